This is an optimization exercise on Yosys and OpenROAD, whose aim is small area and a short achievable clock period, not a production implementation. Only simulation tests tie the RTL to the original design; equivalence was not proved. Runs are listed by start time; runs that overlapped did not see each other's results, and the first one shown may already differ from the original design. The series may have gaps, and a smaller design here may also do less where the tests do not look.

### run.sh
#!/bin/bash
# synth_recipe.tcl (not shown) runs the flow's synth.tcl, then flattens the netlist and writes it again
# the make line also repeats each setting of config.mk as NAME=value (left out here)
make -C /OpenROAD-flow-scripts/flow DESIGN_CONFIG=/design/flow/config.mk WORK_HOME=/design/flow/orfs CLKGATE_MAP_FILE= SYNTH_SCRIPT=/design/flow/synth_recipe.tcl finish
### config.mk
export PLATFORM = sky130hd
export DESIGN_NAME = FPU_Main
export DESIGN_NICKNAME = FPU_Main
export VERILOG_FILES = /design/flow/design.v
export SDC_FILE = /design/flow/constraint.sdc
export NUM_CORES = 8
export LEC_CHECK = 0
export CAP_MARGIN = 20
export CORE_MARGIN = 2
export CORE_UTILIZATION = 40
export SLEW_MARGIN = 20
### constraint.sdc
create_clock -name core_clock -period 25.0 [get_ports {clk}]
set_input_delay 5.0000 -clock core_clock [delete_from_list [all_inputs] [get_ports {clk}]]
set_output_delay 5.0000 -clock core_clock [all_outputs]
set_load 0.01 [all_outputs]
### design.v
module FPU_Main (
    input clk,
    input [31:0] A,
    input [31:0] B,
    input [1:0] S,
    output [31:0] O
);
    localparam [1:0] OP_ADD = 2'd0, OP_SQRT = 2'd1, OP_MUL = 2'd2, OP_DIV = 2'd3;
    localparam [31:0] C_GUESS_M = 32'h3ff0f0f1;   
    localparam [31:0] C_GUESS_A = 32'h4034b4b5;   
    localparam [31:0] C_TWO     = 32'h40000000;
    localparam [31:0] C_X0      = 32'h3f5a827a;   
    localparam [31:0] C_R0      = 32'h3f95f61a;   
    localparam [31:0] C_SQ2     = 32'h3fb504f3;
    localparam [31:0] C_ONE     = 32'h3f800000;
    reg [31:0] A_r, B_r, t, y;      
    reg [1:0]  S_r;
    reg [4:0]  step;
    reg [8:0]  chg;                 
    assign O = t;
    wire sq = (S_r == OP_SQRT);
    wire restart = |chg;
    wire [7:0] Exponent = A_r[30:23];
    wire pos = (Exponent >= 8'd127) ? 1'b1 : 1'b0;
    wire [7:0] Exp_2 = pos ? (Exponent - 8'd127) / 2 : (Exponent - 8'd127 - 1) / 2;
    wire sq_rem = (Exponent - 8'd127) % 2;
    localparam [2:0] MX_DP = 3'd0, MX_T = 3'd1, MX_RC = 3'd2, MX_R0 = 3'd3, MX_ONE = 3'd4, MX_B = 3'd5;
    localparam [2:0] MY_C1 = 3'd0, MY_Y = 3'd1, MY_A = 3'd2, MY_AP = 3'd3, MY_C3E = 3'd4, MY_C3 = 3'd5;
    localparam [1:0] AX_NEGF = 2'd0, AX_NEG = 2'd1, AX_T = 2'd2;
    localparam [1:0] AY_C2 = 2'd0, AY_TWO = 2'd1, AY_X0 = 2'd2, AY_B = 2'd3;
    localparam [2:0] W_NONE = 3'd0, W_TM = 3'd1, W_TA = 3'd2, W_YM = 3'd3, W_YA = 3'd4, W_XA = 3'd5;
    reg [2:0] mxs, mys, wd;
    reg [1:0] axs, ays;
    reg       pfx;                  
    reg [3:0] j;                    
    reg       inner;
    always @* begin
        inner = 1'b0; j = 4'd0;
        if (S_r == OP_DIV) begin
            inner = (step < 5'd12); j = step[3:0];
        end else if (step >= 5'd2 && step < 5'd14) begin
            inner = 1'b1; j = step[3:0] - 4'd2;
        end else if (step >= 5'd15 && step < 5'd27) begin
            inner = 1'b1; j = step[3:0] - 4'd15;
        end
    end
    always @* begin
        mxs = MX_DP; mys = MY_C1; axs = AX_T; ays = AY_B; pfx = 1'b1; wd = W_NONE;
        if ((S_r == OP_DIV || S_r == OP_SQRT) && inner) begin
            case (j)
                4'd0: begin mxs = MX_DP; mys = MY_C1; wd = W_TM; end
                4'd1: begin axs = AX_NEGF; ays = AY_C2; pfx = 1'b0; wd = W_YA; end
                4'd2, 4'd5, 4'd8: begin mxs = MX_DP; mys = MY_Y; wd = W_TM; end
                4'd3, 4'd6, 4'd9: begin axs = AX_NEG; ays = AY_TWO; pfx = 1'b0; wd = W_TA; end
                4'd4, 4'd7: begin mxs = MX_T; mys = MY_Y; wd = W_YM; end
                4'd10: begin mxs = MX_T; mys = MY_Y; wd = W_TM; end
                4'd11: begin mxs = MX_RC; mys = sq ? MY_AP : MY_A; wd = W_TM; end
                default: ;
            endcase
        end else if (S_r == OP_SQRT) begin
            case (step)
                5'd0: begin mxs = MX_R0; mys = MY_AP; wd = W_TM; end
                5'd1: begin axs = AX_T; ays = AY_X0; pfx = 1'b1; wd = W_XA; end
                5'd14, 5'd27: begin axs = AX_T; ays = AY_B; pfx = 1'b1; wd = W_XA; end
                5'd28: begin mxs = MX_B; mys = MY_C3E; wd = W_TM; end
                5'd29: begin mxs = MX_T; mys = MY_C3; wd = sq_rem ? W_TM : W_NONE; end
                default: ;
            endcase
        end else if (S_r == OP_ADD) begin
            case (step)
                5'd0: begin mxs = MX_ONE; mys = MY_A; wd = W_TM; end
                5'd1: begin axs = AX_T; ays = AY_B; pfx = 1'b1; wd = W_TA; end
                default: ;
            endcase
        end else if (S_r == OP_MUL) begin
            if (step == 5'd0) begin mxs = MX_B; mys = MY_A; wd = W_TM; end
        end
    end
    reg [31:0] mx, my;
    always @* begin
        case (mxs)
            MX_DP:  mx = {1'b0, 8'd126, B_r[22:0]};
            MX_T:   mx = t;
            MX_RC:  mx = {B_r[31], t[30:23] + 8'd126 - B_r[30:23], t[22:0]};
            MX_R0:  mx = C_R0;
            MX_ONE: mx = C_ONE;
            default: mx = B_r;
        endcase
        case (mys)
            MY_C1:  my = C_GUESS_M;
            MY_Y:   my = y;
            MY_A:   my = A_r;
            MY_AP:  my = {1'b0, 8'd126, A_r[22:0]};
            MY_C3E: my = {1'b0, 8'd127 + Exp_2, C_SQ2[22:0]};
            default: my = C_SQ2;
        endcase
    end
    wire [47:0] prod = {1'b1, mx[22:0]} * {1'b1, my[22:0]};
    wire [7:0]  pexp = mx[30:23] + my[30:23] - 8'd127;
    wire [31:0] mres = {mx[31] ^ my[31],
                        prod[47] ? pexp + 8'd1 : pexp,
                        prod[47] ? prod[46:24] : prod[45:23]};
    reg [31:0] ax, ay;
    always @* begin
        case (axs)
            AX_NEGF: ax = {1'b1, t[30:0]};
            AX_NEG:  ax = {~t[31], t[30:0]};
            default: ax = t;
        endcase
        case (ays)
            AY_C2:  ay = C_GUESS_A;
            AY_TWO: ay = C_TWO;
            AY_X0:  ay = C_X0;
            default: ay = B_r;
        endcase
    end
    wire        half = (wd == W_XA);
    wire [7:0]  xe = ax[30:23], ye = ay[30:23];
    wire        xbig = (xe > ye) || ((xe == ye) && pfx);
    wire [23:0] bm = xbig ? {1'b1, ax[22:0]} : {1'b1, ay[22:0]};
    wire [7:0]  be = xbig ? xe : ye;
    wire        bs = xbig ? ax[31] : ay[31];
    wire [23:0] sm = xbig ? {1'b1, ay[22:0]} : {1'b1, ax[22:0]};
    wire        ss = xbig ? ay[31] : ax[31];
    wire [7:0]  de = xbig ? xe - ye : ye - xe;
    wire [23:0] sh = (de >= 8'd24) ? 24'd0 : (sm >> de[4:0]);
    wire [24:0] sum = (bs == ss) ? {1'b0, bm} + {1'b0, sh} : {1'b0, bm} - {1'b0, sh};
    reg  [4:0]  lz;
    integer k;
    always @* begin
        lz = 5'd24;
        for (k = 0; k < 24; k = k + 1)
            if (sum[k]) lz = 5'd23 - k[4:0];
    end
    wire [23:0] nrm = sum[23:0] << lz;
    wire [7:0]  be_h = be - {7'd0, half};
    wire [7:0]  aexp = sum[24] ? be_h + 8'd1 : be_h - {3'd0, lz};
    wire [22:0] aman = sum[24] ? sum[23:1] : nrm[22:0];
    wire [31:0] ares = {bs, aexp, aman};
    always @(posedge clk) begin
        A_r <= A;
        S_r <= S;
        chg <= {S != S_r,
                (A[7:0] != A_r[7:0]), (A[15:8] != A_r[15:8]), (A[23:16] != A_r[23:16]), (A[31:24] != A_r[31:24]),
                (B[7:0] != B_r[7:0]) && !sq, (B[15:8] != B_r[15:8]) && !sq,
                (B[23:16] != B_r[23:16]) && !sq, (B[31:24] != B_r[31:24]) && !sq};
        if (restart)
            step <= 5'd0;
        else if (step != 5'd31)
            step <= step + 5'd1;
        if (!sq || restart)
            B_r <= B;
        else if (wd == W_XA)
            B_r <= ares;
        if (!restart) begin
            if (wd == W_TM) t <= mres;
            if (wd == W_TA) t <= ares;
            if (wd == W_YM) y <= mres;
            if (wd == W_YA) y <= ares;
        end
    end
endmodule
==> results.txt, run 1 <==
status finished clean; Core Rows approximately 110; area delta synth->final 8.626%; Slew @ Worst Pin 1116 ps; clock tree sinks around 140; crit-path max FO 35; die area between 80000 and 90000 um2; Reg-to-Reg Start step[0]; CP Data Arrival Time around 17000 ps; critical path startpoint step[0]; WL final 126900 um; top cells by area, synth fa_1 (29%), ha_1 (9.5%), edfxtp_1 (8.6%); IO Count 99; Worst-path clk slew approximately 70 ps; first-pass GRT wire length 191600 um; CTS buffer count 17; CP required ~25000 ps; WHS about 600 ps; via count between 30000 and 40000; kind of critical path reg2reg; Yosys top cell by area fa_1; port bufs between 90 and 100; Die Y a little under 300 um; EDFF count, synth 96; delay-heaviest family, CP compound AO/OA/AOI/OAI gates; clk_skew 13.61 ps; final setup vio count 0; crit path time final around 17000 ps; Mapped Area between 30000 and 40000 um2; reg2reg setup slack approximately 8000 ps; max-slew violation count 0; CP max-delay cell nor4_1; DRC 0; Vias/cell around 5.9; period utilisation layout 68.86%; Final Hold Vio Count 0; number of diodes 0; final RePlAce weighted congestion 0.9759; CP Depth 55; GR Overflow Total 0; CP Launch Type flip-flop; CTS resizes 0; initial DRC count about 2900; Max transition margin around a quarter; Yosys top cell area share between 20% and 30%; CTS H-tree lvls 4; share of cells above drive strength 1 ~5.7%; Worst Setup EP y[30]; buffer and inverter count on the worst path 2; Final nets around 5000; final setup TNS 0 ps; postcts setup bufs 0; root buffer cell clkbuf_16; Post-DRT Antenna Nets 0; clk buf depth 2; final worst setup slack ~7800 ps; first-pass detailed-route iteration total 6; Max Cap Viol 0; Post-CTS Hold Fix Bufs 0; Total Routing Usage GR about 29%; hpwl dp about 99000 um; number of global-route vias before repair ~30000; Critical Path End Type flip-flop; Top FF cell, synth edfxtp_1; Synth Instances 4089; Avg Cell Area, Syn approximately 8.2 um2; Seq/Total Area, Yosys 11.41%; largest net degree at the start of global routing between 50 and 60; initial antenna violation count 1; initial core utilization approximately two fifths; Clock Latency Late Sink ~440 ps; Die Width 294.2 um; Ys Warns 1; Worst Hold Depth 3; Most common cell on crit path a21oi_1; hold crit path type reg2reg; synth unique cells around 110; pre-CTS setup slack 8210 ps; unrepaired setup endpoints after global routing no; core area around 84000 um2; CTS tree yes; slowest cell delay on critical path a little under 700 ps; Synth Register Bits ~140; worst r2r dst y[30]; R2R cell count between 50 and 60; async set-reset flop share out of synthesis 0%; max frequency roughly 0.058 GHz; WL per Instance between 20 and 25 um
worst register-to-register path: cells and delay by family, from the launching register on:
family                     cells  cell delay [ps]
xor gates and xnor gates       4              970
buffers and inverters          2              460
adders and majority gates      7             2360
and+or+nand+nor               12             4470
AOI/OAI and AO/OA             28             7570
DFF                            1              580
muxes                          2              510
metal layers:
layer | share of wire [%] | vias up | routed length [um] | GRT usage, %
li1 | - | 13590 | - | -
met1 | 42 | 15370 | 53000 | 39.41
met2 | 46 | 1410 | 58340 | 47.79
met3 | 8.4 | 283 | 10600 | 4.872
met4 | 3.9 | 2 | 4909 | 10.30
met5 | 0.010 | - | 13 | 0
cell families (layout without fill, tap and decap cells):
logic type                 count (synthesis)  count (layout)  synth area share (%)
and+or+nand+nor                         1293            1293                 16.64
AOI/OAI and AO/OA                        825             825                 16.71
buffers and inverters                    821             829                 9.391
adders and majority gates                742             742                 38.40
xor gates and xnor gates                 182             182                 4.731
DFF                                      144             144                 11.41
muxes                                     82              82                 2.729
worst min path at each step:
stage	startpoint	to	slack (ps)
final	A_r[4]	chg[7]	600
after global routing	A_r[4]	chg[7]	630
after CTS	A_r[4]	chg[7]	610
after detailed placement	A_r[1]	chg[7]	590
after global placement	A_r[4]	chg[7]	580
after floorplan	A_r[31]	chg[4]	540
flip-flops by register name (all words and copies together) (netlist names):
register,flops
A_r,32
B_r,32
t,32
y,32
chg,9
step,5
S_r,2
Yosys cell counts (48+ instances only):
library cell / n
ha_1: 255
edfxtp_1: 96
nor3_1: 81
inv_1: 607
a21oi_1: 202
o21ai_0: 163
nor2_1: 308
mux2i_1: 48
clkbuf_1: 166
xor2_1: 104
xnor2_1: 78
fa_1: 487
a21o_1: 50
dfxtp_1: 48
nand2_1: 657
placed cells by master, fill, tap and decap left out, drive strengths merged, types with 21 or more instances in the layout:
cell	instances
a211oi	38
nand3	42
xnor2	78
nor3	83
buf	88
o21ai	187
and2	39
nor2	310
a21o	50
o22ai	25
edfxtp	96
a31oi	21
o211ai	32
ha	255
xor2	104
mux2	29
o31ai	26
clkdlybuf4s50	98
mux2i	48
nand4	25
inv	614
a21oi	204
nor4	32
nand2	658
dfxtp	48
fa	487
final cells by class:
class	instances	area [um2]
multi-input combinational	3124	26890
timing repair buffer	186	1642
inverter	611	2296
clock inverter	14	155.1
fill	8392	46950
sequential	144	3844
clock buffer	18	429.2
tap	1080	1351
through the flow:
| step | std cells | cell area, um2 | util [%] |
|---|---|---|---|
| after detailed placement | 5145 | 36020 | 43.11 |
| final | 5177 | 36600 | 43.81 |
| after floorplan | 4089 | 33700 | - |
| after global routing | 5177 | 36600 | 43.81 |
| after CTS | 5177 | 36600 | 43.81 |
| after global placement | 5145 | 36020 | 43.11 |
Power of run 1 is not shown: default switching activity piles up to over one toggle a cycle in this logic, so the estimate is an artifact.
==> run 2: too many edits to list; what changed since run 1 <==
design.v: 162 -> 3030 lines; modules unchanged: 0
  fpu_tree: new, 2802 lines, shown in part
  fpu_fa: new, 4 lines
  fpu_hai: new, 4 lines
  FPU_Main: edited, 162 -> 220 lines
==> module fpu_tree as of run 2, first 114 of 2802 lines <==
module fpu_tree (input [23:0] xv, input [23:0] yv, input [25:0] ad, input cin, output [48:0] p);
    wire pp1;
    wire pp2;
    wire pp3;
    wire pp4;
    wire pp5;
    wire pp6;
    wire pp7;
    wire pp8;
    wire pp9;
    wire pp10;
    wire pp11;
    wire pp12;
    wire pp13;
    wire pp14;
    wire pp15;
    wire pp16;
    wire pp17;
    wire pp18;
    wire pp19;
    wire pp20;
    wire pp21;
    wire pp22;
    wire pp23;
    wire pp24;
    wire pp25;
    wire pp26;
    wire pp27;
    wire pp28;
    wire pp29;
    wire pp30;
    wire pp31;
    wire pp32;
    wire pp33;
    wire pp34;
    wire pp35;
    wire pp36;
    wire pp37;
    wire pp38;
    wire pp39;
    wire pp40;
    wire pp41;
    wire pp42;
    wire pp43;
    wire pp44;
    wire pp45;
    wire pp46;
    wire pp47;
    wire pp48;
    wire pp49;
    wire pp50;
    wire pp51;
    wire pp52;
    wire pp53;
    wire pp54;
    wire pp55;
    wire pp56;
    wire pp57;
    wire pp58;
    wire pp59;
    wire pp60;
    wire pp61;
    wire pp62;
    wire pp63;
    wire pp64;
    wire pp65;
    wire pp66;
    wire pp67;
    wire pp68;
    wire pp69;
    wire pp70;
    wire pp71;
    wire pp72;
    wire pp73;
    wire pp74;
    wire pp75;
    wire pp76;
    wire pp77;
    wire pp78;
    wire pp79;
    wire pp80;
    wire pp81;
    wire pp82;
    wire pp83;
    wire pp84;
    wire pp85;
    wire pp86;
    wire pp87;
    wire pp88;
    wire pp89;
    wire pp90;
    wire pp91;
    wire pp92;
    wire pp93;
    wire pp94;
    wire pp95;
    wire pp96;
    wire pp97;
    wire pp98;
    wire pp99;
    wire pp100;
    wire pp101;
    wire pp102;
    wire pp103;
    wire pp104;
    wire pp105;
    wire pp106;
    wire pp107;
    wire pp108;
    wire pp109;
    wire pp110;
    wire pp111;
    wire pp112;
    wire pp113;
==> module fpu_fa as of run 2 <==
module fpu_fa (input a, input b, input ci, output s, output co);
    assign s = a ^ b ^ ci;
    assign co = (a & b) | (a & ci) | (b & ci);
endmodule
==> module fpu_hai as of run 2 <==
module fpu_hai (input a, input b, output s, output co);
    assign s = ~(a ^ b);
    assign co = a | b;
endmodule
==> module FPU_Main as of run 2 <==
module FPU_Main (
    input clk,
    input [31:0] A,
    input [31:0] B,
    input [1:0] S,
    output [31:0] O
);
    localparam [1:0] OP_ADD = 2'd0, OP_SQRT = 2'd1, OP_MUL = 2'd2, OP_DIV = 2'd3;
    localparam [31:0] C_GUESS_M = 32'h3ff0f0f1;   
    localparam [31:0] C_GUESS_A = 32'h4034b4b5;   
    localparam [31:0] C_TWO     = 32'h40000000;
    localparam [31:0] C_X0      = 32'h3f5a827a;   
    localparam [31:0] C_R0      = 32'h3f95f61a;   
    localparam [31:0] C_SQ2     = 32'h3fb504f3;
    reg [31:0] A_r, B_r, t, y;      
    reg [1:0]  S_r;
    reg [4:0]  step;
    reg [8:0]  chg;                 
    reg        nn;                  
    assign O = t;
    wire sq = (S_r == OP_SQRT);
    wire restart = |chg;
    wire [7:0] Exponent = A_r[30:23];
    wire pos = (Exponent >= 8'd127) ? 1'b1 : 1'b0;
    wire [7:0] Exp_2 = pos ? (Exponent - 8'd127) / 2 : (Exponent - 8'd127 - 1) / 2;
    wire sq_rem = (Exponent - 8'd127) % 2;
    wire [8:0] dab = {1'b0, A_r[30:23]} - {1'b0, B_r[30:23]};
    wire [8:0] dba = {1'b0, B_r[30:23]} - {1'b0, A_r[30:23]};
    wire       abig = ~dab[8];                       
    wire [7:0] de = abig ? dab[7:0] : dba[7:0];
    wire       de0 = (de == 8'd0);
    wire       sub0 = A_r[31] ^ B_r[31];
    wire [4:0] nstep = restart ? 5'd0 : (step == 5'd31) ? 5'd31 : step + 5'd1;
    localparam [4:0] O_NONE = 5'd0,
        O_DP_C1 = 5'd1,    
        O_C2_T  = 5'd2,    
        O_DP_Y  = 5'd3,    
        O_TWO_T = 5'd4,    
        O_T_Y_Y = 5'd5,    
        O_T_Y_T = 5'd6,    
        O_RC_N  = 5'd7,    
        O_R0_AP = 5'd8,    
        O_X0_T  = 5'd9,    
        O_X_T   = 5'd10,   
        O_X_C3E = 5'd11,   
        O_T_C3  = 5'd12,   
        O_B_A   = 5'd13,   
        O_SHA   = 5'd14,   
        O_ALN   = 5'd15,   
        O_ADD   = 5'd16,   
        O_SHN   = 5'd17,   
        O_NRM   = 5'd18;   
    reg [3:0] j;
    reg       inner;
    reg [4:0] op;
    always @* begin
        inner = 1'b0; j = 4'd0;
        if (S_r == OP_DIV) begin
            inner = (nstep < 5'd12); j = nstep[3:0];
        end else if (nstep >= 5'd2 && nstep < 5'd14) begin
            inner = 1'b1; j = nstep[3:0] - 4'd2;
        end else if (nstep >= 5'd15 && nstep < 5'd27) begin
            inner = 1'b1; j = nstep[3:0] - 4'd15;
        end
        op = O_NONE;
        if ((S_r == OP_DIV || S_r == OP_SQRT) && inner) begin
            case (j)
                4'd0: op = O_DP_C1;
                4'd1: op = O_C2_T;
                4'd2, 4'd5, 4'd8: op = O_DP_Y;
                4'd3, 4'd6, 4'd9: op = O_TWO_T;
                4'd4, 4'd7: op = O_T_Y_Y;
                4'd10: op = O_T_Y_T;
                4'd11: op = O_RC_N;
                default: ;
            endcase
        end else if (S_r == OP_SQRT) begin
            case (nstep)
                5'd0: op = O_R0_AP;
                5'd1: op = O_X0_T;
                5'd14, 5'd27: op = O_X_T;
                5'd28: op = O_X_C3E;
                5'd29: op = sq_rem ? O_T_C3 : O_NONE;
                default: ;
            endcase
        end else if (S_r == OP_ADD) begin
            case (nstep)
                5'd0: op = O_SHA;
                5'd1: op = O_ALN;
                5'd2: op = O_ADD;
                5'd3: op = O_SHN;
                5'd4: op = O_NRM;
                default: ;
            endcase
        end else begin
            if (nstep == 5'd0) op = O_B_A;
        end
    end
    reg x_br, x_dp, x_t, x_rc, x_ar, x_tr, x_r0, x_c2, x_two, x_x0;
    reg y_c1, y_y, y_a, y_ap, y_c3e, y_c3, y_one, y_half, y_sh;
    reg a_dv, a_sq, a_s0, a_ref_x;
    reg w_mul, w_sqa, w_dva, w_s0a, w_raw, w_nrm;
    reg we_t, we_y, we_x, we_yd, c_nn, c_aln;
    always @(posedge clk) begin
        step <= nstep;
        x_br  <= (op == O_X_T) || (op == O_X_C3E) || (op == O_B_A) ||
                 (((op == O_ALN) && abig) || ((op == O_ADD) && !abig));
        x_ar  <= ((op == O_ALN) && !abig) || ((op == O_ADD) && abig);
        x_dp  <= (op == O_DP_C1) || (op == O_DP_Y);
        x_t   <= (op == O_T_Y_Y) || (op == O_T_Y_T) || (op == O_T_C3);
        x_rc  <= (op == O_RC_N);
        x_tr  <= (op == O_NRM);
        x_r0  <= (op == O_R0_AP);
        x_c2  <= (op == O_C2_T);
        x_two <= (op == O_TWO_T);
        x_x0  <= (op == O_X0_T);
        y_c1  <= (op == O_DP_C1);
        y_y   <= (op == O_DP_Y) || (op == O_T_Y_Y) || (op == O_T_Y_T);
        y_a   <= ((op == O_RC_N) && !sq) || (op == O_B_A);
        y_ap  <= ((op == O_RC_N) && sq) || (op == O_R0_AP);
        y_c3e <= (op == O_X_C3E);
        y_c3  <= (op == O_T_C3);
        y_one <= (op == O_C2_T) || (op == O_TWO_T) || (op == O_ADD);
        y_half <= (op == O_X0_T) || (op == O_X_T);
        y_sh  <= (op == O_ALN) || (op == O_NRM);
        a_dv  <= (op == O_C2_T) || (op == O_TWO_T);
        a_sq  <= (op == O_X0_T) || (op == O_X_T);
        a_ref_x <= (op == O_X_T);
        a_s0  <= (op == O_ADD);
        w_sqa <= (op == O_X0_T) || (op == O_X_T);
        w_dva <= (op == O_C2_T) || (op == O_TWO_T);
        w_s0a <= (op == O_ADD);
        w_raw <= (op == O_ALN);
        w_nrm <= (op == O_NRM);
        w_mul <= !((op == O_X0_T) || (op == O_X_T) || (op == O_C2_T) || (op == O_TWO_T) ||
                   (op == O_ADD) || (op == O_ALN) || (op == O_NRM));
        we_t  <= (op == O_DP_C1) || (op == O_DP_Y) || (op == O_TWO_T) || (op == O_T_Y_T) ||
                 (op == O_RC_N) || (op == O_R0_AP) || (op == O_X_C3E) || (op == O_T_C3) ||
                 (op == O_B_A) || (op == O_ALN) || (op == O_ADD) || (op == O_NRM);
        we_y  <= (op == O_C2_T) || (op == O_T_Y_Y);
        we_x  <= (op == O_X0_T) || (op == O_X_T);
        we_yd <= (op == O_SHA) || (op == O_SHN);
        c_nn  <= (op == O_SHN) || (op == O_NRM);
        c_aln <= (op == O_SHA);
    end
    wire [22:0] xm = ({23{x_br | x_dp}} & B_r[22:0]) | ({23{x_t | x_rc | x_tr}} & t[22:0])
                   | ({23{x_ar}} & A_r[22:0])
                   | ({23{x_r0}} & C_R0[22:0]) | ({23{x_c2}} & C_GUESS_A[22:0])
                   | ({23{x_two}} & C_TWO[22:0]) | ({23{x_x0}} & C_X0[22:0]);
    wire        hx = ~x_tr;
    wire [7:0]  xe = ({8{x_br}} & B_r[30:23]) | ({8{x_dp}} & 8'd126) | ({8{x_t | x_tr}} & t[30:23])
                   | ({8{x_rc}} & (t[30:23] + 8'd126 - B_r[30:23])) | ({8{x_ar}} & A_r[30:23])
                   | ({8{x_r0}} & C_R0[30:23]) | ({8{x_c2}} & C_GUESS_A[30:23])
                   | ({8{x_two}} & C_TWO[30:23]) | ({8{x_x0}} & C_X0[30:23]);
    wire        xs = ((x_br | x_rc) & B_r[31]) | ((x_t | x_tr) & t[31]) | (x_ar & A_r[31]);
    wire [22:0] ym = ({23{y_y | y_sh}} & y[22:0]) | ({23{y_a | y_ap}} & A_r[22:0])
                   | ({23{y_c1}} & C_GUESS_M[22:0]) | ({23{y_c3e | y_c3}} & C_SQ2[22:0]);
    wire        hy = ~y_sh | y[31];
    wire [7:0]  ye = ({8{y_y | y_sh}} & y[30:23]) | ({8{y_a}} & A_r[30:23]) | ({8{y_ap | y_half}} & 8'd126)
                   | ({8{y_c1 | y_c3 | y_one}} & 8'd127) | ({8{y_c3e}} & (8'd127 + Exp_2));
    wire        ys = (y_y & y[31]) | (y_a & A_r[31]);
    wire [1:0]  ref2 = a_ref_x ? B_r[24:23] : C_X0[24:23];
    wire [1:0]  dq = t[24:23] - ref2;                
    wire        sh_p1 = a_sq & (dq == 2'd1);
    wire        sh_m1 = (a_sq & (dq == 2'd3)) | (a_dv & t[23]);
    wire        sh_m2 = a_dv & ~t[23];
    wire        sh_0  = (a_sq & (dq == 2'd0)) | a_s0;
    wire [23:0] av = {a_s0 ? de0 : 1'b1, t[22:0]};
    wire [25:0] aal = ({26{sh_p1}} & {1'b0, av, 1'b0}) | ({26{sh_0}} & {2'b00, av})
                    | ({26{sh_m1}} & {3'b000, av[23:1]}) | ({26{sh_m2}} & {4'b0000, av[23:2]});
    wire        asub = a_dv | (a_s0 & sub0);
    wire [25:0] ad = aal ^ {26{asub}};
    wire [48:0] p;
    fpu_tree u_tree (.xv({hx, xm}), .yv({hy, ym}), .ad(ad), .cin(asub), .p(p));
    wire [7:0]  e0 = xe + ye - 8'd127;
    wire        lo = ~(p[47] | p[46] | p[45] | p[44]);
    wire s48 = w_sqa & p[48];
    wire s47 = p[47] & ((w_sqa & ~p[48]) | w_mul | w_s0a);
    wire s46 = (~p[47] & ((w_sqa & ~p[48]) | w_mul | (w_s0a & (p[46] | lo)))) | w_raw;
    wire s45 = p[45] & (w_dva | (w_s0a & ~p[47] & ~p[46]));
    wire s44 = ~p[45] & (w_dva | (w_s0a & ~p[47] & ~p[46] & p[44]));
    wire s23 = w_nrm;
    wire [22:0] rm = ({23{s48}} & p[47:25]) | ({23{s47}} & p[46:24]) | ({23{s46}} & p[45:23])
                   | ({23{s45}} & p[44:22]) | ({23{s44}} & p[43:21]) | ({23{s23}} & p[22:0]);
    wire [7:0]  re = ({8{s48}} & (e0 + 8'd2)) | ({8{s47}} & (e0 + 8'd1)) | ({8{s46 | s23}} & e0)
                   | ({8{s45}} & (e0 - 8'd1)) | ({8{s44}} & (e0 - 8'd2));
    wire [31:0] res = {xs ^ ys, re, rm};
    reg  [4:0]  lz;
    integer k;
    always @* begin
        lz = 5'd24;
        for (k = 0; k < 23; k = k + 1)
            if (t[k]) lz = 5'd23 - k[4:0];
    end
    wire [4:0]  sa = c_aln ? 5'd23 - de[4:0] : lz;
    wire        sv = c_aln ? (de < 8'd24) : 1'b1;
    reg  [22:0] oh;
    always @* begin
        for (k = 0; k < 23; k = k + 1)
            oh[k] = sv & (sa == k[4:0]);
    end
    wire [31:0] ydec = {sv & (sa == 5'd23), 8'd127 - {3'd0, lz}, oh};
    wire go = ~c_nn | nn;
    always @(posedge clk) begin
        A_r <= A;
        S_r <= S;
        chg <= {S != S_r,
                (A[7:0] != A_r[7:0]), (A[15:8] != A_r[15:8]), (A[23:16] != A_r[23:16]), (A[31:24] != A_r[31:24]),
                (B[7:0] != B_r[7:0]) && !sq, (B[15:8] != B_r[15:8]) && !sq,
                (B[23:16] != B_r[23:16]) && !sq, (B[31:24] != B_r[31:24]) && !sq};
        if (!sq)
            B_r <= B;
        else if (we_x)
            B_r <= res;
        if (we_t && go) t <= res;
        if (we_y) y <= res;
        else if (we_yd && go) y <= ydec;
        if (w_s0a) nn <= lo;
    end
endmodule
removed: run.sh
==> flow/run.sh (new file) <==
#!/bin/bash
set -euo pipefail
bash standard.sh synth > synth.log 2>&1
bash standard.sh SETUP_SLACK_MARGIN=18 finish > layout.log 2>&1
==> standard.sh (new file) <==
#!/bin/bash
# synth_recipe.tcl (not shown) runs the flow's synth.tcl, then flattens the netlist and writes it again
# the make line also repeats each setting of config.mk as NAME=value (left out here)
make -C /OpenROAD-flow-scripts/flow DESIGN_CONFIG=/design/flow/config.mk WORK_HOME=/design/flow/orfs CLKGATE_MAP_FILE= SYNTH_SCRIPT=/design/flow/synth_recipe.tcl "${@:-finish}"
--- a/config.mk
+++ b/config.mk
@@ -9,3 +9,5 @@
 export CORE_MARGIN = 2
 export CORE_UTILIZATION = 40
 export SLEW_MARGIN = 20
+export SYNTH_HIERARCHICAL = 1
+export SYNTH_MINIMUM_KEEP_SIZE = 0
==> run 2 against run 1 <==
  * Area after synthesis shrank 13%
  * Wire length shrank 11%
  * First-iteration DRC count grew 20%
  * Worst hold slack gained 69 ps
  * Clock skew grew 1.5 ps
  * Final cell count shrank 17%
  * Worst setup slack gained 8200 ps
  * Still clean
  * Sequential cell count grew 30
  * Die area shrank 13%
==> results.txt, run 2 <==
status finished clean; most frequent cells in the layout nand2_1 (867), fa_1 (488), inv_1 (216); Critical Path End Type flip-flop; DRC 0; met3 Track Usage GR 8.740%; Yosys top cell area share 35.06%; clk buf depth 2; EDFF count, synth 97; initial DRC count roughly 3400; met1 Usage GRT between 30% and 40%; kind of critical path reg2reg; Worst Setup EP y[17]; clk_skew 15.15 ps; WL final around 110000 um; list of most frequent post-synthesis cells nand2_1 (900), fa_1 (512), inv_1 (225); Most common cell on crit path fa_1; Top FF cell, synth edfxtp_1; R2R cell count 31; Max transition margin a little over a quarter; first-pass GRT wire length between 150000 and 200000 um; Die Width 274.3 um; top cells by area, synth fa_1 (35%), nand2_1 (12%), edfxtp_1 (10%); clock tree sinks 174; grt met2 use between 40% and 50%; Die Y roughly 270 um; largest net degree at the start of global routing 41; Synth Instances about 3200; Vias/cell 6.164; Yosys top cell by area fa_1; final setup vio count 0; CTS H-tree lvls 4; Post-DRT Antenna Nets 0; unrepaired setup endpoints after global routing yes; max-slew violation count 0; IO Count 99; Seq/Total Area, Yosys between 10% and 20%; number of global-route vias before repair 26720; crit-path max FO 10; CTS tree yes; first-pass detailed-route iteration total 14; most numerous cell in the Yosys netlist nand2_1; synth unique cells between 100 and 150; CP Launch Type flip-flop; Max Cap Viol 0; critical path startpoint x_r0; via count roughly 26000; CTS buffer count 17; core area ~73000 um2; Clock Latency Late Sink 450 ps; area delta synth->final 15.53%; most common cell after layout, fill and taps aside nand2_1; Worst-path clk slew ~80 ps; WHS roughly 670 ps; final setup TNS 0 ps; Final Hold Vio Count 0; final RePlAce weighted congestion between 0.9 and 1; async set-reset flop share out of synthesis 0%; Post-Layout Inst Area approximately 34000 um2; GR Overflow Total 0; Reg-to-Reg Start x_r0; grt peak-use layer met2; Avg Cell Area, Syn approximately 9 um2; reg2reg setup slack 16000 ps; CP Data Arrival Time approximately 9200 ps; CP required roughly 25000 ps; max frequency 0.1111 GHz; Post-DP Area 31270 um2; slowest cell delay on critical path 580 ps; Ys Warns 7; Core Rows just under 100; CP max-delay cell fa_1; Synth Register Bits ~170; share of cells above drive strength 1 12.97%; initial core utilization 40.21%; port bufs 98; Slew @ Worst Pin about 1100 ps; Post-CTS Hold Fix Bufs 0; die area 75270 um2; worst hold start A_r[20]; WL per Instance roughly 26 um; Total Routing Usage GR a little under 30%; worst r2r dst y[17]; initial antenna violation count 2; Final nets slightly above 4000; crit path time final around 9000 ps; period utilisation layout between 30% and 40%; hpwl dp approximately 77000 um; Mapped Area just under 30000 um2; root buffer cell clkbuf_16; hold crit path type reg2reg; Final Core Density 46.45%
## run 2: changes by cell type in the layout (fill, tap and decap cells not counted), sizes merged, moves of 51 or more
cell | previous run | this run
o21ai | 187 | 95
a222oi | 0 | 51
nor2 | 310 | 90
nor3 | 83 | 28
nand2 | 658 | 902
a21oi | 204 | 114
ha | 255 | 132
buf | 88 | 161
inv | 614 | 233
## run 2: repair_timing
item	4_1_cts	5_1_grt
endpoints found under the setup margin	94	94
resized for setup	108	117
setup buffers	63	36
gates cloned	9	6
pin swaps	73	78
## run 2: logic make-up after synthesis
family / share of synthesized area [%]
AOI/OAI and AO/OA: 14.47
xor gates and xnor gates: 4.999
adders and majority gates: 40.71
buffers and inverters: 5.791
DFF: 15.24
muxes: 0.5050
and+or+nand+nor: 18.28
## run 2: Yosys stat by module (local to each module, per instance)
module    cell area (um2)  cells  times used  flops+latches
fpu_tree             5239   1065           1              0
fpu_hai             27.53      5          23              0
fpu_fa              20.02      1         507              0
FPU_Main            13210   1552           1            174
## run 2: critical path: cells and delay by family, from the launching register on
| family | cells | cell delay, ps |
|---|---|---|
| AOI/OAI and AO/OA | 9 | 1860 |
| adders and majority gates | 8 | 3550 |
| buffers and inverters | 6 | 670 |
| DFF | 1 | 440 |
| and+or+nand+nor | 8 | 2200 |
## run 2: how the worst min path moves through the flow
stage                         to  slack (ps)  cells past startpoint
after global placement    chg[5]         660                      3
after CTS                 chg[5]         680                      3
after floorplan               nn         470                      0
after global routing      chg[5]         720                      3
final                     chg[5]         670                      3
after detailed placement  chg[5]         660                      3
## run 2: per-stage QoR
| stage | setup WS (ps) | std cells |
|---|---|---|
| after floorplan | 16370 | 3239 |
| after global placement | 14560 | 4143 |
| after detailed placement | 14450 | 4144 |
| after CTS | 16080 | 4248 |
| after global routing | 15850 | 4290 |
| final | 16000 | 4291 |
## run 2: area by class of cell
type	instances	area, um2
Clock buffer	21	470.5
Clock inverter	11	141.4
Multi-Input combinational cell	2635	24110
Sequential cell	174	4464
Tap cell	959	1200
Timing Repair Buffer	264	2539
Fill cell	6939	38940
Antenna cell	1	2.502
Inverter	226	850.8
## run 2: per-layer routing
| layer | wire, um | share of wire, % |
|---|---|---|
| met3 | 14250 | 13 |
| met4 | 5426 | 4.8 |
| met2 | 50390 | 45 |
| met1 | 42480 | 38 |
| met5 | 40 | 0.036 |
Power of run 2 is left out for the same reason.
==> inputs of run 3 (changes only) <==
--- a/design.v
+++ b/design.v
@@ -1662,6 +1662,316 @@
     wire c1661;
     wire s1662;
     wire c1663;
+    wire g1664;
+    wire p1665;
+    wire g1666;
+    wire p1667;
+    wire g1668;
+    wire p1669;
+    wire g1670;
+    wire p1671;
+    wire g1672;
+    wire p1673;
+    wire g1674;
+    wire p1675;
+    wire g1676;
+    wire p1677;
+    wire g1678;
+    wire p1679;
+    wire g1680;
+    wire p1681;
+    wire g1682;
+    wire p1683;
+    wire g1684;
+    wire p1685;
+    wire g1686;
+    wire p1687;
+    wire g1688;
+    wire p1689;
+    wire g1690;
+    wire p1691;
+    wire g1692;
+    wire p1693;
+    wire g1694;
+    wire p1695;
+    wire g1696;
+    wire p1697;
+    wire g1698;
+    wire p1699;
+    wire g1700;
+    wire p1701;
+    wire g1702;
+    wire p1703;
+    wire g1704;
+    wire p1705;
+    wire g1706;
+    wire p1707;
+    wire g1708;
+    wire p1709;
+    wire g1710;
+    wire p1711;
+    wire g1712;
+    wire p1713;
+    wire g1714;
+    wire p1715;
+    wire g1716;
+    wire p1717;
+    wire g1718;
+    wire p1719;
+    wire g1720;
+    wire p1721;
+    wire g1722;
+    wire p1723;
+    wire g1724;
+    wire p1725;
+    wire g1726;
+    wire p1727;
+    wire g1728;
+    wire p1729;
+    wire g1730;
+    wire p1731;
+    wire g1732;
+    wire p1733;
+    wire g1734;
+    wire p1735;
+    wire g1736;
+    wire p1737;
+    wire g1738;
+    wire p1739;
+    wire g1740;
+    wire p1741;
+    wire g1742;
+    wire p1743;
+    wire g1744;
+    wire p1745;
+    wire g1746;
+    wire p1747;
+    wire g1748;
+    wire p1749;
+    wire g1750;
+    wire p1751;
+    wire g1752;
+    wire p1753;
+    wire g1754;
+    wire p1755;
+    wire g1756;
+    wire p1757;
+    wire g1758;
+    wire p1759;
+    wire g1760;
+    wire p1761;
+    wire G1762;
+    wire G1763;
+    wire P1764;
+    wire G1765;
+    wire P1766;
+    wire G1767;
+    wire P1768;
+    wire G1769;
+    wire P1770;
+    wire G1771;
+    wire P1772;
+    wire G1773;
+    wire P1774;
+    wire G1775;
+    wire P1776;
+    wire G1777;
+    wire P1778;
+    wire G1779;
+    wire P1780;
+    wire G1781;
+    wire P1782;
+    wire G1783;
+    wire P1784;
+    wire G1785;
+    wire P1786;
+    wire G1787;
+    wire P1788;
+    wire G1789;
+    wire P1790;
+    wire G1791;
+    wire P1792;
+    wire G1793;
+    wire P1794;
+    wire G1795;
+    wire P1796;
+    wire G1797;
+    wire P1798;
+    wire G1799;
+    wire P1800;
+    wire G1801;
+    wire P1802;
+    wire G1803;
+    wire P1804;
+    wire G1805;
+    wire P1806;
+    wire G1807;
+    wire P1808;
+    wire G1809;
+    wire G1810;
+    wire G1811;
+    wire P1812;
+    wire G1813;
+    wire P1814;
+    wire G1815;
+    wire P1816;
+    wire G1817;
+    wire P1818;
+    wire G1819;
+    wire P1820;
+    wire G1821;
+    wire P1822;
+    wire G1823;
+    wire P1824;
+    wire G1825;
+    wire P1826;
+    wire G1827;
+    wire P1828;
+    wire G1829;
+    wire P1830;
+    wire G1831;
+    wire P1832;
+    wire G1833;
+    wire P1834;
+    wire G1835;
+    wire P1836;
+    wire G1837;
+    wire P1838;
+    wire G1839;
+    wire P1840;
+    wire G1841;
+    wire P1842;
+    wire G1843;
+    wire P1844;
+    wire G1845;
+    wire P1846;
+    wire G1847;
+    wire P1848;
+    wire G1849;
+    wire P1850;
+    wire G1851;
+    wire P1852;
+    wire G1853;
+    wire P1854;
+    wire G1855;
+    wire G1856;
+    wire G1857;
+    wire G1858;
+    wire G1859;
+    wire P1860;
+    wire G1861;
+    wire P1862;
+    wire G1863;
+    wire P1864;
+    wire G1865;
+    wire P1866;
+    wire G1867;
+    wire P1868;
+    wire G1869;
+    wire P1870;
+    wire G1871;
+    wire P1872;
+    wire G1873;
+    wire P1874;
+    wire G1875;
+    wire P1876;
+    wire G1877;
+    wire P1878;
+    wire G1879;
+    wire P1880;
+    wire G1881;
+    wire P1882;
+    wire G1883;
+    wire P1884;
+    wire G1885;
+    wire P1886;
+    wire G1887;
+    wire P1888;
+    wire G1889;
+    wire P1890;
+    wire G1891;
+    wire P1892;
+    wire G1893;
+    wire P1894;
+    wire G1895;
+    wire P1896;
+    wire G1897;
+    wire P1898;
+    wire G1899;
+    wire G1900;
+    wire G1901;
+    wire G1902;
+    wire G1903;
+    wire G1904;
+    wire G1905;
+    wire G1906;
+    wire G1907;
+    wire P1908;
+    wire G1909;
+    wire P1910;
+    wire G1911;
+    wire P1912;
+    wire G1913;
+    wire P1914;
+    wire G1915;
+    wire P1916;
+    wire G1917;
+    wire P1918;
+    wire G1919;
+    wire P1920;
+    wire G1921;
+    wire P1922;
+    wire G1923;
+    wire P1924;
+    wire G1925;
+    wire P1926;
+    wire G1927;
+    wire P1928;
+    wire G1929;
+    wire P1930;
+    wire G1931;
+    wire P1932;
+    wire G1933;
+    wire P1934;
+    wire G1935;
+    wire P1936;
+    wire G1937;
+    wire P1938;
+    wire G1939;
+    wire G1940;
+    wire G1941;
+    wire G1942;
+    wire G1943;
+    wire G1944;
+    wire G1945;
+    wire G1946;
+    wire G1947;
+    wire G1948;
+    wire G1949;
+    wire G1950;
+    wire G1951;
+    wire G1952;
+    wire G1953;
+    wire G1954;
+    wire G1955;
+    wire P1956;
+    wire G1957;
+    wire G1958;
+    wire G1959;
+    wire G1960;
+    wire G1961;
+    wire G1962;
+    wire G1963;
+    wire G1964;
+    wire G1965;
+    wire G1966;
+    wire G1967;
+    wire G1968;
+    wire G1969;
+    wire G1970;
+    wire G1971;
+    wire G1972;
+    wire G1973;
     assign pp1 = ~(xv[0] & yv[0]);
     assign pp2 = ~(xv[1] & yv[0]);
     assign pp3 = ~(xv[2] & yv[0]);
@@ -2265,34 +2575,34 @@
     assign an601 = ~ad[24];
     assign an602 = ~ad[25];
     assign cn603 = ~cin;
-    fpu_hai h1 (.a(pp26), .b(pp3), .s(s604), .co(c605));
+    fpu_fa h1 (.a(pp26), .b(pp3), .ci(1'b1), .s(s604), .co(c605));
     fpu_fa f1 (.a(pp27), .b(pp4), .ci(pp50), .s(s606), .co(c607));
-    fpu_hai h2 (.a(pp73), .b(c605), .s(s608), .co(c609));
+    fpu_fa h2 (.a(pp73), .b(c605), .ci(1'b1), .s(s608), .co(c609));
     fpu_fa f2 (.a(pp28), .b(pp5), .ci(pp51), .s(s610), .co(c611));
-    fpu_fa f3 (.a(pp74), .b(pp97), .ci(c609), .s(s612), .co(c613));
-    fpu_hai h3 (.a(c607), .b(s610), .s(s614), .co(c615));
+    fpu_fa f3 (.a(pp74), .b(pp97), .ci(c607), .s(s612), .co(c613));
+    fpu_fa h3 (.a(s610), .b(c609), .ci(1'b1), .s(s614), .co(c615));
     fpu_fa f4 (.a(pp121), .b(pp29), .ci(pp52), .s(s616), .co(c617));
     fpu_fa f5 (.a(pp6), .b(pp75), .ci(pp98), .s(s618), .co(c619));
     fpu_fa f6 (.a(c611), .b(s616), .ci(s618), .s(s620), .co(c621));
-    fpu_hai h4 (.a(c615), .b(c613), .s(s622), .co(c623));
+    fpu_fa h4 (.a(c613), .b(s620), .ci(1'b1), .s(s622), .co(c623));
     fpu_fa f7 (.a(pp122), .b(pp145), .ci(pp30), .s(s624), .co(c625));
     fpu_fa f8 (.a(pp53), .b(pp7), .ci(pp76), .s(s626), .co(c627));
     fpu_fa f9 (.a(pp99), .b(c617), .ci(c619), .s(s628), .co(c629));
     fpu_fa f10 (.a(s624), .b(s626), .ci(c621), .s(s630), .co(c631));
-    fpu_hai h5 (.a(s628), .b(c623), .s(s632), .co(c633));
+    fpu_fa h5 (.a(s628), .b(s630), .ci(1'b1), .s(s632), .co(c633));
     fpu_fa f11 (.a(pp100), .b(pp123), .ci(pp146), .s(s634), .co(c635));
     fpu_fa f12 (.a(pp169), .b(pp31), .ci(pp54), .s(s636), .co(c637));
     fpu_fa f13 (.a(pp77), .b(pp8), .ci(c625), .s(s638), .co(c639));
     fpu_fa f14 (.a(c627), .b(s634), .ci(s636), .s(s640), .co(c641));
     fpu_fa f15 (.a(s638), .b(c629), .ci(s640), .s(s642), .co(c643));
-    fpu_hai h6 (.a(c633), .b(c631), .s(s644), .co(c645));
+    fpu_fa h6 (.a(c631), .b(s642), .ci(1'b1), .s(s644), .co(c645));
     fpu_fa f16 (.a(pp101), .b(pp124), .ci(pp147), .s(s646), .co(c647));
     fpu_fa f17 (.a(pp170), .b(pp193), .ci(pp32), .s(s648), .co(c649));
     fpu_fa f18 (.a(pp55), .b(pp78), .ci(pp9), .s(s650), .co(c651));
     fpu_fa f19 (.a(c635), .b(c637), .ci(s646), .s(s652), .co(c653));
     fpu_fa f20 (.a(s648), .b(s650), .ci(c639), .s(s654), .co(c655));
     fpu_fa f21 (.a(c641), .b(s652), .ci(s654), .s(s656), .co(c657));
-    fpu_hai h7 (.a(c643), .b(c645), .s(s658), .co(c659));
+    fpu_fa h7 (.a(c643), .b(s656), .ci(1'b1), .s(s658), .co(c659));
     fpu_fa f22 (.a(pp10), .b(pp102), .ci(pp125), .s(s660), .co(c661));
     fpu_fa f23 (.a(pp148), .b(pp171), .ci(pp194), .s(s662), .co(c663));
     fpu_fa f24 (.a(pp217), .b(pp33), .ci(pp56), .s(s664), .co(c665));
@@ -2300,7 +2610,7 @@
     fpu_fa f26 (.a(c651), .b(s660), .ci(s662), .s(s668), .co(c669));
     fpu_fa f27 (.a(s664), .b(c653), .ci(s666), .s(s670), .co(c671));
     fpu_fa f28 (.a(s668), .b(c655), .ci(s670), .s(s672), .co(c673));
-    fpu_hai h8 (.a(c657), .b(c659), .s(s674), .co(c675));
+    fpu_fa h8 (.a(c657), .b(s672), .ci(1'b1), .s(s674), .co(c675));
     fpu_fa f29 (.a(pp103), .b(pp11), .ci(pp126), .s(s676), .co(c677));
     fpu_fa f30 (.a(pp149), .b(pp172), .ci(pp195), .s(s678), .co(c679));
     fpu_fa f31 (.a(pp218), .b(pp241), .ci(pp34), .s(s680), .co(c681));
@@ -2309,7 +2619,7 @@
     fpu_fa f34 (.a(s678), .b(s680), .ci(s682), .s(s686), .co(c687));
     fpu_fa f35 (.a(c667), .b(c669), .ci(s684), .s(s688), .co(c689));
     fpu_fa f36 (.a(s686), .b(c671), .ci(s688), .s(s690), .co(c691));
-    fpu_hai h9 (.a(c673), .b(s690), .s(s692), .co(c693));
+    fpu_fa h9 (.a(c673), .b(s690), .ci(1'b1), .s(s692), .co(c693));
     fpu_fa f37 (.a(pp104), .b(pp12), .ci(pp127), .s(s694), .co(c695));
     fpu_fa f38 (.a(pp150), .b(pp173), .ci(pp196), .s(s696), .co(c697));
     fpu_fa f39 (.a(pp219), .b(pp242), .ci(pp265), .s(s698), .co(c699));
@@ -2319,7 +2629,7 @@
     fpu_fa f43 (.a(s700), .b(c683), .ci(c685), .s(s706), .co(c707));
     fpu_fa f44 (.a(s702), .b(s704), .ci(c687), .s(s708), .co(c709));
     fpu_fa f45 (.a(s706), .b(c689), .ci(s708), .s(s710), .co(c711));
-    fpu_hai h10 (.a(c691), .b(c693), .s(s712), .co(c713));
+    fpu_fa h10 (.a(c691), .b(s710), .ci(1'b1), .s(s712), .co(c713));
     fpu_fa f46 (.a(pp105), .b(pp128), .ci(pp13), .s(s714), .co(c715));
     fpu_fa f47 (.a(pp151), .b(pp174), .ci(pp197), .s(s716), .co(c717));
     fpu_fa f48 (.a(pp220), .b(pp243), .ci(pp266), .s(s718), .co(c719));
@@ -2330,7 +2640,7 @@
     fpu_fa f53 (.a(c703), .b(c705), .ci(s722), .s(s728), .co(c729));
     fpu_fa f54 (.a(s724), .b(s726), .ci(c707), .s(s730), .co(c731));
     fpu_fa f55 (.a(s728), .b(c709), .ci(s730), .s(s732), .co(c733));
-    fpu_hai h11 (.a(c711), .b(s732), .s(s734), .co(c735));
+    fpu_fa h11 (.a(c711), .b(s732), .ci(1'b1), .s(s734), .co(c735));
     fpu_fa f56 (.a(pp106), .b(pp129), .ci(pp14), .s(s736), .co(c737));
     fpu_fa f57 (.a(pp152), .b(pp175), .ci(pp198), .s(s738), .co(c739));
     fpu_fa f58 (.a(pp221), .b(pp244), .ci(pp267), .s(s740), .co(c741));
@@ -2342,7 +2652,7 @@
     fpu_fa f64 (.a(c725), .b(c727), .ci(s746), .s(s752), .co(c753));
     fpu_fa f65 (.a(s748), .b(s750), .ci(c729), .s(s754), .co(c755));
     fpu_fa f66 (.a(s752), .b(c731), .ci(s754), .s(s756), .co(c757));
-    fpu_hai h12 (.a(c733), .b(s756), .s(s758), .co(c759));
+    fpu_fa h12 (.a(c733), .b(s756), .ci(1'b1), .s(s758), .co(c759));
     fpu_fa f67 (.a(pp107), .b(pp130), .ci(pp15), .s(s760), .co(c761));
     fpu_fa f68 (.a(pp153), .b(pp176), .ci(pp199), .s(s762), .co(c763));
     fpu_fa f69 (.a(pp222), .b(pp245), .ci(pp268), .s(s764), .co(c765));
@@ -2355,7 +2665,7 @@
     fpu_fa f76 (.a(s770), .b(s772), .ci(s774), .s(s778), .co(c779));
     fpu_fa f77 (.a(c751), .b(s776), .ci(c753), .s(s780), .co(c781));
     fpu_fa f78 (.a(s778), .b(c755), .ci(s780), .s(s782), .co(c783));
-    fpu_hai h13 (.a(c757), .b(s782), .s(s784), .co(c785));
+    fpu_fa h13 (.a(c757), .b(s782), .ci(1'b1), .s(s784), .co(c785));
     fpu_fa f79 (.a(pp108), .b(pp131), .ci(pp154), .s(s786), .co(c787));
     fpu_fa f80 (.a(pp16), .b(pp177), .ci(pp200), .s(s788), .co(c789));
     fpu_fa f81 (.a(pp223), .b(pp246), .ci(pp269), .s(s790), .co(c791));
@@ -2369,7 +2679,7 @@
     fpu_fa f89 (.a(s798), .b(s800), .ci(s802), .s(s806), .co(c807));
     fpu_fa f90 (.a(c777), .b(c779), .ci(s804), .s(s808), .co(c809));
     fpu_fa f91 (.a(s806), .b(c781), .ci(s808), .s(s810), .co(c811));
-    fpu_hai h14 (.a(c783), .b(s810), .s(s812), .co(c813));
+    fpu_fa h14 (.a(c783), .b(s810), .ci(1'b1), .s(s812), .co(c813));
     fpu_fa f92 (.a(pp109), .b(pp132), .ci(pp155), .s(s814), .co(c815));
     fpu_fa f93 (.a(pp17), .b(pp178), .ci(pp201), .s(s816), .co(c817));
     fpu_fa f94 (.a(pp224), .b(pp247), .ci(pp270), .s(s818), .co(c819));
@@ -2384,7 +2694,7 @@
     fpu_fa f103 (.a(s830), .b(c803), .ci(s832), .s(s836), .co(c837));
     fpu_fa f104 (.a(c805), .b(s834), .ci(c807), .s(s838), .co(c839));
     fpu_fa f105 (.a(s836), .b(c809), .ci(s838), .s(s840), .co(c841));
-    fpu_hai h15 (.a(c811), .b(s840), .s(s842), .co(c843));
+    fpu_fa h15 (.a(c811), .b(s840), .ci(1'b1), .s(s842), .co(c843));
     fpu_fa f106 (.a(pp110), .b(pp133), .ci(pp156), .s(s844), .co(c845));
     fpu_fa f107 (.a(pp179), .b(pp18), .ci(pp202), .s(s846), .co(c847));
     fpu_fa f108 (.a(pp225), .b(pp248), .ci(pp271), .s(s848), .co(c849));
@@ -2400,7 +2710,7 @@
     fpu_fa f118 (.a(s862), .b(c833), .ci(c835), .s(s868), .co(c869));
     fpu_fa f119 (.a(s864), .b(s866), .ci(c837), .s(s870), .co(c871));
     fpu_fa f120 (.a(s868), .b(c839), .ci(s870), .s(s872), .co(c873));
-    fpu_hai h16 (.a(c841), .b(s872), .s(s874), .co(c875));
+    fpu_fa h16 (.a(c841), .b(s872), .ci(1'b1), .s(s874), .co(c875));
     fpu_fa f121 (.a(pp111), .b(pp134), .ci(pp157), .s(s876), .co(c877));
     fpu_fa f122 (.a(pp180), .b(pp19), .ci(pp203), .s(s878), .co(c879));
     fpu_fa f123 (.a(pp226), .b(pp249), .ci(pp272), .s(s880), .co(c881));
@@ -2417,7 +2727,7 @@
     fpu_fa f134 (.a(s896), .b(c865), .ci(c867), .s(s902), .co(c903));
     fpu_fa f135 (.a(s898), .b(s900), .ci(c869), .s(s904), .co(c905));
     fpu_fa f136 (.a(s902), .b(c871), .ci(s904), .s(s906), .co(c907));
-    fpu_hai h17 (.a(c873), .b(s906), .s(s908), .co(c909));
+    fpu_fa h17 (.a(c873), .b(s906), .ci(1'b1), .s(s908), .co(c909));
     fpu_fa f137 (.a(pp112), .b(pp135), .ci(pp158), .s(s910), .co(c911));
     fpu_fa f138 (.a(pp181), .b(pp20), .ci(pp204), .s(s912), .co(c913));
     fpu_fa f139 (.a(pp227), .b(pp250), .ci(pp273), .s(s914), .co(c915));
@@ -2435,7 +2745,7 @@
     fpu_fa f151 (.a(s932), .b(c899), .ci(s934), .s(s938), .co(c939));
     fpu_fa f152 (.a(c901), .b(s936), .ci(c903), .s(s940), .co(c941));
     fpu_fa f153 (.a(s938), .b(c905), .ci(s940), .s(s942), .co(c943));
-    fpu_hai h18 (.a(c907), .b(s942), .s(s944), .co(c945));
+    fpu_fa h18 (.a(c907), .b(s942), .ci(1'b1), .s(s944), .co(c945));
     fpu_fa f154 (.a(pp113), .b(pp136), .ci(pp159), .s(s946), .co(c947));
     fpu_fa f155 (.a(pp182), .b(pp205), .ci(pp21), .s(s948), .co(c949));
     fpu_fa f156 (.a(pp228), .b(pp251), .ci(pp274), .s(s950), .co(c951));
@@ -2454,7 +2764,7 @@
     fpu_fa f169 (.a(c935), .b(s970), .ci(s972), .s(s976), .co(c977));
     fpu_fa f170 (.a(c937), .b(s974), .ci(c939), .s(s978), .co(c979));
     fpu_fa f171 (.a(s976), .b(c941), .ci(s978), .s(s980), .co(c981));
-    fpu_hai h19 (.a(c943), .b(s980), .s(s982), .co(c983));
+    fpu_fa h19 (.a(c943), .b(s980), .ci(1'b1), .s(s982), .co(c983));
     fpu_fa f172 (.a(pp114), .b(pp137), .ci(pp160), .s(s984), .co(c985));
     fpu_fa f173 (.a(pp183), .b(pp206), .ci(pp22), .s(s986), .co(c987));
     fpu_fa f174 (.a(pp229), .b(pp252), .ci(pp275), .s(s988), .co(c989));
@@ -2474,7 +2784,7 @@
     fpu_fa f188 (.a(c973), .b(s1010), .ci(s1012), .s(s1016), .co(c1017));
     fpu_fa f189 (.a(c975), .b(s1014), .ci(c977), .s(s1018), .co(c1019));
     fpu_fa f190 (.a(s1016), .b(c979), .ci(s1018), .s(s1020), .co(c1021));
-    fpu_hai h20 (.a(c981), .b(s1020), .s(s1022), .co(c1023));
+    fpu_fa h20 (.a(c981), .b(s1020), .ci(1'b1), .s(s1022), .co(c1023));
     fpu_fa f191 (.a(pp115), .b(pp138), .ci(pp161), .s(s1024), .co(c1025));
     fpu_fa f192 (.a(pp184), .b(pp207), .ci(pp23), .s(s1026), .co(c1027));
     fpu_fa f193 (.a(pp230), .b(pp253), .ci(pp276), .s(s1028), .co(c1029));
@@ -2495,7 +2805,7 @@
     fpu_fa f208 (.a(c1013), .b(s1052), .ci(s1054), .s(s1058), .co(c1059));
     fpu_fa f209 (.a(c1015), .b(s1056), .ci(c1017), .s(s1060), .co(c1061));
     fpu_fa f210 (.a(s1058), .b(c1019), .ci(s1060), .s(s1062), .co(c1063));
-    fpu_hai h21 (.a(c1021), .b(s1062), .s(s1064), .co(c1065));
+    fpu_fa h21 (.a(c1021), .b(s1062), .ci(1'b1), .s(s1064), .co(c1065));
     fpu_fa f211 (.a(pp116), .b(pp139), .ci(pp162), .s(s1066), .co(c1067));
     fpu_fa f212 (.a(pp185), .b(pp208), .ci(pp231), .s(s1068), .co(c1069));
     fpu_fa f213 (.a(pp24), .b(pp254), .ci(pp277), .s(s1070), .co(c1071));
@@ -2518,7 +2828,7 @@
     fpu_fa f230 (.a(s1098), .b(c1055), .ci(c1057), .s(s1104), .co(c1105));
     fpu_fa f231 (.a(s1100), .b(s1102), .ci(c1059), .s(s1106), .co(c1107));
     fpu_fa f232 (.a(s1104), .b(c1061), .ci(s1106), .s(s1108), .co(c1109));
-    fpu_hai h22 (.a(c1063), .b(s1108), .s(s1110), .co(c1111));
+    fpu_fa h22 (.a(c1063), .b(s1108), .ci(1'b1), .s(s1110), .co(c1111));
     fpu_fa f233 (.a(pp117), .b(pp140), .ci(pp163), .s(s1112), .co(c1113));
     fpu_fa f234 (.a(pp186), .b(pp209), .ci(pp232), .s(s1114), .co(c1115));
     fpu_fa f235 (.a(pp255), .b(pp278), .ci(pp301), .s(s1116), .co(c1117));
@@ -2541,7 +2851,7 @@
     fpu_fa f252 (.a(c1101), .b(s1144), .ci(c1103), .s(s1150), .co(c1151));
     fpu_fa f253 (.a(s1146), .b(s1148), .ci(c1105), .s(s1152), .co(c1153));
     fpu_fa f254 (.a(s1150), .b(c1107), .ci(s1152), .s(s1154), .co(c1155));
-    fpu_hai h23 (.a(c1109), .b(s1154), .s(s1156), .co(c1157));
+    fpu_fa h23 (.a(c1109), .b(s1154), .ci(1'b1), .s(s1156), .co(c1157));
     fpu_fa f255 (.a(pp118), .b(pp141), .ci(pp164), .s(s1158), .co(c1159));
     fpu_fa f256 (.a(pp187), .b(pp210), .ci(pp233), .s(s1160), .co(c1161));
     fpu_fa f257 (.a(pp256), .b(pp279), .ci(pp302), .s(s1162), .co(c1163));
@@ -2795,18 +3105,300 @@
     fpu_fa f505 (.a(pp552), .b(pp575), .ci(c1653), .s(s1658), .co(c1659));
     fpu_fa f506 (.a(s1658), .b(an599), .ci(c1655), .s(s1660), .co(c1661));
     fpu_fa f507 (.a(pp576), .b(c1659), .ci(an600), .s(s1662), .co(c1663));
-    wire [48:0] r0 = {an602, an601, s1662, s1660, s1656, s1650, s1642, c1621, s1620, s1606, s1590, c1553, c1531, s1530, c1481, s1480, s1452, c1391, c1357, c1321, c1283, s1282, s1242, c1157, c1111, c1065, c1023, c983, c945, c909, c875, c843, c813, c785, c759, c735, c713, s710, c675, s672, s656, s642, s632, s620, s614, s608, pp49, pp2, pp1};
-    wire [48:0] r1 = {1'b1, c1663, c1661, c1657, c1651, c1643, c1633, s1632, c1607, c1591, c1573, s1572, s1552, c1507, s1506, c1453, c1423, s1422, s1390, s1356, s1320, c1243, c1201, s1200, s1156, s1110, s1064, s1022, s982, s944, s908, s874, s842, s812, s784, s758, s734, s712, s692, s674, s658, s644, s630, s622, s612, s606, s604, pp25, 1'b1};
-    wire [48:0] q = r0 + r1 + 49'd1;
-    assign p = ~q;
+    fpu_nor2 n0 (.a(pp1), .b(1'b1), .y(g1664));
+    fpu_xor2 x0 (.a(pp1), .b(1'b1), .y(p1665));
+    fpu_nor2 n1 (.a(pp2), .b(pp25), .y(g1666));
+    fpu_xor2 x1 (.a(pp2), .b(pp25), .y(p1667));
+    fpu_nor2 n2 (.a(pp49), .b(s604), .y(g1668));
+    fpu_xor2 x2 (.a(pp49), .b(s604), .y(p1669));
+    fpu_nor2 n3 (.a(s606), .b(s608), .y(g1670));
+    fpu_xor2 x3 (.a(s606), .b(s608), .y(p1671));
+    fpu_nor2 n4 (.a(s612), .b(s614), .y(g1672));
+    fpu_xor2 x4 (.a(s612), .b(s614), .y(p1673));
+    fpu_nor2 n5 (.a(c615), .b(s622), .y(g1674));
+    fpu_xor2 x5 (.a(c615), .b(s622), .y(p1675));
+    fpu_nor2 n6 (.a(c623), .b(s632), .y(g1676));
+    fpu_xor2 x6 (.a(c623), .b(s632), .y(p1677));
+    fpu_nor2 n7 (.a(c633), .b(s644), .y(g1678));
+    fpu_xor2 x7 (.a(c633), .b(s644), .y(p1679));
+    fpu_nor2 n8 (.a(c645), .b(s658), .y(g1680));
+    fpu_xor2 x8 (.a(c645), .b(s658), .y(p1681));
+    fpu_nor2 n9 (.a(c659), .b(s674), .y(g1682));
+    fpu_xor2 x9 (.a(c659), .b(s674), .y(p1683));
+    fpu_nor2 n10 (.a(c675), .b(s692), .y(g1684));
+    fpu_xor2 x10 (.a(c675), .b(s692), .y(p1685));
+    fpu_nor2 n11 (.a(c693), .b(s712), .y(g1686));
+    fpu_xor2 x11 (.a(c693), .b(s712), .y(p1687));
+    fpu_nor2 n12 (.a(c713), .b(s734), .y(g1688));
+    fpu_xor2 x12 (.a(c713), .b(s734), .y(p1689));
+    fpu_nor2 n13 (.a(c735), .b(s758), .y(g1690));
+    fpu_xor2 x13 (.a(c735), .b(s758), .y(p1691));
+    fpu_nor2 n14 (.a(c759), .b(s784), .y(g1692));
+    fpu_xor2 x14 (.a(c759), .b(s784), .y(p1693));
+    fpu_nor2 n15 (.a(c785), .b(s812), .y(g1694));
+    fpu_xor2 x15 (.a(c785), .b(s812), .y(p1695));
+    fpu_nor2 n16 (.a(c813), .b(s842), .y(g1696));
+    fpu_xor2 x16 (.a(c813), .b(s842), .y(p1697));
+    fpu_nor2 n17 (.a(c843), .b(s874), .y(g1698));
+    fpu_xor2 x17 (.a(c843), .b(s874), .y(p1699));
+    fpu_nor2 n18 (.a(c875), .b(s908), .y(g1700));
+    fpu_xor2 x18 (.a(c875), .b(s908), .y(p1701));
+    fpu_nor2 n19 (.a(c909), .b(s944), .y(g1702));
+    fpu_xor2 x19 (.a(c909), .b(s944), .y(p1703));
+    fpu_nor2 n20 (.a(c945), .b(s982), .y(g1704));
+    fpu_xor2 x20 (.a(c945), .b(s982), .y(p1705));
+    fpu_nor2 n21 (.a(c983), .b(s1022), .y(g1706));
+    fpu_xor2 x21 (.a(c983), .b(s1022), .y(p1707));
+    fpu_nor2 n22 (.a(c1023), .b(s1064), .y(g1708));
+    fpu_xor2 x22 (.a(c1023), .b(s1064), .y(p1709));
+    fpu_nor2 n23 (.a(c1065), .b(s1110), .y(g1710));
+    fpu_xor2 x23 (.a(c1065), .b(s1110), .y(p1711));
+    fpu_nor2 n24 (.a(c1111), .b(s1156), .y(g1712));
+    fpu_xor2 x24 (.a(c1111), .b(s1156), .y(p1713));
+    fpu_nor2 n25 (.a(s1200), .b(c1157), .y(g1714));
+    fpu_xor2 x25 (.a(s1200), .b(c1157), .y(p1715));
+    fpu_nor2 n26 (.a(s1242), .b(c1201), .y(g1716));
+    fpu_xor2 x26 (.a(s1242), .b(c1201), .y(p1717));
+    fpu_nor2 n27 (.a(s1282), .b(c1243), .y(g1718));
+    fpu_xor2 x27 (.a(s1282), .b(c1243), .y(p1719));
+    fpu_nor2 n28 (.a(c1283), .b(s1320), .y(g1720));
+    fpu_xor2 x28 (.a(c1283), .b(s1320), .y(p1721));
+    fpu_nor2 n29 (.a(c1321), .b(s1356), .y(g1722));
+    fpu_xor2 x29 (.a(c1321), .b(s1356), .y(p1723));
+    fpu_nor2 n30 (.a(c1357), .b(s1390), .y(g1724));
+    fpu_xor2 x30 (.a(c1357), .b(s1390), .y(p1725));
+    fpu_nor2 n31 (.a(c1391), .b(s1422), .y(g1726));
+    fpu_xor2 x31 (.a(c1391), .b(s1422), .y(p1727));
+    fpu_nor2 n32 (.a(s1452), .b(c1423), .y(g1728));
+    fpu_xor2 x32 (.a(s1452), .b(c1423), .y(p1729));
+    fpu_nor2 n33 (.a(s1480), .b(c1453), .y(g1730));
+    fpu_xor2 x33 (.a(s1480), .b(c1453), .y(p1731));
+    fpu_nor2 n34 (.a(c1481), .b(s1506), .y(g1732));
+    fpu_xor2 x34 (.a(c1481), .b(s1506), .y(p1733));
+    fpu_nor2 n35 (.a(s1530), .b(c1507), .y(g1734));
+    fpu_xor2 x35 (.a(s1530), .b(c1507), .y(p1735));
+    fpu_nor2 n36 (.a(c1531), .b(s1552), .y(g1736));
+    fpu_xor2 x36 (.a(c1531), .b(s1552), .y(p1737));
+    fpu_nor2 n37 (.a(c1553), .b(s1572), .y(g1738));
+    fpu_xor2 x37 (.a(c1553), .b(s1572), .y(p1739));
+    fpu_nor2 n38 (.a(s1590), .b(c1573), .y(g1740));
+    fpu_xor2 x38 (.a(s1590), .b(c1573), .y(p1741));
+    fpu_nor2 n39 (.a(s1606), .b(c1591), .y(g1742));
+    fpu_xor2 x39 (.a(s1606), .b(c1591), .y(p1743));
+    fpu_nor2 n40 (.a(s1620), .b(c1607), .y(g1744));
+    fpu_xor2 x40 (.a(s1620), .b(c1607), .y(p1745));
+    fpu_nor2 n41 (.a(c1621), .b(s1632), .y(g1746));
+    fpu_xor2 x41 (.a(c1621), .b(s1632), .y(p1747));
+    fpu_nor2 n42 (.a(s1642), .b(c1633), .y(g1748));
+    fpu_xor2 x42 (.a(s1642), .b(c1633), .y(p1749));
+    fpu_nor2 n43 (.a(s1650), .b(c1643), .y(g1750));
+    fpu_xor2 x43 (.a(s1650), .b(c1643), .y(p1751));
+    fpu_nor2 n44 (.a(s1656), .b(c1651), .y(g1752));
+    fpu_xor2 x44 (.a(s1656), .b(c1651), .y(p1753));
+    fpu_nor2 n45 (.a(s1660), .b(c1657), .y(g1754));
+    fpu_xor2 x45 (.a(s1660), .b(c1657), .y(p1755));
+    fpu_nor2 n46 (.a(s1662), .b(c1661), .y(g1756));
+    fpu_xor2 x46 (.a(s1662), .b(c1661), .y(p1757));
+    fpu_nor2 n47 (.a(an601), .b(c1663), .y(g1758));
+    fpu_xor2 x47 (.a(an601), .b(c1663), .y(p1759));
+    fpu_nor2 n48 (.a(an602), .b(1'b1), .y(g1760));
+    fpu_xor2 x48 (.a(an602), .b(1'b1), .y(p1761));
+    fpu_g k1 (.gh(g1666), .ph(p1667), .gl(g1664), .g(G1762));
+    fpu_gp k2 (.gh(g1670), .ph(p1671), .gl(g1668), .pl(p1669), .g(G1763), .p(P1764));
+    fpu_gp k3 (.gh(g1674), .ph(p1675), .gl(g1672), .pl(p1673), .g(G1765), .p(P1766));
+    fpu_gp k4 (.gh(g1678), .ph(p1679), .gl(g1676), .pl(p1677), .g(G1767), .p(P1768));
+    fpu_gp k5 (.gh(g1682), .ph(p1683), .gl(g1680), .pl(p1681), .g(G1769), .p(P1770));
+    fpu_gp k6 (.gh(g1686), .ph(p1687), .gl(g1684), .pl(p1685), .g(G1771), .p(P1772));
+    fpu_gp k7 (.gh(g1690), .ph(p1691), .gl(g1688), .pl(p1689), .g(G1773), .p(P1774));
+    fpu_gp k8 (.gh(g1694), .ph(p1695), .gl(g1692), .pl(p1693), .g(G1775), .p(P1776));
+    fpu_gp k9 (.gh(g1698), .ph(p1699), .gl(g1696), .pl(p1697), .g(G1777), .p(P1778));
+    fpu_gp k10 (.gh(g1702), .ph(p1703), .gl(g1700), .pl(p1701), .g(G1779), .p(P1780));
+    fpu_gp k11 (.gh(g1706), .ph(p1707), .gl(g1704), .pl(p1705), .g(G1781), .p(P1782));
+    fpu_gp k12 (.gh(g1710), .ph(p1711), .gl(g1708), .pl(p1709), .g(G1783), .p(P1784));
+    fpu_gp k13 (.gh(g1714), .ph(p1715), .gl(g1712), .pl(p1713), .g(G1785), .p(P1786));
+    fpu_gp k14 (.gh(g1718), .ph(p1719), .gl(g1716), .pl(p1717), .g(G1787), .p(P1788));
+    fpu_gp k15 (.gh(g1722), .ph(p1723), .gl(g1720), .pl(p1721), .g(G1789), .p(P1790));
+    fpu_gp k16 (.gh(g1726), .ph(p1727), .gl(g1724), .pl(p1725), .g(G1791), .p(P1792));
+    fpu_gp k17 (.gh(g1730), .ph(p1731), .gl(g1728), .pl(p1729), .g(G1793), .p(P1794));
+    fpu_gp k18 (.gh(g1734), .ph(p1735), .gl(g1732), .pl(p1733), .g(G1795), .p(P1796));
+    fpu_gp k19 (.gh(g1738), .ph(p1739), .gl(g1736), .pl(p1737), .g(G1797), .p(P1798));
+    fpu_gp k20 (.gh(g1742), .ph(p1743), .gl(g1740), .pl(p1741), .g(G1799), .p(P1800));
+    fpu_gp k21 (.gh(g1746), .ph(p1747), .gl(g1744), .pl(p1745), .g(G1801), .p(P1802));
+    fpu_gp k22 (.gh(g1750), .ph(p1751), .gl(g1748), .pl(p1749), .g(G1803), .p(P1804));
+    fpu_gp k23 (.gh(g1754), .ph(p1755), .gl(g1752), .pl(p1753), .g(G1805), .p(P1806));
+    fpu_gp k24 (.gh(g1758), .ph(p1759), .gl(g1756), .pl(p1757), .g(G1807), .p(P1808));
+    fpu_g k25 (.gh(g1668), .ph(p1669), .gl(G1762), .g(G1809));
+    fpu_g k26 (.gh(G1763), .ph(P1764), .gl(G1762), .g(G1810));
+    fpu_gp k27 (.gh(g1676), .ph(p1677), .gl(G1765), .pl(P1766), .g(G1811), .p(P1812));
+    fpu_gp k28 (.gh(G1767), .ph(P1768), .gl(G1765), .pl(P1766), .g(G1813), .p(P1814));
+    fpu_gp k29 (.gh(g1684), .ph(p1685), .gl(G1769), .pl(P1770), .g(G1815), .p(P1816));
+    fpu_gp k30 (.gh(G1771), .ph(P1772), .gl(G1769), .pl(P1770), .g(G1817), .p(P1818));
+    fpu_gp k31 (.gh(g1692), .ph(p1693), .gl(G1773), .pl(P1774), .g(G1819), .p(P1820));
+    fpu_gp k32 (.gh(G1775), .ph(P1776), .gl(G1773), .pl(P1774), .g(G1821), .p(P1822));
+    fpu_gp k33 (.gh(g1700), .ph(p1701), .gl(G1777), .pl(P1778), .g(G1823), .p(P1824));
+    fpu_gp k34 (.gh(G1779), .ph(P1780), .gl(G1777), .pl(P1778), .g(G1825), .p(P1826));
+    fpu_gp k35 (.gh(g1708), .ph(p1709), .gl(G1781), .pl(P1782), .g(G1827), .p(P1828));
+    fpu_gp k36 (.gh(G1783), .ph(P1784), .gl(G1781), .pl(P1782), .g(G1829), .p(P1830));
+    fpu_gp k37 (.gh(g1716), .ph(p1717), .gl(G1785), .pl(P1786), .g(G1831), .p(P1832));
+    fpu_gp k38 (.gh(G1787), .ph(P1788), .gl(G1785), .pl(P1786), .g(G1833), .p(P1834));
+    fpu_gp k39 (.gh(g1724), .ph(p1725), .gl(G1789), .pl(P1790), .g(G1835), .p(P1836));
+    fpu_gp k40 (.gh(G1791), .ph(P1792), .gl(G1789), .pl(P1790), .g(G1837), .p(P1838));
+    fpu_gp k41 (.gh(g1732), .ph(p1733), .gl(G1793), .pl(P1794), .g(G1839), .p(P1840));
+    fpu_gp k42 (.gh(G1795), .ph(P1796), .gl(G1793), .pl(P1794), .g(G1841), .p(P1842));
+    fpu_gp k43 (.gh(g1740), .ph(p1741), .gl(G1797), .pl(P1798), .g(G1843), .p(P1844));
+    fpu_gp k44 (.gh(G1799), .ph(P1800), .gl(G1797), .pl(P1798), .g(G1845), .p(P1846));
+    fpu_gp k45 (.gh(g1748), .ph(p1749), .gl(G1801), .pl(P1802), .g(G1847), .p(P1848));
+    fpu_gp k46 (.gh(G1803), .ph(P1804), .gl(G1801), .pl(P1802), .g(G1849), .p(P1850));
+    fpu_gp k47 (.gh(g1756), .ph(p1757), .gl(G1805), .pl(P1806), .g(G1851), .p(P1852));
+    fpu_gp k48 (.gh(G1807), .ph(P1808), .gl(G1805), .pl(P1806), .g(G1853), .p(P1854));
+    fpu_g k49 (.gh(g1672), .ph(p1673), .gl(G1810), .g(G1855));
+    fpu_g k50 (.gh(G1765), .ph(P1766), .gl(G1810), .g(G1856));
+    fpu_g k51 (.gh(G1811), .ph(P1812), .gl(G1810), .g(G1857));
+    fpu_g k52 (.gh(G1813), .ph(P1814), .gl(G1810), .g(G1858));
+    fpu_gp k53 (.gh(g1688), .ph(p1689), .gl(G1817), .pl(P1818), .g(G1859), .p(P1860));
+    fpu_gp k54 (.gh(G1773), .ph(P1774), .gl(G1817), .pl(P1818), .g(G1861), .p(P1862));
+    fpu_gp k55 (.gh(G1819), .ph(P1820), .gl(G1817), .pl(P1818), .g(G1863), .p(P1864));
+    fpu_gp k56 (.gh(G1821), .ph(P1822), .gl(G1817), .pl(P1818), .g(G1865), .p(P1866));
+    fpu_gp k57 (.gh(g1704), .ph(p1705), .gl(G1825), .pl(P1826), .g(G1867), .p(P1868));
+    fpu_gp k58 (.gh(G1781), .ph(P1782), .gl(G1825), .pl(P1826), .g(G1869), .p(P1870));
+    fpu_gp k59 (.gh(G1827), .ph(P1828), .gl(G1825), .pl(P1826), .g(G1871), .p(P1872));
+    fpu_gp k60 (.gh(G1829), .ph(P1830), .gl(G1825), .pl(P1826), .g(G1873), .p(P1874));
+    fpu_gp k61 (.gh(g1720), .ph(p1721), .gl(G1833), .pl(P1834), .g(G1875), .p(P1876));
+    fpu_gp k62 (.gh(G1789), .ph(P1790), .gl(G1833), .pl(P1834), .g(G1877), .p(P1878));
+    fpu_gp k63 (.gh(G1835), .ph(P1836), .gl(G1833), .pl(P1834), .g(G1879), .p(P1880));
+    fpu_gp k64 (.gh(G1837), .ph(P1838), .gl(G1833), .pl(P1834), .g(G1881), .p(P1882));
+    fpu_gp k65 (.gh(g1736), .ph(p1737), .gl(G1841), .pl(P1842), .g(G1883), .p(P1884));
+    fpu_gp k66 (.gh(G1797), .ph(P1798), .gl(G1841), .pl(P1842), .g(G1885), .p(P1886));
+    fpu_gp k67 (.gh(G1843), .ph(P1844), .gl(G1841), .pl(P1842), .g(G1887), .p(P1888));
+    fpu_gp k68 (.gh(G1845), .ph(P1846), .gl(G1841), .pl(P1842), .g(G1889), .p(P1890));
+    fpu_gp k69 (.gh(g1752), .ph(p1753), .gl(G1849), .pl(P1850), .g(G1891), .p(P1892));
+    fpu_gp k70 (.gh(G1805), .ph(P1806), .gl(G1849), .pl(P1850), .g(G1893), .p(P1894));
+    fpu_gp k71 (.gh(G1851), .ph(P1852), .gl(G1849), .pl(P1850), .g(G1895), .p(P1896));
+    fpu_gp k72 (.gh(G1853), .ph(P1854), .gl(G1849), .pl(P1850), .g(G1897), .p(P1898));
+    fpu_g k73 (.gh(g1680), .ph(p1681), .gl(G1858), .g(G1899));
+    fpu_g k74 (.gh(G1769), .ph(P1770), .gl(G1858), .g(G1900));
+    fpu_g k75 (.gh(G1815), .ph(P1816), .gl(G1858), .g(G1901));
+    fpu_g k76 (.gh(G1817), .ph(P1818), .gl(G1858), .g(G1902));
+    fpu_g k77 (.gh(G1859), .ph(P1860), .gl(G1858), .g(G1903));
+    fpu_g k78 (.gh(G1861), .ph(P1862), .gl(G1858), .g(G1904));
+    fpu_g k79 (.gh(G1863), .ph(P1864), .gl(G1858), .g(G1905));
+    fpu_g k80 (.gh(G1865), .ph(P1866), .gl(G1858), .g(G1906));
+    fpu_gp k81 (.gh(g1712), .ph(p1713), .gl(G1873), .pl(P1874), .g(G1907), .p(P1908));
+    fpu_gp k82 (.gh(G1785), .ph(P1786), .gl(G1873), .pl(P1874), .g(G1909), .p(P1910));
+    fpu_gp k83 (.gh(G1831), .ph(P1832), .gl(G1873), .pl(P1874), .g(G1911), .p(P1912));
+    fpu_gp k84 (.gh(G1833), .ph(P1834), .gl(G1873), .pl(P1874), .g(G1913), .p(P1914));
+    fpu_gp k85 (.gh(G1875), .ph(P1876), .gl(G1873), .pl(P1874), .g(G1915), .p(P1916));
+    fpu_gp k86 (.gh(G1877), .ph(P1878), .gl(G1873), .pl(P1874), .g(G1917), .p(P1918));
+    fpu_gp k87 (.gh(G1879), .ph(P1880), .gl(G1873), .pl(P1874), .g(G1919), .p(P1920));
+    fpu_gp k88 (.gh(G1881), .ph(P1882), .gl(G1873), .pl(P1874), .g(G1921), .p(P1922));
+    fpu_gp k89 (.gh(g1744), .ph(p1745), .gl(G1889), .pl(P1890), .g(G1923), .p(P1924));
+    fpu_gp k90 (.gh(G1801), .ph(P1802), .gl(G1889), .pl(P1890), .g(G1925), .p(P1926));
+    fpu_gp k91 (.gh(G1847), .ph(P1848), .gl(G1889), .pl(P1890), .g(G1927), .p(P1928));
+    fpu_gp k92 (.gh(G1849), .ph(P1850), .gl(G1889), .pl(P1890), .g(G1929), .p(P1930));
+    fpu_gp k93 (.gh(G1891), .ph(P1892), .gl(G1889), .pl(P1890), .g(G1931), .p(P1932));
+    fpu_gp k94 (.gh(G1893), .ph(P1894), .gl(G1889), .pl(P1890), .g(G1933), .p(P1934));
+    fpu_gp k95 (.gh(G1895), .ph(P1896), .gl(G1889), .pl(P1890), .g(G1935), .p(P1936));
+    fpu_gp k96 (.gh(G1897), .ph(P1898), .gl(G1889), .pl(P1890), .g(G1937), .p(P1938));
+    fpu_g k97 (.gh(g1696), .ph(p1697), .gl(G1906), .g(G1939));
+    fpu_g k98 (.gh(G1777), .ph(P1778), .gl(G1906), .g(G1940));
+    fpu_g k99 (.gh(G1823), .ph(P1824), .gl(G1906), .g(G1941));
+    fpu_g k100 (.gh(G1825), .ph(P1826), .gl(G1906), .g(G1942));
+    fpu_g k101 (.gh(G1867), .ph(P1868), .gl(G1906), .g(G1943));
+    fpu_g k102 (.gh(G1869), .ph(P1870), .gl(G1906), .g(G1944));
+    fpu_g k103 (.gh(G1871), .ph(P1872), .gl(G1906), .g(G1945));
+    fpu_g k104 (.gh(G1873), .ph(P1874), .gl(G1906), .g(G1946));
+    fpu_g k105 (.gh(G1907), .ph(P1908), .gl(G1906), .g(G1947));
+    fpu_g k106 (.gh(G1909), .ph(P1910), .gl(G1906), .g(G1948));
+    fpu_g k107 (.gh(G1911), .ph(P1912), .gl(G1906), .g(G1949));
+    fpu_g k108 (.gh(G1913), .ph(P1914), .gl(G1906), .g(G1950));
+    fpu_g k109 (.gh(G1915), .ph(P1916), .gl(G1906), .g(G1951));
+    fpu_g k110 (.gh(G1917), .ph(P1918), .gl(G1906), .g(G1952));
+    fpu_g k111 (.gh(G1919), .ph(P1920), .gl(G1906), .g(G1953));
+    fpu_g k112 (.gh(G1921), .ph(P1922), .gl(G1906), .g(G1954));
+    fpu_gp k113 (.gh(g1760), .ph(p1761), .gl(G1937), .pl(P1938), .g(G1955), .p(P1956));
+    fpu_g k114 (.gh(g1728), .ph(p1729), .gl(G1954), .g(G1957));
+    fpu_g k115 (.gh(G1793), .ph(P1794), .gl(G1954), .g(G1958));
+    fpu_g k116 (.gh(G1839), .ph(P1840), .gl(G1954), .g(G1959));
+    fpu_g k117 (.gh(G1841), .ph(P1842), .gl(G1954), .g(G1960));
+    fpu_g k118 (.gh(G1883), .ph(P1884), .gl(G1954), .g(G1961));
+    fpu_g k119 (.gh(G1885), .ph(P1886), .gl(G1954), .g(G1962));
+    fpu_g k120 (.gh(G1887), .ph(P1888), .gl(G1954), .g(G1963));
+    fpu_g k121 (.gh(G1889), .ph(P1890), .gl(G1954), .g(G1964));
+    fpu_g k122 (.gh(G1923), .ph(P1924), .gl(G1954), .g(G1965));
+    fpu_g k123 (.gh(G1925), .ph(P1926), .gl(G1954), .g(G1966));
+    fpu_g k124 (.gh(G1927), .ph(P1928), .gl(G1954), .g(G1967));
+    fpu_g k125 (.gh(G1929), .ph(P1930), .gl(G1954), .g(G1968));
+    fpu_g k126 (.gh(G1931), .ph(P1932), .gl(G1954), .g(G1969));
+    fpu_g k127 (.gh(G1933), .ph(P1934), .gl(G1954), .g(G1970));
+    fpu_g k128 (.gh(G1935), .ph(P1936), .gl(G1954), .g(G1971));
+    fpu_g k129 (.gh(G1937), .ph(P1938), .gl(G1954), .g(G1972));
+    fpu_g k130 (.gh(G1955), .ph(P1956), .gl(G1954), .g(G1973));
+    assign p[0] = p1665;
+    assign p[1] = p1667 ^ g1664;
+    assign p[2] = p1669 ^ G1762;
+    assign p[3] = p1671 ^ G1809;
+    assign p[4] = p1673 ^ G1810;
+    assign p[5] = p1675 ^ G1855;
+    assign p[6] = p1677 ^ G1856;
+    assign p[7] = p1679 ^ G1857;
+    assign p[8] = p1681 ^ G1858;
+    assign p[9] = p1683 ^ G1899;
+    assign p[10] = p1685 ^ G1900;
+    assign p[11] = p1687 ^ G1901;
+    assign p[12] = p1689 ^ G1902;
+    assign p[13] = p1691 ^ G1903;
+    assign p[14] = p1693 ^ G1904;
+    assign p[15] = p1695 ^ G1905;
+    assign p[16] = p1697 ^ G1906;
+    assign p[17] = p1699 ^ G1939;
+    assign p[18] = p1701 ^ G1940;
+    assign p[19] = p1703 ^ G1941;
+    assign p[20] = p1705 ^ G1942;
+    assign p[21] = p1707 ^ G1943;
+    assign p[22] = p1709 ^ G1944;
+    assign p[23] = p1711 ^ G1945;
+    assign p[24] = p1713 ^ G1946;
+    assign p[25] = p1715 ^ G1947;
+    assign p[26] = p1717 ^ G1948;
+    assign p[27] = p1719 ^ G1949;
+    assign p[28] = p1721 ^ G1950;
+    assign p[29] = p1723 ^ G1951;
+    assign p[30] = p1725 ^ G1952;
+    assign p[31] = p1727 ^ G1953;
+    assign p[32] = p1729 ^ G1954;
+    assign p[33] = p1731 ^ G1957;
+    assign p[34] = p1733 ^ G1958;
+    assign p[35] = p1735 ^ G1959;
+    assign p[36] = p1737 ^ G1960;
+    assign p[37] = p1739 ^ G1961;
+    assign p[38] = p1741 ^ G1962;
+    assign p[39] = p1743 ^ G1963;
+    assign p[40] = p1745 ^ G1964;
+    assign p[41] = p1747 ^ G1965;
+    assign p[42] = p1749 ^ G1966;
+    assign p[43] = p1751 ^ G1967;
+    assign p[44] = p1753 ^ G1968;
+    assign p[45] = p1755 ^ G1969;
+    assign p[46] = p1757 ^ G1970;
+    assign p[47] = p1759 ^ G1971;
+    assign p[48] = p1761 ^ G1972;
 endmodule
 module fpu_fa (input a, input b, input ci, output s, output co);
     assign s = a ^ b ^ ci;
     assign co = (a & b) | (a & ci) | (b & ci);
 endmodule
-module fpu_hai (input a, input b, output s, output co);
-    assign s = ~(a ^ b);
-    assign co = a | b;
+module fpu_nor2 (input a, input b, output y);
+    assign y = ~(a | b);
+endmodule
+module fpu_xor2 (input a, input b, output y);
+    assign y = a ^ b;
+endmodule
+module fpu_g (input gh, input ph, input gl, output g);
+    assign g = gh | (ph & gl);
+endmodule
+module fpu_gp (input gh, input ph, input gl, input pl, output g, output p);
+    assign g = gh | (ph & gl);
+    assign p = ph & pl;
 endmodule
 module FPU_Main (
     input clk,
@@ -2825,8 +3417,10 @@
     reg [31:0] A_r, B_r, t, y;      
     reg [1:0]  S_r;
     reg [4:0]  step;
-    reg [8:0]  chg;                 
+    reg [1:0]  chg;                 
     reg        nn;                  
+    reg [4:0]  sa;                  
+    reg        sv;                  
     assign O = t;
     wire sq = (S_r == OP_SQRT);
     wire restart = |chg;
@@ -2840,6 +3434,13 @@
     wire [7:0] de = abig ? dab[7:0] : dba[7:0];
     wire       de0 = (de == 8'd0);
     wire       sub0 = A_r[31] ^ B_r[31];
+    reg  [4:0] lz;                                   
+    integer k;
+    always @* begin
+        lz = 5'd24;
+        for (k = 0; k < 23; k = k + 1)
+            if (t[k]) lz = 5'd23 - k[4:0];
+    end
     wire [4:0] nstep = restart ? 5'd0 : (step == 5'd31) ? 5'd31 : step + 5'd1;
     localparam [4:0] O_NONE = 5'd0,
         O_DP_C1 = 5'd1,    
@@ -2855,7 +3456,6 @@
         O_X_C3E = 5'd11,   
         O_T_C3  = 5'd12,   
         O_B_A   = 5'd13,   
-        O_SHA   = 5'd14,   
         O_ALN   = 5'd15,   
         O_ADD   = 5'd16,   
         O_SHN   = 5'd17,   
@@ -2895,44 +3495,74 @@
             endcase
         end else if (S_r == OP_ADD) begin
             case (nstep)
-                5'd0: op = O_SHA;
-                5'd1: op = O_ALN;
-                5'd2: op = O_ADD;
-                5'd3: op = O_SHN;
-                5'd4: op = O_NRM;
+                5'd0: op = O_ALN;
+                5'd1: op = O_ADD;
+                5'd2: op = O_SHN;
+                5'd3: op = O_NRM;
                 default: ;
             endcase
         end else begin
             if (nstep == 5'd0) op = O_B_A;
         end
     end
+    wire n_x_br = (op == O_X_T) || (op == O_X_C3E) || (op == O_B_A) ||
+                  ((op == O_ALN) && abig) || ((op == O_ADD) && !abig);
+    wire n_x_ar = ((op == O_ALN) && !abig) || ((op == O_ADD) && abig);
+    wire n_x_dp = (op == O_DP_C1) || (op == O_DP_Y);
+    wire n_x_t  = (op == O_T_Y_Y) || (op == O_T_Y_T) || (op == O_T_C3);
+    wire n_x_rc = (op == O_RC_N);
+    wire n_x_tr = (op == O_NRM);
+    wire n_x_r0 = (op == O_R0_AP);
+    wire n_x_c2 = (op == O_C2_T);
+    wire n_x_two = (op == O_TWO_T);
+    wire n_x_x0 = (op == O_X0_T);
+    wire n_y_c1 = (op == O_DP_C1);
+    wire n_y_y  = (op == O_DP_Y) || (op == O_T_Y_Y) || (op == O_T_Y_T);
+    wire n_y_a  = ((op == O_RC_N) && !sq) || (op == O_B_A);
+    wire n_y_ap = ((op == O_RC_N) && sq) || (op == O_R0_AP);
+    wire n_y_c3e = (op == O_X_C3E);
+    wire n_y_c3 = (op == O_T_C3);
+    wire n_y_one = (op == O_C2_T) || (op == O_TWO_T) || (op == O_ADD);
+    wire n_y_half = (op == O_X0_T) || (op == O_X_T);
+    wire n_y_sh = (op == O_ALN) || (op == O_NRM);
     reg x_br, x_dp, x_t, x_rc, x_ar, x_tr, x_r0, x_c2, x_two, x_x0;
-    reg y_c1, y_y, y_a, y_ap, y_c3e, y_c3, y_one, y_half, y_sh;
+    reg y_c1, y_y, y_a, y_ap, y_c3e, y_c3, y_one, y_half;
+    reg sxb, sxt, sxa, syy, sya, shen, hy_r, hx_r;
+    reg kx_a, kx_b, kx_c, kx_d, kx_e, kx_f, kx_g;    
+    reg ky_p, ky_q, ky_r;                            
     reg a_dv, a_sq, a_s0, a_ref_x;
     reg w_mul, w_sqa, w_dva, w_s0a, w_raw, w_nrm;
-    reg we_t, we_y, we_x, we_yd, c_nn, c_aln;
+    reg we_t, we_y, we_x, c_nn;
+    reg        c_shn;                                 
+    wire [4:0] n_sa = (op == O_ALN) ? 5'd23 - de[4:0] : c_shn ? lz : sa;
+    wire       n_sv = (op == O_ALN) ? (de < 8'd24) : c_shn ? 1'b1 : sv;
     always @(posedge clk) begin
         step <= nstep;
-        x_br  <= (op == O_X_T) || (op == O_X_C3E) || (op == O_B_A) ||
-                 (((op == O_ALN) && abig) || ((op == O_ADD) && !abig));
-        x_ar  <= ((op == O_ALN) && !abig) || ((op == O_ADD) && abig);
-        x_dp  <= (op == O_DP_C1) || (op == O_DP_Y);
-        x_t   <= (op == O_T_Y_Y) || (op == O_T_Y_T) || (op == O_T_C3);
-        x_rc  <= (op == O_RC_N);
-        x_tr  <= (op == O_NRM);
-        x_r0  <= (op == O_R0_AP);
-        x_c2  <= (op == O_C2_T);
-        x_two <= (op == O_TWO_T);
-        x_x0  <= (op == O_X0_T);
-        y_c1  <= (op == O_DP_C1);
-        y_y   <= (op == O_DP_Y) || (op == O_T_Y_Y) || (op == O_T_Y_T);
-        y_a   <= ((op == O_RC_N) && !sq) || (op == O_B_A);
-        y_ap  <= ((op == O_RC_N) && sq) || (op == O_R0_AP);
-        y_c3e <= (op == O_X_C3E);
-        y_c3  <= (op == O_T_C3);
-        y_one <= (op == O_C2_T) || (op == O_TWO_T) || (op == O_ADD);
-        y_half <= (op == O_X0_T) || (op == O_X_T);
-        y_sh  <= (op == O_ALN) || (op == O_NRM);
+        x_br <= n_x_br; x_ar <= n_x_ar; x_dp <= n_x_dp; x_t <= n_x_t; x_rc <= n_x_rc; x_tr <= n_x_tr;
+        x_r0 <= n_x_r0; x_c2 <= n_x_c2; x_two <= n_x_two; x_x0 <= n_x_x0;
+        y_c1 <= n_y_c1; y_y <= n_y_y; y_a <= n_y_a; y_ap <= n_y_ap; y_c3e <= n_y_c3e; y_c3 <= n_y_c3;
+        y_one <= n_y_one; y_half <= n_y_half;
+        sxb <= n_x_br | n_x_dp;
+        sxt <= n_x_t | n_x_rc | n_x_tr;
+        sxa <= n_x_ar;
+        syy <= n_y_y;
+        sya <= n_y_a | n_y_ap;
+        hx_r <= ~n_x_tr;
+        sa <= n_sa;
+        sv <= n_sv;
+        c_shn <= (op == O_SHN);
+        shen <= n_y_sh & n_sv;
+        hy_r <= ~n_y_sh | ((n_sa == 5'd23) & n_sv);
+        kx_a <= n_x_c2;
+        kx_b <= n_x_r0 | n_x_x0;
+        kx_c <= n_x_r0 | n_x_c2 | n_x_x0;
+        kx_d <= n_x_c2 | n_x_x0;
+        kx_e <= n_x_x0;
+        kx_f <= n_x_r0 | n_x_c2;
+        kx_g <= n_x_r0;
+        ky_p <= n_y_c1 | n_y_c3e | n_y_c3;
+        ky_q <= n_y_c3e | n_y_c3;
+        ky_r <= n_y_c1;
         a_dv  <= (op == O_C2_T) || (op == O_TWO_T);
         a_sq  <= (op == O_X0_T) || (op == O_X_T);
         a_ref_x <= (op == O_X_T);
@@ -2942,32 +3572,37 @@
         w_s0a <= (op == O_ADD);
         w_raw <= (op == O_ALN);
         w_nrm <= (op == O_NRM);
-        w_mul <= !((op == O_X0_T) || (op == O_X_T) || (op == O_C2_T) || (op == O_TWO_T) ||
-                   (op == O_ADD) || (op == O_ALN) || (op == O_NRM));
+        w_mul <= (op == O_DP_C1) || (op == O_DP_Y) || (op == O_T_Y_Y) || (op == O_T_Y_T) ||
+                 (op == O_RC_N) || (op == O_R0_AP) || (op == O_X_C3E) || (op == O_T_C3) || (op == O_B_A);
         we_t  <= (op == O_DP_C1) || (op == O_DP_Y) || (op == O_TWO_T) || (op == O_T_Y_T) ||
                  (op == O_RC_N) || (op == O_R0_AP) || (op == O_X_C3E) || (op == O_T_C3) ||
                  (op == O_B_A) || (op == O_ALN) || (op == O_ADD) || (op == O_NRM);
         we_y  <= (op == O_C2_T) || (op == O_T_Y_Y);
         we_x  <= (op == O_X0_T) || (op == O_X_T);
-        we_yd <= (op == O_SHA) || (op == O_SHN);
-        c_nn  <= (op == O_SHN) || (op == O_NRM);
-        c_aln <= (op == O_SHA);
+        c_nn  <= (op == O_NRM);
+    end
+    wire kx0 = 1'b0;
+    wire [22:0] kxv = {kx_e, kx_a, kx_c, kx_e, kx_f, kx_e, kx_g, kx_c, kx_g, kx_f, kx_f, kx0,
+                       kx_f, kx_b, kx0, kx_a, kx_e, kx_d, kx_c, kx_b, kx_a, kx_b, kx_a};
+    wire [22:0] kyv = {ky_r, ky_p, ky_p, kx0, ky_q, kx0, ky_q, ky_r, ky_r, ky_r, ky_r, kx0,
+                       ky_q, kx0, kx0, ky_p, ky_p, ky_p, ky_p, kx0, kx0, ky_q, ky_p};
+    reg  [22:0] oh;                                   
+    always @* begin
+        for (k = 0; k < 23; k = k + 1)
+            oh[k] = shen & (sa == k[4:0]);
     end
-    wire [22:0] xm = ({23{x_br | x_dp}} & B_r[22:0]) | ({23{x_t | x_rc | x_tr}} & t[22:0])
-                   | ({23{x_ar}} & A_r[22:0])
-                   | ({23{x_r0}} & C_R0[22:0]) | ({23{x_c2}} & C_GUESS_A[22:0])
-                   | ({23{x_two}} & C_TWO[22:0]) | ({23{x_x0}} & C_X0[22:0]);
-    wire        hx = ~x_tr;
+    wire [22:0] xm = ({23{sxb}} & B_r[22:0]) | ({23{sxt}} & t[22:0]) | ({23{sxa}} & A_r[22:0]) | kxv;
+    wire        hx = hx_r;
     wire [7:0]  xe = ({8{x_br}} & B_r[30:23]) | ({8{x_dp}} & 8'd126) | ({8{x_t | x_tr}} & t[30:23])
                    | ({8{x_rc}} & (t[30:23] + 8'd126 - B_r[30:23])) | ({8{x_ar}} & A_r[30:23])
                    | ({8{x_r0}} & C_R0[30:23]) | ({8{x_c2}} & C_GUESS_A[30:23])
                    | ({8{x_two}} & C_TWO[30:23]) | ({8{x_x0}} & C_X0[30:23]);
     wire        xs = ((x_br | x_rc) & B_r[31]) | ((x_t | x_tr) & t[31]) | (x_ar & A_r[31]);
-    wire [22:0] ym = ({23{y_y | y_sh}} & y[22:0]) | ({23{y_a | y_ap}} & A_r[22:0])
-                   | ({23{y_c1}} & C_GUESS_M[22:0]) | ({23{y_c3e | y_c3}} & C_SQ2[22:0]);
-    wire        hy = ~y_sh | y[31];
-    wire [7:0]  ye = ({8{y_y | y_sh}} & y[30:23]) | ({8{y_a}} & A_r[30:23]) | ({8{y_ap | y_half}} & 8'd126)
-                   | ({8{y_c1 | y_c3 | y_one}} & 8'd127) | ({8{y_c3e}} & (8'd127 + Exp_2));
+    wire [22:0] ym = ({23{syy}} & y[22:0]) | ({23{sya}} & A_r[22:0]) | kyv | oh;
+    wire        hy = hy_r;
+    wire [7:0]  ye = ({8{y_y}} & y[30:23]) | ({8{y_a}} & A_r[30:23]) | ({8{y_ap | y_half}} & 8'd126)
+                   | ({8{y_c1 | y_c3 | y_one}} & 8'd127) | ({8{y_c3e}} & (8'd127 + Exp_2))
+                   | ({8{w_nrm}} & (8'd127 - {3'd0, sa}));
     wire        ys = (y_y & y[31]) | (y_a & A_r[31]);
     wire [1:0]  ref2 = a_ref_x ? B_r[24:23] : C_X0[24:23];
     wire [1:0]  dq = t[24:23] - ref2;                
@@ -2983,48 +3618,41 @@
     wire [48:0] p;
     fpu_tree u_tree (.xv({hx, xm}), .yv({hy, ym}), .ad(ad), .cin(asub), .p(p));
     wire [7:0]  e0 = xe + ye - 8'd127;
-    wire        lo = ~(p[47] | p[46] | p[45] | p[44]);
-    wire s48 = w_sqa & p[48];
-    wire s47 = p[47] & ((w_sqa & ~p[48]) | w_mul | w_s0a);
-    wire s46 = (~p[47] & ((w_sqa & ~p[48]) | w_mul | (w_s0a & (p[46] | lo)))) | w_raw;
-    wire s45 = p[45] & (w_dva | (w_s0a & ~p[47] & ~p[46]));
-    wire s44 = ~p[45] & (w_dva | (w_s0a & ~p[47] & ~p[46] & p[44]));
-    wire s23 = w_nrm;
-    wire [22:0] rm = ({23{s48}} & p[47:25]) | ({23{s47}} & p[46:24]) | ({23{s46}} & p[45:23])
-                   | ({23{s45}} & p[44:22]) | ({23{s44}} & p[43:21]) | ({23{s23}} & p[22:0]);
-    wire [7:0]  re = ({8{s48}} & (e0 + 8'd2)) | ({8{s47}} & (e0 + 8'd1)) | ({8{s46 | s23}} & e0)
-                   | ({8{s45}} & (e0 - 8'd1)) | ({8{s44}} & (e0 - 8'd2));
-    wire [31:0] res = {xs ^ ys, re, rm};
-    reg  [4:0]  lz;
-    integer k;
-    always @* begin
-        lz = 5'd24;
-        for (k = 0; k < 23; k = k + 1)
-            if (t[k]) lz = 5'd23 - k[4:0];
-    end
-    wire [4:0]  sa = c_aln ? 5'd23 - de[4:0] : lz;
-    wire        sv = c_aln ? (de < 8'd24) : 1'b1;
-    reg  [22:0] oh;
-    always @* begin
-        for (k = 0; k < 23; k = k + 1)
-            oh[k] = sv & (sa == k[4:0]);
-    end
-    wire [31:0] ydec = {sv & (sa == 5'd23), 8'd127 - {3'd0, lz}, oh};
+    wire        h = ((w_mul | w_s0a) & p[47]) | (w_sqa & (p[48] | p[47])) | (w_dva & p[45]);
+    wire        hs48 = w_sqa & p[48];
+    wire        hs47 = (w_mul | w_s0a) | (w_sqa & ~p[48]);
+    wire        ls46 = w_mul | w_sqa | w_raw | w_s0a;
+    wire [22:0] hi_m = ({23{hs48}} & p[47:25]) | ({23{hs47}} & p[46:24]) | ({23{w_dva}} & p[44:22]);
+    wire [22:0] lo_m = ({23{ls46}} & p[45:23]) | ({23{w_dva}} & p[43:21]) | ({23{w_nrm}} & p[22:0]);
+    wire [7:0]  hi_e = ({8{hs48}} & (e0 + 8'd2)) | ({8{hs47}} & (e0 + 8'd1)) | ({8{w_dva}} & (e0 - 8'd1));
+    wire [7:0]  lo_e = ({8{ls46 | w_nrm}} & e0) | ({8{w_dva}} & (e0 - 8'd2));
+    wire        rs = xs ^ ys;
+    wire [31:0] res, b_in;
+    wire [31:0] b_lo = sq ? {rs, lo_e, lo_m} : B;
+    wire        hb = h & sq;
+    wire [31:0] r_hi = {rs, hi_e, hi_m};
+    wire [31:0] r_lo = {rs, lo_e, lo_m};
+    assign res[31] = rs;
+    assign b_in[31] = b_lo[31];
+    genvar gi;
+    generate
+        for (gi = 0; gi < 31; gi = gi + 1) begin : g_res
+            fpu_mux2 u_r (.s(h), .a(r_hi[gi]), .b(r_lo[gi]), .y(res[gi]));
+            fpu_mux2 u_b (.s(hb), .a(r_hi[gi]), .b(b_lo[gi]), .y(b_in[gi]));
+        end
+    endgenerate
     wire go = ~c_nn | nn;
     always @(posedge clk) begin
         A_r <= A;
         S_r <= S;
-        chg <= {S != S_r,
-                (A[7:0] != A_r[7:0]), (A[15:8] != A_r[15:8]), (A[23:16] != A_r[23:16]), (A[31:24] != A_r[31:24]),
-                (B[7:0] != B_r[7:0]) && !sq, (B[15:8] != B_r[15:8]) && !sq,
-                (B[23:16] != B_r[23:16]) && !sq, (B[31:24] != B_r[31:24]) && !sq};
-        if (!sq)
-            B_r <= B;
-        else if (we_x)
-            B_r <= res;
+        chg <= {(S != S_r) || (A != A_r), (B != B_r) && !sq};
+        if (!sq || we_x)
+            B_r <= b_in;
         if (we_t && go) t <= res;
         if (we_y) y <= res;
-        else if (we_yd && go) y <= ydec;
-        if (w_s0a) nn <= lo;
+        if (w_s0a) nn <= ~(p[47] | p[46]);
     end
 endmodule
+module fpu_mux2 (input s, input a, input b, output y);
+    assign y = s ? a : b;
+endmodule
==> flow/run.sh (replaced) <==
#!/bin/bash
set -euo pipefail
bash standard.sh synth > synth.log 2>&1
bash standard.sh SETUP_SLACK_MARGIN=17 finish > layout.log 2>&1
--- a/config.mk
+++ b/config.mk
@@ -5,6 +5,7 @@
 export SDC_FILE = /design/flow/constraint.sdc
 export NUM_CORES = 8
 export LEC_CHECK = 0
+export ABC_AREA = 1
 export CAP_MARGIN = 20
 export CORE_MARGIN = 2
 export CORE_UTILIZATION = 40
==> run 3 against run 2 <==
  * Still clean on timing, DRC and antenna
  * Via count rose by 10%
  * Core utilization fell by 1.3 points
  * First-iteration DRC count fell by 16%
  * Worst setup slack improved by 1300 ps
  * Sequential cell count rose by 8
  * Final area rose by 5.4%
  * Final cell count rose by 28%
  * Non-clock buffer count did not move
  * Clock skew fell by 5.8 ps
  * Worst hold slack got worse by 160 ps
  * Register-to-register slack improved by 1300 ps
  * Synthesized cell count rose by 32%
==> results.txt, run 3 <==
status finished clean; Worst Setup EP B_r[1]; kind of critical path reg2reg; Mapped Area roughly 32000 um2; most numerous cell in the Yosys netlist nand2_1; Worst-path clk slew 80 ps; Vias/cell between 5 and 6; core area 78870 um2; period utilisation layout a little under a third; top cells by area, synth fa_1 (34%), nand2_1 (22%), edfxtp_1 (9.2%); number of diodes 0; most common cell after layout, fill and taps aside nand2_1; max-slew violation count 0; WL final 115300 um; Critical Path End Type flip-flop; pre-CTS setup slack about 15000 ps; area delta synth->final 11.98%; CTS tree yes; CTS buffer count 17; hold crit path type reg2reg; worst r2r dst B_r[1]; slowest cell delay on critical path about 560 ps; filler instances ~8000; final RePlAce weighted congestion ~0.97; Most common cell on crit path nand2_1; CP Data Arrival Time roughly 7900 ps; port bufs between 90 and 100; Final nets about 5100; Die Y roughly 290 um; Post-CTS Hold Fix Bufs 0; Clock Latency Late Sink 460 ps; final worst setup slack about 17000 ps; Max Cap Viol 0; number of global-route vias before repair around 28000; Seq/Total Area, Yosys about 15%; via count 29170; Post-DRT Antenna Nets 0; Synth Instances 4277; Yosys top cell by area fa_1; Yosys top cell area share between 30% and 40%; DRC 0; Total Routing Usage GR 27.79%; Ys Warns 7; Max transition margin around 30%; Synth Register Bits roughly 180; Slew @ Worst Pin a little over 1000 ps; initial DRC count 2851; final setup TNS 0 ps; final setup vio count 0; WHS approximately 510 ps; GR Overflow Total 0; Final Core Density between 40% and 50%; clk buf depth 2; Avg Cell Area, Syn 7.434 um2; Final Hold Vio Count 0; EDFF count, synth slightly below 100; die area about 82000 um2; WL per Instance between 20 and 25 um; CP max-delay cell fa_1; IO Count between 90 and 100; synth unique cells 67; CP required approximately 25000 ps; Die Width approximately 290 um; initial core utilization between 40 and 50%; reg2reg setup slack 17280 ps; async set-reset flop share out of synthesis 0%; max frequency between 0.1 and 0.15 GHz; Top FF cell, synth edfxtp_1; hpwl dp ~81000 um; CTS H-tree lvls 4; R2R cell count 40; CP Launch Type flip-flop; first-pass detailed-route iteration total 6; root buffer cell clkbuf_16; critical path startpoint sa[1]; Reg-to-Reg Start sa[1]; clock tree sinks ~180; crit path time final around 7700 ps; share of cells above drive strength 1 approximately 7.7%; Reg area 4638 um2; crit-path max FO 14; initial antenna violation count 3; most frequent cells in the layout nand2_1 (1847), inv_1 (683), fa_1 (522); largest net degree at the start of global routing slightly below 50; multi-input logic area roughly 24000 um2; list of most frequent post-synthesis cells nand2_1 (1863), inv_1 (694), fa_1 (534); clk_skew ~9.4 ps; Core Rows between 100 and 150; first-pass GRT wire length 171200 um; unrepaired setup endpoints after global routing no
[run 3: worst min-delay path by stage]
| stage | from | to | slack (ps) | cells after the start |
|---|---|---|---|---|
| after floorplan | sv | sv | 450 | 2 |
| after global placement | sv | sv | 480 | 2 |
| after detailed placement | sv | sv | 490 | 2 |
| after CTS | sv | sv | 510 | 2 |
| after global routing | sv | sv | 570 | 2 |
| final | sv | sv | 510 | 2 |
[run 3: kinds of logic after synthesis]
kind of cell / synth area share [%]
XOR/XNOR: 3.030
other: 0.01179
adder cells (fa/ha/maj): 35.98
multiplexers: 0.03148
buffers and inverters: 12.43
AO/OA/AOI/OAI: 5.757
AND/OR/NAND/NOR: 28.24
flip-flops: 14.51
[run 3: area by class of cell]
cell class	count	share of cell area (%)
timing repair inverter	1	0.02460
multi-input combinational	3264	66.50
sequential	182	13.03
tap	1050	3.690
inverter	710	7.541
timing repair buffer	264	7.686
clock buffer	18	1.205
clock inverter	14	0.3303
[run 3: layer usage]
layer	vias up	GRT usage [%]	wire [um]
li1	13180	-	-
met1	14150	36.77	45820
met2	1534	44.14	52300
met3	309	6.483	11980
met5	-	0	29
met4	4	10.92	5169
[run 3: Yosys stat by module (local to each module, per instance)]
module,times used,flops+latches,cell area [um2]
fpu_gp,81,0,18.77
fpu_tree,1,0,4257
fpu_fa,530,0,20.02
fpu_g,47,0,11.26
fpu_nor2,48,0,3.754
fpu_xor2,49,0,18.77
FPU_Main,1,182,12850
fpu_mux2,62,0,15.01
[run 3: worst max-delay path, delay by kind of cell, from the launching register on]
kind | cells | cell delay, ps
buf+inv | 11 | 1440
flops | 1 | 410
simple gates | 20 | 1740
fa+ha+maj | 7 | 3310
compound gates | 2 | 540
[run 3: stage by stage]
step | cells | cell area [um2]
floorplan | 4304 | 31930
global placement | 5370 | 33540
detailed placement | 5370 | 33540
CTS | 5453 | 34880
global route | 5503 | 35600
finish | 5503 | 35600
[run 3: what timing repair did]
item,in CTS,in global routing
resized for setup,68,94
pin swaps,15,33
buffers inserted,40,40
gates cloned,11,10
setup endpoints to repair,93,93
Power of run 3 is left out for the same reason.
## Run 4: large edit since run 3, in outline
design.v: 3658 -> 3685 lines; modules unchanged: 6
  fpu_tree: edited, 3385 -> 3408 lines, shown in part
  fpu_xnor2: new, 3 lines
  fpu_or2: new, 3 lines
  FPU_Main: edited, 253 -> 251 lines
==> module fpu_tree, changes in run 4, first 31 of 647 lines <==
@@ -2575,34 +2575,41 @@
     assign an601 = ~ad[24];
     assign an602 = ~ad[25];
     assign cn603 = ~cin;
-    fpu_fa h1 (.a(pp26), .b(pp3), .ci(1'b1), .s(s604), .co(c605));
+    fpu_xnor2 hs1 (.a(pp26), .b(pp3), .y(s604));
+    fpu_or2 hc1 (.a(pp26), .b(pp3), .y(c605));
     fpu_fa f1 (.a(pp27), .b(pp4), .ci(pp50), .s(s606), .co(c607));
-    fpu_fa h2 (.a(pp73), .b(c605), .ci(1'b1), .s(s608), .co(c609));
+    fpu_xnor2 hs2 (.a(pp73), .b(c605), .y(s608));
+    fpu_or2 hc2 (.a(pp73), .b(c605), .y(c609));
     fpu_fa f2 (.a(pp28), .b(pp5), .ci(pp51), .s(s610), .co(c611));
     fpu_fa f3 (.a(pp74), .b(pp97), .ci(c607), .s(s612), .co(c613));
-    fpu_fa h3 (.a(s610), .b(c609), .ci(1'b1), .s(s614), .co(c615));
+    fpu_xnor2 hs3 (.a(c609), .b(s610), .y(s614));
+    fpu_or2 hc3 (.a(c609), .b(s610), .y(c615));
     fpu_fa f4 (.a(pp121), .b(pp29), .ci(pp52), .s(s616), .co(c617));
     fpu_fa f5 (.a(pp6), .b(pp75), .ci(pp98), .s(s618), .co(c619));
     fpu_fa f6 (.a(c611), .b(s616), .ci(s618), .s(s620), .co(c621));
-    fpu_fa h4 (.a(c613), .b(s620), .ci(1'b1), .s(s622), .co(c623));
+    fpu_xnor2 hs4 (.a(c615), .b(c613), .y(s622));
+    fpu_or2 hc4 (.a(c615), .b(c613), .y(c623));
     fpu_fa f7 (.a(pp122), .b(pp145), .ci(pp30), .s(s624), .co(c625));
     fpu_fa f8 (.a(pp53), .b(pp7), .ci(pp76), .s(s626), .co(c627));
     fpu_fa f9 (.a(pp99), .b(c617), .ci(c619), .s(s628), .co(c629));
     fpu_fa f10 (.a(s624), .b(s626), .ci(c621), .s(s630), .co(c631));
-    fpu_fa h5 (.a(s628), .b(s630), .ci(1'b1), .s(s632), .co(c633));
+    fpu_xnor2 hs5 (.a(s628), .b(c623), .y(s632));
+    fpu_or2 hc5 (.a(s628), .b(c623), .y(c633));
     fpu_fa f11 (.a(pp100), .b(pp123), .ci(pp146), .s(s634), .co(c635));
     fpu_fa f12 (.a(pp169), .b(pp31), .ci(pp54), .s(s636), .co(c637));
==> module fpu_xnor2 as of run 4 <==
module fpu_xnor2 (input a, input b, output y);
    assign y = ~(a ^ b);
endmodule
==> module fpu_or2 as of run 4 <==
module fpu_or2 (input a, input b, output y);
    assign y = a | b;
endmodule
==> module FPU_Main, changes in run 4 <==
@@ -57,7 +57,8 @@
         O_ALN   = 5'd15,   
         O_ADD   = 5'd16,   
         O_SHN   = 5'd17,   
-        O_NRM   = 5'd18;   
+        O_NRM   = 5'd18,   
+        O_IDT   = 5'd19;   
     reg [3:0] j;
     reg       inner;
     reg [4:0] op;
@@ -70,7 +71,7 @@
         end else if (nstep >= 5'd15 && nstep < 5'd27) begin
             inner = 1'b1; j = nstep[3:0] - 4'd15;
         end
-        op = O_NONE;
+        op = O_IDT;
         if ((S_r == OP_DIV || S_r == OP_SQRT) && inner) begin
             case (j)
                 4'd0: op = O_DP_C1;
@@ -88,7 +89,7 @@
                 5'd1: op = O_X0_T;
                 5'd14, 5'd27: op = O_X_T;
                 5'd28: op = O_X_C3E;
-                5'd29: op = sq_rem ? O_T_C3 : O_NONE;
+                5'd29: op = sq_rem ? O_T_C3 : O_IDT;
                 default: ;
             endcase
         end else if (S_r == OP_ADD) begin
@@ -96,7 +97,7 @@
                 5'd0: op = O_ALN;
                 5'd1: op = O_ADD;
                 5'd2: op = O_SHN;
-                5'd3: op = O_NRM;
+                5'd3: op = nn ? O_NRM : O_IDT;
                 default: ;
             endcase
         end else begin
@@ -107,9 +108,9 @@
                   ((op == O_ALN) && abig) || ((op == O_ADD) && !abig);
     wire n_x_ar = ((op == O_ALN) && !abig) || ((op == O_ADD) && abig);
     wire n_x_dp = (op == O_DP_C1) || (op == O_DP_Y);
-    wire n_x_t  = (op == O_T_Y_Y) || (op == O_T_Y_T) || (op == O_T_C3);
+    wire n_x_t  = (op == O_T_Y_Y) || (op == O_T_Y_T) || (op == O_T_C3) || (op == O_IDT);
     wire n_x_rc = (op == O_RC_N);
-    wire n_x_tr = (op == O_NRM);
+    wire n_x_tr = (op == O_NRM) || (op == O_SHN);
     wire n_x_r0 = (op == O_R0_AP);
     wire n_x_c2 = (op == O_C2_T);
     wire n_x_two = (op == O_TWO_T);
@@ -120,17 +121,18 @@
     wire n_y_ap = ((op == O_RC_N) && sq) || (op == O_R0_AP);
     wire n_y_c3e = (op == O_X_C3E);
     wire n_y_c3 = (op == O_T_C3);
-    wire n_y_one = (op == O_C2_T) || (op == O_TWO_T) || (op == O_ADD);
+    wire n_y_one = (op == O_ADD) || (op == O_SHN) || (op == O_IDT);
+    wire n_y_qtr = (op == O_C2_T) || (op == O_TWO_T);
     wire n_y_half = (op == O_X0_T) || (op == O_X_T);
     wire n_y_sh = (op == O_ALN) || (op == O_NRM);
     reg x_br, x_dp, x_t, x_rc, x_ar, x_tr, x_r0, x_c2, x_two, x_x0;
-    reg y_c1, y_y, y_a, y_ap, y_c3e, y_c3, y_one, y_half;
+    reg y_c1, y_y, y_a, y_ap, y_c3e, y_c3, y_one, y_half, y_qtr;
     reg sxb, sxt, sxa, syy, sya, shen, hy_r, hx_r;
     reg kx_a, kx_b, kx_c, kx_d, kx_e, kx_f, kx_g;    
     reg ky_p, ky_q, ky_r;                            
     reg a_dv, a_sq, a_s0, a_ref_x;
     reg w_mul, w_sqa, w_dva, w_s0a, w_raw, w_nrm;
-    reg we_t, we_y, we_x, c_nn;
+    reg we_y, we_x;
     reg        c_shn;                                 
     wire [4:0] n_sa = (op == O_ALN) ? 5'd23 - de[4:0] : c_shn ? lz : sa;
     wire       n_sv = (op == O_ALN) ? (de < 8'd24) : c_shn ? 1'b1 : sv;
@@ -139,7 +141,7 @@
         x_br <= n_x_br; x_ar <= n_x_ar; x_dp <= n_x_dp; x_t <= n_x_t; x_rc <= n_x_rc; x_tr <= n_x_tr;
         x_r0 <= n_x_r0; x_c2 <= n_x_c2; x_two <= n_x_two; x_x0 <= n_x_x0;
         y_c1 <= n_y_c1; y_y <= n_y_y; y_a <= n_y_a; y_ap <= n_y_ap; y_c3e <= n_y_c3e; y_c3 <= n_y_c3;
-        y_one <= n_y_one; y_half <= n_y_half;
+        y_one <= n_y_one; y_half <= n_y_half; y_qtr <= n_y_qtr;
         sxb <= n_x_br | n_x_dp;
         sxt <= n_x_t | n_x_rc | n_x_tr;
         sxa <= n_x_ar;
@@ -168,16 +170,13 @@
         w_sqa <= (op == O_X0_T) || (op == O_X_T);
         w_dva <= (op == O_C2_T) || (op == O_TWO_T);
         w_s0a <= (op == O_ADD);
-        w_raw <= (op == O_ALN);
+        w_raw <= (op == O_ALN) || (op == O_SHN);
         w_nrm <= (op == O_NRM);
         w_mul <= (op == O_DP_C1) || (op == O_DP_Y) || (op == O_T_Y_Y) || (op == O_T_Y_T) ||
-                 (op == O_RC_N) || (op == O_R0_AP) || (op == O_X_C3E) || (op == O_T_C3) || (op == O_B_A);
-        we_t  <= (op == O_DP_C1) || (op == O_DP_Y) || (op == O_TWO_T) || (op == O_T_Y_T) ||
-                 (op == O_RC_N) || (op == O_R0_AP) || (op == O_X_C3E) || (op == O_T_C3) ||
-                 (op == O_B_A) || (op == O_ALN) || (op == O_ADD) || (op == O_NRM);
+                 (op == O_RC_N) || (op == O_R0_AP) || (op == O_X_C3E) || (op == O_T_C3) || (op == O_B_A) ||
+                 (op == O_IDT);
         we_y  <= (op == O_C2_T) || (op == O_T_Y_Y);
         we_x  <= (op == O_X0_T) || (op == O_X_T);
-        c_nn  <= (op == O_NRM);
     end
     wire kx0 = 1'b0;
     wire [22:0] kxv = {kx_e, kx_a, kx_c, kx_e, kx_f, kx_e, kx_g, kx_c, kx_g, kx_f, kx_f, kx0,
@@ -199,7 +198,7 @@
     wire [22:0] ym = ({23{syy}} & y[22:0]) | ({23{sya}} & A_r[22:0]) | kyv | oh;
     wire        hy = hy_r;
     wire [7:0]  ye = ({8{y_y}} & y[30:23]) | ({8{y_a}} & A_r[30:23]) | ({8{y_ap | y_half}} & 8'd126)
-                   | ({8{y_c1 | y_c3 | y_one}} & 8'd127) | ({8{y_c3e}} & (8'd127 + Exp_2))
+                   | ({8{y_c1 | y_c3 | y_one}} & 8'd127) | ({8{y_qtr}} & 8'd125) | ({8{y_c3e}} & (8'd127 + Exp_2))
                    | ({8{w_nrm}} & (8'd127 - {3'd0, sa}));
     wire        ys = (y_y & y[31]) | (y_a & A_r[31]);
     wire [1:0]  ref2 = a_ref_x ? B_r[24:23] : C_X0[24:23];
@@ -222,8 +221,8 @@
     wire        ls46 = w_mul | w_sqa | w_raw | w_s0a;
     wire [22:0] hi_m = ({23{hs48}} & p[47:25]) | ({23{hs47}} & p[46:24]) | ({23{w_dva}} & p[44:22]);
     wire [22:0] lo_m = ({23{ls46}} & p[45:23]) | ({23{w_dva}} & p[43:21]) | ({23{w_nrm}} & p[22:0]);
-    wire [7:0]  hi_e = ({8{hs48}} & (e0 + 8'd2)) | ({8{hs47}} & (e0 + 8'd1)) | ({8{w_dva}} & (e0 - 8'd1));
-    wire [7:0]  lo_e = ({8{ls46 | w_nrm}} & e0) | ({8{w_dva}} & (e0 - 8'd2));
+    wire [7:0]  hi_e = hs48 ? (e0 + 8'd2) : (e0 + 8'd1);
+    wire [7:0]  lo_e = e0;
     wire        rs = xs ^ ys;
     wire [31:0] res, b_in;
     wire [31:0] b_lo = sq ? {rs, lo_e, lo_m} : B;
@@ -239,14 +238,13 @@
             fpu_mux2 u_b (.s(hb), .a(r_hi[gi]), .b(b_lo[gi]), .y(b_in[gi]));
         end
     endgenerate
-    wire go = ~c_nn | nn;
     always @(posedge clk) begin
         A_r <= A;
         S_r <= S;
         chg <= {(S != S_r) || (A != A_r), (B != B_r) && !sq};
         if (!sq || we_x)
             B_r <= b_in;
-        if (we_t && go) t <= res;
+        t <= res;
         if (we_y) y <= res;
         if (w_s0a) nn <= ~(p[47] | p[46]);
     end
==> run 4 against run 3 <==
  * Sequential share of layout area is 0.52 points lower
  * Final cell count is 0.55% higher
  * Global-route usage is 0.95 points lower
  * Worst setup slack worse by 7.7 ps
  * Wire length is 3.4% lower
  * Register-to-register slack hardly changed
  * Final area is 3.0% lower
  * Core utilization is 0.56 points lower
  * Synthesized cell count is 2.6% higher
  * Area after synthesis is 1.5% lower
  * Non-clock buffer count is 55 lower
  * Count of clock-buffer cells in the layout is 1 higher
  * Largest cell class unchanged
==> results.txt, run 4 <==
clock tree sinks between 150 and 200; Slew @ Worst Pin just over 1000 ps; Vias/cell between 5 and 6; Critical Path End Type flip-flop; root buffer cell clkbuf_16; kind of critical path reg2reg; initial core utilization roughly two fifths; filler instances about 8000; final setup TNS 0 ps; initial DRC count about 2800; number of global-route vias before repair around 28000; most numerous cell in the Yosys netlist nand2_1; status finished clean; Synth Register Bits around 180; EDFF count, synth 65; crit-path max FO slightly above 60; Mapped Area between 30000 and 40000 um2; Final Hold Vio Count 0; clk buf depth 2; Die Width roughly 280 um; Avg Cell Area, Syn 7.139 um2; clk_skew 19.37 ps; WL per Instance 20.13 um; critical path startpoint sa[0]; max-slew violation count 0; final RePlAce weighted congestion roughly 0.95; most frequent cells in the layout nand2_1 (1945), inv_1 (774), fa_1 (486); Clock Latency Late Sink 460 ps; Synth Instances ~4400; Most common cell on crit path nand2_1; slowest cell delay on critical path 660 ps; largest net degree at the start of global routing 63; reg2reg setup slack ~17000 ps; Top FF cell, synth dfxtp_1; IO Count 99; hold crit path type reg2reg; first-pass GRT wire length ~160000 um; GR Overflow Total 0; async set-reset flop share out of synthesis 0%; Ys Warns 7; first-pass detailed-route iteration total 6; worst hold start sv; Reg-to-Reg Start sa[0]; Core Rows roughly 100; core area 77470 um2; CP Launch Type flip-flop; period utilisation layout 30.91%; CTS buffer count 17; Seq/Total Area, Yosys a little over an eighth; hpwl dp 81890 um; R2R cell count 38; synth unique cells between 60 and 70; top cells by area, synth fa_1 (33%), nand2_1 (23%), inv_1 (9.4%); Die Y roughly 280 um; share of cells above drive strength 1 about 6.6%; unrepaired setup endpoints after global routing yes; worst r2r dst y[8]; CP Data Arrival Time ~7900 ps; initial antenna violation count 3; list of most frequent post-synthesis cells nand2_1 (1960), inv_1 (781), fa_1 (511); Worst-path clk slew approximately 80 ps; crit path time final slightly below 8000 ps; Yosys top cell by area fa_1; die area 80590 um2; Total Routing Usage GR around 27%; CTS tree yes; port bufs 98; CTS H-tree lvls 4; Final nets 5112; Post-DRT Antenna Nets 0; DRC 0; Hold EP sv; Worst Hold Depth 2; Yosys top cell area share between 30 and 40%; WL final 111400 um; area delta synth->final 10.23%; CP required 25160 ps; final worst setup slack ~17000 ps; max frequency roughly 0.13 GHz; most common cell after layout, fill and taps aside nand2_1; pre-CTS setup slack between 15000 and 20000 ps; final setup vio count 0; via count 28780; CP max-delay cell fa_2; Max transition margin a little under a third; Max Cap Viol 0
==> run 4: changes by cell type after synthesis, moves of 12 or more <==
cell,delta
nand2_1,+97
edfxtp_1,-32
inv_1,+87
nand4_1,+12
dfxtp_1,+32
fa_1,-23
==> run 4: worst max-delay path, delay by kind of cell, from the launching register on <==
| family | cells | cell delay (ps) |
|---|---|---|
| compound gates | 1 | 320 |
| fa+ha+maj | 7 | 3450 |
| buf+inv | 11 | 1260 |
| simple gates | 19 | 1970 |
| flops | 1 | 380 |
==> run 4: Yosys stat by module, one instance, submodules excluded, excerpt <==
module,times used,flip-flops and latches
FPU_Main,1,182
fpu_xnor2,23,0
fpu_g,47,0
fpu_gp,81,0
fpu_xor2,49,0
fpu_mux2,62,0
fpu_tree,1,0
fpu_or2,23,0
fpu_fa,507,0
==> run 4: timing repair <==
action / CTS / global route
buffers inserted: 3 / 33
resized for setup: 31 / 142
hold buffers: 0 / 0
hold endpoints to repair: 0 / 0
endpoints found under the setup margin: 94 / 93
cloned: 2 / 15
pin swaps: 3 / 27
==> run 4: layout make-up <==
type,instances,area (um2),share of cell area (%)
flip-flops and latches,182,4320,12.51
inverters,805,3043,8.810
repair inverters,1,8.758,0.02536
clock inverters,13,133.9,0.3876
diodes,2,5.005,0.01449
well taps,1040,1301,3.768
multi-input cells,3262,23130,66.98
clock buffers,19,432.9,1.253
repair buffers,209,2158,6.249
==> run 4: metrics by stage <==
stage          cell area, um2  std cells  hold WS, ps  utilization, %
3_3_place_gp            32930       5446        477.4           42.50
4_1_cts                 33620       5483        492.2           43.40
6_report                34540       5533        501.4           44.58
2_1_floorplan           31370       4393        447.8               -
3_5_place_dp            32930       5446        471.9           42.50
5_1_grt                 34530       5531        525.4           44.58
==> run 4: how the worst max path moves through the flow <==
stage,to,depth (start not counted),slack (ps)
3_3_place_gp,y[29],39,15270
3_5_place_dp,y[29],38,15210
6_report,y[8],38,17270
4_1_cts,y[29],38,16960
5_1_grt,y[29],43,16920
2_1_floorplan,B_r[0],35,17160
==> run 4: cell families after synthesis <==
logic type / Yosys count / synth area share [%]
fa+ha+maj: 567 / 34.89
simple gates: 2336 / 29.57
compound gates: 242 / 5.004
xor+xnor: 110 / 3.075
flops: 182 / 13.70
buf+inv: 950 / 13.71
other cells: 1 / 0.01197
mux: 1 / 0.03195
==> run 4: per-layer routing <==
| metal | vias up | global-route usage (%) | share of wire [%] |
|---|---|---|---|
| met3 | 334 | 4.807 | 9.1 |
| met1 | 13810 | 33.91 | 39 |
| li1 | 13200 | - | - |
| met5 | - | 0 | 0.019 |
| met2 | 1434 | 44.34 | 46 |
| met4 | 4 | 13.10 | 5.9 |
Power of run 4 is not shown: the default activity estimate is doubtful for this run.
==> inputs of run 5 (changes only) <==
--- a/design.v
+++ b/design.v
@@ -3476,7 +3476,7 @@
         O_C2_T  = 5'd2,    
         O_DP_Y  = 5'd3,    
         O_TWO_T = 5'd4,    
-        O_T_Y_Y = 5'd5,    
+        O_DPT_C1 = 5'd5,   
         O_T_Y_T = 5'd6,    
         O_RC_N  = 5'd7,    
         O_R0_AP = 5'd8,    
@@ -3505,12 +3505,11 @@
         op = O_IDT;
         if ((S_r == OP_DIV || S_r == OP_SQRT) && inner) begin
             case (j)
-                4'd0: op = O_DP_C1;
+                4'd0: op = sq ? O_DPT_C1 : O_DP_C1;
                 4'd1: op = O_C2_T;
                 4'd2, 4'd5, 4'd8: op = O_DP_Y;
                 4'd3, 4'd6, 4'd9: op = O_TWO_T;
-                4'd4, 4'd7: op = O_T_Y_Y;
-                4'd10: op = O_T_Y_T;
+                4'd4, 4'd7, 4'd10: op = O_T_Y_T;
                 4'd11: op = O_RC_N;
                 default: ;
             endcase
@@ -3535,19 +3534,21 @@
             if (nstep == 5'd0) op = O_B_A;
         end
     end
-    wire n_x_br = (op == O_X_T) || (op == O_X_C3E) || (op == O_B_A) ||
+    wire n_x_br = (op == O_X_T) || (op == O_B_A) ||
                   ((op == O_ALN) && abig) || ((op == O_ADD) && !abig);
     wire n_x_ar = ((op == O_ALN) && !abig) || ((op == O_ADD) && abig);
     wire n_x_dp = (op == O_DP_C1) || (op == O_DP_Y);
-    wire n_x_t  = (op == O_T_Y_Y) || (op == O_T_Y_T) || (op == O_T_C3) || (op == O_IDT);
+    wire n_x_t  = (op == O_T_Y_T) || (op == O_T_C3) || (op == O_IDT) || (op == O_X_C3E);
+    wire n_x_dpt = (op == O_DPT_C1);
     wire n_x_rc = (op == O_RC_N);
     wire n_x_tr = (op == O_NRM) || (op == O_SHN);
     wire n_x_r0 = (op == O_R0_AP);
     wire n_x_c2 = (op == O_C2_T);
     wire n_x_two = (op == O_TWO_T);
     wire n_x_x0 = (op == O_X0_T);
-    wire n_y_c1 = (op == O_DP_C1);
-    wire n_y_y  = (op == O_DP_Y) || (op == O_T_Y_Y) || (op == O_T_Y_T);
+    wire n_y_c1 = (op == O_DP_C1) || (op == O_DPT_C1);
+    wire n_y_y  = (op == O_T_Y_T);
+    wire n_y_t  = (op == O_DP_Y);
     wire n_y_a  = ((op == O_RC_N) && !sq) || (op == O_B_A);
     wire n_y_ap = ((op == O_RC_N) && sq) || (op == O_R0_AP);
     wire n_y_c3e = (op == O_X_C3E);
@@ -3563,7 +3564,7 @@
     reg ky_p, ky_q, ky_r;                            
     reg a_dv, a_sq, a_s0, a_ref_x;
     reg w_mul, w_sqa, w_dva, w_s0a, w_raw, w_nrm;
-    reg we_y, we_x;
+    reg we_y, we_x, x_dpt, y_t, syt;
     reg        c_shn;                                 
     wire [4:0] n_sa = (op == O_ALN) ? 5'd23 - de[4:0] : c_shn ? lz : sa;
     wire       n_sv = (op == O_ALN) ? (de < 8'd24) : c_shn ? 1'b1 : sv;
@@ -3574,7 +3575,10 @@
         y_c1 <= n_y_c1; y_y <= n_y_y; y_a <= n_y_a; y_ap <= n_y_ap; y_c3e <= n_y_c3e; y_c3 <= n_y_c3;
         y_one <= n_y_one; y_half <= n_y_half; y_qtr <= n_y_qtr;
         sxb <= n_x_br | n_x_dp;
-        sxt <= n_x_t | n_x_rc | n_x_tr;
+        sxt <= n_x_t | n_x_rc | n_x_tr | n_x_dpt;
+        x_dpt <= n_x_dpt;
+        y_t <= n_y_t;
+        syt <= n_y_t;
         sxa <= n_x_ar;
         syy <= n_y_y;
         sya <= n_y_a | n_y_ap;
@@ -3603,11 +3607,11 @@
         w_s0a <= (op == O_ADD);
         w_raw <= (op == O_ALN) || (op == O_SHN);
         w_nrm <= (op == O_NRM);
-        w_mul <= (op == O_DP_C1) || (op == O_DP_Y) || (op == O_T_Y_Y) || (op == O_T_Y_T) ||
+        w_mul <= (op == O_DP_C1) || (op == O_DP_Y) || (op == O_DPT_C1) || (op == O_T_Y_T) ||
                  (op == O_RC_N) || (op == O_R0_AP) || (op == O_X_C3E) || (op == O_T_C3) || (op == O_B_A) ||
                  (op == O_IDT);
-        we_y  <= (op == O_C2_T) || (op == O_T_Y_Y);
-        we_x  <= (op == O_X0_T) || (op == O_X_T);
+        we_y  <= (op == O_DP_Y);
+        we_x  <= (op == O_DPT_C1);
     end
     wire kx0 = 1'b0;
     wire [22:0] kxv = {kx_e, kx_a, kx_c, kx_e, kx_f, kx_e, kx_g, kx_c, kx_g, kx_f, kx_f, kx0,
@@ -3621,17 +3625,17 @@
     end
     wire [22:0] xm = ({23{sxb}} & B_r[22:0]) | ({23{sxt}} & t[22:0]) | ({23{sxa}} & A_r[22:0]) | kxv;
     wire        hx = hx_r;
-    wire [7:0]  xe = ({8{x_br}} & B_r[30:23]) | ({8{x_dp}} & 8'd126) | ({8{x_t | x_tr}} & t[30:23])
+    wire [7:0]  xe = ({8{x_br}} & B_r[30:23]) | ({8{x_dp | x_dpt}} & 8'd126) | ({8{x_t | x_tr}} & t[30:23])
                    | ({8{x_rc}} & (t[30:23] + 8'd126 - B_r[30:23])) | ({8{x_ar}} & A_r[30:23])
                    | ({8{x_r0}} & C_R0[30:23]) | ({8{x_c2}} & C_GUESS_A[30:23])
                    | ({8{x_two}} & C_TWO[30:23]) | ({8{x_x0}} & C_X0[30:23]);
     wire        xs = ((x_br | x_rc) & B_r[31]) | ((x_t | x_tr) & t[31]) | (x_ar & A_r[31]);
-    wire [22:0] ym = ({23{syy}} & y[22:0]) | ({23{sya}} & A_r[22:0]) | kyv | oh;
+    wire [22:0] ym = ({23{syy}} & y[22:0]) | ({23{syt}} & t[22:0]) | ({23{sya}} & A_r[22:0]) | kyv | oh;
     wire        hy = hy_r;
-    wire [7:0]  ye = ({8{y_y}} & y[30:23]) | ({8{y_a}} & A_r[30:23]) | ({8{y_ap | y_half}} & 8'd126)
+    wire [7:0]  ye = ({8{y_y}} & y[30:23]) | ({8{y_t}} & t[30:23]) | ({8{y_a}} & A_r[30:23]) | ({8{y_ap | y_half}} & 8'd126)
                    | ({8{y_c1 | y_c3 | y_one}} & 8'd127) | ({8{y_qtr}} & 8'd125) | ({8{y_c3e}} & (8'd127 + Exp_2))
                    | ({8{w_nrm}} & (8'd127 - {3'd0, sa}));
-    wire        ys = (y_y & y[31]) | (y_a & A_r[31]);
+    wire        ys = (y_y & y[31]) | (y_t & t[31]) | (y_a & A_r[31]);
     wire [1:0]  ref2 = a_ref_x ? B_r[24:23] : C_X0[24:23];
     wire [1:0]  dq = t[24:23] - ref2;                
     wire        sh_p1 = a_sq & (dq == 2'd1);
@@ -3652,31 +3656,37 @@
     wire        ls46 = w_mul | w_sqa | w_raw | w_s0a;
     wire [22:0] hi_m = ({23{hs48}} & p[47:25]) | ({23{hs47}} & p[46:24]) | ({23{w_dva}} & p[44:22]);
     wire [22:0] lo_m = ({23{ls46}} & p[45:23]) | ({23{w_dva}} & p[43:21]) | ({23{w_nrm}} & p[22:0]);
-    wire [7:0]  hi_e = hs48 ? (e0 + 8'd2) : (e0 + 8'd1);
+    wire [7:0]  e1 = e0 + 8'd1;
+    wire [7:0]  e2 = e0 + 8'd2;
+    wire [7:0]  hi_e;
+    genvar ge;
+    generate
+        for (ge = 0; ge < 8; ge = ge + 1) begin : g_hie
+            fpu_mux2 u_e (.s(hs48), .a(e2[ge]), .b(e1[ge]), .y(hi_e[ge]));
+        end
+    endgenerate
     wire [7:0]  lo_e = e0;
     wire        rs = xs ^ ys;
-    wire [31:0] res, b_in;
-    wire [31:0] b_lo = sq ? {rs, lo_e, lo_m} : B;
-    wire        hb = h & sq;
+    wire [31:0] res;
     wire [31:0] r_hi = {rs, hi_e, hi_m};
     wire [31:0] r_lo = {rs, lo_e, lo_m};
     assign res[31] = rs;
-    assign b_in[31] = b_lo[31];
     genvar gi;
     generate
         for (gi = 0; gi < 31; gi = gi + 1) begin : g_res
             fpu_mux2 u_r (.s(h), .a(r_hi[gi]), .b(r_lo[gi]), .y(res[gi]));
-            fpu_mux2 u_b (.s(hb), .a(r_hi[gi]), .b(b_lo[gi]), .y(b_in[gi]));
         end
     endgenerate
     always @(posedge clk) begin
         A_r <= A;
         S_r <= S;
         chg <= {(S != S_r) || (A != A_r), (B != B_r) && !sq};
-        if (!sq || we_x)
-            B_r <= b_in;
+        if (!sq)
+            B_r <= B;
+        else if (we_x)
+            B_r <= t;
         t <= res;
-        if (we_y) y <= res;
+        if (we_y) y <= t;
         if (w_s0a) nn <= ~(p[47] | p[46]);
     end
 endmodule
==> run 5 against run 4 <==
  * Critical path type unchanged
  * Wire length hardly changed
  * Worst setup slack worse by 96 ps
  * Final cell count is 1.9% lower
  * Count of clock-buffer cells in the layout is 2 lower
  * Maximum frequency is 1.2% lower
  * Non-clock buffer count is 26 lower
  * Still clean on timing, DRC and antenna
  * Critical endpoint is now t[0]
  * Clock skew is 4.8 ps lower
==> results.txt, run 5 <==
unrepaired setup endpoints after global routing no; Total Routing Usage GR roughly 29%; Ys Warns 7; slowest cell delay on critical path 700 ps; CP Data Arrival Time 8220 ps; hpwl dp about 80000 um; kind of critical path reg2reg; via count around 28000; simple-gate share of the synthesized area 28.74%; largest family of logic cells by synthesized area adder cells; die area between 70000 and 80000 um2; multiplexer share of the synthesized area 0%; Core Rows just over 100; CTS tree yes; initial DRC count approximately 2600; CP max-delay cell dfxtp_1; number of global-route vias before repair roughly 29000; core area 77210 um2; initial antenna violation count 1; Worst-path clk slew 80 ps; final RePlAce weighted congestion 0.9478; list of most frequent post-synthesis cells nand2_1 (1876), inv_1 (751), fa_1 (511); Final nets around 5000; worst r2r dst t[0]; Top FF cell, synth dfxtp_1; Hold EP y[28]; Clock Latency Late Sink ~500 ps; Seq/Total Area, Yosys between 10 and 15%; first-pass GRT wire length between 150000 and 200000 um; Synth Area in Adders 35.04%; max-slew violation count 0; most common cell after layout, fill and taps aside nand2_1; EDFF count, synth 65; XOR/XNOR Fraction of Synth Area 3.380%; Die Width ~280 um; CTS buffer count 17; reg2reg setup slack ~17000 ps; Reg-to-Reg Start t[4]; Yosys top cell area share about 33%; Synth Register Bits 183; Post-DRT Antenna Nets 0; Yosys top cell by area fa_1; synth unique cells 57; root buffer cell clkbuf_16; CP required approximately 25000 ps; Most common cell on crit path nand2_1; port bufs 98; Max Cap Viol 0; WL per Instance between 20 and 25 um; R2R cell count 37; clk_skew ~15 ps; Mapped Area 31090 um2; hold crit path type reg2reg; crit path time final 7825 ps; first-pass detailed-route iteration total 6; clk buf depth 2; Critical Path End Type flip-flop; complex-gate fraction of the synthesized area ~5.5%; Synth Instances 4317; initial core utilization roughly two fifths; IO Count 99; area delta synth->final 9.252%; final setup TNS 0 ps; top cells by area, synth fa_1 (33%), nand2_1 (23%), inv_1 (9.1%); clock tree sinks about 180; largest net degree at the start of global routing 57; Worst Hold Depth 0; share of cells above drive strength 1 approximately 5.3%; CP Launch Type flip-flop; Max transition margin 35.43%; Avg Cell Area, Syn slightly above 7 um2; period utilisation layout a little under a third; WL final between 100000 and 150000 um; Final Hold Vio Count 0; Vias/cell 5.228; max frequency between 0.1 and 0.15 GHz; most frequent cells in the layout nand2_1 (1867), inv_1 (745), fa_1 (503); status finished clean; final setup vio count 0; DRC 0; crit-path max FO 46; CTS H-tree lvls 4; worst hold start t[28]; GR Overflow Total 0; async set-reset flop share out of synthesis 0%; most numerous cell in the Yosys netlist nand2_1; critical path startpoint t[4]; Slew @ Worst Pin around 970 ps; Die Y 282.8 um
-- run 5: cells by family after synthesis --
family | Yosys count
AOI/OAI and AO/OA | 262
DFF | 183
other | 1
buffers and inverters | 920
adders and majority gates | 564
xor gates and xnor gates | 120
and+or+nand+nor | 2267
-- run 5: how the worst max path moves through the flow --
stage / to / slack, ps / cells past startpoint
global route: t[4] / 16920 / 37
detailed placement: t[9] / 16550 / 36
finish: t[0] / 17180 / 37
CTS: t[10] / 17020 / 39
global placement: t[8] / 16680 / 36
floorplan: t[0] / 16580 / 34
-- run 5: final cells by class --
class | instances | area (um2)
fill | 7920 | 43240
multi-input combinational | 3223 | 23110
sequential | 183 | 4325
inverter | 767 | 2892
timing repair buffer | 183 | 1747
tap | 1040 | 1301
clock buffer | 17 | 425.4
clock inverter | 15 | 163.9
antenna | 2 | 5.005
-- run 5: metrics by stage --
step	utilization [%]	worst slack [ps]	hold WS, ps	cells	instance area, um2
3_5_place_dp	42.58	16550	514.2	5366	32880
2_1_floorplan	-	16580	499.4	4321	31470
3_3_place_gp	42.58	16680	516.2	5366	32880
5_1_grt	43.99	16920	534.7	5429	33970
6_report	43.99	17180	528.4	5430	33970
4_1_cts	43.57	17020	531.9	5408	33640
-- run 5: Yosys stat by module, one instance, submodules excluded --
module     cell area, um2  flops+latches  copies in the design  cells
FPU_Main            12260            183                     1   1690
fpu_fa              20.02              0                   507      1
fpu_g               11.26              0                    47      3
fpu_gp              18.77              0                    81      5
fpu_mux2            15.01              0                    39      4
fpu_nor2            3.754              0                    48      1
fpu_or2             11.26              0                    23      3
fpu_tree             4257              0                     1    941
fpu_xnor2           18.77              0                    23      5
fpu_xor2            18.77              0                    49      5
-- run 5: worst max-delay path: cells and delay by family (launching register included) --
kind            cells  cell delay [ps]
buf+inv             9             1340
compound gates      2              660
fa+ha+maj           8             3590
flops               1              700
simple gates       18             1390
-- run 5: what timing repair did --
action	4_1_cts	5_1_grt
buffers inserted	5	20
pin swaps	5	5
gates cloned	5	0
resized for setup	11	32
endpoints found under the setup margin	31	31
hold buffers	0	0
-- run 5: metal layers --
metal  share of wire [%]  wire (um)  up-vias  GRT usage, %
li1                    -          -    13020             -
met1                  39      43500    13690         35.35
met2                  46      51650     1347         46.69
met3                 9.2      10210      331         6.792
met4                 5.4       5991        0         14.84
met5                   0          0        -             0
Power of run 5 is left out: the tool's default activity adds up to more than one toggle a clock period on the data nets, which glitch-free logic cannot reach.
==> inputs of run 6 (changes only) <==
--- a/design.v
+++ b/design.v
@@ -3485,6 +3485,7 @@
         O_X_C3E = 5'd11,   
         O_T_C3  = 5'd12,   
         O_B_A   = 5'd13,   
+        O_FIX   = 5'd14,   
         O_ALN   = 5'd15,   
         O_ADD   = 5'd16,   
         O_SHN   = 5'd17,   
@@ -3522,6 +3523,8 @@
                 5'd29: op = sq_rem ? O_T_C3 : O_IDT;
                 default: ;
             endcase
+        end else if (S_r == OP_DIV) begin
+            if (nstep == 5'd12) op = O_FIX;
         end else if (S_r == OP_ADD) begin
             case (nstep)
                 5'd0: op = O_ALN;
@@ -3538,7 +3541,7 @@
                   ((op == O_ALN) && abig) || ((op == O_ADD) && !abig);
     wire n_x_ar = ((op == O_ALN) && !abig) || ((op == O_ADD) && abig);
     wire n_x_dp = (op == O_DP_C1) || (op == O_DP_Y);
-    wire n_x_t  = (op == O_T_Y_T) || (op == O_T_C3) || (op == O_IDT) || (op == O_X_C3E);
+    wire n_x_t  = (op == O_T_Y_T) || (op == O_T_C3) || (op == O_IDT) || (op == O_X_C3E) || (op == O_FIX);
     wire n_x_dpt = (op == O_DPT_C1);
     wire n_x_rc = (op == O_RC_N);
     wire n_x_tr = (op == O_NRM) || (op == O_SHN);
@@ -3549,35 +3552,54 @@
     wire n_y_c1 = (op == O_DP_C1) || (op == O_DPT_C1);
     wire n_y_y  = (op == O_T_Y_T);
     wire n_y_t  = (op == O_DP_Y);
-    wire n_y_a  = ((op == O_RC_N) && !sq) || (op == O_B_A);
-    wire n_y_ap = ((op == O_RC_N) && sq) || (op == O_R0_AP);
+    wire n_y_a  = (op == O_B_A);
+    wire n_y_ap = (op == O_RC_N) || (op == O_R0_AP);
     wire n_y_c3e = (op == O_X_C3E);
     wire n_y_c3 = (op == O_T_C3);
     wire n_y_one = (op == O_ADD) || (op == O_SHN) || (op == O_IDT);
     wire n_y_qtr = (op == O_C2_T) || (op == O_TWO_T);
     wire n_y_half = (op == O_X0_T) || (op == O_X_T);
     wire n_y_sh = (op == O_ALN) || (op == O_NRM);
-    reg x_br, x_dp, x_t, x_rc, x_ar, x_tr, x_r0, x_c2, x_two, x_x0;
-    reg y_c1, y_y, y_a, y_ap, y_c3e, y_c3, y_one, y_half, y_qtr;
+    reg e1t, e1b, e2y, e2nb, e2a, e2x, e2s;
+    reg [7:0] kr;
+    reg xst, xsb, xsa, yss, yst, ysa;
     reg sxb, sxt, sxa, syy, sya, shen, hy_r, hx_r;
     reg kx_a, kx_b, kx_c, kx_d, kx_e, kx_f, kx_g;    
     reg ky_p, ky_q, ky_r;                            
     reg a_dv, a_sq, a_s0, a_ref_x;
     reg w_mul, w_sqa, w_dva, w_s0a, w_raw, w_nrm;
-    reg we_y, we_x, x_dpt, y_t, syt;
+    reg we_y, we_x, syt;
     reg        c_shn;                                 
     wire [4:0] n_sa = (op == O_ALN) ? 5'd23 - de[4:0] : c_shn ? lz : sa;
     wire       n_sv = (op == O_ALN) ? (de < 8'd24) : c_shn ? 1'b1 : sv;
     always @(posedge clk) begin
         step <= nstep;
-        x_br <= n_x_br; x_ar <= n_x_ar; x_dp <= n_x_dp; x_t <= n_x_t; x_rc <= n_x_rc; x_tr <= n_x_tr;
-        x_r0 <= n_x_r0; x_c2 <= n_x_c2; x_two <= n_x_two; x_x0 <= n_x_x0;
-        y_c1 <= n_y_c1; y_y <= n_y_y; y_a <= n_y_a; y_ap <= n_y_ap; y_c3e <= n_y_c3e; y_c3 <= n_y_c3;
-        y_one <= n_y_one; y_half <= n_y_half; y_qtr <= n_y_qtr;
+        e1t <= (op == O_DP_Y) || (op == O_T_Y_T) || (op == O_RC_N) || (op == O_X_C3E) || (op == O_T_C3) ||
+               (op == O_SHN) || (op == O_NRM) || (op == O_IDT) || (op == O_FIX);
+        e1b <= (op == O_X_T) || (op == O_B_A) || ((op == O_ADD) && !abig);
+        e2y <= (op == O_T_Y_T);
+        e2nb <= (op == O_RC_N);
+        e2a <= (op == O_B_A) || (op == O_FIX) || ((op == O_ADD) && abig);
+        e2x <= (op == O_X_C3E);
+        e2s <= (op == O_NRM);
+        case (op)
+            O_DP_C1, O_DPT_C1, O_C2_T, O_TWO_T, O_R0_AP, O_RC_N: kr <= 8'd126;
+            O_DP_Y, O_X_T: kr <= 8'd255;
+            O_T_Y_T, O_B_A: kr <= 8'd129;
+            O_X0_T:         kr <= 8'd125;
+            O_FIX:          kr <= 8'd130;
+            O_NRM:          kr <= 8'd1;
+            default:        kr <= 8'd0;
+        endcase
+        xst <= (op == O_T_Y_T) || (op == O_X_C3E) || (op == O_T_C3) || (op == O_SHN) || (op == O_NRM) ||
+               (op == O_IDT) || (op == O_FIX);
+        xsb <= (op == O_RC_N) || (op == O_X_T) || (op == O_B_A) || ((op == O_ADD) && !abig);
+        xsa <= (op == O_ADD) && abig;
+        yss <= (op == O_T_Y_T);
+        yst <= (op == O_DP_Y);
+        ysa <= (op == O_B_A) || (op == O_FIX);
         sxb <= n_x_br | n_x_dp;
         sxt <= n_x_t | n_x_rc | n_x_tr | n_x_dpt;
-        x_dpt <= n_x_dpt;
-        y_t <= n_y_t;
         syt <= n_y_t;
         sxa <= n_x_ar;
         syy <= n_y_y;
@@ -3609,7 +3631,7 @@
         w_nrm <= (op == O_NRM);
         w_mul <= (op == O_DP_C1) || (op == O_DP_Y) || (op == O_DPT_C1) || (op == O_T_Y_T) ||
                  (op == O_RC_N) || (op == O_R0_AP) || (op == O_X_C3E) || (op == O_T_C3) || (op == O_B_A) ||
-                 (op == O_IDT);
+                 (op == O_IDT) || (op == O_FIX);
         we_y  <= (op == O_DP_Y);
         we_x  <= (op == O_DPT_C1);
     end
@@ -3625,17 +3647,8 @@
     end
     wire [22:0] xm = ({23{sxb}} & B_r[22:0]) | ({23{sxt}} & t[22:0]) | ({23{sxa}} & A_r[22:0]) | kxv;
     wire        hx = hx_r;
-    wire [7:0]  xe = ({8{x_br}} & B_r[30:23]) | ({8{x_dp | x_dpt}} & 8'd126) | ({8{x_t | x_tr}} & t[30:23])
-                   | ({8{x_rc}} & (t[30:23] + 8'd126 - B_r[30:23])) | ({8{x_ar}} & A_r[30:23])
-                   | ({8{x_r0}} & C_R0[30:23]) | ({8{x_c2}} & C_GUESS_A[30:23])
-                   | ({8{x_two}} & C_TWO[30:23]) | ({8{x_x0}} & C_X0[30:23]);
-    wire        xs = ((x_br | x_rc) & B_r[31]) | ((x_t | x_tr) & t[31]) | (x_ar & A_r[31]);
     wire [22:0] ym = ({23{syy}} & y[22:0]) | ({23{syt}} & t[22:0]) | ({23{sya}} & A_r[22:0]) | kyv | oh;
     wire        hy = hy_r;
-    wire [7:0]  ye = ({8{y_y}} & y[30:23]) | ({8{y_t}} & t[30:23]) | ({8{y_a}} & A_r[30:23]) | ({8{y_ap | y_half}} & 8'd126)
-                   | ({8{y_c1 | y_c3 | y_one}} & 8'd127) | ({8{y_qtr}} & 8'd125) | ({8{y_c3e}} & (8'd127 + Exp_2))
-                   | ({8{w_nrm}} & (8'd127 - {3'd0, sa}));
-    wire        ys = (y_y & y[31]) | (y_t & t[31]) | (y_a & A_r[31]);
     wire [1:0]  ref2 = a_ref_x ? B_r[24:23] : C_X0[24:23];
     wire [1:0]  dq = t[24:23] - ref2;                
     wire        sh_p1 = a_sq & (dq == 2'd1);
@@ -3649,7 +3662,12 @@
     wire [25:0] ad = aal ^ {26{asub}};
     wire [48:0] p;
     fpu_tree u_tree (.xv({hx, xm}), .yv({hy, ym}), .ad(ad), .cin(asub), .p(p));
-    wire [7:0]  e0 = xe + ye - 8'd127;
+    wire [7:0]  ex1 = ({8{e1t}} & t[30:23]) | ({8{e1b}} & B_r[30:23]);
+    wire [7:0]  ex2 = ({8{e2y}} & y[30:23]) | ({8{e2nb}} & ~B_r[30:23]) | ({8{e2a}} & A_r[30:23])
+                    | ({8{e2x}} & Exp_2) | ({8{e2s}} & {3'b111, ~sa});
+    wire [7:0]  e0 = ex1 + ex2 + kr;
+    wire        xs = (xst & t[31]) | (xsb & B_r[31]) | (xsa & A_r[31]);
+    wire        ys = (yss & y[31]) | (yst & t[31]) | (ysa & A_r[31]);
     wire        h = ((w_mul | w_s0a) & p[47]) | (w_sqa & (p[48] | p[47])) | (w_dva & p[45]);
     wire        hs48 = w_sqa & p[48];
     wire        hs47 = (w_mul | w_s0a) | (w_sqa & ~p[48]);
==> run 6 against run 5 <==
  * Core utilization up 0.54 points
  * Final cell count down 1.5%
  * Final area down 0.10%
  * Sequential cell count up 2
  * Largest cell class unchanged
==> results.txt, run 6 <==
worst hold start sv; largest net degree at the start of global routing between 40 and 50; Worst-path clk slew ~80 ps; Layout Cells excl Fill 5350; crit-path max FO 23; R2R cell count 36; port bufs between 90 and 100; final RePlAce weighted congestion 0.9245; kind of critical path reg2reg; core area roughly 76000 um2; Die Width 281.8 um; CP Data Arrival Time 8050 ps; Synth Register Bits between 150 and 200; Final nets 4928; Reg area 4370 um2; CTS buffer count 17; status finished clean; root buffer cell clkbuf_16; unrepaired setup endpoints after global routing no; Ys Warns 7; die area 79400 um2; hpwl dp ~77000 um; final setup TNS 0 ps; synth unique cells a little under 60; Final Hold Vio Count 0; most frequent cells in the layout nand2_1 (1856), inv_1 (754), fa_1 (505); share of cells above drive strength 1 under 10%; via count 27810; Total Routing Usage GR between 20% and 30%; Worst Hold Depth 2; Post-CTS Hold Fix Bufs 0; CTS H-tree lvls 4; first-pass GRT wire length between 150000 and 200000 um; hold crit path type reg2reg; filler instances between 7000 and 8000; Placed Cells incl. Taps ~5300; CP required ~25000 ps; most common cell after layout, fill and taps aside nand2_1; CTS tree yes; Yosys top cell by area fa_1; Seq/Total Area, Yosys approximately 14%; initial DRC count around 2900; Slew @ Worst Pin around 960 ps; clock tree sinks between 150 and 200; Mapped Area between 30000 and 40000 um2; area delta synth->final 9.944%; IO Count ~100; async set-reset flop share out of synthesis 0%; GR Overflow Total 0; multi-input logic area around 23000 um2; worst r2r dst t[20]; WL final around 110000 um; Core Rows roughly 100; clk buf depth 2; period utilisation layout roughly 31%; initial core utilization between 40% and 50%; max frequency approximately 0.13 GHz; WL per Instance slightly above 20 um; Yosys top cell area share about 34%; clk_skew 17.87 ps; initial antenna violation count 3; slowest cell delay on critical path approximately 740 ps; EDFF count, synth 65; final setup vio count 0; max-slew violation count 0; number of diodes 0; Critical Path End Type flip-flop; Top FF cell, synth dfxtp_1; reg2reg setup slack approximately 17000 ps; Hold EP sv; Avg Cell Area, Syn 7.257 um2; CP Launch Type flip-flop; DRC 0; Synth Instances roughly 4300; Vias/cell 5.199; most numerous cell in the Yosys netlist nand2_1; list of most frequent post-synthesis cells nand2_1 (1865), inv_1 (761), fa_1 (517); CP max-delay cell dfxtp_1; Reg-to-Reg Start t[1]; Post-DRT Antenna Nets 0; Die Y approximately 280 um; number of global-route vias before repair 27930; first-pass detailed-route iteration total 7; top cells by area, synth fa_1 (34%), nand2_1 (23%), inv_1 (9.3%); Clock Latency Late Sink around 480 ps; Most common cell on crit path nand2_1; crit path time final 7628 ps; Max Cap Viol 0; Max transition margin between 30% and 40%
run 6: changes by cell type after synthesis, sizes merged, moves of 8 or more:
| cell | before | now |
|---|---|---|
| nor2 | 178 | 144 |
| ha | 53 | 37 |
| nand4 | 36 | 28 |
| o22ai | 5 | 18 |
| a21oi | 78 | 67 |
| xor2 | 76 | 66 |
run 6: area by class of cell:
cell class              instances  share of cell area (%)
flip-flops and latches        185                   12.88
repair buffers                174                   5.210
multi-input cells            3157                   67.72
clock buffers                  17                   1.254
clock inverters                15                  0.5605
inverters                     772                   8.577
well taps                    1030                   3.798
run 6: worst max path at each step:
stage	cells after the start	startpoint	to	slack, ps
floorplan	34	yst	t[0]	16600
global placement	37	sxt	t[7]	16810
detailed placement	35	yst	t[0]	16720
CTS	36	sxb	t[0]	17000
global route	38	t[9]	t[22]	16970
finish	36	t[1]	t[20]	17370
run 6: through the flow:
stage / cell area, um2 / hold slack (ps) / setup WS [ps] / util, %
final: 33930 / 469.0 / 17370 / 44.53
after global routing: 33930 / 487.4 / 16970 / 44.53
after CTS: 33500 / 458.3 / 17000 / 43.97
after detailed placement: 32670 / 438.0 / 16720 / 42.88
after global placement: 32670 / 436.4 / 16810 / 42.88
after floorplan: 31270 / 421.9 / 16600 / -
run 6: per-module statistics from Yosys, one instance, submodules excluded:
| module | cells inside | flip-flops and latches |
|---|---|---|
| FPU_Main | 1626 | 185 |
| fpu_tree | 941 | 0 |
| fpu_fa | 1 | 0 |
| fpu_gp | 5 | 0 |
| fpu_xnor2 | 5 | 0 |
| fpu_xor2 | 5 | 0 |
| fpu_mux2 | 4 | 0 |
| fpu_g | 3 | 0 |
| fpu_or2 | 3 | 0 |
| fpu_nor2 | 1 | 0 |
run 6: per-layer routing:
metal | share of wire, % | vias up | routed length [um] | track usage [%]
li1 | - | 12770 | - | -
met2 | 46 | 1399 | 49950 | 45.71
met1 | 39 | 13280 | 41750 | 34.22
met3 | 9.0 | 362 | 9729 | 5.013
met4 | 6.4 | 0 | 6974 | 15.37
met5 | 0 | - | 0 | 0
run 6: logic make-up after synthesis:
family	count (synthesis)	synth area share (%)
buffers and inverters	920	13.59
AO/OA/AOI/OAI	262	5.530
AND/OR/NAND/NOR	2224	28.69
XOR/XNOR	107	3.036
adder cells (fa/ha/maj)	554	35.03
flip-flops	185	14.11
other	1	0.01215
run 6: what timing repair did:
item | 4_1_cts | 5_1_grt
endpoints found under the setup margin | 23 | 31
setup buffers | 4 | 16
pin swaps | 6 | 6
cloned | 5 | 2
gates resized for setup | 12 | 52
run 6: critical path, delay by kind of cell (launching register included):
| family | cells | cell delay [ps] |
|---|---|---|
| AOI/OAI and AO/OA | 2 | 660 |
| adders and majority gates | 7 | 3420 |
| buffers and inverters | 10 | 1430 |
| DFF | 1 | 740 |
| and+or+nand+nor | 17 | 1250 |
Power of run 6 is not shown: the default activity estimate is doubtful for this run.
==> inputs of run 7 (changes only) <==
--- a/design.v
+++ b/design.v
@@ -1662,316 +1662,6 @@
     wire c1661;
     wire s1662;
     wire c1663;
-    wire g1664;
-    wire p1665;
-    wire g1666;
-    wire p1667;
-    wire g1668;
-    wire p1669;
-    wire g1670;
-    wire p1671;
-    wire g1672;
-    wire p1673;
-    wire g1674;
-    wire p1675;
-    wire g1676;
-    wire p1677;
-    wire g1678;
-    wire p1679;
-    wire g1680;
-    wire p1681;
-    wire g1682;
-    wire p1683;
-    wire g1684;
-    wire p1685;
-    wire g1686;
-    wire p1687;
-    wire g1688;
-    wire p1689;
-    wire g1690;
-    wire p1691;
-    wire g1692;
-    wire p1693;
-    wire g1694;
-    wire p1695;
-    wire g1696;
-    wire p1697;
-    wire g1698;
-    wire p1699;
-    wire g1700;
-    wire p1701;
-    wire g1702;
-    wire p1703;
-    wire g1704;
-    wire p1705;
-    wire g1706;
-    wire p1707;
-    wire g1708;
-    wire p1709;
-    wire g1710;
-    wire p1711;
-    wire g1712;
-    wire p1713;
-    wire g1714;
-    wire p1715;
-    wire g1716;
-    wire p1717;
-    wire g1718;
-    wire p1719;
-    wire g1720;
-    wire p1721;
-    wire g1722;
-    wire p1723;
-    wire g1724;
-    wire p1725;
-    wire g1726;
-    wire p1727;
-    wire g1728;
-    wire p1729;
-    wire g1730;
-    wire p1731;
-    wire g1732;
-    wire p1733;
-    wire g1734;
-    wire p1735;
-    wire g1736;
-    wire p1737;
-    wire g1738;
-    wire p1739;
-    wire g1740;
-    wire p1741;
-    wire g1742;
-    wire p1743;
-    wire g1744;
-    wire p1745;
-    wire g1746;
-    wire p1747;
-    wire g1748;
-    wire p1749;
-    wire g1750;
-    wire p1751;
-    wire g1752;
-    wire p1753;
-    wire g1754;
-    wire p1755;
-    wire g1756;
-    wire p1757;
-    wire g1758;
-    wire p1759;
-    wire g1760;
-    wire p1761;
-    wire G1762;
-    wire G1763;
-    wire P1764;
-    wire G1765;
-    wire P1766;
-    wire G1767;
-    wire P1768;
-    wire G1769;
-    wire P1770;
-    wire G1771;
-    wire P1772;
-    wire G1773;
-    wire P1774;
-    wire G1775;
-    wire P1776;
-    wire G1777;
-    wire P1778;
-    wire G1779;
-    wire P1780;
-    wire G1781;
-    wire P1782;
-    wire G1783;
-    wire P1784;
-    wire G1785;
-    wire P1786;
-    wire G1787;
-    wire P1788;
-    wire G1789;
-    wire P1790;
-    wire G1791;
-    wire P1792;
-    wire G1793;
-    wire P1794;
-    wire G1795;
-    wire P1796;
-    wire G1797;
-    wire P1798;
-    wire G1799;
-    wire P1800;
-    wire G1801;
-    wire P1802;
-    wire G1803;
-    wire P1804;
-    wire G1805;
-    wire P1806;
-    wire G1807;
-    wire P1808;
-    wire G1809;
-    wire G1810;
-    wire G1811;
-    wire P1812;
-    wire G1813;
-    wire P1814;
-    wire G1815;
-    wire P1816;
-    wire G1817;
-    wire P1818;
-    wire G1819;
-    wire P1820;
-    wire G1821;
-    wire P1822;
-    wire G1823;
-    wire P1824;
-    wire G1825;
-    wire P1826;
-    wire G1827;
-    wire P1828;
-    wire G1829;
-    wire P1830;
-    wire G1831;
-    wire P1832;
-    wire G1833;
-    wire P1834;
-    wire G1835;
-    wire P1836;
-    wire G1837;
-    wire P1838;
-    wire G1839;
-    wire P1840;
-    wire G1841;
-    wire P1842;
-    wire G1843;
-    wire P1844;
-    wire G1845;
-    wire P1846;
-    wire G1847;
-    wire P1848;
-    wire G1849;
-    wire P1850;
-    wire G1851;
-    wire P1852;
-    wire G1853;
-    wire P1854;
-    wire G1855;
-    wire G1856;
-    wire G1857;
-    wire G1858;
-    wire G1859;
-    wire P1860;
-    wire G1861;
-    wire P1862;
-    wire G1863;
-    wire P1864;
-    wire G1865;
-    wire P1866;
-    wire G1867;
-    wire P1868;
-    wire G1869;
-    wire P1870;
-    wire G1871;
-    wire P1872;
-    wire G1873;
-    wire P1874;
-    wire G1875;
-    wire P1876;
-    wire G1877;
-    wire P1878;
-    wire G1879;
-    wire P1880;
-    wire G1881;
-    wire P1882;
-    wire G1883;
-    wire P1884;
-    wire G1885;
-    wire P1886;
-    wire G1887;
-    wire P1888;
-    wire G1889;
-    wire P1890;
-    wire G1891;
-    wire P1892;
-    wire G1893;
-    wire P1894;
-    wire G1895;
-    wire P1896;
-    wire G1897;
-    wire P1898;
-    wire G1899;
-    wire G1900;
-    wire G1901;
-    wire G1902;
-    wire G1903;
-    wire G1904;
-    wire G1905;
-    wire G1906;
-    wire G1907;
-    wire P1908;
-    wire G1909;
-    wire P1910;
-    wire G1911;
-    wire P1912;
-    wire G1913;
-    wire P1914;
-    wire G1915;
-    wire P1916;
-    wire G1917;
-    wire P1918;
-    wire G1919;
-    wire P1920;
-    wire G1921;
-    wire P1922;
-    wire G1923;
-    wire P1924;
-    wire G1925;
-    wire P1926;
-    wire G1927;
-    wire P1928;
-    wire G1929;
-    wire P1930;
-    wire G1931;
-    wire P1932;
-    wire G1933;
-    wire P1934;
-    wire G1935;
-    wire P1936;
-    wire G1937;
-    wire P1938;
-    wire G1939;
-    wire G1940;
-    wire G1941;
-    wire G1942;
-    wire G1943;
-    wire G1944;
-    wire G1945;
-    wire G1946;
-    wire G1947;
-    wire G1948;
-    wire G1949;
-    wire G1950;
-    wire G1951;
-    wire G1952;
-    wire G1953;
-    wire G1954;
-    wire G1955;
-    wire P1956;
-    wire G1957;
-    wire G1958;
-    wire G1959;
-    wire G1960;
-    wire G1961;
-    wire G1962;
-    wire G1963;
-    wire G1964;
-    wire G1965;
-    wire G1966;
-    wire G1967;
-    wire G1968;
-    wire G1969;
-    wire G1970;
-    wire G1971;
-    wire G1972;
-    wire G1973;
     assign pp1 = ~(xv[0] & yv[0]);
     assign pp2 = ~(xv[1] & yv[0]);
     assign pp3 = ~(xv[2] & yv[0]);
@@ -3128,234 +2818,631 @@
     fpu_fa f505 (.a(pp552), .b(pp575), .ci(c1653), .s(s1658), .co(c1659));
     fpu_fa f506 (.a(s1658), .b(an599), .ci(c1655), .s(s1660), .co(c1661));
     fpu_fa f507 (.a(pp576), .b(c1659), .ci(an600), .s(s1662), .co(c1663));
-    fpu_nor2 n0 (.a(pp1), .b(1'b1), .y(g1664));
-    fpu_xor2 x0 (.a(pp1), .b(1'b1), .y(p1665));
-    fpu_nor2 n1 (.a(pp2), .b(pp25), .y(g1666));
-    fpu_xor2 x1 (.a(pp2), .b(pp25), .y(p1667));
-    fpu_nor2 n2 (.a(pp49), .b(s604), .y(g1668));
-    fpu_xor2 x2 (.a(pp49), .b(s604), .y(p1669));
-    fpu_nor2 n3 (.a(s608), .b(s606), .y(g1670));
-    fpu_xor2 x3 (.a(s608), .b(s606), .y(p1671));
-    fpu_nor2 n4 (.a(s614), .b(s612), .y(g1672));
-    fpu_xor2 x4 (.a(s614), .b(s612), .y(p1673));
-    fpu_nor2 n5 (.a(s620), .b(s622), .y(g1674));
-    fpu_xor2 x5 (.a(s620), .b(s622), .y(p1675));
-    fpu_nor2 n6 (.a(s632), .b(s630), .y(g1676));
-    fpu_xor2 x6 (.a(s632), .b(s630), .y(p1677));
-    fpu_nor2 n7 (.a(s642), .b(s644), .y(g1678));
-    fpu_xor2 x7 (.a(s642), .b(s644), .y(p1679));
-    fpu_nor2 n8 (.a(s656), .b(s658), .y(g1680));
-    fpu_xor2 x8 (.a(s656), .b(s658), .y(p1681));
-    fpu_nor2 n9 (.a(s672), .b(s674), .y(g1682));
-    fpu_xor2 x9 (.a(s672), .b(s674), .y(p1683));
-    fpu_nor2 n10 (.a(c675), .b(s692), .y(g1684));
-    fpu_xor2 x10 (.a(c675), .b(s692), .y(p1685));
-    fpu_nor2 n11 (.a(c693), .b(s712), .y(g1686));
-    fpu_xor2 x11 (.a(c693), .b(s712), .y(p1687));
-    fpu_nor2 n12 (.a(c713), .b(s734), .y(g1688));
-    fpu_xor2 x12 (.a(c713), .b(s734), .y(p1689));
-    fpu_nor2 n13 (.a(c735), .b(s758), .y(g1690));
-    fpu_xor2 x13 (.a(c735), .b(s758), .y(p1691));
-    fpu_nor2 n14 (.a(c759), .b(s784), .y(g1692));
-    fpu_xor2 x14 (.a(c759), .b(s784), .y(p1693));
-    fpu_nor2 n15 (.a(c785), .b(s812), .y(g1694));
-    fpu_xor2 x15 (.a(c785), .b(s812), .y(p1695));
-    fpu_nor2 n16 (.a(c813), .b(s842), .y(g1696));
-    fpu_xor2 x16 (.a(c813), .b(s842), .y(p1697));
-    fpu_nor2 n17 (.a(c843), .b(s874), .y(g1698));
-    fpu_xor2 x17 (.a(c843), .b(s874), .y(p1699));
-    fpu_nor2 n18 (.a(c875), .b(s908), .y(g1700));
-    fpu_xor2 x18 (.a(c875), .b(s908), .y(p1701));
-    fpu_nor2 n19 (.a(c909), .b(s944), .y(g1702));
-    fpu_xor2 x19 (.a(c909), .b(s944), .y(p1703));
-    fpu_nor2 n20 (.a(c945), .b(s982), .y(g1704));
-    fpu_xor2 x20 (.a(c945), .b(s982), .y(p1705));
-    fpu_nor2 n21 (.a(c983), .b(s1022), .y(g1706));
-    fpu_xor2 x21 (.a(c983), .b(s1022), .y(p1707));
-    fpu_nor2 n22 (.a(c1023), .b(s1064), .y(g1708));
-    fpu_xor2 x22 (.a(c1023), .b(s1064), .y(p1709));
-    fpu_nor2 n23 (.a(c1065), .b(s1110), .y(g1710));
-    fpu_xor2 x23 (.a(c1065), .b(s1110), .y(p1711));
-    fpu_nor2 n24 (.a(c1111), .b(s1156), .y(g1712));
-    fpu_xor2 x24 (.a(c1111), .b(s1156), .y(p1713));
-    fpu_nor2 n25 (.a(c1157), .b(s1200), .y(g1714));
-    fpu_xor2 x25 (.a(c1157), .b(s1200), .y(p1715));
-    fpu_nor2 n26 (.a(s1242), .b(c1201), .y(g1716));
-    fpu_xor2 x26 (.a(s1242), .b(c1201), .y(p1717));
-    fpu_nor2 n27 (.a(c1243), .b(s1282), .y(g1718));
-    fpu_xor2 x27 (.a(c1243), .b(s1282), .y(p1719));
-    fpu_nor2 n28 (.a(c1283), .b(s1320), .y(g1720));
-    fpu_xor2 x28 (.a(c1283), .b(s1320), .y(p1721));
-    fpu_nor2 n29 (.a(c1321), .b(s1356), .y(g1722));
-    fpu_xor2 x29 (.a(c1321), .b(s1356), .y(p1723));
-    fpu_nor2 n30 (.a(c1357), .b(s1390), .y(g1724));
-    fpu_xor2 x30 (.a(c1357), .b(s1390), .y(p1725));
-    fpu_nor2 n31 (.a(c1391), .b(s1422), .y(g1726));
-    fpu_xor2 x31 (.a(c1391), .b(s1422), .y(p1727));
-    fpu_nor2 n32 (.a(c1423), .b(s1452), .y(g1728));
-    fpu_xor2 x32 (.a(c1423), .b(s1452), .y(p1729));
-    fpu_nor2 n33 (.a(c1453), .b(s1480), .y(g1730));
-    fpu_xor2 x33 (.a(c1453), .b(s1480), .y(p1731));
-    fpu_nor2 n34 (.a(c1481), .b(s1506), .y(g1732));
-    fpu_xor2 x34 (.a(c1481), .b(s1506), .y(p1733));
-    fpu_nor2 n35 (.a(c1507), .b(s1530), .y(g1734));
-    fpu_xor2 x35 (.a(c1507), .b(s1530), .y(p1735));
-    fpu_nor2 n36 (.a(c1531), .b(s1552), .y(g1736));
-    fpu_xor2 x36 (.a(c1531), .b(s1552), .y(p1737));
-    fpu_nor2 n37 (.a(c1553), .b(s1572), .y(g1738));
-    fpu_xor2 x37 (.a(c1553), .b(s1572), .y(p1739));
-    fpu_nor2 n38 (.a(c1573), .b(s1590), .y(g1740));
-    fpu_xor2 x38 (.a(c1573), .b(s1590), .y(p1741));
-    fpu_nor2 n39 (.a(s1606), .b(c1591), .y(g1742));
-    fpu_xor2 x39 (.a(s1606), .b(c1591), .y(p1743));
-    fpu_nor2 n40 (.a(s1620), .b(c1607), .y(g1744));
-    fpu_xor2 x40 (.a(s1620), .b(c1607), .y(p1745));
-    fpu_nor2 n41 (.a(c1621), .b(s1632), .y(g1746));
-    fpu_xor2 x41 (.a(c1621), .b(s1632), .y(p1747));
-    fpu_nor2 n42 (.a(c1633), .b(s1642), .y(g1748));
-    fpu_xor2 x42 (.a(c1633), .b(s1642), .y(p1749));
-    fpu_nor2 n43 (.a(c1643), .b(s1650), .y(g1750));
-    fpu_xor2 x43 (.a(c1643), .b(s1650), .y(p1751));
-    fpu_nor2 n44 (.a(s1656), .b(c1651), .y(g1752));
-    fpu_xor2 x44 (.a(s1656), .b(c1651), .y(p1753));
-    fpu_nor2 n45 (.a(s1660), .b(c1657), .y(g1754));
-    fpu_xor2 x45 (.a(s1660), .b(c1657), .y(p1755));
-    fpu_nor2 n46 (.a(s1662), .b(c1661), .y(g1756));
-    fpu_xor2 x46 (.a(s1662), .b(c1661), .y(p1757));
-    fpu_nor2 n47 (.a(an601), .b(c1663), .y(g1758));
-    fpu_xor2 x47 (.a(an601), .b(c1663), .y(p1759));
-    fpu_nor2 n48 (.a(an602), .b(1'b1), .y(g1760));
-    fpu_xor2 x48 (.a(an602), .b(1'b1), .y(p1761));
-    fpu_g k1 (.gh(g1666), .ph(p1667), .gl(g1664), .g(G1762));
-    fpu_gp k2 (.gh(g1670), .ph(p1671), .gl(g1668), .pl(p1669), .g(G1763), .p(P1764));
-    fpu_gp k3 (.gh(g1674), .ph(p1675), .gl(g1672), .pl(p1673), .g(G1765), .p(P1766));
-    fpu_gp k4 (.gh(g1678), .ph(p1679), .gl(g1676), .pl(p1677), .g(G1767), .p(P1768));
-    fpu_gp k5 (.gh(g1682), .ph(p1683), .gl(g1680), .pl(p1681), .g(G1769), .p(P1770));
-    fpu_gp k6 (.gh(g1686), .ph(p1687), .gl(g1684), .pl(p1685), .g(G1771), .p(P1772));
-    fpu_gp k7 (.gh(g1690), .ph(p1691), .gl(g1688), .pl(p1689), .g(G1773), .p(P1774));
-    fpu_gp k8 (.gh(g1694), .ph(p1695), .gl(g1692), .pl(p1693), .g(G1775), .p(P1776));
-    fpu_gp k9 (.gh(g1698), .ph(p1699), .gl(g1696), .pl(p1697), .g(G1777), .p(P1778));
-    fpu_gp k10 (.gh(g1702), .ph(p1703), .gl(g1700), .pl(p1701), .g(G1779), .p(P1780));
-    fpu_gp k11 (.gh(g1706), .ph(p1707), .gl(g1704), .pl(p1705), .g(G1781), .p(P1782));
-    fpu_gp k12 (.gh(g1710), .ph(p1711), .gl(g1708), .pl(p1709), .g(G1783), .p(P1784));
-    fpu_gp k13 (.gh(g1714), .ph(p1715), .gl(g1712), .pl(p1713), .g(G1785), .p(P1786));
-    fpu_gp k14 (.gh(g1718), .ph(p1719), .gl(g1716), .pl(p1717), .g(G1787), .p(P1788));
-    fpu_gp k15 (.gh(g1722), .ph(p1723), .gl(g1720), .pl(p1721), .g(G1789), .p(P1790));
-    fpu_gp k16 (.gh(g1726), .ph(p1727), .gl(g1724), .pl(p1725), .g(G1791), .p(P1792));
-    fpu_gp k17 (.gh(g1730), .ph(p1731), .gl(g1728), .pl(p1729), .g(G1793), .p(P1794));
-    fpu_gp k18 (.gh(g1734), .ph(p1735), .gl(g1732), .pl(p1733), .g(G1795), .p(P1796));
-    fpu_gp k19 (.gh(g1738), .ph(p1739), .gl(g1736), .pl(p1737), .g(G1797), .p(P1798));
-    fpu_gp k20 (.gh(g1742), .ph(p1743), .gl(g1740), .pl(p1741), .g(G1799), .p(P1800));
-    fpu_gp k21 (.gh(g1746), .ph(p1747), .gl(g1744), .pl(p1745), .g(G1801), .p(P1802));
-    fpu_gp k22 (.gh(g1750), .ph(p1751), .gl(g1748), .pl(p1749), .g(G1803), .p(P1804));
-    fpu_gp k23 (.gh(g1754), .ph(p1755), .gl(g1752), .pl(p1753), .g(G1805), .p(P1806));
-    fpu_gp k24 (.gh(g1758), .ph(p1759), .gl(g1756), .pl(p1757), .g(G1807), .p(P1808));
-    fpu_g k25 (.gh(g1668), .ph(p1669), .gl(G1762), .g(G1809));
-    fpu_g k26 (.gh(G1763), .ph(P1764), .gl(G1762), .g(G1810));
-    fpu_gp k27 (.gh(g1676), .ph(p1677), .gl(G1765), .pl(P1766), .g(G1811), .p(P1812));
-    fpu_gp k28 (.gh(G1767), .ph(P1768), .gl(G1765), .pl(P1766), .g(G1813), .p(P1814));
-    fpu_gp k29 (.gh(g1684), .ph(p1685), .gl(G1769), .pl(P1770), .g(G1815), .p(P1816));
-    fpu_gp k30 (.gh(G1771), .ph(P1772), .gl(G1769), .pl(P1770), .g(G1817), .p(P1818));
-    fpu_gp k31 (.gh(g1692), .ph(p1693), .gl(G1773), .pl(P1774), .g(G1819), .p(P1820));
-    fpu_gp k32 (.gh(G1775), .ph(P1776), .gl(G1773), .pl(P1774), .g(G1821), .p(P1822));
-    fpu_gp k33 (.gh(g1700), .ph(p1701), .gl(G1777), .pl(P1778), .g(G1823), .p(P1824));
-    fpu_gp k34 (.gh(G1779), .ph(P1780), .gl(G1777), .pl(P1778), .g(G1825), .p(P1826));
-    fpu_gp k35 (.gh(g1708), .ph(p1709), .gl(G1781), .pl(P1782), .g(G1827), .p(P1828));
-    fpu_gp k36 (.gh(G1783), .ph(P1784), .gl(G1781), .pl(P1782), .g(G1829), .p(P1830));
-    fpu_gp k37 (.gh(g1716), .ph(p1717), .gl(G1785), .pl(P1786), .g(G1831), .p(P1832));
-    fpu_gp k38 (.gh(G1787), .ph(P1788), .gl(G1785), .pl(P1786), .g(G1833), .p(P1834));
-    fpu_gp k39 (.gh(g1724), .ph(p1725), .gl(G1789), .pl(P1790), .g(G1835), .p(P1836));
-    fpu_gp k40 (.gh(G1791), .ph(P1792), .gl(G1789), .pl(P1790), .g(G1837), .p(P1838));
-    fpu_gp k41 (.gh(g1732), .ph(p1733), .gl(G1793), .pl(P1794), .g(G1839), .p(P1840));
-    fpu_gp k42 (.gh(G1795), .ph(P1796), .gl(G1793), .pl(P1794), .g(G1841), .p(P1842));
-    fpu_gp k43 (.gh(g1740), .ph(p1741), .gl(G1797), .pl(P1798), .g(G1843), .p(P1844));
-    fpu_gp k44 (.gh(G1799), .ph(P1800), .gl(G1797), .pl(P1798), .g(G1845), .p(P1846));
-    fpu_gp k45 (.gh(g1748), .ph(p1749), .gl(G1801), .pl(P1802), .g(G1847), .p(P1848));
-    fpu_gp k46 (.gh(G1803), .ph(P1804), .gl(G1801), .pl(P1802), .g(G1849), .p(P1850));
-    fpu_gp k47 (.gh(g1756), .ph(p1757), .gl(G1805), .pl(P1806), .g(G1851), .p(P1852));
-    fpu_gp k48 (.gh(G1807), .ph(P1808), .gl(G1805), .pl(P1806), .g(G1853), .p(P1854));
-    fpu_g k49 (.gh(g1672), .ph(p1673), .gl(G1810), .g(G1855));
-    fpu_g k50 (.gh(G1765), .ph(P1766), .gl(G1810), .g(G1856));
-    fpu_g k51 (.gh(G1811), .ph(P1812), .gl(G1810), .g(G1857));
-    fpu_g k52 (.gh(G1813), .ph(P1814), .gl(G1810), .g(G1858));
-    fpu_gp k53 (.gh(g1688), .ph(p1689), .gl(G1817), .pl(P1818), .g(G1859), .p(P1860));
-    fpu_gp k54 (.gh(G1773), .ph(P1774), .gl(G1817), .pl(P1818), .g(G1861), .p(P1862));
-    fpu_gp k55 (.gh(G1819), .ph(P1820), .gl(G1817), .pl(P1818), .g(G1863), .p(P1864));
-    fpu_gp k56 (.gh(G1821), .ph(P1822), .gl(G1817), .pl(P1818), .g(G1865), .p(P1866));
-    fpu_gp k57 (.gh(g1704), .ph(p1705), .gl(G1825), .pl(P1826), .g(G1867), .p(P1868));
-    fpu_gp k58 (.gh(G1781), .ph(P1782), .gl(G1825), .pl(P1826), .g(G1869), .p(P1870));
-    fpu_gp k59 (.gh(G1827), .ph(P1828), .gl(G1825), .pl(P1826), .g(G1871), .p(P1872));
-    fpu_gp k60 (.gh(G1829), .ph(P1830), .gl(G1825), .pl(P1826), .g(G1873), .p(P1874));
-    fpu_gp k61 (.gh(g1720), .ph(p1721), .gl(G1833), .pl(P1834), .g(G1875), .p(P1876));
-    fpu_gp k62 (.gh(G1789), .ph(P1790), .gl(G1833), .pl(P1834), .g(G1877), .p(P1878));
-    fpu_gp k63 (.gh(G1835), .ph(P1836), .gl(G1833), .pl(P1834), .g(G1879), .p(P1880));
-    fpu_gp k64 (.gh(G1837), .ph(P1838), .gl(G1833), .pl(P1834), .g(G1881), .p(P1882));
-    fpu_gp k65 (.gh(g1736), .ph(p1737), .gl(G1841), .pl(P1842), .g(G1883), .p(P1884));
-    fpu_gp k66 (.gh(G1797), .ph(P1798), .gl(G1841), .pl(P1842), .g(G1885), .p(P1886));
-    fpu_gp k67 (.gh(G1843), .ph(P1844), .gl(G1841), .pl(P1842), .g(G1887), .p(P1888));
-    fpu_gp k68 (.gh(G1845), .ph(P1846), .gl(G1841), .pl(P1842), .g(G1889), .p(P1890));
-    fpu_gp k69 (.gh(g1752), .ph(p1753), .gl(G1849), .pl(P1850), .g(G1891), .p(P1892));
-    fpu_gp k70 (.gh(G1805), .ph(P1806), .gl(G1849), .pl(P1850), .g(G1893), .p(P1894));
-    fpu_gp k71 (.gh(G1851), .ph(P1852), .gl(G1849), .pl(P1850), .g(G1895), .p(P1896));
-    fpu_gp k72 (.gh(G1853), .ph(P1854), .gl(G1849), .pl(P1850), .g(G1897), .p(P1898));
-    fpu_g k73 (.gh(g1680), .ph(p1681), .gl(G1858), .g(G1899));
-    fpu_g k74 (.gh(G1769), .ph(P1770), .gl(G1858), .g(G1900));
-    fpu_g k75 (.gh(G1815), .ph(P1816), .gl(G1858), .g(G1901));
-    fpu_g k76 (.gh(G1817), .ph(P1818), .gl(G1858), .g(G1902));
-    fpu_g k77 (.gh(G1859), .ph(P1860), .gl(G1858), .g(G1903));
-    fpu_g k78 (.gh(G1861), .ph(P1862), .gl(G1858), .g(G1904));
-    fpu_g k79 (.gh(G1863), .ph(P1864), .gl(G1858), .g(G1905));
-    fpu_g k80 (.gh(G1865), .ph(P1866), .gl(G1858), .g(G1906));
-    fpu_gp k81 (.gh(g1712), .ph(p1713), .gl(G1873), .pl(P1874), .g(G1907), .p(P1908));
-    fpu_gp k82 (.gh(G1785), .ph(P1786), .gl(G1873), .pl(P1874), .g(G1909), .p(P1910));
-    fpu_gp k83 (.gh(G1831), .ph(P1832), .gl(G1873), .pl(P1874), .g(G1911), .p(P1912));
-    fpu_gp k84 (.gh(G1833), .ph(P1834), .gl(G1873), .pl(P1874), .g(G1913), .p(P1914));
-    fpu_gp k85 (.gh(G1875), .ph(P1876), .gl(G1873), .pl(P1874), .g(G1915), .p(P1916));
-    fpu_gp k86 (.gh(G1877), .ph(P1878), .gl(G1873), .pl(P1874), .g(G1917), .p(P1918));
-    fpu_gp k87 (.gh(G1879), .ph(P1880), .gl(G1873), .pl(P1874), .g(G1919), .p(P1920));
-    fpu_gp k88 (.gh(G1881), .ph(P1882), .gl(G1873), .pl(P1874), .g(G1921), .p(P1922));
-    fpu_gp k89 (.gh(g1744), .ph(p1745), .gl(G1889), .pl(P1890), .g(G1923), .p(P1924));
-    fpu_gp k90 (.gh(G1801), .ph(P1802), .gl(G1889), .pl(P1890), .g(G1925), .p(P1926));
-    fpu_gp k91 (.gh(G1847), .ph(P1848), .gl(G1889), .pl(P1890), .g(G1927), .p(P1928));
-    fpu_gp k92 (.gh(G1849), .ph(P1850), .gl(G1889), .pl(P1890), .g(G1929), .p(P1930));
-    fpu_gp k93 (.gh(G1891), .ph(P1892), .gl(G1889), .pl(P1890), .g(G1931), .p(P1932));
-    fpu_gp k94 (.gh(G1893), .ph(P1894), .gl(G1889), .pl(P1890), .g(G1933), .p(P1934));
-    fpu_gp k95 (.gh(G1895), .ph(P1896), .gl(G1889), .pl(P1890), .g(G1935), .p(P1936));
-    fpu_gp k96 (.gh(G1897), .ph(P1898), .gl(G1889), .pl(P1890), .g(G1937), .p(P1938));
-    fpu_g k97 (.gh(g1696), .ph(p1697), .gl(G1906), .g(G1939));
-    fpu_g k98 (.gh(G1777), .ph(P1778), .gl(G1906), .g(G1940));
-    fpu_g k99 (.gh(G1823), .ph(P1824), .gl(G1906), .g(G1941));
-    fpu_g k100 (.gh(G1825), .ph(P1826), .gl(G1906), .g(G1942));
-    fpu_g k101 (.gh(G1867), .ph(P1868), .gl(G1906), .g(G1943));
-    fpu_g k102 (.gh(G1869), .ph(P1870), .gl(G1906), .g(G1944));
-    fpu_g k103 (.gh(G1871), .ph(P1872), .gl(G1906), .g(G1945));
-    fpu_g k104 (.gh(G1873), .ph(P1874), .gl(G1906), .g(G1946));
-    fpu_g k105 (.gh(G1907), .ph(P1908), .gl(G1906), .g(G1947));
-    fpu_g k106 (.gh(G1909), .ph(P1910), .gl(G1906), .g(G1948));
-    fpu_g k107 (.gh(G1911), .ph(P1912), .gl(G1906), .g(G1949));
-    fpu_g k108 (.gh(G1913), .ph(P1914), .gl(G1906), .g(G1950));
-    fpu_g k109 (.gh(G1915), .ph(P1916), .gl(G1906), .g(G1951));
-    fpu_g k110 (.gh(G1917), .ph(P1918), .gl(G1906), .g(G1952));
-    fpu_g k111 (.gh(G1919), .ph(P1920), .gl(G1906), .g(G1953));
-    fpu_g k112 (.gh(G1921), .ph(P1922), .gl(G1906), .g(G1954));
-    fpu_gp k113 (.gh(g1760), .ph(p1761), .gl(G1937), .pl(P1938), .g(G1955), .p(P1956));
-    fpu_g k114 (.gh(g1728), .ph(p1729), .gl(G1954), .g(G1957));
-    fpu_g k115 (.gh(G1793), .ph(P1794), .gl(G1954), .g(G1958));
-    fpu_g k116 (.gh(G1839), .ph(P1840), .gl(G1954), .g(G1959));
-    fpu_g k117 (.gh(G1841), .ph(P1842), .gl(G1954), .g(G1960));
-    fpu_g k118 (.gh(G1883), .ph(P1884), .gl(G1954), .g(G1961));
-    fpu_g k119 (.gh(G1885), .ph(P1886), .gl(G1954), .g(G1962));
-    fpu_g k120 (.gh(G1887), .ph(P1888), .gl(G1954), .g(G1963));
-    fpu_g k121 (.gh(G1889), .ph(P1890), .gl(G1954), .g(G1964));
-    fpu_g k122 (.gh(G1923), .ph(P1924), .gl(G1954), .g(G1965));
-    fpu_g k123 (.gh(G1925), .ph(P1926), .gl(G1954), .g(G1966));
-    fpu_g k124 (.gh(G1927), .ph(P1928), .gl(G1954), .g(G1967));
-    fpu_g k125 (.gh(G1929), .ph(P1930), .gl(G1954), .g(G1968));
-    fpu_g k126 (.gh(G1931), .ph(P1932), .gl(G1954), .g(G1969));
-    fpu_g k127 (.gh(G1933), .ph(P1934), .gl(G1954), .g(G1970));
-    fpu_g k128 (.gh(G1935), .ph(P1936), .gl(G1954), .g(G1971));
-    fpu_g k129 (.gh(G1937), .ph(P1938), .gl(G1954), .g(G1972));
-    fpu_g k130 (.gh(G1955), .ph(P1956), .gl(G1954), .g(G1973));
+    wire [48:0] r0 = {an602, an601, s1662, s1660, s1656, c1643, c1633, c1621, s1620, s1606, c1573, c1553, c1531, c1507, c1481, c1453, c1423, c1391, c1357, c1321, c1283, c1243, s1242, c1157, c1111, c1065, c1023, c983, c945, c909, c875, c843, c813, c785, c759, c735, c713, c693, c675, s672, s656, s642, s632, s620, s614, s608, pp49, pp2, pp1};
+    wire [48:0] r1 = {1'b1, c1663, c1661, c1657, c1651, s1650, s1642, s1632, c1607, c1591, s1590, s1572, s1552, s1530, s1506, s1480, s1452, s1422, s1390, s1356, s1320, s1282, c1201, s1200, s1156, s1110, s1064, s1022, s982, s944, s908, s874, s842, s812, s784, s758, s734, s712, s692, s674, s658, s644, s630, s622, s612, s606, s604, pp25, 1'b1};
+    fpu_cpa u_cpa (.a(r0), .b(r1), .p(p));
+endmodule
+module fpu_cpa (input [48:0] a, input [48:0] b, output [48:0] p);
+    wire g1664;
+    wire p1665;
+    wire g1666;
+    wire p1667;
+    wire g1668;
+    wire p1669;
+    wire g1670;
+    wire p1671;
+    wire g1672;
+    wire p1673;
+    wire g1674;
+    wire p1675;
+    wire g1676;
+    wire p1677;
+    wire g1678;
+    wire p1679;
+    wire g1680;
+    wire p1681;
+    wire g1682;
+    wire p1683;
+    wire g1684;
+    wire p1685;
+    wire g1686;
+    wire p1687;
+    wire g1688;
+    wire p1689;
+    wire g1690;
+    wire p1691;
+    wire g1692;
+    wire p1693;
+    wire g1694;
+    wire p1695;
+    wire g1696;
+    wire p1697;
+    wire g1698;
+    wire p1699;
+    wire g1700;
+    wire p1701;
+    wire g1702;
+    wire p1703;
+    wire g1704;
+    wire p1705;
+    wire g1706;
+    wire p1707;
+    wire g1708;
+    wire p1709;
+    wire g1710;
+    wire p1711;
+    wire g1712;
+    wire p1713;
+    wire g1714;
+    wire p1715;
+    wire g1716;
+    wire p1717;
+    wire g1718;
+    wire p1719;
+    wire g1720;
+    wire p1721;
+    wire g1722;
+    wire p1723;
+    wire g1724;
+    wire p1725;
+    wire g1726;
+    wire p1727;
+    wire g1728;
+    wire p1729;
+    wire g1730;
+    wire p1731;
+    wire g1732;
+    wire p1733;
+    wire g1734;
+    wire p1735;
+    wire g1736;
+    wire p1737;
+    wire g1738;
+    wire p1739;
+    wire g1740;
+    wire p1741;
+    wire g1742;
+    wire p1743;
+    wire g1744;
+    wire p1745;
+    wire g1746;
+    wire p1747;
+    wire g1748;
+    wire p1749;
+    wire g1750;
+    wire p1751;
+    wire g1752;
+    wire p1753;
+    wire g1754;
+    wire p1755;
+    wire g1756;
+    wire p1757;
+    wire g1758;
+    wire p1759;
+    wire g1760;
+    wire p1761;
+    wire G1762;
+    wire G1763;
+    wire P1764;
+    wire G1765;
+    wire P1766;
+    wire G1767;
+    wire P1768;
+    wire G1769;
+    wire P1770;
+    wire G1771;
+    wire P1772;
+    wire G1773;
+    wire P1774;
+    wire G1775;
+    wire P1776;
+    wire G1777;
+    wire P1778;
+    wire G1779;
+    wire P1780;
+    wire G1781;
+    wire P1782;
+    wire G1783;
+    wire P1784;
+    wire G1785;
+    wire P1786;
+    wire G1787;
+    wire P1788;
+    wire G1789;
+    wire P1790;
+    wire G1791;
+    wire P1792;
+    wire G1793;
+    wire P1794;
+    wire G1795;
+    wire P1796;
+    wire G1797;
+    wire P1798;
+    wire G1799;
+    wire P1800;
+    wire G1801;
+    wire P1802;
+    wire G1803;
+    wire P1804;
+    wire G1805;
+    wire P1806;
+    wire G1807;
+    wire P1808;
+    wire G1809;
+    wire G1810;
+    wire G1811;
+    wire P1812;
+    wire G1813;
+    wire P1814;
+    wire G1815;
+    wire P1816;
+    wire G1817;
+    wire P1818;
+    wire G1819;
+    wire P1820;
+    wire G1821;
+    wire P1822;
+    wire G1823;
+    wire P1824;
+    wire G1825;
+    wire P1826;
+    wire G1827;
+    wire P1828;
+    wire G1829;
+    wire P1830;
+    wire G1831;
+    wire P1832;
+    wire G1833;
+    wire P1834;
+    wire G1835;
+    wire P1836;
+    wire G1837;
+    wire P1838;
+    wire G1839;
+    wire P1840;
+    wire G1841;
+    wire P1842;
+    wire G1843;
+    wire P1844;
+    wire G1845;
+    wire P1846;
+    wire G1847;
+    wire P1848;
+    wire G1849;
+    wire P1850;
+    wire G1851;
+    wire P1852;
+    wire G1853;
+    wire P1854;
+    wire G1855;
+    wire G1856;
+    wire G1857;
+    wire G1858;
+    wire G1859;
+    wire P1860;
+    wire G1861;
+    wire P1862;
+    wire G1863;
+    wire P1864;
+    wire G1865;
+    wire P1866;
+    wire G1867;
+    wire P1868;
+    wire G1869;
+    wire P1870;
+    wire G1871;
+    wire P1872;
+    wire G1873;
+    wire P1874;
+    wire G1875;
+    wire P1876;
+    wire G1877;
+    wire P1878;
+    wire G1879;
+    wire P1880;
+    wire G1881;
+    wire P1882;
+    wire G1883;
+    wire P1884;
+    wire G1885;
+    wire P1886;
+    wire G1887;
+    wire P1888;
+    wire G1889;
+    wire P1890;
+    wire G1891;
+    wire P1892;
+    wire G1893;
+    wire P1894;
+    wire G1895;
+    wire P1896;
+    wire G1897;
+    wire P1898;
+    wire G1899;
+    wire G1900;
+    wire G1901;
+    wire G1902;
+    wire G1903;
+    wire G1904;
+    wire G1905;
+    wire G1906;
+    wire G1907;
+    wire P1908;
+    wire G1909;
+    wire P1910;
+    wire G1911;
+    wire P1912;
+    wire G1913;
+    wire P1914;
+    wire G1915;
+    wire P1916;
+    wire G1917;
+    wire P1918;
+    wire G1919;
+    wire P1920;
+    wire G1921;
+    wire P1922;
+    wire G1923;
+    wire P1924;
+    wire G1925;
+    wire P1926;
+    wire G1927;
+    wire P1928;
+    wire G1929;
+    wire P1930;
+    wire G1931;
+    wire P1932;
+    wire G1933;
+    wire P1934;
+    wire G1935;
+    wire P1936;
+    wire G1937;
+    wire P1938;
+    wire G1939;
+    wire G1940;
+    wire G1941;
+    wire G1942;
+    wire G1943;
+    wire G1944;
+    wire G1945;
+    wire G1946;
+    wire G1947;
+    wire G1948;
+    wire G1949;
+    wire G1950;
+    wire G1951;
+    wire G1952;
+    wire G1953;
+    wire G1954;
+    wire G1955;
+    wire P1956;
+    wire G1957;
+    wire G1958;
+    wire G1959;
+    wire G1960;
+    wire G1961;
+    wire G1962;
+    wire G1963;
+    wire G1964;
+    wire G1965;
+    wire G1966;
+    wire G1967;
+    wire G1968;
+    wire G1969;
+    wire G1970;
+    wire G1971;
+    wire G1972;
+    wire G1973;
+    assign g1664 = ~(a[0] | b[0]);
+    assign p1665 = a[0] ^ b[0];
+    assign g1666 = ~(a[1] | b[1]);
+    assign p1667 = a[1] ^ b[1];
+    assign g1668 = ~(a[2] | b[2]);
+    assign p1669 = a[2] ^ b[2];
+    assign g1670 = ~(a[3] | b[3]);
+    assign p1671 = a[3] ^ b[3];
+    assign g1672 = ~(a[4] | b[4]);
+    assign p1673 = a[4] ^ b[4];
+    assign g1674 = ~(a[5] | b[5]);
+    assign p1675 = a[5] ^ b[5];
+    assign g1676 = ~(a[6] | b[6]);
+    assign p1677 = a[6] ^ b[6];
+    assign g1678 = ~(a[7] | b[7]);
+    assign p1679 = a[7] ^ b[7];
+    assign g1680 = ~(a[8] | b[8]);
+    assign p1681 = a[8] ^ b[8];
+    assign g1682 = ~(a[9] | b[9]);
+    assign p1683 = a[9] ^ b[9];
+    assign g1684 = ~(a[10] | b[10]);
+    assign p1685 = a[10] ^ b[10];
+    assign g1686 = ~(a[11] | b[11]);
+    assign p1687 = a[11] ^ b[11];
+    assign g1688 = ~(a[12] | b[12]);
+    assign p1689 = a[12] ^ b[12];
+    assign g1690 = ~(a[13] | b[13]);
+    assign p1691 = a[13] ^ b[13];
+    assign g1692 = ~(a[14] | b[14]);
+    assign p1693 = a[14] ^ b[14];
+    assign g1694 = ~(a[15] | b[15]);
+    assign p1695 = a[15] ^ b[15];
+    assign g1696 = ~(a[16] | b[16]);
+    assign p1697 = a[16] ^ b[16];
+    assign g1698 = ~(a[17] | b[17]);
+    assign p1699 = a[17] ^ b[17];
+    assign g1700 = ~(a[18] | b[18]);
+    assign p1701 = a[18] ^ b[18];
+    assign g1702 = ~(a[19] | b[19]);
+    assign p1703 = a[19] ^ b[19];
+    assign g1704 = ~(a[20] | b[20]);
+    assign p1705 = a[20] ^ b[20];
+    assign g1706 = ~(a[21] | b[21]);
+    assign p1707 = a[21] ^ b[21];
+    assign g1708 = ~(a[22] | b[22]);
+    assign p1709 = a[22] ^ b[22];
+    assign g1710 = ~(a[23] | b[23]);
+    assign p1711 = a[23] ^ b[23];
+    assign g1712 = ~(a[24] | b[24]);
+    assign p1713 = a[24] ^ b[24];
+    assign g1714 = ~(a[25] | b[25]);
+    assign p1715 = a[25] ^ b[25];
+    assign g1716 = ~(a[26] | b[26]);
+    assign p1717 = a[26] ^ b[26];
+    assign g1718 = ~(a[27] | b[27]);
+    assign p1719 = a[27] ^ b[27];
+    assign g1720 = ~(a[28] | b[28]);
+    assign p1721 = a[28] ^ b[28];
+    assign g1722 = ~(a[29] | b[29]);
+    assign p1723 = a[29] ^ b[29];
+    assign g1724 = ~(a[30] | b[30]);
+    assign p1725 = a[30] ^ b[30];
+    assign g1726 = ~(a[31] | b[31]);
+    assign p1727 = a[31] ^ b[31];
+    assign g1728 = ~(a[32] | b[32]);
+    assign p1729 = a[32] ^ b[32];
+    assign g1730 = ~(a[33] | b[33]);
+    assign p1731 = a[33] ^ b[33];
+    assign g1732 = ~(a[34] | b[34]);
+    assign p1733 = a[34] ^ b[34];
+    assign g1734 = ~(a[35] | b[35]);
+    assign p1735 = a[35] ^ b[35];
+    assign g1736 = ~(a[36] | b[36]);
+    assign p1737 = a[36] ^ b[36];
+    assign g1738 = ~(a[37] | b[37]);
+    assign p1739 = a[37] ^ b[37];
+    assign g1740 = ~(a[38] | b[38]);
+    assign p1741 = a[38] ^ b[38];
+    assign g1742 = ~(a[39] | b[39]);
+    assign p1743 = a[39] ^ b[39];
+    assign g1744 = ~(a[40] | b[40]);
+    assign p1745 = a[40] ^ b[40];
+    assign g1746 = ~(a[41] | b[41]);
+    assign p1747 = a[41] ^ b[41];
+    assign g1748 = ~(a[42] | b[42]);
+    assign p1749 = a[42] ^ b[42];
+    assign g1750 = ~(a[43] | b[43]);
+    assign p1751 = a[43] ^ b[43];
+    assign g1752 = ~(a[44] | b[44]);
+    assign p1753 = a[44] ^ b[44];
+    assign g1754 = ~(a[45] | b[45]);
+    assign p1755 = a[45] ^ b[45];
+    assign g1756 = ~(a[46] | b[46]);
+    assign p1757 = a[46] ^ b[46];
+    assign g1758 = ~(a[47] | b[47]);
+    assign p1759 = a[47] ^ b[47];
+    assign g1760 = ~(a[48] | b[48]);
+    assign p1761 = a[48] ^ b[48];
+    assign G1762 = g1666 | (p1667 & g1664);
+    assign G1763 = g1670 | (p1671 & g1668);
+    assign P1764 = p1671 & p1669;
+    assign G1765 = g1674 | (p1675 & g1672);
+    assign P1766 = p1675 & p1673;
+    assign G1767 = g1678 | (p1679 & g1676);
+    assign P1768 = p1679 & p1677;
+    assign G1769 = g1682 | (p1683 & g1680);
+    assign P1770 = p1683 & p1681;
+    assign G1771 = g1686 | (p1687 & g1684);
+    assign P1772 = p1687 & p1685;
+    assign G1773 = g1690 | (p1691 & g1688);
+    assign P1774 = p1691 & p1689;
+    assign G1775 = g1694 | (p1695 & g1692);
+    assign P1776 = p1695 & p1693;
+    assign G1777 = g1698 | (p1699 & g1696);
+    assign P1778 = p1699 & p1697;
+    assign G1779 = g1702 | (p1703 & g1700);
+    assign P1780 = p1703 & p1701;
+    assign G1781 = g1706 | (p1707 & g1704);
+    assign P1782 = p1707 & p1705;
+    assign G1783 = g1710 | (p1711 & g1708);
+    assign P1784 = p1711 & p1709;
+    assign G1785 = g1714 | (p1715 & g1712);
+    assign P1786 = p1715 & p1713;
+    assign G1787 = g1718 | (p1719 & g1716);
+    assign P1788 = p1719 & p1717;
+    assign G1789 = g1722 | (p1723 & g1720);
+    assign P1790 = p1723 & p1721;
+    assign G1791 = g1726 | (p1727 & g1724);
+    assign P1792 = p1727 & p1725;
+    assign G1793 = g1730 | (p1731 & g1728);
+    assign P1794 = p1731 & p1729;
+    assign G1795 = g1734 | (p1735 & g1732);
+    assign P1796 = p1735 & p1733;
+    assign G1797 = g1738 | (p1739 & g1736);
+    assign P1798 = p1739 & p1737;
+    assign G1799 = g1742 | (p1743 & g1740);
+    assign P1800 = p1743 & p1741;
+    assign G1801 = g1746 | (p1747 & g1744);
+    assign P1802 = p1747 & p1745;
+    assign G1803 = g1750 | (p1751 & g1748);
+    assign P1804 = p1751 & p1749;
+    assign G1805 = g1754 | (p1755 & g1752);
+    assign P1806 = p1755 & p1753;
+    assign G1807 = g1758 | (p1759 & g1756);
+    assign P1808 = p1759 & p1757;
+    assign G1809 = g1668 | (p1669 & G1762);
+    assign G1810 = G1763 | (P1764 & G1762);
+    assign G1811 = g1676 | (p1677 & G1765);
+    assign P1812 = p1677 & P1766;
+    assign G1813 = G1767 | (P1768 & G1765);
+    assign P1814 = P1768 & P1766;
+    assign G1815 = g1684 | (p1685 & G1769);
+    assign P1816 = p1685 & P1770;
+    assign G1817 = G1771 | (P1772 & G1769);
+    assign P1818 = P1772 & P1770;
+    assign G1819 = g1692 | (p1693 & G1773);
+    assign P1820 = p1693 & P1774;
+    assign G1821 = G1775 | (P1776 & G1773);
+    assign P1822 = P1776 & P1774;
+    assign G1823 = g1700 | (p1701 & G1777);
+    assign P1824 = p1701 & P1778;
+    assign G1825 = G1779 | (P1780 & G1777);
+    assign P1826 = P1780 & P1778;
+    assign G1827 = g1708 | (p1709 & G1781);
+    assign P1828 = p1709 & P1782;
+    assign G1829 = G1783 | (P1784 & G1781);
+    assign P1830 = P1784 & P1782;
+    assign G1831 = g1716 | (p1717 & G1785);
+    assign P1832 = p1717 & P1786;
+    assign G1833 = G1787 | (P1788 & G1785);
+    assign P1834 = P1788 & P1786;
+    assign G1835 = g1724 | (p1725 & G1789);
+    assign P1836 = p1725 & P1790;
+    assign G1837 = G1791 | (P1792 & G1789);
+    assign P1838 = P1792 & P1790;
+    assign G1839 = g1732 | (p1733 & G1793);
+    assign P1840 = p1733 & P1794;
+    assign G1841 = G1795 | (P1796 & G1793);
+    assign P1842 = P1796 & P1794;
+    assign G1843 = g1740 | (p1741 & G1797);
+    assign P1844 = p1741 & P1798;
+    assign G1845 = G1799 | (P1800 & G1797);
+    assign P1846 = P1800 & P1798;
+    assign G1847 = g1748 | (p1749 & G1801);
+    assign P1848 = p1749 & P1802;
+    assign G1849 = G1803 | (P1804 & G1801);
+    assign P1850 = P1804 & P1802;
+    assign G1851 = g1756 | (p1757 & G1805);
+    assign P1852 = p1757 & P1806;
+    assign G1853 = G1807 | (P1808 & G1805);
+    assign P1854 = P1808 & P1806;
+    assign G1855 = g1672 | (p1673 & G1810);
+    assign G1856 = G1765 | (P1766 & G1810);
+    assign G1857 = G1811 | (P1812 & G1810);
+    assign G1858 = G1813 | (P1814 & G1810);
+    assign G1859 = g1688 | (p1689 & G1817);
+    assign P1860 = p1689 & P1818;
+    assign G1861 = G1773 | (P1774 & G1817);
+    assign P1862 = P1774 & P1818;
+    assign G1863 = G1819 | (P1820 & G1817);
+    assign P1864 = P1820 & P1818;
+    assign G1865 = G1821 | (P1822 & G1817);
+    assign P1866 = P1822 & P1818;
+    assign G1867 = g1704 | (p1705 & G1825);
+    assign P1868 = p1705 & P1826;
+    assign G1869 = G1781 | (P1782 & G1825);
+    assign P1870 = P1782 & P1826;
+    assign G1871 = G1827 | (P1828 & G1825);
+    assign P1872 = P1828 & P1826;
+    assign G1873 = G1829 | (P1830 & G1825);
+    assign P1874 = P1830 & P1826;
+    assign G1875 = g1720 | (p1721 & G1833);
+    assign P1876 = p1721 & P1834;
+    assign G1877 = G1789 | (P1790 & G1833);
+    assign P1878 = P1790 & P1834;
+    assign G1879 = G1835 | (P1836 & G1833);
+    assign P1880 = P1836 & P1834;
+    assign G1881 = G1837 | (P1838 & G1833);
+    assign P1882 = P1838 & P1834;
+    assign G1883 = g1736 | (p1737 & G1841);
+    assign P1884 = p1737 & P1842;
+    assign G1885 = G1797 | (P1798 & G1841);
+    assign P1886 = P1798 & P1842;
+    assign G1887 = G1843 | (P1844 & G1841);
+    assign P1888 = P1844 & P1842;
+    assign G1889 = G1845 | (P1846 & G1841);
+    assign P1890 = P1846 & P1842;
+    assign G1891 = g1752 | (p1753 & G1849);
+    assign P1892 = p1753 & P1850;
+    assign G1893 = G1805 | (P1806 & G1849);
+    assign P1894 = P1806 & P1850;
+    assign G1895 = G1851 | (P1852 & G1849);
+    assign P1896 = P1852 & P1850;
+    assign G1897 = G1853 | (P1854 & G1849);
+    assign P1898 = P1854 & P1850;
+    assign G1899 = g1680 | (p1681 & G1858);
+    assign G1900 = G1769 | (P1770 & G1858);
+    assign G1901 = G1815 | (P1816 & G1858);
+    assign G1902 = G1817 | (P1818 & G1858);
+    assign G1903 = G1859 | (P1860 & G1858);
+    assign G1904 = G1861 | (P1862 & G1858);
+    assign G1905 = G1863 | (P1864 & G1858);
+    assign G1906 = G1865 | (P1866 & G1858);
+    assign G1907 = g1712 | (p1713 & G1873);
+    assign P1908 = p1713 & P1874;
+    assign G1909 = G1785 | (P1786 & G1873);
+    assign P1910 = P1786 & P1874;
+    assign G1911 = G1831 | (P1832 & G1873);
+    assign P1912 = P1832 & P1874;
+    assign G1913 = G1833 | (P1834 & G1873);
+    assign P1914 = P1834 & P1874;
+    assign G1915 = G1875 | (P1876 & G1873);
+    assign P1916 = P1876 & P1874;
+    assign G1917 = G1877 | (P1878 & G1873);
+    assign P1918 = P1878 & P1874;
+    assign G1919 = G1879 | (P1880 & G1873);
+    assign P1920 = P1880 & P1874;
+    assign G1921 = G1881 | (P1882 & G1873);
+    assign P1922 = P1882 & P1874;
+    assign G1923 = g1744 | (p1745 & G1889);
+    assign P1924 = p1745 & P1890;
+    assign G1925 = G1801 | (P1802 & G1889);
+    assign P1926 = P1802 & P1890;
+    assign G1927 = G1847 | (P1848 & G1889);
+    assign P1928 = P1848 & P1890;
+    assign G1929 = G1849 | (P1850 & G1889);
+    assign P1930 = P1850 & P1890;
+    assign G1931 = G1891 | (P1892 & G1889);
+    assign P1932 = P1892 & P1890;
+    assign G1933 = G1893 | (P1894 & G1889);
+    assign P1934 = P1894 & P1890;
+    assign G1935 = G1895 | (P1896 & G1889);
+    assign P1936 = P1896 & P1890;
+    assign G1937 = G1897 | (P1898 & G1889);
+    assign P1938 = P1898 & P1890;
+    assign G1939 = g1696 | (p1697 & G1906);
+    assign G1940 = G1777 | (P1778 & G1906);
+    assign G1941 = G1823 | (P1824 & G1906);
+    assign G1942 = G1825 | (P1826 & G1906);
+    assign G1943 = G1867 | (P1868 & G1906);
+    assign G1944 = G1869 | (P1870 & G1906);
+    assign G1945 = G1871 | (P1872 & G1906);
+    assign G1946 = G1873 | (P1874 & G1906);
+    assign G1947 = G1907 | (P1908 & G1906);
+    assign G1948 = G1909 | (P1910 & G1906);
+    assign G1949 = G1911 | (P1912 & G1906);
+    assign G1950 = G1913 | (P1914 & G1906);
+    assign G1951 = G1915 | (P1916 & G1906);
+    assign G1952 = G1917 | (P1918 & G1906);
+    assign G1953 = G1919 | (P1920 & G1906);
+    assign G1954 = G1921 | (P1922 & G1906);
+    assign G1955 = g1760 | (p1761 & G1937);
+    assign P1956 = p1761 & P1938;
+    assign G1957 = g1728 | (p1729 & G1954);
+    assign G1958 = G1793 | (P1794 & G1954);
+    assign G1959 = G1839 | (P1840 & G1954);
+    assign G1960 = G1841 | (P1842 & G1954);
+    assign G1961 = G1883 | (P1884 & G1954);
+    assign G1962 = G1885 | (P1886 & G1954);
+    assign G1963 = G1887 | (P1888 & G1954);
+    assign G1964 = G1889 | (P1890 & G1954);
+    assign G1965 = G1923 | (P1924 & G1954);
+    assign G1966 = G1925 | (P1926 & G1954);
+    assign G1967 = G1927 | (P1928 & G1954);
+    assign G1968 = G1929 | (P1930 & G1954);
+    assign G1969 = G1931 | (P1932 & G1954);
+    assign G1970 = G1933 | (P1934 & G1954);
+    assign G1971 = G1935 | (P1936 & G1954);
+    assign G1972 = G1937 | (P1938 & G1954);
+    assign G1973 = G1955 | (P1956 & G1954);
     assign p[0] = p1665;
     assign p[1] = p1667 ^ g1664;
     assign p[2] = p1669 ^ G1762;
@@ -3416,19 +3503,6 @@
 module fpu_or2 (input a, input b, output y);
     assign y = a | b;
 endmodule
-module fpu_nor2 (input a, input b, output y);
-    assign y = ~(a | b);
-endmodule
-module fpu_xor2 (input a, input b, output y);
-    assign y = a ^ b;
-endmodule
-module fpu_g (input gh, input ph, input gl, output g);
-    assign g = gh | (ph & gl);
-endmodule
-module fpu_gp (input gh, input ph, input gl, input pl, output g, output p);
-    assign g = gh | (ph & gl);
-    assign p = ph & pl;
-endmodule
 module FPU_Main (
     input clk,
     input [31:0] A,
==> run 7 against run 6 <==
  * Clock skew shrank 1.8 ps
  * Wire length decreased by 6.7%
  * Final cell count shrank 11%
  * Sequential cell count did not move
  * Die area down 3.5%
  * Register-to-register slack got worse by 130 ps
  * Largest cell class unchanged
  * Highest routed layer unchanged
==> results.txt, run 7 <==
kind of critical path reg2reg; Die Width 276.8 um; XOR/XNOR Fraction of Synth Area about 3.8%; CP Launch Type flip-flop; Core Rows 100; area delta synth->final 8.982%; Synth Instances around 3700; async set-reset flop share out of synthesis 0%; max-slew violation count 0; clk_skew ~16 ps; met3 Track Usage GR between 5 and 6%; clock tree sinks approximately 190; IO Count slightly below 100; Placed Cells incl. Taps between 4000 and 5000; number of diodes 0; hpwl dp between 70000 and 80000 um; complex-gate fraction of the synthesized area under 10%; initial antenna violation count 1; root buffer cell clkbuf_16; Max Cap Viol 0; first-pass detailed-route iteration total 6; CP Data Arrival Time a little over 8000 ps; most frequent cells in the layout nand2_1 (1402), inv_1 (526), fa_1 (509); max frequency ~0.13 GHz; CP required ~25000 ps; multiplexer share of the synthesized area less than 1%; first-pass GRT wire length about 160000 um; buffer and inverter count on the worst path 8; most numerous cell in the Yosys netlist nand2_1; most common cell after layout, fill and taps aside nand2_1; core area 74070 um2; EDFF count, synth 65; largest family of logic cells by synthesized area adder cells; WL per Instance 21.29 um; delay-heaviest family, CP adder cells; synth unique cells 63; Seq/Total Area, Yosys approximately 15%; largest net degree at the start of global routing 47; initial DRC count between 2000 and 2500; port bufs about 100; clk buf depth 2; Synth Area in Adders roughly two fifths; top cells by area, synth fa_1 (35%), nand2_1 (18%), dfxtp_1 (8.1%); Die Y approximately 280 um; CP max-delay cell dfxtp_1; CTS buffer count 17; Final nets approximately 4400; Final Core Density between 40% and 50%; Max transition margin about a third; met1 Usage GRT between 30% and 40%; grt peak-use layer met2; CTS H-tree lvls 4; Yosys top cell area share a little over a third; DRC 0; slowest cell delay on critical path around 740 ps; Vias/cell between 5 and 6; crit path time final between 7000 and 8000 ps; final RePlAce weighted congestion between 0.9 and 1; Post-DRT Antenna Nets 0; crit-path max FO between 40 and 50; Yosys top cell by area fa_1; Final Hold Vio Count 0; list of most frequent post-synthesis cells nand2_1 (1406), inv_1 (530), fa_1 (523); Worst-path clk slew about 90 ps; Critical Path End Type flip-flop; simple-gate share of the synthesized area between 20% and 30%; share of cells above drive strength 1 7.405%; initial core utilization between 40% and 50%; period utilisation layout 31.02%; Ys Warns 7; WL final slightly above 100000 um; GR Overflow Total 0; grt met2 use 43.98%; CTS tree yes; Avg Cell Area, Syn between 7 and 8 um2; Total Routing Usage GR 26.79%; final setup TNS 0 ps; Post-CTS Hold Fix Bufs 0; Mapped Area approximately 30000 um2; Most common cell on crit path nand2_1; hold crit path type reg2reg; number of global-route vias before repair 26270; Layout Cells excl Fill roughly 4800; status finished clean; via count roughly 25000; Slew @ Worst Pin roughly 1000 ps; final setup vio count 0; Top FF cell, synth dfxtp_1; Clock Latency Late Sink about 470 ps; die area about 77000 um2; unrepaired setup endpoints after global routing no; Synth Register Bits about 190
[run 7: cell count changes after synthesis, sizes merged, moves of 8 or more]
cell and delta:
a21oi +41, ha +47, xnor2 +30, nand2 -442, nand3 +42, xor2 -8
inv -222
[run 7: path summary, 6_finish.rpt]
| check | start | end | slack, ps | depth (start not counted) |
|---|---|---|---|---|
| max | t[4] | t[0] | 17240 | 32 |
| min | t[28] | y[28] | 500 | 0 |
| max reg2reg | t[4] | t[0] | 17240 | 32 |
| min reg2reg | t[28] | y[28] | 500 | 0 |
[run 7: cell families (layout without fill, tap and decap cells)]
group	Yosys count	after routing
compound gates	298	302
xor+xnor	129	129
fa+ha+maj	607	607
buf+inv	695	742
flops	185	185
mux	1	1
other cells	1	2
simple gates	1813	1813
[run 7: what timing repair did]
item,in CTS,in global routing
gates cloned,4,0
setup endpoints to repair,31,31
pin swaps,5,3
gates resized for setup,7,32
setup buffers,4,4
[run 7: per-layer routing]
metal / routed length (um) / up-vias
met5: 0 / -
li1: - / 11500
met2: 47020 / 1188
met4: 5627 / 0
met1: 39710 / 12430
met3: 8789 / 285
[run 7: final cells by class]
cell class                      instances  area, um2
Clock buffer                           18      450.4
Tap cell                              969       1212
Multi-Input combinational cell       2854      22620
Timing Repair Buffer                  161       1573
Sequential cell                       185       4364
Fill cell                            7429      41630
Clock inverter                         14      146.4
Inverter                              549       2077
[run 7: per-stage QoR]
| stage | instance area (um2) | setup slack (ps) | hold WS, ps |
|---|---|---|---|
| floorplan | 30170 | 16630 | 493.1 |
| global placement | 31500 | 16780 | 503.4 |
| detailed placement | 31500 | 16680 | 500.1 |
| CTS | 32240 | 17000 | 514.3 |
| global route | 32440 | 16990 | 522.0 |
| finish | 32440 | 17240 | 502.2 |
[run 7: Yosys stat by module (local to each module, per instance)]
module	area (um2)	cells	flip-flops and latches	times used
fpu_fa	20.02	1	0	507
FPU_Main	12000	1628	185	1
fpu_cpa	2998	554	0	1
fpu_mux2	15.01	4	0	39
fpu_or2	11.26	3	0	23
fpu_xnor2	18.77	5	0	23
fpu_tree	3348	700	0	1
Power of run 7 is not shown: the default activity estimate is doubtful for this run.
==> inputs of run 8 (changes only) <==
--- a/design.v
+++ b/design.v
@@ -2265,41 +2265,34 @@
     assign an601 = ~ad[24];
     assign an602 = ~ad[25];
     assign cn603 = ~cin;
-    fpu_xnor2 hs1 (.a(pp26), .b(pp3), .y(s604));
-    fpu_or2 hc1 (.a(pp26), .b(pp3), .y(c605));
+    fpu_hai h1 (.a(pp26), .b(pp3), .s(s604), .co(c605));
     fpu_fa f1 (.a(pp27), .b(pp4), .ci(pp50), .s(s606), .co(c607));
-    fpu_xnor2 hs2 (.a(pp73), .b(c605), .y(s608));
-    fpu_or2 hc2 (.a(pp73), .b(c605), .y(c609));
+    fpu_hai h2 (.a(pp73), .b(c605), .s(s608), .co(c609));
     fpu_fa f2 (.a(pp28), .b(pp5), .ci(pp51), .s(s610), .co(c611));
     fpu_fa f3 (.a(pp74), .b(pp97), .ci(c607), .s(s612), .co(c613));
-    fpu_xnor2 hs3 (.a(c609), .b(s610), .y(s614));
-    fpu_or2 hc3 (.a(c609), .b(s610), .y(c615));
+    fpu_hai h3 (.a(c609), .b(s610), .s(s614), .co(c615));
     fpu_fa f4 (.a(pp121), .b(pp29), .ci(pp52), .s(s616), .co(c617));
     fpu_fa f5 (.a(pp6), .b(pp75), .ci(pp98), .s(s618), .co(c619));
     fpu_fa f6 (.a(c611), .b(s616), .ci(s618), .s(s620), .co(c621));
-    fpu_xnor2 hs4 (.a(c615), .b(c613), .y(s622));
-    fpu_or2 hc4 (.a(c615), .b(c613), .y(c623));
+    fpu_hai h4 (.a(c615), .b(c613), .s(s622), .co(c623));
     fpu_fa f7 (.a(pp122), .b(pp145), .ci(pp30), .s(s624), .co(c625));
     fpu_fa f8 (.a(pp53), .b(pp7), .ci(pp76), .s(s626), .co(c627));
     fpu_fa f9 (.a(pp99), .b(c617), .ci(c619), .s(s628), .co(c629));
     fpu_fa f10 (.a(s624), .b(s626), .ci(c621), .s(s630), .co(c631));
-    fpu_xnor2 hs5 (.a(s628), .b(c623), .y(s632));
-    fpu_or2 hc5 (.a(s628), .b(c623), .y(c633));
+    fpu_hai h5 (.a(s628), .b(c623), .s(s632), .co(c633));
     fpu_fa f11 (.a(pp100), .b(pp123), .ci(pp146), .s(s634), .co(c635));
     fpu_fa f12 (.a(pp169), .b(pp31), .ci(pp54), .s(s636), .co(c637));
     fpu_fa f13 (.a(pp77), .b(pp8), .ci(c625), .s(s638), .co(c639));
     fpu_fa f14 (.a(c627), .b(s634), .ci(s636), .s(s640), .co(c641));
     fpu_fa f15 (.a(c629), .b(s638), .ci(s640), .s(s642), .co(c643));
-    fpu_xnor2 hs6 (.a(c633), .b(c631), .y(s644));
-    fpu_or2 hc6 (.a(c633), .b(c631), .y(c645));
+    fpu_hai h6 (.a(c633), .b(c631), .s(s644), .co(c645));
     fpu_fa f16 (.a(pp101), .b(pp124), .ci(pp147), .s(s646), .co(c647));
     fpu_fa f17 (.a(pp170), .b(pp193), .ci(pp32), .s(s648), .co(c649));
     fpu_fa f18 (.a(pp55), .b(pp78), .ci(pp9), .s(s650), .co(c651));
     fpu_fa f19 (.a(c635), .b(c637), .ci(s646), .s(s652), .co(c653));
     fpu_fa f20 (.a(s648), .b(s650), .ci(c639), .s(s654), .co(c655));
     fpu_fa f21 (.a(c641), .b(s652), .ci(s654), .s(s656), .co(c657));
-    fpu_xnor2 hs7 (.a(c643), .b(c645), .y(s658));
-    fpu_or2 hc7 (.a(c643), .b(c645), .y(c659));
+    fpu_hai h7 (.a(c643), .b(c645), .s(s658), .co(c659));
     fpu_fa f22 (.a(pp10), .b(pp102), .ci(pp125), .s(s660), .co(c661));
     fpu_fa f23 (.a(pp148), .b(pp171), .ci(pp194), .s(s662), .co(c663));
     fpu_fa f24 (.a(pp217), .b(pp33), .ci(pp56), .s(s664), .co(c665));
@@ -2307,8 +2300,7 @@
     fpu_fa f26 (.a(c651), .b(s660), .ci(s662), .s(s668), .co(c669));
     fpu_fa f27 (.a(s664), .b(c653), .ci(s666), .s(s670), .co(c671));
     fpu_fa f28 (.a(s668), .b(c655), .ci(s670), .s(s672), .co(c673));
-    fpu_xnor2 hs8 (.a(c657), .b(c659), .y(s674));
-    fpu_or2 hc8 (.a(c657), .b(c659), .y(c675));
+    fpu_hai h8 (.a(c657), .b(c659), .s(s674), .co(c675));
     fpu_fa f29 (.a(pp103), .b(pp11), .ci(pp126), .s(s676), .co(c677));
     fpu_fa f30 (.a(pp149), .b(pp172), .ci(pp195), .s(s678), .co(c679));
     fpu_fa f31 (.a(pp218), .b(pp241), .ci(pp34), .s(s680), .co(c681));
@@ -2317,8 +2309,7 @@
     fpu_fa f34 (.a(s678), .b(s680), .ci(c667), .s(s686), .co(c687));
     fpu_fa f35 (.a(s682), .b(c669), .ci(s684), .s(s688), .co(c689));
     fpu_fa f36 (.a(s686), .b(c671), .ci(s688), .s(s690), .co(c691));
-    fpu_xnor2 hs9 (.a(c673), .b(s690), .y(s692));
-    fpu_or2 hc9 (.a(c673), .b(s690), .y(c693));
+    fpu_hai h9 (.a(c673), .b(s690), .s(s692), .co(c693));
     fpu_fa f37 (.a(pp104), .b(pp12), .ci(pp127), .s(s694), .co(c695));
     fpu_fa f38 (.a(pp150), .b(pp173), .ci(pp196), .s(s696), .co(c697));
     fpu_fa f39 (.a(pp219), .b(pp242), .ci(pp265), .s(s698), .co(c699));
@@ -2328,8 +2319,7 @@
     fpu_fa f43 (.a(s700), .b(c683), .ci(c685), .s(s706), .co(c707));
     fpu_fa f44 (.a(s702), .b(s704), .ci(c687), .s(s708), .co(c709));
     fpu_fa f45 (.a(c689), .b(s706), .ci(s708), .s(s710), .co(c711));
-    fpu_xnor2 hs10 (.a(c691), .b(s710), .y(s712));
-    fpu_or2 hc10 (.a(c691), .b(s710), .y(c713));
+    fpu_hai h10 (.a(c691), .b(s710), .s(s712), .co(c713));
     fpu_fa f46 (.a(pp105), .b(pp128), .ci(pp13), .s(s714), .co(c715));
     fpu_fa f47 (.a(pp151), .b(pp174), .ci(pp197), .s(s716), .co(c717));
     fpu_fa f48 (.a(pp220), .b(pp243), .ci(pp266), .s(s718), .co(c719));
@@ -2340,8 +2330,7 @@
     fpu_fa f53 (.a(c703), .b(c705), .ci(s722), .s(s728), .co(c729));
     fpu_fa f54 (.a(s724), .b(s726), .ci(c707), .s(s730), .co(c731));
     fpu_fa f55 (.a(s728), .b(c709), .ci(s730), .s(s732), .co(c733));
-    fpu_xnor2 hs11 (.a(c711), .b(s732), .y(s734));
-    fpu_or2 hc11 (.a(c711), .b(s732), .y(c735));
+    fpu_hai h11 (.a(c711), .b(s732), .s(s734), .co(c735));
     fpu_fa f56 (.a(pp106), .b(pp129), .ci(pp14), .s(s736), .co(c737));
     fpu_fa f57 (.a(pp152), .b(pp175), .ci(pp198), .s(s738), .co(c739));
     fpu_fa f58 (.a(pp221), .b(pp244), .ci(pp267), .s(s740), .co(c741));
@@ -2353,8 +2342,7 @@
     fpu_fa f64 (.a(c725), .b(c727), .ci(s746), .s(s752), .co(c753));
     fpu_fa f65 (.a(s748), .b(c729), .ci(s750), .s(s754), .co(c755));
     fpu_fa f66 (.a(s752), .b(c731), .ci(s754), .s(s756), .co(c757));
-    fpu_xnor2 hs12 (.a(c733), .b(s756), .y(s758));
-    fpu_or2 hc12 (.a(c733), .b(s756), .y(c759));
+    fpu_hai h12 (.a(c733), .b(s756), .s(s758), .co(c759));
     fpu_fa f67 (.a(pp107), .b(pp130), .ci(pp15), .s(s760), .co(c761));
     fpu_fa f68 (.a(pp153), .b(pp176), .ci(pp199), .s(s762), .co(c763));
     fpu_fa f69 (.a(pp222), .b(pp245), .ci(pp268), .s(s764), .co(c765));
@@ -2367,8 +2355,7 @@
     fpu_fa f76 (.a(s770), .b(s772), .ci(s774), .s(s778), .co(c779));
     fpu_fa f77 (.a(c751), .b(c753), .ci(s776), .s(s780), .co(c781));
     fpu_fa f78 (.a(s778), .b(c755), .ci(s780), .s(s782), .co(c783));
-    fpu_xnor2 hs13 (.a(c757), .b(s782), .y(s784));
-    fpu_or2 hc13 (.a(c757), .b(s782), .y(c785));
+    fpu_hai h13 (.a(c757), .b(s782), .s(s784), .co(c785));
     fpu_fa f79 (.a(pp108), .b(pp131), .ci(pp154), .s(s786), .co(c787));
     fpu_fa f80 (.a(pp16), .b(pp177), .ci(pp200), .s(s788), .co(c789));
     fpu_fa f81 (.a(pp223), .b(pp246), .ci(pp269), .s(s790), .co(c791));
@@ -2382,8 +2369,7 @@
     fpu_fa f89 (.a(s798), .b(s800), .ci(s802), .s(s806), .co(c807));
     fpu_fa f90 (.a(c777), .b(c779), .ci(s804), .s(s808), .co(c809));
     fpu_fa f91 (.a(s806), .b(c781), .ci(s808), .s(s810), .co(c811));
-    fpu_xnor2 hs14 (.a(c783), .b(s810), .y(s812));
-    fpu_or2 hc14 (.a(c783), .b(s810), .y(c813));
+    fpu_hai h14 (.a(c783), .b(s810), .s(s812), .co(c813));
     fpu_fa f92 (.a(pp109), .b(pp132), .ci(pp155), .s(s814), .co(c815));
     fpu_fa f93 (.a(pp17), .b(pp178), .ci(pp201), .s(s816), .co(c817));
     fpu_fa f94 (.a(pp224), .b(pp247), .ci(pp270), .s(s818), .co(c819));
@@ -2398,8 +2384,7 @@
     fpu_fa f103 (.a(s830), .b(c803), .ci(c805), .s(s836), .co(c837));
     fpu_fa f104 (.a(s832), .b(s834), .ci(c807), .s(s838), .co(c839));
     fpu_fa f105 (.a(s836), .b(c809), .ci(s838), .s(s840), .co(c841));
-    fpu_xnor2 hs15 (.a(c811), .b(s840), .y(s842));
-    fpu_or2 hc15 (.a(c811), .b(s840), .y(c843));
+    fpu_hai h15 (.a(c811), .b(s840), .s(s842), .co(c843));
     fpu_fa f106 (.a(pp110), .b(pp133), .ci(pp156), .s(s844), .co(c845));
     fpu_fa f107 (.a(pp179), .b(pp18), .ci(pp202), .s(s846), .co(c847));
     fpu_fa f108 (.a(pp225), .b(pp248), .ci(pp271), .s(s848), .co(c849));
@@ -2415,8 +2400,7 @@
     fpu_fa f118 (.a(s862), .b(c833), .ci(c835), .s(s868), .co(c869));
     fpu_fa f119 (.a(s864), .b(s866), .ci(c837), .s(s870), .co(c871));
     fpu_fa f120 (.a(s868), .b(c839), .ci(s870), .s(s872), .co(c873));
-    fpu_xnor2 hs16 (.a(c841), .b(s872), .y(s874));
-    fpu_or2 hc16 (.a(c841), .b(s872), .y(c875));
+    fpu_hai h16 (.a(c841), .b(s872), .s(s874), .co(c875));
     fpu_fa f121 (.a(pp111), .b(pp134), .ci(pp157), .s(s876), .co(c877));
     fpu_fa f122 (.a(pp180), .b(pp19), .ci(pp203), .s(s878), .co(c879));
     fpu_fa f123 (.a(pp226), .b(pp249), .ci(pp272), .s(s880), .co(c881));
@@ -2433,8 +2417,7 @@
     fpu_fa f134 (.a(c865), .b(s896), .ci(c867), .s(s902), .co(c903));
     fpu_fa f135 (.a(s898), .b(s900), .ci(c869), .s(s904), .co(c905));
     fpu_fa f136 (.a(s902), .b(c871), .ci(s904), .s(s906), .co(c907));
-    fpu_xnor2 hs17 (.a(c873), .b(s906), .y(s908));
-    fpu_or2 hc17 (.a(c873), .b(s906), .y(c909));
+    fpu_hai h17 (.a(c873), .b(s906), .s(s908), .co(c909));
     fpu_fa f137 (.a(pp112), .b(pp135), .ci(pp158), .s(s910), .co(c911));
     fpu_fa f138 (.a(pp181), .b(pp20), .ci(pp204), .s(s912), .co(c913));
     fpu_fa f139 (.a(pp227), .b(pp250), .ci(pp273), .s(s914), .co(c915));
@@ -2452,8 +2435,7 @@
     fpu_fa f151 (.a(c899), .b(s932), .ci(s934), .s(s938), .co(c939));
     fpu_fa f152 (.a(c901), .b(c903), .ci(s936), .s(s940), .co(c941));
     fpu_fa f153 (.a(s938), .b(c905), .ci(s940), .s(s942), .co(c943));
-    fpu_xnor2 hs18 (.a(c907), .b(s942), .y(s944));
-    fpu_or2 hc18 (.a(c907), .b(s942), .y(c945));
+    fpu_hai h18 (.a(c907), .b(s942), .s(s944), .co(c945));
     fpu_fa f154 (.a(pp113), .b(pp136), .ci(pp159), .s(s946), .co(c947));
     fpu_fa f155 (.a(pp182), .b(pp205), .ci(pp21), .s(s948), .co(c949));
     fpu_fa f156 (.a(pp228), .b(pp251), .ci(pp274), .s(s950), .co(c951));
@@ -2472,8 +2454,7 @@
     fpu_fa f169 (.a(c935), .b(s970), .ci(s972), .s(s976), .co(c977));
     fpu_fa f170 (.a(c937), .b(c939), .ci(s974), .s(s978), .co(c979));
     fpu_fa f171 (.a(s976), .b(c941), .ci(s978), .s(s980), .co(c981));
-    fpu_xnor2 hs19 (.a(c943), .b(s980), .y(s982));
-    fpu_or2 hc19 (.a(c943), .b(s980), .y(c983));
+    fpu_hai h19 (.a(c943), .b(s980), .s(s982), .co(c983));
     fpu_fa f172 (.a(pp114), .b(pp137), .ci(pp160), .s(s984), .co(c985));
     fpu_fa f173 (.a(pp183), .b(pp206), .ci(pp22), .s(s986), .co(c987));
     fpu_fa f174 (.a(pp229), .b(pp252), .ci(pp275), .s(s988), .co(c989));
@@ -2493,8 +2474,7 @@
     fpu_fa f188 (.a(c973), .b(s1010), .ci(s1012), .s(s1016), .co(c1017));
     fpu_fa f189 (.a(c975), .b(s1014), .ci(c977), .s(s1018), .co(c1019));
     fpu_fa f190 (.a(s1016), .b(c979), .ci(s1018), .s(s1020), .co(c1021));
-    fpu_xnor2 hs20 (.a(c981), .b(s1020), .y(s1022));
-    fpu_or2 hc20 (.a(c981), .b(s1020), .y(c1023));
+    fpu_hai h20 (.a(c981), .b(s1020), .s(s1022), .co(c1023));
     fpu_fa f191 (.a(pp115), .b(pp138), .ci(pp161), .s(s1024), .co(c1025));
     fpu_fa f192 (.a(pp184), .b(pp207), .ci(pp23), .s(s1026), .co(c1027));
     fpu_fa f193 (.a(pp230), .b(pp253), .ci(pp276), .s(s1028), .co(c1029));
@@ -2515,8 +2495,7 @@
     fpu_fa f208 (.a(c1013), .b(s1052), .ci(c1015), .s(s1058), .co(c1059));
     fpu_fa f209 (.a(s1054), .b(s1056), .ci(c1017), .s(s1060), .co(c1061));
     fpu_fa f210 (.a(s1058), .b(c1019), .ci(s1060), .s(s1062), .co(c1063));
-    fpu_xnor2 hs21 (.a(c1021), .b(s1062), .y(s1064));
-    fpu_or2 hc21 (.a(c1021), .b(s1062), .y(c1065));
+    fpu_hai h21 (.a(c1021), .b(s1062), .s(s1064), .co(c1065));
     fpu_fa f211 (.a(pp116), .b(pp139), .ci(pp162), .s(s1066), .co(c1067));
     fpu_fa f212 (.a(pp185), .b(pp208), .ci(pp231), .s(s1068), .co(c1069));
     fpu_fa f213 (.a(pp24), .b(pp254), .ci(pp277), .s(s1070), .co(c1071));
@@ -2539,8 +2518,7 @@
     fpu_fa f230 (.a(s1098), .b(c1055), .ci(c1057), .s(s1104), .co(c1105));
     fpu_fa f231 (.a(s1100), .b(s1102), .ci(c1059), .s(s1106), .co(c1107));
     fpu_fa f232 (.a(s1104), .b(c1061), .ci(s1106), .s(s1108), .co(c1109));
-    fpu_xnor2 hs22 (.a(c1063), .b(s1108), .y(s1110));
-    fpu_or2 hc22 (.a(c1063), .b(s1108), .y(c1111));
+    fpu_hai h22 (.a(c1063), .b(s1108), .s(s1110), .co(c1111));
     fpu_fa f233 (.a(pp117), .b(pp140), .ci(pp163), .s(s1112), .co(c1113));
     fpu_fa f234 (.a(pp186), .b(pp209), .ci(pp232), .s(s1114), .co(c1115));
     fpu_fa f235 (.a(pp255), .b(pp278), .ci(pp301), .s(s1116), .co(c1117));
@@ -2563,8 +2541,7 @@
     fpu_fa f252 (.a(c1101), .b(s1144), .ci(c1103), .s(s1150), .co(c1151));
     fpu_fa f253 (.a(s1146), .b(s1148), .ci(c1105), .s(s1152), .co(c1153));
     fpu_fa f254 (.a(s1150), .b(c1107), .ci(s1152), .s(s1154), .co(c1155));
-    fpu_xnor2 hs23 (.a(c1109), .b(s1154), .y(s1156));
-    fpu_or2 hc23 (.a(c1109), .b(s1154), .y(c1157));
+    fpu_hai h23 (.a(c1109), .b(s1154), .s(s1156), .co(c1157));
     fpu_fa f255 (.a(pp118), .b(pp141), .ci(pp164), .s(s1158), .co(c1159));
     fpu_fa f256 (.a(pp187), .b(pp210), .ci(pp233), .s(s1160), .co(c1161));
     fpu_fa f257 (.a(pp256), .b(pp279), .ci(pp302), .s(s1162), .co(c1163));
@@ -2921,144 +2898,144 @@
     wire p1759;
     wire g1760;
     wire p1761;
-    wire G1762;
+    wire g1762;
     wire G1763;
-    wire P1764;
-    wire G1765;
-    wire P1766;
-    wire G1767;
-    wire P1768;
-    wire G1769;
-    wire P1770;
-    wire G1771;
-    wire P1772;
-    wire G1773;
-    wire P1774;
-    wire G1775;
-    wire P1776;
-    wire G1777;
-    wire P1778;
-    wire G1779;
-    wire P1780;
-    wire G1781;
-    wire P1782;
-    wire G1783;
-    wire P1784;
-    wire G1785;
-    wire P1786;
-    wire G1787;
-    wire P1788;
-    wire G1789;
-    wire P1790;
-    wire G1791;
-    wire P1792;
-    wire G1793;
-    wire P1794;
-    wire G1795;
-    wire P1796;
-    wire G1797;
-    wire P1798;
-    wire G1799;
-    wire P1800;
-    wire G1801;
-    wire P1802;
-    wire G1803;
-    wire P1804;
-    wire G1805;
-    wire P1806;
-    wire G1807;
-    wire P1808;
-    wire G1809;
+    wire G1764;
+    wire P1765;
+    wire G1766;
+    wire P1767;
+    wire G1768;
+    wire P1769;
+    wire G1770;
+    wire P1771;
+    wire G1772;
+    wire P1773;
+    wire G1774;
+    wire P1775;
+    wire G1776;
+    wire P1777;
+    wire G1778;
+    wire P1779;
+    wire G1780;
+    wire P1781;
+    wire G1782;
+    wire P1783;
+    wire G1784;
+    wire P1785;
+    wire G1786;
+    wire P1787;
+    wire G1788;
+    wire P1789;
+    wire G1790;
+    wire P1791;
+    wire G1792;
+    wire P1793;
+    wire G1794;
+    wire P1795;
+    wire G1796;
+    wire P1797;
+    wire G1798;
+    wire P1799;
+    wire G1800;
+    wire P1801;
+    wire G1802;
+    wire P1803;
+    wire G1804;
+    wire P1805;
+    wire G1806;
+    wire P1807;
+    wire G1808;
+    wire P1809;
     wire G1810;
     wire G1811;
-    wire P1812;
-    wire G1813;
-    wire P1814;
-    wire G1815;
-    wire P1816;
-    wire G1817;
-    wire P1818;
-    wire G1819;
-    wire P1820;
-    wire G1821;
-    wire P1822;
-    wire G1823;
-    wire P1824;
-    wire G1825;
-    wire P1826;
-    wire G1827;
-    wire P1828;
-    wire G1829;
-    wire P1830;
-    wire G1831;
-    wire P1832;
-    wire G1833;
-    wire P1834;
-    wire G1835;
-    wire P1836;
-    wire G1837;
-    wire P1838;
-    wire G1839;
-    wire P1840;
-    wire G1841;
-    wire P1842;
-    wire G1843;
-    wire P1844;
-    wire G1845;
-    wire P1846;
-    wire G1847;
-    wire P1848;
-    wire G1849;
-    wire P1850;
-    wire G1851;
-    wire P1852;
-    wire G1853;
-    wire P1854;
-    wire G1855;
+    wire G1812;
+    wire P1813;
+    wire G1814;
+    wire P1815;
+    wire G1816;
+    wire P1817;
+    wire G1818;
+    wire P1819;
+    wire G1820;
+    wire P1821;
+    wire G1822;
+    wire P1823;
+    wire G1824;
+    wire P1825;
+    wire G1826;
+    wire P1827;
+    wire G1828;
+    wire P1829;
+    wire G1830;
+    wire P1831;
+    wire G1832;
+    wire P1833;
+    wire G1834;
+    wire P1835;
+    wire G1836;
+    wire P1837;
+    wire G1838;
+    wire P1839;
+    wire G1840;
+    wire P1841;
+    wire G1842;
+    wire P1843;
+    wire G1844;
+    wire P1845;
+    wire G1846;
+    wire P1847;
+    wire G1848;
+    wire P1849;
+    wire G1850;
+    wire P1851;
+    wire G1852;
+    wire P1853;
+    wire G1854;
+    wire P1855;
     wire G1856;
     wire G1857;
     wire G1858;
     wire G1859;
-    wire P1860;
-    wire G1861;
-    wire P1862;
-    wire G1863;
-    wire P1864;
-    wire G1865;
-    wire P1866;
-    wire G1867;
-    wire P1868;
-    wire G1869;
-    wire P1870;
-    wire G1871;
-    wire P1872;
-    wire G1873;
-    wire P1874;
-    wire G1875;
-    wire P1876;
-    wire G1877;
-    wire P1878;
-    wire G1879;
-    wire P1880;
-    wire G1881;
-    wire P1882;
-    wire G1883;
-    wire P1884;
-    wire G1885;
-    wire P1886;
-    wire G1887;
-    wire P1888;
-    wire G1889;
-    wire P1890;
-    wire G1891;
-    wire P1892;
-    wire G1893;
-    wire P1894;
-    wire G1895;
-    wire P1896;
-    wire G1897;
-    wire P1898;
-    wire G1899;
+    wire G1860;
+    wire P1861;
+    wire G1862;
+    wire P1863;
+    wire G1864;
+    wire P1865;
+    wire G1866;
+    wire P1867;
+    wire G1868;
+    wire P1869;
+    wire G1870;
+    wire P1871;
+    wire G1872;
+    wire P1873;
+    wire G1874;
+    wire P1875;
+    wire G1876;
+    wire P1877;
+    wire G1878;
+    wire P1879;
+    wire G1880;
+    wire P1881;
+    wire G1882;
+    wire P1883;
+    wire G1884;
+    wire P1885;
+    wire G1886;
+    wire P1887;
+    wire G1888;
+    wire P1889;
+    wire G1890;
+    wire P1891;
+    wire G1892;
+    wire P1893;
+    wire G1894;
+    wire P1895;
+    wire G1896;
+    wire P1897;
+    wire G1898;
+    wire P1899;
     wire G1900;
     wire G1901;
     wire G1902;
@@ -3067,38 +3044,38 @@
     wire G1905;
     wire G1906;
     wire G1907;
-    wire P1908;
-    wire G1909;
-    wire P1910;
-    wire G1911;
-    wire P1912;
-    wire G1913;
-    wire P1914;
-    wire G1915;
-    wire P1916;
-    wire G1917;
-    wire P1918;
-    wire G1919;
-    wire P1920;
-    wire G1921;
-    wire P1922;
-    wire G1923;
-    wire P1924;
-    wire G1925;
-    wire P1926;
-    wire G1927;
-    wire P1928;
-    wire G1929;
-    wire P1930;
-    wire G1931;
-    wire P1932;
-    wire G1933;
-    wire P1934;
-    wire G1935;
-    wire P1936;
-    wire G1937;
-    wire P1938;
-    wire G1939;
+    wire G1908;
+    wire P1909;
+    wire G1910;
+    wire P1911;
+    wire G1912;
+    wire P1913;
+    wire G1914;
+    wire P1915;
+    wire G1916;
+    wire P1917;
+    wire G1918;
+    wire P1919;
+    wire G1920;
+    wire P1921;
+    wire G1922;
+    wire P1923;
+    wire G1924;
+    wire P1925;
+    wire G1926;
+    wire P1927;
+    wire G1928;
+    wire P1929;
+    wire G1930;
+    wire P1931;
+    wire G1932;
+    wire P1933;
+    wire G1934;
+    wire P1935;
+    wire G1936;
+    wire P1937;
+    wire G1938;
+    wire P1939;
     wire G1940;
     wire G1941;
     wire G1942;
@@ -3115,8 +3092,8 @@
     wire G1953;
     wire G1954;
     wire G1955;
-    wire P1956;
-    wire G1957;
+    wire G1956;
+    wire P1957;
     wire G1958;
     wire G1959;
     wire G1960;
@@ -3133,375 +3110,375 @@
     wire G1971;
     wire G1972;
     wire G1973;
-    assign g1664 = ~(a[0] | b[0]);
+    wire G1974;
+    assign g1664 = a[0] & b[0];
     assign p1665 = a[0] ^ b[0];
-    assign g1666 = ~(a[1] | b[1]);
+    assign g1666 = a[1] & b[1];
     assign p1667 = a[1] ^ b[1];
-    assign g1668 = ~(a[2] | b[2]);
+    assign g1668 = a[2] & b[2];
     assign p1669 = a[2] ^ b[2];
-    assign g1670 = ~(a[3] | b[3]);
+    assign g1670 = a[3] & b[3];
     assign p1671 = a[3] ^ b[3];
-    assign g1672 = ~(a[4] | b[4]);
+    assign g1672 = a[4] & b[4];
     assign p1673 = a[4] ^ b[4];
-    assign g1674 = ~(a[5] | b[5]);
+    assign g1674 = a[5] & b[5];
     assign p1675 = a[5] ^ b[5];
-    assign g1676 = ~(a[6] | b[6]);
+    assign g1676 = a[6] & b[6];
     assign p1677 = a[6] ^ b[6];
-    assign g1678 = ~(a[7] | b[7]);
+    assign g1678 = a[7] & b[7];
     assign p1679 = a[7] ^ b[7];
-    assign g1680 = ~(a[8] | b[8]);
+    assign g1680 = a[8] & b[8];
     assign p1681 = a[8] ^ b[8];
-    assign g1682 = ~(a[9] | b[9]);
+    assign g1682 = a[9] & b[9];
     assign p1683 = a[9] ^ b[9];
-    assign g1684 = ~(a[10] | b[10]);
+    assign g1684 = a[10] & b[10];
     assign p1685 = a[10] ^ b[10];
-    assign g1686 = ~(a[11] | b[11]);
+    assign g1686 = a[11] & b[11];
     assign p1687 = a[11] ^ b[11];
-    assign g1688 = ~(a[12] | b[12]);
+    assign g1688 = a[12] & b[12];
     assign p1689 = a[12] ^ b[12];
-    assign g1690 = ~(a[13] | b[13]);
+    assign g1690 = a[13] & b[13];
     assign p1691 = a[13] ^ b[13];
-    assign g1692 = ~(a[14] | b[14]);
+    assign g1692 = a[14] & b[14];
     assign p1693 = a[14] ^ b[14];
-    assign g1694 = ~(a[15] | b[15]);
+    assign g1694 = a[15] & b[15];
     assign p1695 = a[15] ^ b[15];
-    assign g1696 = ~(a[16] | b[16]);
+    assign g1696 = a[16] & b[16];
     assign p1697 = a[16] ^ b[16];
-    assign g1698 = ~(a[17] | b[17]);
+    assign g1698 = a[17] & b[17];
     assign p1699 = a[17] ^ b[17];
-    assign g1700 = ~(a[18] | b[18]);
+    assign g1700 = a[18] & b[18];
     assign p1701 = a[18] ^ b[18];
-    assign g1702 = ~(a[19] | b[19]);
+    assign g1702 = a[19] & b[19];
     assign p1703 = a[19] ^ b[19];
-    assign g1704 = ~(a[20] | b[20]);
+    assign g1704 = a[20] & b[20];
     assign p1705 = a[20] ^ b[20];
-    assign g1706 = ~(a[21] | b[21]);
+    assign g1706 = a[21] & b[21];
     assign p1707 = a[21] ^ b[21];
-    assign g1708 = ~(a[22] | b[22]);
+    assign g1708 = a[22] & b[22];
     assign p1709 = a[22] ^ b[22];
-    assign g1710 = ~(a[23] | b[23]);
+    assign g1710 = a[23] & b[23];
     assign p1711 = a[23] ^ b[23];
-    assign g1712 = ~(a[24] | b[24]);
+    assign g1712 = a[24] & b[24];
     assign p1713 = a[24] ^ b[24];
-    assign g1714 = ~(a[25] | b[25]);
+    assign g1714 = a[25] & b[25];
     assign p1715 = a[25] ^ b[25];
-    assign g1716 = ~(a[26] | b[26]);
+    assign g1716 = a[26] & b[26];
     assign p1717 = a[26] ^ b[26];
-    assign g1718 = ~(a[27] | b[27]);
+    assign g1718 = a[27] & b[27];
     assign p1719 = a[27] ^ b[27];
-    assign g1720 = ~(a[28] | b[28]);
+    assign g1720 = a[28] & b[28];
     assign p1721 = a[28] ^ b[28];
-    assign g1722 = ~(a[29] | b[29]);
+    assign g1722 = a[29] & b[29];
     assign p1723 = a[29] ^ b[29];
-    assign g1724 = ~(a[30] | b[30]);
+    assign g1724 = a[30] & b[30];
     assign p1725 = a[30] ^ b[30];
-    assign g1726 = ~(a[31] | b[31]);
+    assign g1726 = a[31] & b[31];
     assign p1727 = a[31] ^ b[31];
-    assign g1728 = ~(a[32] | b[32]);
+    assign g1728 = a[32] & b[32];
     assign p1729 = a[32] ^ b[32];
-    assign g1730 = ~(a[33] | b[33]);
+    assign g1730 = a[33] & b[33];
     assign p1731 = a[33] ^ b[33];
-    assign g1732 = ~(a[34] | b[34]);
+    assign g1732 = a[34] & b[34];
     assign p1733 = a[34] ^ b[34];
-    assign g1734 = ~(a[35] | b[35]);
+    assign g1734 = a[35] & b[35];
     assign p1735 = a[35] ^ b[35];
-    assign g1736 = ~(a[36] | b[36]);
+    assign g1736 = a[36] & b[36];
     assign p1737 = a[36] ^ b[36];
-    assign g1738 = ~(a[37] | b[37]);
+    assign g1738 = a[37] & b[37];
     assign p1739 = a[37] ^ b[37];
-    assign g1740 = ~(a[38] | b[38]);
+    assign g1740 = a[38] & b[38];
     assign p1741 = a[38] ^ b[38];
-    assign g1742 = ~(a[39] | b[39]);
+    assign g1742 = a[39] & b[39];
     assign p1743 = a[39] ^ b[39];
-    assign g1744 = ~(a[40] | b[40]);
+    assign g1744 = a[40] & b[40];
     assign p1745 = a[40] ^ b[40];
-    assign g1746 = ~(a[41] | b[41]);
+    assign g1746 = a[41] & b[41];
     assign p1747 = a[41] ^ b[41];
-    assign g1748 = ~(a[42] | b[42]);
+    assign g1748 = a[42] & b[42];
     assign p1749 = a[42] ^ b[42];
-    assign g1750 = ~(a[43] | b[43]);
+    assign g1750 = a[43] & b[43];
     assign p1751 = a[43] ^ b[43];
-    assign g1752 = ~(a[44] | b[44]);
+    assign g1752 = a[44] & b[44];
     assign p1753 = a[44] ^ b[44];
-    assign g1754 = ~(a[45] | b[45]);
+    assign g1754 = a[45] & b[45];
     assign p1755 = a[45] ^ b[45];
-    assign g1756 = ~(a[46] | b[46]);
+    assign g1756 = a[46] & b[46];
     assign p1757 = a[46] ^ b[46];
-    assign g1758 = ~(a[47] | b[47]);
+    assign g1758 = a[47] & b[47];
     assign p1759 = a[47] ^ b[47];
-    assign g1760 = ~(a[48] | b[48]);
+    assign g1760 = a[48] & b[48];
     assign p1761 = a[48] ^ b[48];
-    assign G1762 = g1666 | (p1667 & g1664);
-    assign G1763 = g1670 | (p1671 & g1668);
-    assign P1764 = p1671 & p1669;
-    assign G1765 = g1674 | (p1675 & g1672);
-    assign P1766 = p1675 & p1673;
-    assign G1767 = g1678 | (p1679 & g1676);
-    assign P1768 = p1679 & p1677;
-    assign G1769 = g1682 | (p1683 & g1680);
-    assign P1770 = p1683 & p1681;
-    assign G1771 = g1686 | (p1687 & g1684);
-    assign P1772 = p1687 & p1685;
-    assign G1773 = g1690 | (p1691 & g1688);
-    assign P1774 = p1691 & p1689;
-    assign G1775 = g1694 | (p1695 & g1692);
-    assign P1776 = p1695 & p1693;
-    assign G1777 = g1698 | (p1699 & g1696);
-    assign P1778 = p1699 & p1697;
-    assign G1779 = g1702 | (p1703 & g1700);
-    assign P1780 = p1703 & p1701;
-    assign G1781 = g1706 | (p1707 & g1704);
-    assign P1782 = p1707 & p1705;
-    assign G1783 = g1710 | (p1711 & g1708);
-    assign P1784 = p1711 & p1709;
-    assign G1785 = g1714 | (p1715 & g1712);
-    assign P1786 = p1715 & p1713;
-    assign G1787 = g1718 | (p1719 & g1716);
-    assign P1788 = p1719 & p1717;
-    assign G1789 = g1722 | (p1723 & g1720);
-    assign P1790 = p1723 & p1721;
-    assign G1791 = g1726 | (p1727 & g1724);
-    assign P1792 = p1727 & p1725;
-    assign G1793 = g1730 | (p1731 & g1728);
-    assign P1794 = p1731 & p1729;
-    assign G1795 = g1734 | (p1735 & g1732);
-    assign P1796 = p1735 & p1733;
-    assign G1797 = g1738 | (p1739 & g1736);
-    assign P1798 = p1739 & p1737;
-    assign G1799 = g1742 | (p1743 & g1740);
-    assign P1800 = p1743 & p1741;
-    assign G1801 = g1746 | (p1747 & g1744);
-    assign P1802 = p1747 & p1745;
-    assign G1803 = g1750 | (p1751 & g1748);
-    assign P1804 = p1751 & p1749;
-    assign G1805 = g1754 | (p1755 & g1752);
-    assign P1806 = p1755 & p1753;
-    assign G1807 = g1758 | (p1759 & g1756);
-    assign P1808 = p1759 & p1757;
-    assign G1809 = g1668 | (p1669 & G1762);
-    assign G1810 = G1763 | (P1764 & G1762);
-    assign G1811 = g1676 | (p1677 & G1765);
-    assign P1812 = p1677 & P1766;
-    assign G1813 = G1767 | (P1768 & G1765);
-    assign P1814 = P1768 & P1766;
-    assign G1815 = g1684 | (p1685 & G1769);
-    assign P1816 = p1685 & P1770;
-    assign G1817 = G1771 | (P1772 & G1769);
-    assign P1818 = P1772 & P1770;
-    assign G1819 = g1692 | (p1693 & G1773);
-    assign P1820 = p1693 & P1774;
-    assign G1821 = G1775 | (P1776 & G1773);
-    assign P1822 = P1776 & P1774;
-    assign G1823 = g1700 | (p1701 & G1777);
-    assign P1824 = p1701 & P1778;
-    assign G1825 = G1779 | (P1780 & G1777);
-    assign P1826 = P1780 & P1778;
-    assign G1827 = g1708 | (p1709 & G1781);
-    assign P1828 = p1709 & P1782;
-    assign G1829 = G1783 | (P1784 & G1781);
-    assign P1830 = P1784 & P1782;
-    assign G1831 = g1716 | (p1717 & G1785);
-    assign P1832 = p1717 & P1786;
-    assign G1833 = G1787 | (P1788 & G1785);
-    assign P1834 = P1788 & P1786;
-    assign G1835 = g1724 | (p1725 & G1789);
-    assign P1836 = p1725 & P1790;
-    assign G1837 = G1791 | (P1792 & G1789);
-    assign P1838 = P1792 & P1790;
-    assign G1839 = g1732 | (p1733 & G1793);
-    assign P1840 = p1733 & P1794;
-    assign G1841 = G1795 | (P1796 & G1793);
-    assign P1842 = P1796 & P1794;
-    assign G1843 = g1740 | (p1741 & G1797);
-    assign P1844 = p1741 & P1798;
-    assign G1845 = G1799 | (P1800 & G1797);
-    assign P1846 = P1800 & P1798;
-    assign G1847 = g1748 | (p1749 & G1801);
-    assign P1848 = p1749 & P1802;
-    assign G1849 = G1803 | (P1804 & G1801);
-    assign P1850 = P1804 & P1802;
-    assign G1851 = g1756 | (p1757 & G1805);
-    assign P1852 = p1757 & P1806;
-    assign G1853 = G1807 | (P1808 & G1805);
-    assign P1854 = P1808 & P1806;
-    assign G1855 = g1672 | (p1673 & G1810);
-    assign G1856 = G1765 | (P1766 & G1810);
-    assign G1857 = G1811 | (P1812 & G1810);
-    assign G1858 = G1813 | (P1814 & G1810);
-    assign G1859 = g1688 | (p1689 & G1817);
-    assign P1860 = p1689 & P1818;
-    assign G1861 = G1773 | (P1774 & G1817);
-    assign P1862 = P1774 & P1818;
-    assign G1863 = G1819 | (P1820 & G1817);
-    assign P1864 = P1820 & P1818;
-    assign G1865 = G1821 | (P1822 & G1817);
-    assign P1866 = P1822 & P1818;
-    assign G1867 = g1704 | (p1705 & G1825);
-    assign P1868 = p1705 & P1826;
-    assign G1869 = G1781 | (P1782 & G1825);
-    assign P1870 = P1782 & P1826;
-    assign G1871 = G1827 | (P1828 & G1825);
-    assign P1872 = P1828 & P1826;
-    assign G1873 = G1829 | (P1830 & G1825);
-    assign P1874 = P1830 & P1826;
-    assign G1875 = g1720 | (p1721 & G1833);
-    assign P1876 = p1721 & P1834;
-    assign G1877 = G1789 | (P1790 & G1833);
-    assign P1878 = P1790 & P1834;
-    assign G1879 = G1835 | (P1836 & G1833);
-    assign P1880 = P1836 & P1834;
-    assign G1881 = G1837 | (P1838 & G1833);
-    assign P1882 = P1838 & P1834;
-    assign G1883 = g1736 | (p1737 & G1841);
-    assign P1884 = p1737 & P1842;
-    assign G1885 = G1797 | (P1798 & G1841);
-    assign P1886 = P1798 & P1842;
-    assign G1887 = G1843 | (P1844 & G1841);
-    assign P1888 = P1844 & P1842;
-    assign G1889 = G1845 | (P1846 & G1841);
-    assign P1890 = P1846 & P1842;
-    assign G1891 = g1752 | (p1753 & G1849);
-    assign P1892 = p1753 & P1850;
-    assign G1893 = G1805 | (P1806 & G1849);
-    assign P1894 = P1806 & P1850;
-    assign G1895 = G1851 | (P1852 & G1849);
-    assign P1896 = P1852 & P1850;
-    assign G1897 = G1853 | (P1854 & G1849);
-    assign P1898 = P1854 & P1850;
-    assign G1899 = g1680 | (p1681 & G1858);
-    assign G1900 = G1769 | (P1770 & G1858);
-    assign G1901 = G1815 | (P1816 & G1858);
-    assign G1902 = G1817 | (P1818 & G1858);
-    assign G1903 = G1859 | (P1860 & G1858);
-    assign G1904 = G1861 | (P1862 & G1858);
-    assign G1905 = G1863 | (P1864 & G1858);
-    assign G1906 = G1865 | (P1866 & G1858);
-    assign G1907 = g1712 | (p1713 & G1873);
-    assign P1908 = p1713 & P1874;
-    assign G1909 = G1785 | (P1786 & G1873);
-    assign P1910 = P1786 & P1874;
-    assign G1911 = G1831 | (P1832 & G1873);
-    assign P1912 = P1832 & P1874;
-    assign G1913 = G1833 | (P1834 & G1873);
-    assign P1914 = P1834 & P1874;
-    assign G1915 = G1875 | (P1876 & G1873);
-    assign P1916 = P1876 & P1874;
-    assign G1917 = G1877 | (P1878 & G1873);
-    assign P1918 = P1878 & P1874;
-    assign G1919 = G1879 | (P1880 & G1873);
-    assign P1920 = P1880 & P1874;
-    assign G1921 = G1881 | (P1882 & G1873);
-    assign P1922 = P1882 & P1874;
-    assign G1923 = g1744 | (p1745 & G1889);
-    assign P1924 = p1745 & P1890;
-    assign G1925 = G1801 | (P1802 & G1889);
-    assign P1926 = P1802 & P1890;
-    assign G1927 = G1847 | (P1848 & G1889);
-    assign P1928 = P1848 & P1890;
-    assign G1929 = G1849 | (P1850 & G1889);
-    assign P1930 = P1850 & P1890;
-    assign G1931 = G1891 | (P1892 & G1889);
-    assign P1932 = P1892 & P1890;
-    assign G1933 = G1893 | (P1894 & G1889);
-    assign P1934 = P1894 & P1890;
-    assign G1935 = G1895 | (P1896 & G1889);
-    assign P1936 = P1896 & P1890;
-    assign G1937 = G1897 | (P1898 & G1889);
-    assign P1938 = P1898 & P1890;
-    assign G1939 = g1696 | (p1697 & G1906);
-    assign G1940 = G1777 | (P1778 & G1906);
-    assign G1941 = G1823 | (P1824 & G1906);
-    assign G1942 = G1825 | (P1826 & G1906);
-    assign G1943 = G1867 | (P1868 & G1906);
-    assign G1944 = G1869 | (P1870 & G1906);
-    assign G1945 = G1871 | (P1872 & G1906);
-    assign G1946 = G1873 | (P1874 & G1906);
-    assign G1947 = G1907 | (P1908 & G1906);
-    assign G1948 = G1909 | (P1910 & G1906);
-    assign G1949 = G1911 | (P1912 & G1906);
-    assign G1950 = G1913 | (P1914 & G1906);
-    assign G1951 = G1915 | (P1916 & G1906);
-    assign G1952 = G1917 | (P1918 & G1906);
-    assign G1953 = G1919 | (P1920 & G1906);
-    assign G1954 = G1921 | (P1922 & G1906);
-    assign G1955 = g1760 | (p1761 & G1937);
-    assign P1956 = p1761 & P1938;
-    assign G1957 = g1728 | (p1729 & G1954);
-    assign G1958 = G1793 | (P1794 & G1954);
-    assign G1959 = G1839 | (P1840 & G1954);
-    assign G1960 = G1841 | (P1842 & G1954);
-    assign G1961 = G1883 | (P1884 & G1954);
-    assign G1962 = G1885 | (P1886 & G1954);
-    assign G1963 = G1887 | (P1888 & G1954);
-    assign G1964 = G1889 | (P1890 & G1954);
-    assign G1965 = G1923 | (P1924 & G1954);
-    assign G1966 = G1925 | (P1926 & G1954);
-    assign G1967 = G1927 | (P1928 & G1954);
-    assign G1968 = G1929 | (P1930 & G1954);
-    assign G1969 = G1931 | (P1932 & G1954);
-    assign G1970 = G1933 | (P1934 & G1954);
-    assign G1971 = G1935 | (P1936 & G1954);
-    assign G1972 = G1937 | (P1938 & G1954);
-    assign G1973 = G1955 | (P1956 & G1954);
+    assign g1762 = g1664 | p1665;
+    assign G1763 = g1666 | (p1667 & g1762);
+    assign G1764 = g1670 | (p1671 & g1668);
+    assign P1765 = p1671 & p1669;
+    assign G1766 = g1674 | (p1675 & g1672);
+    assign P1767 = p1675 & p1673;
+    assign G1768 = g1678 | (p1679 & g1676);
+    assign P1769 = p1679 & p1677;
+    assign G1770 = g1682 | (p1683 & g1680);
+    assign P1771 = p1683 & p1681;
+    assign G1772 = g1686 | (p1687 & g1684);
+    assign P1773 = p1687 & p1685;
+    assign G1774 = g1690 | (p1691 & g1688);
+    assign P1775 = p1691 & p1689;
+    assign G1776 = g1694 | (p1695 & g1692);
+    assign P1777 = p1695 & p1693;
+    assign G1778 = g1698 | (p1699 & g1696);
+    assign P1779 = p1699 & p1697;
+    assign G1780 = g1702 | (p1703 & g1700);
+    assign P1781 = p1703 & p1701;
+    assign G1782 = g1706 | (p1707 & g1704);
+    assign P1783 = p1707 & p1705;
+    assign G1784 = g1710 | (p1711 & g1708);
+    assign P1785 = p1711 & p1709;
+    assign G1786 = g1714 | (p1715 & g1712);
+    assign P1787 = p1715 & p1713;
+    assign G1788 = g1718 | (p1719 & g1716);
+    assign P1789 = p1719 & p1717;
+    assign G1790 = g1722 | (p1723 & g1720);
+    assign P1791 = p1723 & p1721;
+    assign G1792 = g1726 | (p1727 & g1724);
+    assign P1793 = p1727 & p1725;
+    assign G1794 = g1730 | (p1731 & g1728);
+    assign P1795 = p1731 & p1729;
+    assign G1796 = g1734 | (p1735 & g1732);
+    assign P1797 = p1735 & p1733;
+    assign G1798 = g1738 | (p1739 & g1736);
+    assign P1799 = p1739 & p1737;
+    assign G1800 = g1742 | (p1743 & g1740);
+    assign P1801 = p1743 & p1741;
+    assign G1802 = g1746 | (p1747 & g1744);
+    assign P1803 = p1747 & p1745;
+    assign G1804 = g1750 | (p1751 & g1748);
+    assign P1805 = p1751 & p1749;
+    assign G1806 = g1754 | (p1755 & g1752);
+    assign P1807 = p1755 & p1753;
+    assign G1808 = g1758 | (p1759 & g1756);
+    assign P1809 = p1759 & p1757;
+    assign G1810 = g1668 | (p1669 & G1763);
+    assign G1811 = G1764 | (P1765 & G1763);
+    assign G1812 = g1676 | (p1677 & G1766);
+    assign P1813 = p1677 & P1767;
+    assign G1814 = G1768 | (P1769 & G1766);
+    assign P1815 = P1769 & P1767;
+    assign G1816 = g1684 | (p1685 & G1770);
+    assign P1817 = p1685 & P1771;
+    assign G1818 = G1772 | (P1773 & G1770);
+    assign P1819 = P1773 & P1771;
+    assign G1820 = g1692 | (p1693 & G1774);
+    assign P1821 = p1693 & P1775;
+    assign G1822 = G1776 | (P1777 & G1774);
+    assign P1823 = P1777 & P1775;
+    assign G1824 = g1700 | (p1701 & G1778);
+    assign P1825 = p1701 & P1779;
+    assign G1826 = G1780 | (P1781 & G1778);
+    assign P1827 = P1781 & P1779;
+    assign G1828 = g1708 | (p1709 & G1782);
+    assign P1829 = p1709 & P1783;
+    assign G1830 = G1784 | (P1785 & G1782);
+    assign P1831 = P1785 & P1783;
+    assign G1832 = g1716 | (p1717 & G1786);
+    assign P1833 = p1717 & P1787;
+    assign G1834 = G1788 | (P1789 & G1786);
+    assign P1835 = P1789 & P1787;
+    assign G1836 = g1724 | (p1725 & G1790);
+    assign P1837 = p1725 & P1791;
+    assign G1838 = G1792 | (P1793 & G1790);
+    assign P1839 = P1793 & P1791;
+    assign G1840 = g1732 | (p1733 & G1794);
+    assign P1841 = p1733 & P1795;
+    assign G1842 = G1796 | (P1797 & G1794);
+    assign P1843 = P1797 & P1795;
+    assign G1844 = g1740 | (p1741 & G1798);
+    assign P1845 = p1741 & P1799;
+    assign G1846 = G1800 | (P1801 & G1798);
+    assign P1847 = P1801 & P1799;
+    assign G1848 = g1748 | (p1749 & G1802);
+    assign P1849 = p1749 & P1803;
+    assign G1850 = G1804 | (P1805 & G1802);
+    assign P1851 = P1805 & P1803;
+    assign G1852 = g1756 | (p1757 & G1806);
+    assign P1853 = p1757 & P1807;
+    assign G1854 = G1808 | (P1809 & G1806);
+    assign P1855 = P1809 & P1807;
+    assign G1856 = g1672 | (p1673 & G1811);
+    assign G1857 = G1766 | (P1767 & G1811);
+    assign G1858 = G1812 | (P1813 & G1811);
+    assign G1859 = G1814 | (P1815 & G1811);
+    assign G1860 = g1688 | (p1689 & G1818);
+    assign P1861 = p1689 & P1819;
+    assign G1862 = G1774 | (P1775 & G1818);
+    assign P1863 = P1775 & P1819;
+    assign G1864 = G1820 | (P1821 & G1818);
+    assign P1865 = P1821 & P1819;
+    assign G1866 = G1822 | (P1823 & G1818);
+    assign P1867 = P1823 & P1819;
+    assign G1868 = g1704 | (p1705 & G1826);
+    assign P1869 = p1705 & P1827;
+    assign G1870 = G1782 | (P1783 & G1826);
+    assign P1871 = P1783 & P1827;
+    assign G1872 = G1828 | (P1829 & G1826);
+    assign P1873 = P1829 & P1827;
+    assign G1874 = G1830 | (P1831 & G1826);
+    assign P1875 = P1831 & P1827;
+    assign G1876 = g1720 | (p1721 & G1834);
+    assign P1877 = p1721 & P1835;
+    assign G1878 = G1790 | (P1791 & G1834);
+    assign P1879 = P1791 & P1835;
+    assign G1880 = G1836 | (P1837 & G1834);
+    assign P1881 = P1837 & P1835;
+    assign G1882 = G1838 | (P1839 & G1834);
+    assign P1883 = P1839 & P1835;
+    assign G1884 = g1736 | (p1737 & G1842);
+    assign P1885 = p1737 & P1843;
+    assign G1886 = G1798 | (P1799 & G1842);
+    assign P1887 = P1799 & P1843;
+    assign G1888 = G1844 | (P1845 & G1842);
+    assign P1889 = P1845 & P1843;
+    assign G1890 = G1846 | (P1847 & G1842);
+    assign P1891 = P1847 & P1843;
+    assign G1892 = g1752 | (p1753 & G1850);
+    assign P1893 = p1753 & P1851;
+    assign G1894 = G1806 | (P1807 & G1850);
+    assign P1895 = P1807 & P1851;
+    assign G1896 = G1852 | (P1853 & G1850);
+    assign P1897 = P1853 & P1851;
+    assign G1898 = G1854 | (P1855 & G1850);
+    assign P1899 = P1855 & P1851;
+    assign G1900 = g1680 | (p1681 & G1859);
+    assign G1901 = G1770 | (P1771 & G1859);
+    assign G1902 = G1816 | (P1817 & G1859);
+    assign G1903 = G1818 | (P1819 & G1859);
+    assign G1904 = G1860 | (P1861 & G1859);
+    assign G1905 = G1862 | (P1863 & G1859);
+    assign G1906 = G1864 | (P1865 & G1859);
+    assign G1907 = G1866 | (P1867 & G1859);
+    assign G1908 = g1712 | (p1713 & G1874);
+    assign P1909 = p1713 & P1875;
+    assign G1910 = G1786 | (P1787 & G1874);
+    assign P1911 = P1787 & P1875;
+    assign G1912 = G1832 | (P1833 & G1874);
+    assign P1913 = P1833 & P1875;
+    assign G1914 = G1834 | (P1835 & G1874);
+    assign P1915 = P1835 & P1875;
+    assign G1916 = G1876 | (P1877 & G1874);
+    assign P1917 = P1877 & P1875;
+    assign G1918 = G1878 | (P1879 & G1874);
+    assign P1919 = P1879 & P1875;
+    assign G1920 = G1880 | (P1881 & G1874);
+    assign P1921 = P1881 & P1875;
+    assign G1922 = G1882 | (P1883 & G1874);
+    assign P1923 = P1883 & P1875;
+    assign G1924 = g1744 | (p1745 & G1890);
+    assign P1925 = p1745 & P1891;
+    assign G1926 = G1802 | (P1803 & G1890);
+    assign P1927 = P1803 & P1891;
+    assign G1928 = G1848 | (P1849 & G1890);
+    assign P1929 = P1849 & P1891;
+    assign G1930 = G1850 | (P1851 & G1890);
+    assign P1931 = P1851 & P1891;
+    assign G1932 = G1892 | (P1893 & G1890);
+    assign P1933 = P1893 & P1891;
+    assign G1934 = G1894 | (P1895 & G1890);
+    assign P1935 = P1895 & P1891;
+    assign G1936 = G1896 | (P1897 & G1890);
+    assign P1937 = P1897 & P1891;
+    assign G1938 = G1898 | (P1899 & G1890);
+    assign P1939 = P1899 & P1891;
+    assign G1940 = g1696 | (p1697 & G1907);
+    assign G1941 = G1778 | (P1779 & G1907);
+    assign G1942 = G1824 | (P1825 & G1907);
+    assign G1943 = G1826 | (P1827 & G1907);
+    assign G1944 = G1868 | (P1869 & G1907);
+    assign G1945 = G1870 | (P1871 & G1907);
+    assign G1946 = G1872 | (P1873 & G1907);
+    assign G1947 = G1874 | (P1875 & G1907);
+    assign G1948 = G1908 | (P1909 & G1907);
+    assign G1949 = G1910 | (P1911 & G1907);
+    assign G1950 = G1912 | (P1913 & G1907);
+    assign G1951 = G1914 | (P1915 & G1907);
+    assign G1952 = G1916 | (P1917 & G1907);
+    assign G1953 = G1918 | (P1919 & G1907);
+    assign G1954 = G1920 | (P1921 & G1907);
+    assign G1955 = G1922 | (P1923 & G1907);
+    assign G1956 = g1760 | (p1761 & G1938);
+    assign P1957 = p1761 & P1939;
+    assign G1958 = g1728 | (p1729 & G1955);
+    assign G1959 = G1794 | (P1795 & G1955);
+    assign G1960 = G1840 | (P1841 & G1955);
+    assign G1961 = G1842 | (P1843 & G1955);
+    assign G1962 = G1884 | (P1885 & G1955);
+    assign G1963 = G1886 | (P1887 & G1955);
+    assign G1964 = G1888 | (P1889 & G1955);
+    assign G1965 = G1890 | (P1891 & G1955);
+    assign G1966 = G1924 | (P1925 & G1955);
+    assign G1967 = G1926 | (P1927 & G1955);
+    assign G1968 = G1928 | (P1929 & G1955);
+    assign G1969 = G1930 | (P1931 & G1955);
+    assign G1970 = G1932 | (P1933 & G1955);
+    assign G1971 = G1934 | (P1935 & G1955);
+    assign G1972 = G1936 | (P1937 & G1955);
+    assign G1973 = G1938 | (P1939 & G1955);
+    assign G1974 = G1956 | (P1957 & G1955);
     assign p[0] = p1665;
-    assign p[1] = p1667 ^ g1664;
-    assign p[2] = p1669 ^ G1762;
-    assign p[3] = p1671 ^ G1809;
-    assign p[4] = p1673 ^ G1810;
-    assign p[5] = p1675 ^ G1855;
-    assign p[6] = p1677 ^ G1856;
-    assign p[7] = p1679 ^ G1857;
-    assign p[8] = p1681 ^ G1858;
-    assign p[9] = p1683 ^ G1899;
-    assign p[10] = p1685 ^ G1900;
-    assign p[11] = p1687 ^ G1901;
-    assign p[12] = p1689 ^ G1902;
-    assign p[13] = p1691 ^ G1903;
-    assign p[14] = p1693 ^ G1904;
-    assign p[15] = p1695 ^ G1905;
-    assign p[16] = p1697 ^ G1906;
-    assign p[17] = p1699 ^ G1939;
-    assign p[18] = p1701 ^ G1940;
-    assign p[19] = p1703 ^ G1941;
-    assign p[20] = p1705 ^ G1942;
-    assign p[21] = p1707 ^ G1943;
-    assign p[22] = p1709 ^ G1944;
-    assign p[23] = p1711 ^ G1945;
-    assign p[24] = p1713 ^ G1946;
-    assign p[25] = p1715 ^ G1947;
-    assign p[26] = p1717 ^ G1948;
-    assign p[27] = p1719 ^ G1949;
-    assign p[28] = p1721 ^ G1950;
-    assign p[29] = p1723 ^ G1951;
-    assign p[30] = p1725 ^ G1952;
-    assign p[31] = p1727 ^ G1953;
-    assign p[32] = p1729 ^ G1954;
-    assign p[33] = p1731 ^ G1957;
-    assign p[34] = p1733 ^ G1958;
-    assign p[35] = p1735 ^ G1959;
-    assign p[36] = p1737 ^ G1960;
-    assign p[37] = p1739 ^ G1961;
-    assign p[38] = p1741 ^ G1962;
-    assign p[39] = p1743 ^ G1963;
-    assign p[40] = p1745 ^ G1964;
-    assign p[41] = p1747 ^ G1965;
-    assign p[42] = p1749 ^ G1966;
-    assign p[43] = p1751 ^ G1967;
-    assign p[44] = p1753 ^ G1968;
-    assign p[45] = p1755 ^ G1969;
-    assign p[46] = p1757 ^ G1970;
-    assign p[47] = p1759 ^ G1971;
-    assign p[48] = p1761 ^ G1972;
+    assign p[1] = ~(p1667 ^ g1762);
+    assign p[2] = ~(p1669 ^ G1763);
+    assign p[3] = ~(p1671 ^ G1810);
+    assign p[4] = ~(p1673 ^ G1811);
+    assign p[5] = ~(p1675 ^ G1856);
+    assign p[6] = ~(p1677 ^ G1857);
+    assign p[7] = ~(p1679 ^ G1858);
+    assign p[8] = ~(p1681 ^ G1859);
+    assign p[9] = ~(p1683 ^ G1900);
+    assign p[10] = ~(p1685 ^ G1901);
+    assign p[11] = ~(p1687 ^ G1902);
+    assign p[12] = ~(p1689 ^ G1903);
+    assign p[13] = ~(p1691 ^ G1904);
+    assign p[14] = ~(p1693 ^ G1905);
+    assign p[15] = ~(p1695 ^ G1906);
+    assign p[16] = ~(p1697 ^ G1907);
+    assign p[17] = ~(p1699 ^ G1940);
+    assign p[18] = ~(p1701 ^ G1941);
+    assign p[19] = ~(p1703 ^ G1942);
+    assign p[20] = ~(p1705 ^ G1943);
+    assign p[21] = ~(p1707 ^ G1944);
+    assign p[22] = ~(p1709 ^ G1945);
+    assign p[23] = ~(p1711 ^ G1946);
+    assign p[24] = ~(p1713 ^ G1947);
+    assign p[25] = ~(p1715 ^ G1948);
+    assign p[26] = ~(p1717 ^ G1949);
+    assign p[27] = ~(p1719 ^ G1950);
+    assign p[28] = ~(p1721 ^ G1951);
+    assign p[29] = ~(p1723 ^ G1952);
+    assign p[30] = ~(p1725 ^ G1953);
+    assign p[31] = ~(p1727 ^ G1954);
+    assign p[32] = ~(p1729 ^ G1955);
+    assign p[33] = ~(p1731 ^ G1958);
+    assign p[34] = ~(p1733 ^ G1959);
+    assign p[35] = ~(p1735 ^ G1960);
+    assign p[36] = ~(p1737 ^ G1961);
+    assign p[37] = ~(p1739 ^ G1962);
+    assign p[38] = ~(p1741 ^ G1963);
+    assign p[39] = ~(p1743 ^ G1964);
+    assign p[40] = ~(p1745 ^ G1965);
+    assign p[41] = ~(p1747 ^ G1966);
+    assign p[42] = ~(p1749 ^ G1967);
+    assign p[43] = ~(p1751 ^ G1968);
+    assign p[44] = ~(p1753 ^ G1969);
+    assign p[45] = ~(p1755 ^ G1970);
+    assign p[46] = ~(p1757 ^ G1971);
+    assign p[47] = ~(p1759 ^ G1972);
+    assign p[48] = ~(p1761 ^ G1973);
 endmodule
 module fpu_fa (input a, input b, input ci, output s, output co);
     assign s = a ^ b ^ ci;
     assign co = (a & b) | (a & ci) | (b & ci);
 endmodule
-module fpu_xnor2 (input a, input b, output y);
-    assign y = ~(a ^ b);
-endmodule
-module fpu_or2 (input a, input b, output y);
-    assign y = a | b;
+module fpu_hai (input a, input b, output s, output co);
+    assign s = ~(a ^ b);
+    assign co = a | b;
 endmodule
 module FPU_Main (
     input clk,
@@ -3751,24 +3728,14 @@
     wire [7:0]  e1 = e0 + 8'd1;
     wire [7:0]  e2 = e0 + 8'd2;
     wire [7:0]  hi_e;
-    genvar ge;
-    generate
-        for (ge = 0; ge < 8; ge = ge + 1) begin : g_hie
-            fpu_mux2 u_e (.s(hs48), .a(e2[ge]), .b(e1[ge]), .y(hi_e[ge]));
-        end
-    endgenerate
+    fpu_mux8 u_hie (.s(hs48), .a(e2), .b(e1), .y(hi_e));
     wire [7:0]  lo_e = e0;
     wire        rs = xs ^ ys;
     wire [31:0] res;
     wire [31:0] r_hi = {rs, hi_e, hi_m};
     wire [31:0] r_lo = {rs, lo_e, lo_m};
     assign res[31] = rs;
-    genvar gi;
-    generate
-        for (gi = 0; gi < 31; gi = gi + 1) begin : g_res
-            fpu_mux2 u_r (.s(h), .a(r_hi[gi]), .b(r_lo[gi]), .y(res[gi]));
-        end
-    endgenerate
+    fpu_mux31 u_res (.s(h), .a(r_hi[30:0]), .b(r_lo[30:0]), .y(res[30:0]));
     always @(posedge clk) begin
         A_r <= A;
         S_r <= S;
@@ -3782,6 +3749,9 @@
         if (w_s0a) nn <= ~(p[47] | p[46]);
     end
 endmodule
-module fpu_mux2 (input s, input a, input b, output y);
+module fpu_mux31 (input s, input [30:0] a, input [30:0] b, output [30:0] y);
+    assign y = s ? a : b;
+endmodule
+module fpu_mux8 (input s, input [7:0] a, input [7:0] b, output [7:0] y);
     assign y = s ? a : b;
 endmodule
==> run 8 against run 7 <==
  * Final area fell by 2.5%
  * Worst hold slack improved by 32 ps
  * First-iteration DRC count increased by 8.1%
  * Synthesized cell count down 5.4%
  * Via count decreased by 3.1%
  * Global-route usage shrank 0.19 points
  * Sequential share of layout area rose by 0.33 points
  * Clock skew down 1.3 ps
==> results.txt, run 8 <==
status finished clean; Synth Instances 3527; CP max-delay cell fa_1; CTS H-tree lvls 4; final setup vio count 0; CP Launch Type flip-flop; top cells by area, synth fa_1 (36%), nand2_1 (17%), dfxtp_1 (8.2%); Post-DRT Antenna Nets 0; async set-reset flop share out of synthesis 0%; Die Y between 200 and 300 um; Ys Warns 7; most numerous cell in the Yosys netlist nand2_1; crit-path max FO 31; initial core utilization roughly two fifths; EDFF count, synth 65; list of most frequent post-synthesis cells nand2_1 (1306), fa_1 (523), inv_1 (381); CP Data Arrival Time around 8000 ps; slowest cell delay on critical path between 400 and 500 ps; Mapped Area between 20000 and 30000 um2; Layout Cells excl Fill between 4000 and 5000; number of global-route vias before repair about 26000; synth unique cells 64; Die Width about 270 um; kind of critical path reg2reg; filler instances 7302; Final Hold Vio Count 0; period utilisation layout a little under a third; max frequency ~0.13 GHz; final setup TNS 0 ps; Total Routing Usage GR 26.60%; unrepaired setup endpoints after global routing no; CTS tree yes; initial antenna violation count 1; Clock Latency Late Sink 460 ps; die area 75410 um2; area delta synth->final 8.014%; share of cells above drive strength 1 between 7 and 8%; Core Rows 99; Yosys top cell area share a little over a third; final RePlAce weighted congestion just over 0.9; WL final 97950 um; clk buf depth 2; Vias/cell roughly 5.4; CTS buffer count 17; Final Core Density a little over two fifths; Final nets ~4300; GR Overflow Total 0; Avg Cell Area, Syn 8.304 um2; Seq/Total Area, Yosys 14.87%; DRC 0; Yosys top cell by area fa_1; first-pass GRT wire length about 150000 um; initial DRC count between 2000 and 3000; port bufs 98; max-slew violation count 0; crit path time final roughly 7700 ps; WL per Instance between 20 and 25 um; IO Count slightly below 100; Synth Register Bits 185; Most common cell on crit path nand2_1; Placed Cells incl. Taps around 4500; Slew @ Worst Pin between 1000 and 1500 ps; hpwl dp between 70000 and 80000 um; Max Cap Viol 0; Critical Path End Type flip-flop; clk_skew around 15 ps; CP required about 25000 ps; most frequent cells in the layout nand2_1 (1304), fa_1 (523), inv_1 (379); root buffer cell clkbuf_16; core area about 73000 um2; first-pass detailed-route iteration total 7; Post-CTS Hold Fix Bufs 0; clock tree sinks 185; hold crit path type reg2reg; Worst-path clk slew around 80 ps; via count between 20000 and 25000; WHS 534.1 ps; Max transition margin 15.30%; largest net degree at the start of global routing 50; Top FF cell, synth dfxtp_1; most common cell after layout, fill and taps aside nand2_1
## run 8: final timing paths
kind	start	end	slack [ps]	cells after the start
max	yst	t[12]	17260	33
min	a_s0	nn	530	0
min reg2reg	a_s0	nn	530	0
max reg2reg	yst	t[12]	17260	33
## run 8: per-module statistics from Yosys, one instance, submodules excluded, a selection
module	copies in the design	cells inside
fpu_cpa	1	447
fpu_hai	23	5
fpu_mux31	1	100
fpu_fa	507	1
FPU_Main	1	1632
fpu_tree	1	700
## run 8: routing by layer
| metal | share of wire [%] | routed length [um] | up-vias | GRT usage [%] |
|---|---|---|---|---|
| met5 | 0 | 0 | - | 0 |
| met4 | 3.9 | 3803 | 0 | 9.797 |
| met3 | 8.9 | 8710 | 236 | 5.412 |
| met2 | 46 | 45510 | 1211 | 43.44 |
| met1 | 41 | 39930 | 12100 | 34.93 |
| li1 | - | - | 11050 | - |
## run 8: worst max-delay path: cells and delay by family, from the launching register on
kind                       cells  cell delay (ps)
AOI/OAI and AO/OA              3              640
DFF                            1              440
buffers and inverters          9             1440
adders and majority gates      9             3780
and+or+nand+nor               12             1320
## run 8: logic make-up after synthesis
| logic type | synth area share, % |
|---|---|
| other | 0.01280 |
| flip-flops | 14.87 |
| AND/OR/NAND/NOR | 24.66 |
| buffers and inverters | 9.753 |
| XOR/XNOR | 3.947 |
| adder cells (fa/ha/maj) | 40.32 |
| AO/OA/AOI/OAI | 6.446 |
## run 8: cell type report
| cell class | count | area (um2) | area share (%) |
|---|---|---|---|
| flip-flops and latches | 185 | 4362 | 13.79 |
| multi-input cells | 2789 | 22320 | 70.56 |
| clock buffers | 21 | 471.7 | 1.491 |
| repair buffers | 167 | 1660 | 5.248 |
| clock inverters | 11 | 85.08 | 0.2689 |
| diodes | 1 | 2.502 | 0.007910 |
| well taps | 959 | 1200 | 3.793 |
| inverters | 400 | 1516 | 4.793 |
| repair inverters | 2 | 15.01 | 0.04746 |
## run 8: metrics by stage
stage | instance area (um2) | setup slack [ps]
floorplan | 29290 | 17200
global placement | 30740 | 16720
detailed placement | 30740 | 16590
CTS | 31410 | 17010
global route | 31630 | 17010
finish | 31640 | 17260
## run 8: repair_timing
action | 4_1_cts | 5_1_grt
endpoints found under the hold margin | 0 | 0
pin swaps | 1 | 1
buffers inserted | 3 | 7
gates cloned | 3 | 1
setup endpoints to repair | 31 | 31
resized for setup | 17 | 42
Power of run 8 is not shown: the default activity estimate is doubtful for this run.
==> inputs of run 9 (changes only) <==
--- a/design.v
+++ b/design.v
@@ -3716,7 +3716,19 @@
     wire [7:0]  ex1 = ({8{e1t}} & t[30:23]) | ({8{e1b}} & B_r[30:23]);
     wire [7:0]  ex2 = ({8{e2y}} & y[30:23]) | ({8{e2nb}} & ~B_r[30:23]) | ({8{e2a}} & A_r[30:23])
                     | ({8{e2x}} & Exp_2) | ({8{e2s}} & {3'b111, ~sa});
-    wire [7:0]  e0 = ex1 + ex2 + kr;
+    wire [7:0]  es, ec, e0, erc;
+    genvar ge;
+    generate
+        for (ge = 0; ge < 8; ge = ge + 1) begin : g_exp
+            fpu_fa u_c (.a(ex1[ge]), .b(ex2[ge]), .ci(kr[ge]), .s(es[ge]), .co(ec[ge]));
+            if (ge == 0) begin : g_lsb
+                assign e0[0] = es[0];
+                assign erc[0] = 1'b0;
+            end else begin : g_bit
+                fpu_fa u_r (.a(es[ge]), .b(ec[ge-1]), .ci(erc[ge-1]), .s(e0[ge]), .co(erc[ge]));
+            end
+        end
+    endgenerate
     wire        xs = (xst & t[31]) | (xsb & B_r[31]) | (xsa & A_r[31]);
     wire        ys = (yss & y[31]) | (yst & t[31]) | (ysa & A_r[31]);
     wire        h = ((w_mul | w_s0a) & p[47]) | (w_sqa & (p[48] | p[47])) | (w_dva & p[45]);
==> run 9 against run 8 <==
  * Critical path depth shrank 3
  * Maximum frequency is essentially flat
  * Die area shrank 0.77%
  * First-iteration DRC count shrank 13%
  * Area after synthesis shrank 0.78%
  * Critical endpoint is now t[1]
==> results.txt, run 9 <==
status finished clean; share of cells above drive strength 1 7.350%; die area about 75000 um2; final setup vio count 0; hold crit path type reg2reg; most common cell after layout, fill and taps aside nand2_1; Top FF cell, synth dfxtp_1; Max Cap Viol 0; IO Count 99; number of diodes 0; Max transition margin a little under a third; GR Overflow Total 0; Die Y about 270 um; clock tree sinks between 150 and 200; WL per Instance 22.49 um; Critical Path End Type flip-flop; Final Hold Vio Count 0; final RePlAce weighted congestion 0.9554; Vias/cell 5.536; hpwl dp 72710 um; Post-CTS Hold Fix Bufs 0; largest net degree at the start of global routing 47; root buffer cell clkbuf_16; WL final approximately 100000 um; Avg Cell Area, Syn about 8.4 um2; Core Rows 98; initial core utilization roughly two fifths; top cells by area, synth fa_1 (37%), nand2_1 (17%), dfxtp_1 (8.3%); Yosys top cell area share about 37%; initial antenna violation count 1; max frequency 0.1293 GHz; CP required 25410 ps; most frequent cells in the layout nand2_1 (1305), fa_1 (530), inv_1 (341); first-pass GRT wire length around 150000 um; CTS H-tree lvls 4; Total Routing Usage GR ~27%; Seq/Total Area, Yosys 14.98%; synth unique cells 64; CP Data Arrival Time between 8000 and 9000 ps; async set-reset flop share out of synthesis 0%; kind of critical path reg2reg; crit-path max FO 24; multi-input logic area 22180 um2; initial DRC count around 2200; Die Width about 270 um; DRC 0; final setup TNS 0 ps; Worst-path clk slew 80 ps; unrepaired setup endpoints after global routing no; Most common cell on crit path fa_1; Synth Register Bits around 190; Synth Instances roughly 3500; CP max-delay cell dfxtp_1; max-slew violation count 0; most numerous cell in the Yosys netlist nand2_1; Slew @ Worst Pin 1043 ps; port bufs slightly below 100; list of most frequent post-synthesis cells nand2_1 (1306), fa_1 (530), inv_1 (343); number of global-route vias before repair 25070; Mapped Area roughly 29000 um2; CTS buffer count 17; clk_skew about 14 ps; Final nets about 4200; slowest cell delay on critical path a little under 700 ps; via count 24690; Clock Latency Late Sink approximately 460 ps; area delta synth->final 8.021%; EDFF count, synth between 60 and 70; clk buf depth 2; period utilisation layout around 31%; first-pass detailed-route iteration total 6; Yosys top cell by area fa_1; Reg area about 4400 um2; CP Launch Type flip-flop; Post-DRT Antenna Nets 0; filler instances 7106; CTS tree yes; crit path time final about 7700 ps; core area approximately 72000 um2; Ys Warns 7
## run 9: cell count changes in the layout (fill, tap and decap cells not counted), moves of 6 or more
cell     before  now
inv_1       379  341
xor2_1       72   61
nor2_1      121  112
dfxtp_1     114  107
fa_1        523  530
or2_2        18   11
dfxtp_2       6   12
ha_1        107  101
## run 9: area by class of cell
cell class / count / area share (%)
tap: 950 / 3.786
sequential: 185 / 13.93
clock buffer: 17 / 1.355
inverter: 364 / 4.412
clock inverter: 15 / 0.6257
timing repair buffer: 168 / 5.241
multi-input combinational: 2761 / 70.65
## run 9: through the flow
stage               worst slack [ps]  hold WS [ps]  utilization [%]  cells  area, um2
finish                         17260         504.2            43.76   4460      31390
global route                   17010         533.1            43.76   4460      31390
CTS                            17020         506.1            43.39   4452      31120
detailed placement             16710         484.3            42.49   4420      30480
global placement               16760         478.3            42.49   4420      30480
floorplan                      17200         457.1                -   3466      29070
## run 9: metal layers
layer  track usage (%)  wire length, um
met3             5.868            10290
met5                 0                0
met4             7.420             3090
met1             37.10            41180
met2             43.16            45730
## run 9: worst max-delay path: cells and delay by family, from the launching register on
| family | cells | cell delay [ps] |
|---|---|---|
| buffers and inverters | 8 | 1260 |
| AO/OA/AOI/OAI | 3 | 800 |
| flip-flops | 1 | 680 |
| adder cells (fa/ha/maj) | 9 | 3930 |
| AND/OR/NAND/NOR | 10 | 1000 |
## run 9: repair_timing
action | CTS | global route
pin swaps | 0 | 2
endpoints found under the setup margin | 31 | 31
setup buffers | 0 | 7
gates cloned | 0 | 1
gates resized for setup | 7 | 53
## run 9: final timing paths
path | startpoint | end | slack (ps) | cells past startpoint
setup / recovery | t[4] | t[1] | 17260 | 30
hold / removal | sv | sv | 500 | 2
setup reg to reg | t[4] | t[1] | 17260 | 30
hold reg to reg | sv | sv | 500 | 2
## run 9: cell families after synthesis
kind of cell	synth area share [%]
xor+xnor	3.737
simple gates	24.60
fa+ha+maj	40.86
other cells	0.02584
flops	14.98
buf+inv	9.450
mux	0.03444
compound gates	6.312
## run 9: modules after synthesis (local to each module, per instance)
module | times used | area (um2) | flip-flops and latches
fpu_cpa | 1 | 2552 | 0
fpu_fa | 522 | 20.02 | 0
fpu_mux31 | 1 | 382.9 | 0
fpu_tree | 1 | 3348 | 0
fpu_mux8 | 1 | 105.1 | 0
fpu_hai | 23 | 27.53 | 0
FPU_Main | 1 | 11590 | 185
Power of run 9 is not shown: default switching activity piles up to over one toggle a cycle in this logic, so the estimate is an artifact.
==> inputs of run 10 (changes only) <==
--- a/design.v
+++ b/design.v
@@ -3504,10 +3504,8 @@
     assign O = t;
     wire sq = (S_r == OP_SQRT);
     wire restart = |chg;
-    wire [7:0] Exponent = A_r[30:23];
-    wire pos = (Exponent >= 8'd127) ? 1'b1 : 1'b0;
-    wire [7:0] Exp_2 = pos ? (Exponent - 8'd127) / 2 : (Exponent - 8'd127 - 1) / 2;
-    wire sq_rem = (Exponent - 8'd127) % 2;
+    wire       pos = (A_r[30:23] >= 8'd127);
+    wire       sq_rem = ~A_r[23];
     wire [8:0] dab = {1'b0, A_r[30:23]} - {1'b0, B_r[30:23]};
     wire [8:0] dba = {1'b0, B_r[30:23]} - {1'b0, A_r[30:23]};
     wire       abig = ~dab[8];                       
@@ -3638,6 +3636,7 @@
             O_DP_Y, O_X_T: kr <= 8'd255;
             O_T_Y_T, O_B_A: kr <= 8'd129;
             O_X0_T:         kr <= 8'd125;
+            O_X_C3E:        kr <= {7'b1100000, pos & A_r[23]};
             O_FIX:          kr <= 8'd130;
             O_NRM:          kr <= 8'd1;
             default:        kr <= 8'd0;
@@ -3715,7 +3714,7 @@
     fpu_tree u_tree (.xv({hx, xm}), .yv({hy, ym}), .ad(ad), .cin(asub), .p(p));
     wire [7:0]  ex1 = ({8{e1t}} & t[30:23]) | ({8{e1b}} & B_r[30:23]);
     wire [7:0]  ex2 = ({8{e2y}} & y[30:23]) | ({8{e2nb}} & ~B_r[30:23]) | ({8{e2a}} & A_r[30:23])
-                    | ({8{e2x}} & Exp_2) | ({8{e2s}} & {3'b111, ~sa});
+                    | ({8{e2x}} & {1'b0, A_r[30:24]}) | ({8{e2s}} & {3'b111, ~sa});
     wire [7:0]  es, ec, e0, erc;
     genvar ge;
     generate
==> run 10 against run 9 <==
  * Still clean on timing, DRC and antenna
  * Die area is 0.91% lower
  * Register-to-register slack is essentially flat
  * Non-clock buffer count increased by 1
  * Area after synthesis down 0.93%
  * Synthesized cell count down 0.52%
  * Final area fell by 1.1%
  * Maximum frequency is 0.18% lower
  * Clock skew about the same
  * Worst hold slack got worse by 4.3 ps
==> results.txt, run 10 <==
Post-CTS Hold Fix Bufs 0; DRC 0; first-pass GRT wire length between 150000 and 200000 um; Seq/Total Area, Yosys between 10% and 20%; pre-CTS setup slack between 15000 and 20000 ps; final setup TNS 0 ps; Post-DRT Antenna Nets 0; Total Routing Usage GR 27.44%; GR Overflow Total 0; clock tree sinks between 150 and 200; Die Y 272.3 um; CP Launch Type flip-flop; Top FF cell, synth dfxtp_1; WL final 101000 um; most frequent cells in the layout nand2_1 (1307), fa_1 (530), inv_1 (348); Final nets 4172; final RePlAce weighted congestion 0.9971; Mapped Area 28790 um2; most common cell after layout, fill and taps aside nand2_1; clk_skew approximately 13 ps; share of cells above drive strength 1 roughly 6.7%; crit-path max FO 31; hpwl dp between 70000 and 80000 um; Yosys top cell area share between 30% and 40%; Max transition margin about a third; largest net degree at the start of global routing 52; CP max-delay cell dfxtp_1; CTS buffer count 17; EDFF count, synth 65; crit path time final between 7000 and 8000 ps; root buffer cell clkbuf_16; status finished clean; Max Cap Viol 0; die area between 70000 and 80000 um2; list of most frequent post-synthesis cells nand2_1 (1307), fa_1 (530), inv_1 (349); WL per Instance 22.73 um; initial antenna violation count 3; worst hold start t[30]; Ys Warns 7; Vias/cell 5.546; Worst Hold Depth 0; Post-Layout Inst Area 31060 um2; initial DRC count 2701; Clock Latency Late Sink around 450 ps; period utilisation layout just over 30%; initial core utilization between 40% and 50%; Synth Register Bits roughly 190; Reg area around 4400 um2; final worst setup slack ~17000 ps; CP Data Arrival Time between 8000 and 9000 ps; multi-input logic area 21840 um2; top cells by area, synth fa_1 (37%), nand2_1 (17%), dfxtp_1 (8.4%); IO Count between 90 and 100; Die Width 272.3 um; Avg Cell Area, Syn about 8.4 um2; async set-reset flop share out of synthesis 0%; final setup vio count 0; max-slew violation count 0; core area ~70000 um2; clk buf depth 2; Final Hold Vio Count 0; first-pass detailed-route iteration total 6; Critical Path End Type flip-flop; Core Rows between 90 and 100; hold crit path type reg2reg; Reg-to-Reg Start t[19]; via count between 20000 and 25000; max frequency about 0.13 GHz; unrepaired setup endpoints after global routing yes; area delta synth->final 7.870%; synth unique cells a little under 60; port bufs roughly 100; CP required about 25000 ps; Yosys top cell by area fa_1; Slew @ Worst Pin approximately 1000 ps; Worst-path clk slew approximately 80 ps; most numerous cell in the Yosys netlist nand2_1; slowest cell delay on critical path a little under 600 ps; CTS tree yes; number of global-route vias before repair 25360; R2R cell count 32; filler instances between 7000 and 8000; Post-DP Area 30180 um2; critical path startpoint t[19]; CTS H-tree lvls 4; Synth Instances roughly 3400; kind of critical path reg2reg
run 10: cell count changes in the layout (fill, tap and decap cells not counted), sizes merged, moves of 3 or more:
cell / delta
xnor2: -19
nor2: +17
nand3: -16
xor2: +13
nand2: -11
nand4: +7
ha: -6
nor3: -4
nor4: +4
o2111ai: +4
inv: +3
or2: -3
run 10: final timing paths:
kind	to	slack, ps
setup / recovery	t[20]	17250
hold / removal	y[30]	500
setup reg to reg	t[20]	17250
hold reg to reg	y[30]	500
run 10: modules after synthesis (local to each module, per instance):
module     flip-flops and latches  cell area (um2)  times used  cells
fpu_tree                        0             3348           1    700
fpu_fa                          0            20.02         522      1
fpu_cpa                         0             2552           1    447
fpu_mux8                        0            105.1           1     26
fpu_hai                         0            27.53          23      5
fpu_mux31                       0            382.9           1    100
FPU_Main                      186            11320           1   1537
run 10: layer usage:
| metal | track usage (%) | vias to the layer above | wire length, um |
|---|---|---|---|
| li1 | - | 10800 | - |
| met1 | 35.55 | 12180 | 39180 |
| met2 | 44.80 | 1381 | 47130 |
| met3 | 6.471 | 283 | 10560 |
| met4 | 9.919 | 2 | 4146 |
| met5 | 0 | - | 10 |
run 10: worst max-delay path: cells and delay by family, from the launching register on:
kind	cells	cell delay [ps]
fa+ha+maj	9	3780
simple gates	10	1040
flops	1	590
buf+inv	10	1420
compound gates	3	710
run 10: area by class of cell:
class	count	area share (%)
clock buffers	17	1.370
clock inverters	15	0.4834
flip-flops and latches	186	14.13
multi-input cells	2739	70.33
inverters	367	4.472
diodes	1	0.008057
well taps	950	3.827
repair buffers	169	5.378
run 10: cells by family (layout without fill, tap and decap cells):
family                   count (synthesis)  count (layout)  synth area share, %
AND/OR/NAND/NOR                       1711            1711                24.43
adder cells (fa/ha/maj)                625             625                40.98
buffers and inverters                  523             568                9.534
AO/OA/AOI/OAI                          282             282                6.249
flip-flops                             186             186                15.19
XOR/XNOR                               118             118                3.589
other                                    2               4              0.02608
run 10: stage by stage:
step                hold slack (ps)  std cells  utilization [%]
floorplan                     494.3       3448                -
global placement              489.6       4401            42.29
detailed placement            487.8       4401            42.29
CTS                           498.9       4433            43.14
global route                  514.9       4443            43.52
finish                        499.9       4444            43.52
run 10: timing repair:
item	CTS	global route
buffers inserted	0	8
resized for setup	11	53
pin swaps	0	1
gates cloned	0	2
endpoints found under the setup margin	31	31
hold endpoints to repair	0	0
Power of run 10 is left out for the same reason.
==> inputs of run 11 (changes only) <==
--- a/design.v
+++ b/design.v
@@ -3494,7 +3494,9 @@
     localparam [31:0] C_X0      = 32'h3f5a827a;   
     localparam [31:0] C_R0      = 32'h3f95f61a;   
     localparam [31:0] C_SQ2     = 32'h3fb504f3;
-    reg [31:0] A_r, B_r, t, y;      
+    reg [31:0] A_r, B_r, t;         
+    reg [22:0] y;
+    reg        ye0;
     reg [1:0]  S_r;
     reg [4:0]  step;
     reg [1:0]  chg;                 
@@ -3609,9 +3611,9 @@
     wire n_y_qtr = (op == O_C2_T) || (op == O_TWO_T);
     wire n_y_half = (op == O_X0_T) || (op == O_X_T);
     wire n_y_sh = (op == O_ALN) || (op == O_NRM);
-    reg e1t, e1b, e2y, e2nb, e2a, e2x, e2s;
+    reg e1t, e1b, e2y, e2nb, e2a, e2x, e2s;   
     reg [7:0] kr;
-    reg xst, xsb, xsa, yss, yst, ysa;
+    reg xst, xsb, xsa, yst, ysa;
     reg sxb, sxt, sxa, syy, sya, shen, hy_r, hx_r;
     reg kx_a, kx_b, kx_c, kx_d, kx_e, kx_f, kx_g;    
     reg ky_p, ky_q, ky_r;                            
@@ -3626,7 +3628,6 @@
         e1t <= (op == O_DP_Y) || (op == O_T_Y_T) || (op == O_RC_N) || (op == O_X_C3E) || (op == O_T_C3) ||
                (op == O_SHN) || (op == O_NRM) || (op == O_IDT) || (op == O_FIX);
         e1b <= (op == O_X_T) || (op == O_B_A) || ((op == O_ADD) && !abig);
-        e2y <= (op == O_T_Y_T);
         e2nb <= (op == O_RC_N);
         e2a <= (op == O_B_A) || (op == O_FIX) || ((op == O_ADD) && abig);
         e2x <= (op == O_X_C3E);
@@ -3634,7 +3635,8 @@
         case (op)
             O_DP_C1, O_DPT_C1, O_C2_T, O_TWO_T, O_R0_AP, O_RC_N: kr <= 8'd126;
             O_DP_Y, O_X_T: kr <= 8'd255;
-            O_T_Y_T, O_B_A: kr <= 8'd129;
+            O_T_Y_T:        kr <= 8'd255;    
+            O_B_A:          kr <= 8'd129;
             O_X0_T:         kr <= 8'd125;
             O_X_C3E:        kr <= {7'b1100000, pos & A_r[23]};
             O_FIX:          kr <= 8'd130;
@@ -3645,7 +3647,7 @@
                (op == O_IDT) || (op == O_FIX);
         xsb <= (op == O_RC_N) || (op == O_X_T) || (op == O_B_A) || ((op == O_ADD) && !abig);
         xsa <= (op == O_ADD) && abig;
-        yss <= (op == O_T_Y_T);
+        e2y <= (op == O_T_Y_T);
         yst <= (op == O_DP_Y);
         ysa <= (op == O_B_A) || (op == O_FIX);
         sxb <= n_x_br | n_x_dp;
@@ -3713,7 +3715,7 @@
     wire [48:0] p;
     fpu_tree u_tree (.xv({hx, xm}), .yv({hy, ym}), .ad(ad), .cin(asub), .p(p));
     wire [7:0]  ex1 = ({8{e1t}} & t[30:23]) | ({8{e1b}} & B_r[30:23]);
-    wire [7:0]  ex2 = ({8{e2y}} & y[30:23]) | ({8{e2nb}} & ~B_r[30:23]) | ({8{e2a}} & A_r[30:23])
+    wire [7:0]  ex2 = ({8{e2y}} & {7'd0, ye0}) | ({8{e2nb}} & ~B_r[30:23]) | ({8{e2a}} & A_r[30:23])
                     | ({8{e2x}} & {1'b0, A_r[30:24]}) | ({8{e2s}} & {3'b111, ~sa});
     wire [7:0]  es, ec, e0, erc;
     genvar ge;
@@ -3729,7 +3731,7 @@
         end
     endgenerate
     wire        xs = (xst & t[31]) | (xsb & B_r[31]) | (xsa & A_r[31]);
-    wire        ys = (yss & y[31]) | (yst & t[31]) | (ysa & A_r[31]);
+    wire        ys = (yst & t[31]) | (ysa & A_r[31]);
     wire        h = ((w_mul | w_s0a) & p[47]) | (w_sqa & (p[48] | p[47])) | (w_dva & p[45]);
     wire        hs48 = w_sqa & p[48];
     wire        hs47 = (w_mul | w_s0a) | (w_sqa & ~p[48]);
@@ -3756,7 +3758,10 @@
         else if (we_x)
             B_r <= t;
         t <= res;
-        if (we_y) y <= t;
+        if (we_y) begin
+            y <= t[22:0];
+            ye0 <= t[23];
+        end
         if (w_s0a) nn <= ~(p[47] | p[46]);
     end
 endmodule
==> run 11 against run 10 <==
  * Still clean
  * Via count is 1.1% lower
  * Largest cell class unchanged
  * Sequential share of layout area shrank 0.84 points
  * Count of clock-buffer cells in the layout did not move
  * Critical path type unchanged
  * Critical path depth increased by 2
  * Register-to-register slack barely moved
==> results.txt, run 11 <==
Top FF cell, synth dfxtp_1; Critical Path End Type flip-flop; CTS buffer count 17; Max transition margin a little over a third; Die Y around 270 um; most frequent cells in the layout nand2_1 (1275), fa_1 (530), inv_1 (332); Vias/cell 5.510; filler instances 7094; Mapped Area about 29000 um2; die area 73760 um2; Total Routing Usage GR about a quarter; core area between 70000 and 80000 um2; Reg-to-Reg Start t[3]; number of diodes 0; period utilisation layout a little under a third; Synth Instances between 3000 and 4000; slowest cell delay on critical path 670 ps; worst hold start a_s0; Slew @ Worst Pin ~960 ps; Final Hold Vio Count 0; via count around 24000; Worst-path clk slew approximately 80 ps; Yosys top cell by area fa_1; port bufs 98; CP Launch Type flip-flop; WL final between 90000 and 100000 um; clk_skew a little over 20 ps; WL per Instance between 20 and 25 um; hpwl dp about 70000 um; Final nets 4155; Post-CTS Hold Fix Bufs 0; crit path time final ~7700 ps; hold crit path type reg2reg; area delta synth->final 9.083%; largest net degree at the start of global routing 51; status finished clean; initial antenna violation count 0; share of cells above drive strength 1 under 10%; max frequency approximately 0.13 GHz; CP max-delay cell dfxtp_1; Core Rows just under 100; Avg Cell Area, Syn between 8 and 9 um2; Post-DRT Antenna Nets 0; final RePlAce weighted congestion around 0.95; GR Overflow Total 0; Seq/Total Area, Yosys 14.43%; DRC 0; max-slew violation count 0; final setup TNS 0 ps; initial DRC count 2319; kind of critical path reg2reg; final setup vio count 0; CTS tree yes; CP required around 25000 ps; clock tree sinks about 180; async set-reset flop share out of synthesis 0%; most common cell after layout, fill and taps aside nand2_1; CP Data Arrival Time just over 8000 ps; clk buf depth 2; synth unique cells 70; unrepaired setup endpoints after global routing no; top cells by area, synth fa_1 (37%), nand2_1 (17%), dfxtp_1 (8.5%); Ys Warns 7; Max Cap Viol 0; Synth Register Bits roughly 180; critical path startpoint t[3]; list of most frequent post-synthesis cells nand2_1 (1277), fa_1 (530), inv_1 (334); Clock Latency Late Sink approximately 470 ps; IO Count approximately 100; root buffer cell clkbuf_16; crit-path max FO 31; number of global-route vias before repair between 20000 and 25000; most numerous cell in the Yosys netlist nand2_1; first-pass detailed-route iteration total 6; biggest regs A_r: 32 flops, B_r: 32 flops, t: 32 flops; Most common cell on crit path nand2_1; first-pass GRT wire length 148600 um; EDFF count, synth 57; CTS H-tree lvls 4; initial core utilization roughly two fifths; Yosys top cell area share a little under two fifths; Die Width roughly 270 um
[run 11: final timing paths]
kind	to	slack, ps	cells past startpoint
hold / removal	nn	550	0
hold reg to reg	nn	550	0
setup / recovery	t[13]	17260	34
setup reg to reg	t[13]	17260	34
[run 11: kinds of logic after synthesis]
family,count (synthesis),share of synthesized area (%)
AOI/OAI and AO/OA,271,6.199
xor gates and xnor gates,117,3.578
adders and majority gates,625,41.20
buffers and inverters,510,9.349
DFF,178,14.43
muxes,2,0.06990
other,2,0.02622
and+or+nand+nor,1705,25.15
[run 11: critical path: cells and delay by family (launching register included)]
family                     cells  cell delay, ps
and+or+nand+nor               14            1390
adders and majority gates      9            3710
AOI/OAI and AO/OA              2             380
buffers and inverters          9            1400
DFF                            1             670
[run 11: layout make-up]
| type | instances | area [um2] | share of cell area, % |
|---|---|---|---|
| Clock buffer | 17 | 425.4 | 1.362 |
| Clock inverter | 15 | 185.2 | 0.5927 |
| Inverter | 357 | 1363 | 4.361 |
| Multi-Input combinational cell | 2723 | 22040 | 70.56 |
| Sequential cell | 178 | 4153 | 13.29 |
| Tap cell | 950 | 1189 | 3.805 |
| Timing Repair Buffer | 185 | 1877 | 6.007 |
| Timing Repair inverter | 1 | 7.507 | 0.02403 |
[run 11: per-layer routing]
layer  vias up  track usage (%)  share of wire (%)
met4         0            9.543                3.7
met5         -                0                  0
met2      1298            42.59                 46
met1     12170            36.09                 41
li1      10710                -                  -
met3       209            5.184                9.7
[run 11: what timing repair did]
| item | CTS | global route |
|---|---|---|
| setup buffers | 0 | 19 |
| endpoints found under the setup margin | 31 | 31 |
| pin swaps | 0 | 2 |
| gates cloned | 1 | 5 |
| resized for setup | 26 | 52 |
[run 11: per-module statistics from Yosys (local to each module, per instance)]
module | copies in the design | area [um2] | cells inside
FPU_Main | 1 | 11170 | 1500
fpu_cpa | 1 | 2552 | 447
fpu_fa | 522 | 20.02 | 1
fpu_hai | 23 | 27.53 | 5
fpu_mux31 | 1 | 382.9 | 100
fpu_mux8 | 1 | 105.1 | 26
fpu_tree | 1 | 3348 | 700
[run 11: stage by stage]
stage	utilization (%)	hold WS (ps)	worst slack [ps]	std cells	area (um2)
after floorplan	-	478.2	17040	3411	28640
after global placement	42.24	520.8	16490	4369	30090
after detailed placement	42.24	535.9	16320	4369	30090
after CTS	43.20	541.2	17000	4402	30770
after global routing	43.85	558.8	16960	4426	31240
final	43.85	546.8	17260	4426	31240
Power of run 11 is left out for the same reason.
==> inputs of run 12 (changes only) <==
--- a/design.v
+++ b/design.v
@@ -1,4 +1,4 @@
-module fpu_tree (input [23:0] xv, input [23:0] yv, input [25:0] ad, input cin, output [48:0] p);
+module fpu_tree (input [23:0] xv, input [23:0] yv, input [25:0] ad, input cin, output [48:21] p, output [22:0] pl);
     wire pp1;
     wire pp2;
     wire pp3;
@@ -2797,9 +2797,9 @@
     fpu_fa f507 (.a(pp576), .b(c1659), .ci(an600), .s(s1662), .co(c1663));
     wire [48:0] r0 = {an602, an601, s1662, s1660, s1656, c1643, c1633, c1621, s1620, s1606, c1573, c1553, c1531, c1507, c1481, c1453, c1423, c1391, c1357, c1321, c1283, c1243, s1242, c1157, c1111, c1065, c1023, c983, c945, c909, c875, c843, c813, c785, c759, c735, c713, c693, c675, s672, s656, s642, s632, s620, s614, s608, pp49, pp2, pp1};
     wire [48:0] r1 = {1'b1, c1663, c1661, c1657, c1651, s1650, s1642, s1632, c1607, c1591, s1590, s1572, s1552, s1530, s1506, s1480, s1452, s1422, s1390, s1356, s1320, s1282, c1201, s1200, s1156, s1110, s1064, s1022, s982, s944, s908, s874, s842, s812, s784, s758, s734, s712, s692, s674, s658, s644, s630, s622, s612, s606, s604, pp25, 1'b1};
-    fpu_cpa u_cpa (.a(r0), .b(r1), .p(p));
+    fpu_cpa u_cpa (.a(r0), .b(r1), .p(p), .pl(pl));
 endmodule
-module fpu_cpa (input [48:0] a, input [48:0] b, output [48:0] p);
+module fpu_cpa (input [48:0] a, input [48:0] b, output [48:21] p, output [22:0] pl);
     wire g1664;
     wire p1665;
     wire g1666;
@@ -3422,27 +3422,7 @@
     assign G1972 = G1936 | (P1937 & G1955);
     assign G1973 = G1938 | (P1939 & G1955);
     assign G1974 = G1956 | (P1957 & G1955);
-    assign p[0] = p1665;
-    assign p[1] = ~(p1667 ^ g1762);
-    assign p[2] = ~(p1669 ^ G1763);
-    assign p[3] = ~(p1671 ^ G1810);
-    assign p[4] = ~(p1673 ^ G1811);
-    assign p[5] = ~(p1675 ^ G1856);
-    assign p[6] = ~(p1677 ^ G1857);
-    assign p[7] = ~(p1679 ^ G1858);
-    assign p[8] = ~(p1681 ^ G1859);
-    assign p[9] = ~(p1683 ^ G1900);
-    assign p[10] = ~(p1685 ^ G1901);
-    assign p[11] = ~(p1687 ^ G1902);
-    assign p[12] = ~(p1689 ^ G1903);
-    assign p[13] = ~(p1691 ^ G1904);
-    assign p[14] = ~(p1693 ^ G1905);
-    assign p[15] = ~(p1695 ^ G1906);
-    assign p[16] = ~(p1697 ^ G1907);
-    assign p[17] = ~(p1699 ^ G1940);
-    assign p[18] = ~(p1701 ^ G1941);
-    assign p[19] = ~(p1703 ^ G1942);
-    assign p[20] = ~(p1705 ^ G1943);
+    assign pl = {p1709, p1707, p1705, p1703, p1701, p1699, p1697, p1695, p1693, p1691, p1689, p1687, p1685, p1683, p1681, p1679, p1677, p1675, p1673, p1671, p1669, p1667, p1665};
     assign p[21] = ~(p1707 ^ G1944);
     assign p[22] = ~(p1709 ^ G1945);
     assign p[23] = ~(p1711 ^ G1946);
@@ -3712,8 +3692,9 @@
                     | ({26{sh_m1}} & {3'b000, av[23:1]}) | ({26{sh_m2}} & {4'b0000, av[23:2]});
     wire        asub = a_dv | (a_s0 & sub0);
     wire [25:0] ad = aal ^ {26{asub}};
-    wire [48:0] p;
-    fpu_tree u_tree (.xv({hx, xm}), .yv({hy, ym}), .ad(ad), .cin(asub), .p(p));
+    wire [48:21] p;
+    wire [22:0] pl;                  
+    fpu_tree u_tree (.xv({hx, xm}), .yv({hy, ym}), .ad(ad), .cin(asub), .p(p), .pl(pl));
     wire [7:0]  ex1 = ({8{e1t}} & t[30:23]) | ({8{e1b}} & B_r[30:23]);
     wire [7:0]  ex2 = ({8{e2y}} & {7'd0, ye0}) | ({8{e2nb}} & ~B_r[30:23]) | ({8{e2a}} & A_r[30:23])
                     | ({8{e2x}} & {1'b0, A_r[30:24]}) | ({8{e2s}} & {3'b111, ~sa});
@@ -3737,7 +3718,7 @@
     wire        hs47 = (w_mul | w_s0a) | (w_sqa & ~p[48]);
     wire        ls46 = w_mul | w_sqa | w_raw | w_s0a;
     wire [22:0] hi_m = ({23{hs48}} & p[47:25]) | ({23{hs47}} & p[46:24]) | ({23{w_dva}} & p[44:22]);
-    wire [22:0] lo_m = ({23{ls46}} & p[45:23]) | ({23{w_dva}} & p[43:21]) | ({23{w_nrm}} & p[22:0]);
+    wire [22:0] lo_m = ({23{ls46}} & p[45:23]) | ({23{w_dva}} & p[43:21]) | ({23{w_nrm}} & pl);
     wire [7:0]  e1 = e0 + 8'd1;
     wire [7:0]  e2 = e0 + 8'd2;
     wire [7:0]  hi_e;
==> run 12 against run 11 <==
  * Still clean on timing, DRC and antenna
  * Worst setup slack improved by 14 ps
  * Synthesized cell count decreased by 1.3%
  * Final cell count decreased by 2.0%
  * Final area decreased by 3.1%
  * Clock skew decreased by 6.8 ps
  * Maximum frequency increased by 0.18%
  * Non-clock buffer count decreased by 17
  * Sequential cell count unchanged
  * Critical endpoint is now t[10]
==> results.txt, run 12 <==
met3 Track Usage GR around 4.6%; multiplexer share of the synthesized area less than 1%; Worst-path clk slew 80 ps; initial DRC count 2484; initial core utilization 40.36%; via count around 24000; Core Rows between 90 and 100; max frequency ~0.13 GHz; pre-CTS setup slack about 16000 ps; Final Hold Vio Count 0; number of diodes 0; Critical Path End Type flip-flop; worst hold start xst; complex-gate fraction of the synthesized area 6.075%; kind of critical path reg2reg; hold crit path type reg2reg; hpwl dp 70240 um; first-pass GRT wire length 147500 um; most numerous cell in the Yosys netlist nand2_1; Avg Cell Area, Syn between 8 and 9 um2; CP max-delay cell dfxtp_1; grt peak-use layer met2; Total Routing Usage GR a little over a quarter; share of cells above drive strength 1 between 7 and 8%; die area ~73000 um2; number of global-route vias before repair 24650; Worst Hold Depth 3; largest family of logic cells by synthesized area adder cells; Post-DRT Antenna Nets 0; Synth Area in Adders 41.50%; area delta synth->final 7.339%; Top FF cell, synth dfxtp_1; slowest cell delay on critical path roughly 740 ps; unrepaired setup endpoints after global routing no; grt met2 use roughly 42%; CP Launch Type flip-flop; Die Y 269.6 um; XOR/XNOR Fraction of Synth Area under 10%; Hold EP t[31]; Yosys top cell area share 37.25%; Max transition margin between 30% and 40%; CP required 25390 ps; Post-DP Area slightly below 30000 um2; Max Cap Viol 0; final setup TNS 0 ps; final worst setup slack approximately 17000 ps; Post-Layout Inst Area slightly above 30000 um2; most frequent cells in the layout nand2_1 (1270), fa_1 (525), inv_1 (322); period utilisation layout 30.92%; CTS H-tree lvls 4; async set-reset flop share out of synthesis 0%; WL per Instance ~22 um; Ys Warns 7; Die Width roughly 270 um; clk buf depth 2; top cells by area, synth fa_1 (37%), nand2_1 (17%), dfxtp_1 (8.6%); Mapped Area approximately 28000 um2; Seq/Total Area, Yosys 14.65%; GR Overflow Total 0; max-slew violation count 0; Reg-to-Reg Start t[17]; met1 Usage GRT between 30 and 40%; R2R cell count 29; synth unique cells 63; core area about 70000 um2; crit-path max FO 24; Clock Latency Late Sink around 450 ps; Placed Cells incl. Taps 4292; CTS buffer count 17; most common cell after layout, fill and taps aside nand2_1; WL final 96350 um; biggest regs A_r: 32 flops, B_r: 32 flops, t: 32 flops; root buffer cell clkbuf_16; initial antenna violation count 0; clk_skew around 14 ps; Slew @ Worst Pin 950.8 ps; port bufs 98; EDFF count, synth 57; Synth Register Bits between 150 and 200; simple-gate share of the synthesized area about a quarter; first-pass detailed-route iteration total 7; Final nets a little over 4000; status finished clean; Layout Cells excl Fill 4336; CP Data Arrival Time between 8000 and 9000 ps; Vias/cell 5.531; crit path time final between 7000 and 8000 ps; Yosys top cell by area fa_1; IO Count just under 100; list of most frequent post-synthesis cells nand2_1 (1272), fa_1 (525), inv_1 (324); Post-CTS Hold Fix Bufs 0; Most common cell on crit path fa_1; DRC 0; CTS tree yes; final setup vio count 0; reg2reg setup slack between 15000 and 20000 ps; final RePlAce weighted congestion about 0.97; largest net degree at the start of global routing 53; clock tree sinks roughly 180; worst r2r dst t[10]; Synth Instances roughly 3400
==> run 12: metal layers <==
metal	vias up	share of wire, %
met5	-	0
met4	0	3.7
met3	212	9.7
met2	1309	45
met1	11970	41
li1	10490	-
==> run 12: Yosys stat by module (local to each module, per instance), excerpt <==
module	cell area [um2]	cells	copies in the design	flops+latches
FPU_Main	11020	1503	1	178
fpu_mux8	105.1	26	1	0
fpu_tree	3348	700	1	0
fpu_hai	27.53	5	23	0
fpu_cpa	2277	400	1	0
fpu_mux31	382.9	100	1	0
==> run 12: layout make-up <==
cell class              count  area, um2
inverters                 348       1328
flip-flops and latches    178       4145
repair buffers            168       1612
well taps                 940       1176
multi-input cells        2669      21430
clock inverters            15      163.9
clock buffers              17      425.4
repair inverters            1      7.507
fillers                  6958      39620
==> run 12: per-stage QoR <==
step | util (%) | hold slack [ps]
2_1_floorplan | - | 493.1
3_3_place_gp | 42.14 | 524.9
3_5_place_dp | 42.14 | 521.7
4_1_cts | 43.03 | 532.2
5_1_grt | 43.33 | 589.4
6_report | 43.33 | 531.6
==> run 12: how the worst max path moves through the flow <==
stage,startpoint,endpoint,cells past startpoint
detailed placement,yst,t[25],30
finish,t[17],t[10],29
floorplan,yst,t[26],32
global placement,yst,t[30],31
CTS,yst,t[12],26
global route,sa[2],t[18],35
==> run 12: cell families after synthesis <==
| group | after synthesis |
|---|---|
| buffers and inverters | 520 |
| AND/OR/NAND/NOR | 1672 |
| AO/OA/AOI/OAI | 268 |
| multiplexers | 2 |
| other | 2 |
| XOR/XNOR | 103 |
| adder cells (fa/ha/maj) | 621 |
| flip-flops | 178 |
==> run 12: repair_timing <==
action,4_1_cts,5_1_grt
gates resized for setup,10,40
cloned,1,1
hold endpoints to repair,0,0
setup endpoints to repair,31,31
buffers inserted,0,10
==> run 12: worst max-delay path, delay by kind of cell (launching register included) <==
family | cells | cell delay (ps)
buffers and inverters | 5 | 1060
AO/OA/AOI/OAI | 2 | 590
adder cells (fa/ha/maj) | 9 | 3910
flip-flops | 1 | 740
AND/OR/NAND/NOR | 13 | 1350
Power of run 12 is left out for the same reason.
==> inputs of run 13 (changes only) <==
==> flow/run.sh (replaced) <==
#!/bin/bash
set -euo pipefail
bash standard.sh synth > synth.log 2>&1
bash standard.sh SETUP_SLACK_MARGIN=17.4 finish > layout.log 2>&1
==> run 13 against run 12 <==
  * Still clean
  * Final cell count rose by 0.55%
  * Count of clock-buffer cells in the layout grew 4
  * First-iteration DRC count decreased by 3.3%
==> results.txt, run 13 <==
period utilisation layout roughly 30%; CTS H-tree lvls 4; port bufs 98; CP required about 25000 ps; pre-CTS setup slack roughly 16000 ps; Max Cap Viol 0; DRC 0; WL final between 90000 and 100000 um; Post-DRT Antenna Nets 0; area delta synth->final 9.999%; most numerous cell in the Yosys netlist nand2_1; CTS tree yes; kind of critical path reg2reg; max-slew violation count 0; reg2reg setup slack about 18000 ps; Synth Register Bits 178; share of cells above drive strength 1 a little under a tenth; CP Launch Type flip-flop; Final Hold Vio Count 0; Post-DP Area roughly 29000 um2; CP max-delay cell fa_1; list of most frequent post-synthesis cells nand2_1 (1272), fa_1 (525), inv_1 (324); Slew @ Worst Pin between 900 and 1000 ps; slowest cell delay on critical path just under 600 ps; hpwl dp 70740 um; max frequency approximately 0.13 GHz; initial core utilization about two fifths; synth unique cells between 60 and 70; Layout Cells excl Fill roughly 4400; root buffer cell clkbuf_16; Final nets ~4100; biggest regs A_r: 32 flops, B_r: 32 flops, t: 32 flops; die area 72680 um2; initial DRC count about 2400; crit path time final between 7000 and 8000 ps; Clock Latency Late Sink 450 ps; Die Width ~270 um; via count approximately 24000; Critical Path End Type flip-flop; Post-Layout Inst Area 31040 um2; final setup TNS 0 ps; final setup vio count 0; final RePlAce weighted congestion 0.9625; Total Routing Usage GR around a quarter; Yosys top cell by area fa_1; first-pass GRT wire length approximately 150000 um; Max transition margin between 30% and 40%; Synth Instances about 3400; Avg Cell Area, Syn 8.383 um2; Vias/cell about 5.5; status finished clean; Seq/Total Area, Yosys 14.65%; async set-reset flop share out of synthesis 0%; unrepaired setup endpoints after global routing no; WL per Instance 22.90 um; most frequent cells in the layout nand2_1 (1268), fa_1 (522), inv_1 (322); final worst setup slack between 15000 and 20000 ps; clk_skew between 10 and 15 ps; first-pass detailed-route iteration total 6; most common cell after layout, fill and taps aside nand2_1; core area around 70000 um2; Mapped Area 28220 um2; largest net degree at the start of global routing between 50 and 60; IO Count 99; clk buf depth 2; number of global-route vias before repair ~24000; Core Rows 97; Yosys top cell area share between 30% and 40%; crit-path max FO 31; Top FF cell, synth dfxtp_1; Die Y about 270 um; Worst-path clk slew ~70 ps; Most common cell on crit path nand2_1; top cells by area, synth fa_1 (37%), nand2_1 (17%), dfxtp_1 (8.6%); Placed Cells incl. Taps 4291; CP Data Arrival Time ~8000 ps; Ys Warns 7; initial antenna violation count 3; hold crit path type reg2reg; EDFF count, synth 57; GR Overflow Total 0; clock tree sinks between 150 and 200; CTS buffer count 17
[run 13: worst paths after layout]
path | from | to | cells after the start
setup / recovery | sa[2] | t[19] | 34
hold / removal | xst | t[31] | 3
setup reg to reg | sa[2] | t[19] | 34
hold reg to reg | xst | t[31] | 3
[run 13: repair_timing]
| item | 4_1_cts | 5_1_grt |
|---|---|---|
| pin swaps | 1 | 5 |
| hold buffers | 0 | 0 |
| gates cloned | 2 | 10 |
| endpoints found under the hold margin | 0 | 0 |
| setup buffers | 3 | 20 |
| setup endpoints to repair | 32 | 31 |
| resized for setup | 56 | 91 |
[run 13: kinds of logic after synthesis]
kind of cell               share of synthesized area [%]
and+or+nand+nor                                    24.57
adders and majority gates                          41.50
buffers and inverters                              9.902
AOI/OAI and AO/OA                                  6.075
DFF                                                14.65
xor gates and xnor gates                           3.197
other                                            0.02662
muxes                                            0.07095
[run 13: area by class of cell]
cell class	instances	area [um2]
sequential	178	4187
clock inverter	11	85.08
antenna	2	5.005
tap	940	1176
timing repair buffer	190	2126
fill	6914	38870
timing repair inverter	1	7.507
clock buffer	21	504.2
multi-input combinational	2669	21610
inverter	348	1339
[run 13: layer usage]
metal	track usage [%]	up-vias	wire length [um]
met5	0	-	7
met2	42.55	1354	45430
met1	36.64	11930	40400
met3	4.729	247	10290
li1	-	10520	-
met4	8.977	2	3722
[run 13: critical path: cells and delay by family (launching register included)]
| kind | cells | cell delay, ps |
|---|---|---|
| AOI/OAI and AO/OA | 2 | 240 |
| adders and majority gates | 8 | 3650 |
| DFF | 1 | 370 |
| buffers and inverters | 9 | 1180 |
| and+or+nand+nor | 15 | 1870 |
[run 13: per-stage QoR]
stage	utilization [%]	hold WS [ps]
after floorplan	-	493.1
after global placement	42.13	519.6
after detailed placement	42.13	520.8
after CTS	43.27	530.0
after global routing	44.39	554.9
final	44.40	529.7
[run 13: modules after synthesis, one instance, submodules excluded]
module,cells inside,flip-flops and latches
FPU_Main,1503,178
fpu_tree,700,0
fpu_cpa,400,0
fpu_mux31,100,0
fpu_mux8,26,0
fpu_hai,5,0
fpu_fa,1,0
Power of run 13 is left out for the same reason.
==> inputs of run 14 (changes only) <==
--- a/design.v
+++ b/design.v
@@ -3521,7 +3521,8 @@
         O_ADD   = 5'd16,   
         O_SHN   = 5'd17,   
         O_NRM   = 5'd18,   
-        O_IDT   = 5'd19;   
+        O_IDT   = 5'd19,   
+        O_CPA   = 5'd20;   
     reg [3:0] j;
     reg       inner;
     reg [4:0] op;
@@ -3558,10 +3559,11 @@
             if (nstep == 5'd12) op = O_FIX;
         end else if (S_r == OP_ADD) begin
             case (nstep)
-                5'd0: op = O_ALN;
-                5'd1: op = O_ADD;
-                5'd2: op = O_SHN;
-                5'd3: op = nn ? O_NRM : O_IDT;
+                5'd0: op = O_CPA;
+                5'd1: op = O_ALN;
+                5'd2: op = O_ADD;
+                5'd3: op = O_SHN;
+                5'd4: op = nn ? O_NRM : O_IDT;
                 default: ;
             endcase
         end else begin
@@ -3570,9 +3572,8 @@
     end
     wire n_x_br = (op == O_X_T) || (op == O_B_A) ||
                   ((op == O_ALN) && abig) || ((op == O_ADD) && !abig);
-    wire n_x_ar = ((op == O_ALN) && !abig) || ((op == O_ADD) && abig);
     wire n_x_dp = (op == O_DP_C1) || (op == O_DP_Y);
-    wire n_x_t  = (op == O_T_Y_T) || (op == O_T_C3) || (op == O_IDT) || (op == O_X_C3E) || (op == O_FIX);
+    wire n_x_t  = ((op == O_ALN) && !abig) || (op == O_T_Y_T) || (op == O_T_C3) || (op == O_IDT) || (op == O_X_C3E) || (op == O_FIX);
     wire n_x_dpt = (op == O_DPT_C1);
     wire n_x_rc = (op == O_RC_N);
     wire n_x_tr = (op == O_NRM) || (op == O_SHN);
@@ -3583,7 +3584,7 @@
     wire n_y_c1 = (op == O_DP_C1) || (op == O_DPT_C1);
     wire n_y_y  = (op == O_T_Y_T);
     wire n_y_t  = (op == O_DP_Y);
-    wire n_y_a  = (op == O_B_A);
+    wire n_y_a  = (op == O_B_A) || (op == O_CPA) || ((op == O_ADD) && abig);
     wire n_y_ap = (op == O_RC_N) || (op == O_R0_AP);
     wire n_y_c3e = (op == O_X_C3E);
     wire n_y_c3 = (op == O_T_C3);
@@ -3593,8 +3594,8 @@
     wire n_y_sh = (op == O_ALN) || (op == O_NRM);
     reg e1t, e1b, e2y, e2nb, e2a, e2x, e2s;   
     reg [7:0] kr;
-    reg xst, xsb, xsa, yst, ysa;
-    reg sxb, sxt, sxa, syy, sya, shen, hy_r, hx_r;
+    reg xst, xsb, yst, ysa;
+    reg sxb, sxt, syy, sya, shen, hy_r;
     reg kx_a, kx_b, kx_c, kx_d, kx_e, kx_f, kx_g;    
     reg ky_p, ky_q, ky_r;                            
     reg a_dv, a_sq, a_s0, a_ref_x;
@@ -3609,7 +3610,7 @@
                (op == O_SHN) || (op == O_NRM) || (op == O_IDT) || (op == O_FIX);
         e1b <= (op == O_X_T) || (op == O_B_A) || ((op == O_ADD) && !abig);
         e2nb <= (op == O_RC_N);
-        e2a <= (op == O_B_A) || (op == O_FIX) || ((op == O_ADD) && abig);
+        e2a <= (op == O_B_A) || (op == O_FIX) || (op == O_CPA) || ((op == O_ADD) && abig);
         e2x <= (op == O_X_C3E);
         e2s <= (op == O_NRM);
         case (op)
@@ -3626,17 +3627,14 @@
         xst <= (op == O_T_Y_T) || (op == O_X_C3E) || (op == O_T_C3) || (op == O_SHN) || (op == O_NRM) ||
                (op == O_IDT) || (op == O_FIX);
         xsb <= (op == O_RC_N) || (op == O_X_T) || (op == O_B_A) || ((op == O_ADD) && !abig);
-        xsa <= (op == O_ADD) && abig;
         e2y <= (op == O_T_Y_T);
         yst <= (op == O_DP_Y);
-        ysa <= (op == O_B_A) || (op == O_FIX);
+        ysa <= (op == O_B_A) || (op == O_FIX) || (op == O_CPA) || ((op == O_ADD) && abig);
         sxb <= n_x_br | n_x_dp;
         sxt <= n_x_t | n_x_rc | n_x_tr | n_x_dpt;
         syt <= n_y_t;
-        sxa <= n_x_ar;
         syy <= n_y_y;
         sya <= n_y_a | n_y_ap;
-        hx_r <= ~n_x_tr;
         sa <= n_sa;
         sv <= n_sv;
         c_shn <= (op == O_SHN);
@@ -3663,7 +3661,7 @@
         w_nrm <= (op == O_NRM);
         w_mul <= (op == O_DP_C1) || (op == O_DP_Y) || (op == O_DPT_C1) || (op == O_T_Y_T) ||
                  (op == O_RC_N) || (op == O_R0_AP) || (op == O_X_C3E) || (op == O_T_C3) || (op == O_B_A) ||
-                 (op == O_IDT) || (op == O_FIX);
+                 (op == O_IDT) || (op == O_FIX) || (op == O_CPA);
         we_y  <= (op == O_DP_Y);
         we_x  <= (op == O_DPT_C1);
     end
@@ -3677,8 +3675,8 @@
         for (k = 0; k < 23; k = k + 1)
             oh[k] = shen & (sa == k[4:0]);
     end
-    wire [22:0] xm = ({23{sxb}} & B_r[22:0]) | ({23{sxt}} & t[22:0]) | ({23{sxa}} & A_r[22:0]) | kxv;
-    wire        hx = hx_r;
+    wire [22:0] xm = ({23{sxb}} & B_r[22:0]) | ({23{sxt}} & t[22:0]) | kxv;
+    wire        hx = 1'b1;
     wire [22:0] ym = ({23{syy}} & y[22:0]) | ({23{syt}} & t[22:0]) | ({23{sya}} & A_r[22:0]) | kyv | oh;
     wire        hy = hy_r;
     wire [1:0]  ref2 = a_ref_x ? B_r[24:23] : C_X0[24:23];
@@ -3711,7 +3709,7 @@
             end
         end
     endgenerate
-    wire        xs = (xst & t[31]) | (xsb & B_r[31]) | (xsa & A_r[31]);
+    wire        xs = (xst & t[31]) | (xsb & B_r[31]);
     wire        ys = (yst & t[31]) | (ysa & A_r[31]);
     wire        h = ((w_mul | w_s0a) & p[47]) | (w_sqa & (p[48] | p[47])) | (w_dva & p[45]);
     wire        hs48 = w_sqa & p[48];
==> run 14 against run 13 <==
  * Still clean
  * Area after synthesis decreased by 0.38%
  * Critical path depth decreased by 5
  * Sequential cell count decreased by 4
  * Core utilization increased by 0.66 points
  * Worst hold slack got worse by 6.2 ps
  * Critical endpoint is now t[13]
  * Largest cell class unchanged
==> results.txt, run 14 <==
final setup vio count 0; crit path time final roughly 7500 ps; multi-input logic area between 20000 and 25000 um2; hpwl dp about 71000 um; max frequency 0.1336 GHz; Most common cell on crit path nand2_1; top cells by area, synth fa_1 (37%), nand2_1 (16%), dfxtp_1 (8.3%); final setup TNS 0 ps; number of diodes 0; unrepaired setup endpoints after global routing no; filler instances a little under 7000; CTS H-tree lvls 4; most common cell after layout, fill and taps aside nand2_1; Max transition margin about a third; initial core utilization 40.28%; kind of critical path reg2reg; CTS buffer count 17; most numerous cell in the Yosys netlist nand2_1; GR Overflow Total 0; WL final approximately 100000 um; CP required 25340 ps; largest net degree at the start of global routing 50; Total Routing Usage GR 26.97%; Mapped Area approximately 28000 um2; core area about 70000 um2; Critical Path End Type flip-flop; Worst-path clk slew roughly 80 ps; port bufs 98; initial DRC count between 2000 and 2500; pre-CTS setup slack between 15000 and 20000 ps; most frequent cells in the layout nand2_1 (1218), fa_1 (521), inv_1 (333); Final Hold Vio Count 0; Post-DRT Antenna Nets 0; DRC 0; Top FF cell, synth dfxtp_1; Yosys top cell area share between 30% and 40%; Synth Instances 3338; Vias/cell about 5.5; Yosys top cell by area fa_1; WL per Instance between 20 and 25 um; die area approximately 72000 um2; Final nets roughly 4100; first-pass GRT wire length about 150000 um; Slew @ Worst Pin 986.7 ps; period utilisation layout between 20% and 30%; CTS tree yes; Layout Cells excl Fill approximately 4400; Post-CTS Hold Fix Bufs 0; area delta synth->final 11.85%; Die Y roughly 270 um; CP max-delay cell dfxtp_1; status finished clean; CP Launch Type flip-flop; Die Width roughly 270 um; Seq/Total Area, Yosys between 10 and 15%; EDFF count, synth 57; clock tree sinks between 150 and 200; number of global-route vias before repair roughly 24000; CP Data Arrival Time 7820 ps; max-slew violation count 0; Synth Register Bits 174; clk buf depth 2; Core Rows 97; root buffer cell clkbuf_16; first-pass detailed-route iteration total 6; final worst setup slack around 18000 ps; Max Cap Viol 0; slowest cell delay on critical path between 600 and 700 ps; Avg Cell Area, Syn about 8.4 um2; Reg area slightly above 4000 um2; biggest regs A_r: 32 flops, B_r: 32 flops, t: 32 flops; reg2reg setup slack roughly 18000 ps; async set-reset flop share out of synthesis 0%; Clock Latency Late Sink roughly 440 ps; IO Count 99; Placed Cells incl. Taps 4273; synth unique cells just over 60; final RePlAce weighted congestion 0.9935; share of cells above drive strength 1 roughly 11%; crit-path max FO 24; Final Core Density between 40% and 50%; initial antenna violation count 0; clk_skew 8.905 ps; via count ~24000; Ys Warns 7; hold crit path type reg2reg; list of most frequent post-synthesis cells nand2_1 (1224), fa_1 (525), inv_1 (340)
## run 14: cell count changes after synthesis, moves of 4 or more
cell	before	now
nand2_1	1272	1224
nand3_1	147	120
o21ai_0	53	75
inv_1	324	340
a21oi_1	89	98
nand4_1	28	36
dfxtp_1	121	117
nand2_2	29	25
o22ai_1	6	10
## run 14: per-stage QoR
step,hold WS [ps],cell area (um2)
final,523.5,31440
after CTS,522.0,30300
after global routing,537.2,31440
after floorplan,478.2,28130
after detailed placement,508.5,29470
after global placement,510.6,29470
## run 14: final timing paths
path | from | endpoint | cells past startpoint
max reg2reg | t[22] | t[13] | 29
min reg2reg | a_s0 | nn | 0
min | a_s0 | nn | 0
max | t[22] | t[13] | 29
## run 14: layout make-up
| type | instances | area share (%) |
|---|---|---|
| clock buffer | 17 | 1.353 |
| clock inverter | 15 | 0.4656 |
| inverter | 362 | 4.429 |
| multi-input combinational | 2639 | 69.01 |
| sequential | 174 | 13.06 |
| tap | 940 | 3.741 |
| timing repair buffer | 221 | 7.935 |
## run 14: per-layer routing
metal / up-vias / wire length [um] / track usage [%]
met4: 0 / 4328 / 10.20
li1: 10530 / - / -
met3: 239 / 8599 / 4.659
met5: - / 0 / 0
met1: 11850 / 40430 / 36.14
met2: 1277 / 45340 / 43.77
## run 14: worst max-delay path, delay by kind of cell, from the launching register on
kind                     cells  cell delay, ps
flip-flops                   1             630
AND/OR/NAND/NOR             11             940
adder cells (fa/ha/maj)      8            3750
AO/OA/AOI/OAI                5             890
buffers and inverters        5            1100
## run 14: kinds of logic (layout without fill, tap and decap cells)
| kind of cell | count (synthesis) | in the layout | share of synthesized area, % |
|---|---|---|---|
| and+or+nand+nor | 1601 | 1601 | 23.71 |
| buffers and inverters | 532 | 615 | 10.14 |
| adders and majority gates | 621 | 621 | 41.66 |
| xor gates and xnor gates | 102 | 102 | 3.178 |
| other | 3 | 9 | 0.04006 |
| AOI/OAI and AO/OA | 305 | 306 | 6.850 |
| DFF | 174 | 174 | 14.42 |
## run 14: per-module statistics from Yosys, one instance, submodules excluded
module	times used	flops+latches	cell area, um2
FPU_Main	1	174	10910
fpu_cpa	1	0	2277
fpu_fa	522	0	20.02
fpu_hai	23	0	27.53
fpu_mux31	1	0	382.9
fpu_mux8	1	0	105.1
fpu_tree	1	0	3348
## run 14: timing repair
| action | 4_1_cts | 5_1_grt |
|---|---|---|
| endpoints found under the setup margin | 32 | 31 |
| pin swaps | 2 | 4 |
| buffers inserted | 5 | 42 |
| gates resized for setup | 62 | 116 |
| endpoints found under the hold margin | 0 | 0 |
| cloned | 2 | 14 |
Power of run 14 is left out for the same reason.
==> inputs of run 15 (changes only) <==
==> design.v: back to that of run 12 <==
==> flow/run.sh (replaced) <==
#!/bin/bash
set -euo pipefail
bash standard.sh synth > synth.log 2>&1
bash standard.sh SETUP_SLACK_MARGIN=17.4 "BUFFER_PORTS_ARGS=-buffer_cell sky130_fd_sc_hd__buf_1" finish > layout.log 2>&1
==> run 15 against run 14 <==
  * Non-clock buffer count shrank 29
  * Register-to-register slack better by 80 ps
  * Largest cell class unchanged
  * Worst setup slack gained 84 ps
  * Still clean on timing, DRC and antenna
==> results.txt, run 15 <==
status finished clean; Max transition margin 31.22%; Slew @ Worst Pin 1032 ps; list of most frequent post-synthesis cells nand2_1 (1272), fa_1 (525), inv_1 (324); Ys Warns 7; buffer and inverter count on the worst path 7; core area around 70000 um2; kind of critical path reg2reg; Yosys top cell area share between 30% and 40%; Critical Path End Type flip-flop; initial antenna violation count 2; Worst-path clk slew approximately 80 ps; Top Metal Used met5; Avg Cell Area, Syn about 8.4 um2; max-slew violation count 0; root buffer cell clkbuf_16; Yosys top cell by area fa_1; GR Overflow Total 0; Reg-to-Reg Start sa[4]; Core Rows 97; Worst Hold Depth 3; clk_skew 13.52 ps; final setup vio count 0; max frequency ~0.14 GHz; Clock Latency Late Sink between 400 and 500 ps; async set-reset flop share out of synthesis 0%; Total Routing Usage GR roughly a quarter; period utilisation layout roughly 30%; pre-CTS setup slack around 16000 ps; Mapped Area 28220 um2; initial DRC count between 2000 and 3000; filler instances 6978; hold crit path type reg2reg; biggest regs A_r: 32 flops, B_r: 32 flops, t: 32 flops; CTS tree yes; crit path time final 7398 ps; R2R cell count 32; Max Cap Viol 0; most numerous cell in the Yosys netlist nand2_1; Post-CTS Hold Fix Bufs 0; CTS H-tree lvls 4; final RePlAce weighted congestion about 0.94; port bufs 98; met3 WL about 11000 um; met1 WL between 30000 and 40000 um; critical path startpoint sa[4]; Synth Instances roughly 3400; first-pass detailed-route iteration total 6; top cells by area, synth fa_1 (37%), nand2_1 (17%), dfxtp_1 (8.6%); hpwl dp about 70000 um; first-pass GRT wire length between 100000 and 150000 um; Final nets between 4000 and 5000; Top FF cell, synth dfxtp_1; CP Depth 32; worst hold start xsb; via count roughly 24000; IO Count 99; CP Data Arrival Time roughly 7800 ps; share of cells above drive strength 1 under 10%; slowest cell delay on critical path approximately 540 ps; synth unique cells 63; final worst setup slack around 18000 ps; Seq/Total Area, Yosys between 10 and 15%; most common cell after layout, fill and taps aside nand2_1; Final Hold Vio Count 0; WL final between 90000 and 100000 um; area delta synth->final 7.800%; Post-DRT Antenna Nets 0; crit-path max FO 31; Synth Register Bits 178; EDFF count, synth 57; CP max-delay cell fa_1; number of global-route vias before repair between 20000 and 25000; CP required between 20000 and 30000 ps; initial core utilization just over 40%; final setup TNS 0 ps; Die Width 269.6 um; Die Y between 200 and 300 um; die area 72680 um2; unrepaired setup endpoints after global routing no; clock tree sinks 178; WL per Instance between 20 and 25 um; Vias/cell ~5.5; CTS buffer count 17; CP Launch Type flip-flop; clk buf depth 2; routed wl met2 between 40000 and 50000 um; largest net degree at the start of global routing 53; most frequent cells in the layout nand2_1 (1266), fa_1 (523), inv_1 (322); DRC 0; delay-heaviest family, CP adder cells
==> run 15: changes by cell type after synthesis, moves of 3 or more <==
cell      previous run  this run
a21oi_1             98        89
clkbuf_1            40        43
dfxtp_1            117       121
inv_1              340       324
nand2_1           1224      1272
nand2_2             25        29
nand3_1            120       147
nand4_1             36        28
nor3_1              12        15
o21ai_0             75        53
o22ai_1             10         6
xor2_1              50        53
==> run 15: what timing repair did <==
action,CTS,global route
setup buffers,4,21
setup endpoints to repair,32,31
cloned,3,9
gates resized for setup,53,95
pin swaps,1,7
==> run 15: cell type report <==
| cell class | count | area, um2 | share of cell area [%] |
|---|---|---|---|
| clock buffer | 18 | 429.2 | 1.411 |
| timing repair inverter | 1 | 7.507 | 0.02468 |
| clock inverter | 14 | 103.9 | 0.3414 |
| timing repair buffer | 192 | 1583 | 5.203 |
| inverter | 348 | 1341 | 4.410 |
| antenna | 1 | 2.502 | 0.008227 |
| sequential | 178 | 4178 | 13.73 |
| tap | 940 | 1176 | 3.867 |
| multi-input combinational | 2669 | 21600 | 71.00 |
==> run 15: per-module statistics from Yosys, one instance, submodules excluded <==
module	flip-flops and latches	cells inside	copies in the design
fpu_tree	0	700	1
fpu_fa	0	1	522
fpu_cpa	0	400	1
fpu_mux31	0	100	1
FPU_Main	178	1503	1
fpu_mux8	0	26	1
fpu_hai	0	5	23
==> run 15: path summary, 6_finish.rpt <==
kind | end | slack [ps]
setup / recovery | t[21] | 17600
hold reg to reg | t[31] | 560
hold / removal | t[31] | 560
setup reg to reg | t[21] | 17600
==> run 15: worst register-to-register path: cells and delay by family (launching register included) <==
family / cells / cell delay [ps]
AO/OA/AOI/OAI: 4 / 640
adder cells (fa/ha/maj): 9 / 3930
buffers and inverters: 7 / 1040
flip-flops: 1 / 360
AND/OR/NAND/NOR: 12 / 1350
==> run 15: cell families (layout without fill, tap and decap cells) <==
group | after synthesis | after routing | synth area share (%)
adders and majority gates | 621 | 621 | 41.50
DFF | 178 | 178 | 14.65
muxes | 2 | 2 | 0.07095
buffers and inverters | 520 | 573 | 9.902
other | 2 | 4 | 0.02662
AOI/OAI and AO/OA | 268 | 268 | 6.075
and+or+nand+nor | 1672 | 1672 | 24.57
xor gates and xnor gates | 103 | 103 | 3.197
==> run 15: per-layer routing <==
metal	up-vias	track usage [%]
met3	225	5.005
met1	12000	36.64
li1	10520	-
met2	1423	43.11
met4	2	7.149
met5	-	0
==> run 15: metrics by stage <==
stage / instances / hold WS [ps] / cell area, um2 / util, %
4_1_cts: 4330 / 561.6 / 29610 / 42.36
6_report: 4361 / 564.0 / 30420 / 43.51
3_3_place_gp: 4291 / 534.7 / 28840 / 41.25
2_1_floorplan: 3367 / 493.1 / 28220 / -
5_1_grt: 4360 / 581.5 / 30420 / 43.51
3_5_place_dp: 4291 / 542.0 / 28840 / 41.25
Power of run 15 is left out for the same reason.
## Run 16: large edit since run 15, in outline
design.v: 3754 -> 3700 lines; modules unchanged: 4
  fpu_tree: edited, 2801 -> 2747 lines, shown in part
  fpu_cpa: edited, 653 -> 653 lines
  FPU_Main: edited, 286 -> 286 lines
==> module fpu_tree as of run 16, first 112 of 2747 lines <==
module fpu_tree (input [23:0] xv, input [23:0] yv, input [25:0] adn, input cinn, output [48:21] p, output [22:0] pl);
    wire pp1;
    wire pp2;
    wire pp3;
    wire pp4;
    wire pp5;
    wire pp6;
    wire pp7;
    wire pp8;
    wire pp9;
    wire pp10;
    wire pp11;
    wire pp12;
    wire pp13;
    wire pp14;
    wire pp15;
    wire pp16;
    wire pp17;
    wire pp18;
    wire pp19;
    wire pp20;
    wire pp21;
    wire pp22;
    wire pp23;
    wire pp24;
    wire pp25;
    wire pp26;
    wire pp27;
    wire pp28;
    wire pp29;
    wire pp30;
    wire pp31;
    wire pp32;
    wire pp33;
    wire pp34;
    wire pp35;
    wire pp36;
    wire pp37;
    wire pp38;
    wire pp39;
    wire pp40;
    wire pp41;
    wire pp42;
    wire pp43;
    wire pp44;
    wire pp45;
    wire pp46;
    wire pp47;
    wire pp48;
    wire pp49;
    wire pp50;
    wire pp51;
    wire pp52;
    wire pp53;
    wire pp54;
    wire pp55;
    wire pp56;
    wire pp57;
    wire pp58;
    wire pp59;
    wire pp60;
    wire pp61;
    wire pp62;
    wire pp63;
    wire pp64;
    wire pp65;
    wire pp66;
    wire pp67;
    wire pp68;
    wire pp69;
    wire pp70;
    wire pp71;
    wire pp72;
    wire pp73;
    wire pp74;
    wire pp75;
    wire pp76;
    wire pp77;
    wire pp78;
    wire pp79;
    wire pp80;
    wire pp81;
    wire pp82;
    wire pp83;
    wire pp84;
    wire pp85;
    wire pp86;
    wire pp87;
    wire pp88;
    wire pp89;
    wire pp90;
    wire pp91;
    wire pp92;
    wire pp93;
    wire pp94;
    wire pp95;
    wire pp96;
    wire pp97;
    wire pp98;
    wire pp99;
    wire pp100;
    wire pp101;
    wire pp102;
    wire pp103;
    wire pp104;
    wire pp105;
    wire pp106;
    wire pp107;
    wire pp108;
    wire pp109;
    wire pp110;
    wire pp111;
==> module fpu_cpa as of run 16 <==
module fpu_cpa (input [48:0] a, input [48:0] b, output [48:21] p, output [22:0] pl);
    wire g1637;
    wire p1638;
    wire g1639;
    wire p1640;
    wire g1641;
    wire p1642;
    wire g1643;
    wire p1644;
    wire g1645;
    wire p1646;
    wire g1647;
    wire p1648;
    wire g1649;
    wire p1650;
    wire g1651;
    wire p1652;
    wire g1653;
    wire p1654;
    wire g1655;
    wire p1656;
    wire g1657;
    wire p1658;
    wire g1659;
    wire p1660;
    wire g1661;
    wire p1662;
    wire g1663;
    wire p1664;
    wire g1665;
    wire p1666;
    wire g1667;
    wire p1668;
    wire g1669;
    wire p1670;
    wire g1671;
    wire p1672;
    wire g1673;
    wire p1674;
    wire g1675;
    wire p1676;
    wire g1677;
    wire p1678;
    wire g1679;
    wire p1680;
    wire g1681;
    wire p1682;
    wire g1683;
    wire p1684;
    wire g1685;
    wire p1686;
    wire g1687;
    wire p1688;
    wire g1689;
    wire p1690;
    wire g1691;
    wire p1692;
    wire g1693;
    wire p1694;
    wire g1695;
    wire p1696;
    wire g1697;
    wire p1698;
    wire g1699;
    wire p1700;
    wire g1701;
    wire p1702;
    wire g1703;
    wire p1704;
    wire g1705;
    wire p1706;
    wire g1707;
    wire p1708;
    wire g1709;
    wire p1710;
    wire g1711;
    wire p1712;
    wire g1713;
    wire p1714;
    wire g1715;
    wire p1716;
    wire g1717;
    wire p1718;
    wire g1719;
    wire p1720;
    wire g1721;
    wire p1722;
    wire g1723;
    wire p1724;
    wire g1725;
    wire p1726;
    wire g1727;
    wire p1728;
    wire g1729;
    wire p1730;
    wire g1731;
    wire p1732;
    wire g1733;
    wire p1734;
    wire g1735;
    wire G1736;
    wire G1737;
    wire P1738;
    wire G1739;
    wire P1740;
    wire G1741;
    wire P1742;
    wire G1743;
    wire P1744;
    wire G1745;
    wire P1746;
    wire G1747;
    wire P1748;
    wire G1749;
    wire P1750;
    wire G1751;
    wire P1752;
    wire G1753;
    wire P1754;
    wire G1755;
    wire P1756;
    wire G1757;
    wire P1758;
    wire G1759;
    wire P1760;
    wire G1761;
    wire P1762;
    wire G1763;
    wire P1764;
    wire G1765;
    wire P1766;
    wire G1767;
    wire P1768;
    wire G1769;
    wire P1770;
    wire G1771;
    wire P1772;
    wire G1773;
    wire P1774;
    wire G1775;
    wire P1776;
    wire G1777;
    wire P1778;
    wire G1779;
    wire P1780;
    wire G1781;
    wire P1782;
    wire G1783;
    wire G1784;
    wire G1785;
    wire P1786;
    wire G1787;
    wire P1788;
    wire G1789;
    wire P1790;
    wire G1791;
    wire P1792;
    wire G1793;
    wire P1794;
    wire G1795;
    wire P1796;
    wire G1797;
    wire P1798;
    wire G1799;
    wire P1800;
    wire G1801;
    wire P1802;
    wire G1803;
    wire P1804;
    wire G1805;
    wire P1806;
    wire G1807;
    wire P1808;
    wire G1809;
    wire P1810;
    wire G1811;
    wire P1812;
    wire G1813;
    wire P1814;
    wire G1815;
    wire P1816;
    wire G1817;
    wire P1818;
    wire G1819;
    wire P1820;
    wire G1821;
    wire P1822;
    wire G1823;
    wire P1824;
    wire G1825;
    wire P1826;
    wire G1827;
    wire P1828;
    wire G1829;
    wire G1830;
    wire G1831;
    wire G1832;
    wire G1833;
    wire P1834;
    wire G1835;
    wire P1836;
    wire G1837;
    wire P1838;
    wire G1839;
    wire P1840;
    wire G1841;
    wire P1842;
    wire G1843;
    wire P1844;
    wire G1845;
    wire P1846;
    wire G1847;
    wire P1848;
    wire G1849;
    wire P1850;
    wire G1851;
    wire P1852;
    wire G1853;
    wire P1854;
    wire G1855;
    wire P1856;
    wire G1857;
    wire P1858;
    wire G1859;
    wire P1860;
    wire G1861;
    wire P1862;
    wire G1863;
    wire P1864;
    wire G1865;
    wire P1866;
    wire G1867;
    wire P1868;
    wire G1869;
    wire P1870;
    wire G1871;
    wire P1872;
    wire G1873;
    wire G1874;
    wire G1875;
    wire G1876;
    wire G1877;
    wire G1878;
    wire G1879;
    wire G1880;
    wire G1881;
    wire P1882;
    wire G1883;
    wire P1884;
    wire G1885;
    wire P1886;
    wire G1887;
    wire P1888;
    wire G1889;
    wire P1890;
    wire G1891;
    wire P1892;
    wire G1893;
    wire P1894;
    wire G1895;
    wire P1896;
    wire G1897;
    wire P1898;
    wire G1899;
    wire P1900;
    wire G1901;
    wire P1902;
    wire G1903;
    wire P1904;
    wire G1905;
    wire P1906;
    wire G1907;
    wire P1908;
    wire G1909;
    wire P1910;
    wire G1911;
    wire P1912;
    wire G1913;
    wire G1914;
    wire G1915;
    wire G1916;
    wire G1917;
    wire G1918;
    wire G1919;
    wire G1920;
    wire G1921;
    wire G1922;
    wire G1923;
    wire G1924;
    wire G1925;
    wire G1926;
    wire G1927;
    wire G1928;
    wire G1929;
    wire P1930;
    wire G1931;
    wire G1932;
    wire G1933;
    wire G1934;
    wire G1935;
    wire G1936;
    wire G1937;
    wire G1938;
    wire G1939;
    wire G1940;
    wire G1941;
    wire G1942;
    wire G1943;
    wire G1944;
    wire G1945;
    wire G1946;
    wire G1947;
    assign g1637 = a[0] & b[0];
    assign p1638 = a[0] ^ b[0];
    assign g1639 = a[1] & b[1];
    assign p1640 = a[1] ^ b[1];
    assign g1641 = a[2] & b[2];
    assign p1642 = a[2] ^ b[2];
    assign g1643 = a[3] & b[3];
    assign p1644 = a[3] ^ b[3];
    assign g1645 = a[4] & b[4];
    assign p1646 = a[4] ^ b[4];
    assign g1647 = a[5] & b[5];
    assign p1648 = a[5] ^ b[5];
    assign g1649 = a[6] & b[6];
    assign p1650 = a[6] ^ b[6];
    assign g1651 = a[7] & b[7];
    assign p1652 = a[7] ^ b[7];
    assign g1653 = a[8] & b[8];
    assign p1654 = a[8] ^ b[8];
    assign g1655 = a[9] & b[9];
    assign p1656 = a[9] ^ b[9];
    assign g1657 = a[10] & b[10];
    assign p1658 = a[10] ^ b[10];
    assign g1659 = a[11] & b[11];
    assign p1660 = a[11] ^ b[11];
    assign g1661 = a[12] & b[12];
    assign p1662 = a[12] ^ b[12];
    assign g1663 = a[13] & b[13];
    assign p1664 = a[13] ^ b[13];
    assign g1665 = a[14] & b[14];
    assign p1666 = a[14] ^ b[14];
    assign g1667 = a[15] & b[15];
    assign p1668 = a[15] ^ b[15];
    assign g1669 = a[16] & b[16];
    assign p1670 = a[16] ^ b[16];
    assign g1671 = a[17] & b[17];
    assign p1672 = a[17] ^ b[17];
    assign g1673 = a[18] & b[18];
    assign p1674 = a[18] ^ b[18];
    assign g1675 = a[19] & b[19];
    assign p1676 = a[19] ^ b[19];
    assign g1677 = a[20] & b[20];
    assign p1678 = a[20] ^ b[20];
    assign g1679 = a[21] & b[21];
    assign p1680 = a[21] ^ b[21];
    assign g1681 = a[22] & b[22];
    assign p1682 = a[22] ^ b[22];
    assign g1683 = a[23] & b[23];
    assign p1684 = a[23] ^ b[23];
    assign g1685 = a[24] & b[24];
    assign p1686 = a[24] ^ b[24];
    assign g1687 = a[25] & b[25];
    assign p1688 = a[25] ^ b[25];
    assign g1689 = a[26] & b[26];
    assign p1690 = a[26] ^ b[26];
    assign g1691 = a[27] & b[27];
    assign p1692 = a[27] ^ b[27];
    assign g1693 = a[28] & b[28];
    assign p1694 = a[28] ^ b[28];
    assign g1695 = a[29] & b[29];
    assign p1696 = a[29] ^ b[29];
    assign g1697 = a[30] & b[30];
    assign p1698 = a[30] ^ b[30];
    assign g1699 = a[31] & b[31];
    assign p1700 = a[31] ^ b[31];
    assign g1701 = a[32] & b[32];
    assign p1702 = a[32] ^ b[32];
    assign g1703 = a[33] & b[33];
    assign p1704 = a[33] ^ b[33];
    assign g1705 = a[34] & b[34];
    assign p1706 = a[34] ^ b[34];
    assign g1707 = a[35] & b[35];
    assign p1708 = a[35] ^ b[35];
    assign g1709 = a[36] & b[36];
    assign p1710 = a[36] ^ b[36];
    assign g1711 = a[37] & b[37];
    assign p1712 = a[37] ^ b[37];
    assign g1713 = a[38] & b[38];
    assign p1714 = a[38] ^ b[38];
    assign g1715 = a[39] & b[39];
    assign p1716 = a[39] ^ b[39];
    assign g1717 = a[40] & b[40];
    assign p1718 = a[40] ^ b[40];
    assign g1719 = a[41] & b[41];
    assign p1720 = a[41] ^ b[41];
    assign g1721 = a[42] & b[42];
    assign p1722 = a[42] ^ b[42];
    assign g1723 = a[43] & b[43];
    assign p1724 = a[43] ^ b[43];
    assign g1725 = a[44] & b[44];
    assign p1726 = a[44] ^ b[44];
    assign g1727 = a[45] & b[45];
    assign p1728 = a[45] ^ b[45];
    assign g1729 = a[46] & b[46];
    assign p1730 = a[46] ^ b[46];
    assign g1731 = a[47] & b[47];
    assign p1732 = a[47] ^ b[47];
    assign g1733 = a[48] & b[48];
    assign p1734 = a[48] ^ b[48];
    assign g1735 = g1637 | p1638;
    assign G1736 = g1639 | (p1640 & g1735);
    assign G1737 = g1643 | (p1644 & g1641);
    assign P1738 = p1644 & p1642;
    assign G1739 = g1647 | (p1648 & g1645);
    assign P1740 = p1648 & p1646;
    assign G1741 = g1651 | (p1652 & g1649);
    assign P1742 = p1652 & p1650;
    assign G1743 = g1655 | (p1656 & g1653);
    assign P1744 = p1656 & p1654;
    assign G1745 = g1659 | (p1660 & g1657);
    assign P1746 = p1660 & p1658;
    assign G1747 = g1663 | (p1664 & g1661);
    assign P1748 = p1664 & p1662;
    assign G1749 = g1667 | (p1668 & g1665);
    assign P1750 = p1668 & p1666;
    assign G1751 = g1671 | (p1672 & g1669);
    assign P1752 = p1672 & p1670;
    assign G1753 = g1675 | (p1676 & g1673);
    assign P1754 = p1676 & p1674;
    assign G1755 = g1679 | (p1680 & g1677);
    assign P1756 = p1680 & p1678;
    assign G1757 = g1683 | (p1684 & g1681);
    assign P1758 = p1684 & p1682;
    assign G1759 = g1687 | (p1688 & g1685);
    assign P1760 = p1688 & p1686;
    assign G1761 = g1691 | (p1692 & g1689);
    assign P1762 = p1692 & p1690;
    assign G1763 = g1695 | (p1696 & g1693);
    assign P1764 = p1696 & p1694;
    assign G1765 = g1699 | (p1700 & g1697);
    assign P1766 = p1700 & p1698;
    assign G1767 = g1703 | (p1704 & g1701);
    assign P1768 = p1704 & p1702;
    assign G1769 = g1707 | (p1708 & g1705);
    assign P1770 = p1708 & p1706;
    assign G1771 = g1711 | (p1712 & g1709);
    assign P1772 = p1712 & p1710;
    assign G1773 = g1715 | (p1716 & g1713);
    assign P1774 = p1716 & p1714;
    assign G1775 = g1719 | (p1720 & g1717);
    assign P1776 = p1720 & p1718;
    assign G1777 = g1723 | (p1724 & g1721);
    assign P1778 = p1724 & p1722;
    assign G1779 = g1727 | (p1728 & g1725);
    assign P1780 = p1728 & p1726;
    assign G1781 = g1731 | (p1732 & g1729);
    assign P1782 = p1732 & p1730;
    assign G1783 = g1641 | (p1642 & G1736);
    assign G1784 = G1737 | (P1738 & G1736);
    assign G1785 = g1649 | (p1650 & G1739);
    assign P1786 = p1650 & P1740;
    assign G1787 = G1741 | (P1742 & G1739);
    assign P1788 = P1742 & P1740;
    assign G1789 = g1657 | (p1658 & G1743);
    assign P1790 = p1658 & P1744;
    assign G1791 = G1745 | (P1746 & G1743);
    assign P1792 = P1746 & P1744;
    assign G1793 = g1665 | (p1666 & G1747);
    assign P1794 = p1666 & P1748;
    assign G1795 = G1749 | (P1750 & G1747);
    assign P1796 = P1750 & P1748;
    assign G1797 = g1673 | (p1674 & G1751);
    assign P1798 = p1674 & P1752;
    assign G1799 = G1753 | (P1754 & G1751);
    assign P1800 = P1754 & P1752;
    assign G1801 = g1681 | (p1682 & G1755);
    assign P1802 = p1682 & P1756;
    assign G1803 = G1757 | (P1758 & G1755);
    assign P1804 = P1758 & P1756;
    assign G1805 = g1689 | (p1690 & G1759);
    assign P1806 = p1690 & P1760;
    assign G1807 = G1761 | (P1762 & G1759);
    assign P1808 = P1762 & P1760;
    assign G1809 = g1697 | (p1698 & G1763);
    assign P1810 = p1698 & P1764;
    assign G1811 = G1765 | (P1766 & G1763);
    assign P1812 = P1766 & P1764;
    assign G1813 = g1705 | (p1706 & G1767);
    assign P1814 = p1706 & P1768;
    assign G1815 = G1769 | (P1770 & G1767);
    assign P1816 = P1770 & P1768;
    assign G1817 = g1713 | (p1714 & G1771);
    assign P1818 = p1714 & P1772;
    assign G1819 = G1773 | (P1774 & G1771);
    assign P1820 = P1774 & P1772;
    assign G1821 = g1721 | (p1722 & G1775);
    assign P1822 = p1722 & P1776;
    assign G1823 = G1777 | (P1778 & G1775);
    assign P1824 = P1778 & P1776;
    assign G1825 = g1729 | (p1730 & G1779);
    assign P1826 = p1730 & P1780;
    assign G1827 = G1781 | (P1782 & G1779);
    assign P1828 = P1782 & P1780;
    assign G1829 = g1645 | (p1646 & G1784);
    assign G1830 = G1739 | (P1740 & G1784);
    assign G1831 = G1785 | (P1786 & G1784);
    assign G1832 = G1787 | (P1788 & G1784);
    assign G1833 = g1661 | (p1662 & G1791);
    assign P1834 = p1662 & P1792;
    assign G1835 = G1747 | (P1748 & G1791);
    assign P1836 = P1748 & P1792;
    assign G1837 = G1793 | (P1794 & G1791);
    assign P1838 = P1794 & P1792;
    assign G1839 = G1795 | (P1796 & G1791);
    assign P1840 = P1796 & P1792;
    assign G1841 = g1677 | (p1678 & G1799);
    assign P1842 = p1678 & P1800;
    assign G1843 = G1755 | (P1756 & G1799);
    assign P1844 = P1756 & P1800;
    assign G1845 = G1801 | (P1802 & G1799);
    assign P1846 = P1802 & P1800;
    assign G1847 = G1803 | (P1804 & G1799);
    assign P1848 = P1804 & P1800;
    assign G1849 = g1693 | (p1694 & G1807);
    assign P1850 = p1694 & P1808;
    assign G1851 = G1763 | (P1764 & G1807);
    assign P1852 = P1764 & P1808;
    assign G1853 = G1809 | (P1810 & G1807);
    assign P1854 = P1810 & P1808;
    assign G1855 = G1811 | (P1812 & G1807);
    assign P1856 = P1812 & P1808;
    assign G1857 = g1709 | (p1710 & G1815);
    assign P1858 = p1710 & P1816;
    assign G1859 = G1771 | (P1772 & G1815);
    assign P1860 = P1772 & P1816;
    assign G1861 = G1817 | (P1818 & G1815);
    assign P1862 = P1818 & P1816;
    assign G1863 = G1819 | (P1820 & G1815);
    assign P1864 = P1820 & P1816;
    assign G1865 = g1725 | (p1726 & G1823);
    assign P1866 = p1726 & P1824;
    assign G1867 = G1779 | (P1780 & G1823);
    assign P1868 = P1780 & P1824;
    assign G1869 = G1825 | (P1826 & G1823);
    assign P1870 = P1826 & P1824;
    assign G1871 = G1827 | (P1828 & G1823);
    assign P1872 = P1828 & P1824;
    assign G1873 = g1653 | (p1654 & G1832);
    assign G1874 = G1743 | (P1744 & G1832);
    assign G1875 = G1789 | (P1790 & G1832);
    assign G1876 = G1791 | (P1792 & G1832);
    assign G1877 = G1833 | (P1834 & G1832);
    assign G1878 = G1835 | (P1836 & G1832);
    assign G1879 = G1837 | (P1838 & G1832);
    assign G1880 = G1839 | (P1840 & G1832);
    assign G1881 = g1685 | (p1686 & G1847);
    assign P1882 = p1686 & P1848;
    assign G1883 = G1759 | (P1760 & G1847);
    assign P1884 = P1760 & P1848;
    assign G1885 = G1805 | (P1806 & G1847);
    assign P1886 = P1806 & P1848;
    assign G1887 = G1807 | (P1808 & G1847);
    assign P1888 = P1808 & P1848;
    assign G1889 = G1849 | (P1850 & G1847);
    assign P1890 = P1850 & P1848;
    assign G1891 = G1851 | (P1852 & G1847);
    assign P1892 = P1852 & P1848;
    assign G1893 = G1853 | (P1854 & G1847);
    assign P1894 = P1854 & P1848;
    assign G1895 = G1855 | (P1856 & G1847);
    assign P1896 = P1856 & P1848;
    assign G1897 = g1717 | (p1718 & G1863);
    assign P1898 = p1718 & P1864;
    assign G1899 = G1775 | (P1776 & G1863);
    assign P1900 = P1776 & P1864;
    assign G1901 = G1821 | (P1822 & G1863);
    assign P1902 = P1822 & P1864;
    assign G1903 = G1823 | (P1824 & G1863);
    assign P1904 = P1824 & P1864;
    assign G1905 = G1865 | (P1866 & G1863);
    assign P1906 = P1866 & P1864;
    assign G1907 = G1867 | (P1868 & G1863);
    assign P1908 = P1868 & P1864;
    assign G1909 = G1869 | (P1870 & G1863);
    assign P1910 = P1870 & P1864;
    assign G1911 = G1871 | (P1872 & G1863);
    assign P1912 = P1872 & P1864;
    assign G1913 = g1669 | (p1670 & G1880);
    assign G1914 = G1751 | (P1752 & G1880);
    assign G1915 = G1797 | (P1798 & G1880);
    assign G1916 = G1799 | (P1800 & G1880);
    assign G1917 = G1841 | (P1842 & G1880);
    assign G1918 = G1843 | (P1844 & G1880);
    assign G1919 = G1845 | (P1846 & G1880);
    assign G1920 = G1847 | (P1848 & G1880);
    assign G1921 = G1881 | (P1882 & G1880);
    assign G1922 = G1883 | (P1884 & G1880);
    assign G1923 = G1885 | (P1886 & G1880);
    assign G1924 = G1887 | (P1888 & G1880);
    assign G1925 = G1889 | (P1890 & G1880);
    assign G1926 = G1891 | (P1892 & G1880);
    assign G1927 = G1893 | (P1894 & G1880);
    assign G1928 = G1895 | (P1896 & G1880);
    assign G1929 = g1733 | (p1734 & G1911);
    assign P1930 = p1734 & P1912;
    assign G1931 = g1701 | (p1702 & G1928);
    assign G1932 = G1767 | (P1768 & G1928);
    assign G1933 = G1813 | (P1814 & G1928);
    assign G1934 = G1815 | (P1816 & G1928);
    assign G1935 = G1857 | (P1858 & G1928);
    assign G1936 = G1859 | (P1860 & G1928);
    assign G1937 = G1861 | (P1862 & G1928);
    assign G1938 = G1863 | (P1864 & G1928);
    assign G1939 = G1897 | (P1898 & G1928);
    assign G1940 = G1899 | (P1900 & G1928);
    assign G1941 = G1901 | (P1902 & G1928);
    assign G1942 = G1903 | (P1904 & G1928);
    assign G1943 = G1905 | (P1906 & G1928);
    assign G1944 = G1907 | (P1908 & G1928);
    assign G1945 = G1909 | (P1910 & G1928);
    assign G1946 = G1911 | (P1912 & G1928);
    assign G1947 = G1929 | (P1930 & G1928);
    assign pl = {p1682, p1680, p1678, p1676, p1674, p1672, p1670, p1668, p1666, p1664, p1662, p1660, p1658, p1656, p1654, p1652, p1650, p1648, p1646, p1644, p1642, p1640, p1638};
    assign p[21] = ~(p1680 ^ G1917);
    assign p[22] = ~(p1682 ^ G1918);
    assign p[23] = ~(p1684 ^ G1919);
    assign p[24] = ~(p1686 ^ G1920);
    assign p[25] = ~(p1688 ^ G1921);
    assign p[26] = ~(p1690 ^ G1922);
    assign p[27] = ~(p1692 ^ G1923);
    assign p[28] = ~(p1694 ^ G1924);
    assign p[29] = ~(p1696 ^ G1925);
    assign p[30] = ~(p1698 ^ G1926);
    assign p[31] = ~(p1700 ^ G1927);
    assign p[32] = ~(p1702 ^ G1928);
    assign p[33] = ~(p1704 ^ G1931);
    assign p[34] = ~(p1706 ^ G1932);
    assign p[35] = ~(p1708 ^ G1933);
    assign p[36] = ~(p1710 ^ G1934);
    assign p[37] = ~(p1712 ^ G1935);
    assign p[38] = ~(p1714 ^ G1936);
    assign p[39] = ~(p1716 ^ G1937);
    assign p[40] = ~(p1718 ^ G1938);
    assign p[41] = ~(p1720 ^ G1939);
    assign p[42] = ~(p1722 ^ G1940);
    assign p[43] = ~(p1724 ^ G1941);
    assign p[44] = ~(p1726 ^ G1942);
    assign p[45] = ~(p1728 ^ G1943);
    assign p[46] = ~(p1730 ^ G1944);
    assign p[47] = ~(p1732 ^ G1945);
    assign p[48] = ~(p1734 ^ G1946);
endmodule
==> module FPU_Main, changes in run 16 <==
@@ -229,10 +229,10 @@
     wire [25:0] aal = ({26{sh_p1}} & {1'b0, av, 1'b0}) | ({26{sh_0}} & {2'b00, av})
                     | ({26{sh_m1}} & {3'b000, av[23:1]}) | ({26{sh_m2}} & {4'b0000, av[23:2]});
     wire        asub = a_dv | (a_s0 & sub0);
-    wire [25:0] ad = aal ^ {26{asub}};
+    wire [25:0] adn = ~(aal ^ {26{asub}});          
     wire [48:21] p;
     wire [22:0] pl;                  
-    fpu_tree u_tree (.xv({hx, xm}), .yv({hy, ym}), .ad(ad), .cin(asub), .p(p), .pl(pl));
+    fpu_tree u_tree (.xv({hx, xm}), .yv({hy, ym}), .adn(adn), .cinn(~asub), .p(p), .pl(pl));
     wire [7:0]  ex1 = ({8{e1t}} & t[30:23]) | ({8{e1b}} & B_r[30:23]);
     wire [7:0]  ex2 = ({8{e2y}} & {7'd0, ye0}) | ({8{e2nb}} & ~B_r[30:23]) | ({8{e2a}} & A_r[30:23])
                     | ({8{e2x}} & {1'b0, A_r[30:24]}) | ({8{e2s}} & {3'b111, ~sa});
==> run 16 against run 15 <==
  * Non-clock buffer count down 5
  * Critical path type unchanged
  * Wire length down 0.81%
  * Still clean
  * Count of clock-buffer cells in the layout unchanged
  * Largest cell class unchanged
  * Register-to-register slack better by 50 ps
==> results.txt, run 16 <==
via count roughly 24000; Synth Register Bits approximately 180; Top FF cell, synth dfxtp_1; critical path startpoint t[1]; root buffer cell clkbuf_16; final setup vio count 0; clock tree sinks between 150 and 200; clk_skew roughly 15 ps; worst hold start sv; Post-CTS Hold Fix Bufs 0; DRC 0; number of global-route vias before repair 24490; first-pass GRT wire length between 100000 and 150000 um; max frequency 0.1362 GHz; CP max-delay cell dfxtp_1; hold crit path type reg2reg; final RePlAce weighted congestion 0.9497; largest net degree at the start of global routing slightly above 50; CP Launch Type flip-flop; list of most frequent post-synthesis cells nand2_1 (1274), fa_1 (548), inv_1 (209); most common cell after layout, fill and taps aside nand2_1; reg2reg setup slack roughly 18000 ps; period utilisation layout 29.38%; first-pass detailed-route iteration total 8; crit-path max FO 12; initial antenna violation count 0; slowest cell delay on critical path just under 600 ps; CTS H-tree lvls 4; most frequent cells in the layout nand2_1 (1270), fa_1 (547), inv_1 (207); top cells by area, synth fa_1 (39%), nand2_1 (17%), dfxtp_1 (8.6%); Yosys top cell area share between 30 and 40%; CTS buffer count 17; Critical Path End Type flip-flop; Post-DRT Antenna Nets 0; Worst Hold Depth 4; Mapped Area 28030 um2; unrepaired setup endpoints after global routing no; CP required between 20000 and 30000 ps; Core Rows 97; initial DRC count around 2600; grt peak-use layer met2; max-slew violation count 0; Total Routing Usage GR 27.31%; Final nets around 4000; Die Width between 200 and 300 um; most numerous cell in the Yosys netlist nand2_1; biggest regs A_r: 32 flops, B_r: 32 flops, t: 32 flops; filler instances a little under 7000; Ys Warns 7; worst r2r dst t[11]; status finished clean; R2R cell count 25; Slew @ Worst Pin about 1100 ps; Yosys top cell by area fa_1; final setup TNS 0 ps; Reg-to-Reg Start t[1]; Clock Latency Late Sink around 450 ps; WL final roughly 98000 um; async set-reset flop share out of synthesis 0%; die area 72200 um2; CTS tree yes; EDFF count, synth between 50 and 60; Die Y ~270 um; Max transition margin 27.18%; met1 Usage GRT ~37%; Most common cell on crit path fa_1; CP Data Arrival Time ~7700 ps; Max Cap Viol 0; grt met2 use about 44%; Hold EP sv; Avg Cell Area, Syn ~8.6 um2; area delta synth->final 7.514%; port bufs 98; IO Count 99; Synth Instances 3252; Seq/Total Area, Yosys roughly 15%; share of cells above drive strength 1 ~9%; core area around 70000 um2; initial core utilization between 40% and 50%; kind of critical path reg2reg; number of diodes 0; met3 Track Usage GR roughly 4.7%; crit path time final 7345 ps; WL per Instance between 20 and 25 um; hpwl dp roughly 70000 um; Final Hold Vio Count 0; Vias/cell ~5.6; synth unique cells 62; clk buf depth 2; Worst-path clk slew about 80 ps; GR Overflow Total 0
-- run 16: changes by cell type after synthesis, sizes merged, moves of 4 or more --
cell / change
nor2: -5
nand4: +13
xnor2: +4
fa: +23
a21oi: -5
o22ai: +4
ha: -23
nand3: +8
inv: -122
o211ai: -5
-- run 16: logic make-up (layout without fill, tap and decap cells) --
kind of cell	after synthesis	in the layout	share of synthesized area [%]
buf+inv	404	447	8.478
compound gates	261	261	6.009
flops	178	178	14.75
fa+ha+maj	621	621	42.40
other cells	2	26	0.02680
simple gates	1680	1680	25.01
mux	1	1	0.03572
xor+xnor	105	105	3.281
-- run 16: worst max-delay path by stage --
stage	slack, ps	to	cells after the start
after detailed placement	16340	t[0]	29
after CTS	17430	t[24]	35
final	17660	t[11]	25
after floorplan	17510	t[26]	34
after global placement	16420	t[11]	29
after global routing	17390	t[18]	36
-- run 16: final cells by class --
cell class	instances	area, um2	area share, %
clock inverters	14	155.1	0.5149
well taps	940	1176	3.903
flip-flops and latches	178	4175	13.86
inverters	227	873.3	2.898
clock buffers	18	450.4	1.495
multi-input cells	2694	21860	72.54
repair buffers	187	1435	4.763
repair inverters	1	7.507	0.02491
-- run 16: repair_timing --
action,CTS,global route
cloned,1,10
setup buffers,2,19
pin swaps,1,3
endpoints found under the setup margin,32,31
resized for setup,36,80
-- run 16: layer usage --
layer  routed length, um  up-vias
li1                    -    10310
met5                   0        -
met1               39990    11840
met3                9175      238
met4                4005        0
met2               45030     1312
-- run 16: worst max-delay path: cells and delay by family, from the launching register on --
family	cells	cell delay, ps
xor+xnor	1	310
simple gates	8	750
compound gates	4	810
flops	1	580
buf+inv	2	460
fa+ha+maj	10	4340
-- run 16: per-module statistics from Yosys, one instance, submodules excluded --
module | copies in the design | cells | area [um2] | flops+latches
fpu_fa | 545 | 1 | 20.02 | 0
FPU_Main | 1 | 1508 | 11100 | 178
fpu_tree | 1 | 673 | 3247 | 0
fpu_cpa | 1 | 400 | 2277 | 0
fpu_mux31 | 1 | 100 | 382.9 | 0
fpu_mux8 | 1 | 26 | 105.1 | 0
-- run 16: metrics by stage --
step | instance area [um2] | instances | hold WS (ps) | utilization [%] | worst slack (ps)
6_report | 30130 | 4259 | 559.7 | 43.25 | 17660
5_1_grt | 30130 | 4259 | 575.3 | 43.25 | 17390
4_1_cts | 29430 | 4230 | 552.8 | 42.25 | 17430
3_5_place_dp | 28700 | 4195 | 533.6 | 41.19 | 16340
3_3_place_gp | 28700 | 4195 | 526.3 | 41.19 | 16420
2_1_floorplan | 28180 | 3276 | 494.3 | - | 17510
Power of run 16 is left out for the same reason.
==> inputs of run 17 (changes only) <==
--- a/design.v
+++ b/design.v
@@ -3468,51 +3468,60 @@
         O_SHN   = 5'd17,   
         O_NRM   = 5'd18,   
         O_IDT   = 5'd19;   
-    reg [3:0] j;
-    reg       inner;
     reg [4:0] op;
     always @* begin
-        inner = 1'b0; j = 4'd0;
-        if (S_r == OP_DIV) begin
-            inner = (nstep < 5'd12); j = nstep[3:0];
-        end else if (nstep >= 5'd2 && nstep < 5'd14) begin
-            inner = 1'b1; j = nstep[3:0] - 4'd2;
-        end else if (nstep >= 5'd15 && nstep < 5'd27) begin
-            inner = 1'b1; j = nstep[3:0] - 4'd15;
-        end
         op = O_IDT;
-        if ((S_r == OP_DIV || S_r == OP_SQRT) && inner) begin
-            case (j)
-                4'd0: op = sq ? O_DPT_C1 : O_DP_C1;
-                4'd1: op = O_C2_T;
-                4'd2, 4'd5, 4'd8: op = O_DP_Y;
-                4'd3, 4'd6, 4'd9: op = O_TWO_T;
-                4'd4, 4'd7, 4'd10: op = O_T_Y_T;
-                4'd11: op = O_RC_N;
-                default: ;
-            endcase
-        end else if (S_r == OP_SQRT) begin
-            case (nstep)
-                5'd0: op = O_R0_AP;
-                5'd1: op = O_X0_T;
-                5'd14, 5'd27: op = O_X_T;
-                5'd28: op = O_X_C3E;
-                5'd29: op = sq_rem ? O_T_C3 : O_IDT;
-                default: ;
-            endcase
-        end else if (S_r == OP_DIV) begin
-            if (nstep == 5'd12) op = O_FIX;
-        end else if (S_r == OP_ADD) begin
-            case (nstep)
-                5'd0: op = O_ALN;
-                5'd1: op = O_ADD;
-                5'd2: op = O_SHN;
-                5'd3: op = nn ? O_NRM : O_IDT;
-                default: ;
-            endcase
-        end else begin
-            if (nstep == 5'd0) op = O_B_A;
-        end
+        case ({S_r, nstep})
+            {2'd3, 5'd0}: op = O_DP_C1;
+            {2'd3, 5'd1}: op = O_C2_T;
+            {2'd3, 5'd2}: op = O_DP_Y;
+            {2'd3, 5'd3}: op = O_TWO_T;
+            {2'd3, 5'd4}: op = O_T_Y_T;
+            {2'd3, 5'd5}: op = O_DP_Y;
+            {2'd3, 5'd6}: op = O_TWO_T;
+            {2'd3, 5'd7}: op = O_T_Y_T;
+            {2'd3, 5'd8}: op = O_DP_Y;
+            {2'd3, 5'd9}: op = O_TWO_T;
+            {2'd3, 5'd10}: op = O_T_Y_T;
+            {2'd3, 5'd11}: op = O_RC_N;
+            {2'd3, 5'd12}: op = O_FIX;
+            {2'd1, 5'd0}: op = O_R0_AP;
+            {2'd1, 5'd1}: op = O_X0_T;
+            {2'd1, 5'd2}: op = O_DPT_C1;
+            {2'd1, 5'd3}: op = O_C2_T;
+            {2'd1, 5'd4}: op = O_DP_Y;
+            {2'd1, 5'd5}: op = O_TWO_T;
+            {2'd1, 5'd6}: op = O_T_Y_T;
+            {2'd1, 5'd7}: op = O_DP_Y;
+            {2'd1, 5'd8}: op = O_TWO_T;
+            {2'd1, 5'd9}: op = O_T_Y_T;
+            {2'd1, 5'd10}: op = O_DP_Y;
+            {2'd1, 5'd11}: op = O_TWO_T;
+            {2'd1, 5'd12}: op = O_T_Y_T;
+            {2'd1, 5'd13}: op = O_RC_N;
+            {2'd1, 5'd15}: op = O_DPT_C1;
+            {2'd1, 5'd16}: op = O_C2_T;
+            {2'd1, 5'd17}: op = O_DP_Y;
+            {2'd1, 5'd18}: op = O_TWO_T;
+            {2'd1, 5'd19}: op = O_T_Y_T;
+            {2'd1, 5'd20}: op = O_DP_Y;
+            {2'd1, 5'd21}: op = O_TWO_T;
+            {2'd1, 5'd22}: op = O_T_Y_T;
+            {2'd1, 5'd23}: op = O_DP_Y;
+            {2'd1, 5'd24}: op = O_TWO_T;
+            {2'd1, 5'd25}: op = O_T_Y_T;
+            {2'd1, 5'd26}: op = O_RC_N;
+            {2'd1, 5'd14}: op = O_X_T;
+            {2'd1, 5'd27}: op = O_X_T;
+            {2'd1, 5'd28}: op = O_X_C3E;
+            {2'd1, 5'd29}: op = sq_rem ? O_T_C3 : O_IDT;
+            {2'd0, 5'd0}: op = O_ALN;
+            {2'd0, 5'd1}: op = O_ADD;
+            {2'd0, 5'd2}: op = O_SHN;
+            {2'd0, 5'd3}: op = nn ? O_NRM : O_IDT;
+            {2'd2, 5'd0}: op = O_B_A;
+            default: ;
+        endcase
     end
     wire n_x_br = (op == O_X_T) || (op == O_B_A) ||
                   ((op == O_ALN) && abig) || ((op == O_ADD) && !abig);
==> run 17 against run 16 <==
  * Register-to-register slack lost 140 ps
  * Synthesized cell count shrank 1.8%
  * Critical endpoint unchanged
  * Clock skew shrank 1.1 ps
==> results.txt, run 17 <==
final RePlAce weighted congestion roughly 0.93; port bufs 98; WL final approximately 100000 um; IO Count 99; list of most frequent post-synthesis cells nand2_1 (1260), fa_1 (548), inv_1 (193); Ys Warns 7; Die Y about 270 um; number of diodes 0; Yosys top cell area share approximately 40%; Core Rows 96; clk_skew 13.50 ps; CTS tree yes; core area a little under 70000 um2; Slew @ Worst Pin about 940 ps; initial core utilization just over 40%; async set-reset flop share out of synthesis 0%; final setup TNS 0 ps; initial antenna violation count 1; crit path time final between 7000 and 8000 ps; period utilisation layout between 20% and 30%; via count between 20000 and 25000; reg2reg setup slack around 18000 ps; most frequent cells in the layout nand2_1 (1256), fa_1 (548), inv_1 (191); root buffer cell clkbuf_16; number of global-route vias before repair 23630; Clock Latency Late Sink 450 ps; Vias/cell about 5.6; Post-DRT Antenna Nets 0; most numerous cell in the Yosys netlist nand2_1; CTS buffer count 17; Yosys top cell by area fa_1; CP Data Arrival Time just under 8000 ps; status finished clean; CTS H-tree lvls 4; largest net degree at the start of global routing 56; share of cells above drive strength 1 8.815%; Max Cap Viol 0; Final nets around 3900; WL per Instance ~23 um; clock tree sinks between 150 and 200; GR Overflow Total 0; most common cell after layout, fill and taps aside nand2_1; Final Hold Vio Count 0; Mapped Area ~28000 um2; Avg Cell Area, Syn between 8 and 9 um2; Synth Instances about 3200; EDFF count, synth between 50 and 60; Max transition margin between 30% and 40%; initial DRC count around 2700; DRC 0; Worst-path clk slew approximately 70 ps; die area between 70000 and 80000 um2; area delta synth->final 7.793%; unrepaired setup endpoints after global routing no; top cells by area, synth fa_1 (40%), nand2_1 (17%), dfxtp_1 (8.8%); Die Width 266.6 um; max-slew violation count 0; max frequency around 0.13 GHz; kind of critical path reg2reg; biggest regs A_r: 32 flops, B_r: 32 flops, t: 32 flops; final setup vio count 0; hold crit path type reg2reg; first-pass GRT wire length ~140000 um; Total Routing Usage GR between 20% and 30%; filler instances roughly 6800; first-pass detailed-route iteration total 6; Top FF cell, synth dfxtp_1; crit-path max FO 23; CP Launch Type flip-flop; Critical Path End Type flip-flop; Synth Register Bits around 180; clk buf depth 2; hpwl dp approximately 69000 um; CP required between 20000 and 30000 ps; Seq/Total Area, Yosys between 10% and 20%; synth unique cells 57
run 17: changes by cell type in the layout (fill, tap and decap cells not counted), sizes merged, moves of 6 or more:
| cell | previous run | this run |
|---|---|---|
| nor2 | 132 | 125 |
| nand2 | 1309 | 1289 |
| clkbuf | 28 | 36 |
| or2 | 8 | 14 |
| nand3 | 162 | 145 |
| ha | 73 | 67 |
| inv | 235 | 221 |
run 17: layer usage:
layer	wire (um)	GRT usage, %	up-vias
met5	13	0	-
li1	-	-	10130
met4	3748	9.323	2
met3	9916	5.665	207
met1	39030	36.30	11670
met2	44790	42.97	1368
run 17: cells by family after synthesis:
kind of cell	share of synthesized area [%]
fa+ha+maj	42.81
xor+xnor	3.270
other cells	0.02722
flops	14.99
compound gates	5.946
simple gates	24.52
buf+inv	8.441
run 17: stage by stage:
| stage | std cells | setup slack, ps | hold slack (ps) | area, um2 | utilization, % |
|---|---|---|---|---|---|
| after floorplan | 3218 | 17510 | 504.2 | 27740 | - |
| final | 4149 | 17520 | 558.8 | 29730 | 43.43 |
| after detailed placement | 4080 | 16230 | 554.4 | 28190 | 41.17 |
| after CTS | 4115 | 17400 | 558.8 | 28940 | 42.26 |
| after global placement | 4080 | 16320 | 536.0 | 28190 | 41.17 |
| after global routing | 4149 | 17340 | 575.6 | 29730 | 43.43 |
run 17: final timing paths:
kind | start | endpoint | cells after the start
worst max-delay path | t[23] | t[11] | 27
worst max register to register | t[23] | t[11] | 27
worst min-delay path | xsa | t[31] | 3
worst min register to register | xsa | t[31] | 3
run 17: final cells by class:
cell class                 instances  area, um2  share of cell area [%]
clock buffer                      22      485.5                   1.633
clock inverter                    10      95.09                  0.3198
inverter                         219      840.8                   2.828
multi-input combinational       2646      21490                   72.27
sequential                       178       4182                   14.06
tap                              882       1104                   3.711
timing repair buffer             192       1539                   5.176
run 17: critical path, cell delays in order, from the launching register on:
cell	delay (ps)
dfxtp_1	550
inv_1	230
ha_1	260
xnor2_1	170
xor2_1	410
o32ai_2	130
buf_4	250
a22oi_1	180
o221ai_1	160
xor2_1	390
fa_1	530
fa_1	510
fa_1	430
fa_1	470
fa_1	570
ha_4	230
a21oi_2	180
o21ai_2	90
nand2_1	70
nand2_1	80
a21oi_4	190
nand2_8	110
fa_1	590
inv_1	140
nand2_1	110
nand3_1	160
nand2_1	110
nand2_1	50
run 17: repair_timing:
item / CTS / global route
setup endpoints to repair: 32 / 31
setup buffers: 2 / 21
gates cloned: 1 / 13
gates resized for setup: 45 / 82
pin swaps: 1 / 4
hold buffers: 0 / 0
run 17: per-module statistics from Yosys, one instance, submodules excluded:
module | cells inside | flip-flops and latches | area (um2)
FPU_Main | 1450 | 178 | 10660
fpu_cpa | 400 | 0 | 2277
fpu_fa | 1 | 0 | 20.02
fpu_mux31 | 100 | 0 | 382.9
fpu_mux8 | 26 | 0 | 105.1
fpu_tree | 673 | 0 | 3247
Power of run 17 is left out for the same reason.
==> inputs of run 18 (changes only) <==
--- a/design.v
+++ b/design.v
@@ -3447,7 +3447,17 @@
         for (k = 0; k < 23; k = k + 1)
             if (t[k]) lz = 5'd23 - k[4:0];
     end
-    wire [4:0] nstep = restart ? 5'd0 : (step == 5'd31) ? 5'd31 : step + 5'd1;
+    reg  [4:0] nstep;
+    always @* begin
+        if (restart)
+            nstep = 5'd0;
+        else if (step == 5'd31)
+            nstep = 5'd31;
+        else if (step != 5'd31)
+            nstep = step + 5'd1;
+        else
+            nstep = 5'd0;            
+    end
     localparam [4:0] O_NONE = 5'd0,
         O_DP_C1 = 5'd1,    
         O_C2_T  = 5'd2,    
@@ -3472,54 +3482,54 @@
     always @* begin
         op = O_IDT;
         case ({S_r, nstep})
-            {2'd3, 5'd0}: op = O_DP_C1;
-            {2'd3, 5'd1}: op = O_C2_T;
-            {2'd3, 5'd2}: op = O_DP_Y;
-            {2'd3, 5'd3}: op = O_TWO_T;
-            {2'd3, 5'd4}: op = O_T_Y_T;
-            {2'd3, 5'd5}: op = O_DP_Y;
-            {2'd3, 5'd6}: op = O_TWO_T;
-            {2'd3, 5'd7}: op = O_T_Y_T;
-            {2'd3, 5'd8}: op = O_DP_Y;
-            {2'd3, 5'd9}: op = O_TWO_T;
-            {2'd3, 5'd10}: op = O_T_Y_T;
-            {2'd3, 5'd11}: op = O_RC_N;
-            {2'd3, 5'd12}: op = O_FIX;
-            {2'd1, 5'd0}: op = O_R0_AP;
-            {2'd1, 5'd1}: op = O_X0_T;
-            {2'd1, 5'd2}: op = O_DPT_C1;
-            {2'd1, 5'd3}: op = O_C2_T;
-            {2'd1, 5'd4}: op = O_DP_Y;
-            {2'd1, 5'd5}: op = O_TWO_T;
-            {2'd1, 5'd6}: op = O_T_Y_T;
-            {2'd1, 5'd7}: op = O_DP_Y;
-            {2'd1, 5'd8}: op = O_TWO_T;
-            {2'd1, 5'd9}: op = O_T_Y_T;
-            {2'd1, 5'd10}: op = O_DP_Y;
-            {2'd1, 5'd11}: op = O_TWO_T;
-            {2'd1, 5'd12}: op = O_T_Y_T;
-            {2'd1, 5'd13}: op = O_RC_N;
-            {2'd1, 5'd15}: op = O_DPT_C1;
-            {2'd1, 5'd16}: op = O_C2_T;
-            {2'd1, 5'd17}: op = O_DP_Y;
-            {2'd1, 5'd18}: op = O_TWO_T;
-            {2'd1, 5'd19}: op = O_T_Y_T;
-            {2'd1, 5'd20}: op = O_DP_Y;
-            {2'd1, 5'd21}: op = O_TWO_T;
-            {2'd1, 5'd22}: op = O_T_Y_T;
-            {2'd1, 5'd23}: op = O_DP_Y;
-            {2'd1, 5'd24}: op = O_TWO_T;
-            {2'd1, 5'd25}: op = O_T_Y_T;
-            {2'd1, 5'd26}: op = O_RC_N;
-            {2'd1, 5'd14}: op = O_X_T;
-            {2'd1, 5'd27}: op = O_X_T;
-            {2'd1, 5'd28}: op = O_X_C3E;
-            {2'd1, 5'd29}: op = sq_rem ? O_T_C3 : O_IDT;
-            {2'd0, 5'd0}: op = O_ALN;
-            {2'd0, 5'd1}: op = O_ADD;
-            {2'd0, 5'd2}: op = O_SHN;
-            {2'd0, 5'd3}: op = nn ? O_NRM : O_IDT;
-            {2'd2, 5'd0}: op = O_B_A;
+            {2'd3, 5'd1}: op = O_DP_C1;
+            {2'd3, 5'd2}: op = O_C2_T;
+            {2'd3, 5'd3}: op = O_DP_Y;
+            {2'd3, 5'd4}: op = O_TWO_T;
+            {2'd3, 5'd5}: op = O_T_Y_T;
+            {2'd3, 5'd6}: op = O_DP_Y;
+            {2'd3, 5'd7}: op = O_TWO_T;
+            {2'd3, 5'd8}: op = O_T_Y_T;
+            {2'd3, 5'd9}: op = O_DP_Y;
+            {2'd3, 5'd10}: op = O_TWO_T;
+            {2'd3, 5'd11}: op = O_T_Y_T;
+            {2'd3, 5'd12}: op = O_RC_N;
+            {2'd3, 5'd13}: op = O_FIX;
+            {2'd1, 5'd1}: op = O_R0_AP;
+            {2'd1, 5'd2}: op = O_X0_T;
+            {2'd1, 5'd3}: op = O_DPT_C1;
+            {2'd1, 5'd4}: op = O_C2_T;
+            {2'd1, 5'd5}: op = O_DP_Y;
+            {2'd1, 5'd6}: op = O_TWO_T;
+            {2'd1, 5'd7}: op = O_T_Y_T;
+            {2'd1, 5'd8}: op = O_DP_Y;
+            {2'd1, 5'd9}: op = O_TWO_T;
+            {2'd1, 5'd10}: op = O_T_Y_T;
+            {2'd1, 5'd11}: op = O_DP_Y;
+            {2'd1, 5'd12}: op = O_TWO_T;
+            {2'd1, 5'd13}: op = O_T_Y_T;
+            {2'd1, 5'd14}: op = O_RC_N;
+            {2'd1, 5'd16}: op = O_DPT_C1;
+            {2'd1, 5'd17}: op = O_C2_T;
+            {2'd1, 5'd18}: op = O_DP_Y;
+            {2'd1, 5'd19}: op = O_TWO_T;
+            {2'd1, 5'd20}: op = O_T_Y_T;
+            {2'd1, 5'd21}: op = O_DP_Y;
+            {2'd1, 5'd22}: op = O_TWO_T;
+            {2'd1, 5'd23}: op = O_T_Y_T;
+            {2'd1, 5'd24}: op = O_DP_Y;
+            {2'd1, 5'd25}: op = O_TWO_T;
+            {2'd1, 5'd26}: op = O_T_Y_T;
+            {2'd1, 5'd27}: op = O_RC_N;
+            {2'd1, 5'd15}: op = O_X_T;
+            {2'd1, 5'd28}: op = O_X_T;
+            {2'd1, 5'd29}: op = O_X_C3E;
+            {2'd1, 5'd30}: op = sq_rem ? O_T_C3 : O_IDT;
+            {2'd0, 5'd1}: op = O_ALN;
+            {2'd0, 5'd2}: op = O_ADD;
+            {2'd0, 5'd3}: op = O_SHN;
+            {2'd0, 5'd4}: op = nn ? O_NRM : O_IDT;
+            {2'd2, 5'd1}: op = O_B_A;
             default: ;
         endcase
     end
==> run 18 against run 17 <==
  * Sequential cell count did not move
  * Count of clock-buffer cells in the layout fell by 1
  * Final area fell by 0.38%
  * Critical path depth fell by 1
  * Area after synthesis fell by 0.34%
  * Via count fell by 0.30%
  * Wire length fell by 1.7%
  * Core utilization fell by 0.088 points
  * Die area fell by 0.34%
  * Worst hold slack got worse by 17 ps
  * First-iteration DRC count fell by 11%
  * Highest routed layer unchanged
==> results.txt, run 18 <==
synth unique cells between 50 and 60; Post-CTS Hold Fix Bufs 0; first-pass detailed-route iteration total 6; max frequency 0.1348 GHz; R2R cell count 26; slowest cell delay on critical path around 590 ps; Worst Hold Depth 3; crit-path max FO 24; DRC 0; list of most frequent post-synthesis cells nand2_1 (1268), fa_1 (548), inv_1 (186); via count ~23000; Die Width around 270 um; port bufs between 90 and 100; number of global-route vias before repair roughly 24000; Max transition margin 23.54%; most numerous cell in the Yosys netlist nand2_1; Top FF cell, synth dfxtp_1; WL final ~96000 um; initial antenna violation count 1; Layout Cells excl Fill just over 4000; initial core utilization between 40% and 50%; EDFF count, synth 57; Seq/Total Area, Yosys between 10% and 20%; initial DRC count approximately 2400; async set-reset flop share out of synthesis 0%; core area 68350 um2; Final Core Density between 40% and 50%; unrepaired setup endpoints after global routing no; Ys Warns 7; clk buf depth 2; max-slew violation count 0; Clock Latency Late Sink 450 ps; clk_skew 15.57 ps; CP max-delay cell dfxtp_1; Worst-path clk slew about 70 ps; IO Count between 90 and 100; CTS H-tree lvls 4; Most common cell on crit path fa_1; Yosys top cell area share between 30 and 40%; Total Routing Usage GR a little over a quarter; Placed Cells incl. Taps just over 4000; share of cells above drive strength 1 under 10%; root buffer cell clkbuf_16; Yosys top cell by area fa_1; filler instances approximately 6700; CP required 25340 ps; Mapped Area between 20000 and 30000 um2; Core Rows 96; Final nets between 3000 and 4000; Avg Cell Area, Syn about 8.7 um2; Synth Instances 3170; biggest regs A_r: 32 flops, B_r: 32 flops, t: 32 flops; WL per Instance around 23 um; hpwl dp 68880 um; status finished clean; Critical Path End Type flip-flop; final RePlAce weighted congestion between 0.9 and 1; CP Data Arrival Time 7760 ps; CTS buffer count 17; period utilisation layout 29.68%; most common cell after layout, fill and taps aside nand2_1; die area approximately 71000 um2; Synth Register Bits approximately 180; clock tree sinks between 150 and 200; Max Cap Viol 0; hold crit path type reg2reg; Die Y 266.2 um; kind of critical path reg2reg; largest net degree at the start of global routing 57; most frequent cells in the layout nand2_1 (1263), fa_1 (541), inv_1 (185); GR Overflow Total 0; final setup vio count 0; CTS tree yes; CP Launch Type flip-flop; Vias/cell roughly 5.7; Slew @ Worst Pin between 1000 and 1500 ps; number of diodes 0; Final Hold Vio Count 0; crit path time final 7420 ps; first-pass GRT wire length 144700 um; final setup TNS 0 ps; area delta synth->final 7.751%; top cells by area, synth fa_1 (40%), nand2_1 (17%), dfxtp_1 (8.8%); Post-DRT Antenna Nets 0
run 18: cell count changes in the layout (fill, tap and decap cells not counted), moves of 6 or more:
cell	before	now
buf_4	54	44
buf_6	6	17
fa_1	548	541
fa_2	0	7
inv_1	191	185
nand2_1	1256	1263
nand4_1	37	23
nor2_1	98	86
run 18: path summary, 6_finish.rpt:
path                            startpoint  endpoint  slack, ps
worst min register to register         xst     t[31]        540
worst min-delay path                   xst     t[31]        540
worst max-delay path                  t[6]      t[9]      17580
worst max register to register        t[6]      t[9]      17580
run 18: area by class of cell:
type,count,area [um2],area share [%]
clock buffers,21,461.7,1.559
clock inverters,11,123.9,0.4182
inverters,212,813.3,2.746
multi-input cells,2629,21470,72.49
flip-flops and latches,178,4168,14.07
well taps,882,1104,3.725
repair buffers,188,1478,4.988
run 18: metal layers:
| metal | GRT usage, % | wire, um | vias up | part of all wire [%] |
|---|---|---|---|---|
| met5 | 0 | 17 | - | 0.018 |
| li1 | - | - | 10030 | - |
| met2 | 44.01 | 44360 | 1366 | 46 |
| met1 | 36.43 | 38010 | 11670 | 40 |
| met4 | 9.080 | 3624 | 2 | 3.8 |
| met3 | 5.647 | 9796 | 239 | 10 |
run 18: per-module statistics from Yosys (local to each module, per instance):
module | times used | area, um2 | flops+latches
fpu_tree | 1 | 3247 | 0
fpu_fa | 545 | 20.02 | 0
fpu_mux31 | 1 | 382.9 | 0
FPU_Main | 1 | 10570 | 178
fpu_cpa | 1 | 2277 | 0
fpu_mux8 | 1 | 105.1 | 0
run 18: cells by family (layout without fill, tap and decap cells):
| logic type | after synthesis | in the layout | synth area share [%] |
|---|---|---|---|
| fa+ha+maj | 615 | 615 | 42.95 |
| buf+inv | 387 | 432 | 8.383 |
| xor+xnor | 107 | 107 | 3.409 |
| flops | 178 | 178 | 15.04 |
| simple gates | 1616 | 1616 | 23.97 |
| other cells | 2 | 26 | 0.02732 |
| compound gates | 265 | 265 | 6.222 |
run 18: worst max-delay path: cells and delay by family, from the launching register on:
kind / cells / cell delay (ps)
AOI/OAI and AO/OA: 2 / 540
adders and majority gates: 10 / 4460
buffers and inverters: 4 / 760
DFF: 1 / 590
and+or+nand+nor: 10 / 940
run 18: metrics by stage:
step           setup slack (ps)  area, um2  hold WS [ps]
3_3_place_gp              16700      28120         523.2
4_1_cts                   17400      28890         540.9
6_report                  17580      29620         541.9
5_1_grt                   17340      29620         577.2
2_1_floorplan             17430      27580         504.3
3_5_place_dp              16550      28120         530.9
run 18: repair_timing:
item / 4_1_cts / 5_1_grt
setup buffers: 1 / 20
cloned: 1 / 7
gates resized for setup: 49 / 101
setup endpoints to repair: 31 / 31
pin swaps: 1 / 7
Power of run 18 is not shown: the default activity estimate is doubtful for this run.
==> inputs of run 19 (changes only) <==
--- a/design.v
+++ b/design.v
@@ -3057,104 +3057,55 @@
     wire G1945;
     wire G1946;
     wire G1947;
-    assign g1637 = a[0] & b[0];
-    assign p1638 = a[0] ^ b[0];
-    assign g1639 = a[1] & b[1];
-    assign p1640 = a[1] ^ b[1];
-    assign g1641 = a[2] & b[2];
-    assign p1642 = a[2] ^ b[2];
-    assign g1643 = a[3] & b[3];
-    assign p1644 = a[3] ^ b[3];
-    assign g1645 = a[4] & b[4];
-    assign p1646 = a[4] ^ b[4];
-    assign g1647 = a[5] & b[5];
-    assign p1648 = a[5] ^ b[5];
-    assign g1649 = a[6] & b[6];
-    assign p1650 = a[6] ^ b[6];
-    assign g1651 = a[7] & b[7];
-    assign p1652 = a[7] ^ b[7];
-    assign g1653 = a[8] & b[8];
-    assign p1654 = a[8] ^ b[8];
-    assign g1655 = a[9] & b[9];
-    assign p1656 = a[9] ^ b[9];
-    assign g1657 = a[10] & b[10];
-    assign p1658 = a[10] ^ b[10];
-    assign g1659 = a[11] & b[11];
-    assign p1660 = a[11] ^ b[11];
-    assign g1661 = a[12] & b[12];
-    assign p1662 = a[12] ^ b[12];
-    assign g1663 = a[13] & b[13];
-    assign p1664 = a[13] ^ b[13];
-    assign g1665 = a[14] & b[14];
-    assign p1666 = a[14] ^ b[14];
-    assign g1667 = a[15] & b[15];
-    assign p1668 = a[15] ^ b[15];
-    assign g1669 = a[16] & b[16];
-    assign p1670 = a[16] ^ b[16];
-    assign g1671 = a[17] & b[17];
-    assign p1672 = a[17] ^ b[17];
-    assign g1673 = a[18] & b[18];
-    assign p1674 = a[18] ^ b[18];
-    assign g1675 = a[19] & b[19];
-    assign p1676 = a[19] ^ b[19];
-    assign g1677 = a[20] & b[20];
-    assign p1678 = a[20] ^ b[20];
-    assign g1679 = a[21] & b[21];
-    assign p1680 = a[21] ^ b[21];
-    assign g1681 = a[22] & b[22];
-    assign p1682 = a[22] ^ b[22];
-    assign g1683 = a[23] & b[23];
-    assign p1684 = a[23] ^ b[23];
-    assign g1685 = a[24] & b[24];
-    assign p1686 = a[24] ^ b[24];
-    assign g1687 = a[25] & b[25];
-    assign p1688 = a[25] ^ b[25];
-    assign g1689 = a[26] & b[26];
-    assign p1690 = a[26] ^ b[26];
-    assign g1691 = a[27] & b[27];
-    assign p1692 = a[27] ^ b[27];
-    assign g1693 = a[28] & b[28];
-    assign p1694 = a[28] ^ b[28];
-    assign g1695 = a[29] & b[29];
-    assign p1696 = a[29] ^ b[29];
-    assign g1697 = a[30] & b[30];
-    assign p1698 = a[30] ^ b[30];
-    assign g1699 = a[31] & b[31];
-    assign p1700 = a[31] ^ b[31];
-    assign g1701 = a[32] & b[32];
-    assign p1702 = a[32] ^ b[32];
-    assign g1703 = a[33] & b[33];
-    assign p1704 = a[33] ^ b[33];
-    assign g1705 = a[34] & b[34];
-    assign p1706 = a[34] ^ b[34];
-    assign g1707 = a[35] & b[35];
-    assign p1708 = a[35] ^ b[35];
-    assign g1709 = a[36] & b[36];
-    assign p1710 = a[36] ^ b[36];
-    assign g1711 = a[37] & b[37];
-    assign p1712 = a[37] ^ b[37];
-    assign g1713 = a[38] & b[38];
-    assign p1714 = a[38] ^ b[38];
-    assign g1715 = a[39] & b[39];
-    assign p1716 = a[39] ^ b[39];
-    assign g1717 = a[40] & b[40];
-    assign p1718 = a[40] ^ b[40];
-    assign g1719 = a[41] & b[41];
-    assign p1720 = a[41] ^ b[41];
-    assign g1721 = a[42] & b[42];
-    assign p1722 = a[42] ^ b[42];
-    assign g1723 = a[43] & b[43];
-    assign p1724 = a[43] ^ b[43];
-    assign g1725 = a[44] & b[44];
-    assign p1726 = a[44] ^ b[44];
-    assign g1727 = a[45] & b[45];
-    assign p1728 = a[45] ^ b[45];
-    assign g1729 = a[46] & b[46];
-    assign p1730 = a[46] ^ b[46];
-    assign g1731 = a[47] & b[47];
-    assign p1732 = a[47] ^ b[47];
-    assign g1733 = a[48] & b[48];
-    assign p1734 = a[48] ^ b[48];
+    fpu_ha hp0 (.a(a[0]), .b(b[0]), .s(p1638), .co(g1637));
+    fpu_ha hp1 (.a(a[1]), .b(b[1]), .s(p1640), .co(g1639));
+    fpu_ha hp2 (.a(a[2]), .b(b[2]), .s(p1642), .co(g1641));
+    fpu_ha hp3 (.a(a[3]), .b(b[3]), .s(p1644), .co(g1643));
+    fpu_ha hp4 (.a(a[4]), .b(b[4]), .s(p1646), .co(g1645));
+    fpu_ha hp5 (.a(a[5]), .b(b[5]), .s(p1648), .co(g1647));
+    fpu_ha hp6 (.a(a[6]), .b(b[6]), .s(p1650), .co(g1649));
+    fpu_ha hp7 (.a(a[7]), .b(b[7]), .s(p1652), .co(g1651));
+    fpu_ha hp8 (.a(a[8]), .b(b[8]), .s(p1654), .co(g1653));
+    fpu_ha hp9 (.a(a[9]), .b(b[9]), .s(p1656), .co(g1655));
+    fpu_ha hp10 (.a(a[10]), .b(b[10]), .s(p1658), .co(g1657));
+    fpu_ha hp11 (.a(a[11]), .b(b[11]), .s(p1660), .co(g1659));
+    fpu_ha hp12 (.a(a[12]), .b(b[12]), .s(p1662), .co(g1661));
+    fpu_ha hp13 (.a(a[13]), .b(b[13]), .s(p1664), .co(g1663));
+    fpu_ha hp14 (.a(a[14]), .b(b[14]), .s(p1666), .co(g1665));
+    fpu_ha hp15 (.a(a[15]), .b(b[15]), .s(p1668), .co(g1667));
+    fpu_ha hp16 (.a(a[16]), .b(b[16]), .s(p1670), .co(g1669));
+    fpu_ha hp17 (.a(a[17]), .b(b[17]), .s(p1672), .co(g1671));
+    fpu_ha hp18 (.a(a[18]), .b(b[18]), .s(p1674), .co(g1673));
+    fpu_ha hp19 (.a(a[19]), .b(b[19]), .s(p1676), .co(g1675));
+    fpu_ha hp20 (.a(a[20]), .b(b[20]), .s(p1678), .co(g1677));
+    fpu_ha hp21 (.a(a[21]), .b(b[21]), .s(p1680), .co(g1679));
+    fpu_ha hp22 (.a(a[22]), .b(b[22]), .s(p1682), .co(g1681));
+    fpu_ha hp23 (.a(a[23]), .b(b[23]), .s(p1684), .co(g1683));
+    fpu_ha hp24 (.a(a[24]), .b(b[24]), .s(p1686), .co(g1685));
+    fpu_ha hp25 (.a(a[25]), .b(b[25]), .s(p1688), .co(g1687));
+    fpu_ha hp26 (.a(a[26]), .b(b[26]), .s(p1690), .co(g1689));
+    fpu_ha hp27 (.a(a[27]), .b(b[27]), .s(p1692), .co(g1691));
+    fpu_ha hp28 (.a(a[28]), .b(b[28]), .s(p1694), .co(g1693));
+    fpu_ha hp29 (.a(a[29]), .b(b[29]), .s(p1696), .co(g1695));
+    fpu_ha hp30 (.a(a[30]), .b(b[30]), .s(p1698), .co(g1697));
+    fpu_ha hp31 (.a(a[31]), .b(b[31]), .s(p1700), .co(g1699));
+    fpu_ha hp32 (.a(a[32]), .b(b[32]), .s(p1702), .co(g1701));
+    fpu_ha hp33 (.a(a[33]), .b(b[33]), .s(p1704), .co(g1703));
+    fpu_ha hp34 (.a(a[34]), .b(b[34]), .s(p1706), .co(g1705));
+    fpu_ha hp35 (.a(a[35]), .b(b[35]), .s(p1708), .co(g1707));
+    fpu_ha hp36 (.a(a[36]), .b(b[36]), .s(p1710), .co(g1709));
+    fpu_ha hp37 (.a(a[37]), .b(b[37]), .s(p1712), .co(g1711));
+    fpu_ha hp38 (.a(a[38]), .b(b[38]), .s(p1714), .co(g1713));
+    fpu_ha hp39 (.a(a[39]), .b(b[39]), .s(p1716), .co(g1715));
+    fpu_ha hp40 (.a(a[40]), .b(b[40]), .s(p1718), .co(g1717));
+    fpu_ha hp41 (.a(a[41]), .b(b[41]), .s(p1720), .co(g1719));
+    fpu_ha hp42 (.a(a[42]), .b(b[42]), .s(p1722), .co(g1721));
+    fpu_ha hp43 (.a(a[43]), .b(b[43]), .s(p1724), .co(g1723));
+    fpu_ha hp44 (.a(a[44]), .b(b[44]), .s(p1726), .co(g1725));
+    fpu_ha hp45 (.a(a[45]), .b(b[45]), .s(p1728), .co(g1727));
+    fpu_ha hp46 (.a(a[46]), .b(b[46]), .s(p1730), .co(g1729));
+    fpu_ha hp47 (.a(a[47]), .b(b[47]), .s(p1732), .co(g1731));
+    fpu_ha hp48 (.a(a[48]), .b(b[48]), .s(p1734), .co(g1733));
     assign g1735 = g1637 | p1638;
     assign G1736 = g1639 | (p1640 & g1735);
     assign G1737 = g1643 | (p1644 & g1641);
@@ -3398,6 +3349,10 @@
     assign p[47] = ~(p1732 ^ G1945);
     assign p[48] = ~(p1734 ^ G1946);
 endmodule
+module fpu_ha (input a, input b, output s, output co);
+    assign s = a ^ b;
+    assign co = a & b;
+endmodule
 module fpu_fa (input a, input b, input ci, output s, output co);
     assign s = a ^ b ^ ci;
     assign co = (a & b) | (a & ci) | (b & ci);
==> run 19 against run 18 <==
  * Wire length grew 2.7%
  * Highest routed layer is now met4
  * Still clean
  * Synthesized cell count shrank 0.54%
  * Final cell count is essentially flat
  * Clock skew shrank 3.3 ps
  * Count of clock-buffer cells in the layout grew 1
  * Worst setup slack gained 12 ps
  * Non-clock buffer count grew 15
  * Global-route usage grew 0.070 points
==> results.txt, run 19 <==
filler instances around 6600; Synth Instances 3153; final RePlAce weighted congestion 0.9634; Synth Area in Adders 42.97%; Final nets roughly 4000; initial DRC count about 2800; GR Overflow Total 0; Core Rows 96; async set-reset flop share out of synthesis 0%; multi-input logic area between 20000 and 25000 um2; Worst Setup EP t[10]; Yosys top cell by area fa_1; CP Launch Type flip-flop; Total Routing Usage GR roughly 27%; crit-path max FO 31; unrepaired setup endpoints after global routing no; DRC 0; Seq/Total Area, Yosys between 10% and 20%; Reg area roughly 4200 um2; most numerous cell in the Yosys netlist nand2_1; Layout Cells excl Fill 4118; Final Core Density 44.00%; first-pass detailed-route iteration total 7; largest net degree at the start of global routing 58; Mapped Area 27490 um2; critical path startpoint t[15]; Critical Path End Type flip-flop; R2R cell count 29; hold crit path type reg2reg; WL final roughly 98000 um; complex-gate fraction of the synthesized area 6.303%; status finished clean; most common cell after layout, fill and taps aside nand2_1; Placed Cells incl. Taps between 4000 and 5000; Top FF cell, synth dfxtp_1; clk_skew roughly 12 ps; first-pass GRT wire length about 150000 um; CP required 25340 ps; reg2reg setup slack about 18000 ps; Synth Register Bits around 180; simple-gate share of the synthesized area a little under a quarter; Die Y between 200 and 300 um; period utilisation layout 29.63%; list of most frequent post-synthesis cells nand2_1 (1248), fa_1 (547), inv_1 (180); die area ~71000 um2; grt met2 use a little over two fifths; Die Width 266.2 um; multiplexer share of the synthesized area 0%; Worst-path clk slew approximately 70 ps; XOR/XNOR Fraction of Synth Area ~3.6%; IO Count 99; CTS tree yes; met1 Usage GRT between 30 and 40%; Post-DRT Antenna Nets 0; via count roughly 23000; Avg Cell Area, Syn about 8.7 um2; final setup TNS 0 ps; Slew @ Worst Pin 1122 ps; core area 68350 um2; final setup vio count 0; biggest regs A_r: 32 flops, B_r: 32 flops, t: 32 flops; CP Data Arrival Time a little under 8000 ps; Reg-to-Reg Start t[15]; number of global-route vias before repair 24110; Most common cell on crit path nand2_1; port bufs 98; final worst setup slack 17590 ps; synth unique cells 62; kind of critical path reg2reg; met3 Track Usage GR between 5 and 6%; top cells by area, synth fa_1 (40%), nand2_1 (17%), dfxtp_1 (8.8%); area delta synth->final 9.380%; Yosys top cell area share between 30% and 40%; pre-CTS setup slack 15950 ps; CTS buffer count 17; CP max-delay cell fa_1; hpwl dp just under 70000 um; Max transition margin between 20% and 30%; WL per Instance approximately 24 um; share of cells above drive strength 1 9.981%; largest family of logic cells by synthesized area adder cells; number of diodes 0; root buffer cell clkbuf_16; Max Cap Viol 0; EDFF count, synth between 50 and 60; Clock Latency Late Sink around 450 ps; CTS H-tree lvls 4; max frequency approximately 0.13 GHz; slowest cell delay on critical path 550 ps; most frequent cells in the layout nand2_1 (1238), fa_1 (535), inv_1 (179); initial core utilization roughly two fifths; Final Hold Vio Count 0; max-slew violation count 0; Ys Warns 7; initial antenna violation count 1; Vias/cell between 5 and 6; grt peak-use layer met2; clock tree sinks between 150 and 200; clk buf depth 2; crit path time final between 7000 and 8000 ps; worst r2r dst t[10]
-- run 19: cell count changes in the layout (fill, tap and decap cells not counted), sizes merged, moves of 4 or more --
cell	delta
nand2	-23
xor2	+4
inv	-12
buf	+7
clkbuf	+9
a21oi	+5
-- run 19: logic make-up after synthesis --
kind of cell / after synthesis
other: 2
adder cells (fa/ha/maj): 616
AND/OR/NAND/NOR: 1594
XOR/XNOR: 113
flip-flops: 178
buffers and inverters: 378
AO/OA/AOI/OAI: 272
-- run 19: per-module statistics from Yosys, one instance, submodules excluded --
module     flip-flops and latches  cells inside  copies in the design
FPU_Main                      178          1426                     1
fpu_mux31                       0           100                     1
fpu_tree                        0           673                     1
fpu_ha                          0             1                    49
fpu_cpa                         0           334                     1
fpu_fa                          0             1                   545
fpu_mux8                        0            26                     1
-- run 19: worst max-delay path, delay by kind of cell, from the launching register on --
kind	cells	cell delay, ps
adder cells (fa/ha/maj)	9	3940
AND/OR/NAND/NOR	13	1310
buffers and inverters	5	950
AO/OA/AOI/OAI	2	530
flip-flops	1	520
-- run 19: final cells by class --
cell class	count	area share, %
Inverter	202	2.605
Clock buffer	22	1.652
Sequential cell	178	13.93
Multi-Input combinational cell	2621	72.04
Tap cell	882	3.670
Clock inverter	10	0.2288
Timing Repair Buffer	203	5.871
-- run 19: worst min-delay path by stage --
| stage | start | end | slack, ps | depth (start not counted) |
|---|---|---|---|---|
| after floorplan | a_s0 | nn | 500 | 0 |
| after global placement | xst | t[31] | 530 | 3 |
| after detailed placement | xst | t[31] | 530 | 3 |
| after CTS | xsb | t[31] | 530 | 3 |
| after global routing | xst | t[31] | 560 | 3 |
| final | xsb | t[31] | 530 | 3 |
-- run 19: through the flow --
step	hold slack [ps]	cell area, um2
CTS	532.2	28910
detailed placement	525.5	28110
global placement	527.3	28110
floorplan	504.3	27590
finish	533.2	30070
global route	555.8	30070
-- run 19: what timing repair did --
item,CTS,global route
hold buffers,0,0
pin swaps,2,14
gates cloned,1,15
setup endpoints to repair,32,32
setup buffers,5,24
gates resized for setup,52,136
-- run 19: routing by layer --
| layer | vias to the layer above | share of wire (%) |
|---|---|---|
| li1 | 10030 | - |
| met1 | 11810 | 40 |
| met2 | 1375 | 46 |
| met3 | 278 | 9.9 |
| met4 | 0 | 4.1 |
| met5 | - | 0 |
Power of run 19 is not shown: the default activity estimate is doubtful for this run.
==> inputs of run 20 (changes only) <==
--- a/design.v
+++ b/design.v
@@ -3057,55 +3057,104 @@
     wire G1945;
     wire G1946;
     wire G1947;
-    fpu_ha hp0 (.a(a[0]), .b(b[0]), .s(p1638), .co(g1637));
-    fpu_ha hp1 (.a(a[1]), .b(b[1]), .s(p1640), .co(g1639));
-    fpu_ha hp2 (.a(a[2]), .b(b[2]), .s(p1642), .co(g1641));
-    fpu_ha hp3 (.a(a[3]), .b(b[3]), .s(p1644), .co(g1643));
-    fpu_ha hp4 (.a(a[4]), .b(b[4]), .s(p1646), .co(g1645));
-    fpu_ha hp5 (.a(a[5]), .b(b[5]), .s(p1648), .co(g1647));
-    fpu_ha hp6 (.a(a[6]), .b(b[6]), .s(p1650), .co(g1649));
-    fpu_ha hp7 (.a(a[7]), .b(b[7]), .s(p1652), .co(g1651));
-    fpu_ha hp8 (.a(a[8]), .b(b[8]), .s(p1654), .co(g1653));
-    fpu_ha hp9 (.a(a[9]), .b(b[9]), .s(p1656), .co(g1655));
-    fpu_ha hp10 (.a(a[10]), .b(b[10]), .s(p1658), .co(g1657));
-    fpu_ha hp11 (.a(a[11]), .b(b[11]), .s(p1660), .co(g1659));
-    fpu_ha hp12 (.a(a[12]), .b(b[12]), .s(p1662), .co(g1661));
-    fpu_ha hp13 (.a(a[13]), .b(b[13]), .s(p1664), .co(g1663));
-    fpu_ha hp14 (.a(a[14]), .b(b[14]), .s(p1666), .co(g1665));
-    fpu_ha hp15 (.a(a[15]), .b(b[15]), .s(p1668), .co(g1667));
-    fpu_ha hp16 (.a(a[16]), .b(b[16]), .s(p1670), .co(g1669));
-    fpu_ha hp17 (.a(a[17]), .b(b[17]), .s(p1672), .co(g1671));
-    fpu_ha hp18 (.a(a[18]), .b(b[18]), .s(p1674), .co(g1673));
-    fpu_ha hp19 (.a(a[19]), .b(b[19]), .s(p1676), .co(g1675));
-    fpu_ha hp20 (.a(a[20]), .b(b[20]), .s(p1678), .co(g1677));
-    fpu_ha hp21 (.a(a[21]), .b(b[21]), .s(p1680), .co(g1679));
-    fpu_ha hp22 (.a(a[22]), .b(b[22]), .s(p1682), .co(g1681));
-    fpu_ha hp23 (.a(a[23]), .b(b[23]), .s(p1684), .co(g1683));
-    fpu_ha hp24 (.a(a[24]), .b(b[24]), .s(p1686), .co(g1685));
-    fpu_ha hp25 (.a(a[25]), .b(b[25]), .s(p1688), .co(g1687));
-    fpu_ha hp26 (.a(a[26]), .b(b[26]), .s(p1690), .co(g1689));
-    fpu_ha hp27 (.a(a[27]), .b(b[27]), .s(p1692), .co(g1691));
-    fpu_ha hp28 (.a(a[28]), .b(b[28]), .s(p1694), .co(g1693));
-    fpu_ha hp29 (.a(a[29]), .b(b[29]), .s(p1696), .co(g1695));
-    fpu_ha hp30 (.a(a[30]), .b(b[30]), .s(p1698), .co(g1697));
-    fpu_ha hp31 (.a(a[31]), .b(b[31]), .s(p1700), .co(g1699));
-    fpu_ha hp32 (.a(a[32]), .b(b[32]), .s(p1702), .co(g1701));
-    fpu_ha hp33 (.a(a[33]), .b(b[33]), .s(p1704), .co(g1703));
-    fpu_ha hp34 (.a(a[34]), .b(b[34]), .s(p1706), .co(g1705));
-    fpu_ha hp35 (.a(a[35]), .b(b[35]), .s(p1708), .co(g1707));
-    fpu_ha hp36 (.a(a[36]), .b(b[36]), .s(p1710), .co(g1709));
-    fpu_ha hp37 (.a(a[37]), .b(b[37]), .s(p1712), .co(g1711));
-    fpu_ha hp38 (.a(a[38]), .b(b[38]), .s(p1714), .co(g1713));
-    fpu_ha hp39 (.a(a[39]), .b(b[39]), .s(p1716), .co(g1715));
-    fpu_ha hp40 (.a(a[40]), .b(b[40]), .s(p1718), .co(g1717));
-    fpu_ha hp41 (.a(a[41]), .b(b[41]), .s(p1720), .co(g1719));
-    fpu_ha hp42 (.a(a[42]), .b(b[42]), .s(p1722), .co(g1721));
-    fpu_ha hp43 (.a(a[43]), .b(b[43]), .s(p1724), .co(g1723));
-    fpu_ha hp44 (.a(a[44]), .b(b[44]), .s(p1726), .co(g1725));
-    fpu_ha hp45 (.a(a[45]), .b(b[45]), .s(p1728), .co(g1727));
-    fpu_ha hp46 (.a(a[46]), .b(b[46]), .s(p1730), .co(g1729));
-    fpu_ha hp47 (.a(a[47]), .b(b[47]), .s(p1732), .co(g1731));
-    fpu_ha hp48 (.a(a[48]), .b(b[48]), .s(p1734), .co(g1733));
+    assign g1637 = a[0] & b[0];
+    assign p1638 = a[0] ^ b[0];
+    assign g1639 = a[1] & b[1];
+    assign p1640 = a[1] ^ b[1];
+    assign g1641 = a[2] & b[2];
+    assign p1642 = a[2] ^ b[2];
+    assign g1643 = a[3] & b[3];
+    assign p1644 = a[3] ^ b[3];
+    assign g1645 = a[4] & b[4];
+    assign p1646 = a[4] ^ b[4];
+    assign g1647 = a[5] & b[5];
+    assign p1648 = a[5] ^ b[5];
+    assign g1649 = a[6] & b[6];
+    assign p1650 = a[6] ^ b[6];
+    assign g1651 = a[7] & b[7];
+    assign p1652 = a[7] ^ b[7];
+    assign g1653 = a[8] & b[8];
+    assign p1654 = a[8] ^ b[8];
+    assign g1655 = a[9] & b[9];
+    assign p1656 = a[9] ^ b[9];
+    assign g1657 = a[10] & b[10];
+    assign p1658 = a[10] ^ b[10];
+    assign g1659 = a[11] & b[11];
+    assign p1660 = a[11] ^ b[11];
+    assign g1661 = a[12] & b[12];
+    assign p1662 = a[12] ^ b[12];
+    assign g1663 = a[13] & b[13];
+    assign p1664 = a[13] ^ b[13];
+    assign g1665 = a[14] & b[14];
+    assign p1666 = a[14] ^ b[14];
+    assign g1667 = a[15] & b[15];
+    assign p1668 = a[15] ^ b[15];
+    assign g1669 = a[16] & b[16];
+    assign p1670 = a[16] ^ b[16];
+    assign g1671 = a[17] & b[17];
+    assign p1672 = a[17] ^ b[17];
+    assign g1673 = a[18] & b[18];
+    assign p1674 = a[18] ^ b[18];
+    assign g1675 = a[19] & b[19];
+    assign p1676 = a[19] ^ b[19];
+    assign g1677 = a[20] & b[20];
+    assign p1678 = a[20] ^ b[20];
+    assign g1679 = a[21] & b[21];
+    assign p1680 = a[21] ^ b[21];
+    assign g1681 = a[22] & b[22];
+    assign p1682 = a[22] ^ b[22];
+    assign g1683 = a[23] & b[23];
+    assign p1684 = a[23] ^ b[23];
+    assign g1685 = a[24] & b[24];
+    assign p1686 = a[24] ^ b[24];
+    assign g1687 = a[25] & b[25];
+    assign p1688 = a[25] ^ b[25];
+    assign g1689 = a[26] & b[26];
+    assign p1690 = a[26] ^ b[26];
+    assign g1691 = a[27] & b[27];
+    assign p1692 = a[27] ^ b[27];
+    assign g1693 = a[28] & b[28];
+    assign p1694 = a[28] ^ b[28];
+    assign g1695 = a[29] & b[29];
+    assign p1696 = a[29] ^ b[29];
+    assign g1697 = a[30] & b[30];
+    assign p1698 = a[30] ^ b[30];
+    assign g1699 = a[31] & b[31];
+    assign p1700 = a[31] ^ b[31];
+    assign g1701 = a[32] & b[32];
+    assign p1702 = a[32] ^ b[32];
+    assign g1703 = a[33] & b[33];
+    assign p1704 = a[33] ^ b[33];
+    assign g1705 = a[34] & b[34];
+    assign p1706 = a[34] ^ b[34];
+    assign g1707 = a[35] & b[35];
+    assign p1708 = a[35] ^ b[35];
+    assign g1709 = a[36] & b[36];
+    assign p1710 = a[36] ^ b[36];
+    assign g1711 = a[37] & b[37];
+    assign p1712 = a[37] ^ b[37];
+    assign g1713 = a[38] & b[38];
+    assign p1714 = a[38] ^ b[38];
+    assign g1715 = a[39] & b[39];
+    assign p1716 = a[39] ^ b[39];
+    assign g1717 = a[40] & b[40];
+    assign p1718 = a[40] ^ b[40];
+    assign g1719 = a[41] & b[41];
+    assign p1720 = a[41] ^ b[41];
+    assign g1721 = a[42] & b[42];
+    assign p1722 = a[42] ^ b[42];
+    assign g1723 = a[43] & b[43];
+    assign p1724 = a[43] ^ b[43];
+    assign g1725 = a[44] & b[44];
+    assign p1726 = a[44] ^ b[44];
+    assign g1727 = a[45] & b[45];
+    assign p1728 = a[45] ^ b[45];
+    assign g1729 = a[46] & b[46];
+    assign p1730 = a[46] ^ b[46];
+    assign g1731 = a[47] & b[47];
+    assign p1732 = a[47] ^ b[47];
+    assign g1733 = a[48] & b[48];
+    assign p1734 = a[48] ^ b[48];
     assign g1735 = g1637 | p1638;
     assign G1736 = g1639 | (p1640 & g1735);
     assign G1737 = g1643 | (p1644 & g1641);
@@ -3349,10 +3398,6 @@
     assign p[47] = ~(p1732 ^ G1945);
     assign p[48] = ~(p1734 ^ G1946);
 endmodule
-module fpu_ha (input a, input b, output s, output co);
-    assign s = a ^ b;
-    assign co = a & b;
-endmodule
 module fpu_fa (input a, input b, input ci, output s, output co);
     assign s = a ^ b ^ ci;
     assign co = (a & b) | (a & ci) | (b & ci);
@@ -3395,13 +3440,7 @@
     wire [7:0] de = abig ? dab[7:0] : dba[7:0];
     wire       de0 = (de == 8'd0);
     wire       sub0 = A_r[31] ^ B_r[31];
-    reg  [4:0] lz;                                   
     integer k;
-    always @* begin
-        lz = 5'd24;
-        for (k = 0; k < 23; k = k + 1)
-            if (t[k]) lz = 5'd23 - k[4:0];
-    end
     reg  [4:0] nstep;
     always @* begin
         if (restart)
@@ -3430,8 +3469,7 @@
         O_FIX   = 5'd14,   
         O_ALN   = 5'd15,   
         O_ADD   = 5'd16,   
-        O_SHN   = 5'd17,   
-        O_NRM   = 5'd18,   
+        O_NSH   = 5'd17,   
         O_IDT   = 5'd19;   
     reg [4:0] op;
     always @* begin
@@ -3482,8 +3520,30 @@
             {2'd1, 5'd30}: op = sq_rem ? O_T_C3 : O_IDT;
             {2'd0, 5'd1}: op = O_ALN;
             {2'd0, 5'd2}: op = O_ADD;
-            {2'd0, 5'd3}: op = O_SHN;
-            {2'd0, 5'd4}: op = nn ? O_NRM : O_IDT;
+            {2'd0, 5'd3}: op = O_NSH;
+            {2'd0, 5'd4}: op = O_NSH;
+            {2'd0, 5'd5}: op = O_NSH;
+            {2'd0, 5'd6}: op = O_NSH;
+            {2'd0, 5'd7}: op = O_NSH;
+            {2'd0, 5'd8}: op = O_NSH;
+            {2'd0, 5'd9}: op = O_NSH;
+            {2'd0, 5'd10}: op = O_NSH;
+            {2'd0, 5'd11}: op = O_NSH;
+            {2'd0, 5'd12}: op = O_NSH;
+            {2'd0, 5'd13}: op = O_NSH;
+            {2'd0, 5'd14}: op = O_NSH;
+            {2'd0, 5'd15}: op = O_NSH;
+            {2'd0, 5'd16}: op = O_NSH;
+            {2'd0, 5'd17}: op = O_NSH;
+            {2'd0, 5'd18}: op = O_NSH;
+            {2'd0, 5'd19}: op = O_NSH;
+            {2'd0, 5'd20}: op = O_NSH;
+            {2'd0, 5'd21}: op = O_NSH;
+            {2'd0, 5'd22}: op = O_NSH;
+            {2'd0, 5'd23}: op = O_NSH;
+            {2'd0, 5'd24}: op = O_NSH;
+            {2'd0, 5'd25}: op = O_NSH;
+            {2'd0, 5'd26}: op = O_NSH;
             {2'd2, 5'd1}: op = O_B_A;
             default: ;
         endcase
@@ -3495,7 +3555,7 @@
     wire n_x_t  = (op == O_T_Y_T) || (op == O_T_C3) || (op == O_IDT) || (op == O_X_C3E) || (op == O_FIX);
     wire n_x_dpt = (op == O_DPT_C1);
     wire n_x_rc = (op == O_RC_N);
-    wire n_x_tr = (op == O_NRM) || (op == O_SHN);
+    wire n_x_tr = (op == O_NSH);
     wire n_x_r0 = (op == O_R0_AP);
     wire n_x_c2 = (op == O_C2_T);
     wire n_x_two = (op == O_TWO_T);
@@ -3507,31 +3567,30 @@
     wire n_y_ap = (op == O_RC_N) || (op == O_R0_AP);
     wire n_y_c3e = (op == O_X_C3E);
     wire n_y_c3 = (op == O_T_C3);
-    wire n_y_one = (op == O_ADD) || (op == O_SHN) || (op == O_IDT);
+    wire n_y_one = (op == O_ADD) || (op == O_NSH) || (op == O_IDT);
     wire n_y_qtr = (op == O_C2_T) || (op == O_TWO_T);
     wire n_y_half = (op == O_X0_T) || (op == O_X_T);
-    wire n_y_sh = (op == O_ALN) || (op == O_NRM);
-    reg e1t, e1b, e2y, e2nb, e2a, e2x, e2s;   
+    wire n_y_sh = (op == O_ALN);
+    reg e1t, e1b, e2y, e2nb, e2a, e2x, e2n;   
     reg [7:0] kr;
     reg xst, xsb, xsa, yst, ysa;
     reg sxb, sxt, sxa, syy, sya, shen, hy_r, hx_r;
     reg kx_a, kx_b, kx_c, kx_d, kx_e, kx_f, kx_g;    
     reg ky_p, ky_q, ky_r;                            
     reg a_dv, a_sq, a_s0, a_ref_x;
-    reg w_mul, w_sqa, w_dva, w_s0a, w_raw, w_nrm;
+    reg w_mul, w_sqa, w_dva, w_s0a, w_raw, c_nsh;
     reg we_y, we_x, syt;
-    reg        c_shn;                                 
-    wire [4:0] n_sa = (op == O_ALN) ? 5'd23 - de[4:0] : c_shn ? lz : sa;
-    wire       n_sv = (op == O_ALN) ? (de < 8'd24) : c_shn ? 1'b1 : sv;
+    wire [4:0] n_sa = (op == O_ALN) ? 5'd23 - de[4:0] : sa;
+    wire       n_sv = (op == O_ALN) ? (de < 8'd24) : sv;
     always @(posedge clk) begin
         step <= nstep;
         e1t <= (op == O_DP_Y) || (op == O_T_Y_T) || (op == O_RC_N) || (op == O_X_C3E) || (op == O_T_C3) ||
-               (op == O_SHN) || (op == O_NRM) || (op == O_IDT) || (op == O_FIX);
+               (op == O_NSH) || (op == O_IDT) || (op == O_FIX);
         e1b <= (op == O_X_T) || (op == O_B_A) || ((op == O_ADD) && !abig);
         e2nb <= (op == O_RC_N);
         e2a <= (op == O_B_A) || (op == O_FIX) || ((op == O_ADD) && abig);
         e2x <= (op == O_X_C3E);
-        e2s <= (op == O_NRM);
+        e2n <= (op == O_NSH);
         case (op)
             O_DP_C1, O_DPT_C1, O_C2_T, O_TWO_T, O_R0_AP, O_RC_N: kr <= 8'd126;
             O_DP_Y, O_X_T: kr <= 8'd255;
@@ -3540,10 +3599,9 @@
             O_X0_T:         kr <= 8'd125;
             O_X_C3E:        kr <= {7'b1100000, pos & A_r[23]};
             O_FIX:          kr <= 8'd130;
-            O_NRM:          kr <= 8'd1;
             default:        kr <= 8'd0;
         endcase
-        xst <= (op == O_T_Y_T) || (op == O_X_C3E) || (op == O_T_C3) || (op == O_SHN) || (op == O_NRM) ||
+        xst <= (op == O_T_Y_T) || (op == O_X_C3E) || (op == O_T_C3) || (op == O_NSH) ||
                (op == O_IDT) || (op == O_FIX);
         xsb <= (op == O_RC_N) || (op == O_X_T) || (op == O_B_A) || ((op == O_ADD) && !abig);
         xsa <= (op == O_ADD) && abig;
@@ -3559,7 +3617,7 @@
         hx_r <= ~n_x_tr;
         sa <= n_sa;
         sv <= n_sv;
-        c_shn <= (op == O_SHN);
+        c_nsh <= (op == O_NSH);
         shen <= n_y_sh & n_sv;
         hy_r <= ~n_y_sh | ((n_sa == 5'd23) & n_sv);
         kx_a <= n_x_c2;
@@ -3579,8 +3637,7 @@
         w_sqa <= (op == O_X0_T) || (op == O_X_T);
         w_dva <= (op == O_C2_T) || (op == O_TWO_T);
         w_s0a <= (op == O_ADD);
-        w_raw <= (op == O_ALN) || (op == O_SHN);
-        w_nrm <= (op == O_NRM);
+        w_raw <= (op == O_ALN) || (op == O_NSH);
         w_mul <= (op == O_DP_C1) || (op == O_DP_Y) || (op == O_DPT_C1) || (op == O_T_Y_T) ||
                  (op == O_RC_N) || (op == O_R0_AP) || (op == O_X_C3E) || (op == O_T_C3) || (op == O_B_A) ||
                  (op == O_IDT) || (op == O_FIX);
@@ -3600,24 +3657,24 @@
     wire [22:0] xm = ({23{sxb}} & B_r[22:0]) | ({23{sxt}} & t[22:0]) | ({23{sxa}} & A_r[22:0]) | kxv;
     wire        hx = hx_r;
     wire [22:0] ym = ({23{syy}} & y[22:0]) | ({23{syt}} & t[22:0]) | ({23{sya}} & A_r[22:0]) | kyv | oh;
-    wire        hy = hy_r;
+    wire        shift1 = c_nsh & nn;
+    wire        hy = hy_r & ~shift1;
     wire [1:0]  ref2 = a_ref_x ? B_r[24:23] : C_X0[24:23];
     wire [1:0]  dq = t[24:23] - ref2;                
-    wire        sh_p1 = a_sq & (dq == 2'd1);
+    wire        sh_p1 = (a_sq & (dq == 2'd1)) | shift1;
     wire        sh_m1 = (a_sq & (dq == 2'd3)) | (a_dv & t[23]);
     wire        sh_m2 = a_dv & ~t[23];
     wire        sh_0  = (a_sq & (dq == 2'd0)) | a_s0;
-    wire [23:0] av = {a_s0 ? de0 : 1'b1, t[22:0]};
+    wire [23:0] av = {a_s0 ? de0 : ~c_nsh, t[22:0]};
     wire [25:0] aal = ({26{sh_p1}} & {1'b0, av, 1'b0}) | ({26{sh_0}} & {2'b00, av})
                     | ({26{sh_m1}} & {3'b000, av[23:1]}) | ({26{sh_m2}} & {4'b0000, av[23:2]});
     wire        asub = a_dv | (a_s0 & sub0);
     wire [25:0] adn = ~(aal ^ {26{asub}});          
     wire [48:21] p;
-    wire [22:0] pl;                  
-    fpu_tree u_tree (.xv({hx, xm}), .yv({hy, ym}), .adn(adn), .cinn(~asub), .p(p), .pl(pl));
+    fpu_tree u_tree (.xv({hx, xm}), .yv({hy, ym}), .adn(adn), .cinn(~asub), .p(p));
     wire [7:0]  ex1 = ({8{e1t}} & t[30:23]) | ({8{e1b}} & B_r[30:23]);
     wire [7:0]  ex2 = ({8{e2y}} & {7'd0, ye0}) | ({8{e2nb}} & ~B_r[30:23]) | ({8{e2a}} & A_r[30:23])
-                    | ({8{e2x}} & {1'b0, A_r[30:24]}) | ({8{e2s}} & {3'b111, ~sa});
+                    | ({8{e2x}} & {1'b0, A_r[30:24]}) | {8{e2n & nn}};
     wire [7:0]  es, ec, e0, erc;
     genvar ge;
     generate
@@ -3638,7 +3695,7 @@
     wire        hs47 = (w_mul | w_s0a) | (w_sqa & ~p[48]);
     wire        ls46 = w_mul | w_sqa | w_raw | w_s0a;
     wire [22:0] hi_m = ({23{hs48}} & p[47:25]) | ({23{hs47}} & p[46:24]) | ({23{w_dva}} & p[44:22]);
-    wire [22:0] lo_m = ({23{ls46}} & p[45:23]) | ({23{w_dva}} & p[43:21]) | ({23{w_nrm}} & pl);
+    wire [22:0] lo_m = ({23{ls46}} & p[45:23]) | ({23{w_dva}} & p[43:21]);
     wire [7:0]  e1 = e0 + 8'd1;
     wire [7:0]  e2 = e0 + 8'd2;
     wire [7:0]  hi_e;
@@ -3664,6 +3721,7 @@
             ye0 <= t[23];
         end
         if (w_s0a) nn <= ~(p[47] | p[46]);
+        else if (c_nsh) nn <= nn & ~t[22];
     end
 endmodule
 module fpu_mux31 (input s, input [30:0] a, input [30:0] b, output [30:0] y);
==> run 20 against run 19 <==
  * Still clean
  * Critical path depth is 1 higher
  * Count of clock-buffer cells in the layout shrank 5
  * Register-to-register slack better by 50 ps
  * Critical path type unchanged
  * Critical endpoint is now t[6]
  * Largest cell class unchanged
==> results.txt, run 20 <==
Max Cap Viol 0; clk_skew 11.99 ps; initial core utilization a little over 40%; Synth Instances between 3000 and 4000; initial antenna violation count 1; Die Width 263.9 um; most frequent cells in the layout nand2_1 (1198), fa_1 (546), inv_1 (193); Ys Warns 7; most common cell after layout, fill and taps aside nand2_1; CP max-delay cell fa_1; clk buf depth 2; Max transition margin 28.45%; biggest regs A_r: 32 flops, B_r: 32 flops, t: 32 flops; Final Hold Vio Count 0; slowest cell delay on critical path between 500 and 600 ps; kind of critical path reg2reg; crit-path max FO 24; CTS tree yes; WHS 463.8 ps; CP required approximately 25000 ps; Post-DRT Antenna Nets 0; final RePlAce weighted congestion about 0.94; Core Rows 95; unrepaired setup endpoints after global routing no; Post-DP Area about 28000 um2; clock tree sinks 177; crit path time final ~7400 ps; CP Data Arrival Time a little under 8000 ps; final setup TNS 0 ps; Clock Latency Late Sink 440 ps; first-pass detailed-route iteration total 6; max-slew violation count 0; WL final 93400 um; share of cells above drive strength 1 a little under a tenth; hold crit path type reg2reg; number of global-route vias before repair 23600; Vias/cell ~5.6; port bufs approximately 100; max frequency 0.1359 GHz; root buffer cell clkbuf_16; Final nets 3905; Post-CTS Hold Fix Bufs 0; area delta synth->final 9.547%; die area 69650 um2; period utilisation layout ~29%; Avg Cell Area, Syn between 8 and 9 um2; hpwl dp 65730 um; final setup vio count 0; first-pass GRT wire length around 140000 um; initial DRC count around 2400; Slew @ Worst Pin between 1000 and 1500 ps; core area around 67000 um2; largest net degree at the start of global routing 44; Total Routing Usage GR 26.61%; Worst-path clk slew ~70 ps; WL per Instance 22.71 um; Post-Layout Inst Area about 30000 um2; filler instances approximately 6700; CTS H-tree lvls 4; CTS buffer count 17; via count 23010; status finished clean; Mapped Area between 20000 and 30000 um2; IO Count 99; DRC 0; CP Launch Type flip-flop; GR Overflow Total 0; Critical Path End Type flip-flop; Die Y around 260 um
[run 20: cell type report]
type                    instances  area (um2)  share of cell area [%]
multi-input cells            2592       21300                   71.97
flip-flops and latches        177        4136                   13.97
repair buffers                218        1663                   5.617
well taps                     873        1092                   3.690
inverters                     215       834.6                   2.819
clock buffers                  17       425.4                   1.437
clock inverters                15       123.9                  0.4184
repair inverters                2       15.01                 0.05072
diodes                          3       7.507                 0.02536
[run 20: worst max-delay path: cells and delay by family, from the launching register on]
kind | cells | cell delay, ps
fa+ha+maj | 9 | 4090
simple gates | 15 | 1470
buf+inv | 5 | 1120
flops | 1 | 310
compound gates | 1 | 260
[run 20: worst paths after layout]
check	endpoint	slack, ps	start	cells after the start
max reg2reg	t[6]	17640	sxa	30
min	sv	460	sv	2
max	t[6]	17640	sxa	30
min reg2reg	sv	460	sv	2
[run 20: metal layers]
metal	wire length [um]	GRT usage (%)
met5	0	0
met4	3228	8.983
met3	8576	3.878
met2	44750	44.50
met1	36840	35.44
[run 20: through the flow]
step                setup slack [ps]  std cells  utilization [%]
global route                   17340       4109            44.15
CTS                            17390       4053            42.78
global placement               15250       4009            41.48
finish                         17640       4112            44.16
detailed placement             15000       4009            41.48
floorplan                      17600       3134                -
[run 20: timing repair]
action,4_1_cts,5_1_grt
pin swaps,4,8
resized for setup,50,84
setup buffers,11,48
cloned,1,8
setup endpoints to repair,32,32
hold endpoints to repair,0,0
Power of run 20 is not shown: the default activity estimate is doubtful for this run.
==> inputs of run 21 (changes only) <==
--- a/design.v
+++ b/design.v
@@ -3470,7 +3470,8 @@
         O_ALN   = 5'd15,   
         O_ADD   = 5'd16,   
         O_NSH   = 5'd17,   
-        O_IDT   = 5'd19;   
+        O_IDT   = 5'd19,   
+        O_CPA   = 5'd20;   
     reg [4:0] op;
     always @* begin
         op = O_IDT;
@@ -3518,9 +3519,9 @@
             {2'd1, 5'd28}: op = O_X_T;
             {2'd1, 5'd29}: op = O_X_C3E;
             {2'd1, 5'd30}: op = sq_rem ? O_T_C3 : O_IDT;
-            {2'd0, 5'd1}: op = O_ALN;
-            {2'd0, 5'd2}: op = O_ADD;
-            {2'd0, 5'd3}: op = O_NSH;
+            {2'd0, 5'd1}: op = O_CPA;
+            {2'd0, 5'd2}: op = O_ALN;
+            {2'd0, 5'd3}: op = O_ADD;
             {2'd0, 5'd4}: op = O_NSH;
             {2'd0, 5'd5}: op = O_NSH;
             {2'd0, 5'd6}: op = O_NSH;
@@ -3544,15 +3545,15 @@
             {2'd0, 5'd24}: op = O_NSH;
             {2'd0, 5'd25}: op = O_NSH;
             {2'd0, 5'd26}: op = O_NSH;
+            {2'd0, 5'd27}: op = O_NSH;
             {2'd2, 5'd1}: op = O_B_A;
             default: ;
         endcase
     end
     wire n_x_br = (op == O_X_T) || (op == O_B_A) ||
                   ((op == O_ALN) && abig) || ((op == O_ADD) && !abig);
-    wire n_x_ar = ((op == O_ALN) && !abig) || ((op == O_ADD) && abig);
     wire n_x_dp = (op == O_DP_C1) || (op == O_DP_Y);
-    wire n_x_t  = (op == O_T_Y_T) || (op == O_T_C3) || (op == O_IDT) || (op == O_X_C3E) || (op == O_FIX);
+    wire n_x_t  = ((op == O_ALN) && !abig) || (op == O_T_Y_T) || (op == O_T_C3) || (op == O_IDT) || (op == O_X_C3E) || (op == O_FIX);
     wire n_x_dpt = (op == O_DPT_C1);
     wire n_x_rc = (op == O_RC_N);
     wire n_x_tr = (op == O_NSH);
@@ -3563,7 +3564,7 @@
     wire n_y_c1 = (op == O_DP_C1) || (op == O_DPT_C1);
     wire n_y_y  = (op == O_T_Y_T);
     wire n_y_t  = (op == O_DP_Y);
-    wire n_y_a  = (op == O_B_A);
+    wire n_y_a  = (op == O_B_A) || (op == O_CPA) || ((op == O_ADD) && abig);
     wire n_y_ap = (op == O_RC_N) || (op == O_R0_AP);
     wire n_y_c3e = (op == O_X_C3E);
     wire n_y_c3 = (op == O_T_C3);
@@ -3573,8 +3574,8 @@
     wire n_y_sh = (op == O_ALN);
     reg e1t, e1b, e2y, e2nb, e2a, e2x, e2n;   
     reg [7:0] kr;
-    reg xst, xsb, xsa, yst, ysa;
-    reg sxb, sxt, sxa, syy, sya, shen, hy_r, hx_r;
+    reg xst, xsb, yst, ysa;
+    reg sxb, sxt, syy, sya, shen, hy_r;
     reg kx_a, kx_b, kx_c, kx_d, kx_e, kx_f, kx_g;    
     reg ky_p, ky_q, ky_r;                            
     reg a_dv, a_sq, a_s0, a_ref_x;
@@ -3588,7 +3589,7 @@
                (op == O_NSH) || (op == O_IDT) || (op == O_FIX);
         e1b <= (op == O_X_T) || (op == O_B_A) || ((op == O_ADD) && !abig);
         e2nb <= (op == O_RC_N);
-        e2a <= (op == O_B_A) || (op == O_FIX) || ((op == O_ADD) && abig);
+        e2a <= (op == O_B_A) || (op == O_FIX) || (op == O_CPA) || ((op == O_ADD) && abig);
         e2x <= (op == O_X_C3E);
         e2n <= (op == O_NSH);
         case (op)
@@ -3604,17 +3605,14 @@
         xst <= (op == O_T_Y_T) || (op == O_X_C3E) || (op == O_T_C3) || (op == O_NSH) ||
                (op == O_IDT) || (op == O_FIX);
         xsb <= (op == O_RC_N) || (op == O_X_T) || (op == O_B_A) || ((op == O_ADD) && !abig);
-        xsa <= (op == O_ADD) && abig;
         e2y <= (op == O_T_Y_T);
         yst <= (op == O_DP_Y);
-        ysa <= (op == O_B_A) || (op == O_FIX);
+        ysa <= (op == O_B_A) || (op == O_FIX) || (op == O_CPA) || ((op == O_ADD) && abig);
         sxb <= n_x_br | n_x_dp;
         sxt <= n_x_t | n_x_rc | n_x_tr | n_x_dpt;
         syt <= n_y_t;
-        sxa <= n_x_ar;
         syy <= n_y_y;
         sya <= n_y_a | n_y_ap;
-        hx_r <= ~n_x_tr;
         sa <= n_sa;
         sv <= n_sv;
         c_nsh <= (op == O_NSH);
@@ -3640,7 +3638,7 @@
         w_raw <= (op == O_ALN) || (op == O_NSH);
         w_mul <= (op == O_DP_C1) || (op == O_DP_Y) || (op == O_DPT_C1) || (op == O_T_Y_T) ||
                  (op == O_RC_N) || (op == O_R0_AP) || (op == O_X_C3E) || (op == O_T_C3) || (op == O_B_A) ||
-                 (op == O_IDT) || (op == O_FIX);
+                 (op == O_IDT) || (op == O_FIX) || (op == O_CPA);
         we_y  <= (op == O_DP_Y);
         we_x  <= (op == O_DPT_C1);
     end
@@ -3654,8 +3652,8 @@
         for (k = 0; k < 23; k = k + 1)
             oh[k] = shen & (sa == k[4:0]);
     end
-    wire [22:0] xm = ({23{sxb}} & B_r[22:0]) | ({23{sxt}} & t[22:0]) | ({23{sxa}} & A_r[22:0]) | kxv;
-    wire        hx = hx_r;
+    wire [22:0] xm = ({23{sxb}} & B_r[22:0]) | ({23{sxt}} & t[22:0]) | kxv;
+    wire        hx = 1'b1;
     wire [22:0] ym = ({23{syy}} & y[22:0]) | ({23{syt}} & t[22:0]) | ({23{sya}} & A_r[22:0]) | kyv | oh;
     wire        shift1 = c_nsh & nn;
     wire        hy = hy_r & ~shift1;
@@ -3688,7 +3686,7 @@
             end
         end
     endgenerate
-    wire        xs = (xst & t[31]) | (xsb & B_r[31]) | (xsa & A_r[31]);
+    wire        xs = (xst & t[31]) | (xsb & B_r[31]);
     wire        ys = (yst & t[31]) | (ysa & A_r[31]);
     wire        h = ((w_mul | w_s0a) & p[47]) | (w_sqa & (p[48] | p[47])) | (w_dva & p[45]);
     wire        hs48 = w_sqa & p[48];
==> run 21 against run 20 <==
  * Critical endpoint is now t[10]
  * Core utilization decreased by 0.22 points
  * Clock skew increased by 5.8 ps
  * Die area decreased by 0.20%
  * Sequential cell count decreased by 4
  * Register-to-register slack about the same
  * Global-route usage decreased by 1.4 points
  * Still clean
  * Critical path depth decreased by 1
  * Worst setup slack got worse by 12 ps
  * Non-clock buffer count decreased by 17
==> results.txt, run 21 <==
status finished clean; Max Cap Viol 0; hold crit path type reg2reg; clk buf depth 2; most common cell after layout, fill and taps aside nand2_1; initial DRC count approximately 2000; Reg area 4085 um2; CTS buffer count 17; core area 66920 um2; crit-path max FO 24; clock tree sinks roughly 170; WL final ~89000 um; Placed Cells incl. Taps about 4000; Avg Cell Area, Syn 8.804 um2; buffer and inverter count on the worst path 4; initial core utilization between 40% and 50%; final setup vio count 0; port bufs a little under 100; Critical Path End Type flip-flop; share of cells above drive strength 1 10.48%; Clock Latency Late Sink about 450 ps; first-pass GRT wire length around 130000 um; final setup TNS 0 ps; Final nets a little under 4000; Layout Cells excl Fill slightly above 4000; CP required 25320 ps; die area slightly below 70000 um2; max-slew violation count 0; Final Hold Vio Count 0; delay-heaviest family, CP adder cells; Mapped Area around 27000 um2; first-pass detailed-route iteration total 5; CP Data Arrival Time 7690 ps; Ys Warns 7; CTS H-tree lvls 4; max frequency roughly 0.14 GHz; CP Launch Type flip-flop; slowest cell delay on critical path ~540 ps; Post-DRT Antenna Nets 0; final RePlAce weighted congestion 0.9528; multi-input logic area roughly 21000 um2; clk_skew 17.79 ps; Vias/cell approximately 5.5; area delta synth->final 9.029%; Total Routing Usage GR between 20 and 30%; Slew @ Worst Pin ~1000 ps; GR Overflow Total 0; largest net degree at the start of global routing 45; Most common cell on crit path fa_1; Worst-path clk slew around 70 ps; CTS tree yes; worst hold start sv; most frequent cells in the layout nand2_1 (1182), fa_1 (546), inv_1 (193); via count between 20000 and 25000; Core Rows 95; crit path time final roughly 7400 ps; Synth Instances 3063; root buffer cell clkbuf_16; Die Width between 200 and 300 um; Post-CTS Hold Fix Bufs 0; Die Y about 260 um; DRC 0; critical path startpoint t[21]; WL per Instance roughly 22 um; CP max-delay cell dfxtp_1; number of global-route vias before repair 22410; unrepaired setup endpoints after global routing no; filler instances approximately 6600; kind of critical path reg2reg; period utilisation layout 29.48%; biggest regs A_r: 32 flops, B_r: 32 flops, t: 32 flops; Reg-to-Reg Start t[21]; IO Count between 90 and 100; initial antenna violation count 8; Max transition margin between 30% and 40%; hpwl dp approximately 66000 um
## run 21: metrics by stage
step	utilization [%]	hold slack (ps)	instance area [um2]	worst slack, ps
floorplan	-	424.1	27080	17470
global placement	41.55	445.2	27810	16290
detailed placement	41.55	446.9	27810	16130
CTS	42.72	467.0	28590	17400
global route	43.93	517.6	29400	17350
finish	43.94	468.1	29400	17630
## run 21: area by class of cell
cell class              count  area share [%]
clock inverters            15          0.5702
inverters                 216           2.855
diodes                      2         0.01702
well taps                 873           3.715
flip-flops and latches    173           13.89
multi-input cells        2552           72.30
repair inverters            4         0.08937
repair buffers            201           5.111
clock buffers              17           1.447
## run 21: worst paths after layout
| kind | depth (start not counted) | slack, ps | end |
|---|---|---|---|
| min | 2 | 470 | sv |
| min reg2reg | 2 | 470 | sv |
| max | 29 | 17630 | t[10] |
| max reg2reg | 29 | 17630 | t[10] |
## run 21: repair_timing
action	4_1_cts	5_1_grt
setup buffers	8	33
cloned	3	8
gates resized for setup	36	101
setup endpoints to repair	32	32
endpoints found under the hold margin	0	0
pin swaps	0	8
## run 21: metal layers
layer  wire, um  global-route usage (%)  vias to the layer above
li1           -                       -                     9829
met3       7714                   3.757                      222
met1      35070                   33.55                    11110
met4       4034                   10.33                        8
met2      41860                   41.25                     1096
met5         61                       0                        -
## run 21: worst register-to-register path: cells and delay by family, from the launching register on
kind	cells	cell delay (ps)
compound gates	2	290
fa+ha+maj	9	3990
buf+inv	4	960
flops	1	540
simple gates	14	1460
Power of run 21 is not shown: the default activity estimate is doubtful for this run.

## static timing again, ports no longer ideal
How much do the figures lean on ideal ports? The routed layouts below were timed once more, with nothing changed but the port constraints.
Step 1 assumes that a clkbuf_16 drives the clock port and a buf_2 every other input.
Step 2 moves the port delays by t, midway between the first and last clock arrival at a register: inputs arrive t later, outputs are due t later. That takes back most of the time a late clock gives input paths.
Three values: no drivers, after step 1, after step 2; two values: the first two.
run	t, ns	setup slack, ns	worst setup path after step 2	worst register clock-pin slew, ns	worst slew at a driven data input, ns
run 1	0.496	7.785 / 7.785 / 7.785	register to register	0.07 / 0.07	0.06
run 2	0.499	16.002 / 16.002 / 16.002	register to register	0.08 / 0.08	0.07
run 3	0.506	17.279 / 17.279 / 17.279	register to register	0.08 / 0.08	0.06
run 4	0.502	17.272 / 17.272 / 17.134	input to register	0.09 / 0.09	0.05
run 5	0.544	17.176 / 17.176 / 17.176	register to register	0.08 / 0.08	0.07
run 6	0.524	17.372 / 17.372 / 17.372	register to register	0.09 / 0.09	0.05
run 7	0.511	17.244 / 17.244 / 17.244	register to register	0.09 / 0.09	0.07
run 8	0.508	17.257 / 17.257 / 17.257	register to register	0.08 / 0.08	0.06
run 9	0.504	17.263 / 17.263 / 17.263	register to register	0.08 / 0.08	0.04
run 10	0.497	17.249 / 17.249 / 17.249	register to register	0.08 / 0.08	0.06
run 11	0.508	17.257 / 17.257 / 17.257	register to register	0.09 / 0.09	0.05
run 12	0.487	17.270 / 17.270 / 17.270	register to register	0.08 / 0.08	0.04
run 13	0.488	17.551 / 17.551 / 17.551	register to register	0.08 / 0.08	0.04
run 14	0.489	17.518 / 17.518 / 17.518	register to register	0.08 / 0.08	0.04
run 15	0.500	17.602 / 17.602 / 17.602	register to register	0.08 / 0.08	0.05
run 16	0.491	17.655 / 17.655 / 17.655	register to register	0.08 / 0.08	0.07
run 17	0.499	17.518 / 17.518 / 17.518	register to register	0.08 / 0.08	0.05
run 18	0.496	17.580 / 17.580 / 17.580	register to register	0.08 / 0.08	0.04
run 19	0.498	17.592 / 17.592 / 17.592	register to register	0.08 / 0.08	0.04
run 20	0.488	17.643 / 17.643 / 17.643	register to register	0.08 / 0.08	0.14
run 21	0.495	17.631 / 17.631 / 17.631	register to register	0.08 / 0.08	0.08
After both steps setup and hold are still met in every run listed. The setup slack of run 4, which loses most, moves by 0.000 ns with the drivers and by -0.138 ns with both steps.
